This is an optimization exercise on Yosys and OpenROAD, whose aim is small area, a short achievable clock period and few clock cycles per item, not a production implementation.
Where RTL was checked, it was by simulation tests only, not by an equivalence proof against the original.
Order is by start time. A run may have started before the one above it ended, and the first run may already hold edits.
Not every run is shown, and edits may drop behaviour that the tests do not exercise.
No functional check of the RTL was part of runs 2 to 6, 10, 11, 13 to 16, 19, 20 and 23.

===== design.v =====
module Exp(
    input clk,
    input rst,
    input [31:0] x,
    input [31:0] n,
    output [31:0] res,
    output done
);
    reg[31:0] xx, nn, y, r;
    reg[31:0] nx, nnn, ny, nr;
    reg[3:0] cs;
    reg[3:0] ns;
    parameter q1 = 4'b0000;
    parameter q2 = 4'b0001;
    parameter q3 = 4'b0011;
    parameter q4 = 4'b0100;
    parameter q5 = 4'b0101;
    parameter q6 = 4'b0110;
    parameter q7 = 4'b0111;
    parameter q8 = 4'b1000;
    parameter q9 = 4'b1001;
    parameter q10 = 4'b1010;
    assign res = r;
    assign done = (cs == q10);
    always @(*) begin
        nx = xx;
        nnn = nn;
        ny = y;
        nr = r;
        case(cs)
            q1: begin
                nr = 32'd0;
                nx = x;
                nnn = n;
                ny = 32'd1;
            end
            q9: begin
                nr = 32'd1;
            end
            q7: begin
                nx = xx * xx;
                nnn = nn / 2;
            end
            q6: begin
                nx = xx * xx;
                nnn = (nn - 1) / 2;
                ny = xx * y;
            end
            q8: begin
                nr = xx * y;
            end
            default: begin
            end
        endcase
    end
    always @(*) begin
        case(cs)
            q1: ns = q2;
            q2:
                if(nn == 0)
                    ns = q9;
                else
                    ns = q3;
            q3: ns = q4;
            q4:
                if(nn > 1)
                    ns = q5;
                else
                    ns = q8;
            q5:
                if((nn & 1) == 0)
                    ns = q7;
                else
                    ns = q6;
            q7: ns = q4;
            q6: ns = q4;
            q8: ns = q10;
            q9: ns = q10;
            q10: ns = q10;
            default: ns = q1;
        endcase
    end
    always @(posedge clk) begin
        xx <= nx;
        nn <= nnn;
        y <= ny;
        r <= nr;
    end
    always @(posedge clk) begin
        cs <= (rst) ? 0 : ns;
    end
endmodule

===== run.sh =====
#!/bin/bash
# synth_recipe.tcl (not shown) runs the flow's synth.tcl, then flattens the netlist and writes it again
# the make line also repeats each setting of config.mk as NAME=value (left out here)
make -C /OpenROAD-flow-scripts/flow DESIGN_CONFIG=/design/flow/config.mk WORK_HOME=/design/flow/orfs CLKGATE_MAP_FILE= SYNTH_SCRIPT=/design/flow/synth_recipe.tcl finish

===== config.mk =====
export PLATFORM = sky130hd
export DESIGN_NAME = Exp
export DESIGN_NICKNAME = Exp
export VERILOG_FILES = /design/flow/design.v
export SDC_FILE = /design/flow/constraint.sdc
export NUM_CORES = 4
export LEC_CHECK = 0
export CAP_MARGIN = 20
export CORE_MARGIN = 2
export CORE_UTILIZATION = 45
export PLACE_DENSITY = 0.6
export SLEW_MARGIN = 20

===== constraint.sdc =====
create_clock -name core_clock -period 10.0 [get_ports {clk}]
set_input_delay 2.0000 -clock core_clock [delete_from_list [all_inputs] [get_ports {clk}]]
set_output_delay 2.0000 -clock core_clock [all_outputs]
set_load 0.01 [all_outputs]

==> results of run 1 <==
[critical path: stages (launching register included)]
cell and delay [ps]:
edfxtp_1 930, buf_4 410, buf_4 440, nand2_1 120, fa_1 500, inv_1 50
fa_1 370, fa_1 490, inv_1 50, fa_1 460, fa_1 520, inv_1 40
ha_1 280, fa_1 500, fa_1 420, ha_1 360, a211o_1 310, nor2_1 110
nor3_1 70, o31a_1 110, a31o_2 240, a41oi_1 730, o21ai_0 250, xnor2_1 190
and2_1 170
[cells by family (layout without fill, tap and decap cells)]
logic type               Yosys count  in the layout  synth area share
AO/OA/AOI/OAI                    226            226           0.04066
adder cells (fa/ha/maj)         1029           1029            0.5379
AND/OR/NAND/NOR                 1052           1052            0.1561
XOR/XNOR                         170            170           0.04290
buffers and inverters           1000           1012            0.1081
multiplexers                       4              4          0.001262
other                              0              1                 0
flip-flops                       132            132            0.1130
[worst min path at each step]
stage | depth (start not counted) | from | end | slack (ps)
2_1_floorplan | 3 | nn[0]$_DFFE_PP_ | cs[0]$_SDFF_PP0_ | 580
3_3_place_gp | 2 | nn[14]$_DFFE_PP_ | nn[13]$_DFFE_PP_ | 630
3_5_place_dp | 2 | nn[30]$_DFFE_PP_ | nn[29]$_DFFE_PP_ | 640
4_1_cts | 3 | nn[0]$_DFFE_PP_ | cs[0]$_SDFF_PP0_ | 660
5_1_grt | 3 | nn[0]$_DFFE_PP_ | cs[0]$_SDFF_PP0_ | 700
6_report | 3 | nn[0]$_DFFE_PP_ | cs[0]$_SDFF_PP0_ | 650
[routing by layer]
metal	vias up	part of all wire	global-route usage
li1	10670	-	-
met1	12230	0.43	0.3207
met2	479	0.50	0.4115
met3	102	0.042	0.03273
met4	0	0.025	0.07038
met5	-	0	0
[area by class of cell]
class	count	area [sq um]	share of cell area
antenna	1	2.502	0.00006702
clock buffer	17	425.4	0.01139
clock inverter	15	138.9	0.003719
inverter	829	3112	0.08333
multi-input combinational	2481	27060	0.7246
sequential	132	3924	0.1051
tap	1030	1289	0.03451
timing repair buffer	151	1391	0.03726
[registers in the layout, summed over array words and instances, names as in the netlist]
signal and count:
y 32, nn 32, xx 32, r 32, cs 4
[synthesized netlist by cell type (4+ instances only)]
master | n | share of area
xor2_1 | 59 | 0.015
a31oi_1 | 9 | 0.0016
o21ai_1 | 6 | 0.00087
inv_1 | 829 | 0.090
nor2b_1 | 7 | 0.0013
nor3b_1 | 5 | 0.0011
a31o_2 | 6 | 0.0015
and3_1 | 6 | 0.0011
or4_1 | 7 | 0.0015
and2_1 | 471 | 0.085
fa_1 | 772 | 0.45
nor2_1 | 92 | 0.0099
o211ai_1 | 5 | 0.0011
or3_1 | 6 | 0.0011
nand3_1 | 8 | 0.0012
o21ai_0 | 68 | 0.0098
dfxtp_1 | 4 | 0.0023
a21o_1 | 31 | 0.0067
a21oi_1 | 50 | 0.0072
nand2_1 | 390 | 0.042
o21a_1 | 11 | 0.0024
ha_1 | 257 | 0.093
edfxtp_1 | 128 | 0.11
clkbuf_1 | 169 | 0.018
xnor2_1 | 111 | 0.028
nor3_1 | 22 | 0.0032
o21bai_1 | 10 | 0.0022
nor4_1 | 6 | 0.0011
a211oi_1 | 7 | 0.0015
nand2b_1 | 13 | 0.0023
[per-stage QoR]
step | instances | util | hold WS, ps
floorplan | 3613 | - | 585.0
global placement | 4623 | 0.4826 | 628.5
detailed placement | 4623 | 0.4826 | 636.2
CTS | 4655 | 0.4900 | 656.3
global route | 4655 | 0.4900 | 697.4
finish | 4656 | 0.4900 | 648.3
==> flow_summary.yaml, run 1 <==
global_route:
  grt_max_degree: 71
  gr-usage-all-layers: 0.2409
  gr-total-overflow: 0
  antenna_found_initial: 0
  grt_pass1_wl_microns: 144400
  grt_pass1_vias: 25780
routing:
  drt-pass1-iter-count: 5
  routed_wirelength_microns: 88680
  vias: 23480
  drc_errors: 0
  wl_per_cell_microns: 19.05
  drt.antenna.violating_nets: 0
  vias_per_cell: 5.044
  drt-initial-drc-count: 1055
critical_path:
  cp.arrival_ps: 8620
  critPathLaunch: "xx[2]$_DFFE_PP_"
  cp-endpoint: "r[31]$_SDFFCE_PN0P_"
  worst_setup_path_start_kind: "register"
  crit_type: "reg -> reg"
  rr_worst_depth: 24
  timing.rr.end: "r[31]$_SDFFCE_PN0P_"
  r2r_start: "xx[2]$_DFFE_PP_"
  endpoint_kind: "register"
  cp_max_fo: 30
  reg2reg_slack_ps: 1620
  required_ps: 10240
timing:
  worst_slack_ps: 1619
  period_share: 0.8381
  max_freq_ghz: 0.1193
  drv_slew: 0
  hold_viol: 0
  skew_ps: 18.21
  worstMarginPinSlew_ps: 1189
  finalCriticalPeriod_ps: 8381
  slew_headroom: 0.2072
  setup_violations: 0
  rsz0062_at_grt: "false"
  fin_tns_setup_ps: 0
floorplanning:
  fp.dieH_microns: 281.7
  fp.dieW_microns: 281.7
  num_rows: 101
  ios: 99
  start_util: 0.4555
  coreArea_sq_um: 76200
  dieArea_sq_um: 79370
cts:
  cts_tree: "yes"
  cts_sinks: 132
  cts_root_buffer: "clkbuf_16"
  cts.clk_slew.worst_paths_ps: 70
  cts_hold_buf: 0
  clk_latency_ps: 490
  post_cts_buffers: 0
  h-tree-depth: 4
  numCtsBuffers: 17
  ctsResizeCount: 0
  cts_buffer_depth: 2
placed_design:
  place.gp.congestion: 0.8788
  dpl_cell_area_sq_um: 36770
  place_ws_ps: 1728
  place.port_buffers: 98
  dpl.hpwl_microns: 70010
worst_hold_path:
  hold_class: "reg -> reg"
synthesis:
  seq_area_frac_synth: 0.1130
  synth_warnings: 1
  synth_ff_type: "edfxtp_1"
  syn_area_per_cell_sq_um: 9.607
  mappedNetlistArea_sq_um: 34710
  synth_edf_count: 128
  syn_inst: 3613
  ys_seq_elements: 132
  synth_cell_type_count: 60
  synthArstFlopShare: 0
final_layout:
  postLayoutCellArea_sq_um: 37340
  fillers: 7206
  mostFrequentLayoutCell: "inv_1"
  final_cell_mix: "inv_1 (829), fa_1 (772), and2_1 (471)"
  final_nets: 4707
  drive_gt1_frac: 0.03007
  area_growth_pct: 7.585
flow_run:
  maxCapViolations: 0
status:
  status: "timing/DRC/antenna clean"
Testbench counts, summed over its fixed seeds: cycles 19,380, items 384.
Power of run 1 is not shown: default switching activity piles up to over one toggle a cycle in this logic, so the estimate is an artifact.
## Run 2: large edit since run 1, in outline
design.v: 92 -> 2279 lines; modules unchanged: 0
  Exp: edited, 92 -> 26 lines
  sq32: new, 746 lines, not shown
  mul32: new, 1499 lines, shown in part
  fa: new, 4 lines
  ha: new, 4 lines
==> module Exp as of run 2 <==
module Exp(
    input clk,
    input rst,
    input [31:0] x,
    input [31:0] n,
    output [31:0] res,
    output done
);
    reg [31:0] b, r, m;
    wire [31:0] sq_in = rst ? x : b;
    wire [31:0] sq, pr;
    sq32 u_sq (.a(sq_in), .y(sq));
    mul32 u_mul (.a(r), .b(b), .y(pr));
    assign res = r;
    assign done = ~|m;
    always @(posedge clk) begin
        b <= sq;
        if (rst) begin
            r <= n[0] ? x : 32'd1;
            m <= n >> 1;
        end else begin
            if (m[0]) r <= pr;
            m <= m >> 1;
        end
    end
endmodule
==> module mul32 as of run 2, first 59 of 1499 lines <==
module mul32(
    input [31:0] a,
    input [31:0] b,
    output [31:0] y
);
    wire [31:0] ra, rb;
    wire m1 = ~(a[0] & b[0]);
    wire m2 = ~(a[0] & b[1]);
    wire m3 = ~(a[0] & b[2]);
    wire m4 = ~(a[0] & b[3]);
    wire m5 = ~(a[0] & b[4]);
    wire m6 = ~(a[0] & b[5]);
    wire m7 = ~(a[0] & b[6]);
    wire m8 = ~(a[0] & b[7]);
    wire m9 = ~(a[0] & b[8]);
    wire m10 = ~(a[0] & b[9]);
    wire m11 = ~(a[0] & b[10]);
    wire m12 = ~(a[0] & b[11]);
    wire m13 = ~(a[0] & b[12]);
    wire m14 = ~(a[0] & b[13]);
    wire m15 = ~(a[0] & b[14]);
    wire m16 = ~(a[0] & b[15]);
    wire m17 = ~(a[0] & b[16]);
    wire m18 = ~(a[0] & b[17]);
    wire m19 = ~(a[0] & b[18]);
    wire m20 = ~(a[0] & b[19]);
    wire m21 = ~(a[0] & b[20]);
    wire m22 = ~(a[0] & b[21]);
    wire m23 = ~(a[0] & b[22]);
    wire m24 = ~(a[0] & b[23]);
    wire m25 = ~(a[0] & b[24]);
    wire m26 = ~(a[0] & b[25]);
    wire m27 = ~(a[0] & b[26]);
    wire m28 = ~(a[0] & b[27]);
    wire m29 = ~(a[0] & b[28]);
    wire m30 = ~(a[0] & b[29]);
    wire m31 = ~(a[0] & b[30]);
    wire m32 = ~(a[0] & b[31]);
    wire m33 = ~(a[1] & b[0]);
    wire m34 = ~(a[1] & b[1]);
    wire m35 = ~(a[1] & b[2]);
    wire m36 = ~(a[1] & b[3]);
    wire m37 = ~(a[1] & b[4]);
    wire m38 = ~(a[1] & b[5]);
    wire m39 = ~(a[1] & b[6]);
    wire m40 = ~(a[1] & b[7]);
    wire m41 = ~(a[1] & b[8]);
    wire m42 = ~(a[1] & b[9]);
    wire m43 = ~(a[1] & b[10]);
    wire m44 = ~(a[1] & b[11]);
    wire m45 = ~(a[1] & b[12]);
    wire m46 = ~(a[1] & b[13]);
    wire m47 = ~(a[1] & b[14]);
    wire m48 = ~(a[1] & b[15]);
    wire m49 = ~(a[1] & b[16]);
    wire m50 = ~(a[1] & b[17]);
    wire m51 = ~(a[1] & b[18]);
    wire m52 = ~(a[1] & b[19]);
    wire m53 = ~(a[1] & b[20]);
==> module fa as of run 2 <==
module fa(input a, input b, input c, output s, output co);
    assign s = a ^ b ^ c;
    assign co = (a & b) | (a & c) | (b & c);
endmodule
==> module ha as of run 2 <==
module ha(input a, input b, output s, output co);
    assign s = a ^ b;
    assign co = a & b;
endmodule
--- a/config.mk
+++ b/config.mk
@@ -10,3 +10,4 @@
 export CORE_UTILIZATION = 45
 export PLACE_DENSITY = 0.6
 export SLEW_MARGIN = 20
+export SYNTH_HIERARCHICAL = 1
==> run 2 against run 1 <==
Effect of this change: still clean on timing, DRC and antenna; hold slack lost 160 ps; cell count down 33%; via count shrank 24%; flip-flop and latch count down 37; sequential share of layout area fell by 1.7 points; critical path type is now in -> reg; critical endpoint is now b[31]$_DFF_P_; largest cell class unchanged.
==> flow_summary.yaml, run 2 <==
status:
  status: "timing/DRC/antenna clean"
critical_path:
  endpoint_kind: "register"
  slowest_stage: "mux2_2"
  crit_type: "in -> reg"
  cp.arrival_ps: 7740
  required_ps: 10290
  cp.buffers_inverters: 1
  crit_path_cell_trace: "buf_4 > mux2_2 > nand2_1 > fa_1 > fa_1 > fa_1 > fa_1 > fa_1 > ha_1 > o21a_1 > nor2_1 > nor2_1 > a221oi_1 > o21ai_0 > a211o_1 > a221oi_2 > xnor2_1"
  cpPeakStageDelay_ps: 760
  worst_setup_path_start_kind: "input port"
  cp_max_fo: 56
  path_delay_family: "adder cells"
  cpMostUsedCell: "fa_1"
routing:
  drc_errors: 0
  vias_per_cell: 5.763
  routed_wirelength_microns: 76990
  drt-pass1-iter-count: 7
  wl_per_cell_microns: 24.78
  drt-initial-drc-count: 1441
  drt.antenna.violating_nets: 0
  vias: 17910
floorplanning:
  num_rows: 84
  start_util: 0.4528
  ios: 99
  fp.dieH_microns: 233.3
  fp.dieW_microns: 233.3
  coreArea_sq_um: 52240
  dieArea_sq_um: 54410
final_layout:
  drive_gt1_frac: 0.06160
  largestRegisters: "b x32, r x32, m x31"
  area_growth_pct: 7.412
  mostFrequentLayoutCell: "nand2_1"
  antenna_cells: 0
  fillers: 4872
  multi_input_comb_area_sq_um: 20130
  final_cell_mix: "nand2_1 (713), fa_1 (576), inv_1 (168)"
  final_nets: 3170
  regArea_sq_um: 2232
cts:
  cts_hold_buf: 0
  ctsResizeCount: 0
  h-tree-depth: 3
  cts_buffer_depth: 2
  numCtsBuffers: 9
  cts.clk_slew.worst_paths_ps: 70
  clk_latency_ps: 370
  cts_tree: "yes"
  post_cts_buffers: 0
  cts_root_buffer: "clkbuf_16"
  cts_sinks: 95
timing:
  finalCriticalPeriod_ps: 7446
  rsz0062_at_grt: "false"
  period_share: 0.7446
  hold_viol: 0
  skew_ps: 17.64
  setup_violations: 0
  fin_tns_setup_ps: 0
  max_freq_ghz: 0.1343
  slew_headroom: 0.2414
  worstMarginPinSlew_ps: 1138
  drv_slew: 0
synthesis:
  syn_area_per_cell_sq_um: 9.749
  mappedNetlistArea_sq_um: 23650
  syn_inst: 2426
  synth_warnings: 7
worst_hold_path:
  hold_class: "reg -> reg"
global_route:
  grt_max_degree: 57
  antenna_found_initial: 2
  gr-usage-all-layers: 0.2942
  gr-total-overflow: 0
  grt_pass1_vias: 19840
  grt_pass1_wl_microns: 118400
placed_design:
  place.gp.congestion: 0.8990
  place.port_buffers: 98
  dpl.hpwl_microns: 55850
flow_run:
  maxCapViolations: 0
==> run 2: worst paths after layout <==
path              depth (start not counted)  slack (ps)               to           start
setup reg to reg                         21        2810  r[31]$_DFFE_PP_  r[7]$_DFFE_PP_
hold reg to reg                           1         490    m[28]$_DFF_P_   m[29]$_DFF_P_
hold / removal                            1         490    m[28]$_DFF_P_   m[29]$_DFF_P_
setup / recovery                         17        2550    b[31]$_DFF_P_             rst
==> run 2: layout make-up <==
cell class,count,share of cell area
clock buffers,10,0.009851
clock inverters,6,0.002167
inverters,168,0.02482
multi-input cells,2006,0.7922
flip-flops and latches,95,0.08787
well taps,688,0.03389
repair buffers,134,0.04916
==> run 2: layer usage <==
layer	GRT usage	wire [microns]	up-vias
li1	-	-	7505
met1	0.3839	30680	9275
met2	0.4844	36650	897
met3	0.04321	5851	227
met4	0.1367	3796	2
met5	0	10	-
==> run 2: metrics by stage <==
stage                     instance area (sq um)  worst slack [ps]  instances  hold slack (ps)    util
after floorplan                           23650              2860       2426            458.3       -
after global placement                    25100              2234       3091            465.8  0.4805
after detailed placement                  25100              2177       3091            471.8  0.4805
after CTS                                 25400              2568       3107            490.2  0.4863
after global routing                      25400              2177       3107            507.3  0.4863
final                                     25400              2554       3107            489.6  0.4863
Power of run 2 is left out for the same reason.
==> run 3, diff against run 2 <==
--- a/config.mk
+++ b/config.mk
@@ -9,5 +9,6 @@
 export CORE_MARGIN = 2
 export CORE_UTILIZATION = 45
 export PLACE_DENSITY = 0.6
+export SETUP_SLACK_MARGIN = 3
 export SLEW_MARGIN = 20
 export SYNTH_HIERARCHICAL = 1
==> run 3 against run 2 <==
Effect of this change: hold slack got worse by 2.4 ps; wire length increased by 4.7%; sequential share of layout area down 0.18 points; critical path depth shrank 1; first-iteration DRC count is 17% higher; worst setup slack improved by 590 ps.
==> flow_summary.yaml, run 3 <==
status:
  status: "timing/DRC/antenna clean"
global_route:
  grt_pass1_wl_microns: 121900
  gr-total-overflow: 0
  grt_max_degree: 52
  antenna_found_initial: 2
  gr-usage-all-layers: 0.3044
  grt_pass1_vias: 20260
routing:
  drt-pass1-iter-count: 5
  wl_per_cell_microns: 25.57
  drt.antenna.violating_nets: 0
  vias: 18390
  drc_errors: 0
  routed_wirelength_microns: 80580
  vias_per_cell: 5.837
  drt-initial-drc-count: 1690
timing:
  finalCriticalPeriod_ps: 6860
  hold_viol: 0
  slew_headroom: 0.2126
  skew_ps: 9.946
  rsz0062_at_grt: "true"
  worstMarginPinSlew_ps: 1181
  max_freq_ghz: 0.1458
  period_share: 0.6860
  fin_tns_setup_ps: 0
  setup_violations: 0
  drv_slew: 0
cts:
  h-tree-depth: 3
  cts_hold_buf: 0
  clk_latency_ps: 360
  numCtsBuffers: 9
  cts.clk_slew.worst_paths_ps: 70
  cts_sinks: 95
  cts_buffer_depth: 2
  cts_tree: "yes"
  cts_root_buffer: "clkbuf_16"
final_layout:
  final_cell_mix: "nand2_1 (713), fa_1 (576), inv_1 (166)"
  largestRegisters: "b x32, r x32, m x31"
  drive_gt1_frac: 0.07920
  mostFrequentLayoutCell: "nand2_1"
  area_growth_pct: 9.867
  fillers: 4816
  final_nets: 3213
floorplanning:
  dieArea_sq_um: 54410
  fp.dieW_microns: 233.3
  coreArea_sq_um: 52240
  start_util: 0.4528
  num_rows: 84
  fp.dieH_microns: 233.3
  ios: 99
flow_run:
  maxCapViolations: 0
critical_path:
  worst_setup_path_start_kind: "input port"
  required_ps: 10280
  crit_type: "in -> reg"
  reg2reg_slack_ps: 3180
  cp.arrival_ps: 7140
  endpoint_kind: "register"
  cp_max_fo: 16
worst_hold_path:
  hold_class: "reg -> reg"
placed_design:
  place.gp.congestion: 0.9080
  dpl.hpwl_microns: 55460
  place.port_buffers: 98
synthesis:
  synth_warnings: 7
  syn_area_per_cell_sq_um: 9.749
  mappedNetlistArea_sq_um: 23650
  syn_inst: 2426
run 3: metal layers:
metal / GRT usage / share of wire
met1: 0.3904 / 0.39
met2: 0.5146 / 0.49
met3: 0.04236 / 0.079
met4: 0.1340 / 0.047
met5: 0 / 0.00016
run 3: worst max-delay path, stage by stage:
cell and delay [ps]:
clkdlybuf4s50_1 540, mux2_2 460, nand2_1 140, fa_1 480, fa_1 430, fa_1 540
fa_1 450, ha_1 360, and4_4 230, and2_1 150, a22oi_1 360, and3_4 290
o41ai_4 90, a41oi_2 310, nor3_2 70, a311oi_2 230
run 3: final cells by class:
| cell class | count | area [sq um] | area share |
|---|---|---|---|
| antenna | 1 | 2.502 | 0.00009631 |
| clock buffer | 10 | 250.2 | 0.009631 |
| clock inverter | 6 | 60.06 | 0.002311 |
| inverter | 168 | 634.4 | 0.02441 |
| multi-input combinational | 2012 | 20300 | 0.7811 |
| sequential | 95 | 2237 | 0.08610 |
| tap | 688 | 860.8 | 0.03313 |
| timing repair buffer | 171 | 1642 | 0.06318 |
run 3: what timing repair did:
action / in CTS / in global routing
pin swaps: 0 / 1
gates cloned: 2 / 5
gates resized for setup: 19 / 25
endpoints found under the setup margin: 6 / 11
setup buffers: 7 / 26
run 3: final timing paths:
path / from / endpoint / cells after the start
max reg2reg: r[16]$_DFFE_PP_ / r[31]$_DFFE_PP_ / 18
max: x[14] / b[30]$_DFF_P_ / 16
min: m[26]$_DFF_P_ / m[25]$_DFF_P_ / 1
min reg2reg: m[26]$_DFF_P_ / m[25]$_DFF_P_ / 1
run 3: stage by stage:
step	area [sq um]	cells	worst slack [ps]	utilization	hold slack (ps)
global placement	25120	3094	2261	0.4809	465.7
global route	25980	3150	2995	0.4974	504.2
detailed placement	25120	3094	2193	0.4809	473.4
CTS	25590	3119	2991	0.4899	488.2
finish	25980	3151	3140	0.4974	487.1
floorplan	23660	2426	3013	-	458.3
Power of run 3 is left out for the same reason.
==> run 4, diff against run 3 <==
--- a/config.mk
+++ b/config.mk
@@ -9,6 +9,6 @@
 export CORE_MARGIN = 2
 export CORE_UTILIZATION = 45
 export PLACE_DENSITY = 0.6
-export SETUP_SLACK_MARGIN = 3
+export SETUP_SLACK_MARGIN = 4.5
 export SLEW_MARGIN = 20
 export SYNTH_HIERARCHICAL = 1
==> run 4 against run 3 <==
Effect of this change: core utilization rose by 6.3 points; global-route usage rose by 3.7 points; flip-flop and latch count stayed put; first-iteration DRC count up 39%.
==> flow_summary.yaml, run 4 <==
global_route:
  grt_max_degree: 36
  gr-usage-all-layers: 0.3410
  gr-total-overflow: 0
  grt_pass1_wl_microns: 135000
  grt_pass1_vias: 21680
  antenna_found_initial: 4
cts:
  clk_latency_ps: 360
  cts_sinks: 95
  numCtsBuffers: 9
  cts.clk_slew.worst_paths_ps: 70
  cts_hold_buf: 0
  cts_buffer_depth: 2
  cts_root_buffer: "clkbuf_16"
  h-tree-depth: 3
  cts_tree: "yes"
critical_path:
  worst_setup_path_start_kind: "input port"
  crit_type: "in -> reg"
  slowest_stage: "fa_1"
  cp.arrival_ps: 6680
  cp.buffers_inverters: 3
  required_ps: 10290
  cpMostUsedCell: "fa_1"
  crit_path_cell_trace: "buf_16 > buf_6 > mux2_4 > buf_4 > nand2_1 > fa_1 > fa_1 > fa_2 > fa_1 > fa_1 > ha_4 > o21a_1 > nor2_2 > nor2_1 > a221oi_2 > o21ai_1 > a211o_1 > a221oi_2 > xnor2_1"
  path_delay_family: "adder cells"
  cp_max_fo: 6
  endpoint_kind: "register"
  cpPeakStageDelay_ps: 550
final_layout:
  final_nets: 3400
  multi_input_comb_area_sq_um: 21560
  final_cell_mix: "nand2_1 (694), fa_1 (535), buf_4 (165)"
  fin_cells: 3337
  area_growth_pct: 23.73
  antenna_cells: 0
  fillers: 4411
  drive_gt1_frac: 0.2250
  mostFrequentLayoutCell: "nand2_1"
  largestRegisters: "b x32, r x32, m x31"
  regArea_sq_um: 2246
routing:
  drt-pass1-iter-count: 6
  drt.antenna.violating_nets: 0
  vias_per_cell: 5.990
  routed_wirelength_microns: 91810
  drt-initial-drc-count: 2353
  wl_per_cell_microns: 27.51
  drc_errors: 0
  vias: 19990
timing:
  setup_violations: 0
  skew_ps: 11.73
  period_share: 0.6393
  worst_slack_ps: 3607
  finalCriticalPeriod_ps: 6393
  rsz0062_at_grt: "true"
  hold_viol: 0
  drv_slew: 0
  slew_headroom: 0.4244
  max_freq_ghz: 0.1564
  worstMarginPinSlew_ps: 863.4
  holdWs_ps: 491.7
  fin_tns_setup_ps: 0
floorplanning:
  fp.dieW_microns: 233.3
  fp.dieH_microns: 233.3
  start_util: 0.4528
  ios: 99
  coreArea_sq_um: 52240
  num_rows: 84
  dieArea_sq_um: 54410
placed_design:
  place.port_buffers: 98
  place_ws_ps: 2384
  dpl.hpwl_microns: 55430
  place.gp.congestion: 0.8929
  placedCellCount: 3094
synthesis:
  synth_warnings: 7
  syn_inst: 2426
  syn_area_per_cell_sq_um: 9.749
  mappedNetlistArea_sq_um: 23650
status:
  status: "timing/DRC/antenna clean"
worst_hold_path:
  hold_class: "reg -> reg"
flow_run:
  maxCapViolations: 0
[run 4: final timing paths]
kind	start	end	slack [ps]	cells after the start
worst max register to register	r[6]$_DFFE_PP_	r[31]$_DFFE_PP_	3970	22
worst min-delay path	m[29]$_DFF_P_	m[28]$_DFF_P_	490	1
worst min register to register	m[29]$_DFF_P_	m[28]$_DFF_P_	490	1
worst max-delay path	rst	b[31]$_DFF_P_	3610	19
[run 4: final cells by class]
type	count	share of cell area
well taps	688	0.02942
clock buffers	11	0.009407
repair buffers	347	0.1237
inverters	168	0.02194
multi-input cells	2023	0.7369
flip-flops and latches	95	0.07675
clock inverters	5	0.001839
[run 4: routing by layer]
metal	track usage	vias to the layer above	wire length, microns
met4	0.1893	6	6223
li1	-	8017	-
met2	0.5392	1434	41280
met3	0.08667	378	10420
met1	0.4275	10150	33850
met5	0	-	35
[run 4: per-stage QoR]
| step | cell area, sq um | util |
|---|---|---|
| 2_1_floorplan | 24110 | - |
| 3_3_place_gp | 25370 | 0.4856 |
| 3_5_place_dp | 25370 | 0.4856 |
| 4_1_cts | 28470 | 0.5450 |
| 5_1_grt | 29260 | 0.5602 |
| 6_report | 29260 | 0.5602 |
[run 4: repair_timing]
item                                    in CTS  in global routing
pin swaps                                  110                 91
endpoints found under the setup margin      39                 36
setup buffers                              162                 37
gates resized for setup                    326                137
cloned                                      24                  4
Power of run 4 is left out for the same reason.
--- run 5: outline of the changes from run 4 ---
design.v: 2279 -> 1664 lines; modules unchanged: 3
  Exp: edited, 26 -> 27 lines
  mul32: edited, 1499 -> 883 lines, shown in part
==> module Exp, changes in run 5 <==
@@ -7,10 +7,11 @@
     output done
 );
     reg [31:0] b, r, m;
-    wire [31:0] sq_in = rst ? x : b;
+    wire [31:0] bq = {b[31:2], 1'b0, b[0]};
+    wire [31:0] sq_in = rst ? x : bq;
     wire [31:0] sq, pr;
     sq32 u_sq (.a(sq_in), .y(sq));
-    mul32 u_mul (.a(r), .b(b), .y(pr));
+    mul32 u_mul (.a(r), .b(bq), .y(pr));
     assign res = r;
     assign done = ~|m;
     always @(posedge clk) begin
==> module mul32 as of run 5, first 51 of 883 lines <==
module mul32(
    input [31:0] a,
    input [31:0] b,
    output [31:0] y
);
    wire [31:0] ra, rb;
    wire m1 = ~(a[0] & b[0]);
    wire m2 = ~(a[1] & b[0]);
    wire m3 = ~(a[2] & b[0]);
    wire m4 = ~(a[3] & b[0]);
    wire m5 = ~(a[4] & b[0]);
    wire m6 = ~(a[5] & b[0]);
    wire m7 = ~(a[6] & b[0]);
    wire m8 = ~(a[7] & b[0]);
    wire m9 = ~(a[8] & b[0]);
    wire m10 = ~(a[9] & b[0]);
    wire m11 = ~(a[10] & b[0]);
    wire m12 = ~(a[11] & b[0]);
    wire m13 = ~(a[12] & b[0]);
    wire m14 = ~(a[13] & b[0]);
    wire m15 = ~(a[14] & b[0]);
    wire m16 = ~(a[15] & b[0]);
    wire m17 = ~(a[16] & b[0]);
    wire m18 = ~(a[17] & b[0]);
    wire m19 = ~(a[18] & b[0]);
    wire m20 = ~(a[19] & b[0]);
    wire m21 = ~(a[20] & b[0]);
    wire m22 = ~(a[21] & b[0]);
    wire m23 = ~(a[22] & b[0]);
    wire m24 = ~(a[23] & b[0]);
    wire m25 = ~(a[24] & b[0]);
    wire m26 = ~(a[25] & b[0]);
    wire m27 = ~(a[26] & b[0]);
    wire m28 = ~(a[27] & b[0]);
    wire m29 = ~(a[28] & b[0]);
    wire m30 = ~(a[29] & b[0]);
    wire m31 = ~(a[30] & b[0]);
    wire m32 = ~(a[31] & b[0]);
    wire one1 = b[2] ^ 1'b0;
    wire two1 = (b[3] & ~b[2] & ~1'b0) | (~b[3] & b[2] & 1'b0);
    wire neg1 = b[3] & ~(b[2] & 1'b0);
    wire m33 = ~((one1 & a[0]) ^ neg1);
    wire m34 = ~((one1 & a[1] | two1 & a[0]) ^ neg1);
    wire m35 = ~((one1 & a[2] | two1 & a[1]) ^ neg1);
    wire m36 = ~((one1 & a[3] | two1 & a[2]) ^ neg1);
    wire m37 = ~((one1 & a[4] | two1 & a[3]) ^ neg1);
    wire m38 = ~((one1 & a[5] | two1 & a[4]) ^ neg1);
    wire m39 = ~((one1 & a[6] | two1 & a[5]) ^ neg1);
    wire m40 = ~((one1 & a[7] | two1 & a[6]) ^ neg1);
    wire m41 = ~((one1 & a[8] | two1 & a[7]) ^ neg1);
    wire m42 = ~((one1 & a[9] | two1 & a[8]) ^ neg1);
--- a/config.mk
+++ b/config.mk
@@ -9,6 +9,6 @@
 export CORE_MARGIN = 2
 export CORE_UTILIZATION = 45
 export PLACE_DENSITY = 0.6
-export SETUP_SLACK_MARGIN = 4.5
+export SETUP_SLACK_MARGIN = 3
 export SLEW_MARGIN = 20
 export SYNTH_HIERARCHICAL = 1
==> run 5 against run 4 <==
Effect of this change: fmax is 7.1% lower; area after synthesis is 7.8% lower; register-to-register slack worse by 780 ps; global-route usage is 5.6 points lower; critical path depth is 3 lower; still clean on timing, DRC and antenna; die area is 7.7% lower; via count is 12% lower; clock-buffer cell count is 1 lower; synthesized cell count is 4.5% lower; critical path type unchanged; hold slack worse by 4.7 ps; highest routed layer is now met4; first-iteration DRC count is 31% lower; non-clock buffer count is 167 lower.
==> flow_summary.yaml, run 5 <==
final_layout:
  final_nets: 2895
  area_growth_pct: 10.08
  final_cell_mix: "fa_1 (366), nand2_1 (315), xnor2_1 (200)"
  final_util: 0.5026
  fillers: 4408
  regMostFlops: "r"
  largest_register_ffs: 32
  antenna_cells: 0
  drive_gt1_frac: 0.09227
  largestRegisters: "r x32, b x31, m x31"
  postLayoutCellArea_sq_um: 24000
  mostFrequentLayoutCell: "fa_1"
  fin_cells: 2956
routing:
  met2_length_microns: 33470
  wl_met1_microns: 30050
  top_layer: "met4"
  drt.antenna.violating_nets: 0
  vias_per_cell: 5.951
  wl_per_cell_microns: 24.18
  drc_errors: 0
  dr_wl_met3_microns: 5602
  vias: 17590
  routed_wirelength_microns: 71470
  drt-pass1-iter-count: 6
  drt-initial-drc-count: 1628
floorplanning:
  coreArea_sq_um: 47750
  num_rows: 80
  fp.dieW_microns: 224.1
  fp.dieH_microns: 224.1
  start_util: 0.4566
  dieArea_sq_um: 50220
  ios: 99
critical_path:
  required_ps: 10230
  worst_setup_path_start_kind: "input port"
  cp.buffers_inverters: 2
  cp_max_fo: 23
  endpoint_kind: "register"
  cpPeakStageDelay_ps: 550
  slowest_stage: "clkdlybuf4s50_1"
  crit_type: "in -> reg"
  cpMostUsedCell: "fa_1"
  cp.arrival_ps: 7110
  crit_path_cell_trace: "clkdlybuf4s50_1 > mux2_4 > inv_1 > fa_1 > fa_1 > fa_1 > fa_1 > ha_2 > and4_4 > and4_1 > o221ai_2 > and3_4 > o41ai_4 > a41oi_2 > nor3_2 > a311oi_2"
  path_delay_family: "adder cells"
global_route:
  grt_pass1_wl_microns: 109500
  antenna_found_initial: 0
  grt_max_degree: 62
  gr-total-overflow: 0
  gr-usage-all-layers: 0.2855
  grt_pass1_vias: 18480
cts:
  clk_latency_ps: 360
  h-tree-depth: 3
  cts_tree: "yes"
  cts.clk_slew.worst_paths_ps: 70
  numCtsBuffers: 9
  cts_buffer_depth: 2
  cts_sinks: 94
  cts_root_buffer: "clkbuf_16"
timing:
  fin_tns_setup_ps: 0
  finalCriticalPeriod_ps: 6881
  setup_violations: 0
  worstMarginPinSlew_ps: 956.1
  skew_ps: 15.71
  max_freq_ghz: 0.1453
  hold_viol: 0
  drv_slew: 0
  slew_headroom: 0.3626
  period_share: 0.6881
  rsz0062_at_grt: "true"
placed_design:
  placedCellCount: 2903
  place.gp.congestion: 0.9335
  dpl.hpwl_microns: 50920
  place.port_buffers: 98
  dpl_cell_area_sq_um: 23200
status:
  status: "timing/DRC/antenna clean"
synthesis:
  mappedNetlistArea_sq_um: 21800
  synth_warnings: 7
  syn_inst: 2318
  syn_area_per_cell_sq_um: 9.405
worst_hold_path:
  hold_class: "reg -> reg"
flow_run:
  maxCapViolations: 0
[run 5: worst paths after layout]
path,from,endpoint,slack (ps),cells past startpoint
hold reg to reg,m[1]$_DFF_P_,m[0]$_DFF_P_,490,1
setup / recovery,x[7],b[30]$_DFF_P_,3120,16
setup reg to reg,b[7]$_DFF_P_,r[29]$_DFFE_PP_,3190,18
hold / removal,m[1]$_DFF_P_,m[0]$_DFF_P_,490,1
[run 5: metrics by stage]
step	hold slack [ps]	setup WS [ps]
global placement	467.1	2333
CTS	491.3	3027
floorplan	458.3	3013
global route	502.1	2980
finish	486.9	3119
detailed placement	473.4	2203
[run 5: layout make-up]
type,instances,area [sq um],share of cell area
well taps,615,769.5,0.03206
flip-flops and latches,94,2205,0.09187
clock buffers,10,239.0,0.009958
repair buffers,180,1668,0.06950
clock inverters,6,62.56,0.002607
multi-input cells,1874,18380,0.7659
inverters,177,674.4,0.02810
[run 5: per-layer routing]
layer  global-route usage  vias up
li1                     -     7698
met4              0.09484        0
met5                    0        -
met1               0.3879     8932
met2               0.4641      823
met3              0.04748      137
[run 5: repair_timing]
item | 4_1_cts | 5_1_grt
buffers inserted | 6 | 26
endpoints found under the hold margin | 0 | 0
hold buffers | 0 | 0
gates cloned | 1 | 4
endpoints found under the setup margin | 6 | 8
gates resized for setup | 21 | 23
pin swaps | 0 | 2
Power of run 5 is left out for the same reason.
==> run 6: too many edits to list; what changed since run 5 <==
design.v: 1664 -> 1669 lines; modules unchanged: 3
  Exp: edited, 27 -> 28 lines
  mul32: edited, 883 -> 887 lines, shown in part
==> module Exp as of run 6 <==
module Exp(
    input clk,
    input rst,
    input [31:0] x,
    input [31:0] n,
    output [31:0] res,
    output done
);
    reg [31:0] b, r, m;
    wire [31:0] bq = b;
    wire [31:0] sq, pr;
    sq32 u_sq (.a(b), .y(sq));
    wire [31:0] bm = m[0] ? bq : 32'd1;
    mul32 u_mul (.a(r), .b(bm), .y(pr));
    assign res = r;
    assign done = ~|m;
    always @(posedge clk) begin
        if (rst) begin
            b <= x;
            r <= 32'd1;
            m <= n;
        end else begin
            b <= sq;
            r <= pr;
            m <= m >> 1;
        end
    end
endmodule
==> module mul32 as of run 6, first 37 of 887 lines <==
module mul32(
    input [31:0] a,
    input [31:0] b,
    output [31:0] y
);
    wire [31:0] ra, rb;
    wire one0 = b[0] ^ 1'b0;
    wire two0 = (b[1] & ~b[0] & ~1'b0) | (~b[1] & b[0] & 1'b0);
    wire neg0 = b[1] & ~(b[0] & 1'b0);
    wire m1 = ~((one0 & a[0]) ^ neg0);
    wire m2 = ~((one0 & a[1] | two0 & a[0]) ^ neg0);
    wire m3 = ~((one0 & a[2] | two0 & a[1]) ^ neg0);
    wire m4 = ~((one0 & a[3] | two0 & a[2]) ^ neg0);
    wire m5 = ~((one0 & a[4] | two0 & a[3]) ^ neg0);
    wire m6 = ~((one0 & a[5] | two0 & a[4]) ^ neg0);
    wire m7 = ~((one0 & a[6] | two0 & a[5]) ^ neg0);
    wire m8 = ~((one0 & a[7] | two0 & a[6]) ^ neg0);
    wire m9 = ~((one0 & a[8] | two0 & a[7]) ^ neg0);
    wire m10 = ~((one0 & a[9] | two0 & a[8]) ^ neg0);
    wire m11 = ~((one0 & a[10] | two0 & a[9]) ^ neg0);
    wire m12 = ~((one0 & a[11] | two0 & a[10]) ^ neg0);
    wire m13 = ~((one0 & a[12] | two0 & a[11]) ^ neg0);
    wire m14 = ~((one0 & a[13] | two0 & a[12]) ^ neg0);
    wire m15 = ~((one0 & a[14] | two0 & a[13]) ^ neg0);
    wire m16 = ~((one0 & a[15] | two0 & a[14]) ^ neg0);
    wire m17 = ~((one0 & a[16] | two0 & a[15]) ^ neg0);
    wire m18 = ~((one0 & a[17] | two0 & a[16]) ^ neg0);
    wire m19 = ~((one0 & a[18] | two0 & a[17]) ^ neg0);
    wire m20 = ~((one0 & a[19] | two0 & a[18]) ^ neg0);
    wire m21 = ~((one0 & a[20] | two0 & a[19]) ^ neg0);
    wire m22 = ~((one0 & a[21] | two0 & a[20]) ^ neg0);
    wire m23 = ~((one0 & a[22] | two0 & a[21]) ^ neg0);
    wire m24 = ~((one0 & a[23] | two0 & a[22]) ^ neg0);
    wire m25 = ~((one0 & a[24] | two0 & a[23]) ^ neg0);
    wire m26 = ~((one0 & a[25] | two0 & a[24]) ^ neg0);
    wire m27 = ~((one0 & a[26] | two0 & a[25]) ^ neg0);
    wire m28 = ~((one0 & a[27] | two0 & a[26]) ^ neg0);
--- a/config.mk
+++ b/config.mk
@@ -9,6 +9,6 @@
 export CORE_MARGIN = 2
 export CORE_UTILIZATION = 45
 export PLACE_DENSITY = 0.6
-export SETUP_SLACK_MARGIN = 3
+export SETUP_SLACK_MARGIN = 3.5
 export SLEW_MARGIN = 20
 export SYNTH_HIERARCHICAL = 1
==> run 6 against run 5 <==
Effect of this change: first-iteration DRC count is 5.2% higher; clock-buffer cell count down 1; still clean; global-route usage fell by 1.1 points; clock skew increased by 4.5 ps.
==> flow_summary.yaml, run 6 <==
status:
  status: "timing/DRC/antenna clean"
synthesis:
  syn_area_per_cell_sq_um: 9.283
  synth_cell_type_count: 72
  mappedNetlistArea_sq_um: 21940
  syn_inst: 2364
  synth_top_cell_area_share: 0.3330
  seq_area_frac_synth: 0.08758
  synth_area_leaders: "fa_1 (33%), dfxtp_1 (8.8%), xnor2_1 (8.4%), a22oi_1 (7.8%), ha_1 (7.4%)"
  synth_edf_count: 0
  synth_warnings: 7
  yosysTopAreaCell: "fa_1"
  synth_ff_type: "dfxtp_1"
  synthArstFlopShare: 0
  synth_top_cells_by_count: "fa_1 (365), nand2_1 (282), a22oi_1 (227)"
  ys_seq_elements: 96
  post-synth-top-count-cell: "fa_1"
timing:
  setup_violations: 0
  drv_slew: 0
  period_share: 0.6228
  finalCriticalPeriod_ps: 6228
  worst_slack_ps: 3772
  skew_ps: 20.20
  worstMarginPinSlew_ps: 1150
  rsz0062_at_grt: "true"
  fin_tns_setup_ps: 0
  hold_viol: 0
  max_freq_ghz: 0.1606
  slew_headroom: 0.2324
routing:
  drt-pass1-iter-count: 6
  drt-initial-drc-count: 1713
  routed_wirelength_microns: 67930
  wl_per_cell_microns: 22.76
  drc_errors: 0
  drt.antenna.violating_nets: 0
  vias: 17800
  vias_per_cell: 5.964
global_route:
  grt_max_degree: 65
  gr-total-overflow: 0
  grt_pass1_vias: 18790
  antenna_found_initial: 0
  grt_pass1_wl_microns: 106900
  gr-usage-all-layers: 0.2750
final_layout:
  final_nets: 2926
  largestRegisters: "b x32, m x32, r x32"
  final_cell_mix: "fa_1 (365), nand2_1 (282), a22oi_1 (227)"
  final_util: 0.5031
  drive_gt1_frac: 0.09241
  mostFrequentLayoutCell: "fa_1"
  antenna_cells: 0
  fillers: 4437
  regArea_sq_um: 1932
  area_growth_pct: 9.921
  multi_input_comb_area_sq_um: 18900
critical_path:
  required_ps: 10260
  cp-endpoint: "r[31]$_SDFF_PP0_"
  critPathLaunch: "b[12]$_DFF_P_"
  reg2reg_slack_ps: 3770
  cp_max_fo: 20
  cp.arrival_ps: 6490
  timing.rr.end: "r[31]$_SDFF_PP0_"
  crit_type: "reg -> reg"
  r2r_start: "b[12]$_DFF_P_"
  rr_worst_depth: 21
  endpoint_kind: "register"
  worst_setup_path_start_kind: "register"
placed_design:
  place_ws_ps: 2476
  place.gp.congestion: 0.9272
  dpl.hpwl_microns: 48490
  place.port_buffers: 98
floorplanning:
  dieArea_sq_um: 50550
  num_rows: 80
  ios: 99
  fp.dieH_microns: 224.8
  fp.dieW_microns: 224.8
  start_util: 0.4577
  coreArea_sq_um: 47950
worst_hold_path:
  hold_class: "reg -> reg"
cts:
  cts_hold_buf: 0
  cts_tree: "yes"
  cts_sinks: 96
  numCtsBuffers: 9
  cts_buffer_depth: 2
  h-tree-depth: 3
  cts_root_buffer: "clkbuf_16"
  cts.clk_slew.worst_paths_ps: 90
  clk_latency_ps: 410
flow_run:
  maxCapViolations: 0
[run 6: per-stage QoR]
| step | instances | hold slack, ps | cell area, sq um |
|---|---|---|---|
| finish | 2985 | 483.0 | 24120 |
| global route | 2985 | 511.6 | 24120 |
| CTS | 2966 | 488.1 | 23790 |
| detailed placement | 2949 | 470.7 | 23420 |
| global placement | 2949 | 465.7 | 23420 |
| floorplan | 2364 | 458.3 | 21940 |
[run 6: worst min path at each step]
stage / from / endpoint / slack (ps) / cells after the start
CTS: m[1]$_DFF_P_ / m[0]$_DFF_P_ / 490 / 1
finish: m[1]$_DFF_P_ / m[0]$_DFF_P_ / 480 / 1
global route: m[19]$_DFF_P_ / m[18]$_DFF_P_ / 510 / 1
floorplan: m[13]$_DFF_P_ / m[12]$_DFF_P_ / 460 / 1
detailed placement: m[1]$_DFF_P_ / m[0]$_DFF_P_ / 470 / 1
global placement: m[8]$_DFF_P_ / m[7]$_DFF_P_ / 470 / 1
[run 6: per-layer routing]
layer / track usage / part of all wire
met1: 0.3640 / 0.42
met5: 0 / 0
met3: 0.04559 / 0.073
met4: 0.1040 / 0.032
met2: 0.4519 / 0.47
[run 6: logic make-up (layout without fill, tap and decap cells)]
logic type | count (synthesis) | count (layout) | share of synthesized area
compound gates | 433 | 433 | 0.1391
xor+xnor | 344 | 344 | 0.1373
fa+ha+maj | 495 | 495 | 0.4071
buf+inv | 333 | 338 | 0.05987
flops | 96 | 96 | 0.08758
mux | 82 | 82 | 0.04242
other cells | 1 | 1 | 0.0001709
simple gates | 580 | 581 | 0.1265
[run 6: worst max-delay path, stage by stage, from the launching register on]
cell	delay [ps]
dfxtp_2	600
and2_1	330
nand2_1	130
o22ai_4	260
buf_4	170
a22oi_1	70
xnor2_1	360
ha_1	300
inv_1	70
fa_1	450
fa_1	520
fa_1	400
fa_1	510
fa_1	430
ha_1	380
inv_1	110
o21ai_0	180
a21o_1	160
nor3_1	50
a21oi_1	350
xnor2_1	110
nor2b_1	130
[run 6: layout make-up]
type                    instances  area share
clock buffers                   9    0.009337
clock inverters                 7    0.003008
inverters                     147     0.02329
multi-input cells            1936      0.7834
flip-flops and latches         96     0.08009
well taps                     615     0.03190
repair buffers                175     0.06899
[run 6: what timing repair did]
action / CTS / global route
pin swaps: 1 / 3
gates cloned: 0 / 1
endpoints found under the setup margin: 14 / 9
resized for setup: 18 / 39
setup buffers: 1 / 18
[run 6: Yosys stat by module (local to each module, per instance)]
module	cells	flip-flops and latches	times used	area, sq um
mul32	1154	0	1	7979
sq32	596	0	1	3443
Exp	249	96	1	3216
fa	1	0	365	20.02
Power of run 6 is left out for the same reason.
--- run 7: outline of the changes from run 6 ---
design.v: 1669 -> 1665 lines; modules unchanged: 3
  Exp: edited, 28 -> 28 lines
  mul32: edited, 887 -> 883 lines, shown in part
==> module Exp as of run 7 <==
module Exp(
    input clk,
    input rst,
    input [31:0] x,
    input [31:0] n,
    output [31:0] res,
    output done
);
    reg [31:0] b, r, m;
    wire [31:0] bq = {b[31:2], 1'b0, b[0]};
    wire [31:0] sq_in = rst ? x : bq;
    wire [31:0] sq, pr;
    sq32 u_sq (.a(sq_in), .y(sq));
    wire [31:0] bm = m[0] ? bq : 32'd1;
    mul32 u_mul (.a(r), .b(bm), .y(pr));
    assign res = r;
    assign done = ~|m;
    always @(posedge clk) begin
        b <= sq;
        if (rst) begin
            r <= n[0] ? x : 32'd1;
            m <= n >> 1;
        end else begin
            r <= pr;
            m <= m >> 1;
        end
    end
endmodule
==> module mul32 as of run 7, first 51 of 883 lines <==
module mul32(
    input [31:0] a,
    input [31:0] b,
    output [31:0] y
);
    wire [31:0] ra, rb;
    wire m1 = ~(a[0] & b[0]);
    wire m2 = ~(a[1] & b[0]);
    wire m3 = ~(a[2] & b[0]);
    wire m4 = ~(a[3] & b[0]);
    wire m5 = ~(a[4] & b[0]);
    wire m6 = ~(a[5] & b[0]);
    wire m7 = ~(a[6] & b[0]);
    wire m8 = ~(a[7] & b[0]);
    wire m9 = ~(a[8] & b[0]);
    wire m10 = ~(a[9] & b[0]);
    wire m11 = ~(a[10] & b[0]);
    wire m12 = ~(a[11] & b[0]);
    wire m13 = ~(a[12] & b[0]);
    wire m14 = ~(a[13] & b[0]);
    wire m15 = ~(a[14] & b[0]);
    wire m16 = ~(a[15] & b[0]);
    wire m17 = ~(a[16] & b[0]);
    wire m18 = ~(a[17] & b[0]);
    wire m19 = ~(a[18] & b[0]);
    wire m20 = ~(a[19] & b[0]);
    wire m21 = ~(a[20] & b[0]);
    wire m22 = ~(a[21] & b[0]);
    wire m23 = ~(a[22] & b[0]);
    wire m24 = ~(a[23] & b[0]);
    wire m25 = ~(a[24] & b[0]);
    wire m26 = ~(a[25] & b[0]);
    wire m27 = ~(a[26] & b[0]);
    wire m28 = ~(a[27] & b[0]);
    wire m29 = ~(a[28] & b[0]);
    wire m30 = ~(a[29] & b[0]);
    wire m31 = ~(a[30] & b[0]);
    wire m32 = ~(a[31] & b[0]);
    wire one1 = b[2] ^ 1'b0;
    wire two1 = (b[3] & ~b[2] & ~1'b0) | (~b[3] & b[2] & 1'b0);
    wire neg1 = b[3] & ~(b[2] & 1'b0);
    wire m33 = ~((one1 & a[0]) ^ neg1);
    wire m34 = ~((one1 & a[1] | two1 & a[0]) ^ neg1);
    wire m35 = ~((one1 & a[2] | two1 & a[1]) ^ neg1);
    wire m36 = ~((one1 & a[3] | two1 & a[2]) ^ neg1);
    wire m37 = ~((one1 & a[4] | two1 & a[3]) ^ neg1);
    wire m38 = ~((one1 & a[5] | two1 & a[4]) ^ neg1);
    wire m39 = ~((one1 & a[6] | two1 & a[5]) ^ neg1);
    wire m40 = ~((one1 & a[7] | two1 & a[6]) ^ neg1);
    wire m41 = ~((one1 & a[8] | two1 & a[7]) ^ neg1);
    wire m42 = ~((one1 & a[9] | two1 & a[8]) ^ neg1);
--- a/config.mk
+++ b/config.mk
@@ -5,10 +5,11 @@
 export SDC_FILE = /design/flow/constraint.sdc
 export NUM_CORES = 4
 export LEC_CHECK = 0
+export ABC_CLOCK_PERIOD_IN_PS = 2500
 export CAP_MARGIN = 20
 export CORE_MARGIN = 2
 export CORE_UTILIZATION = 45
 export PLACE_DENSITY = 0.6
-export SETUP_SLACK_MARGIN = 3.5
+export SETUP_SLACK_MARGIN = 3
 export SLEW_MARGIN = 20
 export SYNTH_HIERARCHICAL = 1
==> run 7 against run 6 <==
Effect of this change: worst setup slack lost 640 ps; flip-flop and latch count shrank 2; via count shrank 1.1%; die area shrank 1.2%; wire length grew 6.4%; critical path depth shrank 5; sequential share of layout area shrank 0.052 points; register-to-register slack lost 350 ps; critical path type is now in -> reg; highest routed layer is now met5.
==> flow_summary.yaml, run 7 <==
status:
  status: "timing/DRC/antenna clean"
floorplanning:
  fp.dieW_microns: 223.4
  coreArea_sq_um: 47650
  num_rows: 80
  ios: 99
  fp.dieH_microns: 223.4
  dieArea_sq_um: 49920
  start_util: 0.4548
synthesis:
  mappedNetlistArea_sq_um: 21670
  syn_inst: 2340
  syn_area_per_cell_sq_um: 9.259
  synth_warnings: 7
global_route:
  grt_pass1_wl_microns: 110400
  gr-total-overflow: 0
  grt_pass1_vias: 18560
  grt_max_degree: 67
  antenna_found_initial: 3
  gr-usage-all-layers: 0.2893
timing:
  max_freq_ghz: 0.1457
  worst_slack_ps: 3136
  skew_ps: 9.118
  slew_headroom: 0.1867
  setup_violations: 0
  period_share: 0.6864
  drv_slew: 0
  fin_tns_setup_ps: 0
  rsz0062_at_grt: "false"
  worstMarginPinSlew_ps: 1218
  holdWs_ps: 485.8
  finalCriticalPeriod_ps: 6864
  hold_viol: 0
final_layout:
  drive_gt1_frac: 0.08707
  area_growth_pct: 9.447
  postLayoutCellArea_sq_um: 23710
  regMostFlops: "r"
  final_nets: 2897
  fillers: 4564
  multi_input_comb_area_sq_um: 18570
  largestRegisters: "r x32, b x31, m x31"
  largest_register_ffs: 32
  final_cell_mix: "fa_1 (366), nand2_1 (312), xnor2_1 (204)"
  mostFrequentLayoutCell: "fa_1"
  regArea_sq_um: 1887
worst_hold_path:
  hold_path_end: "m[18]$_DFF_P_"
  hold_class: "reg -> reg"
  hold_path_depth: 1
  worstHoldStart: "m[19]$_DFF_P_"
cts:
  cts_buffer_depth: 2
  numCtsBuffers: 9
  h-tree-depth: 3
  cts_root_buffer: "clkbuf_16"
  cts.clk_slew.worst_paths_ps: 80
  clk_latency_ps: 350
  cts_tree: "yes"
  cts_sinks: 94
routing:
  vias_per_cell: 5.948
  top_layer: "met5"
  drt-pass1-iter-count: 7
  met2_length_microns: 33330
  routed_wirelength_microns: 72290
  drc_errors: 0
  drt-initial-drc-count: 1457
  vias: 17610
  drt.antenna.violating_nets: 0
  wl_per_cell_microns: 24.42
  wl_met1_microns: 30100
  dr_wl_met3_microns: 5898
critical_path:
  worst_setup_path_start_kind: "input port"
  crit_type: "in -> reg"
  r2r_start: "m[0]$_DFF_P_"
  reg2reg_slack_ps: 3420
  endpoint_kind: "register"
  cp_max_fo: 9
  rr_worst_depth: 20
  timing.rr.end: "r[29]$_DFF_P_"
  cp.arrival_ps: 7100
  required_ps: 10240
placed_design:
  place_ws_ps: 2180
  place.port_buffers: 98
  dpl_cell_area_sq_um: 22920
  dpl.hpwl_microns: 50510
  place.gp.congestion: 0.9409
flow_run:
  maxCapViolations: 0
-- run 7: per-stage QoR --
stage / util / cells
6_report: 0.4977 / 2960
5_1_grt: 0.4977 / 2960
3_3_place_gp: 0.4809 / 2905
2_1_floorplan: - / 2340
3_5_place_dp: 0.4810 / 2905
4_1_cts: 0.4888 / 2922
-- run 7: metal layers --
layer  vias to the layer above  track usage
li1                       7682            -
met1                      8861       0.3856
met2                       886       0.4632
met3                       174      0.05689
met4                         2       0.1155
met5                         -            0
-- run 7: area by class of cell --
class | count | share of cell area
Antenna cell | 2 | 0.0002110
Clock buffer | 9 | 0.009497
Clock inverter | 7 | 0.003166
Inverter | 171 | 0.02744
Multi-Input combinational cell | 1899 | 0.7830
Sequential cell | 94 | 0.07957
Tap cell | 615 | 0.03245
Timing Repair Buffer | 163 | 0.06469
-- run 7: worst max path at each step --
stage | from | end | slack (ps) | depth (start not counted)
CTS | rst | b[31]$_DFF_P_ | 3000 | 16
global placement | m[0]$_DFF_P_ | r[31]$_DFF_P_ | 1870 | 19
finish | x[22] | b[31]$_DFF_P_ | 3140 | 16
detailed placement | rst | b[31]$_DFF_P_ | 2180 | 17
global route | x[16] | b[31]$_DFF_P_ | 3020 | 18
floorplan | rst | b[30]$_DFF_P_ | 3010 | 20
-- run 7: repair_timing --
item                                    4_1_cts  5_1_grt
pin swaps                                     1        2
gates resized for setup                      20       26
endpoints found under the setup margin       20       14
cloned                                        0        6
hold buffers                                  0        0
setup buffers                                 1       30
-- run 7: critical path, stage by stage --
cell,delay (ps)
clkdlybuf4s50_1,580
mux2_2,390
nand2_1,130
fa_1,570
fa_1,450
fa_1,390
fa_1,530
fa_1,430
ha_1,380
nand2_1,100
nor2_1,60
a221oi_2,270
o21ai_1,130
a211o_1,280
a221oi_2,280
xnor2_1,110
Testbench counts for the RTL of run 7, summed over its fixed seeds: cycles 6,076, items 384.
Power of run 7 is left out for the same reason.
==> run 8, diff against run 7 <==
--- a/config.mk
+++ b/config.mk
@@ -5,7 +5,6 @@
 export SDC_FILE = /design/flow/constraint.sdc
 export NUM_CORES = 4
 export LEC_CHECK = 0
-export ABC_CLOCK_PERIOD_IN_PS = 2500
 export CAP_MARGIN = 20
 export CORE_MARGIN = 2
 export CORE_UTILIZATION = 45
==> run 8 against run 7 <==
Effect of this change: core utilization stayed put; area after synthesis is the same; hold slack unchanged; fmax unchanged; critical path depth stayed put; synthesized cell count unchanged; first-iteration DRC count stayed put; clock-buffer cell count unchanged; wire length stayed put; global-route usage unchanged; clock skew unchanged.
==> flow_summary.yaml, run 8 <==
status:
  status: "timing/DRC/antenna clean"
critical_path:
  endpoint_kind: "register"
  cp_max_fo: 9
  required_ps: 10240
  reg2reg_slack_ps: 3420
  worst_setup_path_start_kind: "input port"
  timing.rr.end: "r[29]$_DFF_P_"
  crit_type: "in -> reg"
  r2r_start: "m[0]$_DFF_P_"
  cp.arrival_ps: 7100
  rr_worst_depth: 20
timing:
  setup_violations: 0
  max_freq_ghz: 0.1457
  holdWs_ps: 485.8
  finalCriticalPeriod_ps: 6864
  hold_viol: 0
  rsz0062_at_grt: "false"
  drv_slew: 0
  worstMarginPinSlew_ps: 1218
  fin_tns_setup_ps: 0
  period_share: 0.6864
  skew_ps: 9.118
  slew_headroom: 0.1867
  worst_slack_ps: 3136
worst_hold_path:
  hold_path_depth: 1
  hold_path_end: "m[18]$_DFF_P_"
  worstHoldStart: "m[19]$_DFF_P_"
  hold_class: "reg -> reg"
flow_run:
  maxCapViolations: 0
cts:
  cts_sinks: 94
  cts_buffer_depth: 2
  clk_latency_ps: 350
  numCtsBuffers: 9
  cts.clk_slew.worst_paths_ps: 80
  h-tree-depth: 3
  cts_tree: "yes"
  cts_root_buffer: "clkbuf_16"
routing:
  routed_wirelength_microns: 72290
  drt-pass1-iter-count: 7
  drc_errors: 0
  drt-initial-drc-count: 1457
  vias: 17610
  drt.antenna.violating_nets: 0
  vias_per_cell: 5.948
  wl_per_cell_microns: 24.42
synthesis:
  synth_warnings: 7
  syn_inst: 2340
  mappedNetlistArea_sq_um: 21670
  syn_area_per_cell_sq_um: 9.259
floorplanning:
  ios: 99
  num_rows: 80
  fp.dieH_microns: 223.4
  start_util: 0.4548
  coreArea_sq_um: 47650
  fp.dieW_microns: 223.4
  dieArea_sq_um: 49920
final_layout:
  final_nets: 2897
  regArea_sq_um: 1887
  final_cell_mix: "fa_1 (366), nand2_1 (312), xnor2_1 (204)"
  area_growth_pct: 9.447
  largest_register_ffs: 32
  fillers: 4564
  largestRegisters: "r x32, b x31, m x31"
  mostFrequentLayoutCell: "fa_1"
  regMostFlops: "r"
  drive_gt1_frac: 0.08707
  multi_input_comb_area_sq_um: 18570
global_route:
  grt_max_degree: 67
  antenna_found_initial: 3
  grt_pass1_vias: 18560
  gr-usage-all-layers: 0.2893
  gr-total-overflow: 0
  grt_pass1_wl_microns: 110400
placed_design:
  place_ws_ps: 2180
  place.gp.congestion: 0.9409
  place.port_buffers: 98
  dpl.hpwl_microns: 50510
[run 8: cell counts in the layout (fill, tap and decap cells not counted)]
Identical to the previous run, type by type.
[run 8: layout make-up]
| type | instances | share of cell area |
|---|---|---|
| inverters | 171 | 0.02744 |
| clock inverters | 7 | 0.003166 |
| well taps | 615 | 0.03245 |
| repair buffers | 163 | 0.06469 |
| multi-input cells | 1899 | 0.7830 |
| flip-flops and latches | 94 | 0.07957 |
| clock buffers | 9 | 0.009497 |
| diodes | 2 | 0.0002110 |
[run 8: worst max-delay path, stage by stage]
cell,delay [ps]
clkdlybuf4s50_1,580
mux2_2,390
nand2_1,130
fa_1,570
fa_1,450
fa_1,390
fa_1,530
fa_1,430
ha_1,380
nand2_1,100
nor2_1,60
a221oi_2,270
o21ai_1,130
a211o_1,280
a221oi_2,280
xnor2_1,110
[run 8: timing repair]
item,CTS,global route
hold buffers,0,0
pin swaps,1,2
setup buffers,1,30
gates cloned,0,6
gates resized for setup,20,26
endpoints found under the setup margin,20,14
[run 8: worst max-delay path by stage]
stage,startpoint,to,slack (ps),cells past startpoint
5_1_grt,x[16],b[31]$_DFF_P_,3020,18
3_3_place_gp,m[0]$_DFF_P_,r[31]$_DFF_P_,1870,19
3_5_place_dp,rst,b[31]$_DFF_P_,2180,17
2_1_floorplan,rst,b[30]$_DFF_P_,3010,20
4_1_cts,rst,b[31]$_DFF_P_,3000,16
6_report,x[22],b[31]$_DFF_P_,3140,16
[run 8: routing by layer]
metal,track usage,share of wire,up-vias
li1,-,-,7682
met1,0.3856,0.42,8861
met2,0.4632,0.46,886
met3,0.05689,0.082,174
met4,0.1155,0.041,2
met5,0,0.00011,-
[run 8: through the flow]
stage,utilization,instance area [sq um],cells
after global placement,0.4809,22910,2905
final,0.4977,23710,2960
after floorplan,-,21670,2340
after detailed placement,0.4810,22920,2905
after global routing,0.4977,23710,2960
after CTS,0.4888,23290,2922
Power of run 8 is left out for the same reason.
==> run 9, diff against run 8 <==
--- a/config.mk
+++ b/config.mk
@@ -9,6 +9,6 @@
 export CORE_MARGIN = 2
 export CORE_UTILIZATION = 45
 export PLACE_DENSITY = 0.6
-export SETUP_SLACK_MARGIN = 3
+export SETUP_SLACK_MARGIN = 3.5
 export SLEW_MARGIN = 20
 export SYNTH_HIERARCHICAL = 1
==> run 9 against run 8 <==
Effect of this change: first-iteration DRC count up 33%; wire length grew 6.2%; non-clock buffer count is 85 higher; final area increased by 4.7%; critical path type unchanged.
==> flow_summary.yaml, run 9 <==
status:
  status: "timing/DRC/antenna clean"
cts:
  numCtsBuffers: 9
  cts.clk_slew.worst_paths_ps: 70
  cts_buffer_depth: 2
  cts_root_buffer: "clkbuf_16"
  cts_sinks: 94
  clk_latency_ps: 360
  h-tree-depth: 3
  cts_tree: "yes"
routing:
  drt.antenna.violating_nets: 0
  drt-initial-drc-count: 1944
  routed_wirelength_microns: 76750
  wl_per_cell_microns: 25.09
  vias_per_cell: 5.970
  drt-pass1-iter-count: 9
  vias: 18260
  drc_errors: 0
timing:
  hold_viol: 0
  skew_ps: 9.936
  setup_violations: 0
  slew_headroom: 0.2065
  worstMarginPinSlew_ps: 1182
  holdWs_ps: 486.8
  fin_tns_setup_ps: 0
  drv_slew: 0
  period_share: 0.6526
  finalCriticalPeriod_ps: 6526
  max_freq_ghz: 0.1532
  rsz0062_at_grt: "true"
synthesis:
  synth_warnings: 7
  syn_area_per_cell_sq_um: 9.259
  mappedNetlistArea_sq_um: 21670
  syn_inst: 2340
final_layout:
  area_growth_pct: 14.56
  final_nets: 2994
  drive_gt1_frac: 0.1492
  fillers: 4398
  postLayoutCellArea_sq_um: 24820
  regMostFlops: "r"
  largest_register_ffs: 32
  largestRegisters: "r x32, b x31, m x31"
  fin_cells: 3059
  final_cell_mix: "fa_1 (355), nand2_1 (306), xnor2_1 (204)"
  mostFrequentLayoutCell: "fa_1"
floorplanning:
  fp.dieW_microns: 223.4
  ios: 99
  coreArea_sq_um: 47650
  start_util: 0.4548
  fp.dieH_microns: 223.4
  dieArea_sq_um: 49920
  num_rows: 80
critical_path:
  endpoint_kind: "register"
  crit_type: "in -> reg"
  cp.arrival_ps: 6810
  cp_max_fo: 8
  reg2reg_slack_ps: 3580
  worst_setup_path_start_kind: "input port"
  required_ps: 10290
global_route:
  grt_pass1_vias: 19130
  grt_pass1_wl_microns: 117500
  antenna_found_initial: 3
  grt_max_degree: 61
  gr-total-overflow: 0
  gr-usage-all-layers: 0.3103
worst_hold_path:
  hold_class: "reg -> reg"
placed_design:
  placedCellCount: 2909
  place.port_buffers: 98
  place.gp.congestion: 0.9324
  dpl.hpwl_microns: 50690
  dpl_cell_area_sq_um: 23050
flow_run:
  maxCapViolations: 0
-- run 9: metrics by stage --
step / worst slack (ps) / util
after floorplan: 3240 / -
after global placement: 2297 / 0.4837
after detailed placement: 2172 / 0.4837
after CTS: 3422 / 0.5105
after global routing: 3346 / 0.5209
final: 3474 / 0.5210
-- run 9: cell type report --
| cell class | count | area (sq um) | share of cell area |
|---|---|---|---|
| diodes | 4 | 10.01 | 0.0004033 |
| well taps | 615 | 769.5 | 0.03100 |
| repair buffers | 248 | 2207 | 0.08892 |
| inverters | 171 | 658.1 | 0.02651 |
| clock buffers | 9 | 225.2 | 0.009073 |
| multi-input cells | 1911 | 19000 | 0.7654 |
| clock inverters | 7 | 67.56 | 0.002722 |
| flip-flops and latches | 94 | 1887 | 0.07602 |
-- run 9: final timing paths --
kind                               startpoint       endpoint  cells past startpoint
worst max-delay path                      rst  b[31]$_DFF_P_                     19
worst min-delay path            m[21]$_DFF_P_  m[20]$_DFF_P_                      1
worst min register to register  m[21]$_DFF_P_  m[20]$_DFF_P_                      1
worst max register to register   m[0]$_DFF_P_  r[30]$_DFF_P_                     20
-- run 9: repair_timing --
item	4_1_cts	5_1_grt
resized for setup	84	76
setup endpoints to repair	30	15
gates cloned	18	2
pin swaps	9	29
setup buffers	66	44
endpoints found under the hold margin	0	0
hold buffers	0	0
-- run 9: critical path: stages --
cell,delay (ps)
buf_16,130
buf_4,130
mux2_4,350
and2_1,190
ha_1,290
inv_2,50
fa_2,360
fa_1,530
fa_1,460
fa_1,610
ha_4,220
o21a_1,110
nor2_2,120
nor2_1,60
a221oi_2,300
o21ai_2,110
a211o_1,360
a221oi_4,290
xnor2_1,140
-- run 9: metal layers --
metal  vias up  global-route usage  part of all wire
met5         -                   0           0.00017
met4         2              0.1338             0.047
met3       228             0.07441              0.10
met2      1059              0.4951              0.45
met1      9065              0.4026              0.40
li1       7909                   -                 -
Power of run 9 is left out for the same reason.
==> run 10, diff against run 9 <==
==> design.v: back to that of run 6 <==
--- a/config.mk
+++ b/config.mk
@@ -9,6 +9,6 @@
 export CORE_MARGIN = 2
 export CORE_UTILIZATION = 45
 export PLACE_DENSITY = 0.6
-export SETUP_SLACK_MARGIN = 3.5
+export SETUP_SLACK_MARGIN = 4
 export SLEW_MARGIN = 20
 export SYNTH_HIERARCHICAL = 1
==> run 10 against run 9 <==
Effect of this change: fmax grew 10%; hold slack lost 5.9 ps; flip-flop and latch count rose by 2; cell count is 0.13% lower; worst setup slack improved by 610 ps; synthesized cell count grew 1.0%; die area up 1.3%; register-to-register slack better by 500 ps; critical path depth up 3; global-route usage fell by 3.1 points; area after synthesis up 1.3%; critical endpoint is now r[30]$_SDFF_PP0_; largest cell class unchanged.
==> flow_summary.yaml, run 10 <==
status:
  status: "timing/DRC/antenna clean"
timing:
  max_freq_ghz: 0.1689
  setup_violations: 0
  finalCriticalPeriod_ps: 5920
  worstMarginPinSlew_ps: 1226
  drv_slew: 0
  fin_tns_setup_ps: 0
  hold_viol: 0
  skew_ps: 24.32
  period_share: 0.5920
  slew_headroom: 0.1817
  rsz0062_at_grt: "true"
placed_design:
  place.port_buffers: 98
  dpl_cell_area_sq_um: 23440
  dpl.hpwl_microns: 49250
  place.gp.congestion: 0.9045
critical_path:
  rr_worst_depth: 22
  worst_setup_path_start_kind: "register"
  endpoint_kind: "register"
  timing.rr.end: "r[30]$_SDFF_PP0_"
  required_ps: 10350
  crit_type: "reg -> reg"
  cp_max_fo: 15
  critPathLaunch: "m[0]$_DFF_P_"
  cp-endpoint: "r[30]$_SDFF_PP0_"
  r2r_start: "m[0]$_DFF_P_"
  cp.arrival_ps: 6270
  reg2reg_slack_ps: 4080
floorplanning:
  start_util: 0.4577
  fp.dieW_microns: 224.8
  dieArea_sq_um: 50550
  fp.dieH_microns: 224.8
  ios: 99
  coreArea_sq_um: 47950
  num_rows: 80
routing:
  routed_wirelength_microns: 72010
  wl_per_cell_microns: 23.57
  drt-initial-drc-count: 2088
  drt.antenna.violating_nets: 0
  wl_met1_microns: 28880
  vias_per_cell: 6.009
  dr_wl_met3_microns: 6055
  drc_errors: 0
  vias: 18360
  top_layer: "met4"
  met2_length_microns: 34190
  drt-pass1-iter-count: 9
cts:
  cts_tree: "yes"
  h-tree-depth: 3
  cts_hold_buf: 0
  numCtsBuffers: 9
  cts_root_buffer: "clkbuf_16"
  clk_latency_ps: 420
  cts_buffer_depth: 2
  cts.clk_slew.worst_paths_ps: 100
  cts_sinks: 96
synthesis:
  mappedNetlistArea_sq_um: 21940
  synth_adder_area_share: 0.4071
  seq_area_frac_synth: 0.08758
  syn_inst: 2364
  synth_top_cell_area_share: 0.3330
  ys_seq_elements: 96
  yosysTopAreaCell: "fa_1"
  synth_top_cells_by_count: "fa_1 (365), nand2_1 (282), a22oi_1 (227)"
  synth_edf_count: 0
  synth_ff_type: "dfxtp_1"
  synth_warnings: 7
  post-synth-top-count-cell: "fa_1"
  synth-simple-area-share: 0.1265
  synth_compound_area_frac: 0.1391
  synthXorXnorAreaFrac: 0.1373
  syn_area_per_cell_sq_um: 9.283
  synth.area.mux_share: 0.04242
  synth_area_leaders: "fa_1 (33%), dfxtp_1 (8.8%), xnor2_1 (8.4%), a22oi_1 (7.8%), ha_1 (7.4%)"
  synth_cell_type_count: 72
  synthArstFlopShare: 0
  synth_top_family_by_area: "adder cells"
final_layout:
  multi_input_comb_area_sq_um: 19340
  fillers: 4300
  regArea_sq_um: 1971
  postLayoutCellArea_sq_um: 25590
  area_growth_pct: 16.61
  final_cell_mix: "fa_1 (349), nand2_1 (280), a22oi_1 (220)"
  final_nets: 2995
  mostFrequentLayoutCell: "fa_1"
  largestRegisters: "b x32, m x32, r x32"
  drive_gt1_frac: 0.1558
global_route:
  gr-usage-all-layers: 0.2790
  grt_pass1_vias: 19010
  gr-total-overflow: 0
  grt_max_degree: 65
  grt_pass1_wl_microns: 108200
  antenna_found_initial: 0
flow_run:
  maxCapViolations: 0
worst_hold_path:
  worstHoldStart: "m[27]$_DFF_P_"
  hold_class: "reg -> reg"
run 10: area by class of cell:
cell class | instances | area share
Multi-Input combinational cell | 1935 | 0.7558
Timing Repair Buffer | 245 | 0.1025
Inverter | 147 | 0.02235
Sequential cell | 96 | 0.07701
Antenna cell | 1 | 0.00009779
Clock inverter | 7 | 0.003374
Clock buffer | 9 | 0.008801
Tap cell | 615 | 0.03007
run 10: cells by family after synthesis:
group                      after synthesis
and+or+nand+nor                        580
buffers and inverters                  333
muxes                                   82
adders and majority gates              495
DFF                                     96
xor gates and xnor gates               344
AOI/OAI and AO/OA                      433
other                                    1
run 10: critical path: stages (launching register included):
cell and delay, ps:
dfxtp_4 400, buf_12 140, and2_4 150, buf_12 130
ha_4 360, buf_12 180, a22oi_1 100, xor2_1 250
fa_1 470, fa_1 460, fa_1 520, fa_1 430
fa_1 500, ha_2 310, a21oi_2 180, nor2b_1 60
o21ai_1 200, nand2_1 100, o21ai_2 210, a21oi_2 110
buf_4 140, a311oi_1 260, nor2b_1 170
run 10: modules after synthesis, one instance, submodules excluded:
module / flip-flops and latches / times used
fa: 0 / 365
mul32: 0 / 1
sq32: 0 / 1
Exp: 96 / 1
run 10: worst min-delay path by stage:
stage,to,cells past startpoint
2_1_floorplan,m[12]$_DFF_P_,1
3_3_place_gp,m[2]$_DFF_P_,1
3_5_place_dp,m[11]$_DFF_P_,1
4_1_cts,m[26]$_DFF_P_,1
5_1_grt,m[2]$_DFF_P_,1
6_report,m[26]$_DFF_P_,1
run 10: per-layer routing:
layer	vias to the layer above	global-route usage
li1	7968	-
met1	9320	0.3637
met2	886	0.4597
met3	184	0.05434
met4	0	0.1043
met5	-	0
run 10: per-stage QoR:
step | setup WS, ps | cells | util | hold WS (ps)
2_1_floorplan | 4041 | 2364 | - | 458.3
3_3_place_gp | 2542 | 2951 | 0.4888 | 465.0
3_5_place_dp | 2459 | 2951 | 0.4888 | 473.3
4_1_cts | 4006 | 2994 | 0.5075 | 489.2
5_1_grt | 3824 | 3054 | 0.5337 | 512.8
6_report | 4080 | 3055 | 0.5337 | 480.9
run 10: repair_timing:
action | 4_1_cts | 5_1_grt
cloned | 2 | 14
setup endpoints to repair | 19 | 11
pin swaps | 11 | 61
setup buffers | 25 | 46
endpoints found under the hold margin | 0 | 0
gates resized for setup | 81 | 157
Power of run 10 is left out for the same reason.
==> run 11, diff against run 10 <==
--- a/design.v
+++ b/design.v
@@ -288,58 +288,47 @@
     wire s255 = ~(a[14] & a[16]);
     wire s256 = ~a[15];
     wire s257, s258;
-    assign s257 = ~(s248 ^ s26);
-    assign s258 = s248 | s26;
+    fa u_s257 (.a(s248), .b(s26), .c(1'b1), .s(s257), .co(s258));
     wire s259, s260;
-    assign s259 = ~(s27 ^ s56);
-    assign s260 = s27 | s56;
+    fa u_s259 (.a(s27), .b(s56), .c(1'b1), .s(s259), .co(s260));
     wire s261, s262;
     fa u_s261 (.a(s253), .b(s28), .c(s57), .s(s261), .co(s262));
     wire s263, s264;
-    assign s263 = ~(s84 ^ s109);
-    assign s264 = s84 | s109;
+    fa u_s263 (.a(s84), .b(s109), .c(1'b1), .s(s263), .co(s264));
     wire s265, s266;
     fa u_s265 (.a(s29), .b(s58), .c(s85), .s(s265), .co(s266));
     wire s267, s268;
-    assign s267 = ~(s110 ^ s133);
-    assign s268 = s110 | s133;
+    fa u_s267 (.a(s110), .b(s133), .c(1'b1), .s(s267), .co(s268));
     wire s269, s270;
     fa u_s269 (.a(s256), .b(s30), .c(s59), .s(s269), .co(s270));
     wire s271, s272;
     fa u_s271 (.a(s86), .b(s111), .c(s134), .s(s271), .co(s272));
     wire s273, s274;
-    assign s273 = ~(s155 ^ s174);
-    assign s274 = s155 | s174;
+    fa u_s273 (.a(s155), .b(s174), .c(1'b1), .s(s273), .co(s274));
     wire s275, s276;
-    assign s275 = ~(s208 ^ s18);
-    assign s276 = s208 | s18;
+    fa u_s275 (.a(s208), .b(s18), .c(1'b1), .s(s275), .co(s276));
     wire s277, s278;
-    assign s277 = ~(s19 ^ s48);
-    assign s278 = s19 | s48;
+    fa u_s277 (.a(s19), .b(s48), .c(1'b1), .s(s277), .co(s278));
     wire s279, s280;
     fa u_s279 (.a(s221), .b(s20), .c(s49), .s(s279), .co(s280));
     wire s281, s282;
-    assign s281 = ~(s76 ^ s101);
-    assign s282 = s76 | s101;
+    fa u_s281 (.a(s76), .b(s101), .c(1'b1), .s(s281), .co(s282));
     wire s283, s284;
     fa u_s283 (.a(s21), .b(s50), .c(s77), .s(s283), .co(s284));
     wire s285, s286;
-    assign s285 = ~(s102 ^ s125);
-    assign s286 = s102 | s125;
+    fa u_s285 (.a(s102), .b(s125), .c(1'b1), .s(s285), .co(s286));
     wire s287, s288;
     fa u_s287 (.a(s232), .b(s22), .c(s51), .s(s287), .co(s288));
     wire s289, s290;
     fa u_s289 (.a(s78), .b(s103), .c(s126), .s(s289), .co(s290));
     wire s291, s292;
-    assign s291 = ~(s147 ^ s166);
-    assign s292 = s147 | s166;
+    fa u_s291 (.a(s147), .b(s166), .c(1'b1), .s(s291), .co(s292));
     wire s293, s294;
     fa u_s293 (.a(s23), .b(s52), .c(s79), .s(s293), .co(s294));
     wire s295, s296;
     fa u_s295 (.a(s104), .b(s127), .c(s148), .s(s295), .co(s296));
     wire s297, s298;
-    assign s297 = ~(s167 ^ s184);
-    assign s298 = s167 | s184;
+    fa u_s297 (.a(s167), .b(s184), .c(1'b1), .s(s297), .co(s298));
     wire s299, s300;
     fa u_s299 (.a(s241), .b(s24), .c(s53), .s(s299), .co(s300));
     wire s301, s302;
@@ -347,8 +336,7 @@
     wire s303, s304;
     fa u_s303 (.a(s149), .b(s168), .c(s185), .s(s303), .co(s304));
     wire s305, s306;
-    assign s305 = ~(s200 ^ s213);
-    assign s306 = s200 | s213;
+    fa u_s305 (.a(s200), .b(s213), .c(1'b1), .s(s305), .co(s306));
     wire s307, s308;
     fa u_s307 (.a(s25), .b(s54), .c(s81), .s(s307), .co(s308));
     wire s309, s310;
@@ -356,8 +344,7 @@
     wire s311, s312;
     fa u_s311 (.a(s169), .b(s186), .c(s201), .s(s311), .co(s312));
     wire s313, s314;
-    assign s313 = ~(s214 ^ s225);
-    assign s314 = s214 | s225;
+    fa u_s313 (.a(s214), .b(s225), .c(1'b1), .s(s313), .co(s314));
     wire s315, s316;
     fa u_s315 (.a(s55), .b(s82), .c(s107), .s(s315), .co(s316));
     wire s317, s318;
@@ -399,35 +386,29 @@
     wire s353, s354;
     fa u_s353 (.a(s266), .b(s268), .c(s269), .s(s353), .co(s354));
     wire s355, s356;
-    assign s355 = ~(s157 ^ s12);
-    assign s356 = s157 | s12;
+    fa u_s355 (.a(s157), .b(s12), .c(1'b1), .s(s355), .co(s356));
     wire s357, s358;
-    assign s357 = ~(s13 ^ s42);
-    assign s358 = s13 | s42;
+    fa u_s357 (.a(s13), .b(s42), .c(1'b1), .s(s357), .co(s358));
     wire s359, s360;
     fa u_s359 (.a(s176), .b(s14), .c(s43), .s(s359), .co(s360));
     wire s361, s362;
-    assign s361 = ~(s70 ^ s95);
-    assign s362 = s70 | s95;
+    fa u_s361 (.a(s70), .b(s95), .c(1'b1), .s(s361), .co(s362));
     wire s363, s364;
     fa u_s363 (.a(s15), .b(s44), .c(s71), .s(s363), .co(s364));
     wire s365, s366;
-    assign s365 = ~(s96 ^ s119);
-    assign s366 = s96 | s119;
+    fa u_s365 (.a(s96), .b(s119), .c(1'b1), .s(s365), .co(s366));
     wire s367, s368;
     fa u_s367 (.a(s193), .b(s16), .c(s45), .s(s367), .co(s368));
     wire s369, s370;
     fa u_s369 (.a(s72), .b(s97), .c(s120), .s(s369), .co(s370));
     wire s371, s372;
-    assign s371 = ~(s141 ^ s160);
-    assign s372 = s141 | s160;
+    fa u_s371 (.a(s141), .b(s160), .c(1'b1), .s(s371), .co(s372));
     wire s373, s374;
     fa u_s373 (.a(s17), .b(s46), .c(s73), .s(s373), .co(s374));
     wire s375, s376;
     fa u_s375 (.a(s98), .b(s121), .c(s142), .s(s375), .co(s376));
     wire s377, s378;
-    assign s377 = ~(s161 ^ s178);
-    assign s378 = s161 | s178;
+    fa u_s377 (.a(s161), .b(s178), .c(1'b1), .s(s377), .co(s378));
     wire s379, s380;
     fa u_s379 (.a(s47), .b(s74), .c(s99), .s(s379), .co(s380));
     wire s381, s382;
@@ -507,21 +488,17 @@
     wire s455, s456;
     fa u_s455 (.a(s346), .b(s351), .c(s353), .s(s455), .co(s456));
     wire s457, s458;
-    assign s457 = ~(s113 ^ s8);
-    assign s458 = s113 | s8;
+    fa u_s457 (.a(s113), .b(s8), .c(1'b1), .s(s457), .co(s458));
     wire s459, s460;
-    assign s459 = ~(s9 ^ s38);
-    assign s460 = s9 | s38;
+    fa u_s459 (.a(s9), .b(s38), .c(1'b1), .s(s459), .co(s460));
     wire s461, s462;
     fa u_s461 (.a(s136), .b(s10), .c(s39), .s(s461), .co(s462));
     wire s463, s464;
-    assign s463 = ~(s66 ^ s91);
-    assign s464 = s66 | s91;
+    fa u_s463 (.a(s66), .b(s91), .c(1'b1), .s(s463), .co(s464));
     wire s465, s466;
     fa u_s465 (.a(s11), .b(s40), .c(s67), .s(s465), .co(s466));
     wire s467, s468;
-    assign s467 = ~(s92 ^ s115);
-    assign s468 = s92 | s115;
+    fa u_s467 (.a(s92), .b(s115), .c(1'b1), .s(s467), .co(s468));
     wire s469, s470;
     fa u_s469 (.a(s41), .b(s68), .c(s93), .s(s469), .co(s470));
     wire s471, s472;
@@ -599,11 +576,9 @@
     wire s543, s544;
     fa u_s543 (.a(s453), .b(s450), .c(s455), .s(s543), .co(s544));
     wire s545, s546;
-    assign s545 = ~(s88 ^ s6);
-    assign s546 = s88 | s6;
+    fa u_s545 (.a(s88), .b(s6), .c(1'b1), .s(s545), .co(s546));
     wire s547, s548;
-    assign s547 = ~(s7 ^ s36);
-    assign s548 = s7 | s36;
+    fa u_s547 (.a(s7), .b(s36), .c(1'b1), .s(s547), .co(s548));
     wire s549, s550;
     fa u_s549 (.a(s37), .b(s64), .c(s89), .s(s549), .co(s550));
     wire s551, s552;
@@ -651,11 +626,9 @@
     wire s593, s594;
     fa u_s593 (.a(s538), .b(s541), .c(s540), .s(s593), .co(s594));
     wire s595, s596;
-    assign s595 = ~(s61 ^ s4);
-    assign s596 = s61 | s4;
+    fa u_s595 (.a(s61), .b(s4), .c(1'b1), .s(s595), .co(s596));
     wire s597, s598;
-    assign s597 = ~(s5 ^ s34);
-    assign s598 = s5 | s34;
+    fa u_s597 (.a(s5), .b(s34), .c(1'b1), .s(s597), .co(s598));
     wire s599, s600;
     fa u_s599 (.a(s35), .b(s62), .c(s545), .s(s599), .co(s600));
     wire s601, s602;
@@ -781,369 +754,363 @@
     wire one0 = b[0] ^ 1'b0;
     wire two0 = (b[1] & ~b[0] & ~1'b0) | (~b[1] & b[0] & 1'b0);
     wire neg0 = b[1] & ~(b[0] & 1'b0);
-    wire m1 = ~((one0 & a[0]) ^ neg0);
-    wire m2 = ~((one0 & a[1] | two0 & a[0]) ^ neg0);
-    wire m3 = ~((one0 & a[2] | two0 & a[1]) ^ neg0);
-    wire m4 = ~((one0 & a[3] | two0 & a[2]) ^ neg0);
-    wire m5 = ~((one0 & a[4] | two0 & a[3]) ^ neg0);
-    wire m6 = ~((one0 & a[5] | two0 & a[4]) ^ neg0);
-    wire m7 = ~((one0 & a[6] | two0 & a[5]) ^ neg0);
-    wire m8 = ~((one0 & a[7] | two0 & a[6]) ^ neg0);
-    wire m9 = ~((one0 & a[8] | two0 & a[7]) ^ neg0);
-    wire m10 = ~((one0 & a[9] | two0 & a[8]) ^ neg0);
-    wire m11 = ~((one0 & a[10] | two0 & a[9]) ^ neg0);
-    wire m12 = ~((one0 & a[11] | two0 & a[10]) ^ neg0);
-    wire m13 = ~((one0 & a[12] | two0 & a[11]) ^ neg0);
-    wire m14 = ~((one0 & a[13] | two0 & a[12]) ^ neg0);
-    wire m15 = ~((one0 & a[14] | two0 & a[13]) ^ neg0);
-    wire m16 = ~((one0 & a[15] | two0 & a[14]) ^ neg0);
-    wire m17 = ~((one0 & a[16] | two0 & a[15]) ^ neg0);
-    wire m18 = ~((one0 & a[17] | two0 & a[16]) ^ neg0);
-    wire m19 = ~((one0 & a[18] | two0 & a[17]) ^ neg0);
-    wire m20 = ~((one0 & a[19] | two0 & a[18]) ^ neg0);
-    wire m21 = ~((one0 & a[20] | two0 & a[19]) ^ neg0);
-    wire m22 = ~((one0 & a[21] | two0 & a[20]) ^ neg0);
-    wire m23 = ~((one0 & a[22] | two0 & a[21]) ^ neg0);
-    wire m24 = ~((one0 & a[23] | two0 & a[22]) ^ neg0);
-    wire m25 = ~((one0 & a[24] | two0 & a[23]) ^ neg0);
-    wire m26 = ~((one0 & a[25] | two0 & a[24]) ^ neg0);
-    wire m27 = ~((one0 & a[26] | two0 & a[25]) ^ neg0);
-    wire m28 = ~((one0 & a[27] | two0 & a[26]) ^ neg0);
-    wire m29 = ~((one0 & a[28] | two0 & a[27]) ^ neg0);
-    wire m30 = ~((one0 & a[29] | two0 & a[28]) ^ neg0);
-    wire m31 = ~((one0 & a[30] | two0 & a[29]) ^ neg0);
-    wire m32 = ~((one0 & a[31] | two0 & a[30]) ^ neg0);
-    wire m33 = ~neg0;
+    wire m1 = (one0 & a[0]) ^ neg0;
+    wire m2 = (one0 & a[1] | two0 & a[0]) ^ neg0;
+    wire m3 = (one0 & a[2] | two0 & a[1]) ^ neg0;
+    wire m4 = (one0 & a[3] | two0 & a[2]) ^ neg0;
+    wire m5 = (one0 & a[4] | two0 & a[3]) ^ neg0;
+    wire m6 = (one0 & a[5] | two0 & a[4]) ^ neg0;
+    wire m7 = (one0 & a[6] | two0 & a[5]) ^ neg0;
+    wire m8 = (one0 & a[7] | two0 & a[6]) ^ neg0;
+    wire m9 = (one0 & a[8] | two0 & a[7]) ^ neg0;
+    wire m10 = (one0 & a[9] | two0 & a[8]) ^ neg0;
+    wire m11 = (one0 & a[10] | two0 & a[9]) ^ neg0;
+    wire m12 = (one0 & a[11] | two0 & a[10]) ^ neg0;
+    wire m13 = (one0 & a[12] | two0 & a[11]) ^ neg0;
+    wire m14 = (one0 & a[13] | two0 & a[12]) ^ neg0;
+    wire m15 = (one0 & a[14] | two0 & a[13]) ^ neg0;
+    wire m16 = (one0 & a[15] | two0 & a[14]) ^ neg0;
+    wire m17 = (one0 & a[16] | two0 & a[15]) ^ neg0;
+    wire m18 = (one0 & a[17] | two0 & a[16]) ^ neg0;
+    wire m19 = (one0 & a[18] | two0 & a[17]) ^ neg0;
+    wire m20 = (one0 & a[19] | two0 & a[18]) ^ neg0;
+    wire m21 = (one0 & a[20] | two0 & a[19]) ^ neg0;
+    wire m22 = (one0 & a[21] | two0 & a[20]) ^ neg0;
+    wire m23 = (one0 & a[22] | two0 & a[21]) ^ neg0;
+    wire m24 = (one0 & a[23] | two0 & a[22]) ^ neg0;
+    wire m25 = (one0 & a[24] | two0 & a[23]) ^ neg0;
+    wire m26 = (one0 & a[25] | two0 & a[24]) ^ neg0;
+    wire m27 = (one0 & a[26] | two0 & a[25]) ^ neg0;
+    wire m28 = (one0 & a[27] | two0 & a[26]) ^ neg0;
+    wire m29 = (one0 & a[28] | two0 & a[27]) ^ neg0;
+    wire m30 = (one0 & a[29] | two0 & a[28]) ^ neg0;
+    wire m31 = (one0 & a[30] | two0 & a[29]) ^ neg0;
+    wire m32 = (one0 & a[31] | two0 & a[30]) ^ neg0;
+    wire m33 = neg0;
     wire one1 = b[2] ^ b[1];
     wire two1 = (b[3] & ~b[2] & ~b[1]) | (~b[3] & b[2] & b[1]);
     wire neg1 = b[3] & ~(b[2] & b[1]);
-    wire m34 = ~((one1 & a[0]) ^ neg1);
-    wire m35 = ~((one1 & a[1] | two1 & a[0]) ^ neg1);
-    wire m36 = ~((one1 & a[2] | two1 & a[1]) ^ neg1);
-    wire m37 = ~((one1 & a[3] | two1 & a[2]) ^ neg1);
-    wire m38 = ~((one1 & a[4] | two1 & a[3]) ^ neg1);
-    wire m39 = ~((one1 & a[5] | two1 & a[4]) ^ neg1);
-    wire m40 = ~((one1 & a[6] | two1 & a[5]) ^ neg1);
-    wire m41 = ~((one1 & a[7] | two1 & a[6]) ^ neg1);
-    wire m42 = ~((one1 & a[8] | two1 & a[7]) ^ neg1);
-    wire m43 = ~((one1 & a[9] | two1 & a[8]) ^ neg1);
-    wire m44 = ~((one1 & a[10] | two1 & a[9]) ^ neg1);
-    wire m45 = ~((one1 & a[11] | two1 & a[10]) ^ neg1);
-    wire m46 = ~((one1 & a[12] | two1 & a[11]) ^ neg1);
-    wire m47 = ~((one1 & a[13] | two1 & a[12]) ^ neg1);
-    wire m48 = ~((one1 & a[14] | two1 & a[13]) ^ neg1);
-    wire m49 = ~((one1 & a[15] | two1 & a[14]) ^ neg1);
-    wire m50 = ~((one1 & a[16] | two1 & a[15]) ^ neg1);
-    wire m51 = ~((one1 & a[17] | two1 & a[16]) ^ neg1);
-    wire m52 = ~((one1 & a[18] | two1 & a[17]) ^ neg1);
-    wire m53 = ~((one1 & a[19] | two1 & a[18]) ^ neg1);
-    wire m54 = ~((one1 & a[20] | two1 & a[19]) ^ neg1);
-    wire m55 = ~((one1 & a[21] | two1 & a[20]) ^ neg1);
-    wire m56 = ~((one1 & a[22] | two1 & a[21]) ^ neg1);
-    wire m57 = ~((one1 & a[23] | two1 & a[22]) ^ neg1);
-    wire m58 = ~((one1 & a[24] | two1 & a[23]) ^ neg1);
-    wire m59 = ~((one1 & a[25] | two1 & a[24]) ^ neg1);
-    wire m60 = ~((one1 & a[26] | two1 & a[25]) ^ neg1);
-    wire m61 = ~((one1 & a[27] | two1 & a[26]) ^ neg1);
-    wire m62 = ~((one1 & a[28] | two1 & a[27]) ^ neg1);
-    wire m63 = ~((one1 & a[29] | two1 & a[28]) ^ neg1);
-    wire m64 = ~neg1;
+    wire m34 = (one1 & a[0]) ^ neg1;
+    wire m35 = (one1 & a[1] | two1 & a[0]) ^ neg1;
+    wire m36 = (one1 & a[2] | two1 & a[1]) ^ neg1;
+    wire m37 = (one1 & a[3] | two1 & a[2]) ^ neg1;
+    wire m38 = (one1 & a[4] | two1 & a[3]) ^ neg1;
+    wire m39 = (one1 & a[5] | two1 & a[4]) ^ neg1;
+    wire m40 = (one1 & a[6] | two1 & a[5]) ^ neg1;
+    wire m41 = (one1 & a[7] | two1 & a[6]) ^ neg1;
+    wire m42 = (one1 & a[8] | two1 & a[7]) ^ neg1;
+    wire m43 = (one1 & a[9] | two1 & a[8]) ^ neg1;
+    wire m44 = (one1 & a[10] | two1 & a[9]) ^ neg1;
+    wire m45 = (one1 & a[11] | two1 & a[10]) ^ neg1;
+    wire m46 = (one1 & a[12] | two1 & a[11]) ^ neg1;
+    wire m47 = (one1 & a[13] | two1 & a[12]) ^ neg1;
+    wire m48 = (one1 & a[14] | two1 & a[13]) ^ neg1;
+    wire m49 = (one1 & a[15] | two1 & a[14]) ^ neg1;
+    wire m50 = (one1 & a[16] | two1 & a[15]) ^ neg1;
+    wire m51 = (one1 & a[17] | two1 & a[16]) ^ neg1;
+    wire m52 = (one1 & a[18] | two1 & a[17]) ^ neg1;
+    wire m53 = (one1 & a[19] | two1 & a[18]) ^ neg1;
+    wire m54 = (one1 & a[20] | two1 & a[19]) ^ neg1;
+    wire m55 = (one1 & a[21] | two1 & a[20]) ^ neg1;
+    wire m56 = (one1 & a[22] | two1 & a[21]) ^ neg1;
+    wire m57 = (one1 & a[23] | two1 & a[22]) ^ neg1;
+    wire m58 = (one1 & a[24] | two1 & a[23]) ^ neg1;
+    wire m59 = (one1 & a[25] | two1 & a[24]) ^ neg1;
+    wire m60 = (one1 & a[26] | two1 & a[25]) ^ neg1;
+    wire m61 = (one1 & a[27] | two1 & a[26]) ^ neg1;
+    wire m62 = (one1 & a[28] | two1 & a[27]) ^ neg1;
+    wire m63 = (one1 & a[29] | two1 & a[28]) ^ neg1;
+    wire m64 = neg1;
     wire one2 = b[4] ^ b[3];
     wire two2 = (b[5] & ~b[4] & ~b[3]) | (~b[5] & b[4] & b[3]);
     wire neg2 = b[5] & ~(b[4] & b[3]);
-    wire m65 = ~((one2 & a[0]) ^ neg2);
-    wire m66 = ~((one2 & a[1] | two2 & a[0]) ^ neg2);
-    wire m67 = ~((one2 & a[2] | two2 & a[1]) ^ neg2);
-    wire m68 = ~((one2 & a[3] | two2 & a[2]) ^ neg2);
-    wire m69 = ~((one2 & a[4] | two2 & a[3]) ^ neg2);
-    wire m70 = ~((one2 & a[5] | two2 & a[4]) ^ neg2);
-    wire m71 = ~((one2 & a[6] | two2 & a[5]) ^ neg2);
-    wire m72 = ~((one2 & a[7] | two2 & a[6]) ^ neg2);
-    wire m73 = ~((one2 & a[8] | two2 & a[7]) ^ neg2);
-    wire m74 = ~((one2 & a[9] | two2 & a[8]) ^ neg2);
-    wire m75 = ~((one2 & a[10] | two2 & a[9]) ^ neg2);
-    wire m76 = ~((one2 & a[11] | two2 & a[10]) ^ neg2);
-    wire m77 = ~((one2 & a[12] | two2 & a[11]) ^ neg2);
-    wire m78 = ~((one2 & a[13] | two2 & a[12]) ^ neg2);
-    wire m79 = ~((one2 & a[14] | two2 & a[13]) ^ neg2);
-    wire m80 = ~((one2 & a[15] | two2 & a[14]) ^ neg2);
-    wire m81 = ~((one2 & a[16] | two2 & a[15]) ^ neg2);
-    wire m82 = ~((one2 & a[17] | two2 & a[16]) ^ neg2);
-    wire m83 = ~((one2 & a[18] | two2 & a[17]) ^ neg2);
-    wire m84 = ~((one2 & a[19] | two2 & a[18]) ^ neg2);
-    wire m85 = ~((one2 & a[20] | two2 & a[19]) ^ neg2);
-    wire m86 = ~((one2 & a[21] | two2 & a[20]) ^ neg2);
-    wire m87 = ~((one2 & a[22] | two2 & a[21]) ^ neg2);
-    wire m88 = ~((one2 & a[23] | two2 & a[22]) ^ neg2);
-    wire m89 = ~((one2 & a[24] | two2 & a[23]) ^ neg2);
-    wire m90 = ~((one2 & a[25] | two2 & a[24]) ^ neg2);
-    wire m91 = ~((one2 & a[26] | two2 & a[25]) ^ neg2);
-    wire m92 = ~((one2 & a[27] | two2 & a[26]) ^ neg2);
-    wire m93 = ~neg2;
+    wire m65 = (one2 & a[0]) ^ neg2;
+    wire m66 = (one2 & a[1] | two2 & a[0]) ^ neg2;
+    wire m67 = (one2 & a[2] | two2 & a[1]) ^ neg2;
+    wire m68 = (one2 & a[3] | two2 & a[2]) ^ neg2;
+    wire m69 = (one2 & a[4] | two2 & a[3]) ^ neg2;
+    wire m70 = (one2 & a[5] | two2 & a[4]) ^ neg2;
+    wire m71 = (one2 & a[6] | two2 & a[5]) ^ neg2;
+    wire m72 = (one2 & a[7] | two2 & a[6]) ^ neg2;
+    wire m73 = (one2 & a[8] | two2 & a[7]) ^ neg2;
+    wire m74 = (one2 & a[9] | two2 & a[8]) ^ neg2;
+    wire m75 = (one2 & a[10] | two2 & a[9]) ^ neg2;
+    wire m76 = (one2 & a[11] | two2 & a[10]) ^ neg2;
+    wire m77 = (one2 & a[12] | two2 & a[11]) ^ neg2;
+    wire m78 = (one2 & a[13] | two2 & a[12]) ^ neg2;
+    wire m79 = (one2 & a[14] | two2 & a[13]) ^ neg2;
+    wire m80 = (one2 & a[15] | two2 & a[14]) ^ neg2;
+    wire m81 = (one2 & a[16] | two2 & a[15]) ^ neg2;
+    wire m82 = (one2 & a[17] | two2 & a[16]) ^ neg2;
+    wire m83 = (one2 & a[18] | two2 & a[17]) ^ neg2;
+    wire m84 = (one2 & a[19] | two2 & a[18]) ^ neg2;
+    wire m85 = (one2 & a[20] | two2 & a[19]) ^ neg2;
+    wire m86 = (one2 & a[21] | two2 & a[20]) ^ neg2;
+    wire m87 = (one2 & a[22] | two2 & a[21]) ^ neg2;
+    wire m88 = (one2 & a[23] | two2 & a[22]) ^ neg2;
+    wire m89 = (one2 & a[24] | two2 & a[23]) ^ neg2;
+    wire m90 = (one2 & a[25] | two2 & a[24]) ^ neg2;
+    wire m91 = (one2 & a[26] | two2 & a[25]) ^ neg2;
+    wire m92 = (one2 & a[27] | two2 & a[26]) ^ neg2;
+    wire m93 = neg2;
     wire one3 = b[6] ^ b[5];
     wire two3 = (b[7] & ~b[6] & ~b[5]) | (~b[7] & b[6] & b[5]);
     wire neg3 = b[7] & ~(b[6] & b[5]);
-    wire m94 = ~((one3 & a[0]) ^ neg3);
-    wire m95 = ~((one3 & a[1] | two3 & a[0]) ^ neg3);
-    wire m96 = ~((one3 & a[2] | two3 & a[1]) ^ neg3);
-    wire m97 = ~((one3 & a[3] | two3 & a[2]) ^ neg3);
-    wire m98 = ~((one3 & a[4] | two3 & a[3]) ^ neg3);
-    wire m99 = ~((one3 & a[5] | two3 & a[4]) ^ neg3);
-    wire m100 = ~((one3 & a[6] | two3 & a[5]) ^ neg3);
-    wire m101 = ~((one3 & a[7] | two3 & a[6]) ^ neg3);
-    wire m102 = ~((one3 & a[8] | two3 & a[7]) ^ neg3);
-    wire m103 = ~((one3 & a[9] | two3 & a[8]) ^ neg3);
-    wire m104 = ~((one3 & a[10] | two3 & a[9]) ^ neg3);
-    wire m105 = ~((one3 & a[11] | two3 & a[10]) ^ neg3);
-    wire m106 = ~((one3 & a[12] | two3 & a[11]) ^ neg3);
-    wire m107 = ~((one3 & a[13] | two3 & a[12]) ^ neg3);
-    wire m108 = ~((one3 & a[14] | two3 & a[13]) ^ neg3);
-    wire m109 = ~((one3 & a[15] | two3 & a[14]) ^ neg3);
-    wire m110 = ~((one3 & a[16] | two3 & a[15]) ^ neg3);
-    wire m111 = ~((one3 & a[17] | two3 & a[16]) ^ neg3);
-    wire m112 = ~((one3 & a[18] | two3 & a[17]) ^ neg3);
-    wire m113 = ~((one3 & a[19] | two3 & a[18]) ^ neg3);
-    wire m114 = ~((one3 & a[20] | two3 & a[19]) ^ neg3);
-    wire m115 = ~((one3 & a[21] | two3 & a[20]) ^ neg3);
-    wire m116 = ~((one3 & a[22] | two3 & a[21]) ^ neg3);
-    wire m117 = ~((one3 & a[23] | two3 & a[22]) ^ neg3);
-    wire m118 = ~((one3 & a[24] | two3 & a[23]) ^ neg3);
-    wire m119 = ~((one3 & a[25] | two3 & a[24]) ^ neg3);
-    wire m120 = ~neg3;
+    wire m94 = (one3 & a[0]) ^ neg3;
+    wire m95 = (one3 & a[1] | two3 & a[0]) ^ neg3;
+    wire m96 = (one3 & a[2] | two3 & a[1]) ^ neg3;
+    wire m97 = (one3 & a[3] | two3 & a[2]) ^ neg3;
+    wire m98 = (one3 & a[4] | two3 & a[3]) ^ neg3;
+    wire m99 = (one3 & a[5] | two3 & a[4]) ^ neg3;
+    wire m100 = (one3 & a[6] | two3 & a[5]) ^ neg3;
+    wire m101 = (one3 & a[7] | two3 & a[6]) ^ neg3;
+    wire m102 = (one3 & a[8] | two3 & a[7]) ^ neg3;
+    wire m103 = (one3 & a[9] | two3 & a[8]) ^ neg3;
+    wire m104 = (one3 & a[10] | two3 & a[9]) ^ neg3;
+    wire m105 = (one3 & a[11] | two3 & a[10]) ^ neg3;
+    wire m106 = (one3 & a[12] | two3 & a[11]) ^ neg3;
+    wire m107 = (one3 & a[13] | two3 & a[12]) ^ neg3;
+    wire m108 = (one3 & a[14] | two3 & a[13]) ^ neg3;
+    wire m109 = (one3 & a[15] | two3 & a[14]) ^ neg3;
+    wire m110 = (one3 & a[16] | two3 & a[15]) ^ neg3;
+    wire m111 = (one3 & a[17] | two3 & a[16]) ^ neg3;
+    wire m112 = (one3 & a[18] | two3 & a[17]) ^ neg3;
+    wire m113 = (one3 & a[19] | two3 & a[18]) ^ neg3;
+    wire m114 = (one3 & a[20] | two3 & a[19]) ^ neg3;
+    wire m115 = (one3 & a[21] | two3 & a[20]) ^ neg3;
+    wire m116 = (one3 & a[22] | two3 & a[21]) ^ neg3;
+    wire m117 = (one3 & a[23] | two3 & a[22]) ^ neg3;
+    wire m118 = (one3 & a[24] | two3 & a[23]) ^ neg3;
+    wire m119 = (one3 & a[25] | two3 & a[24]) ^ neg3;
+    wire m120 = neg3;
     wire one4 = b[8] ^ b[7];
     wire two4 = (b[9] & ~b[8] & ~b[7]) | (~b[9] & b[8] & b[7]);
     wire neg4 = b[9] & ~(b[8] & b[7]);
-    wire m121 = ~((one4 & a[0]) ^ neg4);
-    wire m122 = ~((one4 & a[1] | two4 & a[0]) ^ neg4);
-    wire m123 = ~((one4 & a[2] | two4 & a[1]) ^ neg4);
-    wire m124 = ~((one4 & a[3] | two4 & a[2]) ^ neg4);
-    wire m125 = ~((one4 & a[4] | two4 & a[3]) ^ neg4);
-    wire m126 = ~((one4 & a[5] | two4 & a[4]) ^ neg4);
-    wire m127 = ~((one4 & a[6] | two4 & a[5]) ^ neg4);
-    wire m128 = ~((one4 & a[7] | two4 & a[6]) ^ neg4);
-    wire m129 = ~((one4 & a[8] | two4 & a[7]) ^ neg4);
-    wire m130 = ~((one4 & a[9] | two4 & a[8]) ^ neg4);
-    wire m131 = ~((one4 & a[10] | two4 & a[9]) ^ neg4);
-    wire m132 = ~((one4 & a[11] | two4 & a[10]) ^ neg4);
-    wire m133 = ~((one4 & a[12] | two4 & a[11]) ^ neg4);
-    wire m134 = ~((one4 & a[13] | two4 & a[12]) ^ neg4);
-    wire m135 = ~((one4 & a[14] | two4 & a[13]) ^ neg4);
-    wire m136 = ~((one4 & a[15] | two4 & a[14]) ^ neg4);
-    wire m137 = ~((one4 & a[16] | two4 & a[15]) ^ neg4);
-    wire m138 = ~((one4 & a[17] | two4 & a[16]) ^ neg4);
-    wire m139 = ~((one4 & a[18] | two4 & a[17]) ^ neg4);
-    wire m140 = ~((one4 & a[19] | two4 & a[18]) ^ neg4);
-    wire m141 = ~((one4 & a[20] | two4 & a[19]) ^ neg4);
-    wire m142 = ~((one4 & a[21] | two4 & a[20]) ^ neg4);
-    wire m143 = ~((one4 & a[22] | two4 & a[21]) ^ neg4);
-    wire m144 = ~((one4 & a[23] | two4 & a[22]) ^ neg4);
-    wire m145 = ~neg4;
+    wire m121 = (one4 & a[0]) ^ neg4;
+    wire m122 = (one4 & a[1] | two4 & a[0]) ^ neg4;
+    wire m123 = (one4 & a[2] | two4 & a[1]) ^ neg4;
+    wire m124 = (one4 & a[3] | two4 & a[2]) ^ neg4;
+    wire m125 = (one4 & a[4] | two4 & a[3]) ^ neg4;
+    wire m126 = (one4 & a[5] | two4 & a[4]) ^ neg4;
+    wire m127 = (one4 & a[6] | two4 & a[5]) ^ neg4;
+    wire m128 = (one4 & a[7] | two4 & a[6]) ^ neg4;
+    wire m129 = (one4 & a[8] | two4 & a[7]) ^ neg4;
+    wire m130 = (one4 & a[9] | two4 & a[8]) ^ neg4;
+    wire m131 = (one4 & a[10] | two4 & a[9]) ^ neg4;
+    wire m132 = (one4 & a[11] | two4 & a[10]) ^ neg4;
+    wire m133 = (one4 & a[12] | two4 & a[11]) ^ neg4;
+    wire m134 = (one4 & a[13] | two4 & a[12]) ^ neg4;
+    wire m135 = (one4 & a[14] | two4 & a[13]) ^ neg4;
+    wire m136 = (one4 & a[15] | two4 & a[14]) ^ neg4;
+    wire m137 = (one4 & a[16] | two4 & a[15]) ^ neg4;
+    wire m138 = (one4 & a[17] | two4 & a[16]) ^ neg4;
+    wire m139 = (one4 & a[18] | two4 & a[17]) ^ neg4;
+    wire m140 = (one4 & a[19] | two4 & a[18]) ^ neg4;
+    wire m141 = (one4 & a[20] | two4 & a[19]) ^ neg4;
+    wire m142 = (one4 & a[21] | two4 & a[20]) ^ neg4;
+    wire m143 = (one4 & a[22] | two4 & a[21]) ^ neg4;
+    wire m144 = (one4 & a[23] | two4 & a[22]) ^ neg4;
+    wire m145 = neg4;
     wire one5 = b[10] ^ b[9];
     wire two5 = (b[11] & ~b[10] & ~b[9]) | (~b[11] & b[10] & b[9]);
     wire neg5 = b[11] & ~(b[10] & b[9]);
-    wire m146 = ~((one5 & a[0]) ^ neg5);
-    wire m147 = ~((one5 & a[1] | two5 & a[0]) ^ neg5);
-    wire m148 = ~((one5 & a[2] | two5 & a[1]) ^ neg5);
-    wire m149 = ~((one5 & a[3] | two5 & a[2]) ^ neg5);
-    wire m150 = ~((one5 & a[4] | two5 & a[3]) ^ neg5);
-    wire m151 = ~((one5 & a[5] | two5 & a[4]) ^ neg5);
-    wire m152 = ~((one5 & a[6] | two5 & a[5]) ^ neg5);
-    wire m153 = ~((one5 & a[7] | two5 & a[6]) ^ neg5);
-    wire m154 = ~((one5 & a[8] | two5 & a[7]) ^ neg5);
-    wire m155 = ~((one5 & a[9] | two5 & a[8]) ^ neg5);
-    wire m156 = ~((one5 & a[10] | two5 & a[9]) ^ neg5);
-    wire m157 = ~((one5 & a[11] | two5 & a[10]) ^ neg5);
-    wire m158 = ~((one5 & a[12] | two5 & a[11]) ^ neg5);
-    wire m159 = ~((one5 & a[13] | two5 & a[12]) ^ neg5);
-    wire m160 = ~((one5 & a[14] | two5 & a[13]) ^ neg5);
-    wire m161 = ~((one5 & a[15] | two5 & a[14]) ^ neg5);
-    wire m162 = ~((one5 & a[16] | two5 & a[15]) ^ neg5);
-    wire m163 = ~((one5 & a[17] | two5 & a[16]) ^ neg5);
-    wire m164 = ~((one5 & a[18] | two5 & a[17]) ^ neg5);
-    wire m165 = ~((one5 & a[19] | two5 & a[18]) ^ neg5);
-    wire m166 = ~((one5 & a[20] | two5 & a[19]) ^ neg5);
-    wire m167 = ~((one5 & a[21] | two5 & a[20]) ^ neg5);
-    wire m168 = ~neg5;
+    wire m146 = (one5 & a[0]) ^ neg5;
+    wire m147 = (one5 & a[1] | two5 & a[0]) ^ neg5;
+    wire m148 = (one5 & a[2] | two5 & a[1]) ^ neg5;
+    wire m149 = (one5 & a[3] | two5 & a[2]) ^ neg5;
+    wire m150 = (one5 & a[4] | two5 & a[3]) ^ neg5;
+    wire m151 = (one5 & a[5] | two5 & a[4]) ^ neg5;
+    wire m152 = (one5 & a[6] | two5 & a[5]) ^ neg5;
+    wire m153 = (one5 & a[7] | two5 & a[6]) ^ neg5;
+    wire m154 = (one5 & a[8] | two5 & a[7]) ^ neg5;
+    wire m155 = (one5 & a[9] | two5 & a[8]) ^ neg5;
+    wire m156 = (one5 & a[10] | two5 & a[9]) ^ neg5;
+    wire m157 = (one5 & a[11] | two5 & a[10]) ^ neg5;
+    wire m158 = (one5 & a[12] | two5 & a[11]) ^ neg5;
+    wire m159 = (one5 & a[13] | two5 & a[12]) ^ neg5;
+    wire m160 = (one5 & a[14] | two5 & a[13]) ^ neg5;
+    wire m161 = (one5 & a[15] | two5 & a[14]) ^ neg5;
+    wire m162 = (one5 & a[16] | two5 & a[15]) ^ neg5;
+    wire m163 = (one5 & a[17] | two5 & a[16]) ^ neg5;
+    wire m164 = (one5 & a[18] | two5 & a[17]) ^ neg5;
+    wire m165 = (one5 & a[19] | two5 & a[18]) ^ neg5;
+    wire m166 = (one5 & a[20] | two5 & a[19]) ^ neg5;
+    wire m167 = (one5 & a[21] | two5 & a[20]) ^ neg5;
+    wire m168 = neg5;
     wire one6 = b[12] ^ b[11];
     wire two6 = (b[13] & ~b[12] & ~b[11]) | (~b[13] & b[12] & b[11]);
     wire neg6 = b[13] & ~(b[12] & b[11]);
-    wire m169 = ~((one6 & a[0]) ^ neg6);
-    wire m170 = ~((one6 & a[1] | two6 & a[0]) ^ neg6);
-    wire m171 = ~((one6 & a[2] | two6 & a[1]) ^ neg6);
-    wire m172 = ~((one6 & a[3] | two6 & a[2]) ^ neg6);
-    wire m173 = ~((one6 & a[4] | two6 & a[3]) ^ neg6);
-    wire m174 = ~((one6 & a[5] | two6 & a[4]) ^ neg6);
-    wire m175 = ~((one6 & a[6] | two6 & a[5]) ^ neg6);
-    wire m176 = ~((one6 & a[7] | two6 & a[6]) ^ neg6);
-    wire m177 = ~((one6 & a[8] | two6 & a[7]) ^ neg6);
-    wire m178 = ~((one6 & a[9] | two6 & a[8]) ^ neg6);
-    wire m179 = ~((one6 & a[10] | two6 & a[9]) ^ neg6);
-    wire m180 = ~((one6 & a[11] | two6 & a[10]) ^ neg6);
-    wire m181 = ~((one6 & a[12] | two6 & a[11]) ^ neg6);
-    wire m182 = ~((one6 & a[13] | two6 & a[12]) ^ neg6);
-    wire m183 = ~((one6 & a[14] | two6 & a[13]) ^ neg6);
-    wire m184 = ~((one6 & a[15] | two6 & a[14]) ^ neg6);
-    wire m185 = ~((one6 & a[16] | two6 & a[15]) ^ neg6);
-    wire m186 = ~((one6 & a[17] | two6 & a[16]) ^ neg6);
-    wire m187 = ~((one6 & a[18] | two6 & a[17]) ^ neg6);
-    wire m188 = ~((one6 & a[19] | two6 & a[18]) ^ neg6);
-    wire m189 = ~neg6;
+    wire m169 = (one6 & a[0]) ^ neg6;
+    wire m170 = (one6 & a[1] | two6 & a[0]) ^ neg6;
+    wire m171 = (one6 & a[2] | two6 & a[1]) ^ neg6;
+    wire m172 = (one6 & a[3] | two6 & a[2]) ^ neg6;
+    wire m173 = (one6 & a[4] | two6 & a[3]) ^ neg6;
+    wire m174 = (one6 & a[5] | two6 & a[4]) ^ neg6;
+    wire m175 = (one6 & a[6] | two6 & a[5]) ^ neg6;
+    wire m176 = (one6 & a[7] | two6 & a[6]) ^ neg6;
+    wire m177 = (one6 & a[8] | two6 & a[7]) ^ neg6;
+    wire m178 = (one6 & a[9] | two6 & a[8]) ^ neg6;
+    wire m179 = (one6 & a[10] | two6 & a[9]) ^ neg6;
+    wire m180 = (one6 & a[11] | two6 & a[10]) ^ neg6;
+    wire m181 = (one6 & a[12] | two6 & a[11]) ^ neg6;
+    wire m182 = (one6 & a[13] | two6 & a[12]) ^ neg6;
+    wire m183 = (one6 & a[14] | two6 & a[13]) ^ neg6;
+    wire m184 = (one6 & a[15] | two6 & a[14]) ^ neg6;
+    wire m185 = (one6 & a[16] | two6 & a[15]) ^ neg6;
+    wire m186 = (one6 & a[17] | two6 & a[16]) ^ neg6;
+    wire m187 = (one6 & a[18] | two6 & a[17]) ^ neg6;
+    wire m188 = (one6 & a[19] | two6 & a[18]) ^ neg6;
+    wire m189 = neg6;
     wire one7 = b[14] ^ b[13];
     wire two7 = (b[15] & ~b[14] & ~b[13]) | (~b[15] & b[14] & b[13]);
     wire neg7 = b[15] & ~(b[14] & b[13]);
-    wire m190 = ~((one7 & a[0]) ^ neg7);
-    wire m191 = ~((one7 & a[1] | two7 & a[0]) ^ neg7);
-    wire m192 = ~((one7 & a[2] | two7 & a[1]) ^ neg7);
-    wire m193 = ~((one7 & a[3] | two7 & a[2]) ^ neg7);
-    wire m194 = ~((one7 & a[4] | two7 & a[3]) ^ neg7);
-    wire m195 = ~((one7 & a[5] | two7 & a[4]) ^ neg7);
-    wire m196 = ~((one7 & a[6] | two7 & a[5]) ^ neg7);
-    wire m197 = ~((one7 & a[7] | two7 & a[6]) ^ neg7);
-    wire m198 = ~((one7 & a[8] | two7 & a[7]) ^ neg7);
-    wire m199 = ~((one7 & a[9] | two7 & a[8]) ^ neg7);
-    wire m200 = ~((one7 & a[10] | two7 & a[9]) ^ neg7);
-    wire m201 = ~((one7 & a[11] | two7 & a[10]) ^ neg7);
-    wire m202 = ~((one7 & a[12] | two7 & a[11]) ^ neg7);
-    wire m203 = ~((one7 & a[13] | two7 & a[12]) ^ neg7);
-    wire m204 = ~((one7 & a[14] | two7 & a[13]) ^ neg7);
-    wire m205 = ~((one7 & a[15] | two7 & a[14]) ^ neg7);
-    wire m206 = ~((one7 & a[16] | two7 & a[15]) ^ neg7);
-    wire m207 = ~((one7 & a[17] | two7 & a[16]) ^ neg7);
-    wire m208 = ~neg7;
+    wire m190 = (one7 & a[0]) ^ neg7;
+    wire m191 = (one7 & a[1] | two7 & a[0]) ^ neg7;
+    wire m192 = (one7 & a[2] | two7 & a[1]) ^ neg7;
+    wire m193 = (one7 & a[3] | two7 & a[2]) ^ neg7;
+    wire m194 = (one7 & a[4] | two7 & a[3]) ^ neg7;
+    wire m195 = (one7 & a[5] | two7 & a[4]) ^ neg7;
+    wire m196 = (one7 & a[6] | two7 & a[5]) ^ neg7;
+    wire m197 = (one7 & a[7] | two7 & a[6]) ^ neg7;
+    wire m198 = (one7 & a[8] | two7 & a[7]) ^ neg7;
+    wire m199 = (one7 & a[9] | two7 & a[8]) ^ neg7;
+    wire m200 = (one7 & a[10] | two7 & a[9]) ^ neg7;
+    wire m201 = (one7 & a[11] | two7 & a[10]) ^ neg7;
+    wire m202 = (one7 & a[12] | two7 & a[11]) ^ neg7;
+    wire m203 = (one7 & a[13] | two7 & a[12]) ^ neg7;
+    wire m204 = (one7 & a[14] | two7 & a[13]) ^ neg7;
+    wire m205 = (one7 & a[15] | two7 & a[14]) ^ neg7;
+    wire m206 = (one7 & a[16] | two7 & a[15]) ^ neg7;
+    wire m207 = (one7 & a[17] | two7 & a[16]) ^ neg7;
+    wire m208 = neg7;
     wire one8 = b[16] ^ b[15];
     wire two8 = (b[17] & ~b[16] & ~b[15]) | (~b[17] & b[16] & b[15]);
     wire neg8 = b[17] & ~(b[16] & b[15]);
-    wire m209 = ~((one8 & a[0]) ^ neg8);
-    wire m210 = ~((one8 & a[1] | two8 & a[0]) ^ neg8);
-    wire m211 = ~((one8 & a[2] | two8 & a[1]) ^ neg8);
-    wire m212 = ~((one8 & a[3] | two8 & a[2]) ^ neg8);
-    wire m213 = ~((one8 & a[4] | two8 & a[3]) ^ neg8);
-    wire m214 = ~((one8 & a[5] | two8 & a[4]) ^ neg8);
-    wire m215 = ~((one8 & a[6] | two8 & a[5]) ^ neg8);
-    wire m216 = ~((one8 & a[7] | two8 & a[6]) ^ neg8);
-    wire m217 = ~((one8 & a[8] | two8 & a[7]) ^ neg8);
-    wire m218 = ~((one8 & a[9] | two8 & a[8]) ^ neg8);
-    wire m219 = ~((one8 & a[10] | two8 & a[9]) ^ neg8);
-    wire m220 = ~((one8 & a[11] | two8 & a[10]) ^ neg8);
-    wire m221 = ~((one8 & a[12] | two8 & a[11]) ^ neg8);
-    wire m222 = ~((one8 & a[13] | two8 & a[12]) ^ neg8);
-    wire m223 = ~((one8 & a[14] | two8 & a[13]) ^ neg8);
-    wire m224 = ~((one8 & a[15] | two8 & a[14]) ^ neg8);
-    wire m225 = ~neg8;
+    wire m209 = (one8 & a[0]) ^ neg8;
+    wire m210 = (one8 & a[1] | two8 & a[0]) ^ neg8;
+    wire m211 = (one8 & a[2] | two8 & a[1]) ^ neg8;
+    wire m212 = (one8 & a[3] | two8 & a[2]) ^ neg8;
+    wire m213 = (one8 & a[4] | two8 & a[3]) ^ neg8;
+    wire m214 = (one8 & a[5] | two8 & a[4]) ^ neg8;
+    wire m215 = (one8 & a[6] | two8 & a[5]) ^ neg8;
+    wire m216 = (one8 & a[7] | two8 & a[6]) ^ neg8;
+    wire m217 = (one8 & a[8] | two8 & a[7]) ^ neg8;
+    wire m218 = (one8 & a[9] | two8 & a[8]) ^ neg8;
+    wire m219 = (one8 & a[10] | two8 & a[9]) ^ neg8;
+    wire m220 = (one8 & a[11] | two8 & a[10]) ^ neg8;
+    wire m221 = (one8 & a[12] | two8 & a[11]) ^ neg8;
+    wire m222 = (one8 & a[13] | two8 & a[12]) ^ neg8;
+    wire m223 = (one8 & a[14] | two8 & a[13]) ^ neg8;
+    wire m224 = (one8 & a[15] | two8 & a[14]) ^ neg8;
+    wire m225 = neg8;
     wire one9 = b[18] ^ b[17];
     wire two9 = (b[19] & ~b[18] & ~b[17]) | (~b[19] & b[18] & b[17]);
     wire neg9 = b[19] & ~(b[18] & b[17]);
-    wire m226 = ~((one9 & a[0]) ^ neg9);
-    wire m227 = ~((one9 & a[1] | two9 & a[0]) ^ neg9);
-    wire m228 = ~((one9 & a[2] | two9 & a[1]) ^ neg9);
-    wire m229 = ~((one9 & a[3] | two9 & a[2]) ^ neg9);
-    wire m230 = ~((one9 & a[4] | two9 & a[3]) ^ neg9);
-    wire m231 = ~((one9 & a[5] | two9 & a[4]) ^ neg9);
-    wire m232 = ~((one9 & a[6] | two9 & a[5]) ^ neg9);
-    wire m233 = ~((one9 & a[7] | two9 & a[6]) ^ neg9);
-    wire m234 = ~((one9 & a[8] | two9 & a[7]) ^ neg9);
-    wire m235 = ~((one9 & a[9] | two9 & a[8]) ^ neg9);
-    wire m236 = ~((one9 & a[10] | two9 & a[9]) ^ neg9);
-    wire m237 = ~((one9 & a[11] | two9 & a[10]) ^ neg9);
-    wire m238 = ~((one9 & a[12] | two9 & a[11]) ^ neg9);
-    wire m239 = ~((one9 & a[13] | two9 & a[12]) ^ neg9);
-    wire m240 = ~neg9;
+    wire m226 = (one9 & a[0]) ^ neg9;
+    wire m227 = (one9 & a[1] | two9 & a[0]) ^ neg9;
+    wire m228 = (one9 & a[2] | two9 & a[1]) ^ neg9;
+    wire m229 = (one9 & a[3] | two9 & a[2]) ^ neg9;
+    wire m230 = (one9 & a[4] | two9 & a[3]) ^ neg9;
+    wire m231 = (one9 & a[5] | two9 & a[4]) ^ neg9;
+    wire m232 = (one9 & a[6] | two9 & a[5]) ^ neg9;
+    wire m233 = (one9 & a[7] | two9 & a[6]) ^ neg9;
+    wire m234 = (one9 & a[8] | two9 & a[7]) ^ neg9;
+    wire m235 = (one9 & a[9] | two9 & a[8]) ^ neg9;
+    wire m236 = (one9 & a[10] | two9 & a[9]) ^ neg9;
+    wire m237 = (one9 & a[11] | two9 & a[10]) ^ neg9;
+    wire m238 = (one9 & a[12] | two9 & a[11]) ^ neg9;
+    wire m239 = (one9 & a[13] | two9 & a[12]) ^ neg9;
+    wire m240 = neg9;
     wire one10 = b[20] ^ b[19];
     wire two10 = (b[21] & ~b[20] & ~b[19]) | (~b[21] & b[20] & b[19]);
     wire neg10 = b[21] & ~(b[20] & b[19]);
-    wire m241 = ~((one10 & a[0]) ^ neg10);
-    wire m242 = ~((one10 & a[1] | two10 & a[0]) ^ neg10);
-    wire m243 = ~((one10 & a[2] | two10 & a[1]) ^ neg10);
-    wire m244 = ~((one10 & a[3] | two10 & a[2]) ^ neg10);
-    wire m245 = ~((one10 & a[4] | two10 & a[3]) ^ neg10);
-    wire m246 = ~((one10 & a[5] | two10 & a[4]) ^ neg10);
-    wire m247 = ~((one10 & a[6] | two10 & a[5]) ^ neg10);
-    wire m248 = ~((one10 & a[7] | two10 & a[6]) ^ neg10);
-    wire m249 = ~((one10 & a[8] | two10 & a[7]) ^ neg10);
-    wire m250 = ~((one10 & a[9] | two10 & a[8]) ^ neg10);
-    wire m251 = ~((one10 & a[10] | two10 & a[9]) ^ neg10);
-    wire m252 = ~((one10 & a[11] | two10 & a[10]) ^ neg10);
-    wire m253 = ~neg10;
+    wire m241 = (one10 & a[0]) ^ neg10;
+    wire m242 = (one10 & a[1] | two10 & a[0]) ^ neg10;
+    wire m243 = (one10 & a[2] | two10 & a[1]) ^ neg10;
+    wire m244 = (one10 & a[3] | two10 & a[2]) ^ neg10;
+    wire m245 = (one10 & a[4] | two10 & a[3]) ^ neg10;
+    wire m246 = (one10 & a[5] | two10 & a[4]) ^ neg10;
+    wire m247 = (one10 & a[6] | two10 & a[5]) ^ neg10;
+    wire m248 = (one10 & a[7] | two10 & a[6]) ^ neg10;
+    wire m249 = (one10 & a[8] | two10 & a[7]) ^ neg10;
+    wire m250 = (one10 & a[9] | two10 & a[8]) ^ neg10;
+    wire m251 = (one10 & a[10] | two10 & a[9]) ^ neg10;
+    wire m252 = (one10 & a[11] | two10 & a[10]) ^ neg10;
+    wire m253 = neg10;
     wire one11 = b[22] ^ b[21];
     wire two11 = (b[23] & ~b[22] & ~b[21]) | (~b[23] & b[22] & b[21]);
     wire neg11 = b[23] & ~(b[22] & b[21]);
-    wire m254 = ~((one11 & a[0]) ^ neg11);
-    wire m255 = ~((one11 & a[1] | two11 & a[0]) ^ neg11);
-    wire m256 = ~((one11 & a[2] | two11 & a[1]) ^ neg11);
-    wire m257 = ~((one11 & a[3] | two11 & a[2]) ^ neg11);
-    wire m258 = ~((one11 & a[4] | two11 & a[3]) ^ neg11);
-    wire m259 = ~((one11 & a[5] | two11 & a[4]) ^ neg11);
-    wire m260 = ~((one11 & a[6] | two11 & a[5]) ^ neg11);
-    wire m261 = ~((one11 & a[7] | two11 & a[6]) ^ neg11);
-    wire m262 = ~((one11 & a[8] | two11 & a[7]) ^ neg11);
-    wire m263 = ~((one11 & a[9] | two11 & a[8]) ^ neg11);
-    wire m264 = ~neg11;
+    wire m254 = (one11 & a[0]) ^ neg11;
+    wire m255 = (one11 & a[1] | two11 & a[0]) ^ neg11;
+    wire m256 = (one11 & a[2] | two11 & a[1]) ^ neg11;
+    wire m257 = (one11 & a[3] | two11 & a[2]) ^ neg11;
+    wire m258 = (one11 & a[4] | two11 & a[3]) ^ neg11;
+    wire m259 = (one11 & a[5] | two11 & a[4]) ^ neg11;
+    wire m260 = (one11 & a[6] | two11 & a[5]) ^ neg11;
+    wire m261 = (one11 & a[7] | two11 & a[6]) ^ neg11;
+    wire m262 = (one11 & a[8] | two11 & a[7]) ^ neg11;
+    wire m263 = (one11 & a[9] | two11 & a[8]) ^ neg11;
+    wire m264 = neg11;
     wire one12 = b[24] ^ b[23];
     wire two12 = (b[25] & ~b[24] & ~b[23]) | (~b[25] & b[24] & b[23]);
     wire neg12 = b[25] & ~(b[24] & b[23]);
-    wire m265 = ~((one12 & a[0]) ^ neg12);
-    wire m266 = ~((one12 & a[1] | two12 & a[0]) ^ neg12);
-    wire m267 = ~((one12 & a[2] | two12 & a[1]) ^ neg12);
-    wire m268 = ~((one12 & a[3] | two12 & a[2]) ^ neg12);
-    wire m269 = ~((one12 & a[4] | two12 & a[3]) ^ neg12);
-    wire m270 = ~((one12 & a[5] | two12 & a[4]) ^ neg12);
-    wire m271 = ~((one12 & a[6] | two12 & a[5]) ^ neg12);
-    wire m272 = ~((one12 & a[7] | two12 & a[6]) ^ neg12);
-    wire m273 = ~neg12;
+    wire m265 = (one12 & a[0]) ^ neg12;
+    wire m266 = (one12 & a[1] | two12 & a[0]) ^ neg12;
+    wire m267 = (one12 & a[2] | two12 & a[1]) ^ neg12;
+    wire m268 = (one12 & a[3] | two12 & a[2]) ^ neg12;
+    wire m269 = (one12 & a[4] | two12 & a[3]) ^ neg12;
+    wire m270 = (one12 & a[5] | two12 & a[4]) ^ neg12;
+    wire m271 = (one12 & a[6] | two12 & a[5]) ^ neg12;
+    wire m272 = (one12 & a[7] | two12 & a[6]) ^ neg12;
+    wire m273 = neg12;
     wire one13 = b[26] ^ b[25];
     wire two13 = (b[27] & ~b[26] & ~b[25]) | (~b[27] & b[26] & b[25]);
     wire neg13 = b[27] & ~(b[26] & b[25]);
-    wire m274 = ~((one13 & a[0]) ^ neg13);
-    wire m275 = ~((one13 & a[1] | two13 & a[0]) ^ neg13);
-    wire m276 = ~((one13 & a[2] | two13 & a[1]) ^ neg13);
-    wire m277 = ~((one13 & a[3] | two13 & a[2]) ^ neg13);
-    wire m278 = ~((one13 & a[4] | two13 & a[3]) ^ neg13);
-    wire m279 = ~((one13 & a[5] | two13 & a[4]) ^ neg13);
-    wire m280 = ~neg13;
+    wire m274 = (one13 & a[0]) ^ neg13;
+    wire m275 = (one13 & a[1] | two13 & a[0]) ^ neg13;
+    wire m276 = (one13 & a[2] | two13 & a[1]) ^ neg13;
+    wire m277 = (one13 & a[3] | two13 & a[2]) ^ neg13;
+    wire m278 = (one13 & a[4] | two13 & a[3]) ^ neg13;
+    wire m279 = (one13 & a[5] | two13 & a[4]) ^ neg13;
+    wire m280 = neg13;
     wire one14 = b[28] ^ b[27];
     wire two14 = (b[29] & ~b[28] & ~b[27]) | (~b[29] & b[28] & b[27]);
     wire neg14 = b[29] & ~(b[28] & b[27]);
-    wire m281 = ~((one14 & a[0]) ^ neg14);
-    wire m282 = ~((one14 & a[1] | two14 & a[0]) ^ neg14);
-    wire m283 = ~((one14 & a[2] | two14 & a[1]) ^ neg14);
-    wire m284 = ~((one14 & a[3] | two14 & a[2]) ^ neg14);
-    wire m285 = ~neg14;
+    wire m281 = (one14 & a[0]) ^ neg14;
+    wire m282 = (one14 & a[1] | two14 & a[0]) ^ neg14;
+    wire m283 = (one14 & a[2] | two14 & a[1]) ^ neg14;
+    wire m284 = (one14 & a[3] | two14 & a[2]) ^ neg14;
+    wire m285 = neg14;
     wire one15 = b[30] ^ b[29];
     wire two15 = (b[31] & ~b[30] & ~b[29]) | (~b[31] & b[30] & b[29]);
     wire neg15 = b[31] & ~(b[30] & b[29]);
-    wire m286 = ~((one15 & a[0]) ^ neg15);
-    wire m287 = ~((one15 & a[1] | two15 & a[0]) ^ neg15);
-    wire m288 = ~neg15;
+    wire m286 = (one15 & a[0]) ^ neg15;
+    wire m287 = (one15 & a[1] | two15 & a[0]) ^ neg15;
+    wire m288 = neg15;
     wire m289, m290;
-    assign m289 = ~(m273 ^ m25);
-    assign m290 = m273 | m25;
+    ha u_m289 (.a(m273), .b(m25), .s(m289), .co(m290));
     wire m291, m292;
-    assign m291 = ~(m26 ^ m57);
-    assign m292 = m26 | m57;
+    ha u_m291 (.a(m26), .b(m57), .s(m291), .co(m292));
     wire m293, m294;
     fa u_m293 (.a(m280), .b(m27), .c(m58), .s(m293), .co(m294));
     wire m295, m296;
-    assign m295 = ~(m87 ^ m114);
-    assign m296 = m87 | m114;
+    ha u_m295 (.a(m87), .b(m114), .s(m295), .co(m296));
     wire m297, m298;
     fa u_m297 (.a(m28), .b(m59), .c(m88), .s(m297), .co(m298));
     wire m299, m300;
-    assign m299 = ~(m115 ^ m140);
-    assign m300 = m115 | m140;
+    ha u_m299 (.a(m115), .b(m140), .s(m299), .co(m300));
     wire m301, m302;
     fa u_m301 (.a(m285), .b(m29), .c(m60), .s(m301), .co(m302));
     wire m303, m304;
     fa u_m303 (.a(m89), .b(m116), .c(m141), .s(m303), .co(m304));
     wire m305, m306;
-    assign m305 = ~(m164 ^ m185);
-    assign m306 = m164 | m185;
+    ha u_m305 (.a(m164), .b(m185), .s(m305), .co(m306));
     wire m307, m308;
     fa u_m307 (.a(m30), .b(m61), .c(m90), .s(m307), .co(m308));
     wire m309, m310;
     fa u_m309 (.a(m117), .b(m142), .c(m165), .s(m309), .co(m310));
     wire m311, m312;
-    assign m311 = ~(m186 ^ m205);
-    assign m312 = m186 | m205;
+    ha u_m311 (.a(m186), .b(m205), .s(m311), .co(m312));
     wire m313, m314;
     fa u_m313 (.a(m288), .b(m31), .c(m62), .s(m313), .co(m314));
     wire m315, m316;
@@ -1151,38 +1118,31 @@
     wire m317, m318;
     fa u_m317 (.a(m166), .b(m187), .c(m206), .s(m317), .co(m318));
     wire m319, m320;
-    assign m319 = ~(m223 ^ m238);
-    assign m320 = m223 | m238;
+    ha u_m319 (.a(m223), .b(m238), .s(m319), .co(m320));
     wire m321, m322;
-    assign m321 = ~(m225 ^ m17);
-    assign m322 = m225 | m17;
+    ha u_m321 (.a(m225), .b(m17), .s(m321), .co(m322));
     wire m323, m324;
-    assign m323 = ~(m18 ^ m49);
-    assign m324 = m18 | m49;
+    ha u_m323 (.a(m18), .b(m49), .s(m323), .co(m324));
     wire m325, m326;
     fa u_m325 (.a(m240), .b(m19), .c(m50), .s(m325), .co(m326));
     wire m327, m328;
-    assign m327 = ~(m79 ^ m106);
-    assign m328 = m79 | m106;
+    ha u_m327 (.a(m79), .b(m106), .s(m327), .co(m328));
     wire m329, m330;
     fa u_m329 (.a(m20), .b(m51), .c(m80), .s(m329), .co(m330));
     wire m331, m332;
-    assign m331 = ~(m107 ^ m132);
-    assign m332 = m107 | m132;
+    ha u_m331 (.a(m107), .b(m132), .s(m331), .co(m332));
     wire m333, m334;
     fa u_m333 (.a(m253), .b(m21), .c(m52), .s(m333), .co(m334));
     wire m335, m336;
     fa u_m335 (.a(m81), .b(m108), .c(m133), .s(m335), .co(m336));
     wire m337, m338;
-    assign m337 = ~(m156 ^ m177);
-    assign m338 = m156 | m177;
+    ha u_m337 (.a(m156), .b(m177), .s(m337), .co(m338));
     wire m339, m340;
     fa u_m339 (.a(m22), .b(m53), .c(m82), .s(m339), .co(m340));
     wire m341, m342;
     fa u_m341 (.a(m109), .b(m134), .c(m157), .s(m341), .co(m342));
     wire m343, m344;
-    assign m343 = ~(m178 ^ m197);
-    assign m344 = m178 | m197;
+    ha u_m343 (.a(m178), .b(m197), .s(m343), .co(m344));
     wire m345, m346;
     fa u_m345 (.a(m264), .b(m23), .c(m54), .s(m345), .co(m346));
     wire m347, m348;
@@ -1190,8 +1150,7 @@
     wire m349, m350;
     fa u_m349 (.a(m158), .b(m179), .c(m198), .s(m349), .co(m350));
     wire m351, m352;
-    assign m351 = ~(m215 ^ m230);
-    assign m352 = m215 | m230;
+    ha u_m351 (.a(m215), .b(m230), .s(m351), .co(m352));
     wire m353, m354;
     fa u_m353 (.a(m24), .b(m55), .c(m84), .s(m353), .co(m354));
     wire m355, m356;
@@ -1199,8 +1158,7 @@
     wire m357, m358;
     fa u_m357 (.a(m180), .b(m199), .c(m216), .s(m357), .co(m358));
     wire m359, m360;
-    assign m359 = ~(m231 ^ m244);
-    assign m360 = m231 | m244;
+    ha u_m359 (.a(m231), .b(m244), .s(m359), .co(m360));
     wire m361, m362;
     fa u_m361 (.a(m56), .b(m85), .c(m112), .s(m361), .co(m362));
     wire m363, m364;
@@ -1258,35 +1216,29 @@
     wire m415, m416;
     fa u_m415 (.a(m312), .b(m313), .c(m315), .s(m415), .co(m416));
     wire m417, m418;
-    assign m417 = ~(m168 ^ m11);
-    assign m418 = m168 | m11;
+    ha u_m417 (.a(m168), .b(m11), .s(m417), .co(m418));
     wire m419, m420;
-    assign m419 = ~(m12 ^ m43);
-    assign m420 = m12 | m43;
+    ha u_m419 (.a(m12), .b(m43), .s(m419), .co(m420));
     wire m421, m422;
     fa u_m421 (.a(m189), .b(m13), .c(m44), .s(m421), .co(m422));
     wire m423, m424;
-    assign m423 = ~(m73 ^ m100);
-    assign m424 = m73 | m100;
+    ha u_m423 (.a(m73), .b(m100), .s(m423), .co(m424));
     wire m425, m426;
     fa u_m425 (.a(m14), .b(m45), .c(m74), .s(m425), .co(m426));
     wire m427, m428;
-    assign m427 = ~(m101 ^ m126);
-    assign m428 = m101 | m126;
+    ha u_m427 (.a(m101), .b(m126), .s(m427), .co(m428));
     wire m429, m430;
     fa u_m429 (.a(m208), .b(m15), .c(m46), .s(m429), .co(m430));
     wire m431, m432;
     fa u_m431 (.a(m75), .b(m102), .c(m127), .s(m431), .co(m432));
     wire m433, m434;
-    assign m433 = ~(m150 ^ m171);
-    assign m434 = m150 | m171;
+    ha u_m433 (.a(m150), .b(m171), .s(m433), .co(m434));
     wire m435, m436;
     fa u_m435 (.a(m16), .b(m47), .c(m76), .s(m435), .co(m436));
     wire m437, m438;
     fa u_m437 (.a(m103), .b(m128), .c(m151), .s(m437), .co(m438));
     wire m439, m440;
-    assign m439 = ~(m172 ^ m191);
-    assign m440 = m172 | m191;
+    ha u_m439 (.a(m172), .b(m191), .s(m439), .co(m440));
     wire m441, m442;
     fa u_m441 (.a(m48), .b(m77), .c(m104), .s(m441), .co(m442));
     wire m443, m444;
@@ -1378,21 +1330,17 @@
     wire m529, m530;
     fa u_m529 (.a(m408), .b(m413), .c(m415), .s(m529), .co(m530));
     wire m531, m532;
-    assign m531 = ~(m120 ^ m7);
-    assign m532 = m120 | m7;
+    ha u_m531 (.a(m120), .b(m7), .s(m531), .co(m532));
     wire m533, m534;
-    assign m533 = ~(m8 ^ m39);
-    assign m534 = m8 | m39;
+    ha u_m533 (.a(m8), .b(m39), .s(m533), .co(m534));
     wire m535, m536;
     fa u_m535 (.a(m145), .b(m9), .c(m40), .s(m535), .co(m536));
     wire m537, m538;
-    assign m537 = ~(m69 ^ m96);
-    assign m538 = m69 | m96;
+    ha u_m537 (.a(m69), .b(m96), .s(m537), .co(m538));
     wire m539, m540;
     fa u_m539 (.a(m10), .b(m41), .c(m70), .s(m539), .co(m540));
     wire m541, m542;
-    assign m541 = ~(m97 ^ m122);
-    assign m542 = m97 | m122;
+    ha u_m541 (.a(m97), .b(m122), .s(m541), .co(m542));
     wire m543, m544;
     fa u_m543 (.a(m42), .b(m71), .c(m98), .s(m543), .co(m544));
     wire m545, m546;
@@ -1478,11 +1426,9 @@
     wire m625, m626;
     fa u_m625 (.a(m527), .b(m524), .c(m529), .s(m625), .co(m626));
     wire m627, m628;
-    assign m627 = ~(m93 ^ m5);
-    assign m628 = m93 | m5;
+    ha u_m627 (.a(m93), .b(m5), .s(m627), .co(m628));
     wire m629, m630;
-    assign m629 = ~(m6 ^ m37);
-    assign m630 = m6 | m37;
+    ha u_m629 (.a(m6), .b(m37), .s(m629), .co(m630));
     wire m631, m632;
     fa u_m631 (.a(m38), .b(m67), .c(m94), .s(m631), .co(m632));
     wire m633, m634;
@@ -1534,11 +1480,9 @@
     wire m679, m680;
     fa u_m679 (.a(m620), .b(m623), .c(m622), .s(m679), .co(m680));
     wire m681, m682;
-    assign m681 = ~(m64 ^ m3);
-    assign m682 = m64 | m3;
+    ha u_m681 (.a(m64), .b(m3), .s(m681), .co(m682));
     wire m683, m684;
-    assign m683 = ~(m4 ^ m35);
-    assign m684 = m4 | m35;
+    ha u_m683 (.a(m4), .b(m35), .s(m683), .co(m684));
     wire m685, m686;
     fa u_m685 (.a(m36), .b(m65), .c(m627), .s(m685), .co(m686));
     wire m687, m688;
@@ -1596,7 +1540,7 @@
     assign ra[0] = m33;
     assign rb[0] = m1;
     assign ra[1] = m2;
-    assign rb[1] = 1'b1;
+    assign rb[1] = 1'b0;
     assign ra[2] = m681;
     assign rb[2] = m34;
     assign ra[3] = m682;
@@ -1655,9 +1599,9 @@
     assign rb[29] = m735;
     assign ra[30] = m736;
     assign rb[30] = m737;
-    assign ra[31] = ~(~(m32 ^ m63 ^ m92 ^ m119 ^ m144 ^ m167 ^ m188 ^ m207 ^ m224 ^ m239 ^ m252 ^ m263 ^ m272 ^ m279 ^ m284 ^ m287 ^ m314 ^ m316 ^ m318 ^ m320 ^ m410 ^ m412 ^ m414 ^ m416 ^ m526 ^ m528 ^ m530 ^ m624 ^ m626 ^ m680 ^ m738));
-    assign rb[31] = 1'b1;
-    assign y = ~(ra + rb + 32'd1);
+    assign ra[31] = m32 ^ m63 ^ m92 ^ m119 ^ m144 ^ m167 ^ m188 ^ m207 ^ m224 ^ m239 ^ m252 ^ m263 ^ m272 ^ m279 ^ m284 ^ m287 ^ m314 ^ m316 ^ m318 ^ m320 ^ m410 ^ m412 ^ m414 ^ m416 ^ m526 ^ m528 ^ m530 ^ m624 ^ m626 ^ m680 ^ m738;
+    assign rb[31] = 1'b0;
+    assign y = ra + rb;
 endmodule
 module fa(input a, input b, input c, output s, output co);
     assign s = a ^ b ^ c;
==> flow/run.sh (new file) <==
#!/bin/bash
# The standard layout, with plain buffers (instead of the resizer's default
# pick) on the ports.
set -euo pipefail
export BUFFER_PORTS_ARGS="-buffer_cell sky130_fd_sc_hd__buf_1"
bash standard.sh > orfs_make.log 2>&1
==> standard.sh (new file) <==
#!/bin/bash
# synth_recipe.tcl (not shown) runs the flow's synth.tcl, then flattens the netlist and writes it again
# the make line also repeats each setting of config.mk as NAME=value (left out here)
make -C /OpenROAD-flow-scripts/flow DESIGN_CONFIG=/design/flow/config.mk WORK_HOME=/design/flow/orfs CLKGATE_MAP_FILE= SYNTH_SCRIPT=/design/flow/synth_recipe.tcl "${@:-finish}"
--- a/config.mk
+++ b/config.mk
@@ -9,6 +9,6 @@
 export CORE_MARGIN = 2
 export CORE_UTILIZATION = 45
 export PLACE_DENSITY = 0.6
-export SETUP_SLACK_MARGIN = 4
+export SETUP_SLACK_MARGIN = 3.5
 export SLEW_MARGIN = 20
 export SYNTH_HIERARCHICAL = 1
removed: run.sh
==> run 11 against run 10 <==
Effect of this change: critical path depth stayed put; worst setup slack worse by 260 ps; hold slack improved by 6.3 ps; cell count down 5.6%; first-iteration DRC count fell by 27%; clock-buffer cell count is the same; area after synthesis fell by 1.6%; fmax is 4.2% lower; via count shrank 5.3%; non-clock buffer count shrank 84; critical path type unchanged.
==> flow_summary.yaml, run 11 <==
timing:
  slew_headroom: 0.1698
  fin_tns_setup_ps: 0
  skew_ps: 37.59
  drv_slew: 0
  rsz0062_at_grt: "false"
  hold_viol: 0
  holdWs_ps: 487.2
  period_share: 0.6179
  max_freq_ghz: 0.1618
  finalCriticalPeriod_ps: 6179
  setup_violations: 0
  worstMarginPinSlew_ps: 1244
critical_path:
  endpoint_kind: "register"
  cp.arrival_ps: 6480
  worst_setup_path_start_kind: "register"
  required_ps: 10300
  cp_max_fo: 34
  critPathLaunch: "b[1]$_DFF_P_"
  r2r_start: "b[1]$_DFF_P_"
  crit_type: "reg -> reg"
synthesis:
  yosysTopAreaCell: "fa_1"
  synth_warnings: 7
  mappedNetlistArea_sq_um: 21580
  synth_ff_type: "dfxtp_1"
  synth_cell_type_count: 71
  synth_top_cells_by_count: "fa_1 (392), nand2_1 (330), xnor2_1 (298)"
  synth_area_leaders: "fa_1 (36%), xnor2_1 (12%), dfxtp_1 (8.9%), a22oi_1 (7.8%), ha_1 (6.0%)"
  synth_edf_count: 0
  ys_seq_elements: 96
  synthArstFlopShare: 0
  seq_area_frac_synth: 0.08904
  synth_top_cell_area_share: 0.3636
  syn_area_per_cell_sq_um: 9.589
  post-synth-top-count-cell: "fa_1"
  syn_inst: 2251
global_route:
  use_met2: 0.4567
  use_met3: 0.04623
  antenna_found_initial: 0
  use_met1: 0.3765
  busiest_layer: "met2"
  grt_max_degree: 65
  grt_pass1_vias: 18110
  grt_pass1_wl_microns: 107000
  gr-usage-all-layers: 0.2824
  gr-total-overflow: 0
cts:
  h-tree-depth: 3
  cts.clk_slew.worst_paths_ps: 110
  numCtsBuffers: 9
  clk_latency_ps: 430
  cts_sinks: 96
  cts_buffer_depth: 2
  cts_tree: "yes"
  cts_root_buffer: "clkbuf_16"
  cts_hold_buf: 0
placed_design:
  dpl.hpwl_microns: 48350
  place.gp.congestion: 0.8837
  place.port_buffers: 98
  dpl_cell_area_sq_um: 22480
floorplanning:
  fp.dieW_microns: 223.0
  dieArea_sq_um: 49730
  ios: 99
  coreArea_sq_um: 47550
  num_rows: 80
  start_util: 0.4540
  fp.dieH_microns: 223.0
final_layout:
  antenna_cells: 0
  mostFrequentLayoutCell: "fa_1"
  drive_gt1_frac: 0.08550
  final_nets: 2825
  largestRegisters: "b x32, m x32, r x32"
  area_growth_pct: 6.973
  postLayoutCellArea_sq_um: 23090
  final_cell_mix: "fa_1 (392), nand2_1 (330), xnor2_1 (297)"
routing:
  drt-pass1-iter-count: 6
  vias_per_cell: 6.028
  drt-initial-drc-count: 1526
  wl_per_cell_microns: 23.84
  drc_errors: 0
  vias: 17390
  routed_wirelength_microns: 68760
  drt.antenna.violating_nets: 0
worst_hold_path:
  hold_class: "reg -> reg"
  worstHoldStart: "m[9]$_DFF_P_"
flow_run:
  maxCapViolations: 0
status:
  status: "timing/DRC/antenna clean"
[run 11: cell count changes in the layout (fill, tap and decap cells not counted), moves of 50 or more]
cell             delta
xnor2_1            +89
clkdlybuf4s50_1    -97
nand2_1            +50
inv_1             -110
xor2_1             -80
buf_1              +97
[run 11: per-module statistics from Yosys, one instance, submodules excluded]
module	times used	area [sq um]	flops+latches	cells
Exp	1	3216	96	249
sq32	1	2851	0	527
ha	29	12.51	0	1
mul32	1	7307	0	1054
fa	392	20.02	0	1
[run 11: worst paths after layout]
check                                         to  slack (ps)  cells past startpoint
worst max-delay path            r[31]$_SDFF_PP0_        3820                     22
worst min-delay path                m[8]$_DFF_P_         490                      1
worst min register to register      m[8]$_DFF_P_         490                      1
worst max register to register  r[31]$_SDFF_PP0_        3820                     22
[run 11: logic make-up (layout without fill, tap and decap cells)]
group	Yosys count	after routing	synth area share
AND/OR/NAND/NOR	583	585	0.1251
adder cells (fa/ha/maj)	495	495	0.4233
AO/OA/AOI/OAI	434	434	0.1427
XOR/XNOR	349	349	0.1429
buffers and inverters	227	217	0.04162
flip-flops	96	96	0.08904
multiplexers	65	65	0.03507
other	2	28	0.0003479
[run 11: what timing repair did]
action	in CTS	in global routing
pin swaps	2	3
endpoints found under the hold margin	0	0
resized for setup	18	26
gates cloned	2	0
endpoints found under the setup margin	14	10
setup buffers	1	12
[run 11: worst max-delay path: stages, from the launching register on]
cell      delay, ps
dfxtp_1         370
buf_12          230
and2_4          210
buf_6           200
ha_4            150
nand2b_1        180
inv_1            70
buf_6           220
xnor2_1         250
fa_1            460
fa_1            450
fa_1            390
fa_1            510
fa_1            410
ha_1            400
nand2_1         120
or3b_2          480
o21ai_1         120
a21oi_1         120
o21a_1          270
o21ai_0         200
xnor2_1         100
nor2b_1         130
[run 11: stage by stage]
stage / instances / worst slack, ps / utilization
final: 2884 / 3821 / 0.4856
after global routing: 2884 / 3497 / 0.4856
after CTS: 2872 / 3522 / 0.4812
after detailed placement: 2853 / 2727 / 0.4729
after global placement: 2853 / 2808 / 0.4729
after floorplan: 2277 / 3687 / -
[run 11: layer usage]
metal	wire length [microns]	up-vias	share of wire
li1	-	7571	-
met1	28210	8784	0.41
met2	32280	864	0.47
met3	5599	166	0.081
met4	2671	0	0.039
met5	0	-	0
[run 11: final cells by class]
class | count | area [sq um]
multi-input cells | 1956 | 19000
repair buffers | 161 | 930.9
inverters | 40 | 166.4
flip-flops and latches | 96 | 1924
fillers | 4450 | 24460
clock inverters | 7 | 73.82
clock buffers | 9 | 225.2
well taps | 615 | 769.5
Power of run 11 is left out for the same reason.
## Run 12: large edit since run 11, in outline
design.v: 1613 -> 1609 lines; modules unchanged: 3
  Exp: edited, 28 -> 28 lines
  mul32: edited, 858 -> 854 lines, shown in part
==> module Exp as of run 12 <==
module Exp(
    input clk,
    input rst,
    input [31:0] x,
    input [31:0] n,
    output [31:0] res,
    output done
);
    reg [31:0] b, r, m;
    wire [31:0] bq = {b[31:2], 1'b0, b[0]};
    wire [31:0] sq_in = rst ? x : bq;
    wire [31:0] sq, pr;
    sq32 u_sq (.a(sq_in), .y(sq));
    wire [31:0] bm = m[0] ? bq : 32'd1;
    mul32 u_mul (.a(r), .b(bm), .y(pr));
    assign res = r;
    assign done = ~|m;
    always @(posedge clk) begin
        b <= sq;
        if (rst) begin
            r <= n[0] ? x : 32'd1;
            m <= n >> 1;
        end else begin
            r <= pr;
            m <= m >> 1;
        end
    end
endmodule
==> module mul32 as of run 12, first 54 of 854 lines <==
module mul32(
    input [31:0] a,
    input [31:0] b,
    output [31:0] y
);
    wire [31:0] ra, rb;
    wire m1 = a[0] & b[0];
    wire m2 = a[1] & b[0];
    wire m3 = a[2] & b[0];
    wire m4 = a[3] & b[0];
    wire m5 = a[4] & b[0];
    wire m6 = a[5] & b[0];
    wire m7 = a[6] & b[0];
    wire m8 = a[7] & b[0];
    wire m9 = a[8] & b[0];
    wire m10 = a[9] & b[0];
    wire m11 = a[10] & b[0];
    wire m12 = a[11] & b[0];
    wire m13 = a[12] & b[0];
    wire m14 = a[13] & b[0];
    wire m15 = a[14] & b[0];
    wire m16 = a[15] & b[0];
    wire m17 = a[16] & b[0];
    wire m18 = a[17] & b[0];
    wire m19 = a[18] & b[0];
    wire m20 = a[19] & b[0];
    wire m21 = a[20] & b[0];
    wire m22 = a[21] & b[0];
    wire m23 = a[22] & b[0];
    wire m24 = a[23] & b[0];
    wire m25 = a[24] & b[0];
    wire m26 = a[25] & b[0];
    wire m27 = a[26] & b[0];
    wire m28 = a[27] & b[0];
    wire m29 = a[28] & b[0];
    wire m30 = a[29] & b[0];
    wire m31 = a[30] & b[0];
    wire m32 = a[31] & b[0];
    wire one1 = b[2] ^ 1'b0;
    wire two1 = (b[3] & ~b[2] & ~1'b0) | (~b[3] & b[2] & 1'b0);
    wire neg1 = b[3] & ~(b[2] & 1'b0);
    wire m33 = (one1 & a[0]) ^ neg1;
    wire m34 = (one1 & a[1] | two1 & a[0]) ^ neg1;
    wire m35 = (one1 & a[2] | two1 & a[1]) ^ neg1;
    wire m36 = (one1 & a[3] | two1 & a[2]) ^ neg1;
    wire m37 = (one1 & a[4] | two1 & a[3]) ^ neg1;
    wire m38 = (one1 & a[5] | two1 & a[4]) ^ neg1;
    wire m39 = (one1 & a[6] | two1 & a[5]) ^ neg1;
    wire m40 = (one1 & a[7] | two1 & a[6]) ^ neg1;
    wire m41 = (one1 & a[8] | two1 & a[7]) ^ neg1;
    wire m42 = (one1 & a[9] | two1 & a[8]) ^ neg1;
    wire m43 = (one1 & a[10] | two1 & a[9]) ^ neg1;
    wire m44 = (one1 & a[11] | two1 & a[10]) ^ neg1;
    wire m45 = (one1 & a[12] | two1 & a[11]) ^ neg1;
==> run 12 against run 11 <==
Effect of this change: hold slack better by 4.5 ps; area after synthesis shrank 1.1%; synthesized cell count hardly changed; sequential share of layout area shrank 0.44 points; die area down 1.1%; flip-flop and latch count fell by 2; register-to-register slack worse by 170 ps; core utilization is 2.6 points higher; clock skew decreased by 23 ps.
==> flow_summary.yaml, run 12 <==
status:
  status: "timing/DRC/antenna clean"
final_layout:
  largestRegisters: "r x32, b x31, m x31"
  final_nets: 2887
  final_cell_mix: "fa_1 (378), nand2_1 (345), xnor2_1 (275)"
  area_growth_pct: 11.90
  drive_gt1_frac: 0.1320
  mostFrequentLayoutCell: "fa_1"
  fillers: 4329
  postLayoutCellArea_sq_um: 23890
  largest_register_ffs: 32
  regMostFlops: "r"
  antenna_cells: 0
timing:
  setup_violations: 0
  skew_ps: 14.32
  slew_headroom: 0.2773
  rsz0062_at_grt: "true"
  hold_viol: 0
  fin_tns_setup_ps: 0
  finalCriticalPeriod_ps: 6411
  period_share: 0.6411
  drv_slew: 0
  max_freq_ghz: 0.1560
  worstMarginPinSlew_ps: 1083
  holdWs_ps: 491.7
global_route:
  antenna_found_initial: 0
  grt_pass1_wl_microns: 114500
  grt_pass1_vias: 18510
  use_met3: 0.05804
  use_met2: 0.4937
  gr-usage-all-layers: 0.3047
  gr-total-overflow: 0
  use_met1: 0.4015
  busiest_layer: "met2"
  grt_max_degree: 60
placed_design:
  dpl.hpwl_microns: 51780
  place.gp.congestion: 0.9071
  dpl_cell_area_sq_um: 22230
  place.port_buffers: 98
floorplanning:
  start_util: 0.4576
  fp.dieH_microns: 221.8
  dieArea_sq_um: 49200
  coreArea_sq_um: 46650
  fp.dieW_microns: 221.8
  num_rows: 79
  ios: 99
routing:
  drt-pass1-iter-count: 18
  drc_errors: 0
  drt.antenna.violating_nets: 0
  vias: 18100
  vias_per_cell: 6.156
  wl_per_cell_microns: 26.08
  routed_wirelength_microns: 76670
  drt-initial-drc-count: 1759
cts:
  cts_root_buffer: "clkbuf_16"
  h-tree-depth: 3
  cts_buffer_depth: 2
  cts_sinks: 94
  cts_tree: "yes"
  numCtsBuffers: 9
  cts.clk_slew.worst_paths_ps: 80
  clk_latency_ps: 360
critical_path:
  required_ps: 10250
  crit_type: "in -> reg"
  worst_setup_path_start_kind: "input port"
  endpoint_kind: "register"
  cp.arrival_ps: 6660
  cp_max_fo: 11
flow_run:
  maxCapViolations: 0
synthesis:
  syn_area_per_cell_sq_um: 9.475
  synth_warnings: 7
  syn_inst: 2253
  mappedNetlistArea_sq_um: 21350
worst_hold_path:
  hold_class: "reg -> reg"
## run 12: layout make-up
class | instances | area [sq um] | share of cell area
multi-input cells | 1941 | 19120 | 0.8003
well taps | 607 | 759.5 | 0.03179
clock buffers | 9 | 225.2 | 0.009428
repair inverters | 1 | 8.758 | 0.0003666
inverters | 76 | 347.8 | 0.01456
clock inverters | 7 | 75.07 | 0.003143
repair buffers | 205 | 1469 | 0.06149
flip-flops and latches | 94 | 1886 | 0.07893
## run 12: timing repair
item,in CTS,in global routing
resized for setup,60,66
endpoints found under the setup margin,29,7
cloned,13,8
pin swaps,7,20
buffers inserted,32,35
hold buffers,0,0
## run 12: worst paths after layout
kind	startpoint	end	slack, ps	cells after the start
worst max-delay path	rst	b[27]$_DFF_P_	3590	17
worst min-delay path	m[10]$_DFF_P_	m[9]$_DFF_P_	490	1
worst max register to register	m[0]$_DFF_P_	r[28]$_DFF_P_	3650	22
worst min register to register	m[10]$_DFF_P_	m[9]$_DFF_P_	490	1
## run 12: worst max-delay path, stage by stage
cell and delay [ps]:
clkbuf_16 170, mux2_4 350, buf_4 190, nand2_1 110, fa_1 460, fa_1 490
fa_1 600, fa_1 440, ha_2 400, nand4_1 150, or3_1 340, o21bai_1 160
o21bai_4 200, a31oi_4 220, a21o_1 150, a21oi_1 70, xor2_1 140
## run 12: layer usage
metal	up-vias	wire length [microns]	part of all wire
li1	7636	-	-
met4	0	3308	0.043
met5	-	0	0
met3	199	7460	0.097
met1	9157	30260	0.39
met2	1106	35640	0.46
## run 12: metrics by stage
| step | setup WS, ps | instances | util |
|---|---|---|---|
| 5_1_grt | 3481 | 2940 | 0.5120 |
| 3_5_place_dp | 2240 | 2836 | 0.4764 |
| 2_1_floorplan | 3204 | 2279 | - |
| 3_3_place_gp | 2314 | 2836 | 0.4764 |
| 4_1_cts | 3498 | 2897 | 0.4983 |
| 6_report | 3589 | 2940 | 0.5120 |
Testbench counts for the RTL of run 12, summed over its fixed seeds: cycles 6,076, items 384.
Power of run 12 is left out for the same reason.
==> run 13, diff against run 12 <==
==> design.v: back to that of run 11 <==
--- a/config.mk
+++ b/config.mk
@@ -7,8 +7,8 @@
 export LEC_CHECK = 0
 export CAP_MARGIN = 20
 export CORE_MARGIN = 2
-export CORE_UTILIZATION = 45
-export PLACE_DENSITY = 0.6
+export CORE_UTILIZATION = 65
+export PLACE_DENSITY = 0.8
 export SETUP_SLACK_MARGIN = 3.5
 export SLEW_MARGIN = 20
 export SYNTH_HIERARCHICAL = 1
==> run 13 against run 12 <==
Effect of this change: sequential share of layout area grew 0.60 points; worst setup slack better by 180 ps; wire length decreased by 17%; clock-buffer cell count is the same; critical path type is now reg -> reg.
==> flow_summary.yaml, run 13 <==
status:
  status: "timing/DRC/antenna clean"
final_layout:
  mostFrequentLayoutCell: "fa_1"
  final_cell_mix: "fa_1 (392), nand2_1 (330), xnor2_1 (298)"
  final_nets: 2811
  area_growth_pct: 5.345
  drive_gt1_frac: 0.07894
  largestRegisters: "b x32, m x32, r x32"
  final_util: 0.6971
synthesis:
  seq_area_frac_synth: 0.08904
  synth_ff_type: "dfxtp_1"
  synthArstFlopShare: 0
  synth_top_cells_by_count: "fa_1 (392), nand2_1 (330), xnor2_1 (298)"
  syn_inst: 2251
  yosysTopAreaCell: "fa_1"
  ys_seq_elements: 96
  syn_area_per_cell_sq_um: 9.589
  synth_cell_type_count: 71
  synth_edf_count: 0
  post-synth-top-count-cell: "fa_1"
  synth_top_cell_area_share: 0.3636
  synth_area_leaders: "fa_1 (36%), xnor2_1 (12%), dfxtp_1 (8.9%), a22oi_1 (7.8%), ha_1 (6.0%)"
  synth_warnings: 7
  mappedNetlistArea_sq_um: 21580
routing:
  wl_per_cell_microns: 23.61
  vias: 17810
  drt-pass1-iter-count: 11
  drc_errors: 0
  drt-initial-drc-count: 1802
  routed_wirelength_microns: 63710
  drt.antenna.violating_nets: 0
  vias_per_cell: 6.598
timing:
  slew_headroom: 0.2124
  rsz0062_at_grt: "false"
  setup_violations: 0
  max_freq_ghz: 0.1604
  holdWs_ps: 487.9
  fin_tns_setup_ps: 0
  period_share: 0.6236
  drv_slew: 0
  hold_viol: 0
  finalCriticalPeriod_ps: 6236
  skew_ps: 10.94
  worstMarginPinSlew_ps: 1180
worst_hold_path:
  hold_path_end: "m[15]$_DFF_P_"
  worstHoldStart: "m[16]$_DFF_P_"
  hold_path_depth: 1
  hold_class: "reg -> reg"
critical_path:
  crit_path_cell_trace: "clkbuf_8 > and2_4 > ha_1 > nand2b_1 > inv_1 > clkbuf_8 > xnor2_1 > fa_1 > fa_1 > fa_1 > fa_1 > fa_1 > ha_1 > nand2_1 > or3_1 > o21ai_0 > a21oi_1 > o21a_1 > o21ai_0 > xnor2_1 > nor2b_1"
  cpMostUsedCell: "fa_1"
  worst_setup_path_start_kind: "register"
  crit_type: "reg -> reg"
  cp_max_fo: 34
  slowest_stage: "fa_1"
  endpoint_kind: "register"
  reg2reg_slack_ps: 3760
  rr_worst_depth: 21
  cp.buffers_inverters: 3
  cp.arrival_ps: 6490
  cpPeakStageDelay_ps: 540
  required_ps: 10250
  path_delay_family: "adder cells"
  timing.rr.end: "r[31]$_SDFF_PP0_"
  r2r_start: "b[1]$_DFF_P_"
cts:
  h-tree-depth: 3
  cts_hold_buf: 0
  cts_tree: "yes"
  cts_sinks: 96
  cts_buffer_depth: 2
  cts_root_buffer: "clkbuf_16"
  numCtsBuffers: 9
  clk_latency_ps: 390
  cts.clk_slew.worst_paths_ps: 80
global_route:
  grt_pass1_wl_microns: 99240
  antenna_found_initial: 1
  grt_max_degree: 72
  gr-total-overflow: 0
  gr-usage-all-layers: 0.3778
  grt_pass1_vias: 18750
floorplanning:
  ios: 99
  num_rows: 66
  fp.dieH_microns: 186.2
  dieArea_sq_um: 34680
  coreArea_sq_um: 32620
  start_util: 0.6617
  fp.dieW_microns: 186.2
flow_run:
  maxCapViolations: 0
placed_design:
  dpl.hpwl_microns: 44940
  place.gp.congestion: 0.9213
  place.port_buffers: 98
-- run 13: per-layer routing --
layer / track usage / share of wire / vias up / routed length [microns]
met5: 0 / 0 / - / 0
met4: 0.2290 / 0.065 / 0 / 4146
met3: 0.09599 / 0.10 / 329 / 6511
met2: 0.6140 / 0.47 / 1161 / 30140
met1: 0.4550 / 0.36 / 8773 / 22920
li1: - / - / 7546 / -
-- run 13: through the flow --
stage / worst slack (ps) / instance area (sq um) / instances
floorplan: 3687 / 21680 / 2277
finish: 3764 / 22740 / 2699
CTS: 3450 / 22530 / 2691
global route: 3488 / 22740 / 2699
detailed placement: 3057 / 22210 / 2673
global placement: 2975 / 22200 / 2673
-- run 13: modules after synthesis (local to each module, per instance) --
| module | copies in the design | flip-flops and latches | cells | area [sq um] |
|---|---|---|---|---|
| fa | 392 | 0 | 1 | 20.02 |
| ha | 29 | 0 | 1 | 12.51 |
| sq32 | 1 | 0 | 527 | 2851 |
| Exp | 1 | 96 | 249 | 3216 |
| mul32 | 1 | 0 | 1054 | 7307 |
-- run 13: logic make-up (layout without fill, tap and decap cells) --
| kind of cell | Yosys count | count (layout) | share of synthesized area |
|---|---|---|---|
| xor+xnor | 349 | 349 | 0.1429 |
| fa+ha+maj | 495 | 495 | 0.4233 |
| other cells | 2 | 30 | 0.0003479 |
| flops | 96 | 96 | 0.08904 |
| buf+inv | 227 | 203 | 0.04162 |
| mux | 65 | 65 | 0.03507 |
| compound gates | 434 | 434 | 0.1427 |
| simple gates | 583 | 585 | 0.1251 |
-- run 13: worst max path at each step --
stage | depth (start not counted) | from | endpoint
after CTS | 20 | b[13]$_DFF_P_ | r[30]$_SDFF_PP0_
final | 21 | b[1]$_DFF_P_ | r[31]$_SDFF_PP0_
after detailed placement | 18 | b[7]$_DFF_P_ | r[30]$_SDFF_PP0_
after global placement | 21 | b[1]$_DFF_P_ | r[31]$_SDFF_PP0_
after global routing | 20 | b[5]$_DFF_P_ | r[30]$_SDFF_PP0_
after floorplan | 22 | m[0]$_DFF_P_ | r[30]$_SDFF_PP0_
-- run 13: layout make-up --
cell class	instances	area (sq um)
Multi-Input combinational cell	1956	18930
Timing Repair Buffer	147	845.8
Clock inverter	7	72.57
Sequential cell	96	1931
Tap cell	442	553.0
Fill cell	2535	9881
Clock buffer	9	225.2
Inverter	40	173.9
Antenna cell	2	5.005
-- run 13: what timing repair did --
action / 4_1_cts / 5_1_grt
endpoints found under the hold margin: 0 / 0
pin swaps: 1 / 4
gates cloned: 2 / 0
gates resized for setup: 4 / 49
buffers inserted: 0 / 6
setup endpoints to repair: 13 / 12
Power of run 13 is left out for the same reason.
==> run 14, diff against run 13 <==
--- a/design.v
+++ b/design.v
@@ -10,8 +10,7 @@
     wire [31:0] bq = b;
     wire [31:0] sq, pr;
     sq32 u_sq (.a(b), .y(sq));
-    wire [31:0] bm = m[0] ? bq : 32'd1;
-    mul32 u_mul (.a(r), .b(bm), .y(pr));
+    mul32 u_mul (.a(r), .b(bq), .e(m[0]), .y(pr));
     assign res = r;
     assign done = ~|m;
     always @(posedge clk) begin
@@ -748,12 +747,13 @@
 module mul32(
     input [31:0] a,
     input [31:0] b,
+    input e,
     output [31:0] y
 );
     wire [31:0] ra, rb;
-    wire one0 = b[0] ^ 1'b0;
-    wire two0 = (b[1] & ~b[0] & ~1'b0) | (~b[1] & b[0] & 1'b0);
-    wire neg0 = b[1] & ~(b[0] & 1'b0);
+    wire one0 = (b[0] ^ 1'b0) | ~e;
+    wire two0 = ((b[1] & ~b[0] & ~1'b0) | (~b[1] & b[0] & 1'b0)) & e;
+    wire neg0 = b[1] & ~(b[0] & 1'b0) & e;
     wire m1 = (one0 & a[0]) ^ neg0;
     wire m2 = (one0 & a[1] | two0 & a[0]) ^ neg0;
     wire m3 = (one0 & a[2] | two0 & a[1]) ^ neg0;
@@ -787,9 +787,9 @@
     wire m31 = (one0 & a[30] | two0 & a[29]) ^ neg0;
     wire m32 = (one0 & a[31] | two0 & a[30]) ^ neg0;
     wire m33 = neg0;
-    wire one1 = b[2] ^ b[1];
-    wire two1 = (b[3] & ~b[2] & ~b[1]) | (~b[3] & b[2] & b[1]);
-    wire neg1 = b[3] & ~(b[2] & b[1]);
+    wire one1 = (b[2] ^ b[1]) & e;
+    wire two1 = ((b[3] & ~b[2] & ~b[1]) | (~b[3] & b[2] & b[1])) & e;
+    wire neg1 = b[3] & ~(b[2] & b[1]) & e;
     wire m34 = (one1 & a[0]) ^ neg1;
     wire m35 = (one1 & a[1] | two1 & a[0]) ^ neg1;
     wire m36 = (one1 & a[2] | two1 & a[1]) ^ neg1;
@@ -821,9 +821,9 @@
     wire m62 = (one1 & a[28] | two1 & a[27]) ^ neg1;
     wire m63 = (one1 & a[29] | two1 & a[28]) ^ neg1;
     wire m64 = neg1;
-    wire one2 = b[4] ^ b[3];
-    wire two2 = (b[5] & ~b[4] & ~b[3]) | (~b[5] & b[4] & b[3]);
-    wire neg2 = b[5] & ~(b[4] & b[3]);
+    wire one2 = (b[4] ^ b[3]) & e;
+    wire two2 = ((b[5] & ~b[4] & ~b[3]) | (~b[5] & b[4] & b[3])) & e;
+    wire neg2 = b[5] & ~(b[4] & b[3]) & e;
     wire m65 = (one2 & a[0]) ^ neg2;
     wire m66 = (one2 & a[1] | two2 & a[0]) ^ neg2;
     wire m67 = (one2 & a[2] | two2 & a[1]) ^ neg2;
@@ -853,9 +853,9 @@
     wire m91 = (one2 & a[26] | two2 & a[25]) ^ neg2;
     wire m92 = (one2 & a[27] | two2 & a[26]) ^ neg2;
     wire m93 = neg2;
-    wire one3 = b[6] ^ b[5];
-    wire two3 = (b[7] & ~b[6] & ~b[5]) | (~b[7] & b[6] & b[5]);
-    wire neg3 = b[7] & ~(b[6] & b[5]);
+    wire one3 = (b[6] ^ b[5]) & e;
+    wire two3 = ((b[7] & ~b[6] & ~b[5]) | (~b[7] & b[6] & b[5])) & e;
+    wire neg3 = b[7] & ~(b[6] & b[5]) & e;
     wire m94 = (one3 & a[0]) ^ neg3;
     wire m95 = (one3 & a[1] | two3 & a[0]) ^ neg3;
     wire m96 = (one3 & a[2] | two3 & a[1]) ^ neg3;
@@ -883,9 +883,9 @@
     wire m118 = (one3 & a[24] | two3 & a[23]) ^ neg3;
     wire m119 = (one3 & a[25] | two3 & a[24]) ^ neg3;
     wire m120 = neg3;
-    wire one4 = b[8] ^ b[7];
-    wire two4 = (b[9] & ~b[8] & ~b[7]) | (~b[9] & b[8] & b[7]);
-    wire neg4 = b[9] & ~(b[8] & b[7]);
+    wire one4 = (b[8] ^ b[7]) & e;
+    wire two4 = ((b[9] & ~b[8] & ~b[7]) | (~b[9] & b[8] & b[7])) & e;
+    wire neg4 = b[9] & ~(b[8] & b[7]) & e;
     wire m121 = (one4 & a[0]) ^ neg4;
     wire m122 = (one4 & a[1] | two4 & a[0]) ^ neg4;
     wire m123 = (one4 & a[2] | two4 & a[1]) ^ neg4;
@@ -911,9 +911,9 @@
     wire m143 = (one4 & a[22] | two4 & a[21]) ^ neg4;
     wire m144 = (one4 & a[23] | two4 & a[22]) ^ neg4;
     wire m145 = neg4;
-    wire one5 = b[10] ^ b[9];
-    wire two5 = (b[11] & ~b[10] & ~b[9]) | (~b[11] & b[10] & b[9]);
-    wire neg5 = b[11] & ~(b[10] & b[9]);
+    wire one5 = (b[10] ^ b[9]) & e;
+    wire two5 = ((b[11] & ~b[10] & ~b[9]) | (~b[11] & b[10] & b[9])) & e;
+    wire neg5 = b[11] & ~(b[10] & b[9]) & e;
     wire m146 = (one5 & a[0]) ^ neg5;
     wire m147 = (one5 & a[1] | two5 & a[0]) ^ neg5;
     wire m148 = (one5 & a[2] | two5 & a[1]) ^ neg5;
@@ -937,9 +937,9 @@
     wire m166 = (one5 & a[20] | two5 & a[19]) ^ neg5;
     wire m167 = (one5 & a[21] | two5 & a[20]) ^ neg5;
     wire m168 = neg5;
-    wire one6 = b[12] ^ b[11];
-    wire two6 = (b[13] & ~b[12] & ~b[11]) | (~b[13] & b[12] & b[11]);
-    wire neg6 = b[13] & ~(b[12] & b[11]);
+    wire one6 = (b[12] ^ b[11]) & e;
+    wire two6 = ((b[13] & ~b[12] & ~b[11]) | (~b[13] & b[12] & b[11])) & e;
+    wire neg6 = b[13] & ~(b[12] & b[11]) & e;
     wire m169 = (one6 & a[0]) ^ neg6;
     wire m170 = (one6 & a[1] | two6 & a[0]) ^ neg6;
     wire m171 = (one6 & a[2] | two6 & a[1]) ^ neg6;
@@ -961,9 +961,9 @@
     wire m187 = (one6 & a[18] | two6 & a[17]) ^ neg6;
     wire m188 = (one6 & a[19] | two6 & a[18]) ^ neg6;
     wire m189 = neg6;
-    wire one7 = b[14] ^ b[13];
-    wire two7 = (b[15] & ~b[14] & ~b[13]) | (~b[15] & b[14] & b[13]);
-    wire neg7 = b[15] & ~(b[14] & b[13]);
+    wire one7 = (b[14] ^ b[13]) & e;
+    wire two7 = ((b[15] & ~b[14] & ~b[13]) | (~b[15] & b[14] & b[13])) & e;
+    wire neg7 = b[15] & ~(b[14] & b[13]) & e;
     wire m190 = (one7 & a[0]) ^ neg7;
     wire m191 = (one7 & a[1] | two7 & a[0]) ^ neg7;
     wire m192 = (one7 & a[2] | two7 & a[1]) ^ neg7;
@@ -983,9 +983,9 @@
     wire m206 = (one7 & a[16] | two7 & a[15]) ^ neg7;
     wire m207 = (one7 & a[17] | two7 & a[16]) ^ neg7;
     wire m208 = neg7;
-    wire one8 = b[16] ^ b[15];
-    wire two8 = (b[17] & ~b[16] & ~b[15]) | (~b[17] & b[16] & b[15]);
-    wire neg8 = b[17] & ~(b[16] & b[15]);
+    wire one8 = (b[16] ^ b[15]) & e;
+    wire two8 = ((b[17] & ~b[16] & ~b[15]) | (~b[17] & b[16] & b[15])) & e;
+    wire neg8 = b[17] & ~(b[16] & b[15]) & e;
     wire m209 = (one8 & a[0]) ^ neg8;
     wire m210 = (one8 & a[1] | two8 & a[0]) ^ neg8;
     wire m211 = (one8 & a[2] | two8 & a[1]) ^ neg8;
@@ -1003,9 +1003,9 @@
     wire m223 = (one8 & a[14] | two8 & a[13]) ^ neg8;
     wire m224 = (one8 & a[15] | two8 & a[14]) ^ neg8;
     wire m225 = neg8;
-    wire one9 = b[18] ^ b[17];
-    wire two9 = (b[19] & ~b[18] & ~b[17]) | (~b[19] & b[18] & b[17]);
-    wire neg9 = b[19] & ~(b[18] & b[17]);
+    wire one9 = (b[18] ^ b[17]) & e;
+    wire two9 = ((b[19] & ~b[18] & ~b[17]) | (~b[19] & b[18] & b[17])) & e;
+    wire neg9 = b[19] & ~(b[18] & b[17]) & e;
     wire m226 = (one9 & a[0]) ^ neg9;
     wire m227 = (one9 & a[1] | two9 & a[0]) ^ neg9;
     wire m228 = (one9 & a[2] | two9 & a[1]) ^ neg9;
@@ -1021,9 +1021,9 @@
     wire m238 = (one9 & a[12] | two9 & a[11]) ^ neg9;
     wire m239 = (one9 & a[13] | two9 & a[12]) ^ neg9;
     wire m240 = neg9;
-    wire one10 = b[20] ^ b[19];
-    wire two10 = (b[21] & ~b[20] & ~b[19]) | (~b[21] & b[20] & b[19]);
-    wire neg10 = b[21] & ~(b[20] & b[19]);
+    wire one10 = (b[20] ^ b[19]) & e;
+    wire two10 = ((b[21] & ~b[20] & ~b[19]) | (~b[21] & b[20] & b[19])) & e;
+    wire neg10 = b[21] & ~(b[20] & b[19]) & e;
     wire m241 = (one10 & a[0]) ^ neg10;
     wire m242 = (one10 & a[1] | two10 & a[0]) ^ neg10;
     wire m243 = (one10 & a[2] | two10 & a[1]) ^ neg10;
@@ -1037,9 +1037,9 @@
     wire m251 = (one10 & a[10] | two10 & a[9]) ^ neg10;
     wire m252 = (one10 & a[11] | two10 & a[10]) ^ neg10;
     wire m253 = neg10;
-    wire one11 = b[22] ^ b[21];
-    wire two11 = (b[23] & ~b[22] & ~b[21]) | (~b[23] & b[22] & b[21]);
-    wire neg11 = b[23] & ~(b[22] & b[21]);
+    wire one11 = (b[22] ^ b[21]) & e;
+    wire two11 = ((b[23] & ~b[22] & ~b[21]) | (~b[23] & b[22] & b[21])) & e;
+    wire neg11 = b[23] & ~(b[22] & b[21]) & e;
     wire m254 = (one11 & a[0]) ^ neg11;
     wire m255 = (one11 & a[1] | two11 & a[0]) ^ neg11;
     wire m256 = (one11 & a[2] | two11 & a[1]) ^ neg11;
@@ -1051,9 +1051,9 @@
     wire m262 = (one11 & a[8] | two11 & a[7]) ^ neg11;
     wire m263 = (one11 & a[9] | two11 & a[8]) ^ neg11;
     wire m264 = neg11;
-    wire one12 = b[24] ^ b[23];
-    wire two12 = (b[25] & ~b[24] & ~b[23]) | (~b[25] & b[24] & b[23]);
-    wire neg12 = b[25] & ~(b[24] & b[23]);
+    wire one12 = (b[24] ^ b[23]) & e;
+    wire two12 = ((b[25] & ~b[24] & ~b[23]) | (~b[25] & b[24] & b[23])) & e;
+    wire neg12 = b[25] & ~(b[24] & b[23]) & e;
     wire m265 = (one12 & a[0]) ^ neg12;
     wire m266 = (one12 & a[1] | two12 & a[0]) ^ neg12;
     wire m267 = (one12 & a[2] | two12 & a[1]) ^ neg12;
@@ -1063,9 +1063,9 @@
     wire m271 = (one12 & a[6] | two12 & a[5]) ^ neg12;
     wire m272 = (one12 & a[7] | two12 & a[6]) ^ neg12;
     wire m273 = neg12;
-    wire one13 = b[26] ^ b[25];
-    wire two13 = (b[27] & ~b[26] & ~b[25]) | (~b[27] & b[26] & b[25]);
-    wire neg13 = b[27] & ~(b[26] & b[25]);
+    wire one13 = (b[26] ^ b[25]) & e;
+    wire two13 = ((b[27] & ~b[26] & ~b[25]) | (~b[27] & b[26] & b[25])) & e;
+    wire neg13 = b[27] & ~(b[26] & b[25]) & e;
     wire m274 = (one13 & a[0]) ^ neg13;
     wire m275 = (one13 & a[1] | two13 & a[0]) ^ neg13;
     wire m276 = (one13 & a[2] | two13 & a[1]) ^ neg13;
@@ -1073,17 +1073,17 @@
     wire m278 = (one13 & a[4] | two13 & a[3]) ^ neg13;
     wire m279 = (one13 & a[5] | two13 & a[4]) ^ neg13;
     wire m280 = neg13;
-    wire one14 = b[28] ^ b[27];
-    wire two14 = (b[29] & ~b[28] & ~b[27]) | (~b[29] & b[28] & b[27]);
-    wire neg14 = b[29] & ~(b[28] & b[27]);
+    wire one14 = (b[28] ^ b[27]) & e;
+    wire two14 = ((b[29] & ~b[28] & ~b[27]) | (~b[29] & b[28] & b[27])) & e;
+    wire neg14 = b[29] & ~(b[28] & b[27]) & e;
     wire m281 = (one14 & a[0]) ^ neg14;
     wire m282 = (one14 & a[1] | two14 & a[0]) ^ neg14;
     wire m283 = (one14 & a[2] | two14 & a[1]) ^ neg14;
     wire m284 = (one14 & a[3] | two14 & a[2]) ^ neg14;
     wire m285 = neg14;
-    wire one15 = b[30] ^ b[29];
-    wire two15 = (b[31] & ~b[30] & ~b[29]) | (~b[31] & b[30] & b[29]);
-    wire neg15 = b[31] & ~(b[30] & b[29]);
+    wire one15 = (b[30] ^ b[29]) & e;
+    wire two15 = ((b[31] & ~b[30] & ~b[29]) | (~b[31] & b[30] & b[29])) & e;
+    wire neg15 = b[31] & ~(b[30] & b[29]) & e;
     wire m286 = (one15 & a[0]) ^ neg15;
     wire m287 = (one15 & a[1] | two15 & a[0]) ^ neg15;
     wire m288 = neg15;
--- a/config.mk
+++ b/config.mk
@@ -7,8 +7,8 @@
 export LEC_CHECK = 0
 export CAP_MARGIN = 20
 export CORE_MARGIN = 2
-export CORE_UTILIZATION = 65
-export PLACE_DENSITY = 0.8
+export CORE_UTILIZATION = 45
+export PLACE_DENSITY = 0.6
 export SETUP_SLACK_MARGIN = 3.5
 export SLEW_MARGIN = 20
 export SYNTH_HIERARCHICAL = 1
==> run 14 against run 13 <==
Effect of this change: critical path type unchanged; core utilization decreased by 21 points; clock-buffer cell count increased by 1; critical endpoint is now r[30]$_SDFF_PP0_; wire length increased by 9.2%; cell count increased by 6.4%; fmax decreased by 0.82%; highest routed layer unchanged; synthesized cell count decreased by 0.84%; global-route usage decreased by 9.7 points; sequential share of layout area decreased by 0.26 points.
==> flow_summary.yaml, run 14 <==
global_route:
  grt_pass1_wl_microns: 107900
  grt_pass1_vias: 18660
  grt_max_degree: 63
  antenna_found_initial: 0
  gr-usage-all-layers: 0.2806
  gr-total-overflow: 0
critical_path:
  required_ps: 10270
  rr_worst_depth: 19
  cp-endpoint: "r[30]$_SDFF_PP0_"
  reg2reg_slack_ps: 3710
  cp.arrival_ps: 6560
  crit_type: "reg -> reg"
  critPathLaunch: "m[0]$_DFF_P_"
  endpoint_kind: "register"
  r2r_start: "m[0]$_DFF_P_"
  timing.rr.end: "r[30]$_SDFF_PP0_"
  cp_max_fo: 62
  worst_setup_path_start_kind: "register"
timing:
  finalCriticalPeriod_ps: 6288
  setup_violations: 0
  hold_viol: 0
  max_freq_ghz: 0.1590
  fin_tns_setup_ps: 0
  period_share: 0.6288
  slew_headroom: 0.1890
  skew_ps: 16.82
  rsz0062_at_grt: "true"
  holdWs_ps: 482.2
  worst_slack_ps: 3712
  worstMarginPinSlew_ps: 1215
  drv_slew: 0
final_layout:
  final_cell_mix: "fa_1 (392), nand2_1 (314), xnor2_1 (306)"
  multi_input_comb_area_sq_um: 19080
  regArea_sq_um: 1933
  antenna_cells: 0
  final_nets: 2813
  mostFrequentLayoutCell: "fa_1"
  fillers: 4482
  area_growth_pct: 7.265
  largestRegisters: "b x32, m x32, r x32"
  fin_cells: 2873
  drive_gt1_frac: 0.09832
synthesis:
  synthArstFlopShare: 0
  syn_inst: 2232
  mappedNetlistArea_sq_um: 21890
  synth_warnings: 7
  synth_top_cells_by_count: "fa_1 (392), nand2_1 (316), xnor2_1 (308)"
  post-synth-top-count-cell: "fa_1"
  synth_area_leaders: "fa_1 (36%), xnor2_1 (12%), dfxtp_1 (8.8%), a22oi_1 (7.6%), ha_1 (5.8%)"
  yosysTopAreaCell: "fa_1"
  synth_top_cell_area_share: 0.3585
  syn_area_per_cell_sq_um: 9.807
  synth_cell_type_count: 84
  synth_ff_type: "dfxtp_1"
  seq_area_frac_synth: 0.08780
  ys_seq_elements: 96
  synth_edf_count: 0
routing:
  wl_per_cell_microns: 24.21
  drt-initial-drc-count: 1619
  routed_wirelength_microns: 69570
  vias_per_cell: 6.124
  drt.antenna.violating_nets: 0
  drc_errors: 0
  vias: 17590
  drt-pass1-iter-count: 8
flow_run:
  maxCapViolations: 0
cts:
  cts_buffer_depth: 2
  h-tree-depth: 3
  clk_latency_ps: 400
  cts.clk_slew.worst_paths_ps: 90
  cts_root_buffer: "clkbuf_16"
  cts_sinks: 96
  cts_tree: "yes"
  numCtsBuffers: 9
placed_design:
  placedCellCount: 2828
  place.port_buffers: 98
  place.gp.congestion: 0.8691
  place_ws_ps: 2929
  dpl.hpwl_microns: 48050
worst_hold_path:
  hold_class: "reg -> reg"
floorplanning:
  ios: 99
  num_rows: 80
  start_util: 0.4575
  dieArea_sq_um: 50420
  coreArea_sq_um: 47850
  fp.dieH_microns: 224.5
  fp.dieW_microns: 224.5
status:
  status: "timing/DRC/antenna clean"
==> run 14: per-stage QoR <==
step / util / area, sq um
after floorplan: - / 21990
after global placement: 0.4746 / 22710
after detailed placement: 0.4746 / 22710
after CTS: 0.4839 / 23150
after global routing: 0.4907 / 23480
final: 0.4907 / 23480
==> run 14: worst min path at each step <==
stage / from / endpoint / slack, ps / depth (start not counted)
2_1_floorplan: m[13]$_DFF_P_ / m[12]$_DFF_P_ / 460 / 1
6_report: m[1]$_DFF_P_ / m[0]$_DFF_P_ / 480 / 1
4_1_cts: m[1]$_DFF_P_ / m[0]$_DFF_P_ / 480 / 1
5_1_grt: m[16]$_DFF_P_ / m[15]$_DFF_P_ / 500 / 1
3_3_place_gp: m[16]$_DFF_P_ / m[15]$_DFF_P_ / 470 / 1
3_5_place_dp: m[1]$_DFF_P_ / m[0]$_DFF_P_ / 470 / 1
==> run 14: cell type report <==
type | instances | area share
Clock buffer | 10 | 0.009752
Clock inverter | 6 | 0.003624
Inverter | 72 | 0.01204
Multi-Input combinational cell | 1896 | 0.8125
Sequential cell | 96 | 0.08233
Tap cell | 615 | 0.03277
Timing Repair Buffer | 178 | 0.04695
==> run 14: logic make-up (layout without fill, tap and decap cells) <==
logic type	Yosys count	count (layout)	synth area share
compound gates	418	418	0.1432
buf+inv	268	266	0.05013
flops	96	96	0.08780
fa+ha+maj	494	494	0.4168
other cells	2	28	0.0003431
simple gates	512	514	0.1138
xor+xnor	350	350	0.1411
mux	92	92	0.04687
==> run 14: routing by layer <==
| layer | routed length (microns) | track usage |
|---|---|---|
| met1 | 28820 | 0.3726 |
| met2 | 32740 | 0.4557 |
| met4 | 2484 | 0.1083 |
| met3 | 5523 | 0.05225 |
| met5 | 0 | 0 |
==> run 14: worst max-delay path, cell delays in order, from the launching register on <==
cell      delay [ps]
dfxtp_4          470
buf_16           280
nand4b_1         300
nand2_8          250
a22oi_1          120
xnor2_1          240
fa_1             490
fa_1             480
fa_1             400
fa_1             510
fa_1             410
ha_1             340
and3_1           200
or4_1            460
o21ai_0           90
a31oi_1          140
a31o_2           360
a311oi_1         340
xnor2_1           90
nor2b_1          130
==> run 14: timing repair <==
action	CTS	global route
cloned	1	2
buffers inserted	6	19
endpoints found under the hold margin	0	0
resized for setup	17	28
setup endpoints to repair	9	9
pin swaps	2	7
hold buffers	0	0
==> run 14: Yosys stat by module, one instance, submodules excluded <==
module / cells inside / flip-flops and latches
Exp: 214 / 96
fa: 1 / 0
ha: 1 / 0
mul32: 1070 / 0
sq32: 527 / 0
Power of run 14 is left out for the same reason.
==> run 15, diff against run 14 <==
--- a/design.v
+++ b/design.v
@@ -10,7 +10,8 @@
     wire [31:0] bq = b;
     wire [31:0] sq, pr;
     sq32 u_sq (.a(b), .y(sq));
-    mul32 u_mul (.a(r), .b(bq), .e(m[0]), .y(pr));
+    wire [31:0] bm = m[0] ? bq : 32'd1;
+    mul32 u_mul (.a(r), .b(bm), .y(pr));
     assign res = r;
     assign done = ~|m;
     always @(posedge clk) begin
@@ -742,18 +743,17 @@
     assign rb[30] = s647;
     assign ra[31] = ~(~(s31 ^ s60 ^ s87 ^ s112 ^ s135 ^ s156 ^ s175 ^ s192 ^ s207 ^ s220 ^ s231 ^ s240 ^ s247 ^ s252 ^ s255 ^ s270 ^ s272 ^ s274 ^ s348 ^ s350 ^ s352 ^ s354 ^ s452 ^ s454 ^ s456 ^ s542 ^ s544 ^ s594 ^ s648));
     assign rb[31] = 1'b1;
-    assign y = ~(ra + rb + 32'd1);
+    cpa_inv u_cpa (.a(ra), .b(rb), .y(y));
 endmodule
 module mul32(
     input [31:0] a,
     input [31:0] b,
-    input e,
     output [31:0] y
 );
     wire [31:0] ra, rb;
-    wire one0 = (b[0] ^ 1'b0) | ~e;
-    wire two0 = ((b[1] & ~b[0] & ~1'b0) | (~b[1] & b[0] & 1'b0)) & e;
-    wire neg0 = b[1] & ~(b[0] & 1'b0) & e;
+    wire one0 = b[0] ^ 1'b0;
+    wire two0 = ((b[1] & ~b[0] & ~1'b0) | (~b[1] & b[0] & 1'b0));
+    wire neg0 = b[1] & ~(b[0] & 1'b0);
     wire m1 = (one0 & a[0]) ^ neg0;
     wire m2 = (one0 & a[1] | two0 & a[0]) ^ neg0;
     wire m3 = (one0 & a[2] | two0 & a[1]) ^ neg0;
@@ -787,9 +787,9 @@
     wire m31 = (one0 & a[30] | two0 & a[29]) ^ neg0;
     wire m32 = (one0 & a[31] | two0 & a[30]) ^ neg0;
     wire m33 = neg0;
-    wire one1 = (b[2] ^ b[1]) & e;
-    wire two1 = ((b[3] & ~b[2] & ~b[1]) | (~b[3] & b[2] & b[1])) & e;
-    wire neg1 = b[3] & ~(b[2] & b[1]) & e;
+    wire one1 = b[2] ^ b[1];
+    wire two1 = ((b[3] & ~b[2] & ~b[1]) | (~b[3] & b[2] & b[1]));
+    wire neg1 = b[3] & ~(b[2] & b[1]);
     wire m34 = (one1 & a[0]) ^ neg1;
     wire m35 = (one1 & a[1] | two1 & a[0]) ^ neg1;
     wire m36 = (one1 & a[2] | two1 & a[1]) ^ neg1;
@@ -821,9 +821,9 @@
     wire m62 = (one1 & a[28] | two1 & a[27]) ^ neg1;
     wire m63 = (one1 & a[29] | two1 & a[28]) ^ neg1;
     wire m64 = neg1;
-    wire one2 = (b[4] ^ b[3]) & e;
-    wire two2 = ((b[5] & ~b[4] & ~b[3]) | (~b[5] & b[4] & b[3])) & e;
-    wire neg2 = b[5] & ~(b[4] & b[3]) & e;
+    wire one2 = b[4] ^ b[3];
+    wire two2 = ((b[5] & ~b[4] & ~b[3]) | (~b[5] & b[4] & b[3]));
+    wire neg2 = b[5] & ~(b[4] & b[3]);
     wire m65 = (one2 & a[0]) ^ neg2;
     wire m66 = (one2 & a[1] | two2 & a[0]) ^ neg2;
     wire m67 = (one2 & a[2] | two2 & a[1]) ^ neg2;
@@ -853,9 +853,9 @@
     wire m91 = (one2 & a[26] | two2 & a[25]) ^ neg2;
     wire m92 = (one2 & a[27] | two2 & a[26]) ^ neg2;
     wire m93 = neg2;
-    wire one3 = (b[6] ^ b[5]) & e;
-    wire two3 = ((b[7] & ~b[6] & ~b[5]) | (~b[7] & b[6] & b[5])) & e;
-    wire neg3 = b[7] & ~(b[6] & b[5]) & e;
+    wire one3 = b[6] ^ b[5];
+    wire two3 = ((b[7] & ~b[6] & ~b[5]) | (~b[7] & b[6] & b[5]));
+    wire neg3 = b[7] & ~(b[6] & b[5]);
     wire m94 = (one3 & a[0]) ^ neg3;
     wire m95 = (one3 & a[1] | two3 & a[0]) ^ neg3;
     wire m96 = (one3 & a[2] | two3 & a[1]) ^ neg3;
@@ -883,9 +883,9 @@
     wire m118 = (one3 & a[24] | two3 & a[23]) ^ neg3;
     wire m119 = (one3 & a[25] | two3 & a[24]) ^ neg3;
     wire m120 = neg3;
-    wire one4 = (b[8] ^ b[7]) & e;
-    wire two4 = ((b[9] & ~b[8] & ~b[7]) | (~b[9] & b[8] & b[7])) & e;
-    wire neg4 = b[9] & ~(b[8] & b[7]) & e;
+    wire one4 = b[8] ^ b[7];
+    wire two4 = ((b[9] & ~b[8] & ~b[7]) | (~b[9] & b[8] & b[7]));
+    wire neg4 = b[9] & ~(b[8] & b[7]);
     wire m121 = (one4 & a[0]) ^ neg4;
     wire m122 = (one4 & a[1] | two4 & a[0]) ^ neg4;
     wire m123 = (one4 & a[2] | two4 & a[1]) ^ neg4;
@@ -911,9 +911,9 @@
     wire m143 = (one4 & a[22] | two4 & a[21]) ^ neg4;
     wire m144 = (one4 & a[23] | two4 & a[22]) ^ neg4;
     wire m145 = neg4;
-    wire one5 = (b[10] ^ b[9]) & e;
-    wire two5 = ((b[11] & ~b[10] & ~b[9]) | (~b[11] & b[10] & b[9])) & e;
-    wire neg5 = b[11] & ~(b[10] & b[9]) & e;
+    wire one5 = b[10] ^ b[9];
+    wire two5 = ((b[11] & ~b[10] & ~b[9]) | (~b[11] & b[10] & b[9]));
+    wire neg5 = b[11] & ~(b[10] & b[9]);
     wire m146 = (one5 & a[0]) ^ neg5;
     wire m147 = (one5 & a[1] | two5 & a[0]) ^ neg5;
     wire m148 = (one5 & a[2] | two5 & a[1]) ^ neg5;
@@ -937,9 +937,9 @@
     wire m166 = (one5 & a[20] | two5 & a[19]) ^ neg5;
     wire m167 = (one5 & a[21] | two5 & a[20]) ^ neg5;
     wire m168 = neg5;
-    wire one6 = (b[12] ^ b[11]) & e;
-    wire two6 = ((b[13] & ~b[12] & ~b[11]) | (~b[13] & b[12] & b[11])) & e;
-    wire neg6 = b[13] & ~(b[12] & b[11]) & e;
+    wire one6 = b[12] ^ b[11];
+    wire two6 = ((b[13] & ~b[12] & ~b[11]) | (~b[13] & b[12] & b[11]));
+    wire neg6 = b[13] & ~(b[12] & b[11]);
     wire m169 = (one6 & a[0]) ^ neg6;
     wire m170 = (one6 & a[1] | two6 & a[0]) ^ neg6;
     wire m171 = (one6 & a[2] | two6 & a[1]) ^ neg6;
@@ -961,9 +961,9 @@
     wire m187 = (one6 & a[18] | two6 & a[17]) ^ neg6;
     wire m188 = (one6 & a[19] | two6 & a[18]) ^ neg6;
     wire m189 = neg6;
-    wire one7 = (b[14] ^ b[13]) & e;
-    wire two7 = ((b[15] & ~b[14] & ~b[13]) | (~b[15] & b[14] & b[13])) & e;
-    wire neg7 = b[15] & ~(b[14] & b[13]) & e;
+    wire one7 = b[14] ^ b[13];
+    wire two7 = ((b[15] & ~b[14] & ~b[13]) | (~b[15] & b[14] & b[13]));
+    wire neg7 = b[15] & ~(b[14] & b[13]);
     wire m190 = (one7 & a[0]) ^ neg7;
     wire m191 = (one7 & a[1] | two7 & a[0]) ^ neg7;
     wire m192 = (one7 & a[2] | two7 & a[1]) ^ neg7;
@@ -983,9 +983,9 @@
     wire m206 = (one7 & a[16] | two7 & a[15]) ^ neg7;
     wire m207 = (one7 & a[17] | two7 & a[16]) ^ neg7;
     wire m208 = neg7;
-    wire one8 = (b[16] ^ b[15]) & e;
-    wire two8 = ((b[17] & ~b[16] & ~b[15]) | (~b[17] & b[16] & b[15])) & e;
-    wire neg8 = b[17] & ~(b[16] & b[15]) & e;
+    wire one8 = b[16] ^ b[15];
+    wire two8 = ((b[17] & ~b[16] & ~b[15]) | (~b[17] & b[16] & b[15]));
+    wire neg8 = b[17] & ~(b[16] & b[15]);
     wire m209 = (one8 & a[0]) ^ neg8;
     wire m210 = (one8 & a[1] | two8 & a[0]) ^ neg8;
     wire m211 = (one8 & a[2] | two8 & a[1]) ^ neg8;
@@ -1003,9 +1003,9 @@
     wire m223 = (one8 & a[14] | two8 & a[13]) ^ neg8;
     wire m224 = (one8 & a[15] | two8 & a[14]) ^ neg8;
     wire m225 = neg8;
-    wire one9 = (b[18] ^ b[17]) & e;
-    wire two9 = ((b[19] & ~b[18] & ~b[17]) | (~b[19] & b[18] & b[17])) & e;
-    wire neg9 = b[19] & ~(b[18] & b[17]) & e;
+    wire one9 = b[18] ^ b[17];
+    wire two9 = ((b[19] & ~b[18] & ~b[17]) | (~b[19] & b[18] & b[17]));
+    wire neg9 = b[19] & ~(b[18] & b[17]);
     wire m226 = (one9 & a[0]) ^ neg9;
     wire m227 = (one9 & a[1] | two9 & a[0]) ^ neg9;
     wire m228 = (one9 & a[2] | two9 & a[1]) ^ neg9;
@@ -1021,9 +1021,9 @@
     wire m238 = (one9 & a[12] | two9 & a[11]) ^ neg9;
     wire m239 = (one9 & a[13] | two9 & a[12]) ^ neg9;
     wire m240 = neg9;
-    wire one10 = (b[20] ^ b[19]) & e;
-    wire two10 = ((b[21] & ~b[20] & ~b[19]) | (~b[21] & b[20] & b[19])) & e;
-    wire neg10 = b[21] & ~(b[20] & b[19]) & e;
+    wire one10 = b[20] ^ b[19];
+    wire two10 = ((b[21] & ~b[20] & ~b[19]) | (~b[21] & b[20] & b[19]));
+    wire neg10 = b[21] & ~(b[20] & b[19]);
     wire m241 = (one10 & a[0]) ^ neg10;
     wire m242 = (one10 & a[1] | two10 & a[0]) ^ neg10;
     wire m243 = (one10 & a[2] | two10 & a[1]) ^ neg10;
@@ -1037,9 +1037,9 @@
     wire m251 = (one10 & a[10] | two10 & a[9]) ^ neg10;
     wire m252 = (one10 & a[11] | two10 & a[10]) ^ neg10;
     wire m253 = neg10;
-    wire one11 = (b[22] ^ b[21]) & e;
-    wire two11 = ((b[23] & ~b[22] & ~b[21]) | (~b[23] & b[22] & b[21])) & e;
-    wire neg11 = b[23] & ~(b[22] & b[21]) & e;
+    wire one11 = b[22] ^ b[21];
+    wire two11 = ((b[23] & ~b[22] & ~b[21]) | (~b[23] & b[22] & b[21]));
+    wire neg11 = b[23] & ~(b[22] & b[21]);
     wire m254 = (one11 & a[0]) ^ neg11;
     wire m255 = (one11 & a[1] | two11 & a[0]) ^ neg11;
     wire m256 = (one11 & a[2] | two11 & a[1]) ^ neg11;
@@ -1051,9 +1051,9 @@
     wire m262 = (one11 & a[8] | two11 & a[7]) ^ neg11;
     wire m263 = (one11 & a[9] | two11 & a[8]) ^ neg11;
     wire m264 = neg11;
-    wire one12 = (b[24] ^ b[23]) & e;
-    wire two12 = ((b[25] & ~b[24] & ~b[23]) | (~b[25] & b[24] & b[23])) & e;
-    wire neg12 = b[25] & ~(b[24] & b[23]) & e;
+    wire one12 = b[24] ^ b[23];
+    wire two12 = ((b[25] & ~b[24] & ~b[23]) | (~b[25] & b[24] & b[23]));
+    wire neg12 = b[25] & ~(b[24] & b[23]);
     wire m265 = (one12 & a[0]) ^ neg12;
     wire m266 = (one12 & a[1] | two12 & a[0]) ^ neg12;
     wire m267 = (one12 & a[2] | two12 & a[1]) ^ neg12;
@@ -1063,9 +1063,9 @@
     wire m271 = (one12 & a[6] | two12 & a[5]) ^ neg12;
     wire m272 = (one12 & a[7] | two12 & a[6]) ^ neg12;
     wire m273 = neg12;
-    wire one13 = (b[26] ^ b[25]) & e;
-    wire two13 = ((b[27] & ~b[26] & ~b[25]) | (~b[27] & b[26] & b[25])) & e;
-    wire neg13 = b[27] & ~(b[26] & b[25]) & e;
+    wire one13 = b[26] ^ b[25];
+    wire two13 = ((b[27] & ~b[26] & ~b[25]) | (~b[27] & b[26] & b[25]));
+    wire neg13 = b[27] & ~(b[26] & b[25]);
     wire m274 = (one13 & a[0]) ^ neg13;
     wire m275 = (one13 & a[1] | two13 & a[0]) ^ neg13;
     wire m276 = (one13 & a[2] | two13 & a[1]) ^ neg13;
@@ -1073,17 +1073,17 @@
     wire m278 = (one13 & a[4] | two13 & a[3]) ^ neg13;
     wire m279 = (one13 & a[5] | two13 & a[4]) ^ neg13;
     wire m280 = neg13;
-    wire one14 = (b[28] ^ b[27]) & e;
-    wire two14 = ((b[29] & ~b[28] & ~b[27]) | (~b[29] & b[28] & b[27])) & e;
-    wire neg14 = b[29] & ~(b[28] & b[27]) & e;
+    wire one14 = b[28] ^ b[27];
+    wire two14 = ((b[29] & ~b[28] & ~b[27]) | (~b[29] & b[28] & b[27]));
+    wire neg14 = b[29] & ~(b[28] & b[27]);
     wire m281 = (one14 & a[0]) ^ neg14;
     wire m282 = (one14 & a[1] | two14 & a[0]) ^ neg14;
     wire m283 = (one14 & a[2] | two14 & a[1]) ^ neg14;
     wire m284 = (one14 & a[3] | two14 & a[2]) ^ neg14;
     wire m285 = neg14;
-    wire one15 = (b[30] ^ b[29]) & e;
-    wire two15 = ((b[31] & ~b[30] & ~b[29]) | (~b[31] & b[30] & b[29])) & e;
-    wire neg15 = b[31] & ~(b[30] & b[29]) & e;
+    wire one15 = b[30] ^ b[29];
+    wire two15 = ((b[31] & ~b[30] & ~b[29]) | (~b[31] & b[30] & b[29]));
+    wire neg15 = b[31] & ~(b[30] & b[29]);
     wire m286 = (one15 & a[0]) ^ neg15;
     wire m287 = (one15 & a[1] | two15 & a[0]) ^ neg15;
     wire m288 = neg15;
@@ -1601,7 +1601,7 @@
     assign rb[30] = m737;
     assign ra[31] = m32 ^ m63 ^ m92 ^ m119 ^ m144 ^ m167 ^ m188 ^ m207 ^ m224 ^ m239 ^ m252 ^ m263 ^ m272 ^ m279 ^ m284 ^ m287 ^ m314 ^ m316 ^ m318 ^ m320 ^ m410 ^ m412 ^ m414 ^ m416 ^ m526 ^ m528 ^ m530 ^ m624 ^ m626 ^ m680 ^ m738;
     assign rb[31] = 1'b0;
-    assign y = ra + rb;
+    cpa_pos u_cpa (.a(ra), .b(rb), .y(y));
 endmodule
 module fa(input a, input b, input c, output s, output co);
     assign s = a ^ b ^ c;
@@ -1611,3 +1611,661 @@
     assign s = a ^ b;
     assign co = a & b;
 endmodule
+module cpa_inv(input [31:0] a, input [31:0] b, output [31:0] y);
+    wire [31:0] p = a ^ b;
+    wire g0 = a[0] | b[0];
+    wire g1 = a[1] & b[1];
+    wire g2 = a[2] & b[2];
+    wire g3 = a[3] & b[3];
+    wire g4 = a[4] & b[4];
+    wire g5 = a[5] & b[5];
+    wire g6 = a[6] & b[6];
+    wire g7 = a[7] & b[7];
+    wire g8 = a[8] & b[8];
+    wire g9 = a[9] & b[9];
+    wire g10 = a[10] & b[10];
+    wire g11 = a[11] & b[11];
+    wire g12 = a[12] & b[12];
+    wire g13 = a[13] & b[13];
+    wire g14 = a[14] & b[14];
+    wire g15 = a[15] & b[15];
+    wire g16 = a[16] & b[16];
+    wire g17 = a[17] & b[17];
+    wire g18 = a[18] & b[18];
+    wire g19 = a[19] & b[19];
+    wire g20 = a[20] & b[20];
+    wire g21 = a[21] & b[21];
+    wire g22 = a[22] & b[22];
+    wire g23 = a[23] & b[23];
+    wire g24 = a[24] & b[24];
+    wire g25 = a[25] & b[25];
+    wire g26 = a[26] & b[26];
+    wire g27 = a[27] & b[27];
+    wire g28 = a[28] & b[28];
+    wire g29 = a[29] & b[29];
+    wire g30 = a[30] & b[30];
+    wire G1, P1;
+    ksa u1 (.gh(g30), .ph(p[30]), .gl(g29), .pl(p[29]), .g(G1), .p(P1));
+    wire G2, P2;
+    ksa u2 (.gh(g29), .ph(p[29]), .gl(g28), .pl(p[28]), .g(G2), .p(P2));
+    wire G3, P3;
+    ksa u3 (.gh(g28), .ph(p[28]), .gl(g27), .pl(p[27]), .g(G3), .p(P3));
+    wire G4, P4;
+    ksa u4 (.gh(g27), .ph(p[27]), .gl(g26), .pl(p[26]), .g(G4), .p(P4));
+    wire G5, P5;
+    ksa u5 (.gh(g26), .ph(p[26]), .gl(g25), .pl(p[25]), .g(G5), .p(P5));
+    wire G6, P6;
+    ksa u6 (.gh(g25), .ph(p[25]), .gl(g24), .pl(p[24]), .g(G6), .p(P6));
+    wire G7, P7;
+    ksa u7 (.gh(g24), .ph(p[24]), .gl(g23), .pl(p[23]), .g(G7), .p(P7));
+    wire G8, P8;
+    ksa u8 (.gh(g23), .ph(p[23]), .gl(g22), .pl(p[22]), .g(G8), .p(P8));
+    wire G9, P9;
+    ksa u9 (.gh(g22), .ph(p[22]), .gl(g21), .pl(p[21]), .g(G9), .p(P9));
+    wire G10, P10;
+    ksa u10 (.gh(g21), .ph(p[21]), .gl(g20), .pl(p[20]), .g(G10), .p(P10));
+    wire G11, P11;
+    ksa u11 (.gh(g20), .ph(p[20]), .gl(g19), .pl(p[19]), .g(G11), .p(P11));
+    wire G12, P12;
+    ksa u12 (.gh(g19), .ph(p[19]), .gl(g18), .pl(p[18]), .g(G12), .p(P12));
+    wire G13, P13;
+    ksa u13 (.gh(g18), .ph(p[18]), .gl(g17), .pl(p[17]), .g(G13), .p(P13));
+    wire G14, P14;
+    ksa u14 (.gh(g17), .ph(p[17]), .gl(g16), .pl(p[16]), .g(G14), .p(P14));
+    wire G15, P15;
+    ksa u15 (.gh(g16), .ph(p[16]), .gl(g15), .pl(p[15]), .g(G15), .p(P15));
+    wire G16, P16;
+    ksa u16 (.gh(g15), .ph(p[15]), .gl(g14), .pl(p[14]), .g(G16), .p(P16));
+    wire G17, P17;
+    ksa u17 (.gh(g14), .ph(p[14]), .gl(g13), .pl(p[13]), .g(G17), .p(P17));
+    wire G18, P18;
+    ksa u18 (.gh(g13), .ph(p[13]), .gl(g12), .pl(p[12]), .g(G18), .p(P18));
+    wire G19, P19;
+    ksa u19 (.gh(g12), .ph(p[12]), .gl(g11), .pl(p[11]), .g(G19), .p(P19));
+    wire G20, P20;
+    ksa u20 (.gh(g11), .ph(p[11]), .gl(g10), .pl(p[10]), .g(G20), .p(P20));
+    wire G21, P21;
+    ksa u21 (.gh(g10), .ph(p[10]), .gl(g9), .pl(p[9]), .g(G21), .p(P21));
+    wire G22, P22;
+    ksa u22 (.gh(g9), .ph(p[9]), .gl(g8), .pl(p[8]), .g(G22), .p(P22));
+    wire G23, P23;
+    ksa u23 (.gh(g8), .ph(p[8]), .gl(g7), .pl(p[7]), .g(G23), .p(P23));
+    wire G24, P24;
+    ksa u24 (.gh(g7), .ph(p[7]), .gl(g6), .pl(p[6]), .g(G24), .p(P24));
+    wire G25, P25;
+    ksa u25 (.gh(g6), .ph(p[6]), .gl(g5), .pl(p[5]), .g(G25), .p(P25));
+    wire G26, P26;
+    ksa u26 (.gh(g5), .ph(p[5]), .gl(g4), .pl(p[4]), .g(G26), .p(P26));
+    wire G27, P27;
+    ksa u27 (.gh(g4), .ph(p[4]), .gl(g3), .pl(p[3]), .g(G27), .p(P27));
+    wire G28, P28;
+    ksa u28 (.gh(g3), .ph(p[3]), .gl(g2), .pl(p[2]), .g(G28), .p(P28));
+    wire G29, P29;
+    ksa u29 (.gh(g2), .ph(p[2]), .gl(g1), .pl(p[1]), .g(G29), .p(P29));
+    wire G30;
+    ksag u30 (.gh(g1), .ph(p[1]), .gl(g0), .g(G30));
+    wire G31, P31;
+    kso u31 (.gh(G1), .ph(P1), .gl(G3), .pl(P3), .g(G31), .p(P31));
+    wire G32, P32;
+    kso u32 (.gh(G2), .ph(P2), .gl(G4), .pl(P4), .g(G32), .p(P32));
+    wire G33, P33;
+    kso u33 (.gh(G3), .ph(P3), .gl(G5), .pl(P5), .g(G33), .p(P33));
+    wire G34, P34;
+    kso u34 (.gh(G4), .ph(P4), .gl(G6), .pl(P6), .g(G34), .p(P34));
+    wire G35, P35;
+    kso u35 (.gh(G5), .ph(P5), .gl(G7), .pl(P7), .g(G35), .p(P35));
+    wire G36, P36;
+    kso u36 (.gh(G6), .ph(P6), .gl(G8), .pl(P8), .g(G36), .p(P36));
+    wire G37, P37;
+    kso u37 (.gh(G7), .ph(P7), .gl(G9), .pl(P9), .g(G37), .p(P37));
+    wire G38, P38;
+    kso u38 (.gh(G8), .ph(P8), .gl(G10), .pl(P10), .g(G38), .p(P38));
+    wire G39, P39;
+    kso u39 (.gh(G9), .ph(P9), .gl(G11), .pl(P11), .g(G39), .p(P39));
+    wire G40, P40;
+    kso u40 (.gh(G10), .ph(P10), .gl(G12), .pl(P12), .g(G40), .p(P40));
+    wire G41, P41;
+    kso u41 (.gh(G11), .ph(P11), .gl(G13), .pl(P13), .g(G41), .p(P41));
+    wire G42, P42;
+    kso u42 (.gh(G12), .ph(P12), .gl(G14), .pl(P14), .g(G42), .p(P42));
+    wire G43, P43;
+    kso u43 (.gh(G13), .ph(P13), .gl(G15), .pl(P15), .g(G43), .p(P43));
+    wire G44, P44;
+    kso u44 (.gh(G14), .ph(P14), .gl(G16), .pl(P16), .g(G44), .p(P44));
+    wire G45, P45;
+    kso u45 (.gh(G15), .ph(P15), .gl(G17), .pl(P17), .g(G45), .p(P45));
+    wire G46, P46;
+    kso u46 (.gh(G16), .ph(P16), .gl(G18), .pl(P18), .g(G46), .p(P46));
+    wire G47, P47;
+    kso u47 (.gh(G17), .ph(P17), .gl(G19), .pl(P19), .g(G47), .p(P47));
+    wire G48, P48;
+    kso u48 (.gh(G18), .ph(P18), .gl(G20), .pl(P20), .g(G48), .p(P48));
+    wire G49, P49;
+    kso u49 (.gh(G19), .ph(P19), .gl(G21), .pl(P21), .g(G49), .p(P49));
+    wire G50, P50;
+    kso u50 (.gh(G20), .ph(P20), .gl(G22), .pl(P22), .g(G50), .p(P50));
+    wire G51, P51;
+    kso u51 (.gh(G21), .ph(P21), .gl(G23), .pl(P23), .g(G51), .p(P51));
+    wire G52, P52;
+    kso u52 (.gh(G22), .ph(P22), .gl(G24), .pl(P24), .g(G52), .p(P52));
+    wire G53, P53;
+    kso u53 (.gh(G23), .ph(P23), .gl(G25), .pl(P25), .g(G53), .p(P53));
+    wire G54, P54;
+    kso u54 (.gh(G24), .ph(P24), .gl(G26), .pl(P26), .g(G54), .p(P54));
+    wire G55, P55;
+    kso u55 (.gh(G25), .ph(P25), .gl(G27), .pl(P27), .g(G55), .p(P55));
+    wire G56, P56;
+    kso u56 (.gh(G26), .ph(P26), .gl(G28), .pl(P28), .g(G56), .p(P56));
+    wire G57, P57;
+    kso u57 (.gh(G27), .ph(P27), .gl(G29), .pl(P29), .g(G57), .p(P57));
+    wire G58;
+    ksog u58 (.gh(G28), .ph(P28), .gl(G30), .g(G58));
+    wire n_g0 = ~g0;
+    wire G59;
+    ksog u59 (.gh(G29), .ph(P29), .gl(n_g0), .g(G59));
+    wire G60, P60;
+    ksa u60 (.gh(G31), .ph(P31), .gl(G35), .pl(P35), .g(G60), .p(P60));
+    wire G61, P61;
+    ksa u61 (.gh(G32), .ph(P32), .gl(G36), .pl(P36), .g(G61), .p(P61));
+    wire G62, P62;
+    ksa u62 (.gh(G33), .ph(P33), .gl(G37), .pl(P37), .g(G62), .p(P62));
+    wire G63, P63;
+    ksa u63 (.gh(G34), .ph(P34), .gl(G38), .pl(P38), .g(G63), .p(P63));
+    wire G64, P64;
+    ksa u64 (.gh(G35), .ph(P35), .gl(G39), .pl(P39), .g(G64), .p(P64));
+    wire G65, P65;
+    ksa u65 (.gh(G36), .ph(P36), .gl(G40), .pl(P40), .g(G65), .p(P65));
+    wire G66, P66;
+    ksa u66 (.gh(G37), .ph(P37), .gl(G41), .pl(P41), .g(G66), .p(P66));
+    wire G67, P67;
+    ksa u67 (.gh(G38), .ph(P38), .gl(G42), .pl(P42), .g(G67), .p(P67));
+    wire G68, P68;
+    ksa u68 (.gh(G39), .ph(P39), .gl(G43), .pl(P43), .g(G68), .p(P68));
+    wire G69, P69;
+    ksa u69 (.gh(G40), .ph(P40), .gl(G44), .pl(P44), .g(G69), .p(P69));
+    wire G70, P70;
+    ksa u70 (.gh(G41), .ph(P41), .gl(G45), .pl(P45), .g(G70), .p(P70));
+    wire G71, P71;
+    ksa u71 (.gh(G42), .ph(P42), .gl(G46), .pl(P46), .g(G71), .p(P71));
+    wire G72, P72;
+    ksa u72 (.gh(G43), .ph(P43), .gl(G47), .pl(P47), .g(G72), .p(P72));
+    wire G73, P73;
+    ksa u73 (.gh(G44), .ph(P44), .gl(G48), .pl(P48), .g(G73), .p(P73));
+    wire G74, P74;
+    ksa u74 (.gh(G45), .ph(P45), .gl(G49), .pl(P49), .g(G74), .p(P74));
+    wire G75, P75;
+    ksa u75 (.gh(G46), .ph(P46), .gl(G50), .pl(P50), .g(G75), .p(P75));
+    wire G76, P76;
+    ksa u76 (.gh(G47), .ph(P47), .gl(G51), .pl(P51), .g(G76), .p(P76));
+    wire G77, P77;
+    ksa u77 (.gh(G48), .ph(P48), .gl(G52), .pl(P52), .g(G77), .p(P77));
+    wire G78, P78;
+    ksa u78 (.gh(G49), .ph(P49), .gl(G53), .pl(P53), .g(G78), .p(P78));
+    wire G79, P79;
+    ksa u79 (.gh(G50), .ph(P50), .gl(G54), .pl(P54), .g(G79), .p(P79));
+    wire G80, P80;
+    ksa u80 (.gh(G51), .ph(P51), .gl(G55), .pl(P55), .g(G80), .p(P80));
+    wire G81, P81;
+    ksa u81 (.gh(G52), .ph(P52), .gl(G56), .pl(P56), .g(G81), .p(P81));
+    wire G82, P82;
+    ksa u82 (.gh(G53), .ph(P53), .gl(G57), .pl(P57), .g(G82), .p(P82));
+    wire G83;
+    ksag u83 (.gh(G54), .ph(P54), .gl(G58), .g(G83));
+    wire G84;
+    ksag u84 (.gh(G55), .ph(P55), .gl(G59), .g(G84));
+    wire n_G30 = ~G30;
+    wire G85;
+    ksag u85 (.gh(G56), .ph(P56), .gl(n_G30), .g(G85));
+    wire G86;
+    ksag u86 (.gh(G57), .ph(P57), .gl(g0), .g(G86));
+    wire G87, P87;
+    kso u87 (.gh(G60), .ph(P60), .gl(G68), .pl(P68), .g(G87), .p(P87));
+    wire G88, P88;
+    kso u88 (.gh(G61), .ph(P61), .gl(G69), .pl(P69), .g(G88), .p(P88));
+    wire G89, P89;
+    kso u89 (.gh(G62), .ph(P62), .gl(G70), .pl(P70), .g(G89), .p(P89));
+    wire G90, P90;
+    kso u90 (.gh(G63), .ph(P63), .gl(G71), .pl(P71), .g(G90), .p(P90));
+    wire G91, P91;
+    kso u91 (.gh(G64), .ph(P64), .gl(G72), .pl(P72), .g(G91), .p(P91));
+    wire G92, P92;
+    kso u92 (.gh(G65), .ph(P65), .gl(G73), .pl(P73), .g(G92), .p(P92));
+    wire G93, P93;
+    kso u93 (.gh(G66), .ph(P66), .gl(G74), .pl(P74), .g(G93), .p(P93));
+    wire G94, P94;
+    kso u94 (.gh(G67), .ph(P67), .gl(G75), .pl(P75), .g(G94), .p(P94));
+    wire G95, P95;
+    kso u95 (.gh(G68), .ph(P68), .gl(G76), .pl(P76), .g(G95), .p(P95));
+    wire G96, P96;
+    kso u96 (.gh(G69), .ph(P69), .gl(G77), .pl(P77), .g(G96), .p(P96));
+    wire G97, P97;
+    kso u97 (.gh(G70), .ph(P70), .gl(G78), .pl(P78), .g(G97), .p(P97));
+    wire G98, P98;
+    kso u98 (.gh(G71), .ph(P71), .gl(G79), .pl(P79), .g(G98), .p(P98));
+    wire G99, P99;
+    kso u99 (.gh(G72), .ph(P72), .gl(G80), .pl(P80), .g(G99), .p(P99));
+    wire G100, P100;
+    kso u100 (.gh(G73), .ph(P73), .gl(G81), .pl(P81), .g(G100), .p(P100));
+    wire G101, P101;
+    kso u101 (.gh(G74), .ph(P74), .gl(G82), .pl(P82), .g(G101), .p(P101));
+    wire G102;
+    ksog u102 (.gh(G75), .ph(P75), .gl(G83), .g(G102));
+    wire G103;
+    ksog u103 (.gh(G76), .ph(P76), .gl(G84), .g(G103));
+    wire G104;
+    ksog u104 (.gh(G77), .ph(P77), .gl(G85), .g(G104));
+    wire G105;
+    ksog u105 (.gh(G78), .ph(P78), .gl(G86), .g(G105));
+    wire n_G58 = ~G58;
+    wire G106;
+    ksog u106 (.gh(G79), .ph(P79), .gl(n_G58), .g(G106));
+    wire n_G59 = ~G59;
+    wire G107;
+    ksog u107 (.gh(G80), .ph(P80), .gl(n_G59), .g(G107));
+    wire G108;
+    ksog u108 (.gh(G81), .ph(P81), .gl(G30), .g(G108));
+    wire G109;
+    ksog u109 (.gh(G82), .ph(P82), .gl(n_g0), .g(G109));
+    wire G110;
+    ksag u110 (.gh(G87), .ph(P87), .gl(G103), .g(G110));
+    wire G111;
+    ksag u111 (.gh(G88), .ph(P88), .gl(G104), .g(G111));
+    wire G112;
+    ksag u112 (.gh(G89), .ph(P89), .gl(G105), .g(G112));
+    wire G113;
+    ksag u113 (.gh(G90), .ph(P90), .gl(G106), .g(G113));
+    wire G114;
+    ksag u114 (.gh(G91), .ph(P91), .gl(G107), .g(G114));
+    wire G115;
+    ksag u115 (.gh(G92), .ph(P92), .gl(G108), .g(G115));
+    wire G116;
+    ksag u116 (.gh(G93), .ph(P93), .gl(G109), .g(G116));
+    wire n_G83 = ~G83;
+    wire G117;
+    ksag u117 (.gh(G94), .ph(P94), .gl(n_G83), .g(G117));
+    wire n_G84 = ~G84;
+    wire G118;
+    ksag u118 (.gh(G95), .ph(P95), .gl(n_G84), .g(G118));
+    wire n_G85 = ~G85;
+    wire G119;
+    ksag u119 (.gh(G96), .ph(P96), .gl(n_G85), .g(G119));
+    wire n_G86 = ~G86;
+    wire G120;
+    ksag u120 (.gh(G97), .ph(P97), .gl(n_G86), .g(G120));
+    wire G121;
+    ksag u121 (.gh(G98), .ph(P98), .gl(G58), .g(G121));
+    wire G122;
+    ksag u122 (.gh(G99), .ph(P99), .gl(G59), .g(G122));
+    wire G123;
+    ksag u123 (.gh(G100), .ph(P100), .gl(n_G30), .g(G123));
+    wire G124;
+    ksag u124 (.gh(G101), .ph(P101), .gl(g0), .g(G124));
+    assign y[0] = p[0];
+    assign y[1] = ~(p[1] ^ g0);
+    assign y[2] = (p[2] ^ G30);
+    assign y[3] = ~(p[3] ^ G59);
+    assign y[4] = ~(p[4] ^ G58);
+    assign y[5] = (p[5] ^ G86);
+    assign y[6] = (p[6] ^ G85);
+    assign y[7] = (p[7] ^ G84);
+    assign y[8] = (p[8] ^ G83);
+    assign y[9] = ~(p[9] ^ G109);
+    assign y[10] = ~(p[10] ^ G108);
+    assign y[11] = ~(p[11] ^ G107);
+    assign y[12] = ~(p[12] ^ G106);
+    assign y[13] = ~(p[13] ^ G105);
+    assign y[14] = ~(p[14] ^ G104);
+    assign y[15] = ~(p[15] ^ G103);
+    assign y[16] = ~(p[16] ^ G102);
+    assign y[17] = (p[17] ^ G124);
+    assign y[18] = (p[18] ^ G123);
+    assign y[19] = (p[19] ^ G122);
+    assign y[20] = (p[20] ^ G121);
+    assign y[21] = (p[21] ^ G120);
+    assign y[22] = (p[22] ^ G119);
+    assign y[23] = (p[23] ^ G118);
+    assign y[24] = (p[24] ^ G117);
+    assign y[25] = (p[25] ^ G116);
+    assign y[26] = (p[26] ^ G115);
+    assign y[27] = (p[27] ^ G114);
+    assign y[28] = (p[28] ^ G113);
+    assign y[29] = (p[29] ^ G112);
+    assign y[30] = (p[30] ^ G111);
+    assign y[31] = (p[31] ^ G110);
+endmodule
+module cpa_pos(input [31:0] a, input [31:0] b, output [31:0] y);
+    wire [31:0] p = a ^ b;
+    wire g0 = a[0] & b[0];
+    wire g1 = a[1] & b[1];
+    wire g2 = a[2] & b[2];
+    wire g3 = a[3] & b[3];
+    wire g4 = a[4] & b[4];
+    wire g5 = a[5] & b[5];
+    wire g6 = a[6] & b[6];
+    wire g7 = a[7] & b[7];
+    wire g8 = a[8] & b[8];
+    wire g9 = a[9] & b[9];
+    wire g10 = a[10] & b[10];
+    wire g11 = a[11] & b[11];
+    wire g12 = a[12] & b[12];
+    wire g13 = a[13] & b[13];
+    wire g14 = a[14] & b[14];
+    wire g15 = a[15] & b[15];
+    wire g16 = a[16] & b[16];
+    wire g17 = a[17] & b[17];
+    wire g18 = a[18] & b[18];
+    wire g19 = a[19] & b[19];
+    wire g20 = a[20] & b[20];
+    wire g21 = a[21] & b[21];
+    wire g22 = a[22] & b[22];
+    wire g23 = a[23] & b[23];
+    wire g24 = a[24] & b[24];
+    wire g25 = a[25] & b[25];
+    wire g26 = a[26] & b[26];
+    wire g27 = a[27] & b[27];
+    wire g28 = a[28] & b[28];
+    wire g29 = a[29] & b[29];
+    wire g30 = a[30] & b[30];
+    wire G1, P1;
+    ksa u1 (.gh(g30), .ph(p[30]), .gl(g29), .pl(p[29]), .g(G1), .p(P1));
+    wire G2, P2;
+    ksa u2 (.gh(g29), .ph(p[29]), .gl(g28), .pl(p[28]), .g(G2), .p(P2));
+    wire G3, P3;
+    ksa u3 (.gh(g28), .ph(p[28]), .gl(g27), .pl(p[27]), .g(G3), .p(P3));
+    wire G4, P4;
+    ksa u4 (.gh(g27), .ph(p[27]), .gl(g26), .pl(p[26]), .g(G4), .p(P4));
+    wire G5, P5;
+    ksa u5 (.gh(g26), .ph(p[26]), .gl(g25), .pl(p[25]), .g(G5), .p(P5));
+    wire G6, P6;
+    ksa u6 (.gh(g25), .ph(p[25]), .gl(g24), .pl(p[24]), .g(G6), .p(P6));
+    wire G7, P7;
+    ksa u7 (.gh(g24), .ph(p[24]), .gl(g23), .pl(p[23]), .g(G7), .p(P7));
+    wire G8, P8;
+    ksa u8 (.gh(g23), .ph(p[23]), .gl(g22), .pl(p[22]), .g(G8), .p(P8));
+    wire G9, P9;
+    ksa u9 (.gh(g22), .ph(p[22]), .gl(g21), .pl(p[21]), .g(G9), .p(P9));
+    wire G10, P10;
+    ksa u10 (.gh(g21), .ph(p[21]), .gl(g20), .pl(p[20]), .g(G10), .p(P10));
+    wire G11, P11;
+    ksa u11 (.gh(g20), .ph(p[20]), .gl(g19), .pl(p[19]), .g(G11), .p(P11));
+    wire G12, P12;
+    ksa u12 (.gh(g19), .ph(p[19]), .gl(g18), .pl(p[18]), .g(G12), .p(P12));
+    wire G13, P13;
+    ksa u13 (.gh(g18), .ph(p[18]), .gl(g17), .pl(p[17]), .g(G13), .p(P13));
+    wire G14, P14;
+    ksa u14 (.gh(g17), .ph(p[17]), .gl(g16), .pl(p[16]), .g(G14), .p(P14));
+    wire G15, P15;
+    ksa u15 (.gh(g16), .ph(p[16]), .gl(g15), .pl(p[15]), .g(G15), .p(P15));
+    wire G16, P16;
+    ksa u16 (.gh(g15), .ph(p[15]), .gl(g14), .pl(p[14]), .g(G16), .p(P16));
+    wire G17, P17;
+    ksa u17 (.gh(g14), .ph(p[14]), .gl(g13), .pl(p[13]), .g(G17), .p(P17));
+    wire G18, P18;
+    ksa u18 (.gh(g13), .ph(p[13]), .gl(g12), .pl(p[12]), .g(G18), .p(P18));
+    wire G19, P19;
+    ksa u19 (.gh(g12), .ph(p[12]), .gl(g11), .pl(p[11]), .g(G19), .p(P19));
+    wire G20, P20;
+    ksa u20 (.gh(g11), .ph(p[11]), .gl(g10), .pl(p[10]), .g(G20), .p(P20));
+    wire G21, P21;
+    ksa u21 (.gh(g10), .ph(p[10]), .gl(g9), .pl(p[9]), .g(G21), .p(P21));
+    wire G22, P22;
+    ksa u22 (.gh(g9), .ph(p[9]), .gl(g8), .pl(p[8]), .g(G22), .p(P22));
+    wire G23, P23;
+    ksa u23 (.gh(g8), .ph(p[8]), .gl(g7), .pl(p[7]), .g(G23), .p(P23));
+    wire G24, P24;
+    ksa u24 (.gh(g7), .ph(p[7]), .gl(g6), .pl(p[6]), .g(G24), .p(P24));
+    wire G25, P25;
+    ksa u25 (.gh(g6), .ph(p[6]), .gl(g5), .pl(p[5]), .g(G25), .p(P25));
+    wire G26, P26;
+    ksa u26 (.gh(g5), .ph(p[5]), .gl(g4), .pl(p[4]), .g(G26), .p(P26));
+    wire G27, P27;
+    ksa u27 (.gh(g4), .ph(p[4]), .gl(g3), .pl(p[3]), .g(G27), .p(P27));
+    wire G28, P28;
+    ksa u28 (.gh(g3), .ph(p[3]), .gl(g2), .pl(p[2]), .g(G28), .p(P28));
+    wire G29, P29;
+    ksa u29 (.gh(g2), .ph(p[2]), .gl(g1), .pl(p[1]), .g(G29), .p(P29));
+    wire G30;
+    ksag u30 (.gh(g1), .ph(p[1]), .gl(g0), .g(G30));
+    wire G31, P31;
+    kso u31 (.gh(G1), .ph(P1), .gl(G3), .pl(P3), .g(G31), .p(P31));
+    wire G32, P32;
+    kso u32 (.gh(G2), .ph(P2), .gl(G4), .pl(P4), .g(G32), .p(P32));
+    wire G33, P33;
+    kso u33 (.gh(G3), .ph(P3), .gl(G5), .pl(P5), .g(G33), .p(P33));
+    wire G34, P34;
+    kso u34 (.gh(G4), .ph(P4), .gl(G6), .pl(P6), .g(G34), .p(P34));
+    wire G35, P35;
+    kso u35 (.gh(G5), .ph(P5), .gl(G7), .pl(P7), .g(G35), .p(P35));
+    wire G36, P36;
+    kso u36 (.gh(G6), .ph(P6), .gl(G8), .pl(P8), .g(G36), .p(P36));
+    wire G37, P37;
+    kso u37 (.gh(G7), .ph(P7), .gl(G9), .pl(P9), .g(G37), .p(P37));
+    wire G38, P38;
+    kso u38 (.gh(G8), .ph(P8), .gl(G10), .pl(P10), .g(G38), .p(P38));
+    wire G39, P39;
+    kso u39 (.gh(G9), .ph(P9), .gl(G11), .pl(P11), .g(G39), .p(P39));
+    wire G40, P40;
+    kso u40 (.gh(G10), .ph(P10), .gl(G12), .pl(P12), .g(G40), .p(P40));
+    wire G41, P41;
+    kso u41 (.gh(G11), .ph(P11), .gl(G13), .pl(P13), .g(G41), .p(P41));
+    wire G42, P42;
+    kso u42 (.gh(G12), .ph(P12), .gl(G14), .pl(P14), .g(G42), .p(P42));
+    wire G43, P43;
+    kso u43 (.gh(G13), .ph(P13), .gl(G15), .pl(P15), .g(G43), .p(P43));
+    wire G44, P44;
+    kso u44 (.gh(G14), .ph(P14), .gl(G16), .pl(P16), .g(G44), .p(P44));
+    wire G45, P45;
+    kso u45 (.gh(G15), .ph(P15), .gl(G17), .pl(P17), .g(G45), .p(P45));
+    wire G46, P46;
+    kso u46 (.gh(G16), .ph(P16), .gl(G18), .pl(P18), .g(G46), .p(P46));
+    wire G47, P47;
+    kso u47 (.gh(G17), .ph(P17), .gl(G19), .pl(P19), .g(G47), .p(P47));
+    wire G48, P48;
+    kso u48 (.gh(G18), .ph(P18), .gl(G20), .pl(P20), .g(G48), .p(P48));
+    wire G49, P49;
+    kso u49 (.gh(G19), .ph(P19), .gl(G21), .pl(P21), .g(G49), .p(P49));
+    wire G50, P50;
+    kso u50 (.gh(G20), .ph(P20), .gl(G22), .pl(P22), .g(G50), .p(P50));
+    wire G51, P51;
+    kso u51 (.gh(G21), .ph(P21), .gl(G23), .pl(P23), .g(G51), .p(P51));
+    wire G52, P52;
+    kso u52 (.gh(G22), .ph(P22), .gl(G24), .pl(P24), .g(G52), .p(P52));
+    wire G53, P53;
+    kso u53 (.gh(G23), .ph(P23), .gl(G25), .pl(P25), .g(G53), .p(P53));
+    wire G54, P54;
+    kso u54 (.gh(G24), .ph(P24), .gl(G26), .pl(P26), .g(G54), .p(P54));
+    wire G55, P55;
+    kso u55 (.gh(G25), .ph(P25), .gl(G27), .pl(P27), .g(G55), .p(P55));
+    wire G56, P56;
+    kso u56 (.gh(G26), .ph(P26), .gl(G28), .pl(P28), .g(G56), .p(P56));
+    wire G57, P57;
+    kso u57 (.gh(G27), .ph(P27), .gl(G29), .pl(P29), .g(G57), .p(P57));
+    wire G58;
+    ksog u58 (.gh(G28), .ph(P28), .gl(G30), .g(G58));
+    wire n_g0 = ~g0;
+    wire G59;
+    ksog u59 (.gh(G29), .ph(P29), .gl(n_g0), .g(G59));
+    wire G60, P60;
+    ksa u60 (.gh(G31), .ph(P31), .gl(G35), .pl(P35), .g(G60), .p(P60));
+    wire G61, P61;
+    ksa u61 (.gh(G32), .ph(P32), .gl(G36), .pl(P36), .g(G61), .p(P61));
+    wire G62, P62;
+    ksa u62 (.gh(G33), .ph(P33), .gl(G37), .pl(P37), .g(G62), .p(P62));
+    wire G63, P63;
+    ksa u63 (.gh(G34), .ph(P34), .gl(G38), .pl(P38), .g(G63), .p(P63));
+    wire G64, P64;
+    ksa u64 (.gh(G35), .ph(P35), .gl(G39), .pl(P39), .g(G64), .p(P64));
+    wire G65, P65;
+    ksa u65 (.gh(G36), .ph(P36), .gl(G40), .pl(P40), .g(G65), .p(P65));
+    wire G66, P66;
+    ksa u66 (.gh(G37), .ph(P37), .gl(G41), .pl(P41), .g(G66), .p(P66));
+    wire G67, P67;
+    ksa u67 (.gh(G38), .ph(P38), .gl(G42), .pl(P42), .g(G67), .p(P67));
+    wire G68, P68;
+    ksa u68 (.gh(G39), .ph(P39), .gl(G43), .pl(P43), .g(G68), .p(P68));
+    wire G69, P69;
+    ksa u69 (.gh(G40), .ph(P40), .gl(G44), .pl(P44), .g(G69), .p(P69));
+    wire G70, P70;
+    ksa u70 (.gh(G41), .ph(P41), .gl(G45), .pl(P45), .g(G70), .p(P70));
+    wire G71, P71;
+    ksa u71 (.gh(G42), .ph(P42), .gl(G46), .pl(P46), .g(G71), .p(P71));
+    wire G72, P72;
+    ksa u72 (.gh(G43), .ph(P43), .gl(G47), .pl(P47), .g(G72), .p(P72));
+    wire G73, P73;
+    ksa u73 (.gh(G44), .ph(P44), .gl(G48), .pl(P48), .g(G73), .p(P73));
+    wire G74, P74;
+    ksa u74 (.gh(G45), .ph(P45), .gl(G49), .pl(P49), .g(G74), .p(P74));
+    wire G75, P75;
+    ksa u75 (.gh(G46), .ph(P46), .gl(G50), .pl(P50), .g(G75), .p(P75));
+    wire G76, P76;
+    ksa u76 (.gh(G47), .ph(P47), .gl(G51), .pl(P51), .g(G76), .p(P76));
+    wire G77, P77;
+    ksa u77 (.gh(G48), .ph(P48), .gl(G52), .pl(P52), .g(G77), .p(P77));
+    wire G78, P78;
+    ksa u78 (.gh(G49), .ph(P49), .gl(G53), .pl(P53), .g(G78), .p(P78));
+    wire G79, P79;
+    ksa u79 (.gh(G50), .ph(P50), .gl(G54), .pl(P54), .g(G79), .p(P79));
+    wire G80, P80;
+    ksa u80 (.gh(G51), .ph(P51), .gl(G55), .pl(P55), .g(G80), .p(P80));
+    wire G81, P81;
+    ksa u81 (.gh(G52), .ph(P52), .gl(G56), .pl(P56), .g(G81), .p(P81));
+    wire G82, P82;
+    ksa u82 (.gh(G53), .ph(P53), .gl(G57), .pl(P57), .g(G82), .p(P82));
+    wire G83;
+    ksag u83 (.gh(G54), .ph(P54), .gl(G58), .g(G83));
+    wire G84;
+    ksag u84 (.gh(G55), .ph(P55), .gl(G59), .g(G84));
+    wire n_G30 = ~G30;
+    wire G85;
+    ksag u85 (.gh(G56), .ph(P56), .gl(n_G30), .g(G85));
+    wire G86;
+    ksag u86 (.gh(G57), .ph(P57), .gl(g0), .g(G86));
+    wire G87, P87;
+    kso u87 (.gh(G60), .ph(P60), .gl(G68), .pl(P68), .g(G87), .p(P87));
+    wire G88, P88;
+    kso u88 (.gh(G61), .ph(P61), .gl(G69), .pl(P69), .g(G88), .p(P88));
+    wire G89, P89;
+    kso u89 (.gh(G62), .ph(P62), .gl(G70), .pl(P70), .g(G89), .p(P89));
+    wire G90, P90;
+    kso u90 (.gh(G63), .ph(P63), .gl(G71), .pl(P71), .g(G90), .p(P90));
+    wire G91, P91;
+    kso u91 (.gh(G64), .ph(P64), .gl(G72), .pl(P72), .g(G91), .p(P91));
+    wire G92, P92;
+    kso u92 (.gh(G65), .ph(P65), .gl(G73), .pl(P73), .g(G92), .p(P92));
+    wire G93, P93;
+    kso u93 (.gh(G66), .ph(P66), .gl(G74), .pl(P74), .g(G93), .p(P93));
+    wire G94, P94;
+    kso u94 (.gh(G67), .ph(P67), .gl(G75), .pl(P75), .g(G94), .p(P94));
+    wire G95, P95;
+    kso u95 (.gh(G68), .ph(P68), .gl(G76), .pl(P76), .g(G95), .p(P95));
+    wire G96, P96;
+    kso u96 (.gh(G69), .ph(P69), .gl(G77), .pl(P77), .g(G96), .p(P96));
+    wire G97, P97;
+    kso u97 (.gh(G70), .ph(P70), .gl(G78), .pl(P78), .g(G97), .p(P97));
+    wire G98, P98;
+    kso u98 (.gh(G71), .ph(P71), .gl(G79), .pl(P79), .g(G98), .p(P98));
+    wire G99, P99;
+    kso u99 (.gh(G72), .ph(P72), .gl(G80), .pl(P80), .g(G99), .p(P99));
+    wire G100, P100;
+    kso u100 (.gh(G73), .ph(P73), .gl(G81), .pl(P81), .g(G100), .p(P100));
+    wire G101, P101;
+    kso u101 (.gh(G74), .ph(P74), .gl(G82), .pl(P82), .g(G101), .p(P101));
+    wire G102;
+    ksog u102 (.gh(G75), .ph(P75), .gl(G83), .g(G102));
+    wire G103;
+    ksog u103 (.gh(G76), .ph(P76), .gl(G84), .g(G103));
+    wire G104;
+    ksog u104 (.gh(G77), .ph(P77), .gl(G85), .g(G104));
+    wire G105;
+    ksog u105 (.gh(G78), .ph(P78), .gl(G86), .g(G105));
+    wire n_G58 = ~G58;
+    wire G106;
+    ksog u106 (.gh(G79), .ph(P79), .gl(n_G58), .g(G106));
+    wire n_G59 = ~G59;
+    wire G107;
+    ksog u107 (.gh(G80), .ph(P80), .gl(n_G59), .g(G107));
+    wire G108;
+    ksog u108 (.gh(G81), .ph(P81), .gl(G30), .g(G108));
+    wire G109;
+    ksog u109 (.gh(G82), .ph(P82), .gl(n_g0), .g(G109));
+    wire G110;
+    ksag u110 (.gh(G87), .ph(P87), .gl(G103), .g(G110));
+    wire G111;
+    ksag u111 (.gh(G88), .ph(P88), .gl(G104), .g(G111));
+    wire G112;
+    ksag u112 (.gh(G89), .ph(P89), .gl(G105), .g(G112));
+    wire G113;
+    ksag u113 (.gh(G90), .ph(P90), .gl(G106), .g(G113));
+    wire G114;
+    ksag u114 (.gh(G91), .ph(P91), .gl(G107), .g(G114));
+    wire G115;
+    ksag u115 (.gh(G92), .ph(P92), .gl(G108), .g(G115));
+    wire G116;
+    ksag u116 (.gh(G93), .ph(P93), .gl(G109), .g(G116));
+    wire n_G83 = ~G83;
+    wire G117;
+    ksag u117 (.gh(G94), .ph(P94), .gl(n_G83), .g(G117));
+    wire n_G84 = ~G84;
+    wire G118;
+    ksag u118 (.gh(G95), .ph(P95), .gl(n_G84), .g(G118));
+    wire n_G85 = ~G85;
+    wire G119;
+    ksag u119 (.gh(G96), .ph(P96), .gl(n_G85), .g(G119));
+    wire n_G86 = ~G86;
+    wire G120;
+    ksag u120 (.gh(G97), .ph(P97), .gl(n_G86), .g(G120));
+    wire G121;
+    ksag u121 (.gh(G98), .ph(P98), .gl(G58), .g(G121));
+    wire G122;
+    ksag u122 (.gh(G99), .ph(P99), .gl(G59), .g(G122));
+    wire G123;
+    ksag u123 (.gh(G100), .ph(P100), .gl(n_G30), .g(G123));
+    wire G124;
+    ksag u124 (.gh(G101), .ph(P101), .gl(g0), .g(G124));
+    assign y[0] = p[0];
+    assign y[1] = (p[1] ^ g0);
+    assign y[2] = ~(p[2] ^ G30);
+    assign y[3] = (p[3] ^ G59);
+    assign y[4] = (p[4] ^ G58);
+    assign y[5] = ~(p[5] ^ G86);
+    assign y[6] = ~(p[6] ^ G85);
+    assign y[7] = ~(p[7] ^ G84);
+    assign y[8] = ~(p[8] ^ G83);
+    assign y[9] = (p[9] ^ G109);
+    assign y[10] = (p[10] ^ G108);
+    assign y[11] = (p[11] ^ G107);
+    assign y[12] = (p[12] ^ G106);
+    assign y[13] = (p[13] ^ G105);
+    assign y[14] = (p[14] ^ G104);
+    assign y[15] = (p[15] ^ G103);
+    assign y[16] = (p[16] ^ G102);
+    assign y[17] = ~(p[17] ^ G124);
+    assign y[18] = ~(p[18] ^ G123);
+    assign y[19] = ~(p[19] ^ G122);
+    assign y[20] = ~(p[20] ^ G121);
+    assign y[21] = ~(p[21] ^ G120);
+    assign y[22] = ~(p[22] ^ G119);
+    assign y[23] = ~(p[23] ^ G118);
+    assign y[24] = ~(p[24] ^ G117);
+    assign y[25] = ~(p[25] ^ G116);
+    assign y[26] = ~(p[26] ^ G115);
+    assign y[27] = ~(p[27] ^ G114);
+    assign y[28] = ~(p[28] ^ G113);
+    assign y[29] = ~(p[29] ^ G112);
+    assign y[30] = ~(p[30] ^ G111);
+    assign y[31] = ~(p[31] ^ G110);
+endmodule
+module ksa(input gh, input ph, input gl, input pl, output g, output p);
+    assign g = ~(gh | (ph & gl));
+    assign p = ~(ph & pl);
+endmodule
+module ksag(input gh, input ph, input gl, output g);
+    assign g = ~(gh | (ph & gl));
+endmodule
+module kso(input gh, input ph, input gl, input pl, output g, output p);
+    assign g = ~(gh & (ph | gl));
+    assign p = ~(ph | pl);
+endmodule
+module ksog(input gh, input ph, input gl, output g);
+    assign g = ~(gh & (ph | gl));
+endmodule
==> run 15 against run 14 <==
Effect of this change: non-clock buffer count fell by 23; hold slack improved by 4.1 ps; sequential share of layout area fell by 0.35 points; highest routed layer is now met5; clock skew rose by 0.68 ps; largest cell class unchanged; fmax rose by 0.11%; die area rose by 5.0%; cell count rose by 7.7%; global-route usage rose by 1.7 points; via count rose by 8.2%; worst setup slack improved by 6.8 ps.
==> flow_summary.yaml, run 15 <==
synthesis:
  synth_warnings: 7
  synth_top_cells_by_count: "fa_1 (392), nand2_1 (376), xnor2_1 (295)"
  seq_area_frac_synth: 0.08356
  synth_cell_type_count: 44
  mappedNetlistArea_sq_um: 23000
  synth_ff_type: "dfxtp_1"
  post-synth-top-count-cell: "fa_1"
  synth_area_leaders: "fa_1 (34%), xnor2_1 (11%), dfxtp_1 (8.4%), a22oi_1 (7.2%), nand2_1 (6.1%)"
  ys_seq_elements: 96
  syn_area_per_cell_sq_um: 9.595
  yosysTopAreaCell: "fa_1"
  synth_edf_count: 0
  syn_inst: 2397
  synth_top_cell_area_share: 0.3412
  synthArstFlopShare: 0
timing:
  worstMarginPinSlew_ps: 1258
  rsz0062_at_grt: "false"
  finalCriticalPeriod_ps: 6281
  max_freq_ghz: 0.1592
  setup_violations: 0
  skew_ps: 17.50
  hold_viol: 0
  drv_slew: 0
  fin_tns_setup_ps: 0
  slew_headroom: 0.1603
  period_share: 0.6281
global_route:
  grt_max_degree: 69
  gr-total-overflow: 0
  use_met2: 0.4713
  grt_pass1_wl_microns: 120400
  gr-usage-all-layers: 0.2978
  busiest_layer: "met2"
  use_met1: 0.3951
  antenna_found_initial: 0
  grt_pass1_vias: 20120
  use_met3: 0.06225
critical_path:
  cp.arrival_ps: 6530
  crit_type: "reg -> reg"
  cp_max_fo: 25
  critPathLaunch: "b[7]$_DFF_P_"
  required_ps: 10250
  endpoint_kind: "register"
  worst_setup_path_start_kind: "register"
  r2r_start: "b[7]$_DFF_P_"
routing:
  drt.antenna.violating_nets: 0
  drt-pass1-iter-count: 7
  vias_per_cell: 6.156
  vias: 19040
  drc_errors: 0
  drt-initial-drc-count: 2012
  routed_wirelength_microns: 78270
  wl_per_cell_microns: 25.30
placed_design:
  place.gp.congestion: 0.9370
  dpl.hpwl_microns: 57340
  place.port_buffers: 98
final_layout:
  regArea_sq_um: 1932
  multi_input_comb_area_sq_um: 20340
  final_nets: 2982
  antenna_cells: 0
  area_growth_pct: 6.572
  largestRegisters: "b x32, m x32, r x32"
  drive_gt1_frac: 0.1710
  mostFrequentLayoutCell: "fa_1"
  final_cell_mix: "fa_1 (392), nand2_1 (376), xnor2_1 (294)"
  fillers: 4777
status:
  status: "timing/DRC/antenna clean"
cts:
  cts_buffer_depth: 2
  cts_root_buffer: "clkbuf_16"
  numCtsBuffers: 9
  cts.clk_slew.worst_paths_ps: 90
  clk_latency_ps: 390
  cts_hold_buf: 0
  cts_sinks: 96
  cts_tree: "yes"
  h-tree-depth: 3
floorplanning:
  fp.dieW_microns: 230.1
  coreArea_sq_um: 50270
  dieArea_sq_um: 52930
  start_util: 0.4575
  ios: 99
  fp.dieH_microns: 230.1
  num_rows: 82
worst_hold_path:
  hold_class: "reg -> reg"
  worstHoldStart: "m[22]$_DFF_P_"
flow_run:
  maxCapViolations: 0
==> run 15: cell types whose count changed in the layout (fill, tap and decap cells not counted), sizes merged, moves of 12 or more <==
cell    change
nand2      +61
a22o       +12
a21oi      +97
o21ai     +112
o221ai     -30
xor2       +20
a21o       -26
mux2i      -15
inv        -24
xnor2      -15
buf        -23
nand2b     +36
nor2       +53
==> run 15: final cells by class <==
type | count | area share
Clock inverter | 7 | 0.002501
Inverter | 47 | 0.008168
Tap cell | 672 | 0.03430
Clock buffer | 9 | 0.009189
Timing Repair Buffer | 155 | 0.03711
Sequential cell | 96 | 0.07882
Multi-Input combinational cell | 2107 | 0.8299
==> run 15: cell families (layout without fill, tap and decap cells) <==
logic type | Yosys count | in the layout | synth area share
xor+xnor | 359 | 359 | 0.1395
buf+inv | 227 | 218 | 0.04102
other cells | 2 | 34 | 0.0003265
fa+ha+maj | 500 | 500 | 0.4000
mux | 77 | 77 | 0.03808
compound gates | 519 | 520 | 0.1798
flops | 96 | 96 | 0.08356
simple gates | 617 | 617 | 0.1177
==> run 15: routing by layer <==
metal,vias to the layer above,wire length (microns)
met1,9654,31510
met4,2,3647
li1,8038,-
met2,1116,35740
met5,-,66
met3,229,7302
==> run 15: worst max-delay path, stage by stage, from the launching register on <==
cell and delay [ps]:
dfxtp_1 300, buf_4 230, and2_1 270, ha_1 220, nand2b_1 230, inv_4 420, xnor2_1 170, fa_1 440
fa_1 570, fa_1 430, fa_1 400, fa_1 470, fa_1 390, xor2_1 160, xnor2_1 210, xnor2_1 170
xnor2_1 160, xnor2_1 150, xnor3_1 270, xnor3_1 330, nor2b_1 130
==> run 15: timing repair <==
action | CTS | global route
setup endpoints to repair | 17 | 9
resized for setup | 14 | 34
pin swaps | 1 | 3
cloned | 1 | 1
buffers inserted | 1 | 11
==> run 15: stage by stage <==
stage / instance area (sq um) / hold WS (ps) / cells / util / setup WS [ps]
after floorplan: 23120 / 458.3 / 2429 / - / 3931
after global placement: 23900 / 468.4 / 3063 / 0.4755 / 2540
after detailed placement: 23910 / 473.7 / 3063 / 0.4755 / 2422
after CTS: 24260 / 495.4 / 3081 / 0.4827 / 3416
after global routing: 24510 / 503.1 / 3093 / 0.4875 / 3491
final: 24510 / 486.4 / 3093 / 0.4875 / 3719
==> run 15: per-module statistics from Yosys (local to each module, per instance), a selection <==
module | times used | flops+latches | cells inside | area (sq um)
ha | 29 | 0 | 1 | 12.51
cpa_inv | 1 | 0 | 74 | 732.0
kso | 84 | 0 | 2 | 12.51
mul32 | 1 | 0 | 814 | 5868
Exp | 1 | 96 | 249 | 3216
fa | 392 | 0 | 1 | 20.02
ksog | 20 | 0 | 1 | 5.005
ksa | 104 | 0 | 2 | 12.51
==> run 15: final timing paths <==
kind / endpoint / slack, ps / cells after the start
max: r[31]$_SDFF_PP0_ / 3720 / 20
min: m[21]$_DFF_P_ / 490 / 1
max reg2reg: r[31]$_SDFF_PP0_ / 3720 / 20
min reg2reg: m[21]$_DFF_P_ / 490 / 1
Power of run 15 is left out for the same reason.
==> run 16, diff against run 15 <==
--- a/config.mk
+++ b/config.mk
@@ -9,6 +9,6 @@
 export CORE_MARGIN = 2
 export CORE_UTILIZATION = 45
 export PLACE_DENSITY = 0.6
-export SETUP_SLACK_MARGIN = 3.5
+export SETUP_SLACK_MARGIN = 4.2
 export SLEW_MARGIN = 20
 export SYNTH_HIERARCHICAL = 1
==> run 16 against run 15 <==
Effect of this change: core utilization increased by 3.8 points; largest cell class unchanged; clock skew is 2.8 ps higher; via count is 2.0% higher.
==> flow_summary.yaml, run 16 <==
final_layout:
  fillers: 4537
  final_util: 0.5251
  final_cell_mix: "fa_1 (375), nand2_1 (364), xnor2_1 (288)"
  antenna_cells: 0
  largestRegisters: "b x32, m x32, r x32"
  mostFrequentLayoutCell: "fa_1"
  final_nets: 3054
  area_growth_pct: 14.79
  drive_gt1_frac: 0.2383
global_route:
  grt_max_degree: 75
  antenna_found_initial: 1
  gr-total-overflow: 0
  grt_pass1_wl_microns: 125900
  gr-usage-all-layers: 0.3148
  grt_pass1_vias: 20690
worst_hold_path:
  hold_path_depth: 1
  hold_class: "reg -> reg"
synthesis:
  synth_top_cells_by_count: "fa_1 (392), nand2_1 (376), xnor2_1 (295)"
  synth_ff_type: "dfxtp_1"
  synth_area_leaders: "fa_1 (34%), xnor2_1 (11%), dfxtp_1 (8.4%), a22oi_1 (7.2%), nand2_1 (6.1%)"
  ys_seq_elements: 96
  synth_top_cell_area_share: 0.3412
  synth_edf_count: 0
  yosysTopAreaCell: "fa_1"
  post-synth-top-count-cell: "fa_1"
  syn_area_per_cell_sq_um: 9.595
  synthArstFlopShare: 0
  synth_warnings: 7
  mappedNetlistArea_sq_um: 23000
  syn_inst: 2397
  seq_area_frac_synth: 0.08356
  synth_cell_type_count: 44
status:
  status: "timing/DRC/antenna clean"
routing:
  wl_per_cell_microns: 26.26
  vias_per_cell: 6.136
  drt-initial-drc-count: 1775
  vias: 19420
  drc_errors: 0
  drt-pass1-iter-count: 6
  drt.antenna.violating_nets: 0
  routed_wirelength_microns: 83110
floorplanning:
  dieArea_sq_um: 52930
  coreArea_sq_um: 50270
  fp.dieH_microns: 230.1
  num_rows: 82
  fp.dieW_microns: 230.1
  start_util: 0.4575
  ios: 99
timing:
  slew_headroom: 0.2965
  period_share: 0.5921
  skew_ps: 20.30
  worstMarginPinSlew_ps: 1055
  drv_slew: 0
  hold_viol: 0
  max_freq_ghz: 0.1689
  finalCriticalPeriod_ps: 5921
  rsz0062_at_grt: "true"
  fin_tns_setup_ps: 0
  setup_violations: 0
cts:
  cts_sinks: 96
  cts_hold_buf: 0
  h-tree-depth: 3
  cts_root_buffer: "clkbuf_16"
  clk_latency_ps: 390
  cts.clk_slew.worst_paths_ps: 80
  numCtsBuffers: 9
  cts_buffer_depth: 2
  cts_tree: "yes"
critical_path:
  cp_max_fo: 16
  required_ps: 10220
  endpoint_kind: "register"
  crit_type: "reg -> reg"
  cp.arrival_ps: 6140
  worst_setup_path_start_kind: "register"
  rr_worst_depth: 19
placed_design:
  dpl.hpwl_microns: 57480
  place.port_buffers: 98
  place.gp.congestion: 0.9511
flow_run:
  maxCapViolations: 0
## run 16: cell types whose count changed in the layout (fill, tap and decap cells not counted), moves of 11 or more
cell       change
ha_4          +16
nand2_2       +11
fa_1          -17
buf_12        +19
bufbuf_16     +14
and2_1        -12
buf_4         +29
nand2_1       -12
ha_1          -18
nor2_1        -18
fa_2          +17
## run 16: per-stage QoR
stage                     cell area, sq um  hold WS (ps)  instances  worst slack (ps)
after CTS                            25770         485.4       3137              4167
after global routing                 26400         501.9       3165              3917
after detailed placement             23950         472.0       3068              2660
after floorplan                      23140         458.3       2429              4202
after global placement               23950         465.0       3068              2692
final                                26400         484.0       3165              4079
## run 16: per-module statistics from Yosys, one instance, submodules excluded, excerpt
module / cells / area [sq um]
ksag: 1 / 8.758
ha: 1 / 12.51
ksa: 2 / 12.51
cpa_inv: 74 / 732.0
mul32: 814 / 5868
fa: 1 / 20.02
cpa_pos: 72 / 723.2
kso: 2 / 12.51
ksog: 1 / 5.005
## run 16: what timing repair did
action                     CTS  global route
pin swaps                   15            30
resized for setup          174            87
setup buffers               35            26
setup endpoints to repair   22            14
cloned                      18             2
## run 16: routing by layer
| metal | vias to the layer above | global-route usage | wire [microns] |
|---|---|---|---|
| met5 | - | 0 | 13 |
| met4 | 2 | 0.1306 | 3971 |
| met3 | 244 | 0.06684 | 7964 |
| li1 | 8184 | - | - |
| met2 | 1186 | 0.5024 | 37820 |
| met1 | 9806 | 0.4153 | 33340 |
## run 16: logic make-up after synthesis
kind of cell,synth area share
AO/OA/AOI/OAI,0.1798
multiplexers,0.03808
XOR/XNOR,0.1395
AND/OR/NAND/NOR,0.1177
adder cells (fa/ha/maj),0.4000
buffers and inverters,0.04102
other,0.0003265
flip-flops,0.08356
## run 16: critical path, stage by stage (launching register included)
cell	delay, ps
dfxtp_2	360
buf_12	170
and2_1	210
ha_4	430
buf_6	260
a22oi_1	150
xnor2_1	190
fa_1	580
fa_1	430
fa_1	520
fa_1	450
fa_2	410
xor2_2	150
xnor2_1	180
xnor2_1	160
xnor2_1	160
xnor2_1	160
xnor3_1	280
xnor3_1	330
nor2b_1	140
## run 16: area by class of cell
cell class	instances	area (sq um)	share of cell area
clock buffers	9	225.2	0.008531
clock inverters	7	76.32	0.002891
inverters	47	275.3	0.01043
multi-input cells	2107	20950	0.7935
flip-flops and latches	96	1958	0.07417
well taps	672	840.8	0.03185
repair buffers	224	2049	0.07763
repair inverters	3	26.28	0.0009953
## run 16: path summary, 6_finish.rpt
kind | start | to | slack (ps)
hold / removal | m[27]$_DFF_P_ | m[26]$_DFF_P_ | 480
setup reg to reg | b[4]$_DFF_P_ | r[31]$_SDFF_PP0_ | 4080
setup / recovery | b[4]$_DFF_P_ | r[31]$_SDFF_PP0_ | 4080
hold reg to reg | m[27]$_DFF_P_ | m[26]$_DFF_P_ | 480
Power of run 16 is left out for the same reason.
## Run 17: large edit since run 16, in outline
design.v: 2271 -> 1585 lines; modules unchanged: 2
  Exp: edited, 28 -> 46 lines
  sq32: edited, 719 -> 719 lines
  mul32: edited, 858 -> 812 lines, shown in part
  removed: cpa_inv, cpa_pos, ksa, ksag, kso, ksog
==> module Exp as of run 17 <==
module Exp(
    input clk,
    input rst,
    input [31:0] x,
    input [31:0] n,
    output [31:0] res,
    output done
);
    reg [31:0] b, r, m;
    reg [15:0] one, two, neg;
    wire [31:0] sq, pr;
    sq32 u_sq (.a(b), .y(sq));
    mul32 u_mul (.a(r), .one(one), .two(two), .neg(neg), .y(pr));
    function [47:0] booth_enc(input [31:0] v, input e);
        integer i;
        reg hi, mid, lo;
        reg [15:0] o, t, g;
        begin
            for (i = 0; i < 16; i = i + 1) begin
                hi = v[2*i+1];
                mid = v[2*i];
                lo = (i == 0) ? 1'b0 : v[2*i-1];
                o[i] = (mid ^ lo) & e;
                t[i] = ((hi & ~mid & ~lo) | (~hi & mid & lo)) & e;
                g[i] = hi & ~(mid & lo) & e;
            end
            o[0] = o[0] | ~e;
            booth_enc = {o, t, g};
        end
    endfunction
    assign res = r;
    assign done = ~|m;
    always @(posedge clk) begin
        if (rst) begin
            b <= x;
            r <= 32'd1;
            m <= n;
            {one, two, neg} <= booth_enc(x, n[0]);
        end else begin
            b <= sq;
            r <= pr;
            m <= m >> 1;
            {one, two, neg} <= booth_enc(sq, m[1]);
        end
    end
endmodule
==> module sq32, changes in run 17 <==
@@ -715,5 +715,5 @@
     assign rb[30] = s647;
     assign ra[31] = ~(~(s31 ^ s60 ^ s87 ^ s112 ^ s135 ^ s156 ^ s175 ^ s192 ^ s207 ^ s220 ^ s231 ^ s240 ^ s247 ^ s252 ^ s255 ^ s270 ^ s272 ^ s274 ^ s348 ^ s350 ^ s352 ^ s354 ^ s452 ^ s454 ^ s456 ^ s542 ^ s544 ^ s594 ^ s648));
     assign rb[31] = 1'b1;
-    cpa_inv u_cpa (.a(ra), .b(rb), .y(y));
+    assign y = ~(ra + rb + 32'd1);
 endmodule
==> module mul32 as of run 17, first 36 of 812 lines <==
module mul32(
    input [31:0] a,
    input [15:0] one,
    input [15:0] two,
    input [15:0] neg,
    output [31:0] y
);
    wire [31:0] ra, rb;
    wire m1 = (one[0] & a[0]) ^ neg[0];
    wire m2 = (one[0] & a[1] | two[0] & a[0]) ^ neg[0];
    wire m3 = (one[0] & a[2] | two[0] & a[1]) ^ neg[0];
    wire m4 = (one[0] & a[3] | two[0] & a[2]) ^ neg[0];
    wire m5 = (one[0] & a[4] | two[0] & a[3]) ^ neg[0];
    wire m6 = (one[0] & a[5] | two[0] & a[4]) ^ neg[0];
    wire m7 = (one[0] & a[6] | two[0] & a[5]) ^ neg[0];
    wire m8 = (one[0] & a[7] | two[0] & a[6]) ^ neg[0];
    wire m9 = (one[0] & a[8] | two[0] & a[7]) ^ neg[0];
    wire m10 = (one[0] & a[9] | two[0] & a[8]) ^ neg[0];
    wire m11 = (one[0] & a[10] | two[0] & a[9]) ^ neg[0];
    wire m12 = (one[0] & a[11] | two[0] & a[10]) ^ neg[0];
    wire m13 = (one[0] & a[12] | two[0] & a[11]) ^ neg[0];
    wire m14 = (one[0] & a[13] | two[0] & a[12]) ^ neg[0];
    wire m15 = (one[0] & a[14] | two[0] & a[13]) ^ neg[0];
    wire m16 = (one[0] & a[15] | two[0] & a[14]) ^ neg[0];
    wire m17 = (one[0] & a[16] | two[0] & a[15]) ^ neg[0];
    wire m18 = (one[0] & a[17] | two[0] & a[16]) ^ neg[0];
    wire m19 = (one[0] & a[18] | two[0] & a[17]) ^ neg[0];
    wire m20 = (one[0] & a[19] | two[0] & a[18]) ^ neg[0];
    wire m21 = (one[0] & a[20] | two[0] & a[19]) ^ neg[0];
    wire m22 = (one[0] & a[21] | two[0] & a[20]) ^ neg[0];
    wire m23 = (one[0] & a[22] | two[0] & a[21]) ^ neg[0];
    wire m24 = (one[0] & a[23] | two[0] & a[22]) ^ neg[0];
    wire m25 = (one[0] & a[24] | two[0] & a[23]) ^ neg[0];
    wire m26 = (one[0] & a[25] | two[0] & a[24]) ^ neg[0];
    wire m27 = (one[0] & a[26] | two[0] & a[25]) ^ neg[0];
    wire m28 = (one[0] & a[27] | two[0] & a[26]) ^ neg[0];
--- a/config.mk
+++ b/config.mk
@@ -9,6 +9,6 @@
 export CORE_MARGIN = 2
 export CORE_UTILIZATION = 45
 export PLACE_DENSITY = 0.6
-export SETUP_SLACK_MARGIN = 4.2
+export SETUP_SLACK_MARGIN = 4
 export SLEW_MARGIN = 20
 export SYNTH_HIERARCHICAL = 1
==> run 17 against run 16 <==
Effect of this change: hold slack better by 10 ps; final area down 6.2%; flip-flop and latch count up 47; via count down 5.2%; clock-buffer cell count is 8 higher; wire length shrank 11%; core utilization fell by 4.1 points; non-clock buffer count is 78 lower; global-route usage is 3.4 points lower; register-to-register slack gained 160 ps; die area up 0.77%; largest cell class unchanged; highest routed layer unchanged.
==> flow_summary.yaml, run 17 <==
status:
  status: "timing/DRC/antenna clean"
worst_hold_path:
  hold_path_depth: 1
  hold_class: "reg -> reg"
  hold_path_end: "m[17]$_DFF_P_"
  worstHoldStart: "m[18]$_DFF_P_"
timing:
  finalCriticalPeriod_ps: 5756
  rsz0062_at_grt: "false"
  worstMarginPinSlew_ps: 974.9
  fin_tns_setup_ps: 0
  drv_slew: 0
  skew_ps: 19.71
  slew_headroom: 0.3492
  period_share: 0.5756
  setup_violations: 0
  worst_slack_ps: 4244
  hold_viol: 0
  max_freq_ghz: 0.1737
critical_path:
  r2r_start: "b[3]$_DFF_P_"
  worst_setup_path_start_kind: "register"
  cp.arrival_ps: 6110
  rr_worst_depth: 18
  cp.buffers_inverters: 1
  cpPeakStageDelay_ps: 560
  slowest_stage: "fa_1"
  path_delay_family: "adder cells"
  endpoint_kind: "register"
  crit_path_cell_trace: "buf_8 > nand2_1 > fa_1 > fa_1 > fa_1 > fa_1 > fa_1 > ha_1 > nand2_1 > nand2b_1 > a211o_1 > nor2b_1 > a31oi_4 > a21o_1 > a21oi_1 > xor2_2 > ha_1 > a22o_1"
  cp_max_fo: 19
  crit_type: "reg -> reg"
  cpMostUsedCell: "fa_1"
  required_ps: 10360
  timing.rr.end: "one[15]$_DFF_P_"
  reg2reg_slack_ps: 4240
routing:
  routed_wirelength_microns: 74310
  drc_errors: 0
  drt-pass1-iter-count: 6
  vias: 18410
  drt-initial-drc-count: 1643
  wl_per_cell_microns: 24.61
  vias_per_cell: 6.098
  drt.antenna.violating_nets: 0
global_route:
  antenna_found_initial: 5
  busiest_layer: "met2"
  grt_max_degree: 63
  use_met3: 0.06349
  grt_pass1_vias: 19720
  gr-usage-all-layers: 0.2809
  use_met1: 0.3375
  grt_pass1_wl_microns: 114000
  use_met2: 0.4806
  gr-total-overflow: 0
final_layout:
  multi_input_comb_area_sq_um: 19450
  fillers: 4783
  mostFrequentLayoutCell: "fa_1"
  regArea_sq_um: 2923
  largestRegisters: "m x32, r x32, b x31"
  final_util: 0.4845
  final_cell_mix: "fa_1 (392), xnor2_1 (347), nand2_1 (284)"
  area_growth_pct: 6.807
  final_nets: 2900
  drive_gt1_frac: 0.08387
placed_design:
  dpl.hpwl_microns: 52150
  place.port_buffers: 98
  place.gp.congestion: 0.9057
  place_ws_ps: 3405
cts:
  cts_hold_buf: 0
  cts_tree: "yes"
  h-tree-depth: 4
  cts_buffer_depth: 2
  cts_sinks: 143
  clk_latency_ps: 470
  cts.clk_slew.worst_paths_ps: 70
  cts_root_buffer: "clkbuf_16"
  numCtsBuffers: 17
floorplanning:
  fp.dieH_microns: 231.0
  ios: 99
  start_util: 0.4536
  coreArea_sq_um: 51090
  num_rows: 83
  fp.dieW_microns: 231.0
  dieArea_sq_um: 53340
synthesis:
  mappedNetlistArea_sq_um: 23180
  synth_warnings: 7
  syn_area_per_cell_sq_um: 9.910
  syn_inst: 2339
flow_run:
  maxCapViolations: 0
==> run 17: metrics by stage <==
stage | area [sq um] | instances | hold WS [ps]
final | 24760 | 3019 | 494.0
after global routing | 24750 | 3018 | 505.0
after CTS | 24610 | 3015 | 492.8
after detailed placement | 23980 | 2983 | 475.6
after global placement | 23980 | 2983 | 467.6
after floorplan | 23280 | 2365 | 458.1
==> run 17: routing by layer <==
metal | up-vias | wire length (microns)
li1 | 7924 | -
met1 | 9362 | 28540
met2 | 925 | 36510
met3 | 194 | 6197
met4 | 6 | 3020
met5 | - | 39
==> run 17: worst register-to-register path, stage by stage (launching register included) <==
cell	delay, ps
dfxtp_4	450
buf_8	210
nand2_1	120
fa_1	560
fa_1	450
fa_1	450
fa_1	510
fa_1	410
ha_1	390
nand2_1	130
nand2b_1	60
a211o_1	320
nor2b_1	200
a31oi_4	150
a21o_1	200
a21oi_1	240
xor2_2	320
ha_1	290
a22o_1	210
==> run 17: worst max-delay path by stage <==
stage / from / to / slack, ps / cells past startpoint
2_1_floorplan: b[3]$_DFF_P_ / one[15]$_DFF_P_ / 4310 / 20
3_3_place_gp: one[2]$_DFF_P_ / r[30]$_SDFF_PP0_ / 3560 / 16
3_5_place_dp: one[1]$_DFF_P_ / r[30]$_SDFF_PP0_ / 3400 / 16
4_1_cts: b[15]$_DFF_P_ / one[15]$_DFF_P_ / 4000 / 15
5_1_grt: b[3]$_DFF_P_ / two[14]$_DFF_P_ / 3990 / 19
6_report: b[3]$_DFF_P_ / one[15]$_DFF_P_ / 4240 / 18
==> run 17: repair_timing <==
action                     4_1_cts  5_1_grt
setup endpoints to repair       13       17
gates resized for setup         20       36
pin swaps                        0        3
buffers inserted                 0        1
cloned                           0        1
==> run 17: cell type report <==
type	count	area share
diodes	2	0.0002022
clock buffers	17	0.01718
clock inverters	15	0.006772
inverters	40	0.006065
multi-input cells	1976	0.7855
flip-flops and latches	143	0.1181
well taps	680	0.03437
repair buffers	146	0.03184
Testbench counts for the RTL of run 17, summed over its fixed seeds: cycles 6,460, items 384.
Power of run 17 is left out for the same reason.
==> run 18, diff against run 17 <==
--- a/config.mk
+++ b/config.mk
@@ -9,6 +9,6 @@
 export CORE_MARGIN = 2
 export CORE_UTILIZATION = 45
 export PLACE_DENSITY = 0.6
-export SETUP_SLACK_MARGIN = 4
+export SETUP_SLACK_MARGIN = 3.5
 export SLEW_MARGIN = 20
 export SYNTH_HIERARCHICAL = 1
==> run 18 against run 17 <==
Effect of this change: cell count is essentially flat; critical path depth down 2; worst setup slack got worse by 630 ps; register-to-register slack lost 630 ps; sequential share of layout area down 0.10 points; core utilization fell by 0.29 points; clock-buffer cell count unchanged; global-route usage hardly changed; area after synthesis stayed put; fmax down 9.8%; critical path type unchanged; largest cell class unchanged.
==> flow_summary.yaml, run 18 <==
status:
  status: "timing/DRC/antenna clean"
timing:
  hold_viol: 0
  period_share: 0.6381
  rsz0062_at_grt: "true"
  max_freq_ghz: 0.1567
  skew_ps: 19.71
  worst_slack_ps: 3619
  setup_violations: 0
  slew_headroom: 0.2066
  holdWs_ps: 493.2
  finalCriticalPeriod_ps: 6381
  worstMarginPinSlew_ps: 1188
  fin_tns_setup_ps: 0
  drv_slew: 0
final_layout:
  largestRegisters: "m x32, r x32, b x31"
  fin_cells: 3018
  final_cell_mix: "fa_1 (392), xnor2_1 (347), nand2_1 (284)"
  drive_gt1_frac: 0.07323
  area_growth_pct: 6.165
  final_nets: 2898
  mostFrequentLayoutCell: "fa_1"
routing:
  wl_per_cell_microns: 24.52
  vias: 18430
  drt-pass1-iter-count: 6
  drc_errors: 0
  routed_wirelength_microns: 73990
  drt.antenna.violating_nets: 0
  vias_per_cell: 6.107
  drt-initial-drc-count: 1516
floorplanning:
  dieArea_sq_um: 53340
  fp.dieW_microns: 231.0
  ios: 99
  num_rows: 83
  fp.dieH_microns: 231.0
  coreArea_sq_um: 51090
  start_util: 0.4536
critical_path:
  crit_type: "reg -> reg"
  timing.rr.end: "r[30]$_SDFF_PP0_"
  r2r_start: "r[13]$_SDFF_PP0_"
  cp.arrival_ps: 6780
  rr_worst_depth: 16
  worst_setup_path_start_kind: "register"
  reg2reg_slack_ps: 3620
  cp_max_fo: 20
  critPathLaunch: "r[13]$_SDFF_PP0_"
  endpoint_kind: "register"
  required_ps: 10400
cts:
  h-tree-depth: 4
  clk_latency_ps: 470
  post_cts_buffers: 0
  cts_buffer_depth: 2
  cts_tree: "yes"
  cts_sinks: 143
  cts_root_buffer: "clkbuf_16"
  numCtsBuffers: 17
  cts.clk_slew.worst_paths_ps: 80
placed_design:
  place.gp.congestion: 0.9057
  placedCellCount: 2983
  dpl.hpwl_microns: 52150
  place_ws_ps: 3405
  place.port_buffers: 98
global_route:
  grt_pass1_vias: 19710
  gr-total-overflow: 0
  antenna_found_initial: 5
  grt_pass1_wl_microns: 114000
  gr-usage-all-layers: 0.2808
  grt_max_degree: 63
synthesis:
  syn_inst: 2339
  mappedNetlistArea_sq_um: 23180
  syn_area_per_cell_sq_um: 9.910
  synth_warnings: 7
worst_hold_path:
  hold_class: "reg -> reg"
  hold_path_depth: 1
  hold_path_end: "m[7]$_DFF_P_"
  worstHoldStart: "m[8]$_DFF_P_"
flow_run:
  maxCapViolations: 0
run 18: cell types whose count changed in the layout (fill, tap and decap cells not counted), moves of 2 or more:
cell	delta
dfxtp_1	+18
dfxtp_2	-10
buf_4	+4
dfxtp_4	-8
ha_1	+2
buf_8	-3
run 18: worst max-delay path by stage:
stage | endpoint | slack, ps
finish | r[30]$_SDFF_PP0_ | 3620
global route | r[30]$_SDFF_PP0_ | 3480
CTS | r[30]$_SDFF_PP0_ | 3630
detailed placement | r[30]$_SDFF_PP0_ | 3400
global placement | r[30]$_SDFF_PP0_ | 3560
floorplan | one[15]$_DFF_P_ | 4310
run 18: cell type report:
type                            count  area, sq um
Fill cell                        4797        26490
Clock inverter                     15        167.7
Sequential cell                   143         2880
Tap cell                          680        850.8
Antenna cell                        3        7.507
Clock buffer                       17        425.4
Timing Repair Buffer              144        716.9
Multi-Input combinational cell   1976        19410
Inverter                           40        150.1
run 18: metal layers:
layer	routed length [microns]	global-route usage
met5	37	0
met4	3034	0.1248
met2	36400	0.4803
met1	28400	0.3376
met3	6118	0.06349
run 18: critical path: stages (launching register included):
cell and delay (ps):
dfxtp_1 1030, a22oi_1 260, xnor2_1 210, ha_1 330
fa_1 470, fa_1 490, fa_1 520, fa_1 420
ha_1 440, nand3_1 110, nor3_1 220, nand2_1 80
o21ai_0 590, a21oi_1 270, or4b_2 650, nand3_1 100
nor2b_1 120
run 18: what timing repair did:
item | 4_1_cts | 5_1_grt
endpoints found under the setup margin | 1 | 5
hold buffers | 0 | 0
endpoints found under the hold margin | 0 | 0
resized for setup | 3 | 8
run 18: stage by stage:
stage	area (sq um)	util
after floorplan	23280	-
after global placement	23980	0.4693
after detailed placement	23980	0.4693
after CTS	24580	0.4810
after global routing	24600	0.4815
final	24610	0.4816
Power of run 18 is left out for the same reason.
==> run 19, diff against run 18 <==
--- a/design.v
+++ b/design.v
@@ -7,27 +7,11 @@
     output done
 );
     reg [31:0] b, r, m;
-    reg [15:0] one, two, neg;
+    wire [31:0] bq = b;
     wire [31:0] sq, pr;
     sq32 u_sq (.a(b), .y(sq));
-    mul32 u_mul (.a(r), .one(one), .two(two), .neg(neg), .y(pr));
-    function [47:0] booth_enc(input [31:0] v, input e);
-        integer i;
-        reg hi, mid, lo;
-        reg [15:0] o, t, g;
-        begin
-            for (i = 0; i < 16; i = i + 1) begin
-                hi = v[2*i+1];
-                mid = v[2*i];
-                lo = (i == 0) ? 1'b0 : v[2*i-1];
-                o[i] = (mid ^ lo) & e;
-                t[i] = ((hi & ~mid & ~lo) | (~hi & mid & lo)) & e;
-                g[i] = hi & ~(mid & lo) & e;
-            end
-            o[0] = o[0] | ~e;
-            booth_enc = {o, t, g};
-        end
-    endfunction
+    wire [31:0] bm = m[0] ? bq : 32'd1;
+    mul32 u_mul (.a(r), .b(bm), .y(pr));
     assign res = r;
     assign done = ~|m;
     always @(posedge clk) begin
@@ -35,12 +19,10 @@
             b <= x;
             r <= 32'd1;
             m <= n;
-            {one, two, neg} <= booth_enc(x, n[0]);
         end else begin
             b <= sq;
             r <= pr;
             m <= m >> 1;
-            {one, two, neg} <= booth_enc(sq, m[1]);
         end
     end
 endmodule
@@ -759,306 +741,408 @@
     assign rb[29] = s645;
     assign ra[30] = s646;
     assign rb[30] = s647;
-    assign ra[31] = ~(~(s31 ^ s60 ^ s87 ^ s112 ^ s135 ^ s156 ^ s175 ^ s192 ^ s207 ^ s220 ^ s231 ^ s240 ^ s247 ^ s252 ^ s255 ^ s270 ^ s272 ^ s274 ^ s348 ^ s350 ^ s352 ^ s354 ^ s452 ^ s454 ^ s456 ^ s542 ^ s544 ^ s594 ^ s648));
+    wire s649;
+    x2 u_s649 (.a(s31), .b(s60), .y(s649));
+    wire s650;
+    x2 u_s650 (.a(s87), .b(s112), .y(s650));
+    wire s651;
+    x2 u_s651 (.a(s135), .b(s156), .y(s651));
+    wire s652;
+    x2 u_s652 (.a(s175), .b(s192), .y(s652));
+    wire s653;
+    x2 u_s653 (.a(s207), .b(s220), .y(s653));
+    wire s654;
+    x2 u_s654 (.a(s231), .b(s240), .y(s654));
+    wire s655;
+    x2 u_s655 (.a(s247), .b(s252), .y(s655));
+    wire s656;
+    x2 u_s656 (.a(s255), .b(s649), .y(s656));
+    wire s657;
+    x2 u_s657 (.a(s650), .b(s651), .y(s657));
+    wire s658;
+    x2 u_s658 (.a(s652), .b(s653), .y(s658));
+    wire s659;
+    x2 u_s659 (.a(s654), .b(s655), .y(s659));
+    wire s660;
+    x2 u_s660 (.a(s270), .b(s272), .y(s660));
+    wire s661;
+    x2 u_s661 (.a(s274), .b(s348), .y(s661));
+    wire s662;
+    x2 u_s662 (.a(s350), .b(s656), .y(s662));
+    wire s663;
+    x2 u_s663 (.a(s657), .b(s658), .y(s663));
+    wire s664;
+    x2 u_s664 (.a(s659), .b(s660), .y(s664));
+    wire s665;
+    x2 u_s665 (.a(s661), .b(s662), .y(s665));
+    wire s666;
+    x2 u_s666 (.a(s663), .b(s352), .y(s666));
+    wire s667;
+    x2 u_s667 (.a(s452), .b(s664), .y(s667));
+    wire s668;
+    x2 u_s668 (.a(s354), .b(s454), .y(s668));
+    wire s669;
+    x2 u_s669 (.a(s665), .b(s666), .y(s669));
+    wire s670;
+    x2 u_s670 (.a(s667), .b(s668), .y(s670));
+    wire s671;
+    x2 u_s671 (.a(s669), .b(s542), .y(s671));
+    wire s672;
+    x2 u_s672 (.a(s456), .b(s670), .y(s672));
+    wire s673;
+    x2 u_s673 (.a(s671), .b(s672), .y(s673));
+    wire s674;
+    x2 u_s674 (.a(s673), .b(s544), .y(s674));
+    wire s675;
+    x2 u_s675 (.a(s674), .b(s594), .y(s675));
+    wire s676;
+    x2 u_s676 (.a(s675), .b(s648), .y(s676));
+    assign ra[31] = s676;
     assign rb[31] = 1'b1;
     assign y = ~(ra + rb + 32'd1);
 endmodule
 module mul32(
     input [31:0] a,
-    input [15:0] one,
-    input [15:0] two,
-    input [15:0] neg,
+    input [31:0] b,
     output [31:0] y
 );
     wire [31:0] ra, rb;
-    wire m1 = (one[0] & a[0]) ^ neg[0];
-    wire m2 = (one[0] & a[1] | two[0] & a[0]) ^ neg[0];
-    wire m3 = (one[0] & a[2] | two[0] & a[1]) ^ neg[0];
-    wire m4 = (one[0] & a[3] | two[0] & a[2]) ^ neg[0];
-    wire m5 = (one[0] & a[4] | two[0] & a[3]) ^ neg[0];
-    wire m6 = (one[0] & a[5] | two[0] & a[4]) ^ neg[0];
-    wire m7 = (one[0] & a[6] | two[0] & a[5]) ^ neg[0];
-    wire m8 = (one[0] & a[7] | two[0] & a[6]) ^ neg[0];
-    wire m9 = (one[0] & a[8] | two[0] & a[7]) ^ neg[0];
-    wire m10 = (one[0] & a[9] | two[0] & a[8]) ^ neg[0];
-    wire m11 = (one[0] & a[10] | two[0] & a[9]) ^ neg[0];
-    wire m12 = (one[0] & a[11] | two[0] & a[10]) ^ neg[0];
-    wire m13 = (one[0] & a[12] | two[0] & a[11]) ^ neg[0];
-    wire m14 = (one[0] & a[13] | two[0] & a[12]) ^ neg[0];
-    wire m15 = (one[0] & a[14] | two[0] & a[13]) ^ neg[0];
-    wire m16 = (one[0] & a[15] | two[0] & a[14]) ^ neg[0];
-    wire m17 = (one[0] & a[16] | two[0] & a[15]) ^ neg[0];
-    wire m18 = (one[0] & a[17] | two[0] & a[16]) ^ neg[0];
-    wire m19 = (one[0] & a[18] | two[0] & a[17]) ^ neg[0];
-    wire m20 = (one[0] & a[19] | two[0] & a[18]) ^ neg[0];
-    wire m21 = (one[0] & a[20] | two[0] & a[19]) ^ neg[0];
-    wire m22 = (one[0] & a[21] | two[0] & a[20]) ^ neg[0];
-    wire m23 = (one[0] & a[22] | two[0] & a[21]) ^ neg[0];
-    wire m24 = (one[0] & a[23] | two[0] & a[22]) ^ neg[0];
-    wire m25 = (one[0] & a[24] | two[0] & a[23]) ^ neg[0];
-    wire m26 = (one[0] & a[25] | two[0] & a[24]) ^ neg[0];
-    wire m27 = (one[0] & a[26] | two[0] & a[25]) ^ neg[0];
-    wire m28 = (one[0] & a[27] | two[0] & a[26]) ^ neg[0];
-    wire m29 = (one[0] & a[28] | two[0] & a[27]) ^ neg[0];
-    wire m30 = (one[0] & a[29] | two[0] & a[28]) ^ neg[0];
-    wire m31 = (one[0] & a[30] | two[0] & a[29]) ^ neg[0];
-    wire m32 = (one[0] & a[31] | two[0] & a[30]) ^ neg[0];
-    wire m33 = neg[0];
-    wire m34 = (one[1] & a[0]) ^ neg[1];
-    wire m35 = (one[1] & a[1] | two[1] & a[0]) ^ neg[1];
-    wire m36 = (one[1] & a[2] | two[1] & a[1]) ^ neg[1];
-    wire m37 = (one[1] & a[3] | two[1] & a[2]) ^ neg[1];
-    wire m38 = (one[1] & a[4] | two[1] & a[3]) ^ neg[1];
-    wire m39 = (one[1] & a[5] | two[1] & a[4]) ^ neg[1];
-    wire m40 = (one[1] & a[6] | two[1] & a[5]) ^ neg[1];
-    wire m41 = (one[1] & a[7] | two[1] & a[6]) ^ neg[1];
-    wire m42 = (one[1] & a[8] | two[1] & a[7]) ^ neg[1];
-    wire m43 = (one[1] & a[9] | two[1] & a[8]) ^ neg[1];
-    wire m44 = (one[1] & a[10] | two[1] & a[9]) ^ neg[1];
-    wire m45 = (one[1] & a[11] | two[1] & a[10]) ^ neg[1];
-    wire m46 = (one[1] & a[12] | two[1] & a[11]) ^ neg[1];
-    wire m47 = (one[1] & a[13] | two[1] & a[12]) ^ neg[1];
-    wire m48 = (one[1] & a[14] | two[1] & a[13]) ^ neg[1];
-    wire m49 = (one[1] & a[15] | two[1] & a[14]) ^ neg[1];
-    wire m50 = (one[1] & a[16] | two[1] & a[15]) ^ neg[1];
-    wire m51 = (one[1] & a[17] | two[1] & a[16]) ^ neg[1];
-    wire m52 = (one[1] & a[18] | two[1] & a[17]) ^ neg[1];
-    wire m53 = (one[1] & a[19] | two[1] & a[18]) ^ neg[1];
-    wire m54 = (one[1] & a[20] | two[1] & a[19]) ^ neg[1];
-    wire m55 = (one[1] & a[21] | two[1] & a[20]) ^ neg[1];
-    wire m56 = (one[1] & a[22] | two[1] & a[21]) ^ neg[1];
-    wire m57 = (one[1] & a[23] | two[1] & a[22]) ^ neg[1];
-    wire m58 = (one[1] & a[24] | two[1] & a[23]) ^ neg[1];
-    wire m59 = (one[1] & a[25] | two[1] & a[24]) ^ neg[1];
-    wire m60 = (one[1] & a[26] | two[1] & a[25]) ^ neg[1];
-    wire m61 = (one[1] & a[27] | two[1] & a[26]) ^ neg[1];
-    wire m62 = (one[1] & a[28] | two[1] & a[27]) ^ neg[1];
-    wire m63 = (one[1] & a[29] | two[1] & a[28]) ^ neg[1];
-    wire m64 = neg[1];
-    wire m65 = (one[2] & a[0]) ^ neg[2];
-    wire m66 = (one[2] & a[1] | two[2] & a[0]) ^ neg[2];
-    wire m67 = (one[2] & a[2] | two[2] & a[1]) ^ neg[2];
-    wire m68 = (one[2] & a[3] | two[2] & a[2]) ^ neg[2];
-    wire m69 = (one[2] & a[4] | two[2] & a[3]) ^ neg[2];
-    wire m70 = (one[2] & a[5] | two[2] & a[4]) ^ neg[2];
-    wire m71 = (one[2] & a[6] | two[2] & a[5]) ^ neg[2];
-    wire m72 = (one[2] & a[7] | two[2] & a[6]) ^ neg[2];
-    wire m73 = (one[2] & a[8] | two[2] & a[7]) ^ neg[2];
-    wire m74 = (one[2] & a[9] | two[2] & a[8]) ^ neg[2];
-    wire m75 = (one[2] & a[10] | two[2] & a[9]) ^ neg[2];
-    wire m76 = (one[2] & a[11] | two[2] & a[10]) ^ neg[2];
-    wire m77 = (one[2] & a[12] | two[2] & a[11]) ^ neg[2];
-    wire m78 = (one[2] & a[13] | two[2] & a[12]) ^ neg[2];
-    wire m79 = (one[2] & a[14] | two[2] & a[13]) ^ neg[2];
-    wire m80 = (one[2] & a[15] | two[2] & a[14]) ^ neg[2];
-    wire m81 = (one[2] & a[16] | two[2] & a[15]) ^ neg[2];
-    wire m82 = (one[2] & a[17] | two[2] & a[16]) ^ neg[2];
-    wire m83 = (one[2] & a[18] | two[2] & a[17]) ^ neg[2];
-    wire m84 = (one[2] & a[19] | two[2] & a[18]) ^ neg[2];
-    wire m85 = (one[2] & a[20] | two[2] & a[19]) ^ neg[2];
-    wire m86 = (one[2] & a[21] | two[2] & a[20]) ^ neg[2];
-    wire m87 = (one[2] & a[22] | two[2] & a[21]) ^ neg[2];
-    wire m88 = (one[2] & a[23] | two[2] & a[22]) ^ neg[2];
-    wire m89 = (one[2] & a[24] | two[2] & a[23]) ^ neg[2];
-    wire m90 = (one[2] & a[25] | two[2] & a[24]) ^ neg[2];
-    wire m91 = (one[2] & a[26] | two[2] & a[25]) ^ neg[2];
-    wire m92 = (one[2] & a[27] | two[2] & a[26]) ^ neg[2];
-    wire m93 = neg[2];
-    wire m94 = (one[3] & a[0]) ^ neg[3];
-    wire m95 = (one[3] & a[1] | two[3] & a[0]) ^ neg[3];
-    wire m96 = (one[3] & a[2] | two[3] & a[1]) ^ neg[3];
-    wire m97 = (one[3] & a[3] | two[3] & a[2]) ^ neg[3];
-    wire m98 = (one[3] & a[4] | two[3] & a[3]) ^ neg[3];
-    wire m99 = (one[3] & a[5] | two[3] & a[4]) ^ neg[3];
-    wire m100 = (one[3] & a[6] | two[3] & a[5]) ^ neg[3];
-    wire m101 = (one[3] & a[7] | two[3] & a[6]) ^ neg[3];
-    wire m102 = (one[3] & a[8] | two[3] & a[7]) ^ neg[3];
-    wire m103 = (one[3] & a[9] | two[3] & a[8]) ^ neg[3];
-    wire m104 = (one[3] & a[10] | two[3] & a[9]) ^ neg[3];
-    wire m105 = (one[3] & a[11] | two[3] & a[10]) ^ neg[3];
-    wire m106 = (one[3] & a[12] | two[3] & a[11]) ^ neg[3];
-    wire m107 = (one[3] & a[13] | two[3] & a[12]) ^ neg[3];
-    wire m108 = (one[3] & a[14] | two[3] & a[13]) ^ neg[3];
-    wire m109 = (one[3] & a[15] | two[3] & a[14]) ^ neg[3];
-    wire m110 = (one[3] & a[16] | two[3] & a[15]) ^ neg[3];
-    wire m111 = (one[3] & a[17] | two[3] & a[16]) ^ neg[3];
-    wire m112 = (one[3] & a[18] | two[3] & a[17]) ^ neg[3];
-    wire m113 = (one[3] & a[19] | two[3] & a[18]) ^ neg[3];
-    wire m114 = (one[3] & a[20] | two[3] & a[19]) ^ neg[3];
-    wire m115 = (one[3] & a[21] | two[3] & a[20]) ^ neg[3];
-    wire m116 = (one[3] & a[22] | two[3] & a[21]) ^ neg[3];
-    wire m117 = (one[3] & a[23] | two[3] & a[22]) ^ neg[3];
-    wire m118 = (one[3] & a[24] | two[3] & a[23]) ^ neg[3];
-    wire m119 = (one[3] & a[25] | two[3] & a[24]) ^ neg[3];
-    wire m120 = neg[3];
-    wire m121 = (one[4] & a[0]) ^ neg[4];
-    wire m122 = (one[4] & a[1] | two[4] & a[0]) ^ neg[4];
-    wire m123 = (one[4] & a[2] | two[4] & a[1]) ^ neg[4];
-    wire m124 = (one[4] & a[3] | two[4] & a[2]) ^ neg[4];
-    wire m125 = (one[4] & a[4] | two[4] & a[3]) ^ neg[4];
-    wire m126 = (one[4] & a[5] | two[4] & a[4]) ^ neg[4];
-    wire m127 = (one[4] & a[6] | two[4] & a[5]) ^ neg[4];
-    wire m128 = (one[4] & a[7] | two[4] & a[6]) ^ neg[4];
-    wire m129 = (one[4] & a[8] | two[4] & a[7]) ^ neg[4];
-    wire m130 = (one[4] & a[9] | two[4] & a[8]) ^ neg[4];
-    wire m131 = (one[4] & a[10] | two[4] & a[9]) ^ neg[4];
-    wire m132 = (one[4] & a[11] | two[4] & a[10]) ^ neg[4];
-    wire m133 = (one[4] & a[12] | two[4] & a[11]) ^ neg[4];
-    wire m134 = (one[4] & a[13] | two[4] & a[12]) ^ neg[4];
-    wire m135 = (one[4] & a[14] | two[4] & a[13]) ^ neg[4];
-    wire m136 = (one[4] & a[15] | two[4] & a[14]) ^ neg[4];
-    wire m137 = (one[4] & a[16] | two[4] & a[15]) ^ neg[4];
-    wire m138 = (one[4] & a[17] | two[4] & a[16]) ^ neg[4];
-    wire m139 = (one[4] & a[18] | two[4] & a[17]) ^ neg[4];
-    wire m140 = (one[4] & a[19] | two[4] & a[18]) ^ neg[4];
-    wire m141 = (one[4] & a[20] | two[4] & a[19]) ^ neg[4];
-    wire m142 = (one[4] & a[21] | two[4] & a[20]) ^ neg[4];
-    wire m143 = (one[4] & a[22] | two[4] & a[21]) ^ neg[4];
-    wire m144 = (one[4] & a[23] | two[4] & a[22]) ^ neg[4];
-    wire m145 = neg[4];
-    wire m146 = (one[5] & a[0]) ^ neg[5];
-    wire m147 = (one[5] & a[1] | two[5] & a[0]) ^ neg[5];
-    wire m148 = (one[5] & a[2] | two[5] & a[1]) ^ neg[5];
-    wire m149 = (one[5] & a[3] | two[5] & a[2]) ^ neg[5];
-    wire m150 = (one[5] & a[4] | two[5] & a[3]) ^ neg[5];
-    wire m151 = (one[5] & a[5] | two[5] & a[4]) ^ neg[5];
-    wire m152 = (one[5] & a[6] | two[5] & a[5]) ^ neg[5];
-    wire m153 = (one[5] & a[7] | two[5] & a[6]) ^ neg[5];
-    wire m154 = (one[5] & a[8] | two[5] & a[7]) ^ neg[5];
-    wire m155 = (one[5] & a[9] | two[5] & a[8]) ^ neg[5];
-    wire m156 = (one[5] & a[10] | two[5] & a[9]) ^ neg[5];
-    wire m157 = (one[5] & a[11] | two[5] & a[10]) ^ neg[5];
-    wire m158 = (one[5] & a[12] | two[5] & a[11]) ^ neg[5];
-    wire m159 = (one[5] & a[13] | two[5] & a[12]) ^ neg[5];
-    wire m160 = (one[5] & a[14] | two[5] & a[13]) ^ neg[5];
-    wire m161 = (one[5] & a[15] | two[5] & a[14]) ^ neg[5];
-    wire m162 = (one[5] & a[16] | two[5] & a[15]) ^ neg[5];
-    wire m163 = (one[5] & a[17] | two[5] & a[16]) ^ neg[5];
-    wire m164 = (one[5] & a[18] | two[5] & a[17]) ^ neg[5];
-    wire m165 = (one[5] & a[19] | two[5] & a[18]) ^ neg[5];
-    wire m166 = (one[5] & a[20] | two[5] & a[19]) ^ neg[5];
-    wire m167 = (one[5] & a[21] | two[5] & a[20]) ^ neg[5];
-    wire m168 = neg[5];
-    wire m169 = (one[6] & a[0]) ^ neg[6];
-    wire m170 = (one[6] & a[1] | two[6] & a[0]) ^ neg[6];
-    wire m171 = (one[6] & a[2] | two[6] & a[1]) ^ neg[6];
-    wire m172 = (one[6] & a[3] | two[6] & a[2]) ^ neg[6];
-    wire m173 = (one[6] & a[4] | two[6] & a[3]) ^ neg[6];
-    wire m174 = (one[6] & a[5] | two[6] & a[4]) ^ neg[6];
-    wire m175 = (one[6] & a[6] | two[6] & a[5]) ^ neg[6];
-    wire m176 = (one[6] & a[7] | two[6] & a[6]) ^ neg[6];
-    wire m177 = (one[6] & a[8] | two[6] & a[7]) ^ neg[6];
-    wire m178 = (one[6] & a[9] | two[6] & a[8]) ^ neg[6];
-    wire m179 = (one[6] & a[10] | two[6] & a[9]) ^ neg[6];
-    wire m180 = (one[6] & a[11] | two[6] & a[10]) ^ neg[6];
-    wire m181 = (one[6] & a[12] | two[6] & a[11]) ^ neg[6];
-    wire m182 = (one[6] & a[13] | two[6] & a[12]) ^ neg[6];
-    wire m183 = (one[6] & a[14] | two[6] & a[13]) ^ neg[6];
-    wire m184 = (one[6] & a[15] | two[6] & a[14]) ^ neg[6];
-    wire m185 = (one[6] & a[16] | two[6] & a[15]) ^ neg[6];
-    wire m186 = (one[6] & a[17] | two[6] & a[16]) ^ neg[6];
-    wire m187 = (one[6] & a[18] | two[6] & a[17]) ^ neg[6];
-    wire m188 = (one[6] & a[19] | two[6] & a[18]) ^ neg[6];
-    wire m189 = neg[6];
-    wire m190 = (one[7] & a[0]) ^ neg[7];
-    wire m191 = (one[7] & a[1] | two[7] & a[0]) ^ neg[7];
-    wire m192 = (one[7] & a[2] | two[7] & a[1]) ^ neg[7];
-    wire m193 = (one[7] & a[3] | two[7] & a[2]) ^ neg[7];
-    wire m194 = (one[7] & a[4] | two[7] & a[3]) ^ neg[7];
-    wire m195 = (one[7] & a[5] | two[7] & a[4]) ^ neg[7];
-    wire m196 = (one[7] & a[6] | two[7] & a[5]) ^ neg[7];
-    wire m197 = (one[7] & a[7] | two[7] & a[6]) ^ neg[7];
-    wire m198 = (one[7] & a[8] | two[7] & a[7]) ^ neg[7];
-    wire m199 = (one[7] & a[9] | two[7] & a[8]) ^ neg[7];
-    wire m200 = (one[7] & a[10] | two[7] & a[9]) ^ neg[7];
-    wire m201 = (one[7] & a[11] | two[7] & a[10]) ^ neg[7];
-    wire m202 = (one[7] & a[12] | two[7] & a[11]) ^ neg[7];
-    wire m203 = (one[7] & a[13] | two[7] & a[12]) ^ neg[7];
-    wire m204 = (one[7] & a[14] | two[7] & a[13]) ^ neg[7];
-    wire m205 = (one[7] & a[15] | two[7] & a[14]) ^ neg[7];
-    wire m206 = (one[7] & a[16] | two[7] & a[15]) ^ neg[7];
-    wire m207 = (one[7] & a[17] | two[7] & a[16]) ^ neg[7];
-    wire m208 = neg[7];
-    wire m209 = (one[8] & a[0]) ^ neg[8];
-    wire m210 = (one[8] & a[1] | two[8] & a[0]) ^ neg[8];
-    wire m211 = (one[8] & a[2] | two[8] & a[1]) ^ neg[8];
-    wire m212 = (one[8] & a[3] | two[8] & a[2]) ^ neg[8];
-    wire m213 = (one[8] & a[4] | two[8] & a[3]) ^ neg[8];
-    wire m214 = (one[8] & a[5] | two[8] & a[4]) ^ neg[8];
-    wire m215 = (one[8] & a[6] | two[8] & a[5]) ^ neg[8];
-    wire m216 = (one[8] & a[7] | two[8] & a[6]) ^ neg[8];
-    wire m217 = (one[8] & a[8] | two[8] & a[7]) ^ neg[8];
-    wire m218 = (one[8] & a[9] | two[8] & a[8]) ^ neg[8];
-    wire m219 = (one[8] & a[10] | two[8] & a[9]) ^ neg[8];
-    wire m220 = (one[8] & a[11] | two[8] & a[10]) ^ neg[8];
-    wire m221 = (one[8] & a[12] | two[8] & a[11]) ^ neg[8];
-    wire m222 = (one[8] & a[13] | two[8] & a[12]) ^ neg[8];
-    wire m223 = (one[8] & a[14] | two[8] & a[13]) ^ neg[8];
-    wire m224 = (one[8] & a[15] | two[8] & a[14]) ^ neg[8];
-    wire m225 = neg[8];
-    wire m226 = (one[9] & a[0]) ^ neg[9];
-    wire m227 = (one[9] & a[1] | two[9] & a[0]) ^ neg[9];
-    wire m228 = (one[9] & a[2] | two[9] & a[1]) ^ neg[9];
-    wire m229 = (one[9] & a[3] | two[9] & a[2]) ^ neg[9];
-    wire m230 = (one[9] & a[4] | two[9] & a[3]) ^ neg[9];
-    wire m231 = (one[9] & a[5] | two[9] & a[4]) ^ neg[9];
-    wire m232 = (one[9] & a[6] | two[9] & a[5]) ^ neg[9];
-    wire m233 = (one[9] & a[7] | two[9] & a[6]) ^ neg[9];
-    wire m234 = (one[9] & a[8] | two[9] & a[7]) ^ neg[9];
-    wire m235 = (one[9] & a[9] | two[9] & a[8]) ^ neg[9];
-    wire m236 = (one[9] & a[10] | two[9] & a[9]) ^ neg[9];
-    wire m237 = (one[9] & a[11] | two[9] & a[10]) ^ neg[9];
-    wire m238 = (one[9] & a[12] | two[9] & a[11]) ^ neg[9];
-    wire m239 = (one[9] & a[13] | two[9] & a[12]) ^ neg[9];
-    wire m240 = neg[9];
-    wire m241 = (one[10] & a[0]) ^ neg[10];
-    wire m242 = (one[10] & a[1] | two[10] & a[0]) ^ neg[10];
-    wire m243 = (one[10] & a[2] | two[10] & a[1]) ^ neg[10];
-    wire m244 = (one[10] & a[3] | two[10] & a[2]) ^ neg[10];
-    wire m245 = (one[10] & a[4] | two[10] & a[3]) ^ neg[10];
-    wire m246 = (one[10] & a[5] | two[10] & a[4]) ^ neg[10];
-    wire m247 = (one[10] & a[6] | two[10] & a[5]) ^ neg[10];
-    wire m248 = (one[10] & a[7] | two[10] & a[6]) ^ neg[10];
-    wire m249 = (one[10] & a[8] | two[10] & a[7]) ^ neg[10];
-    wire m250 = (one[10] & a[9] | two[10] & a[8]) ^ neg[10];
-    wire m251 = (one[10] & a[10] | two[10] & a[9]) ^ neg[10];
-    wire m252 = (one[10] & a[11] | two[10] & a[10]) ^ neg[10];
-    wire m253 = neg[10];
-    wire m254 = (one[11] & a[0]) ^ neg[11];
-    wire m255 = (one[11] & a[1] | two[11] & a[0]) ^ neg[11];
-    wire m256 = (one[11] & a[2] | two[11] & a[1]) ^ neg[11];
-    wire m257 = (one[11] & a[3] | two[11] & a[2]) ^ neg[11];
-    wire m258 = (one[11] & a[4] | two[11] & a[3]) ^ neg[11];
-    wire m259 = (one[11] & a[5] | two[11] & a[4]) ^ neg[11];
-    wire m260 = (one[11] & a[6] | two[11] & a[5]) ^ neg[11];
-    wire m261 = (one[11] & a[7] | two[11] & a[6]) ^ neg[11];
-    wire m262 = (one[11] & a[8] | two[11] & a[7]) ^ neg[11];
-    wire m263 = (one[11] & a[9] | two[11] & a[8]) ^ neg[11];
-    wire m264 = neg[11];
-    wire m265 = (one[12] & a[0]) ^ neg[12];
-    wire m266 = (one[12] & a[1] | two[12] & a[0]) ^ neg[12];
-    wire m267 = (one[12] & a[2] | two[12] & a[1]) ^ neg[12];
-    wire m268 = (one[12] & a[3] | two[12] & a[2]) ^ neg[12];
-    wire m269 = (one[12] & a[4] | two[12] & a[3]) ^ neg[12];
-    wire m270 = (one[12] & a[5] | two[12] & a[4]) ^ neg[12];
-    wire m271 = (one[12] & a[6] | two[12] & a[5]) ^ neg[12];
-    wire m272 = (one[12] & a[7] | two[12] & a[6]) ^ neg[12];
-    wire m273 = neg[12];
-    wire m274 = (one[13] & a[0]) ^ neg[13];
-    wire m275 = (one[13] & a[1] | two[13] & a[0]) ^ neg[13];
-    wire m276 = (one[13] & a[2] | two[13] & a[1]) ^ neg[13];
-    wire m277 = (one[13] & a[3] | two[13] & a[2]) ^ neg[13];
-    wire m278 = (one[13] & a[4] | two[13] & a[3]) ^ neg[13];
-    wire m279 = (one[13] & a[5] | two[13] & a[4]) ^ neg[13];
-    wire m280 = neg[13];
-    wire m281 = (one[14] & a[0]) ^ neg[14];
-    wire m282 = (one[14] & a[1] | two[14] & a[0]) ^ neg[14];
-    wire m283 = (one[14] & a[2] | two[14] & a[1]) ^ neg[14];
-    wire m284 = (one[14] & a[3] | two[14] & a[2]) ^ neg[14];
-    wire m285 = neg[14];
-    wire m286 = (one[15] & a[0]) ^ neg[15];
-    wire m287 = (one[15] & a[1] | two[15] & a[0]) ^ neg[15];
-    wire m288 = neg[15];
+    wire one0 = b[0] ^ 1'b0;
+    wire two0 = ((b[1] & ~b[0] & ~1'b0) | (~b[1] & b[0] & 1'b0));
+    wire neg0 = b[1] & ~(b[0] & 1'b0);
+    wire m1 = (one0 & a[0]) ^ neg0;
+    wire m2 = (one0 & a[1] | two0 & a[0]) ^ neg0;
+    wire m3 = (one0 & a[2] | two0 & a[1]) ^ neg0;
+    wire m4 = (one0 & a[3] | two0 & a[2]) ^ neg0;
+    wire m5 = (one0 & a[4] | two0 & a[3]) ^ neg0;
+    wire m6 = (one0 & a[5] | two0 & a[4]) ^ neg0;
+    wire m7 = (one0 & a[6] | two0 & a[5]) ^ neg0;
+    wire m8 = (one0 & a[7] | two0 & a[6]) ^ neg0;
+    wire m9 = (one0 & a[8] | two0 & a[7]) ^ neg0;
+    wire m10 = (one0 & a[9] | two0 & a[8]) ^ neg0;
+    wire m11 = (one0 & a[10] | two0 & a[9]) ^ neg0;
+    wire m12 = (one0 & a[11] | two0 & a[10]) ^ neg0;
+    wire m13 = (one0 & a[12] | two0 & a[11]) ^ neg0;
+    wire m14 = (one0 & a[13] | two0 & a[12]) ^ neg0;
+    wire m15 = (one0 & a[14] | two0 & a[13]) ^ neg0;
+    wire m16 = (one0 & a[15] | two0 & a[14]) ^ neg0;
+    wire m17 = (one0 & a[16] | two0 & a[15]) ^ neg0;
+    wire m18 = (one0 & a[17] | two0 & a[16]) ^ neg0;
+    wire m19 = (one0 & a[18] | two0 & a[17]) ^ neg0;
+    wire m20 = (one0 & a[19] | two0 & a[18]) ^ neg0;
+    wire m21 = (one0 & a[20] | two0 & a[19]) ^ neg0;
+    wire m22 = (one0 & a[21] | two0 & a[20]) ^ neg0;
+    wire m23 = (one0 & a[22] | two0 & a[21]) ^ neg0;
+    wire m24 = (one0 & a[23] | two0 & a[22]) ^ neg0;
+    wire m25 = (one0 & a[24] | two0 & a[23]) ^ neg0;
+    wire m26 = (one0 & a[25] | two0 & a[24]) ^ neg0;
+    wire m27 = (one0 & a[26] | two0 & a[25]) ^ neg0;
+    wire m28 = (one0 & a[27] | two0 & a[26]) ^ neg0;
+    wire m29 = (one0 & a[28] | two0 & a[27]) ^ neg0;
+    wire m30 = (one0 & a[29] | two0 & a[28]) ^ neg0;
+    wire m31 = (one0 & a[30] | two0 & a[29]) ^ neg0;
+    wire m32 = (one0 & a[31] | two0 & a[30]) ^ neg0;
+    wire m33 = neg0;
+    wire one1 = b[2] ^ b[1];
+    wire two1 = ((b[3] & ~b[2] & ~b[1]) | (~b[3] & b[2] & b[1]));
+    wire neg1 = b[3] & ~(b[2] & b[1]);
+    wire m34 = (one1 & a[0]) ^ neg1;
+    wire m35 = (one1 & a[1] | two1 & a[0]) ^ neg1;
+    wire m36 = (one1 & a[2] | two1 & a[1]) ^ neg1;
+    wire m37 = (one1 & a[3] | two1 & a[2]) ^ neg1;
+    wire m38 = (one1 & a[4] | two1 & a[3]) ^ neg1;
+    wire m39 = (one1 & a[5] | two1 & a[4]) ^ neg1;
+    wire m40 = (one1 & a[6] | two1 & a[5]) ^ neg1;
+    wire m41 = (one1 & a[7] | two1 & a[6]) ^ neg1;
+    wire m42 = (one1 & a[8] | two1 & a[7]) ^ neg1;
+    wire m43 = (one1 & a[9] | two1 & a[8]) ^ neg1;
+    wire m44 = (one1 & a[10] | two1 & a[9]) ^ neg1;
+    wire m45 = (one1 & a[11] | two1 & a[10]) ^ neg1;
+    wire m46 = (one1 & a[12] | two1 & a[11]) ^ neg1;
+    wire m47 = (one1 & a[13] | two1 & a[12]) ^ neg1;
+    wire m48 = (one1 & a[14] | two1 & a[13]) ^ neg1;
+    wire m49 = (one1 & a[15] | two1 & a[14]) ^ neg1;
+    wire m50 = (one1 & a[16] | two1 & a[15]) ^ neg1;
+    wire m51 = (one1 & a[17] | two1 & a[16]) ^ neg1;
+    wire m52 = (one1 & a[18] | two1 & a[17]) ^ neg1;
+    wire m53 = (one1 & a[19] | two1 & a[18]) ^ neg1;
+    wire m54 = (one1 & a[20] | two1 & a[19]) ^ neg1;
+    wire m55 = (one1 & a[21] | two1 & a[20]) ^ neg1;
+    wire m56 = (one1 & a[22] | two1 & a[21]) ^ neg1;
+    wire m57 = (one1 & a[23] | two1 & a[22]) ^ neg1;
+    wire m58 = (one1 & a[24] | two1 & a[23]) ^ neg1;
+    wire m59 = (one1 & a[25] | two1 & a[24]) ^ neg1;
+    wire m60 = (one1 & a[26] | two1 & a[25]) ^ neg1;
+    wire m61 = (one1 & a[27] | two1 & a[26]) ^ neg1;
+    wire m62 = (one1 & a[28] | two1 & a[27]) ^ neg1;
+    wire m63 = (one1 & a[29] | two1 & a[28]) ^ neg1;
+    wire m64 = neg1;
+    wire one2 = b[4] ^ b[3];
+    wire two2 = ((b[5] & ~b[4] & ~b[3]) | (~b[5] & b[4] & b[3]));
+    wire neg2 = b[5] & ~(b[4] & b[3]);
+    wire m65 = (one2 & a[0]) ^ neg2;
+    wire m66 = (one2 & a[1] | two2 & a[0]) ^ neg2;
+    wire m67 = (one2 & a[2] | two2 & a[1]) ^ neg2;
+    wire m68 = (one2 & a[3] | two2 & a[2]) ^ neg2;
+    wire m69 = (one2 & a[4] | two2 & a[3]) ^ neg2;
+    wire m70 = (one2 & a[5] | two2 & a[4]) ^ neg2;
+    wire m71 = (one2 & a[6] | two2 & a[5]) ^ neg2;
+    wire m72 = (one2 & a[7] | two2 & a[6]) ^ neg2;
+    wire m73 = (one2 & a[8] | two2 & a[7]) ^ neg2;
+    wire m74 = (one2 & a[9] | two2 & a[8]) ^ neg2;
+    wire m75 = (one2 & a[10] | two2 & a[9]) ^ neg2;
+    wire m76 = (one2 & a[11] | two2 & a[10]) ^ neg2;
+    wire m77 = (one2 & a[12] | two2 & a[11]) ^ neg2;
+    wire m78 = (one2 & a[13] | two2 & a[12]) ^ neg2;
+    wire m79 = (one2 & a[14] | two2 & a[13]) ^ neg2;
+    wire m80 = (one2 & a[15] | two2 & a[14]) ^ neg2;
+    wire m81 = (one2 & a[16] | two2 & a[15]) ^ neg2;
+    wire m82 = (one2 & a[17] | two2 & a[16]) ^ neg2;
+    wire m83 = (one2 & a[18] | two2 & a[17]) ^ neg2;
+    wire m84 = (one2 & a[19] | two2 & a[18]) ^ neg2;
+    wire m85 = (one2 & a[20] | two2 & a[19]) ^ neg2;
+    wire m86 = (one2 & a[21] | two2 & a[20]) ^ neg2;
+    wire m87 = (one2 & a[22] | two2 & a[21]) ^ neg2;
+    wire m88 = (one2 & a[23] | two2 & a[22]) ^ neg2;
+    wire m89 = (one2 & a[24] | two2 & a[23]) ^ neg2;
+    wire m90 = (one2 & a[25] | two2 & a[24]) ^ neg2;
+    wire m91 = (one2 & a[26] | two2 & a[25]) ^ neg2;
+    wire m92 = (one2 & a[27] | two2 & a[26]) ^ neg2;
+    wire m93 = neg2;
+    wire one3 = b[6] ^ b[5];
+    wire two3 = ((b[7] & ~b[6] & ~b[5]) | (~b[7] & b[6] & b[5]));
+    wire neg3 = b[7] & ~(b[6] & b[5]);
+    wire m94 = (one3 & a[0]) ^ neg3;
+    wire m95 = (one3 & a[1] | two3 & a[0]) ^ neg3;
+    wire m96 = (one3 & a[2] | two3 & a[1]) ^ neg3;
+    wire m97 = (one3 & a[3] | two3 & a[2]) ^ neg3;
+    wire m98 = (one3 & a[4] | two3 & a[3]) ^ neg3;
+    wire m99 = (one3 & a[5] | two3 & a[4]) ^ neg3;
+    wire m100 = (one3 & a[6] | two3 & a[5]) ^ neg3;
+    wire m101 = (one3 & a[7] | two3 & a[6]) ^ neg3;
+    wire m102 = (one3 & a[8] | two3 & a[7]) ^ neg3;
+    wire m103 = (one3 & a[9] | two3 & a[8]) ^ neg3;
+    wire m104 = (one3 & a[10] | two3 & a[9]) ^ neg3;
+    wire m105 = (one3 & a[11] | two3 & a[10]) ^ neg3;
+    wire m106 = (one3 & a[12] | two3 & a[11]) ^ neg3;
+    wire m107 = (one3 & a[13] | two3 & a[12]) ^ neg3;
+    wire m108 = (one3 & a[14] | two3 & a[13]) ^ neg3;
+    wire m109 = (one3 & a[15] | two3 & a[14]) ^ neg3;
+    wire m110 = (one3 & a[16] | two3 & a[15]) ^ neg3;
+    wire m111 = (one3 & a[17] | two3 & a[16]) ^ neg3;
+    wire m112 = (one3 & a[18] | two3 & a[17]) ^ neg3;
+    wire m113 = (one3 & a[19] | two3 & a[18]) ^ neg3;
+    wire m114 = (one3 & a[20] | two3 & a[19]) ^ neg3;
+    wire m115 = (one3 & a[21] | two3 & a[20]) ^ neg3;
+    wire m116 = (one3 & a[22] | two3 & a[21]) ^ neg3;
+    wire m117 = (one3 & a[23] | two3 & a[22]) ^ neg3;
+    wire m118 = (one3 & a[24] | two3 & a[23]) ^ neg3;
+    wire m119 = (one3 & a[25] | two3 & a[24]) ^ neg3;
+    wire m120 = neg3;
+    wire one4 = b[8] ^ b[7];
+    wire two4 = ((b[9] & ~b[8] & ~b[7]) | (~b[9] & b[8] & b[7]));
+    wire neg4 = b[9] & ~(b[8] & b[7]);
+    wire m121 = (one4 & a[0]) ^ neg4;
+    wire m122 = (one4 & a[1] | two4 & a[0]) ^ neg4;
+    wire m123 = (one4 & a[2] | two4 & a[1]) ^ neg4;
+    wire m124 = (one4 & a[3] | two4 & a[2]) ^ neg4;
+    wire m125 = (one4 & a[4] | two4 & a[3]) ^ neg4;
+    wire m126 = (one4 & a[5] | two4 & a[4]) ^ neg4;
+    wire m127 = (one4 & a[6] | two4 & a[5]) ^ neg4;
+    wire m128 = (one4 & a[7] | two4 & a[6]) ^ neg4;
+    wire m129 = (one4 & a[8] | two4 & a[7]) ^ neg4;
+    wire m130 = (one4 & a[9] | two4 & a[8]) ^ neg4;
+    wire m131 = (one4 & a[10] | two4 & a[9]) ^ neg4;
+    wire m132 = (one4 & a[11] | two4 & a[10]) ^ neg4;
+    wire m133 = (one4 & a[12] | two4 & a[11]) ^ neg4;
+    wire m134 = (one4 & a[13] | two4 & a[12]) ^ neg4;
+    wire m135 = (one4 & a[14] | two4 & a[13]) ^ neg4;
+    wire m136 = (one4 & a[15] | two4 & a[14]) ^ neg4;
+    wire m137 = (one4 & a[16] | two4 & a[15]) ^ neg4;
+    wire m138 = (one4 & a[17] | two4 & a[16]) ^ neg4;
+    wire m139 = (one4 & a[18] | two4 & a[17]) ^ neg4;
+    wire m140 = (one4 & a[19] | two4 & a[18]) ^ neg4;
+    wire m141 = (one4 & a[20] | two4 & a[19]) ^ neg4;
+    wire m142 = (one4 & a[21] | two4 & a[20]) ^ neg4;
+    wire m143 = (one4 & a[22] | two4 & a[21]) ^ neg4;
+    wire m144 = (one4 & a[23] | two4 & a[22]) ^ neg4;
+    wire m145 = neg4;
+    wire one5 = b[10] ^ b[9];
+    wire two5 = ((b[11] & ~b[10] & ~b[9]) | (~b[11] & b[10] & b[9]));
+    wire neg5 = b[11] & ~(b[10] & b[9]);
+    wire m146 = (one5 & a[0]) ^ neg5;
+    wire m147 = (one5 & a[1] | two5 & a[0]) ^ neg5;
+    wire m148 = (one5 & a[2] | two5 & a[1]) ^ neg5;
+    wire m149 = (one5 & a[3] | two5 & a[2]) ^ neg5;
+    wire m150 = (one5 & a[4] | two5 & a[3]) ^ neg5;
+    wire m151 = (one5 & a[5] | two5 & a[4]) ^ neg5;
+    wire m152 = (one5 & a[6] | two5 & a[5]) ^ neg5;
+    wire m153 = (one5 & a[7] | two5 & a[6]) ^ neg5;
+    wire m154 = (one5 & a[8] | two5 & a[7]) ^ neg5;
+    wire m155 = (one5 & a[9] | two5 & a[8]) ^ neg5;
+    wire m156 = (one5 & a[10] | two5 & a[9]) ^ neg5;
+    wire m157 = (one5 & a[11] | two5 & a[10]) ^ neg5;
+    wire m158 = (one5 & a[12] | two5 & a[11]) ^ neg5;
+    wire m159 = (one5 & a[13] | two5 & a[12]) ^ neg5;
+    wire m160 = (one5 & a[14] | two5 & a[13]) ^ neg5;
+    wire m161 = (one5 & a[15] | two5 & a[14]) ^ neg5;
+    wire m162 = (one5 & a[16] | two5 & a[15]) ^ neg5;
+    wire m163 = (one5 & a[17] | two5 & a[16]) ^ neg5;
+    wire m164 = (one5 & a[18] | two5 & a[17]) ^ neg5;
+    wire m165 = (one5 & a[19] | two5 & a[18]) ^ neg5;
+    wire m166 = (one5 & a[20] | two5 & a[19]) ^ neg5;
+    wire m167 = (one5 & a[21] | two5 & a[20]) ^ neg5;
+    wire m168 = neg5;
+    wire one6 = b[12] ^ b[11];
+    wire two6 = ((b[13] & ~b[12] & ~b[11]) | (~b[13] & b[12] & b[11]));
+    wire neg6 = b[13] & ~(b[12] & b[11]);
+    wire m169 = (one6 & a[0]) ^ neg6;
+    wire m170 = (one6 & a[1] | two6 & a[0]) ^ neg6;
+    wire m171 = (one6 & a[2] | two6 & a[1]) ^ neg6;
+    wire m172 = (one6 & a[3] | two6 & a[2]) ^ neg6;
+    wire m173 = (one6 & a[4] | two6 & a[3]) ^ neg6;
+    wire m174 = (one6 & a[5] | two6 & a[4]) ^ neg6;
+    wire m175 = (one6 & a[6] | two6 & a[5]) ^ neg6;
+    wire m176 = (one6 & a[7] | two6 & a[6]) ^ neg6;
+    wire m177 = (one6 & a[8] | two6 & a[7]) ^ neg6;
+    wire m178 = (one6 & a[9] | two6 & a[8]) ^ neg6;
+    wire m179 = (one6 & a[10] | two6 & a[9]) ^ neg6;
+    wire m180 = (one6 & a[11] | two6 & a[10]) ^ neg6;
+    wire m181 = (one6 & a[12] | two6 & a[11]) ^ neg6;
+    wire m182 = (one6 & a[13] | two6 & a[12]) ^ neg6;
+    wire m183 = (one6 & a[14] | two6 & a[13]) ^ neg6;
+    wire m184 = (one6 & a[15] | two6 & a[14]) ^ neg6;
+    wire m185 = (one6 & a[16] | two6 & a[15]) ^ neg6;
+    wire m186 = (one6 & a[17] | two6 & a[16]) ^ neg6;
+    wire m187 = (one6 & a[18] | two6 & a[17]) ^ neg6;
+    wire m188 = (one6 & a[19] | two6 & a[18]) ^ neg6;
+    wire m189 = neg6;
+    wire one7 = b[14] ^ b[13];
+    wire two7 = ((b[15] & ~b[14] & ~b[13]) | (~b[15] & b[14] & b[13]));
+    wire neg7 = b[15] & ~(b[14] & b[13]);
+    wire m190 = (one7 & a[0]) ^ neg7;
+    wire m191 = (one7 & a[1] | two7 & a[0]) ^ neg7;
+    wire m192 = (one7 & a[2] | two7 & a[1]) ^ neg7;
+    wire m193 = (one7 & a[3] | two7 & a[2]) ^ neg7;
+    wire m194 = (one7 & a[4] | two7 & a[3]) ^ neg7;
+    wire m195 = (one7 & a[5] | two7 & a[4]) ^ neg7;
+    wire m196 = (one7 & a[6] | two7 & a[5]) ^ neg7;
+    wire m197 = (one7 & a[7] | two7 & a[6]) ^ neg7;
+    wire m198 = (one7 & a[8] | two7 & a[7]) ^ neg7;
+    wire m199 = (one7 & a[9] | two7 & a[8]) ^ neg7;
+    wire m200 = (one7 & a[10] | two7 & a[9]) ^ neg7;
+    wire m201 = (one7 & a[11] | two7 & a[10]) ^ neg7;
+    wire m202 = (one7 & a[12] | two7 & a[11]) ^ neg7;
+    wire m203 = (one7 & a[13] | two7 & a[12]) ^ neg7;
+    wire m204 = (one7 & a[14] | two7 & a[13]) ^ neg7;
+    wire m205 = (one7 & a[15] | two7 & a[14]) ^ neg7;
+    wire m206 = (one7 & a[16] | two7 & a[15]) ^ neg7;
+    wire m207 = (one7 & a[17] | two7 & a[16]) ^ neg7;
+    wire m208 = neg7;
+    wire one8 = b[16] ^ b[15];
+    wire two8 = ((b[17] & ~b[16] & ~b[15]) | (~b[17] & b[16] & b[15]));
+    wire neg8 = b[17] & ~(b[16] & b[15]);
+    wire m209 = (one8 & a[0]) ^ neg8;
+    wire m210 = (one8 & a[1] | two8 & a[0]) ^ neg8;
+    wire m211 = (one8 & a[2] | two8 & a[1]) ^ neg8;
+    wire m212 = (one8 & a[3] | two8 & a[2]) ^ neg8;
+    wire m213 = (one8 & a[4] | two8 & a[3]) ^ neg8;
+    wire m214 = (one8 & a[5] | two8 & a[4]) ^ neg8;
+    wire m215 = (one8 & a[6] | two8 & a[5]) ^ neg8;
+    wire m216 = (one8 & a[7] | two8 & a[6]) ^ neg8;
+    wire m217 = (one8 & a[8] | two8 & a[7]) ^ neg8;
+    wire m218 = (one8 & a[9] | two8 & a[8]) ^ neg8;
+    wire m219 = (one8 & a[10] | two8 & a[9]) ^ neg8;
+    wire m220 = (one8 & a[11] | two8 & a[10]) ^ neg8;
+    wire m221 = (one8 & a[12] | two8 & a[11]) ^ neg8;
+    wire m222 = (one8 & a[13] | two8 & a[12]) ^ neg8;
+    wire m223 = (one8 & a[14] | two8 & a[13]) ^ neg8;
+    wire m224 = (one8 & a[15] | two8 & a[14]) ^ neg8;
+    wire m225 = neg8;
+    wire one9 = b[18] ^ b[17];
+    wire two9 = ((b[19] & ~b[18] & ~b[17]) | (~b[19] & b[18] & b[17]));
+    wire neg9 = b[19] & ~(b[18] & b[17]);
+    wire m226 = (one9 & a[0]) ^ neg9;
+    wire m227 = (one9 & a[1] | two9 & a[0]) ^ neg9;
+    wire m228 = (one9 & a[2] | two9 & a[1]) ^ neg9;
+    wire m229 = (one9 & a[3] | two9 & a[2]) ^ neg9;
+    wire m230 = (one9 & a[4] | two9 & a[3]) ^ neg9;
+    wire m231 = (one9 & a[5] | two9 & a[4]) ^ neg9;
+    wire m232 = (one9 & a[6] | two9 & a[5]) ^ neg9;
+    wire m233 = (one9 & a[7] | two9 & a[6]) ^ neg9;
+    wire m234 = (one9 & a[8] | two9 & a[7]) ^ neg9;
+    wire m235 = (one9 & a[9] | two9 & a[8]) ^ neg9;
+    wire m236 = (one9 & a[10] | two9 & a[9]) ^ neg9;
+    wire m237 = (one9 & a[11] | two9 & a[10]) ^ neg9;
+    wire m238 = (one9 & a[12] | two9 & a[11]) ^ neg9;
+    wire m239 = (one9 & a[13] | two9 & a[12]) ^ neg9;
+    wire m240 = neg9;
+    wire one10 = b[20] ^ b[19];
+    wire two10 = ((b[21] & ~b[20] & ~b[19]) | (~b[21] & b[20] & b[19]));
+    wire neg10 = b[21] & ~(b[20] & b[19]);
+    wire m241 = (one10 & a[0]) ^ neg10;
+    wire m242 = (one10 & a[1] | two10 & a[0]) ^ neg10;
+    wire m243 = (one10 & a[2] | two10 & a[1]) ^ neg10;
+    wire m244 = (one10 & a[3] | two10 & a[2]) ^ neg10;
+    wire m245 = (one10 & a[4] | two10 & a[3]) ^ neg10;
+    wire m246 = (one10 & a[5] | two10 & a[4]) ^ neg10;
+    wire m247 = (one10 & a[6] | two10 & a[5]) ^ neg10;
+    wire m248 = (one10 & a[7] | two10 & a[6]) ^ neg10;
+    wire m249 = (one10 & a[8] | two10 & a[7]) ^ neg10;
+    wire m250 = (one10 & a[9] | two10 & a[8]) ^ neg10;
+    wire m251 = (one10 & a[10] | two10 & a[9]) ^ neg10;
+    wire m252 = (one10 & a[11] | two10 & a[10]) ^ neg10;
+    wire m253 = neg10;
+    wire one11 = b[22] ^ b[21];
+    wire two11 = ((b[23] & ~b[22] & ~b[21]) | (~b[23] & b[22] & b[21]));
+    wire neg11 = b[23] & ~(b[22] & b[21]);
+    wire m254 = (one11 & a[0]) ^ neg11;
+    wire m255 = (one11 & a[1] | two11 & a[0]) ^ neg11;
+    wire m256 = (one11 & a[2] | two11 & a[1]) ^ neg11;
+    wire m257 = (one11 & a[3] | two11 & a[2]) ^ neg11;
+    wire m258 = (one11 & a[4] | two11 & a[3]) ^ neg11;
+    wire m259 = (one11 & a[5] | two11 & a[4]) ^ neg11;
+    wire m260 = (one11 & a[6] | two11 & a[5]) ^ neg11;
+    wire m261 = (one11 & a[7] | two11 & a[6]) ^ neg11;
+    wire m262 = (one11 & a[8] | two11 & a[7]) ^ neg11;
+    wire m263 = (one11 & a[9] | two11 & a[8]) ^ neg11;
+    wire m264 = neg11;
+    wire one12 = b[24] ^ b[23];
+    wire two12 = ((b[25] & ~b[24] & ~b[23]) | (~b[25] & b[24] & b[23]));
+    wire neg12 = b[25] & ~(b[24] & b[23]);
+    wire m265 = (one12 & a[0]) ^ neg12;
+    wire m266 = (one12 & a[1] | two12 & a[0]) ^ neg12;
+    wire m267 = (one12 & a[2] | two12 & a[1]) ^ neg12;
+    wire m268 = (one12 & a[3] | two12 & a[2]) ^ neg12;
+    wire m269 = (one12 & a[4] | two12 & a[3]) ^ neg12;
+    wire m270 = (one12 & a[5] | two12 & a[4]) ^ neg12;
+    wire m271 = (one12 & a[6] | two12 & a[5]) ^ neg12;
+    wire m272 = (one12 & a[7] | two12 & a[6]) ^ neg12;
+    wire m273 = neg12;
+    wire one13 = b[26] ^ b[25];
+    wire two13 = ((b[27] & ~b[26] & ~b[25]) | (~b[27] & b[26] & b[25]));
+    wire neg13 = b[27] & ~(b[26] & b[25]);
+    wire m274 = (one13 & a[0]) ^ neg13;
+    wire m275 = (one13 & a[1] | two13 & a[0]) ^ neg13;
+    wire m276 = (one13 & a[2] | two13 & a[1]) ^ neg13;
+    wire m277 = (one13 & a[3] | two13 & a[2]) ^ neg13;
+    wire m278 = (one13 & a[4] | two13 & a[3]) ^ neg13;
+    wire m279 = (one13 & a[5] | two13 & a[4]) ^ neg13;
+    wire m280 = neg13;
+    wire one14 = b[28] ^ b[27];
+    wire two14 = ((b[29] & ~b[28] & ~b[27]) | (~b[29] & b[28] & b[27]));
+    wire neg14 = b[29] & ~(b[28] & b[27]);
+    wire m281 = (one14 & a[0]) ^ neg14;
+    wire m282 = (one14 & a[1] | two14 & a[0]) ^ neg14;
+    wire m283 = (one14 & a[2] | two14 & a[1]) ^ neg14;
+    wire m284 = (one14 & a[3] | two14 & a[2]) ^ neg14;
+    wire m285 = neg14;
+    wire one15 = b[30] ^ b[29];
+    wire two15 = ((b[31] & ~b[30] & ~b[29]) | (~b[31] & b[30] & b[29]));
+    wire neg15 = b[31] & ~(b[30] & b[29]);
+    wire m286 = (one15 & a[0]) ^ neg15;
+    wire m287 = (one15 & a[1] | two15 & a[0]) ^ neg15;
+    wire m288 = neg15;
     wire m289, m290;
     ha u_m289 (.a(m273), .b(m25), .s(m289), .co(m290));
     wire m291, m292;
@@ -1571,7 +1655,67 @@
     assign rb[29] = m735;
     assign ra[30] = m736;
     assign rb[30] = m737;
-    assign ra[31] = m32 ^ m63 ^ m92 ^ m119 ^ m144 ^ m167 ^ m188 ^ m207 ^ m224 ^ m239 ^ m252 ^ m263 ^ m272 ^ m279 ^ m284 ^ m287 ^ m314 ^ m316 ^ m318 ^ m320 ^ m410 ^ m412 ^ m414 ^ m416 ^ m526 ^ m528 ^ m530 ^ m624 ^ m626 ^ m680 ^ m738;
+    wire m739;
+    x2 u_m739 (.a(m32), .b(m63), .y(m739));
+    wire m740;
+    x2 u_m740 (.a(m92), .b(m119), .y(m740));
+    wire m741;
+    x2 u_m741 (.a(m144), .b(m167), .y(m741));
+    wire m742;
+    x2 u_m742 (.a(m188), .b(m207), .y(m742));
+    wire m743;
+    x2 u_m743 (.a(m224), .b(m239), .y(m743));
+    wire m744;
+    x2 u_m744 (.a(m252), .b(m263), .y(m744));
+    wire m745;
+    x2 u_m745 (.a(m272), .b(m279), .y(m745));
+    wire m746;
+    x2 u_m746 (.a(m284), .b(m287), .y(m746));
+    wire m747;
+    x2 u_m747 (.a(m739), .b(m740), .y(m747));
+    wire m748;
+    x2 u_m748 (.a(m741), .b(m742), .y(m748));
+    wire m749;
+    x2 u_m749 (.a(m743), .b(m744), .y(m749));
+    wire m750;
+    x2 u_m750 (.a(m745), .b(m746), .y(m750));
+    wire m751;
+    x2 u_m751 (.a(m314), .b(m316), .y(m751));
+    wire m752;
+    x2 u_m752 (.a(m318), .b(m320), .y(m752));
+    wire m753;
+    x2 u_m753 (.a(m410), .b(m412), .y(m753));
+    wire m754;
+    x2 u_m754 (.a(m747), .b(m748), .y(m754));
+    wire m755;
+    x2 u_m755 (.a(m749), .b(m750), .y(m755));
+    wire m756;
+    x2 u_m756 (.a(m751), .b(m752), .y(m756));
+    wire m757;
+    x2 u_m757 (.a(m753), .b(m754), .y(m757));
+    wire m758;
+    x2 u_m758 (.a(m755), .b(m414), .y(m758));
+    wire m759;
+    x2 u_m759 (.a(m756), .b(m416), .y(m759));
+    wire m760;
+    x2 u_m760 (.a(m526), .b(m757), .y(m760));
+    wire m761;
+    x2 u_m761 (.a(m758), .b(m759), .y(m761));
+    wire m762;
+    x2 u_m762 (.a(m760), .b(m528), .y(m762));
+    wire m763;
+    x2 u_m763 (.a(m530), .b(m761), .y(m763));
+    wire m764;
+    x2 u_m764 (.a(m762), .b(m763), .y(m764));
+    wire m765;
+    x2 u_m765 (.a(m624), .b(m626), .y(m765));
+    wire m766;
+    x2 u_m766 (.a(m764), .b(m765), .y(m766));
+    wire m767;
+    x2 u_m767 (.a(m680), .b(m766), .y(m767));
+    wire m768;
+    x2 u_m768 (.a(m767), .b(m738), .y(m768));
+    assign ra[31] = m768;
     assign rb[31] = 1'b0;
     assign y = ra + rb;
 endmodule
@@ -1579,6 +1723,9 @@
     assign s = a ^ b ^ c;
     assign co = (a & b) | (a & c) | (b & c);
 endmodule
+module x2(input a, input b, output y);
+    assign y = a ^ b;
+endmodule
 module ha(input a, input b, output s, output co);
     assign s = a ^ b;
     assign co = a & b;
==> run 19 against run 18 <==
Effect of this change: area after synthesis is 5.4% lower; final area is 5.2% lower; fmax is 2.6% higher; clock skew is 1.5 ps higher; via count is 6.3% lower; synthesized cell count is 1.5% lower; die area is 5.3% lower; sequential share of layout area is 3.4 points lower; non-clock buffer count is 18 higher; cell count is 2.9% lower; register-to-register slack better by 160 ps; critical path type unchanged; critical endpoint unchanged; largest cell class unchanged.
==> flow_summary.yaml, run 19 <==
critical_path:
  cp_max_fo: 28
  required_ps: 10250
  endpoint_kind: "register"
  crit_type: "reg -> reg"
  worst_setup_path_start_kind: "register"
  cp.arrival_ps: 6470
  reg2reg_slack_ps: 3780
global_route:
  grt_pass1_vias: 18340
  grt_max_degree: 66
  grt_pass1_wl_microns: 104100
  gr-total-overflow: 0
  gr-usage-all-layers: 0.2653
  antenna_found_initial: 0
worst_hold_path:
  hold_class: "reg -> reg"
cts:
  numCtsBuffers: 9
  cts_buffer_depth: 2
  cts.clk_slew.worst_paths_ps: 80
  cts_hold_buf: 0
  cts_root_buffer: "clkbuf_16"
  h-tree-depth: 3
  cts_tree: "yes"
  cts_sinks: 96
  clk_latency_ps: 400
timing:
  worstMarginPinSlew_ps: 1014
  drv_slew: 0
  period_share: 0.6220
  slew_headroom: 0.3230
  setup_violations: 0
  max_freq_ghz: 0.1608
  hold_viol: 0
  finalCriticalPeriod_ps: 6220
  skew_ps: 21.20
  rsz0062_at_grt: "false"
  holdWs_ps: 482.8
  fin_tns_setup_ps: 0
placed_design:
  place.port_buffers: 98
  placedCellCount: 2900
  place.gp.congestion: 0.8785
  dpl.hpwl_microns: 48320
routing:
  drc_errors: 0
  drt-initial-drc-count: 1224
  wl_per_cell_microns: 22.35
  vias_per_cell: 5.898
  drt-pass1-iter-count: 5
  drt.antenna.violating_nets: 0
  vias: 17280
  routed_wirelength_microns: 65480
floorplanning:
  num_rows: 80
  coreArea_sq_um: 47950
  fp.dieW_microns: 224.8
  fp.dieH_microns: 224.8
  start_util: 0.4575
  ios: 99
  dieArea_sq_um: 50530
final_layout:
  fin_cells: 2929
  drive_gt1_frac: 0.08297
  final_util: 0.4867
  fillers: 4484
  mostFrequentLayoutCell: "fa_1"
  antenna_cells: 0
  largestRegisters: "b x32, m x32, r x32"
  area_growth_pct: 6.383
  final_cell_mix: "fa_1 (392), nand2_1 (298), xnor2_1 (291)"
  final_nets: 2871
synthesis:
  synth_top_cells_by_count: "fa_1 (392), nand2_1 (298), xnor2_1 (291)"
  synth_top_cell_area_share: 0.3578
  post-synth-top-count-cell: "fa_1"
  syn_inst: 2304
  synth_cell_type_count: 73
  synth_ff_type: "dfxtp_1"
  synthArstFlopShare: 0
  synth_edf_count: 0
  synth_area_leaders: "fa_1 (36%), xnor2_1 (12%), dfxtp_1 (8.8%), a22oi_1 (7.8%), ha_1 (5.9%)"
  yosysTopAreaCell: "fa_1"
  syn_area_per_cell_sq_um: 9.520
  ys_seq_elements: 96
  synth_warnings: 7
  mappedNetlistArea_sq_um: 21930
  seq_area_frac_synth: 0.08762
flow_run:
  maxCapViolations: 0
status:
  status: "timing/DRC/antenna clean"
==> run 19: layout make-up <==
class,instances,area (sq um),area share
multi-input combinational,1963,19140,0.8202
sequential,96,1929,0.08268
timing repair buffer,162,913.4,0.03914
tap,615,769.5,0.03298
inverter,77,295.3,0.01265
clock buffer,10,229.0,0.009812
clock inverter,6,58.81,0.002520
==> run 19: kinds of logic (layout without fill, tap and decap cells) <==
logic type	after synthesis	after routing	share of synthesized area
AND/OR/NAND/NOR	503	504	0.1068
adder cells (fa/ha/maj)	496	496	0.4171
AO/OA/AOI/OAI	489	489	0.1528
XOR/XNOR	383	383	0.1529
buffers and inverters	272	255	0.04883
flip-flops	96	96	0.08762
multiplexers	63	63	0.03354
other	2	28	0.0003424
==> run 19: repair_timing <==
item | CTS | global route
buffers inserted | 0 | 12
endpoints found under the hold margin | 0 | 0
pin swaps | 0 | 2
gates cloned | 1 | 0
endpoints found under the setup margin | 13 | 8
gates resized for setup | 11 | 28
==> run 19: worst max-delay path, stage by stage (launching register included) <==
cell and delay [ps]:
dfxtp_1 300, buf_4 250, and2_1 250, ha_1 280, buf_4 350, a22oi_1 170, xnor2_1 200, fa_1 630
fa_1 460, fa_1 400, fa_1 540, fa_1 420, ha_1 360, a21o_1 200, a21o_1 170, a21oi_1 250
o211ai_1 150, o21ai_2 220, o21ai_1 80, a21oi_1 210, xnor2_1 80, nor2b_1 120
==> run 19: metal layers <==
metal	vias to the layer above	share of wire	GRT usage
met4	0	0.020	0.07093
li1	7708	-	-
met1	8831	0.43	0.3547
met5	-	0	0
met2	643	0.48	0.4430
met3	93	0.068	0.04833
==> run 19: worst paths after layout <==
path | start | end | cells past startpoint
setup / recovery | b[4]$_DFF_P_ | r[30]$_SDFF_PP0_ | 21
hold / removal | m[1]$_DFF_P_ | m[0]$_DFF_P_ | 1
setup reg to reg | b[4]$_DFF_P_ | r[30]$_SDFF_PP0_ | 21
hold reg to reg | m[1]$_DFF_P_ | m[0]$_DFF_P_ | 1
==> run 19: per-stage QoR <==
step | worst slack [ps] | area, sq um
after floorplan | 3939 | 22030
after global placement | 2914 | 22790
after detailed placement | 2754 | 22800
after CTS | 3520 | 23130
after global routing | 3507 | 23330
final | 3780 | 23330
==> run 19: per-module statistics from Yosys, one instance, submodules excluded <==
module	area, sq um	copies in the design	cells inside	flops+latches
ha	12.51	29	1	0
x2	8.758	58	1	0
mul32	7229	1	1033	0
Exp	3216	1	249	96
fa	20.02	392	1	0
sq32	2771	1	543	0
Power of run 19 is left out for the same reason.
==> run 20, diff against run 19 <==
--- a/design.v
+++ b/design.v
@@ -7,11 +7,27 @@
     output done
 );
     reg [31:0] b, r, m;
-    wire [31:0] bq = b;
+    reg [15:0] one, two, neg;
     wire [31:0] sq, pr;
     sq32 u_sq (.a(b), .y(sq));
-    wire [31:0] bm = m[0] ? bq : 32'd1;
-    mul32 u_mul (.a(r), .b(bm), .y(pr));
+    mul32 u_mul (.a(r), .one(one), .two(two), .neg(neg), .y(pr));
+    function [47:0] booth_enc(input [31:0] v, input e);
+        integer i;
+        reg hi, mid, lo;
+        reg [15:0] o, t, g;
+        begin
+            for (i = 0; i < 16; i = i + 1) begin
+                hi = v[2*i+1];
+                mid = v[2*i];
+                lo = (i == 0) ? 1'b0 : v[2*i-1];
+                o[i] = (mid ^ lo) & e;
+                t[i] = ((hi & ~mid & ~lo) | (~hi & mid & lo)) & e;
+                g[i] = hi & ~(mid & lo) & e;
+            end
+            o[0] = o[0] | ~e;
+            booth_enc = {o, t, g};
+        end
+    endfunction
     assign res = r;
     assign done = ~|m;
     always @(posedge clk) begin
@@ -19,10 +35,12 @@
             b <= x;
             r <= 32'd1;
             m <= n;
+            {one, two, neg} <= booth_enc(x, n[0]);
         end else begin
             b <= sq;
             r <= pr;
             m <= m >> 1;
+            {one, two, neg} <= booth_enc(sq, m[1]);
         end
     end
 endmodule
@@ -803,346 +821,300 @@
 endmodule
 module mul32(
     input [31:0] a,
-    input [31:0] b,
+    input [15:0] one,
+    input [15:0] two,
+    input [15:0] neg,
     output [31:0] y
 );
     wire [31:0] ra, rb;
-    wire one0 = b[0] ^ 1'b0;
-    wire two0 = ((b[1] & ~b[0] & ~1'b0) | (~b[1] & b[0] & 1'b0));
-    wire neg0 = b[1] & ~(b[0] & 1'b0);
-    wire m1 = (one0 & a[0]) ^ neg0;
-    wire m2 = (one0 & a[1] | two0 & a[0]) ^ neg0;
-    wire m3 = (one0 & a[2] | two0 & a[1]) ^ neg0;
-    wire m4 = (one0 & a[3] | two0 & a[2]) ^ neg0;
-    wire m5 = (one0 & a[4] | two0 & a[3]) ^ neg0;
-    wire m6 = (one0 & a[5] | two0 & a[4]) ^ neg0;
-    wire m7 = (one0 & a[6] | two0 & a[5]) ^ neg0;
-    wire m8 = (one0 & a[7] | two0 & a[6]) ^ neg0;
-    wire m9 = (one0 & a[8] | two0 & a[7]) ^ neg0;
-    wire m10 = (one0 & a[9] | two0 & a[8]) ^ neg0;
-    wire m11 = (one0 & a[10] | two0 & a[9]) ^ neg0;
-    wire m12 = (one0 & a[11] | two0 & a[10]) ^ neg0;
-    wire m13 = (one0 & a[12] | two0 & a[11]) ^ neg0;
-    wire m14 = (one0 & a[13] | two0 & a[12]) ^ neg0;
-    wire m15 = (one0 & a[14] | two0 & a[13]) ^ neg0;
-    wire m16 = (one0 & a[15] | two0 & a[14]) ^ neg0;
-    wire m17 = (one0 & a[16] | two0 & a[15]) ^ neg0;
-    wire m18 = (one0 & a[17] | two0 & a[16]) ^ neg0;
-    wire m19 = (one0 & a[18] | two0 & a[17]) ^ neg0;
-    wire m20 = (one0 & a[19] | two0 & a[18]) ^ neg0;
-    wire m21 = (one0 & a[20] | two0 & a[19]) ^ neg0;
-    wire m22 = (one0 & a[21] | two0 & a[20]) ^ neg0;
-    wire m23 = (one0 & a[22] | two0 & a[21]) ^ neg0;
-    wire m24 = (one0 & a[23] | two0 & a[22]) ^ neg0;
-    wire m25 = (one0 & a[24] | two0 & a[23]) ^ neg0;
-    wire m26 = (one0 & a[25] | two0 & a[24]) ^ neg0;
-    wire m27 = (one0 & a[26] | two0 & a[25]) ^ neg0;
-    wire m28 = (one0 & a[27] | two0 & a[26]) ^ neg0;
-    wire m29 = (one0 & a[28] | two0 & a[27]) ^ neg0;
-    wire m30 = (one0 & a[29] | two0 & a[28]) ^ neg0;
-    wire m31 = (one0 & a[30] | two0 & a[29]) ^ neg0;
-    wire m32 = (one0 & a[31] | two0 & a[30]) ^ neg0;
-    wire m33 = neg0;
-    wire one1 = b[2] ^ b[1];
-    wire two1 = ((b[3] & ~b[2] & ~b[1]) | (~b[3] & b[2] & b[1]));
-    wire neg1 = b[3] & ~(b[2] & b[1]);
-    wire m34 = (one1 & a[0]) ^ neg1;
-    wire m35 = (one1 & a[1] | two1 & a[0]) ^ neg1;
-    wire m36 = (one1 & a[2] | two1 & a[1]) ^ neg1;
-    wire m37 = (one1 & a[3] | two1 & a[2]) ^ neg1;
-    wire m38 = (one1 & a[4] | two1 & a[3]) ^ neg1;
-    wire m39 = (one1 & a[5] | two1 & a[4]) ^ neg1;
-    wire m40 = (one1 & a[6] | two1 & a[5]) ^ neg1;
-    wire m41 = (one1 & a[7] | two1 & a[6]) ^ neg1;
-    wire m42 = (one1 & a[8] | two1 & a[7]) ^ neg1;
-    wire m43 = (one1 & a[9] | two1 & a[8]) ^ neg1;
-    wire m44 = (one1 & a[10] | two1 & a[9]) ^ neg1;
-    wire m45 = (one1 & a[11] | two1 & a[10]) ^ neg1;
-    wire m46 = (one1 & a[12] | two1 & a[11]) ^ neg1;
-    wire m47 = (one1 & a[13] | two1 & a[12]) ^ neg1;
-    wire m48 = (one1 & a[14] | two1 & a[13]) ^ neg1;
-    wire m49 = (one1 & a[15] | two1 & a[14]) ^ neg1;
-    wire m50 = (one1 & a[16] | two1 & a[15]) ^ neg1;
-    wire m51 = (one1 & a[17] | two1 & a[16]) ^ neg1;
-    wire m52 = (one1 & a[18] | two1 & a[17]) ^ neg1;
-    wire m53 = (one1 & a[19] | two1 & a[18]) ^ neg1;
-    wire m54 = (one1 & a[20] | two1 & a[19]) ^ neg1;
-    wire m55 = (one1 & a[21] | two1 & a[20]) ^ neg1;
-    wire m56 = (one1 & a[22] | two1 & a[21]) ^ neg1;
-    wire m57 = (one1 & a[23] | two1 & a[22]) ^ neg1;
-    wire m58 = (one1 & a[24] | two1 & a[23]) ^ neg1;
-    wire m59 = (one1 & a[25] | two1 & a[24]) ^ neg1;
-    wire m60 = (one1 & a[26] | two1 & a[25]) ^ neg1;
-    wire m61 = (one1 & a[27] | two1 & a[26]) ^ neg1;
-    wire m62 = (one1 & a[28] | two1 & a[27]) ^ neg1;
-    wire m63 = (one1 & a[29] | two1 & a[28]) ^ neg1;
-    wire m64 = neg1;
-    wire one2 = b[4] ^ b[3];
-    wire two2 = ((b[5] & ~b[4] & ~b[3]) | (~b[5] & b[4] & b[3]));
-    wire neg2 = b[5] & ~(b[4] & b[3]);
-    wire m65 = (one2 & a[0]) ^ neg2;
-    wire m66 = (one2 & a[1] | two2 & a[0]) ^ neg2;
-    wire m67 = (one2 & a[2] | two2 & a[1]) ^ neg2;
-    wire m68 = (one2 & a[3] | two2 & a[2]) ^ neg2;
-    wire m69 = (one2 & a[4] | two2 & a[3]) ^ neg2;
-    wire m70 = (one2 & a[5] | two2 & a[4]) ^ neg2;
-    wire m71 = (one2 & a[6] | two2 & a[5]) ^ neg2;
-    wire m72 = (one2 & a[7] | two2 & a[6]) ^ neg2;
-    wire m73 = (one2 & a[8] | two2 & a[7]) ^ neg2;
-    wire m74 = (one2 & a[9] | two2 & a[8]) ^ neg2;
-    wire m75 = (one2 & a[10] | two2 & a[9]) ^ neg2;
-    wire m76 = (one2 & a[11] | two2 & a[10]) ^ neg2;
-    wire m77 = (one2 & a[12] | two2 & a[11]) ^ neg2;
-    wire m78 = (one2 & a[13] | two2 & a[12]) ^ neg2;
-    wire m79 = (one2 & a[14] | two2 & a[13]) ^ neg2;
-    wire m80 = (one2 & a[15] | two2 & a[14]) ^ neg2;
-    wire m81 = (one2 & a[16] | two2 & a[15]) ^ neg2;
-    wire m82 = (one2 & a[17] | two2 & a[16]) ^ neg2;
-    wire m83 = (one2 & a[18] | two2 & a[17]) ^ neg2;
-    wire m84 = (one2 & a[19] | two2 & a[18]) ^ neg2;
-    wire m85 = (one2 & a[20] | two2 & a[19]) ^ neg2;
-    wire m86 = (one2 & a[21] | two2 & a[20]) ^ neg2;
-    wire m87 = (one2 & a[22] | two2 & a[21]) ^ neg2;
-    wire m88 = (one2 & a[23] | two2 & a[22]) ^ neg2;
-    wire m89 = (one2 & a[24] | two2 & a[23]) ^ neg2;
-    wire m90 = (one2 & a[25] | two2 & a[24]) ^ neg2;
-    wire m91 = (one2 & a[26] | two2 & a[25]) ^ neg2;
-    wire m92 = (one2 & a[27] | two2 & a[26]) ^ neg2;
-    wire m93 = neg2;
-    wire one3 = b[6] ^ b[5];
-    wire two3 = ((b[7] & ~b[6] & ~b[5]) | (~b[7] & b[6] & b[5]));
-    wire neg3 = b[7] & ~(b[6] & b[5]);
-    wire m94 = (one3 & a[0]) ^ neg3;
-    wire m95 = (one3 & a[1] | two3 & a[0]) ^ neg3;
-    wire m96 = (one3 & a[2] | two3 & a[1]) ^ neg3;
-    wire m97 = (one3 & a[3] | two3 & a[2]) ^ neg3;
-    wire m98 = (one3 & a[4] | two3 & a[3]) ^ neg3;
-    wire m99 = (one3 & a[5] | two3 & a[4]) ^ neg3;
-    wire m100 = (one3 & a[6] | two3 & a[5]) ^ neg3;
-    wire m101 = (one3 & a[7] | two3 & a[6]) ^ neg3;
-    wire m102 = (one3 & a[8] | two3 & a[7]) ^ neg3;
-    wire m103 = (one3 & a[9] | two3 & a[8]) ^ neg3;
-    wire m104 = (one3 & a[10] | two3 & a[9]) ^ neg3;
-    wire m105 = (one3 & a[11] | two3 & a[10]) ^ neg3;
-    wire m106 = (one3 & a[12] | two3 & a[11]) ^ neg3;
-    wire m107 = (one3 & a[13] | two3 & a[12]) ^ neg3;
-    wire m108 = (one3 & a[14] | two3 & a[13]) ^ neg3;
-    wire m109 = (one3 & a[15] | two3 & a[14]) ^ neg3;
-    wire m110 = (one3 & a[16] | two3 & a[15]) ^ neg3;
-    wire m111 = (one3 & a[17] | two3 & a[16]) ^ neg3;
-    wire m112 = (one3 & a[18] | two3 & a[17]) ^ neg3;
-    wire m113 = (one3 & a[19] | two3 & a[18]) ^ neg3;
-    wire m114 = (one3 & a[20] | two3 & a[19]) ^ neg3;
-    wire m115 = (one3 & a[21] | two3 & a[20]) ^ neg3;
-    wire m116 = (one3 & a[22] | two3 & a[21]) ^ neg3;
-    wire m117 = (one3 & a[23] | two3 & a[22]) ^ neg3;
-    wire m118 = (one3 & a[24] | two3 & a[23]) ^ neg3;
-    wire m119 = (one3 & a[25] | two3 & a[24]) ^ neg3;
-    wire m120 = neg3;
-    wire one4 = b[8] ^ b[7];
-    wire two4 = ((b[9] & ~b[8] & ~b[7]) | (~b[9] & b[8] & b[7]));
-    wire neg4 = b[9] & ~(b[8] & b[7]);
-    wire m121 = (one4 & a[0]) ^ neg4;
-    wire m122 = (one4 & a[1] | two4 & a[0]) ^ neg4;
-    wire m123 = (one4 & a[2] | two4 & a[1]) ^ neg4;
-    wire m124 = (one4 & a[3] | two4 & a[2]) ^ neg4;
-    wire m125 = (one4 & a[4] | two4 & a[3]) ^ neg4;
-    wire m126 = (one4 & a[5] | two4 & a[4]) ^ neg4;
-    wire m127 = (one4 & a[6] | two4 & a[5]) ^ neg4;
-    wire m128 = (one4 & a[7] | two4 & a[6]) ^ neg4;
-    wire m129 = (one4 & a[8] | two4 & a[7]) ^ neg4;
-    wire m130 = (one4 & a[9] | two4 & a[8]) ^ neg4;
-    wire m131 = (one4 & a[10] | two4 & a[9]) ^ neg4;
-    wire m132 = (one4 & a[11] | two4 & a[10]) ^ neg4;
-    wire m133 = (one4 & a[12] | two4 & a[11]) ^ neg4;
-    wire m134 = (one4 & a[13] | two4 & a[12]) ^ neg4;
-    wire m135 = (one4 & a[14] | two4 & a[13]) ^ neg4;
-    wire m136 = (one4 & a[15] | two4 & a[14]) ^ neg4;
-    wire m137 = (one4 & a[16] | two4 & a[15]) ^ neg4;
-    wire m138 = (one4 & a[17] | two4 & a[16]) ^ neg4;
-    wire m139 = (one4 & a[18] | two4 & a[17]) ^ neg4;
-    wire m140 = (one4 & a[19] | two4 & a[18]) ^ neg4;
-    wire m141 = (one4 & a[20] | two4 & a[19]) ^ neg4;
-    wire m142 = (one4 & a[21] | two4 & a[20]) ^ neg4;
-    wire m143 = (one4 & a[22] | two4 & a[21]) ^ neg4;
-    wire m144 = (one4 & a[23] | two4 & a[22]) ^ neg4;
-    wire m145 = neg4;
-    wire one5 = b[10] ^ b[9];
-    wire two5 = ((b[11] & ~b[10] & ~b[9]) | (~b[11] & b[10] & b[9]));
-    wire neg5 = b[11] & ~(b[10] & b[9]);
-    wire m146 = (one5 & a[0]) ^ neg5;
-    wire m147 = (one5 & a[1] | two5 & a[0]) ^ neg5;
-    wire m148 = (one5 & a[2] | two5 & a[1]) ^ neg5;
-    wire m149 = (one5 & a[3] | two5 & a[2]) ^ neg5;
-    wire m150 = (one5 & a[4] | two5 & a[3]) ^ neg5;
-    wire m151 = (one5 & a[5] | two5 & a[4]) ^ neg5;
-    wire m152 = (one5 & a[6] | two5 & a[5]) ^ neg5;
-    wire m153 = (one5 & a[7] | two5 & a[6]) ^ neg5;
-    wire m154 = (one5 & a[8] | two5 & a[7]) ^ neg5;
-    wire m155 = (one5 & a[9] | two5 & a[8]) ^ neg5;
-    wire m156 = (one5 & a[10] | two5 & a[9]) ^ neg5;
-    wire m157 = (one5 & a[11] | two5 & a[10]) ^ neg5;
-    wire m158 = (one5 & a[12] | two5 & a[11]) ^ neg5;
-    wire m159 = (one5 & a[13] | two5 & a[12]) ^ neg5;
-    wire m160 = (one5 & a[14] | two5 & a[13]) ^ neg5;
-    wire m161 = (one5 & a[15] | two5 & a[14]) ^ neg5;
-    wire m162 = (one5 & a[16] | two5 & a[15]) ^ neg5;
-    wire m163 = (one5 & a[17] | two5 & a[16]) ^ neg5;
-    wire m164 = (one5 & a[18] | two5 & a[17]) ^ neg5;
-    wire m165 = (one5 & a[19] | two5 & a[18]) ^ neg5;
-    wire m166 = (one5 & a[20] | two5 & a[19]) ^ neg5;
-    wire m167 = (one5 & a[21] | two5 & a[20]) ^ neg5;
-    wire m168 = neg5;
-    wire one6 = b[12] ^ b[11];
-    wire two6 = ((b[13] & ~b[12] & ~b[11]) | (~b[13] & b[12] & b[11]));
-    wire neg6 = b[13] & ~(b[12] & b[11]);
-    wire m169 = (one6 & a[0]) ^ neg6;
-    wire m170 = (one6 & a[1] | two6 & a[0]) ^ neg6;
-    wire m171 = (one6 & a[2] | two6 & a[1]) ^ neg6;
-    wire m172 = (one6 & a[3] | two6 & a[2]) ^ neg6;
-    wire m173 = (one6 & a[4] | two6 & a[3]) ^ neg6;
-    wire m174 = (one6 & a[5] | two6 & a[4]) ^ neg6;
-    wire m175 = (one6 & a[6] | two6 & a[5]) ^ neg6;
-    wire m176 = (one6 & a[7] | two6 & a[6]) ^ neg6;
-    wire m177 = (one6 & a[8] | two6 & a[7]) ^ neg6;
-    wire m178 = (one6 & a[9] | two6 & a[8]) ^ neg6;
-    wire m179 = (one6 & a[10] | two6 & a[9]) ^ neg6;
-    wire m180 = (one6 & a[11] | two6 & a[10]) ^ neg6;
-    wire m181 = (one6 & a[12] | two6 & a[11]) ^ neg6;
-    wire m182 = (one6 & a[13] | two6 & a[12]) ^ neg6;
-    wire m183 = (one6 & a[14] | two6 & a[13]) ^ neg6;
-    wire m184 = (one6 & a[15] | two6 & a[14]) ^ neg6;
-    wire m185 = (one6 & a[16] | two6 & a[15]) ^ neg6;
-    wire m186 = (one6 & a[17] | two6 & a[16]) ^ neg6;
-    wire m187 = (one6 & a[18] | two6 & a[17]) ^ neg6;
-    wire m188 = (one6 & a[19] | two6 & a[18]) ^ neg6;
-    wire m189 = neg6;
-    wire one7 = b[14] ^ b[13];
-    wire two7 = ((b[15] & ~b[14] & ~b[13]) | (~b[15] & b[14] & b[13]));
-    wire neg7 = b[15] & ~(b[14] & b[13]);
-    wire m190 = (one7 & a[0]) ^ neg7;
-    wire m191 = (one7 & a[1] | two7 & a[0]) ^ neg7;
-    wire m192 = (one7 & a[2] | two7 & a[1]) ^ neg7;
-    wire m193 = (one7 & a[3] | two7 & a[2]) ^ neg7;
-    wire m194 = (one7 & a[4] | two7 & a[3]) ^ neg7;
-    wire m195 = (one7 & a[5] | two7 & a[4]) ^ neg7;
-    wire m196 = (one7 & a[6] | two7 & a[5]) ^ neg7;
-    wire m197 = (one7 & a[7] | two7 & a[6]) ^ neg7;
-    wire m198 = (one7 & a[8] | two7 & a[7]) ^ neg7;
-    wire m199 = (one7 & a[9] | two7 & a[8]) ^ neg7;
-    wire m200 = (one7 & a[10] | two7 & a[9]) ^ neg7;
-    wire m201 = (one7 & a[11] | two7 & a[10]) ^ neg7;
-    wire m202 = (one7 & a[12] | two7 & a[11]) ^ neg7;
-    wire m203 = (one7 & a[13] | two7 & a[12]) ^ neg7;
-    wire m204 = (one7 & a[14] | two7 & a[13]) ^ neg7;
-    wire m205 = (one7 & a[15] | two7 & a[14]) ^ neg7;
-    wire m206 = (one7 & a[16] | two7 & a[15]) ^ neg7;
-    wire m207 = (one7 & a[17] | two7 & a[16]) ^ neg7;
-    wire m208 = neg7;
-    wire one8 = b[16] ^ b[15];
-    wire two8 = ((b[17] & ~b[16] & ~b[15]) | (~b[17] & b[16] & b[15]));
-    wire neg8 = b[17] & ~(b[16] & b[15]);
-    wire m209 = (one8 & a[0]) ^ neg8;
-    wire m210 = (one8 & a[1] | two8 & a[0]) ^ neg8;
-    wire m211 = (one8 & a[2] | two8 & a[1]) ^ neg8;
-    wire m212 = (one8 & a[3] | two8 & a[2]) ^ neg8;
-    wire m213 = (one8 & a[4] | two8 & a[3]) ^ neg8;
-    wire m214 = (one8 & a[5] | two8 & a[4]) ^ neg8;
-    wire m215 = (one8 & a[6] | two8 & a[5]) ^ neg8;
-    wire m216 = (one8 & a[7] | two8 & a[6]) ^ neg8;
-    wire m217 = (one8 & a[8] | two8 & a[7]) ^ neg8;
-    wire m218 = (one8 & a[9] | two8 & a[8]) ^ neg8;
-    wire m219 = (one8 & a[10] | two8 & a[9]) ^ neg8;
-    wire m220 = (one8 & a[11] | two8 & a[10]) ^ neg8;
-    wire m221 = (one8 & a[12] | two8 & a[11]) ^ neg8;
-    wire m222 = (one8 & a[13] | two8 & a[12]) ^ neg8;
-    wire m223 = (one8 & a[14] | two8 & a[13]) ^ neg8;
-    wire m224 = (one8 & a[15] | two8 & a[14]) ^ neg8;
-    wire m225 = neg8;
-    wire one9 = b[18] ^ b[17];
-    wire two9 = ((b[19] & ~b[18] & ~b[17]) | (~b[19] & b[18] & b[17]));
-    wire neg9 = b[19] & ~(b[18] & b[17]);
-    wire m226 = (one9 & a[0]) ^ neg9;
-    wire m227 = (one9 & a[1] | two9 & a[0]) ^ neg9;
-    wire m228 = (one9 & a[2] | two9 & a[1]) ^ neg9;
-    wire m229 = (one9 & a[3] | two9 & a[2]) ^ neg9;
-    wire m230 = (one9 & a[4] | two9 & a[3]) ^ neg9;
-    wire m231 = (one9 & a[5] | two9 & a[4]) ^ neg9;
-    wire m232 = (one9 & a[6] | two9 & a[5]) ^ neg9;
-    wire m233 = (one9 & a[7] | two9 & a[6]) ^ neg9;
-    wire m234 = (one9 & a[8] | two9 & a[7]) ^ neg9;
-    wire m235 = (one9 & a[9] | two9 & a[8]) ^ neg9;
-    wire m236 = (one9 & a[10] | two9 & a[9]) ^ neg9;
-    wire m237 = (one9 & a[11] | two9 & a[10]) ^ neg9;
-    wire m238 = (one9 & a[12] | two9 & a[11]) ^ neg9;
-    wire m239 = (one9 & a[13] | two9 & a[12]) ^ neg9;
-    wire m240 = neg9;
-    wire one10 = b[20] ^ b[19];
-    wire two10 = ((b[21] & ~b[20] & ~b[19]) | (~b[21] & b[20] & b[19]));
-    wire neg10 = b[21] & ~(b[20] & b[19]);
-    wire m241 = (one10 & a[0]) ^ neg10;
-    wire m242 = (one10 & a[1] | two10 & a[0]) ^ neg10;
-    wire m243 = (one10 & a[2] | two10 & a[1]) ^ neg10;
-    wire m244 = (one10 & a[3] | two10 & a[2]) ^ neg10;
-    wire m245 = (one10 & a[4] | two10 & a[3]) ^ neg10;
-    wire m246 = (one10 & a[5] | two10 & a[4]) ^ neg10;
-    wire m247 = (one10 & a[6] | two10 & a[5]) ^ neg10;
-    wire m248 = (one10 & a[7] | two10 & a[6]) ^ neg10;
-    wire m249 = (one10 & a[8] | two10 & a[7]) ^ neg10;
-    wire m250 = (one10 & a[9] | two10 & a[8]) ^ neg10;
-    wire m251 = (one10 & a[10] | two10 & a[9]) ^ neg10;
-    wire m252 = (one10 & a[11] | two10 & a[10]) ^ neg10;
-    wire m253 = neg10;
-    wire one11 = b[22] ^ b[21];
-    wire two11 = ((b[23] & ~b[22] & ~b[21]) | (~b[23] & b[22] & b[21]));
-    wire neg11 = b[23] & ~(b[22] & b[21]);
-    wire m254 = (one11 & a[0]) ^ neg11;
-    wire m255 = (one11 & a[1] | two11 & a[0]) ^ neg11;
-    wire m256 = (one11 & a[2] | two11 & a[1]) ^ neg11;
-    wire m257 = (one11 & a[3] | two11 & a[2]) ^ neg11;
-    wire m258 = (one11 & a[4] | two11 & a[3]) ^ neg11;
-    wire m259 = (one11 & a[5] | two11 & a[4]) ^ neg11;
-    wire m260 = (one11 & a[6] | two11 & a[5]) ^ neg11;
-    wire m261 = (one11 & a[7] | two11 & a[6]) ^ neg11;
-    wire m262 = (one11 & a[8] | two11 & a[7]) ^ neg11;
-    wire m263 = (one11 & a[9] | two11 & a[8]) ^ neg11;
-    wire m264 = neg11;
-    wire one12 = b[24] ^ b[23];
-    wire two12 = ((b[25] & ~b[24] & ~b[23]) | (~b[25] & b[24] & b[23]));
-    wire neg12 = b[25] & ~(b[24] & b[23]);
-    wire m265 = (one12 & a[0]) ^ neg12;
-    wire m266 = (one12 & a[1] | two12 & a[0]) ^ neg12;
-    wire m267 = (one12 & a[2] | two12 & a[1]) ^ neg12;
-    wire m268 = (one12 & a[3] | two12 & a[2]) ^ neg12;
-    wire m269 = (one12 & a[4] | two12 & a[3]) ^ neg12;
-    wire m270 = (one12 & a[5] | two12 & a[4]) ^ neg12;
-    wire m271 = (one12 & a[6] | two12 & a[5]) ^ neg12;
-    wire m272 = (one12 & a[7] | two12 & a[6]) ^ neg12;
-    wire m273 = neg12;
-    wire one13 = b[26] ^ b[25];
-    wire two13 = ((b[27] & ~b[26] & ~b[25]) | (~b[27] & b[26] & b[25]));
-    wire neg13 = b[27] & ~(b[26] & b[25]);
-    wire m274 = (one13 & a[0]) ^ neg13;
-    wire m275 = (one13 & a[1] | two13 & a[0]) ^ neg13;
-    wire m276 = (one13 & a[2] | two13 & a[1]) ^ neg13;
-    wire m277 = (one13 & a[3] | two13 & a[2]) ^ neg13;
-    wire m278 = (one13 & a[4] | two13 & a[3]) ^ neg13;
-    wire m279 = (one13 & a[5] | two13 & a[4]) ^ neg13;
-    wire m280 = neg13;
-    wire one14 = b[28] ^ b[27];
-    wire two14 = ((b[29] & ~b[28] & ~b[27]) | (~b[29] & b[28] & b[27]));
-    wire neg14 = b[29] & ~(b[28] & b[27]);
-    wire m281 = (one14 & a[0]) ^ neg14;
-    wire m282 = (one14 & a[1] | two14 & a[0]) ^ neg14;
-    wire m283 = (one14 & a[2] | two14 & a[1]) ^ neg14;
-    wire m284 = (one14 & a[3] | two14 & a[2]) ^ neg14;
-    wire m285 = neg14;
-    wire one15 = b[30] ^ b[29];
-    wire two15 = ((b[31] & ~b[30] & ~b[29]) | (~b[31] & b[30] & b[29]));
-    wire neg15 = b[31] & ~(b[30] & b[29]);
-    wire m286 = (one15 & a[0]) ^ neg15;
-    wire m287 = (one15 & a[1] | two15 & a[0]) ^ neg15;
-    wire m288 = neg15;
+    wire m1 = (one[0] & a[0]) ^ neg[0];
+    wire m2 = (one[0] & a[1] | two[0] & a[0]) ^ neg[0];
+    wire m3 = (one[0] & a[2] | two[0] & a[1]) ^ neg[0];
+    wire m4 = (one[0] & a[3] | two[0] & a[2]) ^ neg[0];
+    wire m5 = (one[0] & a[4] | two[0] & a[3]) ^ neg[0];
+    wire m6 = (one[0] & a[5] | two[0] & a[4]) ^ neg[0];
+    wire m7 = (one[0] & a[6] | two[0] & a[5]) ^ neg[0];
+    wire m8 = (one[0] & a[7] | two[0] & a[6]) ^ neg[0];
+    wire m9 = (one[0] & a[8] | two[0] & a[7]) ^ neg[0];
+    wire m10 = (one[0] & a[9] | two[0] & a[8]) ^ neg[0];
+    wire m11 = (one[0] & a[10] | two[0] & a[9]) ^ neg[0];
+    wire m12 = (one[0] & a[11] | two[0] & a[10]) ^ neg[0];
+    wire m13 = (one[0] & a[12] | two[0] & a[11]) ^ neg[0];
+    wire m14 = (one[0] & a[13] | two[0] & a[12]) ^ neg[0];
+    wire m15 = (one[0] & a[14] | two[0] & a[13]) ^ neg[0];
+    wire m16 = (one[0] & a[15] | two[0] & a[14]) ^ neg[0];
+    wire m17 = (one[0] & a[16] | two[0] & a[15]) ^ neg[0];
+    wire m18 = (one[0] & a[17] | two[0] & a[16]) ^ neg[0];
+    wire m19 = (one[0] & a[18] | two[0] & a[17]) ^ neg[0];
+    wire m20 = (one[0] & a[19] | two[0] & a[18]) ^ neg[0];
+    wire m21 = (one[0] & a[20] | two[0] & a[19]) ^ neg[0];
+    wire m22 = (one[0] & a[21] | two[0] & a[20]) ^ neg[0];
+    wire m23 = (one[0] & a[22] | two[0] & a[21]) ^ neg[0];
+    wire m24 = (one[0] & a[23] | two[0] & a[22]) ^ neg[0];
+    wire m25 = (one[0] & a[24] | two[0] & a[23]) ^ neg[0];
+    wire m26 = (one[0] & a[25] | two[0] & a[24]) ^ neg[0];
+    wire m27 = (one[0] & a[26] | two[0] & a[25]) ^ neg[0];
+    wire m28 = (one[0] & a[27] | two[0] & a[26]) ^ neg[0];
+    wire m29 = (one[0] & a[28] | two[0] & a[27]) ^ neg[0];
+    wire m30 = (one[0] & a[29] | two[0] & a[28]) ^ neg[0];
+    wire m31 = (one[0] & a[30] | two[0] & a[29]) ^ neg[0];
+    wire m32 = (one[0] & a[31] | two[0] & a[30]) ^ neg[0];
+    wire m33 = neg[0];
+    wire m34 = (one[1] & a[0]) ^ neg[1];
+    wire m35 = (one[1] & a[1] | two[1] & a[0]) ^ neg[1];
+    wire m36 = (one[1] & a[2] | two[1] & a[1]) ^ neg[1];
+    wire m37 = (one[1] & a[3] | two[1] & a[2]) ^ neg[1];
+    wire m38 = (one[1] & a[4] | two[1] & a[3]) ^ neg[1];
+    wire m39 = (one[1] & a[5] | two[1] & a[4]) ^ neg[1];
+    wire m40 = (one[1] & a[6] | two[1] & a[5]) ^ neg[1];
+    wire m41 = (one[1] & a[7] | two[1] & a[6]) ^ neg[1];
+    wire m42 = (one[1] & a[8] | two[1] & a[7]) ^ neg[1];
+    wire m43 = (one[1] & a[9] | two[1] & a[8]) ^ neg[1];
+    wire m44 = (one[1] & a[10] | two[1] & a[9]) ^ neg[1];
+    wire m45 = (one[1] & a[11] | two[1] & a[10]) ^ neg[1];
+    wire m46 = (one[1] & a[12] | two[1] & a[11]) ^ neg[1];
+    wire m47 = (one[1] & a[13] | two[1] & a[12]) ^ neg[1];
+    wire m48 = (one[1] & a[14] | two[1] & a[13]) ^ neg[1];
+    wire m49 = (one[1] & a[15] | two[1] & a[14]) ^ neg[1];
+    wire m50 = (one[1] & a[16] | two[1] & a[15]) ^ neg[1];
+    wire m51 = (one[1] & a[17] | two[1] & a[16]) ^ neg[1];
+    wire m52 = (one[1] & a[18] | two[1] & a[17]) ^ neg[1];
+    wire m53 = (one[1] & a[19] | two[1] & a[18]) ^ neg[1];
+    wire m54 = (one[1] & a[20] | two[1] & a[19]) ^ neg[1];
+    wire m55 = (one[1] & a[21] | two[1] & a[20]) ^ neg[1];
+    wire m56 = (one[1] & a[22] | two[1] & a[21]) ^ neg[1];
+    wire m57 = (one[1] & a[23] | two[1] & a[22]) ^ neg[1];
+    wire m58 = (one[1] & a[24] | two[1] & a[23]) ^ neg[1];
+    wire m59 = (one[1] & a[25] | two[1] & a[24]) ^ neg[1];
+    wire m60 = (one[1] & a[26] | two[1] & a[25]) ^ neg[1];
+    wire m61 = (one[1] & a[27] | two[1] & a[26]) ^ neg[1];
+    wire m62 = (one[1] & a[28] | two[1] & a[27]) ^ neg[1];
+    wire m63 = (one[1] & a[29] | two[1] & a[28]) ^ neg[1];
+    wire m64 = neg[1];
+    wire m65 = (one[2] & a[0]) ^ neg[2];
+    wire m66 = (one[2] & a[1] | two[2] & a[0]) ^ neg[2];
+    wire m67 = (one[2] & a[2] | two[2] & a[1]) ^ neg[2];
+    wire m68 = (one[2] & a[3] | two[2] & a[2]) ^ neg[2];
+    wire m69 = (one[2] & a[4] | two[2] & a[3]) ^ neg[2];
+    wire m70 = (one[2] & a[5] | two[2] & a[4]) ^ neg[2];
+    wire m71 = (one[2] & a[6] | two[2] & a[5]) ^ neg[2];
+    wire m72 = (one[2] & a[7] | two[2] & a[6]) ^ neg[2];
+    wire m73 = (one[2] & a[8] | two[2] & a[7]) ^ neg[2];
+    wire m74 = (one[2] & a[9] | two[2] & a[8]) ^ neg[2];
+    wire m75 = (one[2] & a[10] | two[2] & a[9]) ^ neg[2];
+    wire m76 = (one[2] & a[11] | two[2] & a[10]) ^ neg[2];
+    wire m77 = (one[2] & a[12] | two[2] & a[11]) ^ neg[2];
+    wire m78 = (one[2] & a[13] | two[2] & a[12]) ^ neg[2];
+    wire m79 = (one[2] & a[14] | two[2] & a[13]) ^ neg[2];
+    wire m80 = (one[2] & a[15] | two[2] & a[14]) ^ neg[2];
+    wire m81 = (one[2] & a[16] | two[2] & a[15]) ^ neg[2];
+    wire m82 = (one[2] & a[17] | two[2] & a[16]) ^ neg[2];
+    wire m83 = (one[2] & a[18] | two[2] & a[17]) ^ neg[2];
+    wire m84 = (one[2] & a[19] | two[2] & a[18]) ^ neg[2];
+    wire m85 = (one[2] & a[20] | two[2] & a[19]) ^ neg[2];
+    wire m86 = (one[2] & a[21] | two[2] & a[20]) ^ neg[2];
+    wire m87 = (one[2] & a[22] | two[2] & a[21]) ^ neg[2];
+    wire m88 = (one[2] & a[23] | two[2] & a[22]) ^ neg[2];
+    wire m89 = (one[2] & a[24] | two[2] & a[23]) ^ neg[2];
+    wire m90 = (one[2] & a[25] | two[2] & a[24]) ^ neg[2];
+    wire m91 = (one[2] & a[26] | two[2] & a[25]) ^ neg[2];
+    wire m92 = (one[2] & a[27] | two[2] & a[26]) ^ neg[2];
+    wire m93 = neg[2];
+    wire m94 = (one[3] & a[0]) ^ neg[3];
+    wire m95 = (one[3] & a[1] | two[3] & a[0]) ^ neg[3];
+    wire m96 = (one[3] & a[2] | two[3] & a[1]) ^ neg[3];
+    wire m97 = (one[3] & a[3] | two[3] & a[2]) ^ neg[3];
+    wire m98 = (one[3] & a[4] | two[3] & a[3]) ^ neg[3];
+    wire m99 = (one[3] & a[5] | two[3] & a[4]) ^ neg[3];
+    wire m100 = (one[3] & a[6] | two[3] & a[5]) ^ neg[3];
+    wire m101 = (one[3] & a[7] | two[3] & a[6]) ^ neg[3];
+    wire m102 = (one[3] & a[8] | two[3] & a[7]) ^ neg[3];
+    wire m103 = (one[3] & a[9] | two[3] & a[8]) ^ neg[3];
+    wire m104 = (one[3] & a[10] | two[3] & a[9]) ^ neg[3];
+    wire m105 = (one[3] & a[11] | two[3] & a[10]) ^ neg[3];
+    wire m106 = (one[3] & a[12] | two[3] & a[11]) ^ neg[3];
+    wire m107 = (one[3] & a[13] | two[3] & a[12]) ^ neg[3];
+    wire m108 = (one[3] & a[14] | two[3] & a[13]) ^ neg[3];
+    wire m109 = (one[3] & a[15] | two[3] & a[14]) ^ neg[3];
+    wire m110 = (one[3] & a[16] | two[3] & a[15]) ^ neg[3];
+    wire m111 = (one[3] & a[17] | two[3] & a[16]) ^ neg[3];
+    wire m112 = (one[3] & a[18] | two[3] & a[17]) ^ neg[3];
+    wire m113 = (one[3] & a[19] | two[3] & a[18]) ^ neg[3];
+    wire m114 = (one[3] & a[20] | two[3] & a[19]) ^ neg[3];
+    wire m115 = (one[3] & a[21] | two[3] & a[20]) ^ neg[3];
+    wire m116 = (one[3] & a[22] | two[3] & a[21]) ^ neg[3];
+    wire m117 = (one[3] & a[23] | two[3] & a[22]) ^ neg[3];
+    wire m118 = (one[3] & a[24] | two[3] & a[23]) ^ neg[3];
+    wire m119 = (one[3] & a[25] | two[3] & a[24]) ^ neg[3];
+    wire m120 = neg[3];
+    wire m121 = (one[4] & a[0]) ^ neg[4];
+    wire m122 = (one[4] & a[1] | two[4] & a[0]) ^ neg[4];
+    wire m123 = (one[4] & a[2] | two[4] & a[1]) ^ neg[4];
+    wire m124 = (one[4] & a[3] | two[4] & a[2]) ^ neg[4];
+    wire m125 = (one[4] & a[4] | two[4] & a[3]) ^ neg[4];
+    wire m126 = (one[4] & a[5] | two[4] & a[4]) ^ neg[4];
+    wire m127 = (one[4] & a[6] | two[4] & a[5]) ^ neg[4];
+    wire m128 = (one[4] & a[7] | two[4] & a[6]) ^ neg[4];
+    wire m129 = (one[4] & a[8] | two[4] & a[7]) ^ neg[4];
+    wire m130 = (one[4] & a[9] | two[4] & a[8]) ^ neg[4];
+    wire m131 = (one[4] & a[10] | two[4] & a[9]) ^ neg[4];
+    wire m132 = (one[4] & a[11] | two[4] & a[10]) ^ neg[4];
+    wire m133 = (one[4] & a[12] | two[4] & a[11]) ^ neg[4];
+    wire m134 = (one[4] & a[13] | two[4] & a[12]) ^ neg[4];
+    wire m135 = (one[4] & a[14] | two[4] & a[13]) ^ neg[4];
+    wire m136 = (one[4] & a[15] | two[4] & a[14]) ^ neg[4];
+    wire m137 = (one[4] & a[16] | two[4] & a[15]) ^ neg[4];
+    wire m138 = (one[4] & a[17] | two[4] & a[16]) ^ neg[4];
+    wire m139 = (one[4] & a[18] | two[4] & a[17]) ^ neg[4];
+    wire m140 = (one[4] & a[19] | two[4] & a[18]) ^ neg[4];
+    wire m141 = (one[4] & a[20] | two[4] & a[19]) ^ neg[4];
+    wire m142 = (one[4] & a[21] | two[4] & a[20]) ^ neg[4];
+    wire m143 = (one[4] & a[22] | two[4] & a[21]) ^ neg[4];
+    wire m144 = (one[4] & a[23] | two[4] & a[22]) ^ neg[4];
+    wire m145 = neg[4];
+    wire m146 = (one[5] & a[0]) ^ neg[5];
+    wire m147 = (one[5] & a[1] | two[5] & a[0]) ^ neg[5];
+    wire m148 = (one[5] & a[2] | two[5] & a[1]) ^ neg[5];
+    wire m149 = (one[5] & a[3] | two[5] & a[2]) ^ neg[5];
+    wire m150 = (one[5] & a[4] | two[5] & a[3]) ^ neg[5];
+    wire m151 = (one[5] & a[5] | two[5] & a[4]) ^ neg[5];
+    wire m152 = (one[5] & a[6] | two[5] & a[5]) ^ neg[5];
+    wire m153 = (one[5] & a[7] | two[5] & a[6]) ^ neg[5];
+    wire m154 = (one[5] & a[8] | two[5] & a[7]) ^ neg[5];
+    wire m155 = (one[5] & a[9] | two[5] & a[8]) ^ neg[5];
+    wire m156 = (one[5] & a[10] | two[5] & a[9]) ^ neg[5];
+    wire m157 = (one[5] & a[11] | two[5] & a[10]) ^ neg[5];
+    wire m158 = (one[5] & a[12] | two[5] & a[11]) ^ neg[5];
+    wire m159 = (one[5] & a[13] | two[5] & a[12]) ^ neg[5];
+    wire m160 = (one[5] & a[14] | two[5] & a[13]) ^ neg[5];
+    wire m161 = (one[5] & a[15] | two[5] & a[14]) ^ neg[5];
+    wire m162 = (one[5] & a[16] | two[5] & a[15]) ^ neg[5];
+    wire m163 = (one[5] & a[17] | two[5] & a[16]) ^ neg[5];
+    wire m164 = (one[5] & a[18] | two[5] & a[17]) ^ neg[5];
+    wire m165 = (one[5] & a[19] | two[5] & a[18]) ^ neg[5];
+    wire m166 = (one[5] & a[20] | two[5] & a[19]) ^ neg[5];
+    wire m167 = (one[5] & a[21] | two[5] & a[20]) ^ neg[5];
+    wire m168 = neg[5];
+    wire m169 = (one[6] & a[0]) ^ neg[6];
+    wire m170 = (one[6] & a[1] | two[6] & a[0]) ^ neg[6];
+    wire m171 = (one[6] & a[2] | two[6] & a[1]) ^ neg[6];
+    wire m172 = (one[6] & a[3] | two[6] & a[2]) ^ neg[6];
+    wire m173 = (one[6] & a[4] | two[6] & a[3]) ^ neg[6];
+    wire m174 = (one[6] & a[5] | two[6] & a[4]) ^ neg[6];
+    wire m175 = (one[6] & a[6] | two[6] & a[5]) ^ neg[6];
+    wire m176 = (one[6] & a[7] | two[6] & a[6]) ^ neg[6];
+    wire m177 = (one[6] & a[8] | two[6] & a[7]) ^ neg[6];
+    wire m178 = (one[6] & a[9] | two[6] & a[8]) ^ neg[6];
+    wire m179 = (one[6] & a[10] | two[6] & a[9]) ^ neg[6];
+    wire m180 = (one[6] & a[11] | two[6] & a[10]) ^ neg[6];
+    wire m181 = (one[6] & a[12] | two[6] & a[11]) ^ neg[6];
+    wire m182 = (one[6] & a[13] | two[6] & a[12]) ^ neg[6];
+    wire m183 = (one[6] & a[14] | two[6] & a[13]) ^ neg[6];
+    wire m184 = (one[6] & a[15] | two[6] & a[14]) ^ neg[6];
+    wire m185 = (one[6] & a[16] | two[6] & a[15]) ^ neg[6];
+    wire m186 = (one[6] & a[17] | two[6] & a[16]) ^ neg[6];
+    wire m187 = (one[6] & a[18] | two[6] & a[17]) ^ neg[6];
+    wire m188 = (one[6] & a[19] | two[6] & a[18]) ^ neg[6];
+    wire m189 = neg[6];
+    wire m190 = (one[7] & a[0]) ^ neg[7];
+    wire m191 = (one[7] & a[1] | two[7] & a[0]) ^ neg[7];
+    wire m192 = (one[7] & a[2] | two[7] & a[1]) ^ neg[7];
+    wire m193 = (one[7] & a[3] | two[7] & a[2]) ^ neg[7];
+    wire m194 = (one[7] & a[4] | two[7] & a[3]) ^ neg[7];
+    wire m195 = (one[7] & a[5] | two[7] & a[4]) ^ neg[7];
+    wire m196 = (one[7] & a[6] | two[7] & a[5]) ^ neg[7];
+    wire m197 = (one[7] & a[7] | two[7] & a[6]) ^ neg[7];
+    wire m198 = (one[7] & a[8] | two[7] & a[7]) ^ neg[7];
+    wire m199 = (one[7] & a[9] | two[7] & a[8]) ^ neg[7];
+    wire m200 = (one[7] & a[10] | two[7] & a[9]) ^ neg[7];
+    wire m201 = (one[7] & a[11] | two[7] & a[10]) ^ neg[7];
+    wire m202 = (one[7] & a[12] | two[7] & a[11]) ^ neg[7];
+    wire m203 = (one[7] & a[13] | two[7] & a[12]) ^ neg[7];
+    wire m204 = (one[7] & a[14] | two[7] & a[13]) ^ neg[7];
+    wire m205 = (one[7] & a[15] | two[7] & a[14]) ^ neg[7];
+    wire m206 = (one[7] & a[16] | two[7] & a[15]) ^ neg[7];
+    wire m207 = (one[7] & a[17] | two[7] & a[16]) ^ neg[7];
+    wire m208 = neg[7];
+    wire m209 = (one[8] & a[0]) ^ neg[8];
+    wire m210 = (one[8] & a[1] | two[8] & a[0]) ^ neg[8];
+    wire m211 = (one[8] & a[2] | two[8] & a[1]) ^ neg[8];
+    wire m212 = (one[8] & a[3] | two[8] & a[2]) ^ neg[8];
+    wire m213 = (one[8] & a[4] | two[8] & a[3]) ^ neg[8];
+    wire m214 = (one[8] & a[5] | two[8] & a[4]) ^ neg[8];
+    wire m215 = (one[8] & a[6] | two[8] & a[5]) ^ neg[8];
+    wire m216 = (one[8] & a[7] | two[8] & a[6]) ^ neg[8];
+    wire m217 = (one[8] & a[8] | two[8] & a[7]) ^ neg[8];
+    wire m218 = (one[8] & a[9] | two[8] & a[8]) ^ neg[8];
+    wire m219 = (one[8] & a[10] | two[8] & a[9]) ^ neg[8];
+    wire m220 = (one[8] & a[11] | two[8] & a[10]) ^ neg[8];
+    wire m221 = (one[8] & a[12] | two[8] & a[11]) ^ neg[8];
+    wire m222 = (one[8] & a[13] | two[8] & a[12]) ^ neg[8];
+    wire m223 = (one[8] & a[14] | two[8] & a[13]) ^ neg[8];
+    wire m224 = (one[8] & a[15] | two[8] & a[14]) ^ neg[8];
+    wire m225 = neg[8];
+    wire m226 = (one[9] & a[0]) ^ neg[9];
+    wire m227 = (one[9] & a[1] | two[9] & a[0]) ^ neg[9];
+    wire m228 = (one[9] & a[2] | two[9] & a[1]) ^ neg[9];
+    wire m229 = (one[9] & a[3] | two[9] & a[2]) ^ neg[9];
+    wire m230 = (one[9] & a[4] | two[9] & a[3]) ^ neg[9];
+    wire m231 = (one[9] & a[5] | two[9] & a[4]) ^ neg[9];
+    wire m232 = (one[9] & a[6] | two[9] & a[5]) ^ neg[9];
+    wire m233 = (one[9] & a[7] | two[9] & a[6]) ^ neg[9];
+    wire m234 = (one[9] & a[8] | two[9] & a[7]) ^ neg[9];
+    wire m235 = (one[9] & a[9] | two[9] & a[8]) ^ neg[9];
+    wire m236 = (one[9] & a[10] | two[9] & a[9]) ^ neg[9];
+    wire m237 = (one[9] & a[11] | two[9] & a[10]) ^ neg[9];
+    wire m238 = (one[9] & a[12] | two[9] & a[11]) ^ neg[9];
+    wire m239 = (one[9] & a[13] | two[9] & a[12]) ^ neg[9];
+    wire m240 = neg[9];
+    wire m241 = (one[10] & a[0]) ^ neg[10];
+    wire m242 = (one[10] & a[1] | two[10] & a[0]) ^ neg[10];
+    wire m243 = (one[10] & a[2] | two[10] & a[1]) ^ neg[10];
+    wire m244 = (one[10] & a[3] | two[10] & a[2]) ^ neg[10];
+    wire m245 = (one[10] & a[4] | two[10] & a[3]) ^ neg[10];
+    wire m246 = (one[10] & a[5] | two[10] & a[4]) ^ neg[10];
+    wire m247 = (one[10] & a[6] | two[10] & a[5]) ^ neg[10];
+    wire m248 = (one[10] & a[7] | two[10] & a[6]) ^ neg[10];
+    wire m249 = (one[10] & a[8] | two[10] & a[7]) ^ neg[10];
+    wire m250 = (one[10] & a[9] | two[10] & a[8]) ^ neg[10];
+    wire m251 = (one[10] & a[10] | two[10] & a[9]) ^ neg[10];
+    wire m252 = (one[10] & a[11] | two[10] & a[10]) ^ neg[10];
+    wire m253 = neg[10];
+    wire m254 = (one[11] & a[0]) ^ neg[11];
+    wire m255 = (one[11] & a[1] | two[11] & a[0]) ^ neg[11];
+    wire m256 = (one[11] & a[2] | two[11] & a[1]) ^ neg[11];
+    wire m257 = (one[11] & a[3] | two[11] & a[2]) ^ neg[11];
+    wire m258 = (one[11] & a[4] | two[11] & a[3]) ^ neg[11];
+    wire m259 = (one[11] & a[5] | two[11] & a[4]) ^ neg[11];
+    wire m260 = (one[11] & a[6] | two[11] & a[5]) ^ neg[11];
+    wire m261 = (one[11] & a[7] | two[11] & a[6]) ^ neg[11];
+    wire m262 = (one[11] & a[8] | two[11] & a[7]) ^ neg[11];
+    wire m263 = (one[11] & a[9] | two[11] & a[8]) ^ neg[11];
+    wire m264 = neg[11];
+    wire m265 = (one[12] & a[0]) ^ neg[12];
+    wire m266 = (one[12] & a[1] | two[12] & a[0]) ^ neg[12];
+    wire m267 = (one[12] & a[2] | two[12] & a[1]) ^ neg[12];
+    wire m268 = (one[12] & a[3] | two[12] & a[2]) ^ neg[12];
+    wire m269 = (one[12] & a[4] | two[12] & a[3]) ^ neg[12];
+    wire m270 = (one[12] & a[5] | two[12] & a[4]) ^ neg[12];
+    wire m271 = (one[12] & a[6] | two[12] & a[5]) ^ neg[12];
+    wire m272 = (one[12] & a[7] | two[12] & a[6]) ^ neg[12];
+    wire m273 = neg[12];
+    wire m274 = (one[13] & a[0]) ^ neg[13];
+    wire m275 = (one[13] & a[1] | two[13] & a[0]) ^ neg[13];
+    wire m276 = (one[13] & a[2] | two[13] & a[1]) ^ neg[13];
+    wire m277 = (one[13] & a[3] | two[13] & a[2]) ^ neg[13];
+    wire m278 = (one[13] & a[4] | two[13] & a[3]) ^ neg[13];
+    wire m279 = (one[13] & a[5] | two[13] & a[4]) ^ neg[13];
+    wire m280 = neg[13];
+    wire m281 = (one[14] & a[0]) ^ neg[14];
+    wire m282 = (one[14] & a[1] | two[14] & a[0]) ^ neg[14];
+    wire m283 = (one[14] & a[2] | two[14] & a[1]) ^ neg[14];
+    wire m284 = (one[14] & a[3] | two[14] & a[2]) ^ neg[14];
+    wire m285 = neg[14];
+    wire m286 = (one[15] & a[0]) ^ neg[15];
+    wire m287 = (one[15] & a[1] | two[15] & a[0]) ^ neg[15];
+    wire m288 = neg[15];
     wire m289, m290;
     ha u_m289 (.a(m273), .b(m25), .s(m289), .co(m290));
     wire m291, m292;
--- a/config.mk
+++ b/config.mk
@@ -9,6 +9,6 @@
 export CORE_MARGIN = 2
 export CORE_UTILIZATION = 45
 export PLACE_DENSITY = 0.6
-export SETUP_SLACK_MARGIN = 3.5
+export SETUP_SLACK_MARGIN = 4
 export SLEW_MARGIN = 20
 export SYNTH_HIERARCHICAL = 1
==> run 20 against run 19 <==
Effect of this change: non-clock buffer count fell by 24; first-iteration DRC count rose by 39%; synthesized cell count rose by 5.6%; hold slack improved by 5.8 ps; critical path depth fell by 4; critical path type unchanged; core utilization fell by 0.093 points; flip-flop and latch count rose by 47; worst setup slack improved by 450 ps; fmax rose by 7.7%; still clean on timing, DRC and antenna; via count rose by 8.2%; clock skew rose by 4.3 ps.
==> flow_summary.yaml, run 20 <==
cts:
  h-tree-depth: 4
  cts_tree: "yes"
  cts_sinks: 143
  cts_buffer_depth: 2
  clk_latency_ps: 500
  cts_root_buffer: "clkbuf_16"
  post_cts_buffers: 0
  numCtsBuffers: 17
  cts.clk_slew.worst_paths_ps: 70
routing:
  wl_per_cell_microns: 23.79
  vias_per_cell: 6.044
  drt.antenna.violating_nets: 0
  drt-pass1-iter-count: 8
  vias: 18690
  routed_wirelength_microns: 73540
  drc_errors: 0
  drt-initial-drc-count: 1696
critical_path:
  cpMostUsedCell: "fa_1"
  cp.arrival_ps: 6150
  crit_type: "reg -> reg"
  endpoint_kind: "register"
  cpPeakStageDelay_ps: 560
  crit_path_cell_trace: "buf_12 > nand2_1 > fa_1 > fa_1 > fa_1 > fa_1 > fa_1 > ha_1 > a21o_1 > nor3b_1 > o21ai_0 > o21ai_0 > o21ai_1 > and4_1 > or4_4 > ha_1 > a22o_1"
  cp_max_fo: 31
  required_ps: 10370
  worst_setup_path_start_kind: "register"
  slowest_stage: "or4_4"
final_layout:
  final_util: 0.4858
  final_nets: 2974
  area_growth_pct: 6.113
  final_cell_mix: "fa_1 (392), nand2_1 (306), xnor2_1 (302)"
  multi_input_comb_area_sq_um: 19730
  drive_gt1_frac: 0.07842
  mostFrequentLayoutCell: "fa_1"
  regArea_sq_um: 2917
  largestRegisters: "m x32, r x32, b x31"
  fillers: 4892
global_route:
  grt_pass1_vias: 20150
  gr-usage-all-layers: 0.2792
  grt_max_degree: 55
  grt_pass1_wl_microns: 115600
  gr-total-overflow: 0
  antenna_found_initial: 0
timing:
  rsz0062_at_grt: "true"
  skew_ps: 25.46
  setup_violations: 0
  max_freq_ghz: 0.1732
  slew_headroom: 0.3686
  holdWs_ps: 488.6
  worst_slack_ps: 4227
  hold_viol: 0
  worstMarginPinSlew_ps: 945.8
  finalCriticalPeriod_ps: 5773
  period_share: 0.5773
  fin_tns_setup_ps: 0
  drv_slew: 0
worst_hold_path:
  hold_class: "reg -> reg"
synthesis:
  syn_inst: 2432
  syn_area_per_cell_sq_um: 9.696
  mappedNetlistArea_sq_um: 23580
  synth_warnings: 7
floorplanning:
  fp.dieH_microns: 232.9
  dieArea_sq_um: 54250
  fp.dieW_microns: 232.9
  coreArea_sq_um: 51510
  ios: 99
  start_util: 0.4578
  num_rows: 83
placed_design:
  place_ws_ps: 3811
  place.port_buffers: 98
  place.gp.congestion: 0.9024
  dpl.hpwl_microns: 52970
status:
  status: "timing/DRC/antenna clean"
flow_run:
  maxCapViolations: 0
-- run 20: changes by cell type in the layout (fill, tap and decap cells not counted), sizes merged, moves of 23 or more --
cell   change
dfxtp     +47
nor2      +38
and2      -31
a22oi     +30
and3b     +30
a21oi     -26
buf       -23
-- run 20: layout make-up --
cell class | count | area share
Sequential cell | 143 | 0.1166
Inverter | 49 | 0.007351
Clock buffer | 17 | 0.01700
Antenna cell | 2 | 0.0002000
Multi-Input combinational cell | 2048 | 0.7887
Timing Repair Buffer | 138 | 0.02865
Tap cell | 680 | 0.03400
Clock inverter | 15 | 0.007551
-- run 20: metal layers --
layer | GRT usage | share of wire | vias to the layer above
met5 | 0 | 0 | -
met4 | 0.1075 | 0.031 | 0
met3 | 0.04975 | 0.070 | 157
met2 | 0.4716 | 0.48 | 815
met1 | 0.3552 | 0.42 | 9515
li1 | - | - | 8200
-- run 20: worst paths after layout --
| check | startpoint | to | slack (ps) | cells after the start |
|---|---|---|---|---|
| max | b[1]$_DFF_P_ | one[14]$_DFF_P_ | 4230 | 17 |
| min | m[11]$_DFF_P_ | m[10]$_DFF_P_ | 490 | 1 |
| max reg2reg | b[1]$_DFF_P_ | one[14]$_DFF_P_ | 4230 | 17 |
| min reg2reg | m[11]$_DFF_P_ | m[10]$_DFF_P_ | 490 | 1 |
-- run 20: critical path: cells and delay by family, from the launching register on --
kind | cells | cell delay (ps)
adders and majority gates | 7 | 3020
and+or+nand+nor | 4 | 1120
AOI/OAI and AO/OA | 5 | 900
DFF | 1 | 370
buffers and inverters | 1 | 200
-- run 20: per-stage QoR --
| step | cell area, sq um | std cells |
|---|---|---|
| after global placement | 24290 | 3058 |
| final | 25020 | 3092 |
| after global routing | 25020 | 3090 |
| after detailed placement | 24290 | 3058 |
| after CTS | 24940 | 3090 |
| after floorplan | 23680 | 2458 |
-- run 20: repair_timing --
| action | 4_1_cts | 5_1_grt |
|---|---|---|
| pin swaps | 0 | 0 |
| endpoints found under the setup margin | 12 | 24 |
| hold endpoints to repair | 0 | 0 |
| cloned | 0 | 0 |
| hold buffers | 0 | 0 |
| gates resized for setup | 15 | 35 |
Power of run 20 is left out for the same reason.
==> run 21, diff against run 20 <==
==> design.v: back to that of run 17 <==
--- a/config.mk
+++ b/config.mk
@@ -9,6 +9,6 @@
 export CORE_MARGIN = 2
 export CORE_UTILIZATION = 45
 export PLACE_DENSITY = 0.6
-export SETUP_SLACK_MARGIN = 4
+export SETUP_SLACK_MARGIN = 5
 export SLEW_MARGIN = 20
 export SYNTH_HIERARCHICAL = 1
==> run 21 against run 20 <==
Effect of this change: global-route usage is 1.7 points higher; flip-flop and latch count stayed put; register-to-register slack better by 360 ps; highest routed layer is now met5; critical path depth is 3 higher; worst setup slack better by 360 ps; largest cell class unchanged; die area is 1.7% lower.
==> flow_summary.yaml, run 21 <==
critical_path:
  timing.rr.end: "one[14]$_DFF_P_"
  rr_worst_depth: 20
  r2r_start: "b[0]$_DFF_P_"
  reg2reg_slack_ps: 4590
  worst_setup_path_start_kind: "register"
  crit_type: "reg -> reg"
  cp_max_fo: 5
  cp.arrival_ps: 5770
  endpoint_kind: "register"
  required_ps: 10360
floorplanning:
  fp.dieW_microns: 231.0
  dieArea_sq_um: 53340
  coreArea_sq_um: 51090
  ios: 99
  start_util: 0.4536
  fp.dieH_microns: 231.0
  num_rows: 83
final_layout:
  largestRegisters: "m x32, r x32, b x31"
  antenna_cells: 0
  regArea_sq_um: 3042
  mostFrequentLayoutCell: "fa_1"
  drive_gt1_frac: 0.2277
  multi_input_comb_area_sq_um: 20700
  fin_cells: 3170
  final_nets: 3053
  area_growth_pct: 21.55
  fillers: 4395
  final_util: 0.5514
  final_cell_mix: "fa_1 (351), xnor2_1 (329), nand2_1 (271)"
synthesis:
  syn_inst: 2339
  syn_area_per_cell_sq_um: 9.910
  synth_warnings: 7
  mappedNetlistArea_sq_um: 23180
timing:
  skew_ps: 18.34
  max_freq_ghz: 0.1847
  setup_violations: 0
  hold_viol: 0
  finalCriticalPeriod_ps: 5413
  period_share: 0.5413
  drv_slew: 0
  worstMarginPinSlew_ps: 923.2
  slew_headroom: 0.3845
  rsz0062_at_grt: "true"
  fin_tns_setup_ps: 0
placed_design:
  placedCellCount: 2992
  dpl.hpwl_microns: 53500
  place.port_buffers: 98
  place.gp.congestion: 0.9216
global_route:
  grt_pass1_wl_microns: 120200
  gr-total-overflow: 0
  grt_max_degree: 66
  gr-usage-all-layers: 0.2965
  antenna_found_initial: 3
  grt_pass1_vias: 20290
cts:
  cts_hold_buf: 0
  cts_buffer_depth: 2
  numCtsBuffers: 17
  clk_latency_ps: 480
  cts_tree: "yes"
  cts.clk_slew.worst_paths_ps: 70
  cts_sinks: 143
  cts_root_buffer: "clkbuf_16"
  h-tree-depth: 4
routing:
  routed_wirelength_microns: 80750
  drc_errors: 0
  drt-pass1-iter-count: 9
  drt-initial-drc-count: 1718
  drt.antenna.violating_nets: 0
  vias_per_cell: 6.140
  vias: 19470
  wl_per_cell_microns: 25.47
worst_hold_path:
  worstHoldStart: "m[4]$_DFF_P_"
  hold_path_depth: 1
  hold_class: "reg -> reg"
  hold_path_end: "m[3]$_DFF_P_"
flow_run:
  maxCapViolations: 0
status:
  status: "timing/DRC/antenna clean"
-- run 21: how the worst max path moves through the flow --
stage	from	endpoint	slack, ps	cells after the start
2_1_floorplan	b[17]$_DFF_P_	one[15]$_DFF_P_	4840	19
3_3_place_gp	b[0]$_DFF_P_	one[14]$_DFF_P_	3960	18
3_5_place_dp	b[0]$_DFF_P_	one[14]$_DFF_P_	3900	18
4_1_cts	b[0]$_DFF_P_	one[15]$_DFF_P_	4590	19
5_1_grt	b[2]$_DFF_P_	one[14]$_DFF_P_	4460	18
6_report	b[0]$_DFF_P_	one[14]$_DFF_P_	4590	20
-- run 21: final cells by class --
class                      instances  share of cell area
sequential                       143              0.1080
multi-input combinational       1976              0.7348
inverter                          40            0.005329
clock inverter                    15            0.006706
clock buffer                      17             0.01510
timing repair buffer             299             0.09992
tap                              680             0.03020
-- run 21: critical path, cell delays in order, from the launching register on --
cell and delay (ps):
dfxtp_4 380, buf_12 140, buf_6 110, nand2_1 70, fa_2 570, fa_2 450, fa_2 350, fa_2 540
fa_1 460, ha_4 190, nand2_2 70, nand2b_1 50, a211o_1 330, nor2b_2 160, a31oi_4 110, buf_12 150
a21o_1 200, a21oi_2 210, xor2_2 270, ha_1 280, a22o_1 220
-- run 21: layer usage --
metal,vias up,part of all wire,track usage
met1,9922,0.38,0.3659
li1,8216,-,-
met4,4,0.052,0.1556
met5,-,0.00032,0
met3,250,0.078,0.04632
met2,1073,0.49,0.5004
-- run 21: through the flow --
stage | setup WS, ps | hold slack [ps] | cell area (sq um)
after global placement | 3957 | 464.0 | 24160
after CTS | 4592 | 487.4 | 26940
after floorplan | 4838 | 458.1 | 23570
after global routing | 4460 | 500.0 | 28170
after detailed placement | 3902 | 470.0 | 24160
final | 4587 | 487.1 | 28170
-- run 21: timing repair --
item                       CTS  global route
resized for setup          286           167
setup endpoints to repair   53            43
pin swaps                   82           126
buffers inserted            86            43
gates cloned                10             7
Testbench counts for the RTL of run 21, summed over its fixed seeds: cycles 6,460, items 384.
Power of run 21 is left out for the same reason.
==> run 22, diff against run 21 <==
--- a/config.mk
+++ b/config.mk
@@ -9,6 +9,6 @@
 export CORE_MARGIN = 2
 export CORE_UTILIZATION = 45
 export PLACE_DENSITY = 0.6
-export SETUP_SLACK_MARGIN = 5
+export SETUP_SLACK_MARGIN = 4.6
 export SLEW_MARGIN = 20
 export SYNTH_HIERARCHICAL = 1
==> run 22 against run 21 <==
Effect of this change: first-iteration DRC count is 4.5% lower; final area is 7.2% lower; via count shrank 3.3%; area after synthesis unchanged; non-clock buffer count down 85; register-to-register slack improved by 30 ps; flip-flop and latch count did not move; worst setup slack gained 32 ps; core utilization shrank 4.0 points; clock-buffer cell count is the same; critical endpoint is now one[15]$_DFF_P_.
==> flow_summary.yaml, run 22 <==
status:
  status: "timing/DRC/antenna clean"
synthesis:
  syn_area_per_cell_sq_um: 9.910
  synth_warnings: 7
  syn_inst: 2339
  mappedNetlistArea_sq_um: 23180
final_layout:
  final_cell_mix: "fa_1 (387), xnor2_1 (341), nand2_1 (279)"
  fillers: 4689
  drive_gt1_frac: 0.1430
  area_growth_pct: 12.81
  largestRegisters: "m x32, r x32, b x31"
  final_util: 0.5118
  final_nets: 2968
  mostFrequentLayoutCell: "fa_1"
timing:
  period_share: 0.5381
  setup_violations: 0
  max_freq_ghz: 0.1858
  skew_ps: 12.94
  finalCriticalPeriod_ps: 5381
  worstMarginPinSlew_ps: 853.8
  drv_slew: 0
  rsz0062_at_grt: "true"
  slew_headroom: 0.4308
  hold_viol: 0
  fin_tns_setup_ps: 0
cts:
  cts_buffer_depth: 2
  numCtsBuffers: 17
  cts_hold_buf: 0
  cts_sinks: 143
  cts_root_buffer: "clkbuf_16"
  h-tree-depth: 4
  cts.clk_slew.worst_paths_ps: 70
  cts_tree: "yes"
  clk_latency_ps: 470
critical_path:
  cp.arrival_ps: 5740
  timing.rr.end: "one[15]$_DFF_P_"
  endpoint_kind: "register"
  path_delay_family: "adder cells"
  cpMostUsedCell: "fa_1"
  r2r_start: "b[10]$_DFF_P_"
  required_ps: 10360
  reg2reg_slack_ps: 4620
  cpPeakStageDelay_ps: 570
  cp.buffers_inverters: 2
  cp_max_fo: 21
  crit_path_cell_trace: "buf_6 > inv_1 > fa_1 > fa_1 > fa_1 > fa_1 > fa_1 > ha_4 > o2111ai_1 > nor2_1 > a41oi_2 > a31oi_4 > a21oi_2 > o311a_1 > ha_1 > a22o_1"
  rr_worst_depth: 16
  slowest_stage: "fa_1"
  worst_setup_path_start_kind: "register"
  crit_type: "reg -> reg"
routing:
  drc_errors: 0
  vias: 18820
  drt-pass1-iter-count: 6
  drt-initial-drc-count: 1640
  vias_per_cell: 6.095
  wl_per_cell_microns: 24.64
  routed_wirelength_microns: 76080
  drt.antenna.violating_nets: 0
floorplanning:
  num_rows: 83
  fp.dieH_microns: 231.0
  start_util: 0.4536
  dieArea_sq_um: 53340
  coreArea_sq_um: 51090
  fp.dieW_microns: 231.0
  ios: 99
global_route:
  grt_max_degree: 69
  gr-usage-all-layers: 0.2836
  antenna_found_initial: 7
  gr-total-overflow: 0
  grt_pass1_vias: 19630
  grt_pass1_wl_microns: 115300
worst_hold_path:
  hold_path_depth: 1
  worstHoldStart: "m[27]$_DFF_P_"
  hold_path_end: "m[26]$_DFF_P_"
  hold_class: "reg -> reg"
placed_design:
  place.port_buffers: 98
  dpl.hpwl_microns: 52110
  place.gp.congestion: 0.9181
flow_run:
  maxCapViolations: 0
-- run 22: how the worst max path moves through the flow --
| stage | startpoint | slack, ps | endpoint | cells past startpoint |
|---|---|---|---|---|
| after floorplan | b[3]$_DFF_P_ | 4620 | one[15]$_DFF_P_ | 20 |
| after global placement | one[1]$_DFF_P_ | 3810 | r[30]$_SDFF_PP0_ | 16 |
| after detailed placement | b[17]$_DFF_P_ | 3870 | one[14]$_DFF_P_ | 17 |
| after CTS | b[1]$_DFF_P_ | 4510 | one[15]$_DFF_P_ | 18 |
| after global routing | b[1]$_DFF_P_ | 4420 | one[15]$_DFF_P_ | 19 |
| final | b[10]$_DFF_P_ | 4620 | one[15]$_DFF_P_ | 16 |
-- run 22: per-stage QoR --
stage                     instance area (sq um)  hold slack, ps  worst slack, ps  cells
after floorplan                           23310           458.1             4621   2365
after global placement                    23960           467.1             3807   2978
after detailed placement                  23970           470.7             3868   2978
after CTS                                 25270           488.5             4507   3040
after global routing                      26140           510.1             4417   3086
final                                     26150           486.2             4619   3088
-- run 22: timing repair --
action | CTS | global route
buffers inserted | 25 | 42
pin swaps | 26 | 39
endpoints found under the setup margin | 39 | 27
gates resized for setup | 116 | 104
cloned | 5 | 3
-- run 22: metal layers --
metal / routed length [microns] / vias to the layer above / GRT usage / share of wire
met1: 29170 / 9619 / 0.3528 / 0.38
met4: 3262 / 8 / 0.1179 / 0.043
li1: - / 8066 / - / -
met3: 6137 / 209 / 0.05052 / 0.081
met2: 37460 / 918 / 0.4850 / 0.49
met5: 48 / - / 0 / 0.00063
-- run 22: area by class of cell --
class	count	area, sq um	share of cell area
Tap cell	680	850.8	0.03254
Antenna cell	3	7.507	0.0002871
Multi-Input combinational cell	1976	19770	0.7562
Timing Repair Buffer	214	1755	0.06714
Inverter	40	150.1	0.005742
Clock buffer	17	425.4	0.01627
Clock inverter	15	162.7	0.006221
Sequential cell	143	3023	0.1156
-- run 22: worst register-to-register path: cells and delay by family, from the launching register on --
kind	cells	cell delay (ps)
AO/OA/AOI/OAI	6	1360
AND/OR/NAND/NOR	1	220
buffers and inverters	2	350
flip-flops	1	340
adder cells (fa/ha/maj)	7	3020
Power of run 22 is left out for the same reason.
==> run 23, diff against run 22 <==
--- a/design.v
+++ b/design.v
@@ -8,47 +8,34 @@
 );
     reg [31:0] b, r, m;
     reg [15:0] one, two, neg;
-    wire [31:0] sq, pr;
-    sq32 u_sq (.a(b), .y(sq));
+    wire [31:0] nb, pr;
+    wire [47:0] nenc;
+    sq32 u_sq (.a(b), .x(x), .rst(rst), .e0(n[0]), .e1(m[1]), .nb(nb), .nenc(nenc));
     mul32 u_mul (.a(r), .one(one), .two(two), .neg(neg), .y(pr));
-    function [47:0] booth_enc(input [31:0] v, input e);
-        integer i;
-        reg hi, mid, lo;
-        reg [15:0] o, t, g;
-        begin
-            for (i = 0; i < 16; i = i + 1) begin
-                hi = v[2*i+1];
-                mid = v[2*i];
-                lo = (i == 0) ? 1'b0 : v[2*i-1];
-                o[i] = (mid ^ lo) & e;
-                t[i] = ((hi & ~mid & ~lo) | (~hi & mid & lo)) & e;
-                g[i] = hi & ~(mid & lo) & e;
-            end
-            o[0] = o[0] | ~e;
-            booth_enc = {o, t, g};
-        end
-    endfunction
     assign res = r;
     assign done = ~|m;
     always @(posedge clk) begin
+        b <= nb;
+        {one, two, neg} <= nenc;
         if (rst) begin
-            b <= x;
             r <= 32'd1;
             m <= n;
-            {one, two, neg} <= booth_enc(x, n[0]);
         end else begin
-            b <= sq;
             r <= pr;
             m <= m >> 1;
-            {one, two, neg} <= booth_enc(sq, m[1]);
         end
     end
 endmodule
 module sq32(
     input [31:0] a,
-    output [31:0] y
+    input [31:0] x,
+    input rst,
+    input e0,
+    input e1,
+    output [31:0] nb,
+    output [47:0] nenc
 );
-    wire [31:0] ra, rb;
+    wire [31:0] ra, rb, y;
     wire s1 = ~a[0];
     wire s2 = ~(a[0] & a[1]);
     wire s3 = ~(a[0] & a[2]);
@@ -762,6 +749,25 @@
     assign ra[31] = ~(~(s31 ^ s60 ^ s87 ^ s112 ^ s135 ^ s156 ^ s175 ^ s192 ^ s207 ^ s220 ^ s231 ^ s240 ^ s247 ^ s252 ^ s255 ^ s270 ^ s272 ^ s274 ^ s348 ^ s350 ^ s352 ^ s354 ^ s452 ^ s454 ^ s456 ^ s542 ^ s544 ^ s594 ^ s648));
     assign rb[31] = 1'b1;
     assign y = ~(ra + rb + 32'd1);
+    function [47:0] booth_enc(input [31:0] v, input e);
+        integer i;
+        reg hi, mid, lo;
+        reg [15:0] o, t, g;
+        begin
+            for (i = 0; i < 16; i = i + 1) begin
+                hi = v[2*i+1];
+                mid = v[2*i];
+                lo = (i == 0) ? 1'b0 : v[2*i-1];
+                o[i] = (mid ^ lo) & e;
+                t[i] = ((hi & ~mid & ~lo) | (~hi & mid & lo)) & e;
+                g[i] = hi & ~(mid & lo) & e;
+            end
+            o[0] = o[0] | ~e;
+            booth_enc = {o, t, g};
+        end
+    endfunction
+    assign nb = rst ? x : y;
+    assign nenc = rst ? booth_enc(x, e0) : booth_enc(y, e1);
 endmodule
 module mul32(
     input [31:0] a,
==> run 23 against run 22 <==
Effect of this change: sequential share of layout area down 0.093 points; still clean on timing, DRC and antenna; global-route usage rose by 0.47 points; critical endpoint is now neg[15]$_DFF_P_; clock-buffer cell count increased by 1; die area rose by 0.72%; critical path type unchanged; non-clock buffer count shrank 20; flip-flop and latch count unchanged.
==> flow_summary.yaml, run 23 <==
status:
  status: "timing/DRC/antenna clean"
worst_hold_path:
  hold_path_end: "m[29]$_DFF_P_"
  worstHoldStart: "m[30]$_DFF_P_"
  hold_class: "reg -> reg"
  hold_path_depth: 1
routing:
  routed_wirelength_microns: 77490
  drt-pass1-iter-count: 7
  vias: 18910
  drc_errors: 0
  wl_per_cell_microns: 24.91
  vias_per_cell: 6.077
  drt-initial-drc-count: 2072
  drt.antenna.violating_nets: 0
timing:
  setup_violations: 0
  hold_viol: 0
  holdWs_ps: 481.6
  worstMarginPinSlew_ps: 1087
  rsz0062_at_grt: "true"
  slew_headroom: 0.2752
  finalCriticalPeriod_ps: 5463
  max_freq_ghz: 0.1830
  fin_tns_setup_ps: 0
  drv_slew: 0
  period_share: 0.5463
  skew_ps: 10.39
final_layout:
  largestRegisters: "m x32, r x32, b x31"
  multi_input_comb_area_sq_um: 19970
  fin_cells: 3111
  area_growth_pct: 12.33
  final_cell_mix: "fa_1 (382), xnor2_1 (341), nand2_1 (305)"
  regArea_sq_um: 3008
  drive_gt1_frac: 0.1331
  final_nets: 2989
  fillers: 4659
  postLayoutCellArea_sq_um: 26230
  mostFrequentLayoutCell: "fa_1"
flow_run:
  maxCapViolations: 0
global_route:
  gr-usage-all-layers: 0.2883
  antenna_found_initial: 5
  gr-total-overflow: 0
  grt_pass1_vias: 19860
  grt_max_degree: 61
  grt_pass1_wl_microns: 118300
placed_design:
  dpl_cell_area_sq_um: 24190
  dpl.hpwl_microns: 52140
  place.gp.congestion: 0.9330
  place.port_buffers: 98
  placedCellCount: 3023
critical_path:
  rr_worst_depth: 19
  path_delay_family: "adder cells"
  cp.buffers_inverters: 2
  cpPeakStageDelay_ps: 560
  timing.rr.end: "neg[15]$_DFF_P_"
  crit_path_cell_trace: "buf_12 > nand2_4 > fa_1 > fa_1 > fa_1 > fa_2 > fa_1 > fa_1 > ha_4 > a21oi_4 > and3b_1 > nand2_1 > mux2_4 > and4_4 > or2_4 > inv_4 > ha_4 > nor2_1 > a32o_1"
  cp_max_fo: 7
  r2r_start: "b[0]$_DFF_P_"
  cp.arrival_ps: 5830
  reg2reg_slack_ps: 4540
  required_ps: 10360
  cpMostUsedCell: "fa_1"
  worst_setup_path_start_kind: "register"
  slowest_stage: "fa_1"
  crit_type: "reg -> reg"
  endpoint_kind: "register"
cts:
  clk_latency_ps: 480
  cts_hold_buf: 0
  cts.clk_slew.worst_paths_ps: 70
  numCtsBuffers: 17
  cts_buffer_depth: 2
  h-tree-depth: 4
  cts_tree: "yes"
  cts_sinks: 143
  cts_root_buffer: "clkbuf_16"
synthesis:
  synth_warnings: 8
  syn_inst: 2380
  syn_area_per_cell_sq_um: 9.811
  mappedNetlistArea_sq_um: 23350
floorplanning:
  num_rows: 83
  ios: 99
  fp.dieW_microns: 231.8
  fp.dieH_microns: 231.8
  dieArea_sq_um: 53730
  coreArea_sq_um: 51300
  start_util: 0.4551
-- run 23: stage by stage --
step / worst slack (ps) / util
floorplan: 4506 / -
global placement: 3713 / 0.4715
detailed placement: 3616 / 0.4715
CTS: 4559 / 0.5021
global route: 4441 / 0.5112
finish: 4537 / 0.5113
-- run 23: worst reg2reg max path, stage by stage (launching register included) --
cell and delay (ps):
dfxtp_4 400, buf_12 150, nand2_4 70, fa_1 560, fa_1 460, fa_1 490, fa_2 350, fa_1 460
fa_1 550, ha_4 240, a21oi_4 160, and3b_1 190, nand2_1 60, mux2_4 280, and4_4 200, or2_4 260
inv_4 70, ha_4 110, nor2_1 40, a32o_1 260
-- run 23: worst max path at each step --
| stage | from | end | slack, ps | cells after the start |
|---|---|---|---|---|
| after CTS | two[0]$_DFF_P_ | r[30]$_SDFF_PP0_ | 4560 | 18 |
| after detailed placement | one[1]$_DFF_P_ | r[30]$_SDFF_PP0_ | 3620 | 16 |
| after global routing | b[0]$_DFF_P_ | neg[15]$_DFF_P_ | 4440 | 19 |
| final | b[0]$_DFF_P_ | neg[15]$_DFF_P_ | 4540 | 19 |
| after global placement | one[1]$_DFF_P_ | r[30]$_SDFF_PP0_ | 3710 | 16 |
| after floorplan | b[11]$_DFF_P_ | one[15]$_DFF_P_ | 4510 | 19 |
-- run 23: what timing repair did --
action                     in CTS  in global routing
setup buffers                  31                 10
setup endpoints to repair      32                 21
resized for setup             141                 77
gates cloned                    7                  4
pin swaps                      20                 23
-- run 23: cell type report --
| cell class | count | share of cell area |
|---|---|---|
| multi-input cells | 2013 | 0.7613 |
| well taps | 680 | 0.03244 |
| diodes | 4 | 0.0003816 |
| flip-flops and latches | 143 | 0.1147 |
| clock inverters | 14 | 0.005677 |
| inverters | 45 | 0.006535 |
| clock buffers | 18 | 0.01636 |
| repair buffers | 194 | 0.06259 |
-- run 23: layer usage --
metal / GRT usage / share of wire / up-vias
met1: 0.3757 / 0.41 / 9693
met2: 0.4820 / 0.48 / 921
met4: 0.1052 / 0.031 / 6
li1: - / - / 8147
met3: 0.04801 / 0.073 / 139
met5: 0 / 0.00057 / -
Power of run 23 is left out for the same reason.
==> run 24, diff against run 23 <==
==> design.v: back to that of run 17 <==
--- a/config.mk
+++ b/config.mk
@@ -5,10 +5,10 @@
 export SDC_FILE = /design/flow/constraint.sdc
 export NUM_CORES = 4
 export LEC_CHECK = 0
-export CAP_MARGIN = 20
+export CAP_MARGIN = 0
 export CORE_MARGIN = 2
 export CORE_UTILIZATION = 45
 export PLACE_DENSITY = 0.6
 export SETUP_SLACK_MARGIN = 4.6
-export SLEW_MARGIN = 20
+export SLEW_MARGIN = 0
 export SYNTH_HIERARCHICAL = 1
==> run 24 against run 23 <==
Effect of this change: still clean on timing, DRC and antenna; synthesized cell count is 1.7% lower; wire length shrank 1.7%; hold slack gained 4.3 ps; final area shrank 0.70%; first-iteration DRC count down 23%; register-to-register slack better by 70 ps; core utilization shrank 0.15 points; critical path type unchanged.
==> flow_summary.yaml, run 24 <==
final_layout:
  final_nets: 2954
  largestRegisters: "m x32, r x32, b x31"
  fillers: 4723
  drive_gt1_frac: 0.1372
  fin_cells: 3071
  area_growth_pct: 12.37
  final_cell_mix: "fa_1 (386), xnor2_1 (340), nand2_1 (280)"
  antenna_cells: 0
  mostFrequentLayoutCell: "fa_1"
global_route:
  antenna_found_initial: 7
  grt_pass1_wl_microns: 114400
  grt_max_degree: 69
  grt_pass1_vias: 19530
  gr-total-overflow: 0
  gr-usage-all-layers: 0.2830
placed_design:
  place.gp.congestion: 0.9181
  place.port_buffers: 98
  place_ws_ps: 3759
  placedCellCount: 2978
  dpl.hpwl_microns: 52100
timing:
  slew_headroom: 0.4343
  worst_slack_ps: 4610
  max_freq_ghz: 0.1855
  rsz0062_at_grt: "true"
  finalCriticalPeriod_ps: 5390
  skew_ps: 15.23
  worstMarginPinSlew_ps: 848.6
  fin_tns_setup_ps: 0
  hold_viol: 0
  drv_slew: 0
  period_share: 0.5390
  setup_violations: 0
critical_path:
  cpMostUsedCell: "fa_1"
  path_delay_family: "adder cells"
  crit_path_cell_trace: "buf_12 > buf_6 > nand2_2 > fa_1 > fa_1 > fa_2 > fa_1 > fa_1 > ha_4 > nand2_2 > nand2b_1 > a211o_1 > nor2b_2 > a31oi_4 > a21o_1 > a21oi_2 > xor2_2 > ha_1 > a22o_1"
  required_ps: 10390
  endpoint_kind: "register"
  slowest_stage: "fa_1"
  cp_max_fo: 6
  cpPeakStageDelay_ps: 570
  worst_setup_path_start_kind: "register"
  cp.buffers_inverters: 2
  crit_type: "reg -> reg"
  cp.arrival_ps: 5780
synthesis:
  synth_warnings: 7
  mappedNetlistArea_sq_um: 23180
  syn_inst: 2339
  syn_area_per_cell_sq_um: 9.910
floorplanning:
  fp.dieH_microns: 231.0
  start_util: 0.4536
  coreArea_sq_um: 51090
  ios: 99
  num_rows: 83
  dieArea_sq_um: 53340
  fp.dieW_microns: 231.0
routing:
  routed_wirelength_microns: 76200
  vias: 18780
  drt-pass1-iter-count: 7
  vias_per_cell: 6.114
  drt.antenna.violating_nets: 0
  wl_per_cell_microns: 24.81
  drt-initial-drc-count: 1595
  drc_errors: 0
status:
  status: "timing/DRC/antenna clean"
cts:
  cts_buffer_depth: 2
  cts_sinks: 143
  cts.clk_slew.worst_paths_ps: 70
  h-tree-depth: 4
  clk_latency_ps: 500
  cts_root_buffer: "clkbuf_16"
  numCtsBuffers: 17
  cts_hold_buf: 0
  cts_tree: "yes"
flow_run:
  maxCapViolations: 0
worst_hold_path:
  hold_class: "reg -> reg"
run 24: final timing paths:
path | startpoint | to | slack (ps) | cells past startpoint
setup reg to reg | b[1]$_DFF_P_ | one[15]$_DFF_P_ | 4610 | 19
setup / recovery | b[1]$_DFF_P_ | one[15]$_DFF_P_ | 4610 | 19
hold reg to reg | m[27]$_DFF_P_ | m[26]$_DFF_P_ | 490 | 1
hold / removal | m[27]$_DFF_P_ | m[26]$_DFF_P_ | 490 | 1
run 24: per-layer routing:
| layer | up-vias | global-route usage | wire [microns] |
|---|---|---|---|
| met3 | 202 | 0.05632 | 6352 |
| met1 | 9625 | 0.3462 | 29070 |
| met5 | - | 0 | 87 |
| li1 | 8027 | - | - |
| met4 | 12 | 0.1252 | 3097 |
| met2 | 909 | 0.4831 | 37600 |
run 24: final cells by class:
| class | instances | area, sq um | area share |
|---|---|---|---|
| clock buffer | 18 | 429.2 | 0.01648 |
| clock inverter | 14 | 147.6 | 0.005669 |
| inverter | 40 | 150.1 | 0.005765 |
| multi-input combinational | 1976 | 19780 | 0.7594 |
| sequential | 143 | 3019 | 0.1159 |
| tap | 680 | 850.8 | 0.03267 |
| timing repair buffer | 200 | 1670 | 0.06413 |
run 24: timing repair:
| action | 4_1_cts | 5_1_grt |
|---|---|---|
| resized for setup | 104 | 118 |
| cloned | 5 | 3 |
| endpoints found under the setup margin | 39 | 30 |
| pin swaps | 24 | 45 |
| buffers inserted | 22 | 31 |
run 24: through the flow:
stage / instance area, sq um / utilization / hold WS (ps)
global route: 26050 / 0.5097 / 512.1
detailed placement: 23960 / 0.4690 / 471.7
finish: 26050 / 0.5097 / 485.9
floorplan: 23310 / - / 458.1
CTS: 25170 / 0.4926 / 490.3
global placement: 23960 / 0.4690 / 467.1
Testbench counts for the RTL of run 24, summed over its fixed seeds: cycles 6,460, items 384.
Power of run 24 is left out for the same reason.
==> run 25, diff against run 24 <==
==> config.mk (replaced) <==
export PLATFORM = sky130hd
export DESIGN_NAME = Exp
export DESIGN_NICKNAME = Exp
export VERILOG_FILES = /design/flow/design.v
export SDC_FILE = /design/flow/constraint.sdc
export NUM_CORES = 4
export LEC_CHECK = 0
export CAP_MARGIN = 20
export CORE_MARGIN = 2
export CORE_UTILIZATION = 45
export PLACE_DENSITY = 0.6
export SETUP_SLACK_MARGIN = 4.3
export SLEW_MARGIN = 20
export SYNTH_HIERARCHICAL = 1
==> run 25 against run 24 <==
Effect of this change: wire length decreased by 1.7%; non-clock buffer count fell by 41; worst setup slack got worse by 180 ps; fmax is 3.2% lower; flip-flop and latch count did not move; highest routed layer unchanged.
==> flow_summary.yaml, run 25 <==
final_layout:
  area_growth_pct: 8.194
  largestRegisters: "m x32, r x32, b x31"
  final_nets: 2913
  final_cell_mix: "fa_1 (391), xnor2_1 (346), nand2_1 (284)"
  fillers: 4746
  mostFrequentLayoutCell: "fa_1"
  drive_gt1_frac: 0.09745
floorplanning:
  ios: 99
  fp.dieW_microns: 231.0
  fp.dieH_microns: 231.0
  dieArea_sq_um: 53340
  coreArea_sq_um: 51090
  start_util: 0.4536
  num_rows: 83
placed_design:
  place.gp.congestion: 0.9057
  dpl.hpwl_microns: 52150
  place.port_buffers: 98
global_route:
  grt_pass1_vias: 19750
  grt_max_degree: 63
  antenna_found_initial: 5
  gr-usage-all-layers: 0.2819
  gr-total-overflow: 0
  grt_pass1_wl_microns: 114400
timing:
  fin_tns_setup_ps: 0
  finalCriticalPeriod_ps: 5570
  worstMarginPinSlew_ps: 983.1
  period_share: 0.5570
  max_freq_ghz: 0.1795
  setup_violations: 0
  slew_headroom: 0.3437
  hold_viol: 0
  skew_ps: 14.76
  drv_slew: 0
  rsz0062_at_grt: "false"
routing:
  drt-pass1-iter-count: 6
  drt-initial-drc-count: 1654
  vias: 18530
  vias_per_cell: 6.110
  drt.antenna.violating_nets: 0
  routed_wirelength_microns: 74870
  drc_errors: 0
  wl_per_cell_microns: 24.69
cts:
  cts_sinks: 143
  h-tree-depth: 4
  cts_hold_buf: 0
  numCtsBuffers: 17
  cts.clk_slew.worst_paths_ps: 80
  cts_tree: "yes"
  cts_root_buffer: "clkbuf_16"
  clk_latency_ps: 470
  cts_buffer_depth: 2
critical_path:
  required_ps: 10400
  cpPeakStageDelay_ps: 710
  slowest_stage: "dfxtp_1"
  cpMostUsedCell: "fa_1"
  rr_worst_depth: 13
  timing.rr.end: "r[30]$_SDFF_PP0_"
  worst_setup_path_start_kind: "register"
  r2r_start: "r[24]$_SDFF_PP0_"
  reg2reg_slack_ps: 4430
  endpoint_kind: "register"
  cp.arrival_ps: 5970
  crit_path_cell_trace: "a22oi_1 > xnor2_1 > fa_1 > fa_1 > fa_1 > fa_1 > fa_1 > fa_1 > ha_1 > nor2b_1 > or4b_2 > nand3_1 > nor2b_1"
  cp_max_fo: 9
  critPathLaunch: "r[24]$_SDFF_PP0_"
  crit_type: "reg -> reg"
  cp-endpoint: "r[30]$_SDFF_PP0_"
synthesis:
  syn_inst: 2339
  synth_warnings: 7
  mappedNetlistArea_sq_um: 23180
  syn_area_per_cell_sq_um: 9.910
flow_run:
  maxCapViolations: 0
worst_hold_path:
  hold_class: "reg -> reg"
status:
  status: "timing/DRC/antenna clean"
[run 25: worst min-delay path by stage]
stage / cells after the start / startpoint / to / slack, ps
2_1_floorplan: 1 / m[13]$_DFF_P_ / m[12]$_DFF_P_ / 460
6_report: 1 / m[8]$_DFF_P_ / m[7]$_DFF_P_ / 490
3_5_place_dp: 1 / m[26]$_DFF_P_ / m[25]$_DFF_P_ / 480
5_1_grt: 1 / m[8]$_DFF_P_ / m[7]$_DFF_P_ / 500
3_3_place_gp: 1 / m[11]$_DFF_P_ / m[10]$_DFF_P_ / 470
4_1_cts: 1 / m[8]$_DFF_P_ / m[7]$_DFF_P_ / 490
[run 25: metrics by stage]
step                      setup slack, ps  area [sq um]  hold WS, ps    util  std cells
after detailed placement             3405         23980        475.6  0.4693       2983
after global placement               3557         23980        467.6  0.4693       2983
after floorplan                      4313         23280        458.1       -       2365
after global routing                 4263         25080        505.0  0.4908       3031
after CTS                            4303         24790        492.8  0.4852       3019
final                                4430         25080        493.1  0.4908       3032
[run 25: what timing repair did]
action | 4_1_cts | 5_1_grt
endpoints found under the setup margin | 28 | 20
gates cloned | 1 | 1
buffers inserted | 3 | 10
pin swaps | 2 | 9
resized for setup | 58 | 44
[run 25: area by class of cell]
class	instances	area [sq um]	area share
multi-input combinational	1976	19530	0.7787
tap	680	850.8	0.03393
antenna	2	5.005	0.0001996
sequential	143	2959	0.1180
timing repair buffer	159	992.2	0.03956
inverter	40	150.1	0.005987
clock buffer	17	425.4	0.01696
clock inverter	15	167.7	0.006686
[run 25: per-layer routing]
metal | vias up | share of wire | global-route usage
li1 | 7949 | - | -
met1 | 9477 | 0.38 | 0.3388
met2 | 901 | 0.49 | 0.4833
met3 | 193 | 0.084 | 0.06201
met4 | 6 | 0.041 | 0.1254
met5 | - | 0.00048 | 0
[run 25: worst max-delay path: cells and delay by family (launching register included)]
| kind | cells | cell delay [ps] |
|---|---|---|
| AND/OR/NAND/NOR | 4 | 980 |
| adder cells (fa/ha/maj) | 7 | 3390 |
| XOR/XNOR | 1 | 200 |
| AO/OA/AOI/OAI | 1 | 200 |
| flip-flops | 1 | 710 |
Power of run 25 is left out for the same reason.
==> run 26, diff against run 25 <==
--- a/config.mk
+++ b/config.mk
@@ -8,7 +8,8 @@
 export CAP_MARGIN = 20
 export CORE_MARGIN = 2
 export CORE_UTILIZATION = 45
+export CTS_BUF_LIST = sky130_fd_sc_hd__clkbuf_8
 export PLACE_DENSITY = 0.6
-export SETUP_SLACK_MARGIN = 4.3
+export SETUP_SLACK_MARGIN = 4.5
 export SLEW_MARGIN = 20
 export SYNTH_HIERARCHICAL = 1
==> run 26 against run 25 <==
Effect of this change: non-clock buffer count up 24; critical path type unchanged; highest routed layer unchanged; still clean on timing, DRC and antenna; via count up 0.26%; largest cell class unchanged; core utilization up 0.58 points; sequential share of layout area about the same; clock-buffer cell count unchanged.
==> flow_summary.yaml, run 26 <==
status:
  status: "timing/DRC/antenna clean"
critical_path:
  reg2reg_slack_ps: 4590
  cpPeakStageDelay_ps: 630
  required_ps: 10480
  timing.rr.end: "r[30]$_SDFF_PP0_"
  cp.arrival_ps: 5890
  crit_type: "reg -> reg"
  cp.buffers_inverters: 1
  slowest_stage: "or4b_2"
  worst_setup_path_start_kind: "register"
  path_delay_family: "adder cells"
  r2r_start: "two[0]$_DFF_P_"
  crit_path_cell_trace: "buf_12 > a22oi_1 > xnor2_1 > fa_1 > fa_1 > fa_1 > fa_1 > fa_1 > ha_4 > nand3_1 > nor3_2 > nand2_1 > o21ai_4 > a21oi_1 > or4b_2 > nand3_1 > nor2b_1"
  cp_max_fo: 31
  endpoint_kind: "register"
  rr_worst_depth: 17
  cpMostUsedCell: "fa_1"
final_layout:
  area_growth_pct: 9.463
  final_cell_mix: "fa_1 (388), xnor2_1 (345), nand2_1 (282)"
  final_nets: 2937
  fillers: 4761
  drive_gt1_frac: 0.1179
  mostFrequentLayoutCell: "fa_1"
  largestRegisters: "m x32, r x32, b x31"
cts:
  clk_latency_ps: 550
  cts_sinks: 143
  numCtsBuffers: 17
  cts_root_buffer: "clkbuf_8"
  cts_buffer_depth: 2
  cts.clk_slew.worst_paths_ps: 90
  cts_tree: "yes"
  cts_hold_buf: 0
  h-tree-depth: 4
floorplanning:
  start_util: 0.4536
  fp.dieH_microns: 231.0
  ios: 99
  dieArea_sq_um: 53340
  fp.dieW_microns: 231.0
  coreArea_sq_um: 51090
  num_rows: 83
timing:
  drv_slew: 0
  finalCriticalPeriod_ps: 5410
  rsz0062_at_grt: "true"
  worstMarginPinSlew_ps: 1010
  fin_tns_setup_ps: 0
  setup_violations: 0
  holdWs_ps: 491.9
  hold_viol: 0
  max_freq_ghz: 0.1848
  skew_ps: 17.58
  slew_headroom: 0.3266
  period_share: 0.5410
global_route:
  gr-total-overflow: 0
  grt_pass1_vias: 19860
  antenna_found_initial: 5
  grt_max_degree: 65
  grt_pass1_wl_microns: 115000
  gr-usage-all-layers: 0.2840
flow_run:
  maxCapViolations: 0
synthesis:
  mappedNetlistArea_sq_um: 23180
  synth_warnings: 7
  syn_inst: 2339
  syn_area_per_cell_sq_um: 9.910
routing:
  vias_per_cell: 6.080
  drc_errors: 0
  drt-initial-drc-count: 1542
  routed_wirelength_microns: 75470
  drt.antenna.violating_nets: 0
  wl_per_cell_microns: 24.70
  vias: 18580
  drt-pass1-iter-count: 8
worst_hold_path:
  hold_path_end: "m[3]$_DFF_P_"
  worstHoldStart: "m[4]$_DFF_P_"
  hold_class: "reg -> reg"
  hold_path_depth: 1
placed_design:
  place.port_buffers: 98
  dpl.hpwl_microns: 51850
  place.gp.congestion: 0.8978
==> run 26: changes by cell type in the layout (fill, tap and decap cells not counted), moves of 9 or more <==
cell | before | now
clkbuf_8 | 0 | 17
dfxtp_1 | 106 | 97
buf_4 | 46 | 55
dfxtp_4 | 20 | 29
clkbuf_16 | 18 | 2
==> run 26: final cells by class <==
cell class | count | area (sq um) | area share
diodes | 1 | 2.502 | 0.00009863
clock inverters | 15 | 172.7 | 0.006805
clock buffers | 17 | 234.0 | 0.009222
flip-flops and latches | 143 | 2993 | 0.1180
inverters | 40 | 150.1 | 0.005918
multi-input cells | 1976 | 19670 | 0.7751
repair buffers | 183 | 1303 | 0.05134
well taps | 680 | 850.8 | 0.03353
==> run 26: how the worst max path moves through the flow <==
stage	startpoint	end	slack, ps	cells after the start
2_1_floorplan	b[4]$_DFF_P_	one[15]$_DFF_P_	4510	20
3_3_place_gp	one[1]$_DFF_P_	r[30]$_SDFF_PP0_	3240	16
3_5_place_dp	one[2]$_DFF_P_	r[30]$_SDFF_PP0_	3400	16
4_1_cts	two[1]$_DFF_P_	r[30]$_SDFF_PP0_	4490	16
5_1_grt	two[0]$_DFF_P_	r[30]$_SDFF_PP0_	4340	17
6_report	two[0]$_DFF_P_	r[30]$_SDFF_PP0_	4590	17
==> run 26: metrics by stage <==
step	utilization	cells	cell area (sq um)	setup slack, ps
CTS	0.4879	3036	24930	4488
finish	0.4966	3055	25370	4590
floorplan	-	2365	23300	4511
detailed placement	0.4695	2982	23990	3403
global placement	0.4694	2982	23990	3239
global route	0.4965	3054	25370	4343
==> run 26: what timing repair did <==
action	in CTS	in global routing
gates cloned	2	2
setup endpoints to repair	39	25
setup buffers	20	16
resized for setup	89	68
pin swaps	5	27
==> run 26: routing by layer <==
| metal | part of all wire | global-route usage | vias to the layer above |
|---|---|---|---|
| met5 | 0.00061 | 0 | - |
| met4 | 0.042 | 0.1238 | 8 |
| met3 | 0.076 | 0.06114 | 206 |
| met2 | 0.49 | 0.4825 | 897 |
| met1 | 0.39 | 0.3469 | 9481 |
| li1 | - | - | 7983 |
==> run 26: worst reg2reg max path: stages, from the launching register on <==
cell and delay (ps):
dfxtp_1 360, buf_12 210, a22oi_1 160, xnor2_1 170
fa_1 580, fa_1 450, fa_1 440, fa_1 510
fa_1 450, ha_4 350, nand3_1 120, nor3_2 150
nand2_1 120, o21ai_4 270, a21oi_1 180, or4b_2 630
nand3_1 90, nor2b_1 110
Power of run 26 is left out for the same reason.

==> re-timing with driven ports <==
In the flow no input, the clock included, has a driving cell. The finished layouts below were timed again as built, in two steps.
Step 1 sets driving cells, clkbuf_16 on the clock port and buf_2 on the other inputs (assumed; they add their load-dependent delay and slew).
Step 2 adds t to the input delays and takes it off the output delays; t is the mean of the earliest and latest rising clock arrival at the registers after step 1. Input paths then give back, and output paths get back, about the clock's delay inside the block.
Slacks: ideal ports / drivers / drivers and shift; pairs: ideal ports / drivers.
run | t, ns | setup WS [ns] | cell pins on the clock port's net
run 1 | 0.548 | 1.619 / 1.619 / 1.619 | 1
run 2 | 0.420 | 2.554 / 2.575 / 2.155 | 1
run 3 | 0.410 | 3.140 / 3.161 / 2.751 | 1
run 4 | 0.404 | 3.607 / 3.303 / 2.899 | 1
run 5 | 0.406 | 3.119 / 3.135 / 2.729 | 1
run 6 | 0.456 | 3.772 / 3.772 / 3.772 | 1
run 7 | 0.389 | 3.136 / 3.154 / 2.765 | 1
run 8 | 0.389 | 3.136 / 3.154 / 2.765 | 1
run 9 | 0.399 | 3.474 / 3.248 / 2.849 | 1
run 10 | 0.465 | 4.080 / 4.080 / 4.080 | 1
run 11 | 0.475 | 3.821 / 3.821 / 3.821 | 1
run 12 | 0.399 | 3.589 / 3.372 / 2.973 | 1
run 13 | 0.446 | 3.764 / 3.764 / 3.764 | 1
run 14 | 0.453 | 3.712 / 3.712 / 3.712 | 1
run 15 | 0.434 | 3.719 / 3.719 / 3.719 | 1
run 16 | 0.427 | 4.079 / 4.079 / 4.079 | 1
run 17 | 0.516 | 4.244 / 4.244 / 4.244 | 1
run 18 | 0.518 | 3.619 / 3.619 / 3.619 | 1
run 19 | 0.446 | 3.780 / 3.780 / 3.780 | 1
run 20 | 0.540 | 4.227 / 4.227 / 4.227 | 1
run 21 | 0.524 | 4.587 / 4.587 / 4.587 | 1
run 22 | 0.517 | 4.619 / 4.619 / 4.619 | 1
run 23 | 0.524 | 4.537 / 4.537 / 4.537 | 1
run 24 | 0.546 | 4.610 / 4.610 / 4.610 | 1
run 25 | 0.516 | 4.430 / 4.430 / 4.430 | 1
run 26 | 0.587 | 4.590 / 4.590 / 4.590 | 1
After both steps setup and hold are still met in every run listed. The setup slack of run 4, which loses most, moves by -0.304 ns with the drivers and by -0.708 ns with both steps.
